This design comes from an exercise in tuning for small area on the open sky130 flow, not from production work.
Where RTL was checked, it was by simulation tests only, not by an equivalence proof against the original.
The runs stand in the order in which they began. Some may have run side by side, so a run need not build on the results above it, and the first need not be the original design.
Some runs may be left out. An edit can pass the tests and still lose a function that they never use.
For runs 1, 11, 13 to 16, 19 to 21, 30, 34 and 38, only the layout was checked, not whether the RTL still works.

<file path="flow/run.sh">
#!/bin/bash
# synth_recipe.tcl (not shown) runs the flow's synth.tcl, then flattens the netlist and writes it again
# the make line also repeats each setting of config.mk as NAME=value (left out here)
make -C /OpenROAD-flow-scripts/flow DESIGN_CONFIG=/design/flow/config.mk WORK_HOME=/design/flow/orfs CLKGATE_MAP_FILE= SYNTH_SCRIPT=/design/flow/synth_recipe.tcl finish
</file>
<file path="flow/config.mk">
export PLATFORM = sky130hd
export DESIGN_NAME = top_level
export DESIGN_NICKNAME = top_level
export VERILOG_FILES = /design/flow/design.v
export SDC_FILE = /design/flow/constraint.sdc
export NUM_CORES = 8
export LEC_CHECK = 0
export CAP_MARGIN = 20
export CORE_MARGIN = 2
export CORE_UTILIZATION = 30
export PLACE_DENSITY = 0.45
export SLEW_MARGIN = 20
</file>
<file path="flow/constraint.sdc">
create_clock -name core_clock -period 20.0 [get_ports {clk}]
set_input_delay 4.0000 -clock core_clock [delete_from_list [all_inputs] [get_ports {clk}]]
set_output_delay 4.0000 -clock core_clock [all_outputs]
set_load 0.01 [all_outputs]
</file>
<file path="flow/design.v">
module CU (
    clk, rst, st1, episode, step, controller
);
    input clk, rst;
    input [3:0] st1;
    output [3:0] step, controller;
    output [11:0] episode;
    reg [3:0] step_temp, controller_temp;
    reg [11:0] episode_temp;
    always @(posedge clk ) begin
        if (rst) begin
            controller_temp <= 4'd0;
            step_temp <= 4'd0;
            episode_temp <= 12'd0;
        end else begin
            controller_temp <= controller_temp + 4'd1;
            if(controller_temp == 4'd9) begin
                controller_temp <= 4'd1;
                step_temp <= step_temp + 4'd1;
                if ((step_temp == 4'd15)||(st1 == 4'd9)) begin
                    step_temp <= 4'd1;
                    episode_temp <= episode_temp + 12'd1;
                end
            end
        end
    end
    assign step = step_temp;
    assign controller = controller_temp;
    assign episode = episode_temp;
endmodule
module state_to_matrix_module (
    st, in_layer_1, in_layer_2, in_layer_3,
    in_layer_4, in_layer_5, in_layer_6,
    in_layer_7, in_layer_8, in_layer_9
);
    input [3:0] st;
    output signed [15:0] in_layer_1, in_layer_2, in_layer_3,
                        in_layer_4, in_layer_5, in_layer_6,
                        in_layer_7, in_layer_8, in_layer_9;
    assign in_layer_1 = (st == 4'd1)? 16'b000001_0000000000 : 16'd0;
    assign in_layer_2 = (st == 4'd2)? 16'b000001_0000000000 : 16'd0;
    assign in_layer_3 = (st == 4'd3)? 16'b000001_0000000000 : 16'd0;
    assign in_layer_4 = (st == 4'd4)? 16'b000001_0000000000 : 16'd0;
    assign in_layer_5 = (st == 4'd5)? 16'b000001_0000000000 : 16'd0;
    assign in_layer_6 = (st == 4'd6)? 16'b000001_0000000000 : 16'd0;
    assign in_layer_7 = (st == 4'd7)? 16'b000001_0000000000 : 16'd0;
    assign in_layer_8 = (st == 4'd8)? 16'b000001_0000000000 : 16'd0;
    assign in_layer_9 = (st == 4'd9)? 16'b000001_0000000000 : 16'd0;
endmodule
module reward_module (clk, st, st1, step, reward);
    input clk;
    input [3:0] step, st, st1;
    output [15:0] reward;
    wire [15:0] reward_temp, penalty_temp;
    parameter [15:0] minusfive_representation = -16'b000101_0000000000;
    parameter [15:0] ten_representation = 16'b001010_0000000000;
    assign reward_temp = ((st1 == 4'd5) || (st1 == 4'd7) 
                        || (st1 == 4'd8))? minusfive_representation :
                        ((st1 == 4'd9)? ten_representation : 16'd0);
    assign penalty_temp = ((st1 == st) || 
                        (step == 4'd15))? minusfive_representation : 16'd0;
    assign reward = reward_temp + penalty_temp;
endmodule
module a_reg_module (
    clk, rst, step, controller, a1, a
);
    input clk, rst;
    input [3:0] step, controller;
    input signed [15:0] a1;
    output signed [15:0] a;
    reg signed [15:0] temp;
    always @(posedge clk ) begin
        if(rst) begin
            temp <= 16'd0;
        end
        else begin
            if(step != 4'd0) begin
                if(controller == 4'd1) begin
                    temp <= a1;
                end
                else temp <= temp;
            end
            else temp <= temp;
        end
    end
    assign a = temp;
endmodule
module activationFunction(clk, rst, ctrl, z, dout);
 input clk;
 input rst;
 input [3:0] ctrl;
 input signed [15:0] z;
 output signed [15:0] dout;
 reg [15:0] a1;
 always @(posedge clk) begin
  if (rst == 1'b1) begin
    a1 <= 16'd0;
  end
  else
  begin
    if (ctrl == 4'b0011)
      begin
        if (z[15] == 1'b1) 
          begin
            if ((-z) > 16'b000101_0000000000)
            begin
              a1 <= 16'd0;
            end
            else if (((-z) > 16'b000010_0110000000) && ((-z) < 16'b000101_0000000000)) 
              a1 <= (16'b000001_0000000000)-(((-z) >> 5) + 16'b000000_1101100000);
            else if (((-z) > 16'b000001_0000000000) && ((-z) < 16'b000010_0110000000))
              a1 <= (16'b000001_0000000000)-(((-z) >> 3) + 16'b000000_1010000000);
            else
              a1 <= (16'b000001_0000000000)-(((-z) >> 2) + 16'b000000_1000000000);
          end
        else if (z[15] == 1'b0)
          begin
            if (z > 16'b000101_0000000000)
              a1 <= 16'b000001_0000000000;
            else if ((z > 16'b000010_0110000000) && (z < 16'b000101_0000000000))
              a1 <= (z>>5) + 16'b000000_1101100000;
            else if ((z > 16'b000001_0000000000) && (z < 16'b000010_0110000000))
              a1 <= (z>>3) + 16'b000000_1010000000;
            else
              a1 <= (z>>2) + 16'b000000_1000000000;
          end
        else
          begin
            a1 <= a1;
          end
      end
    else
      begin
        a1 <= a1;
      end
  end
 end
assign dout = a1;
endmodule
module activationFunctionB(clk, rst, ctrl, z, dout);
 input clk;
 input rst;
 input [3:0] ctrl;
 input signed [15:0] z;
 output signed [15:0] dout;
 reg [15:0] a1;
 always @(posedge clk) begin
  if (rst == 1'b1) begin
    a1 <= 16'd0;
  end
  else
  begin
    if (ctrl == 4'b0101)
      begin
        if (z[15] == 1'b1) 
          begin
            if ((-z) > 16'b000101_0000000000)
            begin
              a1 <= 16'd0;
            end
            else if (((-z) > 16'b000010_0110000000) && ((-z) < 16'b000101_0000000000)) 
              a1 <= (16'b000001_0000000000)-(((-z) >> 5) + 16'b000000_1101100000);
            else if (((-z) > 16'b000001_0000000000) && ((-z) < 16'b000010_0110000000))
              a1 <= (16'b000001_0000000000)-(((-z) >> 3) + 16'b000000_1010000000);
            else
              a1 <= (16'b000001_0000000000)-(((-z) >> 2) + 16'b000000_1000000000);
          end
        else if (z[15] == 1'b0)
          begin
            if (z > 16'b000101_0000000000)
              a1 <= 16'b000001_0000000000;
            else if ((z > 16'b000010_0110000000) && (z < 16'b000101_0000000000))
              a1 <= (z>>5) + 16'b000000_1101100000;
            else if ((z > 16'b000001_0000000000) && (z < 16'b000010_0110000000))
              a1 <= (z>>3) + 16'b000000_1010000000;
            else
              a1 <= (z>>2) + 16'b000000_1000000000;
          end
        else
          begin
            a1 <= a1;
          end
      end
    else
      begin
        a1 <= a1;
      end
  end
 end
assign dout = a1;
endmodule
module weight2(
 input clk, rst,
 input [3:0] st, ctrl, step,
 input signed [15:0] deltaw2_11, deltaw2_12, deltaw2_13, deltaw2_14,
deltaw2_15,
 input signed [15:0] deltaw2_21, deltaw2_22, deltaw2_23, deltaw2_24,
deltaw2_25,
 input signed [15:0] deltaw2_31, deltaw2_32, deltaw2_33, deltaw2_34,
deltaw2_35,
 input signed [15:0] deltaw2_41, deltaw2_42, deltaw2_43, deltaw2_44,
deltaw2_45,
 input signed [15:0] deltaw2_51, deltaw2_52, deltaw2_53, deltaw2_54,
deltaw2_55,
 input signed [15:0] deltaw2_61, deltaw2_62, deltaw2_63, deltaw2_64,
deltaw2_65,
 input signed [15:0] deltaw2_71, deltaw2_72, deltaw2_73, deltaw2_74,
deltaw2_75,
 input signed [15:0] deltaw2_81, deltaw2_82, deltaw2_83, deltaw2_84,
deltaw2_85,
 input signed [15:0] deltaw2_91, deltaw2_92, deltaw2_93, deltaw2_94,
deltaw2_95,
 output signed [15:0] w2_1, w2_2, w2_3, w2_4, w2_5
 );
 reg signed[15:0] w21[0:8];  
 reg signed[15:0] w22[0:8];  
 reg signed[15:0] w23[0:8];  
 reg signed[15:0] w24[0:8];  
 reg signed[15:0] w25[0:8];  
 always @(posedge clk) begin
   if (rst) begin  
     w21[0] <= 16'b0000000110101011;
     w21[1] <= 16'b0000000101001101;
     w21[2] <= 16'b0000000100101010;
     w21[3] <= 16'b0000000110001001;
     w21[4] <= 16'b0000000100000110;
     w21[5] <= 16'b0000000100100100;
     w21[6] <= 16'b0000000110000011;
     w21[7] <= 16'b0000000110101000;
     w21[8] <= 16'b0000000100010010;
     w22[0] <= 16'b0000001000100111;
     w22[1] <= 16'b0000000101001101;
     w22[2] <= 16'b0000000100101010;
     w22[3] <= 16'b0000000110001001;
     w22[4] <= 16'b0000000100000110;
     w22[5] <= 16'b0000000100100100;
     w22[6] <= 16'b0000000110000011;
     w22[7] <= 16'b0000000110101000;
     w22[8] <= 16'b0000000100010010;
     w23[0] <= 16'b0000000010001111;
     w23[1] <= 16'b0000000101001101;
     w23[2] <= 16'b0000000100101010;
     w23[3] <= 16'b0000000110001001;
     w23[4] <= 16'b0000000100000110;
     w23[5] <= 16'b0000000100100100;
     w23[6] <= 16'b0000000110000011;
     w23[7] <= 16'b0000000110101000;
     w23[8] <= 16'b0000000100010010;
     w24[0] <= 16'b0000000000101000;
     w24[1] <= 16'b0000000101001101;
     w24[2] <= 16'b0000000100101010;
     w24[3] <= 16'b0000000110001001;
     w24[4] <= 16'b0000000100000110;
     w24[5] <= 16'b0000000100100100;
     w24[6] <= 16'b0000000110000011;
     w24[7] <= 16'b0000000110101000;
     w24[8] <= 16'b0000000100010010;
     w25[0] <= 16'b0000001010111111;
     w25[1] <= 16'b0000000101001101;
     w25[2] <= 16'b0000000100101010;
     w25[3] <= 16'b0000000110001001;
     w25[4] <= 16'b0000000100000110;
     w25[5] <= 16'b0000000100100100;
     w25[6] <= 16'b0000000110000011;
     w25[7] <= 16'b0000000110101000;
     w25[8] <= 16'b0000000100010010;
   end
   else
   if (step != 4'b0000) begin
     if (ctrl == 4'b0001) begin
		 w21[0] <= deltaw2_11 + w21[0];
		 w21[1] <= deltaw2_21 + w21[1];
		 w21[2] <= deltaw2_31 + w21[2];
		 w21[3] <= deltaw2_41 + w21[3];
		 w21[4] <= deltaw2_51 + w21[4];
		 w21[5] <= deltaw2_61 + w21[5];
		 w21[6] <= deltaw2_71 + w21[6];
		 w21[7] <= deltaw2_81 + w21[7];
		 w21[8] <= deltaw2_91 + w21[8];
		 w22[0] <= deltaw2_12 + w22[0];
		 w22[1] <= deltaw2_22 + w22[1];
		 w22[2] <= deltaw2_32 + w22[2];
		 w22[3] <= deltaw2_42 + w22[3];
		 w22[4] <= deltaw2_52 + w22[4];
		 w22[5] <= deltaw2_62 + w22[5];
		 w22[6] <= deltaw2_72 + w22[6];
		 w22[7] <= deltaw2_82 + w22[7];
		 w22[8] <= deltaw2_92 + w22[8];
		 w23[0] <= deltaw2_13 + w23[0];
		 w23[1] <= deltaw2_23 + w23[1];
		 w23[2] <= deltaw2_33 + w23[2];
		 w23[3] <= deltaw2_43 + w23[3];
		 w23[4] <= deltaw2_53 + w23[4];
		 w23[5] <= deltaw2_63 + w23[5];
		 w23[6] <= deltaw2_73 + w23[6];
		 w23[7] <= deltaw2_83 + w23[7];
		 w23[8] <= deltaw2_93 + w23[8];
		 w24[0] <= deltaw2_14 + w24[0];
		 w24[1] <= deltaw2_24 + w24[1];
		 w24[2] <= deltaw2_34 + w24[2];
		 w24[3] <= deltaw2_44 + w24[3];
		 w24[4] <= deltaw2_54 + w24[4];
		 w24[5] <= deltaw2_64 + w24[5];
		 w24[6] <= deltaw2_74 + w24[6];
		 w24[7] <= deltaw2_84 + w24[7];
		 w24[8] <= deltaw2_94 + w24[8];
		 w25[0] <= deltaw2_15 + w25[0];
		 w25[1] <= deltaw2_25 + w25[1];
		 w25[2] <= deltaw2_35 + w25[2];
		 w25[3] <= deltaw2_45 + w25[3];
		 w25[4] <= deltaw2_55 + w25[4];
		 w25[5] <= deltaw2_65 + w25[5];
		 w25[6] <= deltaw2_75 + w25[6];
		 w25[7] <= deltaw2_85 + w25[7];
		 w25[8] <= deltaw2_95 + w25[8];
	  end
	  else begin
			w21[0] <= w21[0];
			w21[1] <= w21[1];
			w21[2] <= w21[2];
			w21[3] <= w21[3];
			w21[4] <= w21[4];
			w21[5] <= w21[5];
			w21[6] <= w21[6];
			w21[7] <= w21[7];
			w21[8] <= w21[8];
			w22[0] <= w22[0];
			w22[1] <= w22[1];
			w22[2] <= w22[2];
			w22[3] <= w22[3];
			w22[4] <= w22[4];
			w22[5] <= w22[5];
			w22[6] <= w22[6];
			w22[7] <= w22[7];
			w22[8] <= w22[8];
			w23[0] <= w23[0];
			w23[1] <= w23[1];
			w23[2] <= w23[2];
			w23[3] <= w23[3];
			w23[4] <= w23[4];
			w23[5] <= w23[5];
			w23[6] <= w23[6];
			w23[7] <= w23[7];
			w23[8] <= w23[8];
			w24[0] <= w24[0];
			w24[1] <= w24[1];
			w24[2] <= w24[2];
			w24[3] <= w24[3];
			w24[4] <= w24[4];
			w24[5] <= w24[5];
			w24[6] <= w24[6];
			w24[7] <= w24[7];
			w24[8] <= w24[8];
			w25[0] <= w25[0];
			w25[1] <= w25[1];
			w25[2] <= w25[2];
			w25[3] <= w25[3];
			w25[4] <= w25[4];
			w25[5] <= w25[5];
			w25[6] <= w25[6];
			w25[7] <= w25[7];
			w25[8] <= w25[8];
     	   end
   end
   else begin
		    w21[0] <= w21[0];
			w21[1] <= w21[1];
			w21[2] <= w21[2];
			w21[3] <= w21[3];
			w21[4] <= w21[4];
			w21[5] <= w21[5];
			w21[6] <= w21[6];
			w21[7] <= w21[7];
			w21[8] <= w21[8];
			w22[0] <= w22[0];
			w22[1] <= w22[1];
			w22[2] <= w22[2];
			w22[3] <= w22[3];
			w22[4] <= w22[4];
			w22[5] <= w22[5];
			w22[6] <= w22[6];
			w22[7] <= w22[7];
			w22[8] <= w22[8];
			w23[0] <= w23[0];
			w23[1] <= w23[1];
			w23[2] <= w23[2];
			w23[3] <= w23[3];
			w23[4] <= w23[4];
			w23[5] <= w23[5];
			w23[6] <= w23[6];
			w23[7] <= w23[7];
			w23[8] <= w23[8];
			w24[0] <= w24[0];
			w24[1] <= w24[1];
			w24[2] <= w24[2];
			w24[3] <= w24[3];
			w24[4] <= w24[4];
			w24[5] <= w24[5];
			w24[6] <= w24[6];
			w24[7] <= w24[7];
			w24[8] <= w24[8];
			w25[0] <= w25[0];
			w25[1] <= w25[1];
			w25[2] <= w25[2];
			w25[3] <= w25[3];
			w25[4] <= w25[4];
			w25[5] <= w25[5];
			w25[6] <= w25[6];
			w25[7] <= w25[7];
			w25[8] <= w25[8];
   		end
 end
wire [3:0] row = st - 4'd1;
assign w2_1 = (row < 4'd9) ? w21[row] : 16'sd0;
assign w2_2 = (row < 4'd9) ? w22[row] : 16'sd0;
assign w2_3 = (row < 4'd9) ? w23[row] : 16'sd0;
assign w2_4 = (row < 4'd9) ? w24[row] : 16'sd0;
assign w2_5 = (row < 4'd9) ? w25[row] : 16'sd0;
endmodule
module bias2 (input clk, rst,
			  input [3:0] ctrl, step,
			  input signed [15:0] deltab2_1, deltab2_2, deltab2_3, deltab2_4, deltab2_5,
			  output signed [15:0] bias2_1, bias2_2, bias2_3, bias2_4, bias2_5);
 reg signed [15:0] bias2 [0:4];
 always @(posedge clk) begin
   if (rst) begin  
     bias2[0] <= 16'b1111111111111111;
     bias2[1] <= 16'b1111111111111111;
     bias2[2] <= 16'b1111111111111111;
     bias2[3] <= 16'b1111111111111111;
     bias2[4] <= 16'b1111111111111111;
   end
   else
   if (step != 4'b0000) begin
	  if (ctrl == 4'b0001) begin
		 bias2[0] <= bias2[0] + deltab2_1;
		 bias2[1] <= bias2[1] + deltab2_2;
		 bias2[2] <= bias2[2] + deltab2_3;
		 bias2[3] <= bias2[3] + deltab2_4;
		 bias2[4] <= bias2[4] + deltab2_5;
	  end
     else begin
		    bias2[0] <= bias2[0];
			bias2[1] <= bias2[1];
			bias2[2] <= bias2[2];
			bias2[3] <= bias2[3];
			bias2[4] <= bias2[4];
	      end
   end
	else begin
		    bias2[0] <= bias2[0];
			bias2[1] <= bias2[1];
			bias2[2] <= bias2[2];
			bias2[3] <= bias2[3];
			bias2[4] <= bias2[4];
         end
 end
 assign bias2_1 = bias2[0];
 assign bias2_2 = bias2[1];
 assign bias2_3 = bias2[2];
 assign bias2_4 = bias2[3];
 assign bias2_5 = bias2[4];
endmodule
module weight3(
 input clk, rst,
 input [3:0] ctrl, step,
 input signed [15:0] deltaw3_11, deltaw3_12, deltaw3_13, deltaw3_14,
 input signed [15:0] deltaw3_21, deltaw3_22, deltaw3_23, deltaw3_24,
 input signed [15:0] deltaw3_31, deltaw3_32, deltaw3_33, deltaw3_34,
 input signed [15:0] deltaw3_41, deltaw3_42, deltaw3_43, deltaw3_44,
 input signed [15:0] deltaw3_51, deltaw3_52, deltaw3_53, deltaw3_54,
 output signed [15:0] w3_11, w3_12, w3_13, w3_14,
                      w3_21, w3_22, w3_23, w3_24,
					  w3_31, w3_32, w3_33, w3_34,
					  w3_41, w3_42, w3_43, w3_44,
					  w3_51, w3_52, w3_53, w3_54
 );
 reg signed[15:0] w31[0:4];  
 reg signed[15:0] w32[0:4];  
 reg signed[15:0] w33[0:4];  
 reg signed[15:0] w34[0:4];  
 always @(posedge clk) begin
   if (rst) begin  
     w31[0] <= 16'b0000000111001010;
     w31[1] <= 16'b0000001110100010;
     w31[2] <= 16'b0000000100101100;
     w31[3] <= 16'b0000000100100110;
     w31[4] <= 16'b0000000010000101;
     w32[0] <= 16'b0000000000010100;
     w32[1] <= 16'b0000001010110111;
     w32[2] <= 16'b0000000011011101;
     w32[3] <= 16'b0000000100100110;
     w32[4] <= 16'b0000000010110101;
     w33[0] <= 16'b0000000000010110;
     w33[1] <= 16'b0000001110000100;
     w33[2] <= 16'b0000000101100100;
     w33[3] <= 16'b0000000001011010;
     w33[4] <= 16'b0000000100110110;
     w34[0] <= 16'b0000000010100011;
     w34[1] <= 16'b0000000001011001;
     w34[2] <= 16'b0000000001010111;
     w34[3] <= 16'b0000000101010101;
     w34[4] <= 16'b0000000100101011;
   end
   else
   if (step != 4'b0000) begin  
     if (ctrl == 4'b0011) begin  
		 w31[0] <= deltaw3_11 + w31[0];
		 w31[1] <= deltaw3_21 + w31[1];
		 w31[2] <= deltaw3_31 + w31[2];
		 w31[3] <= deltaw3_41 + w31[3];
		 w31[4] <= deltaw3_51 + w31[4];
		 w32[0] <= deltaw3_12 + w32[0];
		 w32[1] <= deltaw3_22 + w32[1];
		 w32[2] <= deltaw3_32 + w32[2];
		 w32[3] <= deltaw3_42 + w32[3];
		 w32[4] <= deltaw3_52 + w32[4];
		 w33[0] <= deltaw3_13 + w33[0];
		 w33[1] <= deltaw3_23 + w33[1];
		 w33[2] <= deltaw3_33 + w33[2];
		 w33[3] <= deltaw3_43 + w33[3];
		 w33[4] <= deltaw3_53 + w33[4];
		 w34[0] <= deltaw3_14 + w34[0];
		 w34[1] <= deltaw3_24 + w34[1];
		 w34[2] <= deltaw3_34 + w34[2];
		 w34[3] <= deltaw3_44 + w34[3];
		 w34[4] <= deltaw3_54 + w34[4];
	  end
	  else begin
			w31[0] <= w31[0];
			w31[1] <= w31[1];
			w31[2] <= w31[2];
			w31[3] <= w31[3];
			w31[4] <= w31[4];
			w32[0] <= w32[0];
			w32[1] <= w32[1];
			w32[2] <= w32[2];
			w32[3] <= w32[3];
			w32[4] <= w32[4];
			w33[0] <= w33[0];
			w33[1] <= w33[1];
			w33[2] <= w33[2];
			w33[3] <= w33[3];
			w33[4] <= w33[4];
			w34[0] <= w34[0];
			w34[1] <= w34[1];
			w34[2] <= w34[2];
			w34[3] <= w34[3];
			w34[4] <= w34[4];
	  end
   end
   else begin
	        w31[0] <= w31[0];
			w31[1] <= w31[1];
			w31[2] <= w31[2];
			w31[3] <= w31[3];
			w31[4] <= w31[4];
			w32[0] <= w32[0];
			w32[1] <= w32[1];
			w32[2] <= w32[2];
			w32[3] <= w32[3];
			w32[4] <= w32[4];
			w33[0] <= w33[0];
			w33[1] <= w33[1];
			w33[2] <= w33[2];
			w33[3] <= w33[3];
			w33[4] <= w33[4];
			w34[0] <= w34[0];
			w34[1] <= w34[1];
			w34[2] <= w34[2];
			w34[3] <= w34[3];
			w34[4] <= w34[4];
        end
 end
assign w3_11 = w31[0];
assign w3_21 = w31[1];
assign w3_31 = w31[2];
assign w3_41 = w31[3];
assign w3_51 = w31[4];
assign w3_12 = w32[0];
assign w3_22 = w32[1];
assign w3_32 = w32[2];
assign w3_42 = w32[3];
assign w3_52 = w32[4];
assign w3_13 = w33[0];
assign w3_23 = w33[1];
assign w3_33 = w33[2];
assign w3_43 = w33[3];
assign w3_53 = w33[4];
assign w3_14 = w34[0];
assign w3_24 = w34[1];
assign w3_34 = w34[2];
assign w3_44 = w34[3];
assign w3_54 = w34[4];
endmodule
module bias3 (input clk, rst,
			  input [3:0] ctrl, step,
			  input signed  [15:0] deltab3_1, deltab3_2, deltab3_3, deltab3_4,
			  output signed [15:0] bias3_1, bias3_2, bias3_3, bias3_4);
 reg signed [15:0] bias3 [0:3];
 always @(posedge clk) begin
   if (rst) begin  
     bias3[0] <= 16'b1111111111111111;
     bias3[1] <= 16'b1111111111111111;
     bias3[2] <= 16'b1111111111111111;
     bias3[3] <= 16'b1111111111111111;
   end
   else
   if (step != 4'b0000) begin
	  if (ctrl == 4'b0011) begin
		 bias3[0] <= bias3[0] + deltab3_1;
		 bias3[1] <= bias3[1] + deltab3_2;
		 bias3[2] <= bias3[2] + deltab3_3;
		 bias3[3] <= bias3[3] + deltab3_4;
	  end
     else begin
		    bias3[0] <= bias3[0];
			bias3[1] <= bias3[1];
			bias3[2] <= bias3[2];
			bias3[3] <= bias3[3];
	      end
   end
   else begin
	        bias3[0] <= bias3[0];
			bias3[1] <= bias3[1];
			bias3[2] <= bias3[2];
			bias3[3] <= bias3[3];
   	    end
 end
 assign bias3_1 = bias3[0];
 assign bias3_2 = bias3[1];
 assign bias3_3 = bias3[2];
 assign bias3_4 = bias3[3];
endmodule
module fwd_prop(
 input clk, rst,
 input signed [15:0] deltaw2_11, deltaw2_12, deltaw2_13, deltaw2_14,
deltaw2_15,
 input signed [15:0] deltaw2_21, deltaw2_22, deltaw2_23, deltaw2_24,
deltaw2_25,
 input signed [15:0] deltaw2_31, deltaw2_32, deltaw2_33, deltaw2_34,
deltaw2_35,
 input signed [15:0] deltaw2_41, deltaw2_42, deltaw2_43, deltaw2_44,
deltaw2_45,
 input signed [15:0] deltaw2_51, deltaw2_52, deltaw2_53, deltaw2_54,
deltaw2_55,
 input signed [15:0] deltaw2_61, deltaw2_62, deltaw2_63, deltaw2_64,
deltaw2_65,
 input signed [15:0] deltaw2_71, deltaw2_72, deltaw2_73, deltaw2_74,
deltaw2_75,
 input signed [15:0] deltaw2_81, deltaw2_82, deltaw2_83, deltaw2_84,
deltaw2_85,
 input signed [15:0] deltaw2_91, deltaw2_92, deltaw2_93, deltaw2_94,
deltaw2_95,
 input signed [15:0] deltab2_1, deltab2_2, deltab2_3, deltab2_4, deltab2_5,
 input signed [15:0] deltaw3_11, deltaw3_12, deltaw3_13, deltaw3_14,
 input signed [15:0] deltaw3_21, deltaw3_22, deltaw3_23, deltaw3_24,
 input signed [15:0] deltaw3_31, deltaw3_32, deltaw3_33, deltaw3_34,
 input signed [15:0] deltaw3_41, deltaw3_42, deltaw3_43, deltaw3_44,
 input signed [15:0] deltaw3_51, deltaw3_52, deltaw3_53, deltaw3_54,
 input signed [15:0] deltab3_1, deltab3_2, deltab3_3, deltab3_4,
 input [3:0] ctrl, step, st,
 output signed [15:0] a2_1out, a2_2out, a2_3out, a2_4out, a2_5out,
 output signed [15:0] w3_11out, w3_12out, w3_13out, w3_14out,
                      w3_21out, w3_22out, w3_23out, w3_24out,
                      w3_31out, w3_32out, w3_33out, w3_34out,
                      w3_41out, w3_42out, w3_43out, w3_44out,
                      w3_51out, w3_52out, w3_53out, w3_54out,
 output signed [15:0] a3_1out, a3_2out, a3_3out, a3_4out,
 output signed [15:0] a2st_1, a2st_2, a2st_3, a2st_4, a2st_5,
 output signed [15:0] a3st_1, a3st_2, a3st_3, a3st_4
 );
 wire signed [15:0] w2_1, w2_2, w2_3, w2_4, w2_5;
 wire signed [15:0] w3_11, w3_12, w3_13, w3_14, 
                    w3_21, w3_22, w3_23, w3_24,
                    w3_31, w3_32, w3_33, w3_34, 
                    w3_41, w3_42, w3_43, w3_44, 
                    w3_51, w3_52, w3_53, w3_54;
 wire signed [15:0] bias2_1, bias2_2, bias2_3, bias2_4, bias2_5;
 wire signed [15:0] sumA_1, sumA_2, sumA_3, sumA_4, sumA_5;
 wire signed [15:0] a2_1, a2_2, a2_3, a2_4, a2_5;
 wire signed [15:0] a3_1, a3_2, a3_3, a3_4;
 wire signed [15:0] bias3_1, bias3_2, bias3_3, bias3_4;
 wire signed [31:0] mult_1, mult_2, mult_3, mult_4;
 wire signed [15:0] sumB_1, sumB_2, sumB_3, sumB_4;
 reg signed [15:0] zout2_1, zout2_2, zout2_3, zout2_4, zout2_5;
 reg signed [15:0] zout3_1, zout3_2, zout3_3, zout3_4;
weight2 read_weight_2 (.clk(clk), .rst(rst), .st(st), .ctrl(ctrl), .step(step), .w2_1(w2_1), .w2_2(w2_2), .w2_3(w2_3), .w2_4(w2_4), .w2_5(w2_5),
 .deltaw2_11(deltaw2_11), .deltaw2_12(deltaw2_12), .deltaw2_13(deltaw2_13
), .deltaw2_14(deltaw2_14), .deltaw2_15(deltaw2_15),
 .deltaw2_21(deltaw2_21), .deltaw2_22(deltaw2_22), .deltaw2_23(deltaw2_23
), .deltaw2_24(deltaw2_24), .deltaw2_25(deltaw2_25),
 .deltaw2_31(deltaw2_31), .deltaw2_32(deltaw2_32), .deltaw2_33(deltaw2_33
), .deltaw2_34(deltaw2_34), .deltaw2_35(deltaw2_35),
 .deltaw2_41(deltaw2_41), .deltaw2_42(deltaw2_42), .deltaw2_43(deltaw2_43
), .deltaw2_44(deltaw2_44), .deltaw2_45(deltaw2_45),
 .deltaw2_51(deltaw2_51), .deltaw2_52(deltaw2_52), .deltaw2_53(deltaw2_53
), .deltaw2_54(deltaw2_54), .deltaw2_55(deltaw2_55),
 .deltaw2_61(deltaw2_61), .deltaw2_62(deltaw2_62), .deltaw2_63(deltaw2_63
), .deltaw2_64(deltaw2_64), .deltaw2_65(deltaw2_65),
 .deltaw2_71(deltaw2_71), .deltaw2_72(deltaw2_72), .deltaw2_73(deltaw2_73
), .deltaw2_74(deltaw2_74), .deltaw2_75(deltaw2_75),
 .deltaw2_81(deltaw2_81), .deltaw2_82(deltaw2_82), .deltaw2_83(deltaw2_83
), .deltaw2_84(deltaw2_84), .deltaw2_85(deltaw2_85),
 .deltaw2_91(deltaw2_91), .deltaw2_92(deltaw2_92), .deltaw2_93(deltaw2_93
), .deltaw2_94(deltaw2_94), .deltaw2_95(deltaw2_95));
bias2 BIAS2 (.clk(clk), .rst(rst), .ctrl(ctrl), .step(step), .bias2_1(bias2_1), .bias2_2(bias2_2), .bias2_3(bias2_3), .bias2_4(bias2_4), .bias2_5(bias2_5), .deltab2_1(deltab2_1), .deltab2_2(deltab2_2), .deltab2_3(deltab2_3), .deltab2_4(deltab2_4), .deltab2_5(deltab2_5));
assign sumA_1 = (w2_1 + bias2_1);
assign sumA_2 = (w2_2 + bias2_2);
assign sumA_3 = (w2_3 + bias2_3);
assign sumA_4 = (w2_4 + bias2_4);
assign sumA_5 = (w2_5 + bias2_5);
always @(posedge clk)
 begin
   if (rst == 1'b1)
    begin
      zout2_1 <= 16'b000000_0000000000;
      zout2_2 <= 16'b000000_0000000000;
      zout2_3 <= 16'b000000_0000000000;
      zout2_4 <= 16'b000000_0000000000;
      zout2_5 <= 16'b000000_0000000000;
    end
   else
    begin
     if (step != 4'b0000)
      begin
        if (ctrl == 4'b0010)
         begin
          zout2_1 <= sumA_1;
          zout2_2 <= sumA_2;
          zout2_3 <= sumA_3;
          zout2_4 <= sumA_4;
          zout2_5 <= sumA_5;
         end
        else
         begin
          zout2_1 <= zout2_1;
          zout2_2 <= zout2_2;
          zout2_3 <= zout2_3;
          zout2_4 <= zout2_4;
          zout2_5 <= zout2_5;
         end
      end
     else
      begin
          zout2_1 <= zout2_1;
          zout2_2 <= zout2_2;
          zout2_3 <= zout2_3;
          zout2_4 <= zout2_4;
          zout2_5 <= zout2_5;
      end
    end
 end
activationFunction acf1 (.clk(clk), .rst(rst), .ctrl(ctrl), .z(zout2_1), .dout(a2_1));
activationFunction acf2 (.clk(clk), .rst(rst), .ctrl(ctrl), .z(zout2_2), .dout(a2_2));
activationFunction acf3 (.clk(clk), .rst(rst), .ctrl(ctrl), .z(zout2_3), .dout(a2_3));
activationFunction acf4 (.clk(clk), .rst(rst), .ctrl(ctrl), .z(zout2_4), .dout(a2_4));
activationFunction acf5 (.clk(clk), .rst(rst), .ctrl(ctrl), .z(zout2_5), .dout(a2_5));
a_reg_module a2st_1_mod (.clk(clk), .rst(rst), .step(step), .controller(ctrl), .a1(a2_1), .a(a2st_1));
a_reg_module a2st_2_mod (.clk(clk), .rst(rst), .step(step), .controller(ctrl), .a1(a2_2), .a(a2st_2));
a_reg_module a2st_3_mod (.clk(clk), .rst(rst), .step(step), .controller(ctrl), .a1(a2_3), .a(a2st_3));
a_reg_module a2st_4_mod (.clk(clk), .rst(rst), .step(step), .controller(ctrl), .a1(a2_4), .a(a2st_4));
a_reg_module a2st_5_mod (.clk(clk), .rst(rst), .step(step), .controller(ctrl), .a1(a2_5), .a(a2st_5));
weight3 read_weight_3
(.step(step), .clk(clk), .rst(rst), .ctrl(ctrl), .w3_11(w3_11), .w3_12(w3_12), .w3_13(w3_13), .w3_14(w3_14),
 .w3_21(w3_21), .w3_22(w3_22), .w3_23(w3_23), .w3_24(w3_24), .w3_31(w3_31), .w3_32(w3_32), .w3_33(w3_33),
 .w3_34(w3_34), .w3_41(w3_41), .w3_42(w3_42), .w3_43(w3_43), .w3_44(w3_44), .w3_51(w3_51), .w3_52(w3_52),
 .w3_53(w3_53), .w3_54(w3_54),
 .deltaw3_11(deltaw3_11), .deltaw3_12(deltaw3_12), .deltaw3_13(deltaw3_13), .deltaw3_14(deltaw3_14),
 .deltaw3_21(deltaw3_21), .deltaw3_22(deltaw3_22), .deltaw3_23(deltaw3_23), .deltaw3_24(deltaw3_24),
 .deltaw3_31(deltaw3_31), .deltaw3_32(deltaw3_32), .deltaw3_33(deltaw3_33), .deltaw3_34(deltaw3_34),
 .deltaw3_41(deltaw3_41), .deltaw3_42(deltaw3_42), .deltaw3_43(deltaw3_43), .deltaw3_44(deltaw3_44),
 .deltaw3_51(deltaw3_51), .deltaw3_52(deltaw3_52), .deltaw3_53(deltaw3_53), .deltaw3_54(deltaw3_54));
bias3 BIAS3 (.clk(clk), .rst(rst), .ctrl(ctrl), .step(step), .bias3_1(bias3_1), .bias3_2(bias3_2), .bias3_3(bias3_3), .bias3_4(bias3_4), .deltab3_1(deltab3_1), .deltab3_2(deltab3_2), .deltab3_3(deltab3_3), .deltab3_4(deltab3_4));
assign mult_1 = (w3_11 * a2_1) + (w3_21 * a2_2) + (w3_31 * a2_3) + (w3_41 * a2_4) + (w3_51 * a2_5);
assign mult_2 = (w3_12 * a2_1) + (w3_22 * a2_2) + (w3_32 * a2_3) + (w3_42 * a2_4) + (w3_52 * a2_5);
assign mult_3 = (w3_13 * a2_1) + (w3_23 * a2_2) + (w3_33 * a2_3) + (w3_43 * a2_4) + (w3_53 * a2_5);
assign mult_4 = (w3_14 * a2_1) + (w3_24 * a2_2) + (w3_34 * a2_3) + (w3_44 * a2_4) + (w3_54 * a2_5);
assign sumB_1 = mult_1[25:10] + bias3_1;
assign sumB_2 = mult_2[25:10] + bias3_2;
assign sumB_3 = mult_3[25:10] + bias3_3;
assign sumB_4 = mult_4[25:10] + bias3_4;
always @(posedge clk)
 begin
   if (rst == 1'b1)
    begin
	      zout3_1 <= 16'b000000_0000000000;
          zout3_2 <= 16'b000000_0000000000;
          zout3_3 <= 16'b000000_0000000000;
          zout3_4 <= 16'b000000_0000000000;
    end
   else
    begin
     if (step != 4'b0000)
      begin
        if (ctrl == 4'b0100)
         begin
          zout3_1 <= sumB_1;
          zout3_2 <= sumB_2;
          zout3_3 <= sumB_3;
          zout3_4 <= sumB_4;
         end
        else
         begin
          zout3_1 <= zout3_1;
          zout3_2 <= zout3_2;
          zout3_3 <= zout3_3;
          zout3_4 <= zout3_4;
         end
      end
     else
      begin
          zout3_1 <= zout3_1;
          zout3_2 <= zout3_2;
          zout3_3 <= zout3_3;
          zout3_4 <= zout3_4;
      end
    end
 end
activationFunctionB acf_out_1 (.clk(clk), .rst(rst), .ctrl(ctrl), .z(zout3_1), .dout(a3_1));
activationFunctionB acf_out_2 (.clk(clk), .rst(rst), .ctrl(ctrl), .z(zout3_2), .dout(a3_2));
activationFunctionB acf_out_3 (.clk(clk), .rst(rst), .ctrl(ctrl), .z(zout3_3), .dout(a3_3));
activationFunctionB acf_out_4 (.clk(clk), .rst(rst), .ctrl(ctrl), .z(zout3_4), .dout(a3_4));
a_reg_module a3st_1_mod (.clk(clk), .rst(rst), .step(step), .controller(ctrl), .a1(a3_1), .a(a3st_1));
a_reg_module a3st_2_mod (.clk(clk), .rst(rst), .step(step), .controller(ctrl), .a1(a3_2), .a(a3st_2));
a_reg_module a3st_3_mod (.clk(clk), .rst(rst), .step(step), .controller(ctrl), .a1(a3_3), .a(a3st_3));
a_reg_module a3st_4_mod (.clk(clk), .rst(rst), .step(step), .controller(ctrl), .a1(a3_4), .a(a3st_4));
assign a2_1out = a2_1;
assign a2_2out = a2_2;
assign a2_3out = a2_3;
assign a2_4out = a2_4;
assign a2_5out = a2_5;
assign a3_1out = a3_1;
assign a3_2out = a3_2;
assign a3_3out = a3_3;
assign a3_4out = a3_4;
assign w3_11out = w3_11;
assign w3_12out = w3_12;
assign w3_13out = w3_13;
assign w3_14out = w3_14;
assign w3_21out = w3_21;
assign w3_22out = w3_22;
assign w3_23out = w3_23;
assign w3_24out = w3_24;
assign w3_31out = w3_31;
assign w3_32out = w3_32;
assign w3_33out = w3_33;
assign w3_34out = w3_34;
assign w3_41out = w3_41;
assign w3_42out = w3_42;
assign w3_43out = w3_43;
assign w3_44out = w3_44;
assign w3_51out = w3_51;
assign w3_52out = w3_52;
assign w3_53out = w3_53;
assign w3_54out = w3_54;
endmodule
module Action_determiner (
    clk, rst, seed, step, controller, episode,
    Qst_0, Qst_1, Qst_2, Qst_3, 
    Qst1_0, Qst1_1, Qst1_2, Qst1_3, act, st, st1, Qt, maxQt1
);
    input clk, rst;
    input [11:0] seed;
    input [3:0] step, controller;
    input [11:0] episode;
    input [15:0] Qst_0, Qst_1, Qst_2, Qst_3;
    input [15:0] Qst1_0, Qst1_1, Qst1_2, Qst1_3;
    output [1:0] act;
    output [3:0] st, st1;
    output [15:0] Qt, maxQt1;
    wire comparison_result;
    wire [1:0] qmax_act, random_act;
    qnext_max qnex_max_mod(
        Qst1_0, Qst1_1, Qst1_2, Qst1_3, maxQt1
    );
    qmax_action qmaxact_mod(
        Qst_0, Qst_1, Qst_2, Qst_3, Qt, qmax_act
    );
    random_action randomact_mod(
        clk, rst, seed, episode, random_act, comparison_result
    );
    assign act = comparison_result? qmax_act : random_act;
    grid_checker check(
        clk, rst, act, step, controller, st, st1
    );
endmodule
module qnext_max (
    Qst1_0, Qst1_1, Qst1_2, Qst1_3, maxQt1
);
    input signed [15:0] Qst1_0, Qst1_1, Qst1_2, Qst1_3;
    output signed [15:0] maxQt1;
    wire signed [15:0] wire1, wire2;
    assign wire1 = (Qst1_0 > Qst1_1)? Qst1_0 : Qst1_1;
    assign wire2 = (Qst1_2 > Qst1_3)? Qst1_2 : Qst1_3;
    assign maxQt1 = (wire1 > wire2)? wire1 : wire2;
endmodule
module qmax_action (
    Qst_0, Qst_1, Qst_2, Qst_3, Qt, qmax_act
);
    input signed [15:0] Qst_0, Qst_1, Qst_2, Qst_3;
    output [1:0] qmax_act;
    output signed [15:0] Qt;
    parameter right = 2'd0; 
    parameter up = 2'd1; 
    parameter left = 2'd2; 
    parameter down = 2'd3;
    wire signed [15:0] wire1, wire2, wire3;
    assign wire1 = (Qst_0 > Qst_1)? Qst_0 : Qst_1;
    assign wire2 = (Qst_2 > Qst_3)? Qst_2 : Qst_3;
    assign wire3 = (wire1 > wire2)? wire1 : wire2;
    assign Qt = wire3;
    assign qmax_act = (wire3 == Qst_0)? right :
                        (wire3 == Qst_1)? up :
                        (wire3 == Qst_2)? left : down;
endmodule
module LFSR(clk, rst, seed, random);
    input clk, rst;
    input [11:0] seed;
    output [11:0] random; 
    reg [11:0] reg_rand; 
    wire feedback; 
    parameter init = 12'b001010010110;  
    assign feedback = reg_rand[10] ^ reg_rand[7]; 
    always @ (posedge clk) begin 
        if (rst) reg_rand <= seed;
        else reg_rand <= {reg_rand[10:0], feedback}; 
    end
    assign random = reg_rand; 
endmodule
module random_action(
    clk, rst, seed, episode, random_act, comparison_result
);
    input clk, rst;
    input [11:0] seed;
    input [11:0] episode;
    output comparison_result;
    output [1:0] random_act;
    wire [11:0] random;
    LFSR random_generator(clk, rst, seed, random);
    assign comparison_result = (episode < random)? 1'b1 : 1'b0;
    assign random_act = random[1:0];
endmodule
module grid_checker (
    clk, rst, act, step, controller, st, st1
);
    input clk, rst;
    input [1:0] act;
    input [3:0] step, controller;
    output [3:0] st, st1;
    wire [1:0] i_new, j_new, i_next, j_next;
    wire [1:0] i_current_moved,j_current_moved;
    wire [1:0] i_current, j_current;
    wire [3:0] current_state, next_state;
    wire initial_pos = 1'b1;
    assign i_current_moved = ((step == 4'd15) || rst)? 3'd1 : ((act == 2'd1)? (i_current - 3'd1) : ((act == 2'd3)? (i_current + 3'd1) : i_current));
    assign j_current_moved = ((step == 4'd15) || rst)? 3'd1 : ((act == 2'd2)? (j_current - 3'd1) : ((act == 2'd0)? (j_current + 3'd1) : j_current));
    assign i_new = ((i_current_moved == 3'd0) || (i_current_moved == 3'd4))? i_current : i_current_moved;
    assign j_new = ((j_current_moved == 3'd0) || (j_current_moved == 3'd4))? j_current : j_current_moved;
    assign i_next = ((step == 4'd15) || rst)? initial_pos : i_new;
    assign j_next = ((step == 4'd15) || rst)? initial_pos : j_new;
    assign next_state = ((i_next - 1)*3) + j_next;
    regpos regpos_i (clk, rst, controller, i_next, i_current);
    regpos regpos_j (clk, rst, controller, j_next, j_current);
    regstate reg_state (clk, rst, controller, next_state, current_state);
    assign st1 = next_state;
    assign st = current_state;
endmodule
module regpos (
    clk, rst, controller, din, dout
);
    input clk, rst;
    input [3:0] controller, din;
    output reg [1:0] dout;
    always @(posedge clk ) begin
        if (rst) begin
            dout <= 2'd1;
        end else begin
            if(controller == 4'd1) begin
                dout <= din;    
            end
            else 
                dout <= dout;
        end
    end
endmodule
module regstate (
    clk, rst, controller, din, dout
);
    input clk, rst;
    input [3:0] controller, din;
    output reg [3:0] dout;
    always @(posedge clk ) begin
        if (rst) begin
            dout <= 4'd1;
        end else begin
            if(controller == 4'd1) begin
                dout <= din;    
            end
            else 
                dout <= dout;
        end
    end
endmodule
module dadz_module (
    clk, rst, step, controller, a, dadz
);
    input  clk, rst;
    input [3:0] step, controller;
    input signed [15:0] a;
    output signed [15:0] dadz;
    reg signed [31:0] temp;
    parameter [15:0] one_representation = 16'b000001_0000000000;
    always @(posedge clk ) begin
        if(rst) begin
            temp = 31'd0;
        end
        else begin
            if(step != 4'd0) begin
                if(controller == 4'd6) begin
                    temp <= (one_representation - a) * a;
                end
                else temp = temp;
            end
            else temp = temp;
        end
    end
    assign dadz = temp[25:10];
endmodule
module delta3_module (
    clk, rst, act, step, controller, reward, maxQt1, Qt, delta3
);
    input clk, rst;
    input [1:0] act;
    input [3:0] step, controller;
    input signed [15:0] reward, maxQt1, Qt;
    output signed [15:0] delta3;
    reg signed [31:0] temp;
    wire signed [31:0] mul1, update_temp;
    assign mul1 = (maxQt1 >>> 1) + (maxQt1 >>> 2) + (maxQt1 >>> 3);
    assign update_temp = mul1 + reward - Qt;
    always @(posedge clk ) begin
        if(rst) begin
            temp = 31'd0;
        end
        else begin
            if(step != 4'd0) begin
                if((controller == 4'd7) && (act == 2'd0))begin
                    temp <= update_temp;
                end
                else temp = temp;
            end
            else temp = temp;
        end
    end
    assign delta3 = temp[25:10];
endmodule
module delta3_module1 (
    clk, rst, act, step, controller, reward, maxQt1, Qt, delta3
);
    input clk, rst;
    input [1:0] act;
    input [3:0] step, controller;
    input signed [15:0] reward, maxQt1, Qt;
    output signed [15:0] delta3;
    reg signed [31:0] temp;
    wire signed [31:0] mul1, update_temp;
    assign mul1 = (maxQt1 >>> 1) + (maxQt1 >>> 2) + (maxQt1 >>> 3);
    assign update_temp = mul1 + reward - Qt;
    always @(posedge clk ) begin
        if(rst) begin
            temp = 31'd0;
        end
        else begin
            if(step != 4'd0) begin
                if((controller == 4'd7) && (act == 2'd1))begin
                    temp <= update_temp;
                end
                else temp = temp;
            end
            else temp = temp;
        end
    end
    assign delta3 = temp[25:10];
endmodule
module delta3_module2 (
    clk, rst, act, step, controller, reward, maxQt1, Qt, delta3
);
    input clk, rst;
    input [1:0] act;
    input [3:0] step, controller;
    input signed [15:0] reward, maxQt1, Qt;
    output signed [15:0] delta3;
    reg signed [31:0] temp;
    wire signed [31:0] mul1, update_temp;
    assign mul1 = (maxQt1 >>> 1) + (maxQt1 >>> 2) + (maxQt1 >>> 3);
    assign update_temp = mul1 + reward - Qt;
    always @(posedge clk ) begin
        if(rst) begin
            temp = 31'd0;
        end
        else begin
            if(step != 4'd0) begin
                if((controller == 4'd7) && (act == 2'd2))begin
                    temp <= update_temp;
                end
                else temp = temp;
            end
            else temp = temp;
        end
    end
    assign delta3 = temp[25:10];
endmodule
module delta3_module3 (
    clk, rst, act, step, controller, reward, maxQt1, Qt, delta3
);
    input clk, rst;
    input [1:0] act;
    input [3:0] step, controller;
    input signed [15:0] reward, maxQt1, Qt;
    output signed [15:0] delta3;
    reg signed [31:0] temp;
    wire signed [31:0] mul1, update_temp;
    assign mul1 = (maxQt1 >>> 1) + (maxQt1 >>> 2) + (maxQt1 >>> 3);
    assign update_temp = mul1 + reward - Qt;
    always @(posedge clk ) begin
        if(rst) begin
            temp = 31'd0;
        end
        else begin
            if(step != 4'd0) begin
                if((controller == 4'd7) && (act == 2'd3))begin
                    temp <= update_temp;
                end
                else temp = temp;
            end
            else temp = temp;
        end
    end
    assign delta3 = temp[25:10];
endmodule
module dcdw23_module (
    clk, rst, step, controller, a2, delta3, deltaw3
);
    input clk, rst;
    input [3:0] step, controller;
    input signed [15:0] a2, delta3;
    output signed [15:0] deltaw3;
    reg signed [31:0] temp;
    always @(posedge clk ) begin
        if (rst) begin
            temp <= 32'd0;
        end else begin
            if(step != 4'd0) begin
                if(controller == 9) begin
                    temp <= (a2*delta3);
                end
                else temp <= temp;
            end
            else temp <= temp;
        end
    end
    assign deltaw3 = (temp[25:10]) * 16'b000000_0000100000;
endmodule
module delta2_module (
    clk, rst, controller, step, w3i1, w3i2, w3i3, w3i4,
    delta31, delta32, delta33, delta34, dadz, delta2
);
    input clk, rst;
    input [3:0] step, controller;
    input signed [15:0] w3i1, w3i2, w3i3, w3i4;
    input signed [15:0] delta31, delta32, delta33, delta34, dadz;
    output signed [15:0] delta2;
    reg signed [47:0] temp;
    wire signed [47:0] mul1, mul2, mul3, mul4;
    assign mul1 = (w3i1 * delta31);
    assign mul2 = (w3i2 * delta32);
    assign mul3 = (w3i3 * delta33);
    assign mul4 = (w3i4 * delta34);
    always @(posedge clk ) begin
        if(rst) begin
            temp <= 48'd0;
        end
        else begin
            if(step != 4'd0) begin
                if(controller == 4'd8) begin
                    temp <= (mul1 + mul2 + mul3 + mul4)* dadz;
                end
                else temp <= temp;
            end
            else temp <= temp;
        end
    end
    assign delta2 = temp[37:22];
endmodule
module dcdw12_module (
    clk, rst, step, controller, in_layer, delta2, deltaw2
);
    input clk, rst;
    input [3:0] step, controller;
    input signed [15:0] in_layer, delta2;
    output signed [15:0] deltaw2;
    reg signed [31:0] temp;
    always @(posedge clk ) begin
        if (rst) begin
            temp <= 32'd0;
        end else begin
            if(step != 4'd0) begin
                if(controller == 9) begin
                    temp <= (in_layer*delta2);
                end
                else temp <= temp;
            end
            else temp <= temp;
        end
    end
    assign deltaw2 = (temp[25:10]) * 16'b000000_0000100000;
endmodule
module db_module (
    clk, rst, step, controller, delta, deltab
);
    input clk, rst;
    input [3:0] step, controller;
    input signed [15:0] delta;
    output signed [15:0] deltab;
    reg signed [31:0] temp;
	 always @(posedge clk ) begin
        if (rst) begin
            temp <= 32'd0;
        end else begin
            if(step != 4'd0) begin
                if(controller == 9) begin
                    temp <= (delta);
                end
                else temp <= temp;
            end
            else temp <= temp;
        end
    end
    assign deltab = (temp[25:10]) * 16'b000000_0000100000;
endmodule
module Backward (
    clk, rst, 
    step, controller, st, st1,
    act,
    a3_0, a3_1, a3_2, a3_3,
    a2_0, a2_1, a2_2, a2_3, a2_4,
    w3_0_0, w3_0_1, w3_0_2, w3_0_3, w3_0_4, 
    w3_1_0, w3_1_1, w3_1_2, w3_1_3, w3_1_4, 
    w3_2_0, w3_2_1, w3_2_2, w3_2_3, w3_2_4,
    w3_3_0, w3_3_1, w3_3_2, w3_3_3, w3_3_4,
    Qt, maxQt1,
    deltaw3_0_0, deltaw3_0_1, deltaw3_0_2, deltaw3_0_3, deltaw3_0_4,
    deltaw3_1_0, deltaw3_1_1, deltaw3_1_2, deltaw3_1_3, deltaw3_1_4,
    deltaw3_2_0, deltaw3_2_1, deltaw3_2_2, deltaw3_2_3, deltaw3_2_4,
    deltaw3_3_0, deltaw3_3_1, deltaw3_3_2, deltaw3_3_3, deltaw3_3_4,
    deltaw2_0_0, deltaw2_0_1, deltaw2_0_2, deltaw2_0_3, deltaw2_0_4, 
    deltaw2_0_5, deltaw2_0_6, deltaw2_0_7, deltaw2_0_8,
    deltaw2_1_0, deltaw2_1_1, deltaw2_1_2, deltaw2_1_3, deltaw2_1_4, 
    deltaw2_1_5, deltaw2_1_6, deltaw2_1_7, deltaw2_1_8,
    deltaw2_2_0, deltaw2_2_1, deltaw2_2_2, deltaw2_2_3, deltaw2_2_4, 
    deltaw2_2_5, deltaw2_2_6, deltaw2_2_7, deltaw2_2_8,
    deltaw2_3_0, deltaw2_3_1, deltaw2_3_2, deltaw2_3_3, deltaw2_3_4, 
    deltaw2_3_5, deltaw2_3_6, deltaw2_3_7, deltaw2_3_8,
    deltaw2_4_0, deltaw2_4_1, deltaw2_4_2, deltaw2_4_3, deltaw2_4_4, 
    deltaw2_4_5, deltaw2_4_6, deltaw2_4_7, deltaw2_4_8,
    deltab3_0, deltab3_1, deltab3_2, deltab3_3,
    deltab2_0, deltab2_1, deltab2_2, deltab2_3, deltab2_4
);
    input clk, rst;
    input [1:0] act;
    input [3:0] step, controller, st, st1;
    input signed [15:0] Qt, maxQt1;
    input signed [15:0] a3_0, a3_1, a3_2, a3_3;
    input signed [15:0] a2_0, a2_1, a2_2, a2_3, a2_4;
    input signed [15:0] w3_0_0, w3_1_0, w3_2_0, w3_3_0,
                        w3_0_1, w3_1_1, w3_2_1, w3_3_1,
                        w3_0_2, w3_1_2, w3_2_2, w3_3_2,
                        w3_0_3, w3_1_3, w3_2_3, w3_3_3,
                        w3_0_4, w3_1_4, w3_2_4, w3_3_4;
    output signed [15:0] deltaw3_0_0, deltaw3_0_1, deltaw3_0_2, deltaw3_0_3, deltaw3_0_4,
                        deltaw3_1_0, deltaw3_1_1, deltaw3_1_2, deltaw3_1_3, deltaw3_1_4,
                        deltaw3_2_0, deltaw3_2_1, deltaw3_2_2, deltaw3_2_3, deltaw3_2_4,
                        deltaw3_3_0, deltaw3_3_1, deltaw3_3_2, deltaw3_3_3, deltaw3_3_4;
    output signed [15:0] deltaw2_0_0, deltaw2_0_1, deltaw2_0_2, deltaw2_0_3, deltaw2_0_4, 
                        deltaw2_0_5, deltaw2_0_6, deltaw2_0_7, deltaw2_0_8,
                        deltaw2_1_0, deltaw2_1_1, deltaw2_1_2, deltaw2_1_3, deltaw2_1_4, 
                        deltaw2_1_5, deltaw2_1_6, deltaw2_1_7, deltaw2_1_8,
                        deltaw2_2_0, deltaw2_2_1, deltaw2_2_2, deltaw2_2_3, deltaw2_2_4, 
                        deltaw2_2_5, deltaw2_2_6, deltaw2_2_7, deltaw2_2_8,
                        deltaw2_3_0, deltaw2_3_1, deltaw2_3_2, deltaw2_3_3, deltaw2_3_4, 
                        deltaw2_3_5, deltaw2_3_6, deltaw2_3_7, deltaw2_3_8,
                        deltaw2_4_0, deltaw2_4_1, deltaw2_4_2, deltaw2_4_3, deltaw2_4_4, 
                        deltaw2_4_5, deltaw2_4_6, deltaw2_4_7, deltaw2_4_8;
    output signed [15:0] deltab3_0, deltab3_1, deltab3_2, deltab3_3;
    output signed [15:0] deltab2_0, deltab2_1, deltab2_2, deltab2_3, deltab2_4;
    wire signed [15:0] reward;
    wire signed [15:0] dadz2_0, dadz2_1, dadz2_2, dadz2_3, dadz2_4;
    wire signed [15:0] delta3_0, delta3_1, delta3_2, delta3_3;
    wire signed [15:0] delta2_0, delta2_1, delta2_2, delta2_3, delta2_4;
    wire signed [15:0] in_layer1, in_layer2, in_layer3,
                        in_layer4, in_layer5, in_layer6,
                        in_layer7, in_layer8, in_layer9;
    reward_module rewardmodule(clk, st, st1, step, reward);
    dadz_module dadz2_0_module(
        clk, rst, step, controller, a2_0, dadz2_0
    );
    dadz_module dadz2_1_module(
        clk, rst, step, controller, a2_1, dadz2_1
    );
    dadz_module dadz2_2_module(
        clk, rst, step, controller, a2_2, dadz2_2
    );
    dadz_module dadz2_3_module(
        clk, rst, step, controller, a2_3, dadz2_3
    );
    dadz_module dadz2_4_module(
        clk, rst, step, controller, a2_4, dadz2_4
    );
    delta3_module delta3_0_mod(
        clk, rst, act, step, controller, reward, maxQt1, Qt, delta3_0
    );
    delta3_module1 delta3_1_mod(
        clk, rst, act, step, controller, reward, maxQt1, Qt, delta3_1
    );
    delta3_module2 delta3_2_mod(
        clk, rst, act, step, controller, reward, maxQt1, Qt, delta3_2
    );
    delta3_module3 delta3_3_mod(
        clk, rst, act, step, controller, reward, maxQt1, Qt, delta3_3
    );
    dcdw23_module dcdw23_mod0_0(
        clk, rst, step, controller, a2_0, delta3_0, deltaw3_0_0
    );
    dcdw23_module dcdw23_mod0_1(
        clk, rst, step, controller, a2_1, delta3_0, deltaw3_0_1
    );
    dcdw23_module dcdw23_mod0_2(
        clk, rst, step, controller, a2_2, delta3_0, deltaw3_0_2
    );
    dcdw23_module dcdw23_mod0_3(
        clk, rst, step, controller, a2_3, delta3_0, deltaw3_0_3
    );
    dcdw23_module dcdw23_mod0_4(
        clk, rst, step, controller, a2_4, delta3_0, deltaw3_0_4
    );
    dcdw23_module dcdw23_mod1_0(
        clk, rst, step, controller, a2_0, delta3_1, deltaw3_1_0
    );
    dcdw23_module dcdw23_mod1_1(
        clk, rst, step, controller, a2_1, delta3_1, deltaw3_1_1
    );
    dcdw23_module dcdw23_mod1_2(
        clk, rst, step, controller, a2_2, delta3_1, deltaw3_1_2
    );
    dcdw23_module dcdw23_mod1_3(
        clk, rst, step, controller, a2_3, delta3_1, deltaw3_1_3
    );
    dcdw23_module dcdw23_mod1_4(
        clk, rst, step, controller, a2_4, delta3_1, deltaw3_1_4
    );
    dcdw23_module dcdw23_mod2_0(
        clk, rst, step, controller, a2_0, delta3_2, deltaw3_2_0
    );
    dcdw23_module dcdw23_mod2_1(
        clk, rst, step, controller, a2_1, delta3_2, deltaw3_2_1
    );
    dcdw23_module dcdw23_mod2_2(
        clk, rst, step, controller, a2_2, delta3_2, deltaw3_2_2
    );
    dcdw23_module dcdw23_mod2_3(
        clk, rst, step, controller, a2_3, delta3_2, deltaw3_2_3
    );
    dcdw23_module dcdw23_mod2_4(
        clk, rst, step, controller, a2_4, delta3_2, deltaw3_2_4
    );
    dcdw23_module dcdw23_mod3_0(
        clk, rst, step, controller, a2_0, delta3_3, deltaw3_3_0
    );
    dcdw23_module dcdw23_mod3_1(
        clk, rst, step, controller, a2_1, delta3_3, deltaw3_3_1
    );
    dcdw23_module dcdw23_mod3_2(
        clk, rst, step, controller, a2_2, delta3_3, deltaw3_3_2
    );
    dcdw23_module dcdw23_mod3_3(
        clk, rst, step, controller, a2_3, delta3_3, deltaw3_3_3
    );
    dcdw23_module dcdw23_mod3_4(
        clk, rst, step, controller, a2_4, delta3_3, deltaw3_3_4
    );
    delta2_module delta2_0_mod(
        clk, rst, controller, step, 
        w3_0_0, w3_1_0, w3_2_0, w3_3_0,
        delta3_0, delta3_1, delta3_2, delta3_3, 
        dadz2_0, delta2_0
    );
    delta2_module delta2_1_mod(
        clk, rst, controller, step, 
        w3_0_1, w3_1_1, w3_2_1, w3_3_1,
        delta3_0, delta3_1, delta3_2, delta3_3, 
        dadz2_1, delta2_1
    );
    delta2_module delta2_2_mod(
        clk, rst, controller, step, 
        w3_0_2, w3_1_2, w3_2_2, w3_3_2,
        delta3_0, delta3_1, delta3_2, delta3_3, 
        dadz2_2, delta2_2
    );
    delta2_module delta2_3_mod(
        clk, rst, controller, step, 
        w3_0_3, w3_1_3, w3_2_3, w3_3_3,
        delta3_0, delta3_1, delta3_2, delta3_3, 
        dadz2_3, delta2_3
    );
    delta2_module delta2_4_mod(
        clk, rst, controller, step, 
        w3_0_4, w3_1_4, w3_2_4, w3_3_4,
        delta3_0, delta3_1, delta3_2, delta3_3, 
        dadz2_4, delta2_4
    );
    state_to_matrix_module matrix_x(
        st, in_layer1, in_layer2, in_layer3,
        in_layer4, in_layer5, in_layer6,
        in_layer7, in_layer8, in_layer9
    );
    dcdw12_module dcdw12_mod0_0(
        clk, rst, step, controller, in_layer1, delta2_0, deltaw2_0_0
    );
    dcdw12_module dcdw12_mod0_1(
        clk, rst, step, controller, in_layer2, delta2_0, deltaw2_0_1
    );
    dcdw12_module dcdw12_mod0_2(
        clk, rst, step, controller, in_layer3, delta2_0, deltaw2_0_2
    );
    dcdw12_module dcdw12_mod0_3(
        clk, rst, step, controller, in_layer4, delta2_0, deltaw2_0_3
    );
    dcdw12_module dcdw12_mod0_4(
        clk, rst, step, controller, in_layer5, delta2_0, deltaw2_0_4
    );
    dcdw12_module dcdw12_mod0_5(
        clk, rst, step, controller, in_layer6, delta2_0, deltaw2_0_5
    );
    dcdw12_module dcdw12_mod0_6(
        clk, rst, step, controller, in_layer7, delta2_0, deltaw2_0_6
    );
    dcdw12_module dcdw12_mod0_7(
        clk, rst, step, controller, in_layer8, delta2_0, deltaw2_0_7
    );
    dcdw12_module dcdw12_mod0_8(
        clk, rst, step, controller, in_layer9, delta2_0, deltaw2_0_8
    );
    dcdw12_module dcdw12_mod1_0(
        clk, rst, step, controller, in_layer1, delta2_1, deltaw2_1_0
    );
    dcdw12_module dcdw12_mod1_1(
        clk, rst, step, controller, in_layer2, delta2_1, deltaw2_1_1
    );
    dcdw12_module dcdw12_mod1_2(
        clk, rst, step, controller, in_layer3, delta2_1, deltaw2_1_2
    );
    dcdw12_module dcdw12_mod1_3(
        clk, rst, step, controller, in_layer4, delta2_1, deltaw2_1_3
    );
    dcdw12_module dcdw12_mod1_4(
        clk, rst, step, controller, in_layer5, delta2_1, deltaw2_1_4
    );
    dcdw12_module dcdw12_mod1_5(
        clk, rst, step, controller, in_layer6, delta2_1, deltaw2_1_5
    );
    dcdw12_module dcdw12_mod1_6(
        clk, rst, step, controller, in_layer7, delta2_1, deltaw2_1_6
    );
    dcdw12_module dcdw12_mod1_7(
        clk, rst, step, controller, in_layer8, delta2_1, deltaw2_1_7
    );
    dcdw12_module dcdw12_mod1_8(
        clk, rst, step, controller, in_layer9, delta2_1, deltaw2_1_8
    );
    dcdw12_module dcdw12_mod2_0(
        clk, rst, step, controller, in_layer1, delta2_2, deltaw2_2_0
    );
    dcdw12_module dcdw12_mod2_1(
        clk, rst, step, controller, in_layer2, delta2_2, deltaw2_2_1
    );
    dcdw12_module dcdw12_mod2_2(
        clk, rst, step, controller, in_layer3, delta2_2, deltaw2_2_2
    );
    dcdw12_module dcdw12_mod2_3(
        clk, rst, step, controller, in_layer4, delta2_2, deltaw2_2_3
    );
    dcdw12_module dcdw12_mod2_4(
        clk, rst, step, controller, in_layer5, delta2_2, deltaw2_2_4
    );
    dcdw12_module dcdw12_mod2_5(
        clk, rst, step, controller, in_layer6, delta2_2, deltaw2_2_5
    );
    dcdw12_module dcdw12_mod2_6(
        clk, rst, step, controller, in_layer7, delta2_2, deltaw2_2_6
    );
    dcdw12_module dcdw12_mod2_7(
        clk, rst, step, controller, in_layer8, delta2_2, deltaw2_2_7
    );
    dcdw12_module dcdw12_mod2_8(
        clk, rst, step, controller, in_layer9, delta2_2, deltaw2_2_8
    );
    dcdw12_module dcdw12_mod3_0(
        clk, rst, step, controller, in_layer1, delta2_3, deltaw2_3_0
    );
    dcdw12_module dcdw12_mod3_1(
        clk, rst, step, controller, in_layer2, delta2_3, deltaw2_3_1
    );
    dcdw12_module dcdw12_mod3_2(
        clk, rst, step, controller, in_layer3, delta2_3, deltaw2_3_2
    );
    dcdw12_module dcdw12_mod3_3(
        clk, rst, step, controller, in_layer4, delta2_3, deltaw2_3_3
    );
    dcdw12_module dcdw12_mod3_4(
        clk, rst, step, controller, in_layer5, delta2_3, deltaw2_3_4
    );
    dcdw12_module dcdw12_mod3_5(
        clk, rst, step, controller, in_layer6, delta2_3, deltaw2_3_5
    );
    dcdw12_module dcdw12_mod3_6(
        clk, rst, step, controller, in_layer7, delta2_3, deltaw2_3_6
    );
    dcdw12_module dcdw12_mod3_7(
        clk, rst, step, controller, in_layer8, delta2_3, deltaw2_3_7
    );
    dcdw12_module dcdw12_mod3_8(
        clk, rst, step, controller, in_layer9, delta2_3, deltaw2_3_8
    );
	 dcdw12_module dcdw12_mod4_0(
        clk, rst, step, controller, in_layer1, delta2_4, deltaw2_4_0
    );
    dcdw12_module dcdw12_mod4_1(
        clk, rst, step, controller, in_layer2, delta2_4, deltaw2_4_1
    );
    dcdw12_module dcdw12_mod4_2(
        clk, rst, step, controller, in_layer3, delta2_4, deltaw2_4_2
    );
    dcdw12_module dcdw12_mod4_3(
        clk, rst, step, controller, in_layer4, delta2_4, deltaw2_4_3
    );
    dcdw12_module dcdw12_mod4_4(
        clk, rst, step, controller, in_layer5, delta2_4, deltaw2_4_4
    );
    dcdw12_module dcdw12_mod4_5(
        clk, rst, step, controller, in_layer6, delta2_4, deltaw2_4_5
    );
    dcdw12_module dcdw12_mod4_6(
        clk, rst, step, controller, in_layer7, delta2_4, deltaw2_4_6
    );
    dcdw12_module dcdw12_mod4_7(
        clk, rst, step, controller, in_layer8, delta2_4, deltaw2_4_7
    );
    dcdw12_module dcdw12_mod4_8(
        clk, rst, step, controller, in_layer9, delta2_4, deltaw2_4_8
    );
    db_module db2_0(
        clk, rst, step, controller, delta2_0, deltab2_0
    );
    db_module db2_1(
        clk, rst, step, controller, delta2_1, deltab2_1
    );
    db_module db2_2(
        clk, rst, step, controller, delta2_2, deltab2_2
    );
    db_module db2_3(
        clk, rst, step, controller, delta2_3, deltab2_3
    );
    db_module db2_4(
        clk, rst, step, controller, delta2_4, deltab2_4
    );
    db_module db3_0(
        clk, rst, step, controller, delta3_0, deltab3_0
    );
    db_module db3_1(
        clk, rst, step, controller, delta3_1, deltab3_1
    );
    db_module db3_2(
        clk, rst, step, controller, delta3_2, deltab3_2
    );
    db_module db3_3(
        clk, rst, step, controller, delta3_3, deltab3_3
    );
endmodule
module top_level (
    clk, rst, seed,
    action, state, next_state, step_o, phase, episode_o, q_cur, q_next
);
    input clk, rst;
    input [11:0] seed;           
    output [1:0] action;         
    output [3:0] state;          
    output [3:0] next_state;     
    output [3:0] step_o;         
    output [3:0] phase;          
    output [11:0] episode_o;     
    output [63:0] q_cur;         
    output [63:0] q_next;        
    wire [1:0] act;
    wire [3:0] step, controller, st, st1;
    wire [11:0] episode;
    wire signed [15:0] Qt, maxQt1;
    wire signed [15:0] deltaw2_0_0, deltaw2_1_0, deltaw2_2_0, deltaw2_3_0, deltaw2_4_0,
                        deltaw2_0_1, deltaw2_1_1, deltaw2_2_1, deltaw2_3_1, deltaw2_4_1,
                        deltaw2_0_2, deltaw2_1_2, deltaw2_2_2, deltaw2_3_2, deltaw2_4_2,
                        deltaw2_0_3, deltaw2_1_3, deltaw2_2_3, deltaw2_3_3, deltaw2_4_3,
                        deltaw2_0_4, deltaw2_1_4, deltaw2_2_4, deltaw2_3_4, deltaw2_4_4,
                        deltaw2_0_5, deltaw2_1_5, deltaw2_2_5, deltaw2_3_5, deltaw2_4_5,
                        deltaw2_0_6, deltaw2_1_6, deltaw2_2_6, deltaw2_3_6, deltaw2_4_6,
                        deltaw2_0_7, deltaw2_1_7, deltaw2_2_7, deltaw2_3_7, deltaw2_4_7,
                        deltaw2_0_8, deltaw2_1_8, deltaw2_2_8, deltaw2_3_8, deltaw2_4_8;
    wire signed [15:0] deltab2_0, deltab2_1, deltab2_2, deltab2_3, deltab2_4;
    wire signed [15:0] deltaw3_0_0, deltaw3_1_0, deltaw3_2_0, deltaw3_3_0,
                        deltaw3_0_1, deltaw3_1_1, deltaw3_2_1, deltaw3_3_1,
                        deltaw3_0_2, deltaw3_1_2, deltaw3_2_2, deltaw3_3_2,
                        deltaw3_0_3, deltaw3_1_3, deltaw3_2_3, deltaw3_3_3,
                        deltaw3_0_4, deltaw3_1_4, deltaw3_2_4, deltaw3_3_4;
    wire signed [15:0] deltab3_0, deltab3_1, deltab3_2, deltab3_3;
    wire signed [15:0] a2_1out, a2_2out, a2_3out, a2_4out, a2_5out;
    wire signed [15:0] w3_0_0, w3_1_0, w3_2_0, w3_3_0,
                        w3_0_1, w3_1_1, w3_2_1, w3_3_1,
                        w3_0_2, w3_1_2, w3_2_2, w3_3_2,
                        w3_0_3, w3_1_3, w3_2_3, w3_3_3,
                        w3_0_4, w3_1_4, w3_2_4, w3_3_4;
    wire signed [15:0] a3_1out, a3_2out, a3_3out, a3_4out;
    wire signed [15:0] a2st_1, a2st_2, a2st_3, a2st_4, a2st_5;
    wire signed [15:0] a3st_1, a3st_2, a3st_3, a3st_4;
    CU CU_mod(
        clk, rst, st1, episode, step, controller
    );
fwd_prop forward_porp(
    clk, rst,
    deltaw2_0_0, deltaw2_1_0, deltaw2_2_0, deltaw2_3_0, deltaw2_4_0,
    deltaw2_0_1, deltaw2_1_1, deltaw2_2_1, deltaw2_3_1, deltaw2_4_1,
    deltaw2_0_2, deltaw2_1_2, deltaw2_2_2, deltaw2_3_2, deltaw2_4_2,
    deltaw2_0_3, deltaw2_1_3, deltaw2_2_3, deltaw2_3_3, deltaw2_4_3,
    deltaw2_0_4, deltaw2_1_4, deltaw2_2_4, deltaw2_3_4, deltaw2_4_4,
    deltaw2_0_5, deltaw2_1_5, deltaw2_2_5, deltaw2_3_5, deltaw2_4_5,
    deltaw2_0_6, deltaw2_1_6, deltaw2_2_6, deltaw2_3_6, deltaw2_4_6,
    deltaw2_0_7, deltaw2_1_7, deltaw2_2_7, deltaw2_3_7, deltaw2_4_7,
    deltaw2_0_8, deltaw2_1_8, deltaw2_2_8, deltaw2_3_8, deltaw2_4_8,
    deltab2_0, deltab2_1, deltab2_2, deltab2_3, deltab2_4,
    deltaw3_0_0, deltaw3_1_0, deltaw3_2_0, deltaw3_3_0,
    deltaw3_0_1, deltaw3_1_1, deltaw3_2_1, deltaw3_3_1,
    deltaw3_0_2, deltaw3_1_2, deltaw3_2_2, deltaw3_3_2,
    deltaw3_0_3, deltaw3_1_3, deltaw3_2_3, deltaw3_3_3,
    deltaw3_0_4, deltaw3_1_4, deltaw3_2_4, deltaw3_3_4,
    deltab3_0, deltab3_1, deltab3_2, deltab3_3,
    controller, step, st,
    a2_1out, a2_2out, a2_3out, a2_4out, a2_5out,
    w3_0_0, w3_1_0, w3_2_0, w3_3_0,
    w3_0_1, w3_1_1, w3_2_1, w3_3_1,
    w3_0_2, w3_1_2, w3_2_2, w3_3_2,
    w3_0_3, w3_1_3, w3_2_3, w3_3_3,
    w3_0_4, w3_1_4, w3_2_4, w3_3_4,
    a3_1out, a3_2out, a3_3out, a3_4out,
    a2st_1, a2st_2, a2st_3, a2st_4, a2st_5,
    a3st_1, a3st_2, a3st_3, a3st_4
);
Action_determiner action_determiner_mod(
    clk, rst, seed, step, controller, episode,
    a3st_1, a3st_2, a3st_3, a3st_4,
    a3_1out, a3_2out, a3_3out, a3_4out, act, st, st1, Qt, maxQt1
);
Backward backprop(
    clk, rst, 
    step, controller, st, st1,
    act,
    a3st_1, a3st_2, a3st_3, a3st_4,
    a2st_1, a2st_2, a2st_3, a2st_4, a2st_5,
    w3_0_0, w3_0_1, w3_0_2, w3_0_3, w3_0_4, 
    w3_1_0, w3_1_1, w3_1_2, w3_1_3, w3_1_4, 
    w3_2_0, w3_2_1, w3_2_2, w3_2_3, w3_2_4,
    w3_3_0, w3_3_1, w3_3_2, w3_3_3, w3_3_4,
    Qt, maxQt1,
    deltaw3_0_0, deltaw3_0_1, deltaw3_0_2, deltaw3_0_3, deltaw3_0_4,
    deltaw3_1_0, deltaw3_1_1, deltaw3_1_2, deltaw3_1_3, deltaw3_1_4,
    deltaw3_2_0, deltaw3_2_1, deltaw3_2_2, deltaw3_2_3, deltaw3_2_4,
    deltaw3_3_0, deltaw3_3_1, deltaw3_3_2, deltaw3_3_3, deltaw3_3_4,
    deltaw2_0_0, deltaw2_0_1, deltaw2_0_2, deltaw2_0_3, deltaw2_0_4, 
    deltaw2_0_5, deltaw2_0_6, deltaw2_0_7, deltaw2_0_8,
    deltaw2_1_0, deltaw2_1_1, deltaw2_1_2, deltaw2_1_3, deltaw2_1_4, 
    deltaw2_1_5, deltaw2_1_6, deltaw2_1_7, deltaw2_1_8,
    deltaw2_2_0, deltaw2_2_1, deltaw2_2_2, deltaw2_2_3, deltaw2_2_4, 
    deltaw2_2_5, deltaw2_2_6, deltaw2_2_7, deltaw2_2_8,
    deltaw2_3_0, deltaw2_3_1, deltaw2_3_2, deltaw2_3_3, deltaw2_3_4, 
    deltaw2_3_5, deltaw2_3_6, deltaw2_3_7, deltaw2_3_8,
    deltaw2_4_0, deltaw2_4_1, deltaw2_4_2, deltaw2_4_3, deltaw2_4_4, 
    deltaw2_4_5, deltaw2_4_6, deltaw2_4_7, deltaw2_4_8,
    deltab3_0, deltab3_1, deltab3_2, deltab3_3,
    deltab2_0, deltab2_1, deltab2_2, deltab2_3, deltab2_4
);
    assign action = act;
    assign state = st;
    assign next_state = st1;
    assign step_o = step;
    assign phase = controller;
    assign episode_o = episode;
    assign q_cur = {a3st_4, a3st_3, a3st_2, a3st_1};
    assign q_next = {a3_4out, a3_3out, a3_2out, a3_1out};
endmodule
</file>
==> reports/metrics.yaml, run 1 <==
status:
  outcome: "no timing/DRC/antenna violations"
finish:
  drive_above_1_share: 0.04074
  layout_common_cells: "inv_1, fa_1, nand2_1"
  area_growth_pct: 7.761
  final_common_cell: "inv_1"
  fin_util: 0.3241
  nets: 74800
die:
  initial_utilization: 0.3008
  fp.dieW_um: 1342
  coreArea_um2: 1787000
  die_h_um: 1342
  ios: 172
  dieArea_um2: 1802000
  rows: 491
setup_path:
  worstPathArrival_ns: 17.70
  worstSetupPathType: "reg -> reg"
  startpoint_type: "flop"
  path_max_fanout: 39
  cp_common_cell: "fa_1"
  r2r-start: "backprop.delta3_1_mod.temp[10]"
  crit_required_ns: 21.06
  slowest_delay_ns: 0.66
  crit_family: "adder cells"
  rr_worst_depth: 51
  critPathBufInv: 11
  r2r_end: "backprop.delta2_4_mod.temp[37]"
  reg2reg_slack_ns: 3.36
  slowest_stage: "dfxtp_4"
  endpoint_kind: "flop"
sta:
  finalSetupViolations: 0
  max_freq_mhz: 60.09
  tightest_slew_ns: 1.291
  period_minus_slack_ns: 16.64
  relSlewSlack: 0.1330
  whs_ns: 0.4415
  fin_setup_tns_ns: 0
  skew_ns: 0.1724
  post-route-period-util: 0.8321
  rsz0062_at_grt: "no"
  finalHoldViolCount: 0
  slew_violations: 0
worst_hold_path:
  min_path_type: "reg -> reg"
  min_from: "backprop.delta2_0_mod.temp[33]"
  worstHoldEndpoint: "backprop.db2_0.temp[11]"
  hold_depth: 2
clock_tree:
  clkLatencyLatePin_ns: 1.19
  clkTransAtPathRegs_ns: 0.06
  root_buffer: "clkbuf_16"
  ctsResizeCount: 0
  ctsHtreeMaxLevel: 5
  ctsLongestPathBuffers: 5
  cts_tree: "yes"
  numCtsBuffers: 333
  clock-sinks: 2222
  cts_hold_buffers: 0
  post-cts-setup-buffers: 0
logic_synthesis:
  avgSynthCellArea_um2: 8.953
  synth_seq_cells: 2222
  ys_types: 111
  async_flop_share: 0
  netlist_area_um2: 537400
  syn_inst: 60020
  synth-edff-count: 0
  synth-seq-area-share: 0.08278
  synth_ff_type: "dfxtp_1"
  yosys_warnings: 34
global_routing:
  grt.total_usage: 0.2409
  grt_first_pass_wirelength_um: 3133000
  first_global_vias: 421100
  antenna_found_initial: 219
  gr-total-overflow: 0
  grt_max_degree: 172
routing:
  avgRoutedWirePerCell_um: 26.39
  drtAntennaViolNets: 0
  wl_met2_um: 954500
  wl_met1_um: 933600
  wl_met3_um: 179600
  drc_errors: 0
  drt_iter0_drc: 33220
  drt_wl_total_um: 2176000
  num_vias: 401800
  routed_via_density: 4.872
  drtPass1Iterations: 8
  highest_layer: "met5"
place:
  dp_hpwl_um: 1742000
  port-buffer-count: 171
  gp_congestion: 0.9427
job:
  max-cap-violations: 0
## flip-flops by register name (all words and copies together) (netlist names), 44 cells and up, named ones only
name,count
forward_porp.read_weight_2.w21,99
forward_porp.read_weight_2.w22,99
forward_porp.read_weight_2.w23,99
forward_porp.read_weight_2.w24,99
forward_porp.read_weight_2.w25,99
forward_porp.BIAS2.bias2,55
forward_porp.read_weight_3.w31,55
forward_porp.read_weight_3.w32,55
forward_porp.read_weight_3.w33,55
forward_porp.read_weight_3.w34,55
forward_porp.BIAS3.bias3,44
## metal layers
metal | track usage | up-vias
met5 | 0 | -
met1 | 0.3250 | 210800
met4 | 0.09682 | 86
li1 | - | 175800
met2 | 0.3738 | 12680
met3 | 0.05465 | 2380
## worst max-delay path by stage
| stage | start | endpoint | slack [ns] | cells after the start |
|---|---|---|---|---|
| after floorplan | backprop.delta3_0_mod.temp[18] | backprop.delta2_0_mod.temp[36] | 5.75 | 49 |
| after global placement | backprop.delta3_1_mod.temp[10] | backprop.delta2_4_mod.temp[37] | 3.45 | 50 |
| after global routing | backprop.delta3_1_mod.temp[10] | backprop.delta2_4_mod.temp[37] | 2.54 | 51 |
| after detailed placement | backprop.delta3_3_mod.temp[10] | backprop.delta2_1_mod.temp[37] | 3.54 | 48 |
| final | backprop.delta3_1_mod.temp[10] | backprop.delta2_4_mod.temp[37] | 3.36 | 51 |
| after CTS | backprop.delta3_3_mod.temp[12] | backprop.delta2_2_mod.temp[36] | 3.47 | 48 |
## synthesized netlist by cell type, types with 19 or more instances
cell type  number  area share
inv_1       12530       0.088
fa_1        11850        0.44
nand2_1      9009       0.063
ha_1         4537        0.11
and2_1       3551       0.041
clkbuf_1     3121       0.022
a21oi_1      2534       0.024
dfxtp_1      2222       0.083
xnor2_1      1747       0.028
nor2_1       1533       0.011
nand2b_1     1257       0.015
xor2_1        718       0.012
o21ai_0       710      0.0066
nand3_1       649      0.0060
nor2b_1       564      0.0066
a21o_1        545      0.0076
nor3_1        322      0.0030
o21bai_1      305      0.0043
a22oi_1       231      0.0032
a211oi_1      194      0.0027
or3_1         172      0.0020
buf_1         141     0.00098
mux2i_1       141      0.0026
a221oi_1      134      0.0022
o211ai_1      125      0.0017
o311ai_0      107      0.0017
and3_1        105      0.0012
o21a_1         93      0.0013
nand4_1        78     0.00091
a31oi_1        65     0.00076
a222oi_1       61      0.0011
a22o_1         50     0.00081
nor4_1         40     0.00047
o31ai_1        38     0.00053
or2_2          38     0.00044
a41o_1         33     0.00061
nand3b_1       27     0.00038
nor3b_1        26     0.00036
mux2_2         25     0.00052
a2111oi_0      20     0.00033
a211o_1        19     0.00031
## metrics by stage
stage                     cell area (µm²)  std cells  setup WS, ns
final                              579100      82460         3.357
after global routing               578800      82360         2.542
after CTS                          578700      82330         3.474
after detailed placement           567300      81720         3.538
after global placement             567200      81720         3.448
after floorplan                    537400      60020         5.751
## area by class of cell
type,count,area [µm²]
antenna,131,327.8
timing repair buffer,1322,10740
tap,23660,29610
fill,187900,1207000
inverter,12550,47120
multi-input combinational,41970,434900
sequential,2222,45040
clock buffer,458,9569
clock inverter,146,1809
## worst min-delay path, stage by stage (launching register included)
cell and delay [ns]:
dfxtp_1 0.36, nand2_1 0.07, a21oi_1 0.05
## logic make-up after synthesis
| group | after synthesis | synth area share |
|---|---|---|
| compound gates | 5463 | 0.06279 |
| xor+xnor | 2473 | 0.04050 |
| simple gates | 17470 | 0.1527 |
| mux | 173 | 0.003325 |
| flops | 2222 | 0.08278 |
| fa+ha+maj | 16390 | 0.5472 |
| buf+inv | 15830 | 0.1107 |
Power of run 1 is not shown: the default activity estimate is doubtful for this run.
==> run 2, diff against run 1 <==
==> flow/design.v (replaced) <==
module top_level (
    clk, rst, seed,
    action, state, next_state, step_o, phase, episode_o, q_cur, q_next
);
    input clk, rst;
    input [11:0] seed;
    output [1:0] action;
    output [3:0] state;
    output [3:0] next_state;
    output [3:0] step_o;
    output [3:0] phase;
    output [11:0] episode_o;
    output [63:0] q_cur;
    output [63:0] q_next;
    integer r, p, i;
    function [15:0] w2init;           
        input integer row, col;
        begin
            case (row)
            0: case (col)
                0: w2init = 16'b0000000110101011;
                1: w2init = 16'b0000001000100111;
                2: w2init = 16'b0000000010001111;
                3: w2init = 16'b0000000000101000;
                default: w2init = 16'b0000001010111111;
               endcase
            1: w2init = 16'b0000000101001101;
            2: w2init = 16'b0000000100101010;
            3: w2init = 16'b0000000110001001;
            4: w2init = 16'b0000000100000110;
            5: w2init = 16'b0000000100100100;
            6: w2init = 16'b0000000110000011;
            7: w2init = 16'b0000000110101000;
            default: w2init = 16'b0000000100010010;
            endcase
        end
    endfunction
    function [15:0] w3init;           
        input integer out, col;
        begin
            case (out*5+col)
            0:  w3init = 16'b0000000111001010;
            1:  w3init = 16'b0000001110100010;
            2:  w3init = 16'b0000000100101100;
            3:  w3init = 16'b0000000100100110;
            4:  w3init = 16'b0000000010000101;
            5:  w3init = 16'b0000000000010100;
            6:  w3init = 16'b0000001010110111;
            7:  w3init = 16'b0000000011011101;
            8:  w3init = 16'b0000000100100110;
            9:  w3init = 16'b0000000010110101;
            10: w3init = 16'b0000000000010110;
            11: w3init = 16'b0000001110000100;
            12: w3init = 16'b0000000101100100;
            13: w3init = 16'b0000000001011010;
            14: w3init = 16'b0000000100110110;
            15: w3init = 16'b0000000010100011;
            16: w3init = 16'b0000000001011001;
            17: w3init = 16'b0000000001010111;
            18: w3init = 16'b0000000101010101;
            default: w3init = 16'b0000000100101011;
            endcase
        end
    endfunction
    function [4:0] w3lo;
        input integer out;
        input [2:0] col;
        reg [15:0] t;
        begin
            t = w3init(out, col);
            w3lo = t[4:0];
        end
    endfunction
    function [4:0] w2lof;
        input [3:0] row;
        input [2:0] col;
        reg [15:0] t;
        begin
            t = w2init(row, col);
            w2lof = t[4:0];
        end
    endfunction
    function [11:0] actf;
        input [15:0] z;
        reg [15:0] nz, a1;
        begin
            nz = -z;
            if (z[15] == 1'b1) begin
                if (nz > 16'b000101_0000000000)
                    a1 = 16'd0;
                else if ((nz > 16'b000010_0110000000) && (nz < 16'b000101_0000000000))
                    a1 = (16'b000001_0000000000)-((nz >> 5) + 16'b000000_1101100000);
                else if ((nz > 16'b000001_0000000000) && (nz < 16'b000010_0110000000))
                    a1 = (16'b000001_0000000000)-((nz >> 3) + 16'b000000_1010000000);
                else
                    a1 = (16'b000001_0000000000)-((nz >> 2) + 16'b000000_1000000000);
            end else begin
                if (z > 16'b000101_0000000000)
                    a1 = 16'b000001_0000000000;
                else if ((z > 16'b000010_0110000000) && (z < 16'b000101_0000000000))
                    a1 = (z >> 5) + 16'b000000_1101100000;
                else if ((z > 16'b000001_0000000000) && (z < 16'b000010_0110000000))
                    a1 = (z >> 3) + 16'b000000_1010000000;
                else
                    a1 = (z >> 2) + 16'b000000_1000000000;
            end
            actf = a1[11:0];
        end
    endfunction
    function [3:0] gmove;
        input [1:0] ci, cj, a;
        input [3:0] stp;
        reg [1:0] im, jm, in_, jn;
        begin
            im = (a == 2'd1) ? (ci - 2'd1) : ((a == 2'd3) ? (ci + 2'd1) : ci);
            jm = (a == 2'd2) ? (cj - 2'd1) : ((a == 2'd0) ? (cj + 2'd1) : cj);
            in_ = (im == 2'd0) ? ci : im;
            jn = (jm == 2'd0) ? cj : jm;
            gmove = (stp == 4'd15) ? 4'b0101 : {in_, jn};
        end
    endfunction
    function [3:0] ij2st;
        input [3:0] ij;
        begin
            ij2st = ((ij[3:2] - 4'd1) * 4'd3) + ij[1:0];
        end
    endfunction
    function [11:0] lfsr_sh;
        input [11:0] x;
        begin
            lfsr_sh = {x[10:0], x[10] ^ x[7]};
        end
    endfunction
    reg [3:0] ctrl, step;
    reg [11:0] ep;
    wire [3:0] st1;
    always @(posedge clk) begin
        if (rst) begin
            ctrl <= 4'd0;
            step <= 4'd0;
            ep <= 12'd0;
        end else begin
            ctrl <= ctrl + 4'd1;
            if (ctrl == 4'd9) begin
                ctrl <= 4'd1;
                step <= step + 4'd1;
                if ((step == 4'd15) || (st1 == 4'd9)) begin
                    step <= 4'd1;
                    ep <= ep + 12'd1;
                end
            end
        end
    end
    reg [11:0] lf;
    always @(posedge clk) begin
        if (rst) lf <= seed;
        else lf <= lfsr_sh(lf);
    end
    reg [11:0] qc0, qc1, qc2, qc3, qn0, qn1, qn2, qn3;
    wire signed [11:0] sc0 = qc0, sc1 = qc1, sc2 = qc2, sc3 = qc3;
    wire signed [11:0] cm1 = (sc0 > sc1) ? sc0 : sc1;
    wire signed [11:0] cm2 = (sc2 > sc3) ? sc2 : sc3;
    wire signed [11:0] qt = (cm1 > cm2) ? cm1 : cm2;
    wire [1:0] qact = (qt == sc0) ? 2'd0 : (qt == sc1) ? 2'd1 : (qt == sc2) ? 2'd2 : 2'd3;
    wire signed [11:0] sn0 = qn0, sn1 = qn1, sn2 = qn2, sn3 = qn3;
    wire signed [11:0] nm1 = (sn0 > sn1) ? sn0 : sn1;
    wire signed [11:0] nm2 = (sn2 > sn3) ? sn2 : sn3;
    wire signed [11:0] qmx = (nm1 > nm2) ? nm1 : nm2;
    wire [1:0] act = (ep < lf) ? qact : lf[1:0];
    reg [1:0] gi, gj;
    wire [3:0] ijn = gmove(gi, gj, act, step);
    assign st1 = ij2st(ijn);
    wire [3:0] st = ij2st({gi, gj});
    always @(posedge clk) begin
        if (rst) begin
            gi <= 2'd1;
            gj <= 2'd1;
        end else if (ctrl == 4'd1) begin
            gi <= ijn[3:2];
            gj <= ijn[1:0];
        end
    end
    reg signed [4:0] dl0, dl1, dl2, dl3;
    wire [11:0] lf7 = lfsr_sh(lf);
    wire [1:0] act7 = (ep < lf7) ? qact : lf7[1:0];
    wire [3:0] st1_7 = ij2st(gmove(gi, gj, act7, step));
    wire signed [15:0] rw_a = ((st1_7 == 4'd5) || (st1_7 == 4'd7) || (st1_7 == 4'd8)) ? -16'sd5120 :
                              ((st1_7 == 4'd9) ? 16'sd10240 : 16'sd0);
    wire signed [15:0] rw_b = ((st1_7 == st) || (step == 4'd15)) ? -16'sd5120 : 16'sd0;
    wire signed [15:0] rwd = rw_a + rw_b;
    wire signed [15:0] tdu = (qmx >>> 1) + (qmx >>> 2) + (qmx >>> 3) + rwd - qt;
    wire signed [4:0] tdd = tdu[14:10];
    always @(posedge clk) begin
        if (rst) begin
            dl0 <= 5'sd0; dl1 <= 5'sd0; dl2 <= 5'sd0; dl3 <= 5'sd0;
        end else if ((ctrl == 4'd6) && (step != 4'd0)) begin
            case (act7)
                2'd0: dl0 <= tdd;
                2'd1: dl1 <= tdd;
                2'd2: dl2 <= tdd;
                default: dl3 <= tdd;
            endcase
        end
    end
    wire [11:0] lf9 = lfsr_sh(lfsr_sh(lf));
    wire [11:0] lf1 = lfsr_sh(lf9);
    wire [1:0] act9 = (ep < lf9) ? qact : lf9[1:0];
    wire wrap9 = (step == 4'd15) || (ij2st(gmove(gi, gj, act9, step)) == 4'd9);
    wire [11:0] ep1 = wrap9 ? ep + 12'd1 : ep;
    wire [3:0] step1 = wrap9 ? 4'd1 : step + 4'd1;
    wire [1:0] act1 = (ep1 < lf1) ? qact : lf1[1:0];
    wire [3:0] stnew = ij2st(gmove(gi, gj, act1, step1));
    reg [3:0] st_old, st_new;
    always @(posedge clk) begin
        if (rst) begin
            st_old <= 4'd1;
            st_new <= 4'd1;
        end else if (ctrl == 4'd7) begin
            st_old <= st;
            st_new <= stnew;
        end
    end
    reg run;
    always @(posedge clk) begin
        if (rst) run <= 1'b0;
        else if (ctrl == 4'd6) run <= 1'b1;
    end
    wire s1 = (ctrl == 4'd7) || (ctrl == 4'd8) || (ctrl == 4'd9) || (ctrl == 4'd1) || (ctrl == 4'd2);
    wire s2 = run && ((ctrl == 4'd8) || (ctrl == 4'd9) || (ctrl == 4'd1) || (ctrl == 4'd2) || (ctrl == 4'd3));
    wire s3 = run && ((ctrl == 4'd9) || (ctrl == 4'd1) || (ctrl == 4'd2) || (ctrl == 4'd3) || (ctrl == 4'd4));
    reg [2:0] ph;
    always @(posedge clk) begin
        if (rst) ph <= 3'd0;
        else ph <= (ph == 3'd4) ? 3'd0 : ph + 3'd1;
    end
    function [2:0] colat;
        input [2:0] phase_, pos;
        reg [3:0] s;
        begin
            s = phase_ + pos;
            colat = (s >= 4'd5) ? s - 4'd5 : s;
        end
    endfunction
    wire [2:0] col0 = colat(ph, 3'd0);    
    wire [2:0] col4 = colat(ph, 3'd4);    
    wire [2:0] col3 = colat(ph, 3'd3);    
    reg [9*55-1:0] w2r;         
    reg [54:0] b2r;             
    reg [4*55-1:0] w3r;         
    reg [54:0] apr;             
    reg [54:0] acr;             
    reg [10:0] b3h0, b3h1, b3h2, b3h3;
    wire signed [15:0] w3s0 = {w3r[0*55 +: 11], w3lo(0, col0)};
    wire signed [15:0] w3s1 = {w3r[1*55 +: 11], w3lo(1, col0)};
    wire signed [15:0] w3s2 = {w3r[2*55 +: 11], w3lo(2, col0)};
    wire signed [15:0] w3s3 = {w3r[3*55 +: 11], w3lo(3, col0)};
    wire signed [21:0] sdel = w3s0 * dl0 + w3s1 * dl1 + w3s2 * dl2 + w3s3 * dl3;
    wire [10:0] aprev = apr[10:0];
    wire [19:0] asq = aprev[9:0] * aprev[9:0];
    wire [9:0] dzp = aprev[9:0] - ((asq + 20'd1023) >> 10);
    wire [8:0] dadz = aprev[10] ? 9'd0 : dzp[8:0];         
    wire signed [9:0] dadz_s = {1'b0, dadz};
    wire signed [30:0] pd = sdel * dadz_s;
    wire [7:0] delta2 = pd[29:22];                         
    wire signed [11:0] aps = {1'b0, aprev};
    wire signed [16:0] ad0 = aps * dl0, ad1 = aps * dl1, ad2 = aps * dl2, ad3 = aps * dl3;
    wire [10:0] w3n0 = w3r[0*55 +: 11] + {{4{ad0[16]}}, ad0[16:10]};
    wire [10:0] w3n1 = w3r[1*55 +: 11] + {{4{ad1[16]}}, ad1[16:10]};
    wire [10:0] w3n2 = w3r[2*55 +: 11] + {{4{ad2[16]}}, ad2[16:10]};
    wire [10:0] w3n3 = w3r[3*55 +: 11] + {{4{ad3[16]}}, ad3[16:10]};
    reg [7:0] d2r;
    always @(posedge clk) begin
        if (rst) d2r <= 8'd0;
        else if (s1) d2r <= delta2;
    end
    wire [3:0] orow = st_old - 4'd1;
    wire [3:0] nrow = st_new - 4'd1;
    reg [10:0] w2o, w2nr;
    always @* begin
        w2o = 11'd0;
        w2nr = 11'd0;
        for (r = 0; r < 9; r = r + 1) begin
            w2o = w2o | ({11{orow == r}} & w2r[r*55+44 +: 11]);
            w2nr = w2nr | ({11{nrow == r}} & w2r[r*55+44 +: 11]);
        end
    end
    wire [10:0] w2u = w2o + {{3{d2r[7]}}, d2r};
    wire [10:0] w2n = (st_new == st_old) ? w2u : w2nr;
    wire [10:0] b2n = b2r[54:44] - {10'd0, d2r[7]};
    wire [4:0] w2lo = w2lof(nrow, col4);
    wire [15:0] z2 = {w2n, w2lo} + {b2n, 5'b11111};
    wire [11:0] anext_f = actf(z2);
    wire [10:0] anext = anext_f[10:0];
    wire signed [11:0] acur3 = {1'b0, acr[43:33]};
    wire signed [15:0] w3t0 = {w3r[0*55+33 +: 11], w3lo(0, col3)};
    wire signed [15:0] w3t1 = {w3r[1*55+33 +: 11], w3lo(1, col3)};
    wire signed [15:0] w3t2 = {w3r[2*55+33 +: 11], w3lo(2, col3)};
    wire signed [15:0] w3t3 = {w3r[3*55+33 +: 11], w3lo(3, col3)};
    wire signed [27:0] m0 = w3t0 * acur3, m1 = w3t1 * acur3, m2 = w3t2 * acur3, m3 = w3t3 * acur3;
    reg [25:0] acc0, acc1, acc2, acc3;
    wire clr = (ctrl == 4'd9);
    always @(posedge clk) begin
        if (rst) begin
            acc0 <= 26'd0; acc1 <= 26'd0; acc2 <= 26'd0; acc3 <= 26'd0;
        end else if (s3) begin
            acc0 <= (clr ? 26'd0 : acc0) + m0[25:0];
            acc1 <= (clr ? 26'd0 : acc1) + m1[25:0];
            acc2 <= (clr ? 26'd0 : acc2) + m2[25:0];
            acc3 <= (clr ? 26'd0 : acc3) + m3[25:0];
        end
    end
    always @(posedge clk) begin
        if (rst) begin
            for (r = 0; r < 9; r = r + 1)
                for (p = 0; p < 5; p = p + 1)
                    w2r[(r*5+p)*11 +: 11] <= w2init(r, p) >> 5;
            for (p = 0; p < 5; p = p + 1)
                b2r[p*11 +: 11] <= 11'h7FF;
            for (i = 0; i < 4; i = i + 1)
                for (p = 0; p < 5; p = p + 1)
                    w3r[(i*5+p)*11 +: 11] <= w3init(i, p) >> 5;
            apr <= 55'd0;
            acr <= {5{11'd512}};
        end else begin
            for (r = 0; r < 9; r = r + 1) begin
                w2r[r*55 +: 55] <= {w2r[r*55 +: 11], w2r[r*55+11 +: 44]};
                if (s2 && (orow == r)) w2r[r*55+33 +: 11] <= w2u;
            end
            b2r <= {b2r[10:0], b2r[54:11]};
            if (s2) b2r[43:33] <= b2n;
            for (i = 0; i < 4; i = i + 1) begin
                w3r[i*55 +: 55] <= {w3r[i*55 +: 11], w3r[i*55+11 +: 44]};
            end
            if (s1) begin
                w3r[0*55+44 +: 11] <= w3n0;
                w3r[1*55+44 +: 11] <= w3n1;
                w3r[2*55+44 +: 11] <= w3n2;
                w3r[3*55+44 +: 11] <= w3n3;
            end
            apr <= {s1 ? acr[10:0] : apr[10:0], apr[54:11]};
            acr <= {acr[10:0], acr[54:11]};
            if (s2) acr[43:33] <= anext;
        end
    end
    wire [15:0] z30 = acc0[25:10] + {b3h0, 5'b11111};
    wire [15:0] z31 = acc1[25:10] + {b3h1, 5'b11111};
    wire [15:0] z32 = acc2[25:10] + {b3h2, 5'b11111};
    wire [15:0] z33 = acc3[25:10] + {b3h3, 5'b11111};
    always @(posedge clk) begin
        if (rst) begin
            b3h0 <= 11'h7FF; b3h1 <= 11'h7FF; b3h2 <= 11'h7FF; b3h3 <= 11'h7FF;
            qn0 <= 12'd0; qn1 <= 12'd0; qn2 <= 12'd0; qn3 <= 12'd0;
            qc0 <= 12'd0; qc1 <= 12'd0; qc2 <= 12'd0; qc3 <= 12'd0;
        end else begin
            if (ctrl == 4'd7) begin
                b3h0 <= b3h0 - {10'd0, dl0[4]};
                b3h1 <= b3h1 - {10'd0, dl1[4]};
                b3h2 <= b3h2 - {10'd0, dl2[4]};
                b3h3 <= b3h3 - {10'd0, dl3[4]};
            end
            if (ctrl == 4'd5) begin
                qn0 <= actf(z30);
                qn1 <= actf(z31);
                qn2 <= actf(z32);
                qn3 <= actf(z33);
            end
            if ((ctrl == 4'd1) && (step != 4'd0)) begin
                qc0 <= qn0; qc1 <= qn1; qc2 <= qn2; qc3 <= qn3;
            end
        end
    end
    assign action = act;
    assign state = st;
    assign next_state = st1;
    assign step_o = step;
    assign phase = ctrl;
    assign episode_o = ep;
    assign q_cur = {{4{qc3[11]}}, qc3, {4{qc2[11]}}, qc2, {4{qc1[11]}}, qc1, {4{qc0[11]}}, qc0};
    assign q_next = {{4{qn3[11]}}, qn3, {4{qn2[11]}}, qn2, {4{qn1[11]}}, qn1, {4{qn0[11]}}, qn0};
endmodule
==> reports/metrics.yaml, run 2 <==
logic_synthesis:
  netlist_area_um2: 113000  # -79%
  synth_ff_type: "dfxtp_1"
  ys_types: 113  # +1.8%
  syn_inst: 12810  # -79%
  synth-edff-count: 0  # unchanged
  synth_area_leader_cell: "fa_1"
  async_flop_share: 0  # unchanged
  yosysMostFrequentCell: "inv_1"
  avgSynthCellArea_um2: 8.828  # -1.4%
  yosysTopAreaCellShare: 0.2433  # -0.1983
  synthTopCellsByCount: "inv_1, nand2_1, fa_1, dfxtp_1, ha_1"
  synth_seq_cells: 1200  # -46%
  synth_area_leaders: "fa_1, dfxtp_1, ha_1, inv_1, nand2_1"
  yosys_warnings: 1  # -97%
  synth-seq-area-share: 0.2125  # +0.1297
setup_path:
  reg2reg_slack_ns: 3.34  # -0.02 ns
  path_max_fanout: 14  # -64%
  worstSetupPathType: "reg -> reg"
  cp_common_cell: "fa_1"
  slowest_stage: "xor2_1"
  worstPathArrival_ns: 17.45  # -0.25 ns
  slowest_delay_ns: 0.59  # -0.07 ns
  crit_required_ns: 20.79  # -0.27 ns
  endpoint_kind: "flop"
  startpoint_type: "flop"
sta:
  tightest_slew_ns: 1.095  # -0.1959 ns
  skew_ns: 0.09324  # -0.07912 ns
  finalHoldViolCount: 0  # unchanged
  relSlewSlack: 0.2583  # +0.1253
  fin_setup_tns_ns: 0  # unchanged
  period_minus_slack_ns: 16.66  # +0.01721 ns
  finalSetupViolations: 0  # unchanged
  max_freq_mhz: 60.02  # -0.10%
  rsz0062_at_grt: "no"
  slew_violations: 0  # unchanged
  post-route-period-util: 0.8330  # +0.0008605
status:
  outcome: "no timing/DRC/antenna violations"
routing:
  drc_errors: 0  # unchanged
  drtAntennaViolNets: 0  # unchanged
  drt_iter0_drc: 4976  # -85%
  drt_wl_total_um: 341400  # -84%
  routed_via_density: 4.694  # -3.7%
  num_vias: 83670  # -79%
  avgRoutedWirePerCell_um: 19.15  # -27%
  drtPass1Iterations: 6  # -2
global_routing:
  grt.total_usage: 0.1794  # -0.06157
  first_global_vias: 85250  # -80%
  grt_max_degree: 205  # +19%
  antenna_found_initial: 18  # -92%
  grt_first_pass_wirelength_um: 533600  # -83%
  gr-total-overflow: 0  # unchanged
clock_tree:
  cts_tree: "yes"
  cts_hold_buffers: 0  # unchanged
  ctsHtreeMaxLevel: 4  # -1
  post-cts-setup-buffers: 0  # unchanged
  numCtsBuffers: 153  # -54%
  clock-sinks: 1200  # -46%
  clkTransAtPathRegs_ns: 0.07  # about the same
  root_buffer: "clkbuf_16"
  ctsResizeCount: 0  # unchanged
  clkLatencyLatePin_ns: 0.87  # -0.32 ns
  ctsLongestPathBuffers: 4  # -1
place:
  dp_hpwl_um: 261100  # -85%
  post_dp_cell_area_um2: 120200  # -79%
  port-buffer-count: 171  # unchanged
  gp_congestion: 0.8633  # -8.4%
worst_hold_path:
  min_path_type: "reg -> reg"
job:
  max-cap-violations: 0  # unchanged
die:
  fp.dieW_um: 617.9  # -54%
  dieArea_um2: 381800  # -79%
  rows: 225  # -54%
  coreArea_um2: 375300  # -79%
  ios: 172  # unchanged
  die_h_um: 617.9  # -54%
  initial_utilization: 0.3012  # +0.0004437
finish:
  regMostFlops: "w2r"
  nets: 15060  # -80%
  reg_top3: "w2r (495), w3r (220)"
  drive_above_1_share: 0.06223  # +0.02149
  layout_common_cells: "inv_1, nand2_1, fa_1"
  largest_reg_flops: 495
  area_growth_pct: 11.22
  final_common_cell: "inv_1"
  final_area_um2: 125700  # -78%
-- run 2: changes by cell type after synthesis, sizes merged, moves of 437 or more --
cell / change
clkbuf: -2553
nand3: -532
dfxtp: -1022
nand2b: -1125
xor2: -549
nor2: -799
xnor2: -1328
o21ai: -437
and2: -2889
inv: -10820
a21oi: -1907
ha: -3568
nand2: -7573
fa: -10480
-- run 2: path summary, 6_finish.rpt --
kind              startpoint  endpoint  cells after the start
setup / recovery       ph[1]    d2r[7]                     60
hold / removal      w2r[143]  w2r[132]                      1
setup reg to reg       ph[1]    d2r[7]                     60
hold reg to reg     w2r[143]  w2r[132]                      1
-- run 2: cell type report --
| type | count | area [µm²] |
|---|---|---|
| fill | 39230 | 249500 |
| sequential | 1200 | 24050 |
| tap | 4994 | 6248 |
| clock inverter | 75 | 1122 |
| multi-input combinational | 9251 | 80210 |
| antenna | 9 | 22.52 |
| clock buffer | 200 | 4308 |
| inverter | 1718 | 6449 |
| timing repair buffer | 380 | 3318 |
-- run 2: cell families (layout without fill, tap and decap cells) --
kind of cell	Yosys count	after routing	share of synthesized area
AND/OR/NAND/NOR	4374	4374	0.1941
multiplexers	127	127	0.01183
XOR/XNOR	593	593	0.04651
flip-flops	1200	1200	0.2125
adder cells (fa/ha/maj)	2343	2343	0.3506
AO/OA/AOI/OAI	1814	1814	0.1048
buffers and inverters	2355	2373	0.07970
other	0	9	0
-- run 2: per-stage QoR --
step	instances	util	hold WS [ns]	worst slack (ns)
final	17830	0.3350	0.3507	3.340
after global routing	17820	0.3350	0.3648	1.884
after CTS	17820	0.3349	0.3444	3.159
after detailed placement	17540	0.3204	0.3923	3.190
after global placement	17540	0.3203	0.3900	3.250
after floorplan	12810	-	0.3895	5.109
-- run 2: worst max-delay path: cells and delay by family, from the launching register on --
family                   cells  cell delay, ns
flip-flops                   1            0.56
AND/OR/NAND/NOR              4            0.88
AO/OA/AOI/OAI               28            5.71
adder cells (fa/ha/maj)     17            7.47
XOR/XNOR                     2            0.77
buffers and inverters        9            1.20
-- run 2: layer usage --
layer | share of wire | GRT usage
met5 | 0.000038 | 0
met4 | 0.020 | 0.03612
met3 | 0.036 | 0.01745
met2 | 0.44 | 0.2845
met1 | 0.50 | 0.2633
Power of run 2 is not shown: the default activity estimate is doubtful for this run.
## Run 3: large edit since run 2, in outline
flow/design.v: 380 -> 2954 lines; modules unchanged: 0
  mac_arith: new, 1308 lines, not shown
  fa_cell: new, 4 lines
  ha_cell: new, 4 lines
  bwd_arith: new, 1245 lines, not shown
  top_level: edited, 380 -> 393 lines, not shown
==> module fa_cell as of run 3 <==
module fa_cell (input a, input b, input c, output s, output co);
    assign s = a ^ b ^ c;
    assign co = (a & b) | (a & c) | (b & c);
endmodule
==> module ha_cell as of run 3 <==
module ha_cell (input a, input b, output s, output co);
    assign s = a ^ b;
    assign co = a & b;
endmodule
--- a/flow/config.mk
+++ b/flow/config.mk
@@ -12 +12,3 @@
 export SLEW_MARGIN = 20
+export SYNTH_HIERARCHICAL = 1
+export SYNTH_MINIMUM_KEEP_SIZE = 0
==> reports/metrics.yaml, run 3 <==
status:
  outcome: "no timing/DRC/antenna violations"
routing:
  drtPass1Iterations: 6  # unchanged
  avgRoutedWirePerCell_um: 21.28  # +11%
  drc_errors: 0  # unchanged
  drt_wl_total_um: 313800  # -8.1%
  routed_via_density: 5.033  # +7.2%
  drt_iter0_drc: 4811  # -3.3%
  drtAntennaViolNets: 0  # unchanged
  num_vias: 74240  # -11%
worst_hold_path:
  min_path_type: "reg -> reg"
  min_from: "w2r[178]"
global_routing:
  gr-total-overflow: 0  # unchanged
  grt.total_usage: 0.1962  # +0.01680
  grt_first_pass_wirelength_um: 483600  # -9.4%
  grt_max_degree: 192  # -6.3%
  antenna_found_initial: 5  # -13
  first_global_vias: 78020  # -8.5%
logic_synthesis:
  synth_area_leader_cell: "dfxtp_1"
  synth-seq-area-share: 0.2601  # +0.04758
  synthTopCellsByCount: "nand2_1, dfxtp_1, fa_1, nor2_1, a21oi_1"
  synth_ff_type: "dfxtp_1"
  netlist_area_um2: 94220  # -17%
  yosysMostFrequentCell: "nand2_1"
  async_flop_share: 0  # unchanged
  synth-edff-count: 0  # unchanged
  synth_seq_cells: 1224  # +2.0%
  yosys_warnings: 7  # +6
  avgSynthCellArea_um2: 8.831  # about the same
  syn_inst: 10670  # -17%
  synth_area_leaders: "dfxtp_1, fa_1, nand2_1, ha_1, a21oi_1"
  ys_types: 125  # +11%
  yosysTopAreaCellShare: 0.2601  # +0.01676
setup_path:
  reg2reg_slack_ns: 2.69  # -0.65 ns
  cp_common_cell: "ha_1"
  crit_required_ns: 20.62  # -0.17 ns
  r2r-start: "st_old[0]"
  worstSetupPathType: "reg -> reg"
  endpoint_kind: "flop"
  worstPathArrival_ns: 17.93  # +0.48 ns
  path_max_fanout: 20  # +6
  critPathBufInv: 3  # -6
  slowest_stage: "xnor2_1"
  crit_path_start: "st_old[0]"
  crit_family: "compound AO/OA/AOI/OAI gates"
  slowest_delay_ns: 0.81  # +0.22 ns
  startpoint_type: "flop"
die:
  die_h_um: 564.4  # -8.7%
  rows: 205  # -8.9%
  coreArea_um2: 312200  # -17%
  fp.dieW_um: 564.4  # -8.7%
  initial_utilization: 0.3018  # +0.0005764
  dieArea_um2: 318500  # -17%
  ios: 172  # unchanged
place:
  dp_hpwl_um: 228500  # -12%
  gp_congestion: 0.8733  # +1.2%
  port-buffer-count: 171  # unchanged
sta:
  period_minus_slack_ns: 17.31  # +0.6499 ns
  tightest_slew_ns: 1.288  # +0.1926 ns
  finalHoldViolCount: 0  # unchanged
  post-route-period-util: 0.8655  # +0.03250
  relSlewSlack: 0.1382  # -0.1201
  skew_ns: 0.06614  # -0.02710 ns
  slew_violations: 0  # unchanged
  max_freq_mhz: 57.77  # -3.8%
  finalSetupViolations: 0  # unchanged
  fin_setup_tns_ns: 0  # unchanged
  rsz0062_at_grt: "no"
finish:
  nets: 12310  # -18%
  drive_above_1_share: 0.05063  # -0.01160
  area_growth_pct: 11.08
  largest_reg_flops: 495  # unchanged
  final_common_cell: "nand2_1"
  regMostFlops: "w2r"
  reg_top3: "w2r (495), w3r (220)"
  fillers: 32260  # -18%
  layout_common_cells: "nand2_1, dfxtp_1, fa_1"
clock_tree:
  clkLatencyLatePin_ns: 0.83  # -0.04 ns
  ctsLongestPathBuffers: 4  # unchanged
  cts_tree: "yes"
  clkTransAtPathRegs_ns: 0.07  # about the same
  ctsResizeCount: 0  # unchanged
  numCtsBuffers: 145  # -5.2%
  clock-sinks: 1224  # +2.0%
  ctsHtreeMaxLevel: 4  # unchanged
  cts_hold_buffers: 0  # unchanged
  root_buffer: "clkbuf_16"
  post-cts-setup-buffers: 0  # unchanged
job:
  max-cap-violations: 0  # unchanged
[run 3: logic make-up (layout without fill, tap and decap cells)]
logic type	count (synthesis)	count (layout)	share of synthesized area
muxes	80	80	0.009097
other	0	5	0
xor gates and xnor gates	391	391	0.03692
AOI/OAI and AO/OA	1648	1648	0.1118
DFF	1224	1224	0.2601
adders and majority gates	1792	1792	0.3309
and+or+nand+nor	4407	4407	0.2046
buffers and inverters	1127	1064	0.04656
[run 3: worst paths after layout]
kind              endpoint  cells past startpoint
setup / recovery    dl2[3]                     68
hold / removal    w2r[167]                      1
setup reg to reg    dl2[3]                     68
hold reg to reg   w2r[167]                      1
[run 3: layout make-up]
| type | instances | area, µm² | share of cell area |
|---|---|---|---|
| multi-input cells | 8318 | 65550 | 0.6264 |
| flip-flops and latches | 1224 | 24530 | 0.2344 |
| well taps | 4140 | 5180 | 0.04949 |
| clock buffers | 202 | 4138 | 0.03954 |
| repair buffers | 315 | 2848 | 0.02721 |
| inverters | 498 | 1877 | 0.01793 |
| clock inverters | 49 | 520.5 | 0.004973 |
| diodes | 5 | 12.51 | 0.0001196 |
[run 3: metrics by stage]
| step | std cells | worst slack [ns] | cell area, µm² | util | hold WS (ns) |
|---|---|---|---|---|---|
| after floorplan | 10670 | 5.645 | 94220 | - | 0.3517 |
| after global placement | 14500 | 2.786 | 99900 | 0.3200 | 0.3523 |
| after detailed placement | 14500 | 2.931 | 99940 | 0.3201 | 0.3548 |
| after CTS | 14750 | 2.752 | 104600 | 0.3351 | 0.3424 |
| after global routing | 14750 | 1.228 | 104600 | 0.3352 | 0.3443 |
| final | 14750 | 2.690 | 104700 | 0.3353 | 0.3477 |
[run 3: worst register-to-register path: cells and delay by family (launching register included)]
family                   cells  cell delay [ns]
adder cells (fa/ha/maj)      8             2.81
AO/OA/AOI/OAI               32             6.85
buffers and inverters        3             0.41
flip-flops                   1             0.56
XOR/XNOR                     4             1.56
multiplexers                 4             1.23
AND/OR/NAND/NOR             17             3.71
[run 3: metal layers]
layer / part of all wire / track usage
met4: 0.022 / 0.04426
met2: 0.48 / 0.3321
met3: 0.045 / 0.02421
met5: 0.000029 / 0
met1: 0.45 / 0.2658
[run 3: per-module statistics from Yosys, one instance, submodules excluded]
module | cell area, µm² | cells inside | times used | flops+latches
mac_arith | 9569 | 1707 | 1 | 0
fa_cell | 20.02 | 1 | 1138 | 0
ha_cell | 12.51 | 1 | 16 | 0
bwd_arith | 8613 | 1515 | 1 | 0
top_level | 53050 | 6293 | 1 | 1224
Power of run 3 is not shown: the default activity estimate is doubtful for this run.
--- run 4: outline of the changes from run 3 ---
flow/design.v: 2954 -> 2909 lines; modules unchanged: 2
  mac_arith: edited, 1308 -> 1309 lines, not shown
  bwd_arith: edited, 1245 -> 1203 lines, not shown
  top_level: edited, 393 -> 389 lines, not shown
==> reports/metrics.yaml, run 4 <==
sta:
  skew_ns: 0.07655  # +0.01041 ns
  finalHoldViolCount: 0  # unchanged
  finalSetupViolations: 0  # unchanged
  slew_violations: 0  # unchanged
  tightest_slew_ns: 1.182  # -0.1063 ns
  period_minus_slack_ns: 18.24  # +0.9330 ns
  post-route-period-util: 0.9122  # +0.04665
  rsz0062_at_grt: "no"
  relSlewSlack: 0.2093  # +0.07110
  fin_setup_tns_ns: 0  # unchanged
  max_freq_mhz: 54.82  # -5.1%
die:
  fp.dieW_um: 555.4  # -1.6%
  coreArea_um2: 302800  # -3.0%
  ios: 172  # unchanged
  initial_utilization: 0.3012  # -0.0005978
  rows: 202  # -1.5%
  die_h_um: 555.4  # -1.6%
  dieArea_um2: 308400  # -3.2%
global_routing:
  antenna_found_initial: 12  # +7
  gr-total-overflow: 0  # unchanged
  first_global_vias: 72910  # -6.6%
  grt_first_pass_wirelength_um: 462800  # -4.3%
  grt.total_usage: 0.1939  # -0.002248
  grt_max_degree: 165  # -14%
routing:
  drtAntennaViolNets: 0  # unchanged
  avgRoutedWirePerCell_um: 21.59  # +1.5%
  drc_errors: 0  # unchanged
  routed_via_density: 5.008  # -0.49%
  drtPass1Iterations: 8  # +2
  drt_wl_total_um: 301000  # -4.1%
  num_vias: 69830  # -5.9%
  drt_iter0_drc: 4633  # -3.7%
finish:
  layout_common_cells: "nand2_1, dfxtp_1, fa_1"
  largest_reg_flops: 495  # unchanged
  reg_top3: "w2r (495), w3r (220)"
  nets: 11610  # -5.6%
  regMostFlops: "w2r"
  drive_above_1_share: 0.05464  # +0.004009
  final_common_cell: "nand2_1"
  area_growth_pct: 11.72
setup_path:
  crit_cells: 73  # +7.4%
  crit_required_ns: 20.64  # +0.02 ns
  crit_path_start: "st_old[3]"
  worstSetupPathType: "reg -> reg"
  rr_worst_depth: 73  # +7.4%
  reg2reg_slack_ns: 1.76  # -0.93 ns
  path_max_fanout: 21  # +5.0%
  cp_common_cell: "a21oi_1"
  slowest_stage: "xnor2_1"
  crit_family: "compound AO/OA/AOI/OAI gates"
  r2r-start: "st_old[3]"
  endpoint: "dl0[4]"
  r2r_end: "dl0[4]"
  critPathBufInv: 5  # +2
  worstPathArrival_ns: 18.88  # +0.95 ns
  endpoint_kind: "flop"
  slowest_delay_ns: 0.75  # -0.06 ns
  startpoint_type: "flop"
clock_tree:
  numCtsBuffers: 153  # +5.5%
  root_buffer: "clkbuf_16"
  cts_tree: "yes"
  cts_hold_buffers: 0  # unchanged
  clkTransAtPathRegs_ns: 0.06  # about the same
  clkLatencyLatePin_ns: 0.85  # +0.02 ns
  ctsResizeCount: 0  # unchanged
  clock-sinks: 1224  # unchanged
  ctsLongestPathBuffers: 4  # unchanged
  post-cts-setup-buffers: 0  # unchanged
  ctsHtreeMaxLevel: 4  # unchanged
place:
  port-buffer-count: 171  # unchanged
  gp_congestion: 0.8738  # about the same
  dp_hpwl_um: 221500  # -3.1%
logic_synthesis:
  synth_compound_area_frac: 0.1048  # -0.006999
  ys_types: 112  # -10%
  yosysTopAreaCellShare: 0.2687  # +0.008581
  synth_top_family_by_area: "adder cells"
  synth_area_leaders: "dfxtp_1, fa_1, nand2_1, ha_1, nor2_1"
  synth_seq_cells: 1224  # unchanged
  yosysMostFrequentCell: "nand2_1"
  synth_ff_type: "dfxtp_1"
  syn_inst: 9971  # -6.5%
  synth_area_leader_cell: "dfxtp_1"
  synth-seq-area-share: 0.2687  # +0.008581
  synthAdderAreaFrac: 0.3348  # +0.003921
  yosys.area_share.xor_xnor: 0.03408  # -0.002843
  synthTopCellsByCount: "nand2_1, dfxtp_1, fa_1, nor2_1, ha_1"
  yosys_warnings: 7  # unchanged
  synth-edff-count: 0  # unchanged
  synth.mux.area_fraction: 0.01916  # +0.01007
  netlist_area_um2: 91210  # -3.2%
  yosys.area_share.simple: 0.1933  # -0.01137
  async_flop_share: 0  # unchanged
  avgSynthCellArea_um2: 9.147  # +3.6%
worst_hold_path:
  min_path_type: "reg -> reg"
job:
  max-cap-violations: 0  # unchanged
status:
  outcome: "no timing/DRC/antenna violations"
-- run 4: worst min-delay path by stage --
stage                           to     start  cells past startpoint
after detailed placement  w3r[143]  w3r[154]                      1
final                     w2r[448]  w2r[459]                      1
after global routing      w2r[117]  w2r[128]                      1
after CTS                 w2r[393]  w2r[404]                      1
after floorplan             acr[0]   acr[11]                      1
after global placement     apr[16]   apr[27]                      1
-- run 4: layout make-up --
| class | instances | area, µm² |
|---|---|---|
| well taps | 3978 | 4977 |
| flip-flops and latches | 1224 | 24520 |
| clock inverters | 65 | 852.1 |
| diodes | 9 | 22.52 |
| inverters | 457 | 1725 |
| fillers | 31090 | 200900 |
| clock buffers | 199 | 4254 |
| multi-input cells | 7702 | 62750 |
| repair buffers | 309 | 2803 |
-- run 4: modules after synthesis (local to each module, per instance) --
module	copies in the design	cells inside	cell area [µm²]	flops+latches
top_level	1	5591	50020	1224
fa_cell	1118	1	20.02	0
mac_arith	1	1756	10060	0
ha_cell	16	1	12.51	0
bwd_arith	1	1490	8541	0
-- run 4: kinds of logic (layout without fill, tap and decap cells) --
logic type / count (synthesis) / count (layout)
AND/OR/NAND/NOR: 3972 / 3972
flip-flops: 1224 / 1224
multiplexers: 168 / 168
adder cells (fa/ha/maj): 1754 / 1754
other: 0 / 9
XOR/XNOR: 354 / 354
AO/OA/AOI/OAI: 1454 / 1454
buffers and inverters: 1045 / 1030
-- run 4: layer usage --
| layer | global-route usage | up-vias | routed length (µm) |
|---|---|---|---|
| li1 | - | 32390 | - |
| met1 | 0.2815 | 35340 | 145100 |
| met2 | 0.3083 | 1760 | 136700 |
| met3 | 0.02178 | 335 | 13540 |
| met4 | 0.04153 | 2 | 5664 |
| met5 | 0 | - | 8 |
-- run 4: worst reg2reg max path: cells and delay by family (launching register included) --
| kind | cells | cell delay (ns) |
|---|---|---|
| multiplexers | 6 | 2.23 |
| adder cells (fa/ha/maj) | 8 | 2.69 |
| AO/OA/AOI/OAI | 32 | 6.11 |
| AND/OR/NAND/NOR | 19 | 4.32 |
| buffers and inverters | 5 | 0.78 |
| XOR/XNOR | 3 | 1.38 |
| flip-flops | 1 | 0.55 |
-- run 4: per-stage QoR --
step / setup slack [ns] / util / cells / instance area [µm²] / hold slack (ns)
after floorplan: 4.916 / - / 9971 / 91210 / 0.3517
after global placement: 1.946 / 0.3195 / 13670 / 96740 / 0.3523
after detailed placement: 2.064 / 0.3195 / 13670 / 96740 / 0.3548
after CTS: 1.988 / 0.3364 / 13930 / 101800 / 0.2981
after global routing: 0.4874 / 0.3365 / 13940 / 101900 / 0.3140
final: 1.757 / 0.3365 / 13940 / 101900 / 0.2994
Power of run 4 is not shown: the default activity estimate is doubtful for this run.
==> run 5, diff against run 4 <==
--- a/flow/config.mk
+++ b/flow/config.mk
@@ -10,2 +10,3 @@
 export CORE_UTILIZATION = 30
+export CTS_BUF_LIST = sky130_fd_sc_hd__clkbuf_4
 export PLACE_DENSITY = 0.45
==> reports/metrics.yaml, run 5 <==
status:
  outcome: "no timing/DRC/antenna violations"
logic_synthesis:
  synth_seq_cells: 1224  # unchanged
  ys_types: 112  # unchanged
  synthAdderAreaFrac: 0.3348  # unchanged
  synth-edff-count: 0  # unchanged
  synth_area_leaders: "dfxtp_1, fa_1, nand2_1, ha_1, nor2_1"
  synth_top_family_by_area: "adder cells"
  synthTopCellsByCount: "nand2_1, dfxtp_1, fa_1, nor2_1, ha_1"
  avgSynthCellArea_um2: 9.147  # unchanged
  synth-seq-area-share: 0.2687  # unchanged
  async_flop_share: 0  # unchanged
  yosys.area_share.simple: 0.1933  # unchanged
  synth.mux.area_fraction: 0.01916  # unchanged
  netlist_area_um2: 91210  # unchanged
  yosys.area_share.xor_xnor: 0.03408  # unchanged
  yosysMostFrequentCell: "nand2_1"
  synth_area_leader_cell: "dfxtp_1"
  synth_compound_area_frac: 0.1048  # unchanged
  yosys_warnings: 7  # unchanged
  syn_inst: 9971  # unchanged
  yosysTopAreaCellShare: 0.2687  # unchanged
  synth_ff_type: "dfxtp_1"
die:
  coreArea_um2: 302800  # unchanged
  fp.dieW_um: 555.4  # unchanged
  ios: 172  # unchanged
  die_h_um: 555.4  # unchanged
  dieArea_um2: 308400  # unchanged
  initial_utilization: 0.3012  # unchanged
  rows: 202  # unchanged
routing:
  drc_errors: 0  # unchanged
  drtPass1Iterations: 6  # -2
  routed_via_density: 4.972  # -0.72%
  drt_wl_total_um: 302100  # +0.36%
  num_vias: 70920  # +1.6%
  drtAntennaViolNets: 0  # unchanged
  avgRoutedWirePerCell_um: 21.18  # -1.9%
  drt_iter0_drc: 4798  # +3.6%
sta:
  rsz0062_at_grt: "no"
  tightest_slew_ns: 1.192  # +0.01001 ns
  relSlewSlack: 0.2026  # -0.006701
  post-route-period-util: 0.9112  # -0.0009275
  skew_ns: 0.1320  # +0.05544 ns
  period_minus_slack_ns: 18.22  # -0.01855 ns
  slew_violations: 0  # unchanged
  fin_setup_tns_ns: 0  # unchanged
  whs_ns: 0.3025  # +0.003038 ns
  max_freq_mhz: 54.87  # +0.10%
  finalHoldViolCount: 0  # unchanged
  finalSetupViolations: 0  # unchanged
place:
  dp_hpwl_um: 221500  # unchanged
  gp_congestion: 0.8738  # unchanged
  post_dp_cell_area_um2: 96740  # unchanged
  port-buffer-count: 171  # unchanged
finish:
  final_common_cell: "nand2_1"
  layout_common_cells: "nand2_1, dfxtp_1, fa_1"
  largest_reg_flops: 495  # unchanged
  drive_above_1_share: 0.07828  # +0.02364
  area_growth_pct: 10.62
  reg_top3: "w2r (495), w3r (220)"
  nets: 11800  # +1.6%
  regMostFlops: "w2r"
  final_area_um2: 100900  # -0.99%
setup_path:
  startpoint_type: "flop"
  path_max_fanout: 21  # unchanged
  r2r-start: "st_old[3]"
  endpoint_kind: "flop"
  rr_worst_depth: 73  # unchanged
  worstSetupPathType: "reg -> reg"
  crit_required_ns: 21.19  # +0.55 ns
  slowest_stage: "xnor2_1"
  cp_common_cell: "a21oi_1"
  crit_path_start: "st_old[3]"
  slowest_delay_ns: 0.72  # -0.03 ns
  endpoint: "dl0[2]"
  r2r_end: "dl0[2]"
  reg2reg_slack_ns: 1.78  # +0.02 ns
  worstPathArrival_ns: 19.42  # +0.54 ns
clock_tree:
  ctsResizeCount: 0  # unchanged
  clkLatencyLatePin_ns: 1.35  # +0.50 ns
  clkTransAtPathRegs_ns: 0.06  # about the same
  root_buffer: "clkbuf_4"
  cts_hold_buffers: 0  # unchanged
  numCtsBuffers: 342  # +120%
  ctsLongestPathBuffers: 4  # unchanged
  clock-sinks: 1224  # unchanged
  ctsHtreeMaxLevel: 5  # +1
  post-cts-setup-buffers: 0  # unchanged
  cts_tree: "yes"
global_routing:
  grt_first_pass_wirelength_um: 465700  # +0.63%
  gr-total-overflow: 0  # unchanged
  grt_max_degree: 165  # unchanged
  grt.total_usage: 0.1948  # +0.0008684
  first_global_vias: 74490  # +2.2%
  antenna_found_initial: 16  # +4
worst_hold_path:
  min_path_type: "reg -> reg"
job:
  max-cap-violations: 0  # unchanged
[run 5: cell counts after synthesis]
No cell type changed its count.
[run 5: logic make-up after synthesis]
group	after synthesis
simple gates	3972
fa+ha+maj	1754
compound gates	1454
flops	1224
buf+inv	1045
xor+xnor	354
mux	168
[run 5: modules after synthesis, one instance, submodules excluded]
module     cells inside  flip-flops and latches  times used
ha_cell               1                       0          16
top_level          5591                    1224           1
bwd_arith          1490                       0           1
mac_arith          1756                       0           1
fa_cell               1                       0        1118
[run 5: per-layer routing]
metal	track usage	wire length [µm]	vias up
met1	0.2783	144400	35700
met2	0.3084	137200	1871
met3	0.02913	14970	383
li1	-	-	32960
met4	0.04401	5420	6
met5	0	41	-
[run 5: worst min path at each step]
stage / startpoint / to / slack, ns / depth (start not counted)
5_1_grt: w2r[470] / w2r[459] / 0.31 / 1
6_report: w3r[28] / w3r[17] / 0.30 / 1
3_5_place_dp: w3r[154] / w3r[143] / 0.35 / 1
3_3_place_gp: apr[27] / apr[16] / 0.35 / 1
4_1_cts: w2r[470] / w2r[459] / 0.28 / 1
2_1_floorplan: acr[11] / acr[0] / 0.35 / 1
[run 5: metrics by stage]
step | instances | utilization | worst slack, ns
2_1_floorplan | 9971 | - | 4.916
3_3_place_gp | 13670 | 0.3195 | 1.946
3_5_place_dp | 13670 | 0.3195 | 2.064
4_1_cts | 14250 | 0.3330 | 1.959
5_1_grt | 14250 | 0.3331 | 0.4276
6_report | 14270 | 0.3332 | 1.776
[run 5: final cells by class]
cell class / count / area (µm²)
Sequential cell: 1224 / 24520
Inverter: 457 / 1725
Fill cell: 31400 / 201900
Clock inverter: 118 / 623.1
Clock buffer: 461 / 3461
Antenna cell: 16 / 40.04
Multi-Input combinational cell: 7702 / 62750
Timing Repair Buffer: 309 / 2803
Tap cell: 3978 / 4977
[run 5: critical path, delay by kind of cell (launching register included)]
family	cells	cell delay [ns]
AOI/OAI and AO/OA	33	6.57
and+or+nand+nor	18	4.27
adders and majority gates	8	2.68
muxes	5	1.83
xor gates and xnor gates	3	1.36
buffers and inverters	6	0.84
DFF	1	0.55
Power of run 5 is not shown: the default activity estimate is doubtful for this run.
==> run 6, diff against run 5 <==
--- a/flow/config.mk
+++ b/flow/config.mk
@@ -11,2 +11,3 @@
 export CTS_BUF_LIST = sky130_fd_sc_hd__clkbuf_4
+export CTS_CLUSTER_SIZE = 30
 export PLACE_DENSITY = 0.45
==> reports/metrics.yaml, run 6 <==
global_routing:
  grt_first_pass_wirelength_um: 465700  # unchanged
  antenna_found_initial: 16  # unchanged
  grt.total_usage: 0.1948  # unchanged
  first_global_vias: 74490  # unchanged
  gr-total-overflow: 0  # unchanged
  grt_max_degree: 165  # unchanged
clock_tree:
  clkLatencyLatePin_ns: 1.35  # about the same
  ctsLongestPathBuffers: 4  # unchanged
  ctsHtreeMaxLevel: 5  # unchanged
  numCtsBuffers: 342  # unchanged
  root_buffer: "clkbuf_4"
  cts_hold_buffers: 0  # unchanged
  cts_tree: "yes"
  clkTransAtPathRegs_ns: 0.06  # about the same
  clock-sinks: 1224  # unchanged
  post-cts-setup-buffers: 0  # unchanged
  ctsResizeCount: 0  # unchanged
sta:
  post-route-period-util: 0.9112  # unchanged
  relSlewSlack: 0.2026  # unchanged
  skew_ns: 0.1320  # unchanged
  finalSetupViolations: 0  # unchanged
  max_freq_mhz: 54.87  # unchanged
  fin_ws_ns: 1.776  # unchanged
  whs_ns: 0.3025  # unchanged
  fin_setup_tns_ns: 0  # unchanged
  finalHoldViolCount: 0  # unchanged
  period_minus_slack_ns: 18.22  # unchanged
  tightest_slew_ns: 1.192  # unchanged
  rsz0062_at_grt: "no"
  slew_violations: 0  # unchanged
logic_synthesis:
  yosysMostFrequentCell: "nand2_1"
  async_flop_share: 0  # unchanged
  synth_area_leader_cell: "dfxtp_1"
  ys_types: 112  # unchanged
  synth-seq-area-share: 0.2687  # unchanged
  yosys_warnings: 7  # unchanged
  avgSynthCellArea_um2: 9.147  # unchanged
  yosysTopAreaCellShare: 0.2687  # unchanged
  syn_inst: 9971  # unchanged
  synth_seq_cells: 1224  # unchanged
  synth_ff_type: "dfxtp_1"
  netlist_area_um2: 91210  # unchanged
  synth-edff-count: 0  # unchanged
  synthTopCellsByCount: "nand2_1, dfxtp_1, fa_1, nor2_1, ha_1"
  synth_area_leaders: "dfxtp_1, fa_1, nand2_1, ha_1, nor2_1"
finish:
  final_common_cell: "nand2_1"
  layout_common_cells: "nand2_1, dfxtp_1, fa_1"
  largest_reg_flops: 495  # unchanged
  nets: 11800  # unchanged
  drive_above_1_share: 0.07828  # unchanged
  area_growth_pct: 10.62  # unchanged
  reg_top3: "w2r (495), w3r (220)"
  regMostFlops: "w2r"
routing:
  drtPass1Iterations: 6  # unchanged
  num_vias: 70920  # unchanged
  drtAntennaViolNets: 0  # unchanged
  drc_errors: 0  # unchanged
  routed_via_density: 4.972  # unchanged
  drt_iter0_drc: 4798  # unchanged
  drt_wl_total_um: 302100  # unchanged
  avgRoutedWirePerCell_um: 21.18  # unchanged
setup_path:
  slowest_delay_ns: 0.72  # about the same
  endpoint_kind: "flop"
  rr_worst_depth: 73  # unchanged
  worstPathArrival_ns: 19.42  # about the same
  cp_common_cell: "a21oi_1"
  worstSetupPathType: "reg -> reg"
  r2r_end: "dl0[2]"
  reg2reg_slack_ns: 1.78  # about the same
  crit_family: "compound AO/OA/AOI/OAI gates"
  startpoint_type: "flop"
  path_max_fanout: 21  # unchanged
  crit_cells: 73  # unchanged
  crit_required_ns: 21.19  # about the same
  r2r-start: "st_old[3]"
  critPathBufInv: 6  # unchanged
  slowest_stage: "xnor2_1"
worst_hold_path:
  min_path_type: "reg -> reg"
  min_from: "w3r[28]"
  hold_depth: 1  # unchanged
  worstHoldEndpoint: "w3r[17]"
die:
  dieArea_um2: 308400  # unchanged
  coreArea_um2: 302800  # unchanged
  initial_utilization: 0.3012  # unchanged
  ios: 172  # unchanged
  fp.dieW_um: 555.4  # unchanged
  rows: 202  # unchanged
  die_h_um: 555.4  # unchanged
job:
  max-cap-violations: 0  # unchanged
place:
  dp_hpwl_um: 221500  # unchanged
  dp_worst_setup_slack_ns: 2.064  # unchanged
  gp_congestion: 0.8738  # unchanged
  port-buffer-count: 171  # unchanged
status:
  outcome: "no timing/DRC/antenna violations"
==> run 6: cell families (layout without fill, tap and decap cells) <==
family / count (synthesis) / after routing / synth area share
xor+xnor: 354 / 354 / 0.03408
fa+ha+maj: 1754 / 1754 / 0.3348
simple gates: 3972 / 3972 / 0.1933
compound gates: 1454 / 1454 / 0.1048
buf+inv: 1045 / 1345 / 0.04520
other cells: 0 / 16 / 0
flops: 1224 / 1224 / 0.2687
mux: 168 / 168 / 0.01916
==> run 6: per-module statistics from Yosys, one instance, submodules excluded <==
module     cells inside  area, µm²  times used  flops+latches
bwd_arith          1490       8541           1              0
fa_cell               1      20.02        1118              0
top_level          5591      50020           1           1224
ha_cell               1      12.51          16              0
mac_arith          1756      10060           1              0
==> run 6: how the worst max path moves through the flow <==
stage	startpoint	to	slack, ns
floorplan	st_old[2]	dl0[2]	4.92
global placement	st_old[3]	dl0[2]	1.95
detailed placement	st_old[3]	dl0[2]	2.06
CTS	st_old[3]	dl0[2]	1.96
global route	st_old[0]	dl1[2]	0.43
finish	st_old[3]	dl0[2]	1.78
==> run 6: routing by layer <==
metal / part of all wire / GRT usage / vias up
met2: 0.45 / 0.3084 / 1871
met1: 0.48 / 0.2783 / 35700
met5: 0.00014 / 0 / -
met4: 0.018 / 0.04401 / 6
li1: - / - / 32960
met3: 0.050 / 0.02913 / 383
==> run 6: worst reg2reg max path, delay by kind of cell, from the launching register on <==
family | cells | cell delay (ns)
AOI/OAI and AO/OA | 33 | 6.59
and+or+nand+nor | 18 | 4.27
adders and majority gates | 8 | 2.68
muxes | 5 | 1.84
xor gates and xnor gates | 3 | 1.36
buffers and inverters | 6 | 0.86
DFF | 1 | 0.55
==> run 6: area by class of cell <==
type | count | area [µm²]
fillers | 31400 | 201900
inverters | 457 | 1725
clock inverters | 118 | 623.1
flip-flops and latches | 1224 | 24520
clock buffers | 461 | 3461
repair buffers | 309 | 2803
well taps | 3978 | 4977
diodes | 16 | 40.04
multi-input cells | 7702 | 62750
==> run 6: through the flow <==
| step | util | cell area, µm² | std cells |
|---|---|---|---|
| finish | 0.3332 | 100900 | 14270 |
| global route | 0.3331 | 100900 | 14250 |
| CTS | 0.3330 | 100800 | 14250 |
| detailed placement | 0.3195 | 96740 | 13670 |
| global placement | 0.3195 | 96740 | 13670 |
| floorplan | - | 91210 | 9971 |
Power of run 6 is not shown: the default activity estimate is doubtful for this run.
==> run 7, diff against run 6 <==
--- a/flow/config.mk
+++ b/flow/config.mk
@@ -10,4 +10,3 @@
 export CORE_UTILIZATION = 30
-export CTS_BUF_LIST = sky130_fd_sc_hd__clkbuf_4
-export CTS_CLUSTER_SIZE = 30
+export CTS_BUF_LIST = sky130_fd_sc_hd__clkbuf_8
 export PLACE_DENSITY = 0.45
==> reports/metrics.yaml, run 7 <==
status:
  outcome: "no timing/DRC/antenna violations"
logic_synthesis:
  synth_compound_area_frac: 0.1048  # unchanged
  ys_types: 112  # unchanged
  synth_area_leader_cell: "dfxtp_1"
  yosys_warnings: 7  # unchanged
  avgSynthCellArea_um2: 9.147  # unchanged
  yosys.area_share.xor_xnor: 0.03408  # unchanged
  synthAdderAreaFrac: 0.3348  # unchanged
  syn_inst: 9971  # unchanged
  netlist_area_um2: 91210  # unchanged
  synth-edff-count: 0  # unchanged
  synth-seq-area-share: 0.2687  # unchanged
  async_flop_share: 0  # unchanged
  synth_area_leaders: "dfxtp_1, fa_1, nand2_1, ha_1, nor2_1"
  yosysTopAreaCellShare: 0.2687  # unchanged
  synth.mux.area_fraction: 0.01916  # unchanged
  synthTopCellsByCount: "nand2_1, dfxtp_1, fa_1, nor2_1, ha_1"
  synth_seq_cells: 1224  # unchanged
  synth_top_family_by_area: "adder cells"
  yosysMostFrequentCell: "nand2_1"
  synth_ff_type: "dfxtp_1"
  yosys.area_share.simple: 0.1933  # unchanged
routing:
  drtAntennaViolNets: 0  # unchanged
  drtPass1Iterations: 6  # unchanged
  num_vias: 70180  # -1.1%
  drt_iter0_drc: 4665  # -2.8%
  routed_via_density: 4.986  # +0.29%
  drt_wl_total_um: 301900  # about the same
  avgRoutedWirePerCell_um: 21.45  # +1.3%
  drc_errors: 0  # unchanged
finish:
  layout_common_cells: "nand2_1, dfxtp_1, fa_1"
  regMostFlops: "w2r"
  reg_top3: "w2r (495), w3r (220)"
  final_common_cell: "nand2_1"
  drive_above_1_share: 0.06431  # -0.01397
  largest_reg_flops: 495  # unchanged
  area_growth_pct: 11.47
  nets: 11680  # -1.0%
sta:
  slew_violations: 0  # unchanged
  fin_ws_ns: 1.775  # -0.0006000 ns
  finalSetupViolations: 0  # unchanged
  fin_setup_tns_ns: 0  # unchanged
  skew_ns: 0.1101  # -0.02189 ns
  max_freq_mhz: 54.87  # about the same
  post-route-period-util: 0.9113  # about the same
  rsz0062_at_grt: "no"
  relSlewSlack: 0.1643  # -0.03829
  finalHoldViolCount: 0  # unchanged
  tightest_slew_ns: 1.249  # +0.05722 ns
  period_minus_slack_ns: 18.23  # +0.0006000 ns
clock_tree:
  ctsHtreeMaxLevel: 4  # -1
  post-cts-setup-buffers: 0  # unchanged
  root_buffer: "clkbuf_8"
  ctsLongestPathBuffers: 4  # unchanged
  cts_tree: "yes"
  clock-sinks: 1224  # unchanged
  numCtsBuffers: 221  # -35%
  cts_hold_buffers: 0  # unchanged
  clkTransAtPathRegs_ns: 0.07  # about the same
  ctsResizeCount: 0  # unchanged
  clkLatencyLatePin_ns: 1.04  # -0.31 ns
global_routing:
  gr-total-overflow: 0  # unchanged
  antenna_found_initial: 11  # -5
  first_global_vias: 73600  # -1.2%
  grt.total_usage: 0.1944  # -0.0003916
  grt_first_pass_wirelength_um: 464400  # -0.27%
  grt_max_degree: 165  # unchanged
place:
  port-buffer-count: 171  # unchanged
  gp_congestion: 0.8738  # unchanged
  dp_worst_setup_slack_ns: 2.064  # unchanged
  dp_hpwl_um: 221500  # unchanged
setup_path:
  endpoint_kind: "flop"
  cp_common_cell: "a21oi_1"
  crit_required_ns: 20.87  # -0.32 ns
  path_max_fanout: 21  # unchanged
  worstPathArrival_ns: 19.09  # -0.33 ns
  startpoint_type: "flop"
  slowest_stage: "xnor2_1"
  worstSetupPathType: "reg -> reg"
  slowest_delay_ns: 0.72  # about the same
die:
  die_h_um: 555.4  # unchanged
  dieArea_um2: 308400  # unchanged
  coreArea_um2: 302800  # unchanged
  initial_utilization: 0.3012  # unchanged
  fp.dieW_um: 555.4  # unchanged
  ios: 172  # unchanged
  rows: 202  # unchanged
job:
  max-cap-violations: 0  # unchanged
worst_hold_path:
  min_path_type: "reg -> reg"
run 7: cell type report:
cell class	count	area, µm²
Clock inverter	129	1165
Tap cell	3978	4977
Sequential cell	1224	24520
Timing Repair Buffer	309	2803
Fill cell	31180	201100
Clock buffer	271	3730
Antenna cell	4	10.01
Multi-Input combinational cell	7702	62750
Inverter	457	1725
run 7: path summary, 6_finish.rpt:
kind | startpoint | endpoint | slack (ns) | cells after the start
hold reg to reg | w2r[395] | w2r[439] | 0.27 | 1
setup / recovery | st_old[3] | dl0[2] | 1.77 | 74
setup reg to reg | st_old[3] | dl0[2] | 1.77 | 74
hold / removal | w2r[395] | w2r[439] | 0.27 | 1
run 7: critical path, delay by kind of cell, from the launching register on:
family | cells | cell delay, ns
flip-flops | 1 | 0.55
adder cells (fa/ha/maj) | 8 | 2.67
AO/OA/AOI/OAI | 31 | 5.87
AND/OR/NAND/NOR | 20 | 4.99
buffers and inverters | 7 | 0.95
multiplexers | 4 | 1.54
XOR/XNOR | 4 | 1.47
run 7: through the flow:
stage | instances | area (µm²) | hold WS (ns) | utilization
finish | 14070 | 101700 | 0.2670 | 0.3358
global route | 14070 | 101700 | 0.2853 | 0.3358
CTS | 14070 | 101600 | 0.2656 | 0.3357
detailed placement | 13670 | 96740 | 0.3548 | 0.3195
global placement | 13670 | 96740 | 0.3523 | 0.3195
floorplan | 9971 | 91210 | 0.3517 | -
run 7: layer usage:
metal	routed length [µm]	vias to the layer above	GRT usage
met2	137200	1760	0.3092
met4	5552	4	0.04226
met3	13730	361	0.02403
met1	145400	35510	0.2804
met5	27	-	0
li1	-	32540	-
run 7: cells by family (layout without fill, tap and decap cells):
logic type	Yosys count	after routing
compound gates	1454	1454
xor+xnor	354	354
fa+ha+maj	1754	1754
buf+inv	1045	1166
flops	1224	1224
mux	168	168
other cells	0	4
simple gates	3972	3972
run 7: modules after synthesis, one instance, submodules excluded:
module | cells inside | flip-flops and latches
fa_cell | 1 | 0
mac_arith | 1756 | 0
top_level | 5591 | 1224
bwd_arith | 1490 | 0
ha_cell | 1 | 0
Power of run 7 is not shown: the default activity estimate is doubtful for this run.
## Run 8: large edit since run 7, in outline
flow/design.v: 2909 -> 3425 lines; modules unchanged: 2
  mac_arith: edited, 1309 -> 1617 lines, not shown
  bwd_arith: edited, 1203 -> 1371 lines, not shown
  top_level: edited, 389 -> 420 lines, not shown
  rs_cell: new, 9 lines
==> module rs_cell as of run 8 <==
module rs_cell #(parameter V = 1'b0) (input q, input rst, input rstn, output d);
    generate
        if (V) begin : g_one
            assign d = ~(q & rstn);
        end else begin : g_zero
            assign d = ~(q | rst);
        end
    endgenerate
endmodule
--- a/flow/config.mk
+++ b/flow/config.mk
@@ -10,3 +10,3 @@
 export CORE_UTILIZATION = 30
-export CTS_BUF_LIST = sky130_fd_sc_hd__clkbuf_8
+export CTS_BUF_LIST = sky130_fd_sc_hd__clkbuf_4
 export PLACE_DENSITY = 0.45
==> reports/metrics.yaml, run 8 <==
setup_path:
  crit_family: "compound AO/OA/AOI/OAI gates"
  slowest_stage: "nor3_1"
  rr_worst_depth: 66  # -11%
  slowest_delay_ns: 0.76  # +0.04 ns
  worstPathArrival_ns: 18.48  # -0.61 ns
  cp_common_cell: "a21o_1"
  startpoint_type: "flop"
  reg2reg_slack_ns: 2.51  # +0.73 ns
  critPathBufInv: 4  # -3
  worstSetupPathType: "reg -> reg"
  crit_required_ns: 20.99  # +0.12 ns
  r2r_end: "dl3[4]"
  path_max_fanout: 18  # -14%
  endpoint_kind: "flop"
  r2r-start: "st_old[3]"
finish:
  drive_above_1_share: 0.07859  # +0.01428
  nets: 11370  # -2.7%
  area_growth_pct: 11.44  # about the same
  largest_reg_flops: 495  # unchanged
  reg_top3: "w2r (495), w3r (220)"
  fillers: 30220  # -3.1%
  final_common_cell: "nand2_1"
  layout_common_cells: "nand2_1, fa_1, dfxtp_1"
  regMostFlops: "w2r"
  final_area_um2: 98560  # -3.1%
global_routing:
  grt.total_usage: 0.1902  # -0.004181
  grt_first_pass_wirelength_um: 442000  # -4.8%
  first_global_vias: 71520  # -2.8%
  antenna_found_initial: 11  # unchanged
  grt_max_degree: 154  # -6.7%
  gr-total-overflow: 0  # unchanged
sta:
  finalSetupViolations: 0  # unchanged
  fin_setup_tns_ns: 0  # unchanged
  period_minus_slack_ns: 17.49  # -0.7330 ns
  tightest_slew_ns: 1.317  # +0.06817 ns
  max_freq_mhz: 57.17  # +4.2%
  relSlewSlack: 0.1187  # -0.04562
  post-route-period-util: 0.8746  # -0.03665
  slew_violations: 0  # unchanged
  rsz0062_at_grt: "no"
  finalHoldViolCount: 0  # unchanged
  skew_ns: 0.1443  # +0.03418 ns
place:
  port-buffer-count: 171  # unchanged
  post_dp_cell_area_um2: 94400  # -2.4%
  dp_hpwl_um: 208500  # -5.9%
  gp_congestion: 0.8681  # -0.65%
die:
  coreArea_um2: 293600  # -3.0%
  die_h_um: 547.0  # -1.5%
  ios: 172  # unchanged
  rows: 199  # -1.5%
  dieArea_um2: 299200  # -3.0%
  fp.dieW_um: 547.0  # -1.5%
  initial_utilization: 0.3013  # about the same
clock_tree:
  clock-sinks: 1224  # unchanged
  ctsLongestPathBuffers: 4  # unchanged
  cts_hold_buffers: 0  # unchanged
  clkTransAtPathRegs_ns: 0.06  # about the same
  root_buffer: "clkbuf_4"
  numCtsBuffers: 340  # +54%
  cts_tree: "yes"
  ctsResizeCount: 0  # unchanged
  ctsHtreeMaxLevel: 5  # +1
  post-cts-setup-buffers: 0  # unchanged
  clkLatencyLatePin_ns: 1.21  # +0.17 ns
logic_synthesis:
  ys_types: 102  # -8.9%
  avgSynthCellArea_um2: 9.405  # +2.8%
  synth_area_leader_cell: "fa_1"
  yosysMostFrequentCell: "nand2_1"
  yosys_warnings: 7  # unchanged
  async_flop_share: 0  # unchanged
  synth_area_leaders: "fa_1, dfxtp_1, nand2_1, ha_1, nor2_1"
  syn_inst: 9403  # -5.7%
  synthTopCellsByCount: "nand2_1, fa_1, dfxtp_1, nor2_1, inv_1"
  synth_seq_cells: 1224  # unchanged
  synth-edff-count: 0  # unchanged
  yosysTopAreaCellShare: 0.2931  # +0.02448
  netlist_area_um2: 88440  # -3.0%
  synth-seq-area-share: 0.2771  # +0.008404
  synth_ff_type: "dfxtp_1"
routing:
  routed_via_density: 4.881  # -2.1%
  drt_wl_total_um: 284300  # -5.8%
  avgRoutedWirePerCell_um: 20.69  # -3.5%
  drtAntennaViolNets: 0  # unchanged
  num_vias: 67060  # -4.4%
  drc_errors: 0  # unchanged
  drtPass1Iterations: 7  # +1
  drt_iter0_drc: 4172  # -11%
worst_hold_path:
  hold_depth: 1  # unchanged
  min_from: "w2r[279]"
  min_path_type: "reg -> reg"
  worstHoldEndpoint: "w2r[323]"
status:
  outcome: "no timing/DRC/antenna violations"
job:
  max-cap-violations: 0  # unchanged
-- run 8: cell types whose count changed after synthesis, moves of 52 or more --
cell,delta
xnor2_1,-70
nand2_1,-52
a21o_1,-72
clkbuf_1,-183
fa_1,+149
a21oi_1,-88
inv_1,+116
ha_1,-140
buf_2,+73
xor2_1,-61
-- run 8: cell type report --
class / instances / area [µm²] / share of cell area
clock buffers: 461 / 3461 / 0.03512
clock inverters: 99 / 658.1 / 0.006678
well taps: 3919 / 4903 / 0.04975
diodes: 8 / 20.02 / 0.0002031
flip-flops and latches: 1224 / 24510 / 0.2487
multi-input cells: 7122 / 59890 / 0.6076
inverters: 575 / 2166 / 0.02198
repair buffers: 330 / 2948 / 0.02991
-- run 8: Yosys stat by module (local to each module, per instance), excerpt --
module	copies in the design	cells inside	cell area (µm²)
mac_arith	1	1200	5727
bwd_arith	1	1408	7607
ha_cell	16	1	12.51
fa_cell	1270	1	20.02
top_level	1	4805	46840
-- run 8: layer usage --
metal / vias up / routed length, µm / part of all wire / track usage
met4: 10 / 6242 / 0.022 / 0.04731
met5: - / 70 / 0.00025 / 0
met3: 385 / 13720 / 0.048 / 0.02934
met2: 1751 / 130700 / 0.46 / 0.3056
li1: 30810 / - / - / -
met1: 34110 / 133600 / 0.47 / 0.2666
-- run 8: worst max path at each step --
stage          startpoint     end  slack [ns]  cells past startpoint
2_1_floorplan   st_old[3]  dl3[4]        4.82                     74
3_3_place_gp    st_old[3]  dl3[4]        2.61                     66
3_5_place_dp    st_old[3]  dl3[4]        2.70                     66
4_1_cts         st_old[3]  dl3[4]        2.52                     66
5_1_grt         st_old[3]  dl3[4]         1.0                     62
6_report        st_old[3]  dl3[4]        2.51                     66
-- run 8: stage by stage --
| step | instances | util | hold WS (ns) | worst slack, ns |
|---|---|---|---|---|
| 2_1_floorplan | 9403 | - | 0.3517 | 4.825 |
| 3_3_place_gp | 13170 | 0.3215 | 0.3517 | 2.606 |
| 3_5_place_dp | 13170 | 0.3216 | 0.3548 | 2.704 |
| 4_1_cts | 13730 | 0.3356 | 0.2588 | 2.524 |
| 5_1_grt | 13730 | 0.3357 | 0.2828 | 0.9962 |
| 6_report | 13740 | 0.3357 | 0.2589 | 2.508 |
-- run 8: logic make-up (layout without fill, tap and decap cells) --
kind of cell	count (synthesis)	in the layout	share of synthesized area
simple gates	3816	3816	0.1904
mux	134	134	0.01600
fa+ha+maj	1762	1762	0.3591
flops	1224	1224	0.2771
xor+xnor	224	224	0.02248
other cells	0	8	0
buf+inv	1057	1465	0.04820
compound gates	1186	1186	0.08670
Power of run 8 is not shown: the default activity estimate is doubtful for this run.
==> run 9, diff against run 8 <==
--- a/flow/config.mk
+++ b/flow/config.mk
@@ -10,3 +10,5 @@
 export CORE_UTILIZATION = 30
-export CTS_BUF_LIST = sky130_fd_sc_hd__clkbuf_4
+export CTS_BUF_LIST = sky130_fd_sc_hd__clkbuf_8
+export CTS_CLUSTER_DIAMETER = 80
+export CTS_CLUSTER_SIZE = 15
 export PLACE_DENSITY = 0.45
==> reports/metrics.yaml, run 9 <==
status:
  outcome: "no timing/DRC/antenna violations"
place:
  dp_hpwl_um: 208500  # unchanged
  gp_congestion: 0.8681  # unchanged
  dp_cells: 13170  # unchanged
  dp_worst_setup_slack_ns: 2.704  # unchanged
  port-buffer-count: 171  # unchanged
sta:
  tightest_slew_ns: 1.307  # -0.01017 ns
  post-route-period-util: 0.8662  # -0.008424
  max_freq_mhz: 57.72  # +0.97%
  fin_ws_ns: 2.676  # +0.1685 ns
  finalSetupViolations: 0  # unchanged
  period_minus_slack_ns: 17.32  # -0.1685 ns
  finalHoldViolCount: 0  # unchanged
  rsz0062_at_grt: "no"
  fin_setup_tns_ns: 0  # unchanged
  slew_violations: 0  # unchanged
  relSlewSlack: 0.1255  # +0.006804
  skew_ns: 0.08030  # -0.06398 ns
routing:
  drt_wl_total_um: 280800  # -1.2%
  drt_iter0_drc: 4344  # +4.1%
  drc_errors: 0  # unchanged
  avgRoutedWirePerCell_um: 21.07  # +1.8%
  routed_via_density: 4.900  # +0.38%
  drtAntennaViolNets: 0  # unchanged
  drtPass1Iterations: 7  # unchanged
  num_vias: 65300  # -2.6%
setup_path:
  critPathBufInv: 4  # unchanged
  startpoint_type: "flop"
  slowest_delay_ns: 0.76  # about the same
  crit_family: "compound AO/OA/AOI/OAI gates"
  slowest_stage: "a21oi_2"
  path_max_fanout: 18  # unchanged
  worstPathArrival_ns: 18.05  # -0.43 ns
  crit_required_ns: 20.73  # -0.26 ns
  worstSetupPathType: "reg -> reg"
  cp_common_cell: "a21o_1"
  endpoint_kind: "flop"
clock_tree:
  numCtsBuffers: 107  # -69%
  clock-sinks: 1224  # unchanged
  ctsLongestPathBuffers: 3  # -1
  ctsResizeCount: 0  # unchanged
  cts_hold_buffers: 0  # unchanged
  clkLatencyLatePin_ns: 0.90  # -0.31 ns
  cts_tree: "yes"
  ctsHtreeMaxLevel: 3  # -2
  root_buffer: "clkbuf_8"
  post-cts-setup-buffers: 0  # unchanged
  clkTransAtPathRegs_ns: 0.09  # +0.03 ns
finish:
  drive_above_1_share: 0.04457  # -0.03401
  regMostFlops: "w2r"
  largest_reg_flops: 495  # unchanged
  fillers: 30170  # -0.17%
  nets: 11130  # -2.0%
  layout_common_cells: "nand2_1, fa_1, dfxtp_1"
  final_common_cell: "nand2_1"
  layout.cells.non_filler: 13330  # -3.0%
  reg_top3: "w2r (495), w3r (220)"
  area_growth_pct: 9.023
logic_synthesis:
  avgSynthCellArea_um2: 9.405  # unchanged
  synth_area_leader_cell: "fa_1"
  netlist_area_um2: 88440  # unchanged
  synth-seq-area-share: 0.2771  # unchanged
  syn_inst: 9403  # unchanged
  async_flop_share: 0  # unchanged
  yosys_warnings: 7  # unchanged
  yosysMostFrequentCell: "nand2_1"
  synth-edff-count: 0  # unchanged
  synth_area_leaders: "fa_1, dfxtp_1, nand2_1, ha_1, nor2_1"
  yosysTopAreaCellShare: 0.2931  # unchanged
  ys_types: 102  # unchanged
  synth_ff_type: "dfxtp_1"
  synthTopCellsByCount: "nand2_1, fa_1, dfxtp_1, nor2_1, inv_1"
  synth_seq_cells: 1224  # unchanged
die:
  ios: 172  # unchanged
  coreArea_um2: 293600  # unchanged
  dieArea_um2: 299200  # unchanged
  fp.dieW_um: 547.0  # unchanged
  die_h_um: 547.0  # unchanged
  rows: 199  # unchanged
  initial_utilization: 0.3013  # unchanged
global_routing:
  grt.total_usage: 0.1879  # -0.002299
  antenna_found_initial: 5  # -6
  first_global_vias: 69110  # -3.4%
  grt_max_degree: 154  # unchanged
  gr-total-overflow: 0  # unchanged
  grt_first_pass_wirelength_um: 435900  # -1.4%
worst_hold_path:
  min_path_type: "reg -> reg"
job:
  max-cap-violations: 0  # unchanged
## run 9: cell types whose count changed in the layout (fill, tap and decap cells not counted), sizes merged
cell and delta:
diode -2, clkinvlp -2, clkinv -68, inv +14
buf +1, bufinv -5, clkbuf -351
## run 9: stage by stage
step	hold WS, ns	area, µm²	utilization
floorplan	0.3517	88440	-
global placement	0.3517	94370	0.3215
detailed placement	0.3548	94400	0.3216
CTS	0.3339	96380	0.3283
global route	0.3485	96410	0.3284
finish	0.3403	96420	0.3285
## run 9: final timing paths
| kind | startpoint | end | slack (ns) | cells after the start |
|---|---|---|---|---|
| setup reg to reg | st_old[3] | dl3[4] | 2.68 | 66 |
| hold / removal | w2r[290] | w2r[279] | 0.34 | 1 |
| setup / recovery | st_old[3] | dl3[4] | 2.68 | 66 |
| hold reg to reg | w2r[290] | w2r[279] | 0.34 | 1 |
## run 9: Yosys stat by module (local to each module, per instance), a selection
module,flops+latches,cells,area (µm²),copies in the design
top_level,1224,4805,46840,1
mac_arith,0,1200,5727,1
bwd_arith,0,1408,7607,1
ha_cell,0,1,12.51,16
fa_cell,0,1,20.02,1270
## run 9: logic make-up (layout without fill, tap and decap cells)
| group | count (synthesis) | in the layout | synth area share |
|---|---|---|---|
| mux | 134 | 134 | 0.01600 |
| xor+xnor | 224 | 224 | 0.02248 |
| other cells | 0 | 6 | 0 |
| compound gates | 1186 | 1186 | 0.08670 |
| simple gates | 3816 | 3816 | 0.1904 |
| flops | 1224 | 1224 | 0.2771 |
| buf+inv | 1057 | 1054 | 0.04820 |
| fa+ha+maj | 1762 | 1762 | 0.3591 |
## run 9: layout make-up
cell class,instances,area [µm²],area share
Sequential cell,1224,24510,0.2542
Inverter,575,2166,0.02246
Clock buffer,110,1514,0.01570
Timing Repair Buffer,331,2959,0.03069
Clock inverter,38,467.9,0.004853
Multi-Input combinational cell,7122,59880,0.6211
Tap cell,3919,4903,0.05086
Antenna cell,6,15.01,0.0001557
## run 9: per-layer routing
metal / GRT usage / wire [µm] / up-vias
li1: - / - / 30060
met1: 0.2684 / 133000 / 33300
met2: 0.3038 / 129100 / 1636
met3: 0.02355 / 13150 / 295
met4: 0.03825 / 5479 / 2
met5: 0 / 14 / -
Power of run 9 is not shown: the default activity estimate is doubtful for this run.
==> run 10, diff against run 9 <==
--- a/flow/config.mk
+++ b/flow/config.mk
@@ -10,5 +10,5 @@
 export CORE_UTILIZATION = 30
-export CTS_BUF_LIST = sky130_fd_sc_hd__clkbuf_8
-export CTS_CLUSTER_DIAMETER = 80
-export CTS_CLUSTER_SIZE = 15
+export CTS_BUF_LIST = sky130_fd_sc_hd__clkbuf_16
+export CTS_CLUSTER_DIAMETER = 120
+export CTS_CLUSTER_SIZE = 24
 export PLACE_DENSITY = 0.45
==> reports/metrics.yaml, run 10 <==
place:
  port-buffer-count: 171  # unchanged
  dp_hpwl_um: 208500  # unchanged
  gp_congestion: 0.8681  # unchanged
finish:
  nets: 11090  # -0.37%
  reg_top3: "w2r (495), w3r (220)"
  area_growth_pct: 8.933  # about the same
  drive_above_1_share: 0.03833  # -0.006241
  fillers: 30130  # -0.15%
  largest_reg_flops: 495  # unchanged
  final_common_cell: "nand2_1"
  regMostFlops: "w2r"
  layout_common_cells: "nand2_1, fa_1, dfxtp_1"
die:
  fp.dieW_um: 547.0  # unchanged
  dieArea_um2: 299200  # unchanged
  rows: 199  # unchanged
  coreArea_um2: 293600  # unchanged
  initial_utilization: 0.3013  # unchanged
  die_h_um: 547.0  # unchanged
  ios: 172  # unchanged
setup_path:
  r2r_end: "dl3[4]"
  worstSetupPathType: "reg -> reg"
  crit_path_start: "st_old[3]"
  r2r-start: "st_old[3]"
  startpoint_type: "flop"
  slowest_delay_ns: 0.77  # about the same
  slowest_stage: "nor3_1"
  path_max_fanout: 18  # unchanged
  reg2reg_slack_ns: 2.53  # -0.15 ns
  endpoint: "dl3[4]"
  rr_worst_depth: 62  # -6.1%
  worstPathArrival_ns: 18.04  # about the same
  endpoint_kind: "flop"
  crit_required_ns: 20.57  # -0.16 ns
  cp_common_cell: "ha_1"
status:
  outcome: "no timing/DRC/antenna violations"
sta:
  finalHoldViolCount: 0  # unchanged
  fin_setup_tns_ns: 0  # unchanged
  period_minus_slack_ns: 17.47  # +0.1481 ns
  slew_violations: 0  # unchanged
  finalSetupViolations: 0  # unchanged
  post-route-period-util: 0.8736  # +0.007406
  rsz0062_at_grt: "no"
  max_freq_mhz: 57.24  # -0.85%
  tightest_slew_ns: 1.253  # -0.05365 ns
  skew_ns: 0.06266  # -0.01764 ns
  relSlewSlack: 0.1614  # +0.03590
clock_tree:
  numCtsBuffers: 66  # -38%
  post-cts-setup-buffers: 0  # unchanged
  ctsResizeCount: 0  # unchanged
  clkTransAtPathRegs_ns: 0.10  # about the same
  ctsHtreeMaxLevel: 3  # unchanged
  clock-sinks: 1224  # unchanged
  ctsLongestPathBuffers: 3  # unchanged
  cts_tree: "yes"
  cts_hold_buffers: 0  # unchanged
  root_buffer: "clkbuf_16"
  clkLatencyLatePin_ns: 0.73  # -0.17 ns
routing:
  routed_via_density: 4.905  # +0.11%
  drtPass1Iterations: 8  # +1
  drt_wl_total_um: 279800  # -0.33%
  drtAntennaViolNets: 0  # unchanged
  drt_iter0_drc: 4198  # -3.4%
  num_vias: 65050  # -0.37%
  avgRoutedWirePerCell_um: 21.10  # +0.15%
  drc_errors: 0  # unchanged
logic_synthesis:
  synth_seq_cells: 1224  # unchanged
  yosysTopAreaCellShare: 0.2931  # unchanged
  synth-seq-area-share: 0.2771  # unchanged
  synth_area_leaders: "fa_1, dfxtp_1, nand2_1, ha_1, nor2_1"
  syn_inst: 9403  # unchanged
  ys_types: 102  # unchanged
  avgSynthCellArea_um2: 9.405  # unchanged
  async_flop_share: 0  # unchanged
  synth_ff_type: "dfxtp_1"
  synth_area_leader_cell: "fa_1"
  yosys_warnings: 7  # unchanged
  synthTopCellsByCount: "nand2_1, fa_1, dfxtp_1, nor2_1, inv_1"
  netlist_area_um2: 88440  # unchanged
  synth-edff-count: 0  # unchanged
  yosysMostFrequentCell: "nand2_1"
global_routing:
  antenna_found_initial: 3  # -2
  gr-total-overflow: 0  # unchanged
  grt_first_pass_wirelength_um: 434800  # -0.26%
  grt.total_usage: 0.1875  # -0.0004191
  grt_max_degree: 154  # unchanged
  first_global_vias: 68630  # -0.69%
worst_hold_path:
  min_path_type: "reg -> reg"
job:
  max-cap-violations: 0  # unchanged
==> run 10: changes by cell type in the layout (fill, tap and decap cells not counted), sizes merged <==
| cell | delta |
|---|---|
| bufinv | -4 |
| clkbuf | -43 |
| clkinv | +1 |
| clkinvlp | -2 |
| diode | -3 |
| inv | -13 |
==> run 10: critical path, delay by kind of cell, from the launching register on <==
family,cells,cell delay (ns)
XOR/XNOR,3,1.18
multiplexers,1,0.45
flip-flops,1,0.60
adder cells (fa/ha/maj),8,2.86
buffers and inverters,4,0.47
AO/OA/AOI/OAI,27,7.26
AND/OR/NAND/NOR,19,4.47
==> run 10: worst min-delay path by stage <==
stage / from / end / slack (ns) / cells past startpoint
floorplan: acr[11] / acr[0] / 0.35 / 1
global placement: w2r[295] / w2r[284] / 0.35 / 1
detailed placement: w2r[135] / w2r[124] / 0.35 / 1
CTS: w2r[15] / w2r[4] / 0.32 / 1
global route: b2r[17] / b2r[6] / 0.33 / 1
finish: b2r[17] / b2r[6] / 0.33 / 1
==> run 10: layout make-up <==
| class | instances | area [µm²] | area share |
|---|---|---|---|
| multi-input combinational | 7122 | 59880 | 0.6216 |
| sequential | 1224 | 24510 | 0.2544 |
| tap | 3919 | 4903 | 0.05090 |
| timing repair buffer | 331 | 2959 | 0.03072 |
| inverter | 575 | 2166 | 0.02248 |
| clock buffer | 67 | 1677 | 0.01740 |
| clock inverter | 20 | 232.7 | 0.002416 |
| antenna | 3 | 7.507 | 0.00007792 |
==> run 10: logic make-up after synthesis <==
kind of cell / after synthesis / share of synthesized area
buffers and inverters: 1057 / 0.04820
DFF: 1224 / 0.2771
and+or+nand+nor: 3816 / 0.1904
adders and majority gates: 1762 / 0.3591
xor gates and xnor gates: 224 / 0.02248
AOI/OAI and AO/OA: 1186 / 0.08670
muxes: 134 / 0.01600
==> run 10: metrics by stage <==
stage | utilization | hold slack [ns] | cells | setup WS (ns) | instance area (µm²)
finish | 0.3282 | 0.3259 | 13260 | 2.528 | 96340
global route | 0.3282 | 0.3307 | 13260 | 1.016 | 96330
CTS | 0.3281 | 0.3247 | 13260 | 2.546 | 96310
detailed placement | 0.3216 | 0.3548 | 13170 | 2.704 | 94400
global placement | 0.3215 | 0.3517 | 13170 | 2.606 | 94370
floorplan | - | 0.3517 | 9403 | 4.825 | 88440
==> run 10: Yosys stat by module, one instance, submodules excluded, excerpt <==
module	flip-flops and latches	cells	copies in the design	cell area [µm²]
top_level	1224	4805	1	46840
bwd_arith	0	1408	1	7607
mac_arith	0	1200	1	5727
fa_cell	0	1	1270	20.02
ha_cell	0	1	16	12.51
==> run 10: metal layers <==
layer  track usage  share of wire
met2        0.3034           0.46
met3       0.02165          0.043
met5             0       0.000079
met4       0.03800          0.019
met1        0.2688           0.48
Power of run 10 is not shown: the default activity estimate is doubtful for this run.
--- run 11: outline of the changes from run 10 ---
flow/design.v: 3425 -> 3641 lines; modules unchanged: 4
  bwd_arith: edited, 1371 -> 1589 lines, shown in part
  top_level: edited, 420 -> 418 lines, not shown
==> module bwd_arith, changes in run 11, first 14 of 886 lines <==
@@ -4,4 +4,5 @@
     input [10:0] aprev,
+    input [10:0] w3h0, w3h1, w3h2, w3h3,
     output [7:0] delta2,
-    output [4:0] q0, q1, q2, q3
+    output [10:0] w3n0, w3n1, w3n2, w3n3
 );
@@ -11,3 +12,3 @@
     wire [29:0] pd;
-    wire [14:0] ad0, ad1, ad2, ad3;
+    wire [20:0] ad0, ad1, ad2, ad3;
     wire gs_1 = ~((w3s0[0] & dl0[4]) ^ ~(w3s0[1] & dl0[3]));
@@ -684,3 +685,60 @@
     wire [19:0] gq_o;
removed: flow/run.sh
==> flow/flow/run.sh (new file) <==
#!/bin/bash
set -euo pipefail
export BUFFER_PORTS_ARGS="-buffer_cell sky130_fd_sc_hd__buf_1"
export CTS_ARGS="-sink_clustering_enable -repair_clock_nets -dont_use_dummy_load -buf_list sky130_fd_sc_hd__clkbuf_8 -sink_clustering_size 15 -sink_clustering_max_diameter 80"
bash standard.sh > standard.log 2>&1
==> flow/standard.sh (new file) <==
#!/bin/bash
# synth_recipe.tcl (not shown) runs the flow's synth.tcl, then flattens the netlist and writes it again
# the make line also repeats each setting of config.mk as NAME=value (left out here)
make -C /OpenROAD-flow-scripts/flow DESIGN_CONFIG=/design/flow/config.mk WORK_HOME=/design/flow/orfs CLKGATE_MAP_FILE= SYNTH_SCRIPT=/design/flow/synth_recipe.tcl "${@:-finish}"
--- a/flow/config.mk
+++ b/flow/config.mk
@@ -10,5 +10,5 @@
 export CORE_UTILIZATION = 30
-export CTS_BUF_LIST = sky130_fd_sc_hd__clkbuf_16
-export CTS_CLUSTER_DIAMETER = 120
-export CTS_CLUSTER_SIZE = 24
+export CTS_BUF_LIST = sky130_fd_sc_hd__clkbuf_8
+export CTS_CLUSTER_DIAMETER = 80
+export CTS_CLUSTER_SIZE = 15
 export PLACE_DENSITY = 0.45
==> reports/metrics.yaml, run 11 <==
sta:
  tightest_slew_ns: 1.159  # -0.09469 ns
  rsz0062_at_grt: "no"
  fin_setup_tns_ns: 0  # unchanged
  period_minus_slack_ns: 17.04  # -0.4336 ns
  slew_violations: 0  # unchanged
  skew_ns: 0.1552  # +0.09258 ns
  post-route-period-util: 0.8519  # -0.02168
  finalSetupViolations: 0  # unchanged
  finalHoldViolCount: 0  # unchanged
  relSlewSlack: 0.2247  # +0.06336
  max_freq_mhz: 58.69  # +2.5%
setup_path:
  path_max_fanout: 22  # +4
  endpoint_kind: "flop"
  worstPathArrival_ns: 17.84  # -0.20 ns
  startpoint_type: "flop"
  worstSetupPathType: "reg -> reg"
  reg2reg_slack_ns: 2.96  # +0.43 ns
  cp_common_cell: "ha_1"
  slowest_stage: "xor2_1"
  crit_required_ns: 20.80  # +0.23 ns
  slowest_delay_ns: 0.76  # about the same
routing:
  routed_via_density: 4.885  # -0.41%
  drt_iter0_drc: 4522  # +7.7%
  drtPass1Iterations: 21  # +13
  drtAntennaViolNets: 0  # unchanged
  drt_wl_total_um: 285800  # +2.1%
  avgRoutedWirePerCell_um: 21.68  # +2.8%
  num_vias: 64390  # -1.0%
  drc_errors: 0  # unchanged
clock_tree:
  clkTransAtPathRegs_ns: 0.10  # about the same
  ctsLongestPathBuffers: 3  # unchanged
  root_buffer: "clkbuf_8"
  clock-sinks: 1224  # unchanged
  cts_hold_buffers: 0  # unchanged
  clkLatencyLatePin_ns: 0.95  # +0.22 ns
  cts_tree: "yes"
  post-cts-setup-buffers: 0  # unchanged
  numCtsBuffers: 111  # +68%
  ctsHtreeMaxLevel: 3  # unchanged
  ctsResizeCount: 0  # unchanged
finish:
  regMostFlops: "w2r"
  reg_top3: "w2r (495), w3r (220)"
  drive_above_1_share: 0.04237  # +0.004035
  layout.cells.non_filler: 13180  # -0.62%
  nets: 11020  # -0.64%
  largest_reg_flops: 495  # unchanged
  area_growth_pct: 6.923
  final_common_cell: "nand2_1"
  layout_common_cells: "nand2_1, fa_1, dfxtp_1"
  fillers: 30650  # +1.7%
logic_synthesis:
  ys_types: 112  # +9.8%
  yosys.area_share.xor_xnor: 0.02164  # -0.0008356
  async_flop_share: 0  # unchanged
  syn_inst: 9335  # -0.72%
  synth.mux.area_fraction: 0.02435  # +0.008344
  synth_top_family_by_area: "adder cells"
  synthAdderAreaFrac: 0.3627  # +0.003554
  synthTopCellsByCount: "nand2_1, fa_1, dfxtp_1, nor2_1, inv_1"
  yosys.area_share.simple: 0.1866  # -0.003808
  synth_area_leaders: "fa_1, dfxtp_1, nand2_1, ha_1, nor2_1"
  avgSynthCellArea_um2: 9.481  # +0.80%
  netlist_area_um2: 88500  # about the same
  yosysMostFrequentCell: "nand2_1"
  synth_compound_area_frac: 0.07692  # -0.009773
  synth-seq-area-share: 0.2769  # about the same
  synth_ff_type: "dfxtp_1"
  yosys_warnings: 7  # unchanged
  yosysTopAreaCellShare: 0.3047  # +0.01156
  synth-edff-count: 0  # unchanged
  synth_seq_cells: 1224  # unchanged
  synth_area_leader_cell: "fa_1"
global_routing:
  grt_max_degree: 165  # +7.1%
  first_global_vias: 67440  # -1.7%
  grt_first_pass_wirelength_um: 436400  # +0.37%
  grt.met3_usage: 0.02583  # +0.004188
  met2_usage: 0.2992  # -0.004214
  grt.total_usage: 0.1904  # +0.002882
  antenna_found_initial: 10  # +7
  gr-total-overflow: 0  # unchanged
  gr-usage-met1: 0.2765  # +0.007711
  top_usage_layer: "met2"
place:
  gp_congestion: 0.8729  # +0.55%
  port-buffer-count: 171  # unchanged
  dp_cells: 13060  # -0.83%
  dp_hpwl_um: 209700  # +0.57%
die:
  coreArea_um2: 293800  # about the same
  initial_utilization: 0.3012  # about the same
  fp.dieW_um: 547.1  # about the same
  dieArea_um2: 299400  # about the same
  ios: 172  # unchanged
  rows: 199  # unchanged
  die_h_um: 547.1  # about the same
status:
  outcome: "no timing/DRC/antenna violations"
worst_hold_path:
  min_path_type: "reg -> reg"
job:
  max-cap-violations: 0  # unchanged
[run 11: cell count changes after synthesis, sizes merged, moves of 26 or more]
| cell | change |
|---|---|
| ha | -57 |
| nand3 | -26 |
| o31ai | +35 |
| mux2i | +49 |
| o21ai | -47 |
| fa | +52 |
| inv | +52 |
| nand2 | +46 |
| a21oi | -35 |
| nand2b | -33 |
[run 11: logic make-up after synthesis]
| logic type | count (synthesis) |
|---|---|
| and+or+nand+nor | 3759 |
| adders and majority gates | 1758 |
| DFF | 1224 |
| buffers and inverters | 1121 |
| AOI/OAI and AO/OA | 1052 |
| xor gates and xnor gates | 217 |
| muxes | 204 |
[run 11: path summary, 6_finish.rpt]
path	cells past startpoint	end	startpoint
worst max-delay path	64	dl3[2]	st_old[3]
worst min-delay path	1	w3r[15]	w3r[26]
worst max register to register	64	dl3[2]	st_old[3]
worst min register to register	1	w3r[15]	w3r[26]
[run 11: per-layer routing]
layer  wire length (µm)  up-vias
li1                   -    29450
met1             135700    32970
met2             129100     1632
met3              14690      340
met4               6275        0
met5                  0        -
[run 11: metrics by stage]
step	cell area (µm²)	hold WS, ns	util	setup WS [ns]
6_report	94630	0.2618	0.3221	2.962
5_1_grt	94620	0.2891	0.3221	1.685
4_1_cts	94600	0.2779	0.3220	3.151
3_5_place_dp	93070	0.3548	0.3168	3.197
3_3_place_gp	93070	0.3526	0.3168	3.353
2_1_floorplan	88500	0.3517	-	5.435
[run 11: per-module statistics from Yosys (local to each module, per instance), excerpt]
module,times used,cell area [µm²],flops+latches,cells
top_level,1,45940,1224,4677
fa_cell,1326,20.02,0,1
ha_cell,17,12.51,0,1
mac_arith,1,5727,0,1200
bwd_arith,1,7436,0,1411
[run 11: layout make-up]
cell class                 instances  area (µm²)  share of cell area
clock buffer                     111        1528             0.01614
inverter                         624        2350             0.02483
sequential                      1224       24520              0.2592
tap                             3919        4903             0.05182
multi-input combinational       6990       59620              0.6300
antenna                            8       20.02           0.0002116
timing repair buffer             303        1687             0.01782
[run 11: critical path: cells and delay by family, from the launching register on]
kind / cells / cell delay [ns]
xor+xnor: 2 / 0.89
buf+inv: 4 / 0.48
mux: 2 / 0.43
simple gates: 19 / 4.15
compound gates: 27 / 6.81
fa+ha+maj: 10 / 3.52
flops: 1 / 0.62
Power of run 11 is not shown: the default activity estimate is doubtful for this run.
==> run 12, diff against run 11 <==
==> flow/design.v: back to that of run 8 <==
==> flow/run.sh (new file) <==
#!/bin/bash
# synth_recipe.tcl (not shown) runs the flow's synth.tcl, then flattens the netlist and writes it again
# the make line also repeats each setting of config.mk as NAME=value (left out here)
make -C /OpenROAD-flow-scripts/flow DESIGN_CONFIG=/design/flow/config.mk WORK_HOME=/design/flow/orfs CLKGATE_MAP_FILE= SYNTH_SCRIPT=/design/flow/synth_recipe.tcl finish
--- a/flow/config.mk
+++ b/flow/config.mk
@@ -10,5 +10,5 @@
 export CORE_UTILIZATION = 30
-export CTS_BUF_LIST = sky130_fd_sc_hd__clkbuf_8
-export CTS_CLUSTER_DIAMETER = 80
-export CTS_CLUSTER_SIZE = 15
+export CTS_BUF_LIST = sky130_fd_sc_hd__clkbuf_16
+export CTS_CLUSTER_DIAMETER = 130
+export CTS_CLUSTER_SIZE = 27
 export PLACE_DENSITY = 0.45
removed: flow/flow/run.sh
removed: flow/standard.sh
==> reports/metrics.yaml, run 12 <==
status:
  outcome: "no timing/DRC/antenna violations"
routing:
  drc_errors: 0  # unchanged
  avgRoutedWirePerCell_um: 21.11  # -2.7%
  routed_via_density: 4.908  # +0.46%
  drt_wl_total_um: 279600  # -2.2%
  drtAntennaViolNets: 0  # unchanged
  drtPass1Iterations: 7  # -67%
  drt_iter0_drc: 4237  # -6.3%
  num_vias: 65010  # +0.97%
job:
  max-cap-violations: 0  # unchanged
finish:
  regMostFlops: "w2r"
  area_growth_pct: 8.617
  final_area_um2: 96060  # +1.5%
  nets: 11080  # +0.55%
  multi_input_comb_area_um2: 59880  # +0.45%
  final_common_cell: "nand2_1"
  area.sequential_um2: 24510  # about the same
  drive_above_1_share: 0.03732  # -0.005054
  reg_top3: "w2r (495), w3r (220)"
  largest_reg_flops: 495  # unchanged
  layout_common_cells: "nand2_1, fa_1, dfxtp_1"
  fillers: 30150  # -1.6%
setup_path:
  slowest_delay_ns: 0.76  # about the same
  path_max_fanout: 18  # -18%
  cp_common_cell: "ha_1"
  crit_family: "compound AO/OA/AOI/OAI gates"
  crit_required_ns: 20.60  # -0.20 ns
  worstSetupPathType: "reg -> reg"
  endpoint_kind: "flop"
  worstPathArrival_ns: 18.04  # +0.20 ns
  critPathBufInv: 4  # unchanged
  crit_cells: 62  # -3.1%
  startpoint_type: "flop"
  slowest_stage: "nor3_1"
  rr_worst_depth: 62  # -3.1%
logic_synthesis:
  synthTopCellsByCount: "nand2_1, fa_1, dfxtp_1, nor2_1, inv_1"
  synth_area_leader_cell: "fa_1"
  syn_inst: 9403  # +0.73%
  synth_ff_type: "dfxtp_1"
  synth-edff-count: 0  # unchanged
  yosysTopAreaCellShare: 0.2931  # -0.01156
  async_flop_share: 0  # unchanged
  avgSynthCellArea_um2: 9.405  # -0.79%
  yosys_warnings: 7  # unchanged
  synth_seq_cells: 1224  # unchanged
  synth-seq-area-share: 0.2771  # about the same
  synth_area_leaders: "fa_1, dfxtp_1, nand2_1, ha_1, nor2_1"
  netlist_area_um2: 88440  # about the same
  yosysMostFrequentCell: "nand2_1"
  ys_types: 102  # -8.9%
clock_tree:
  cts_hold_buffers: 0  # unchanged
  numCtsBuffers: 56  # -50%
  clock-sinks: 1224  # unchanged
  clkLatencyLatePin_ns: 0.74  # -0.21 ns
  ctsLongestPathBuffers: 3  # unchanged
  post-cts-setup-buffers: 0  # unchanged
  clkTransAtPathRegs_ns: 0.10  # about the same
  ctsResizeCount: 0  # unchanged
  root_buffer: "clkbuf_16"
  cts_tree: "yes"
  ctsHtreeMaxLevel: 2  # -1
die:
  ios: 172  # unchanged
  initial_utilization: 0.3013  # about the same
  dieArea_um2: 299200  # about the same
  die_h_um: 547.0  # about the same
  rows: 199  # unchanged
  coreArea_um2: 293600  # about the same
  fp.dieW_um: 547.0  # about the same
sta:
  slew_violations: 0  # unchanged
  rsz0062_at_grt: "no"
  relSlewSlack: 0.1907  # -0.03401
  post-route-period-util: 0.8721  # +0.02024
  finalHoldViolCount: 0  # unchanged
  max_freq_mhz: 57.33  # -2.3%
  skew_ns: 0.05095  # -0.1043 ns
  period_minus_slack_ns: 17.44  # +0.4048 ns
  fin_setup_tns_ns: 0  # unchanged
  finalSetupViolations: 0  # unchanged
  tightest_slew_ns: 1.209  # +0.05083 ns
global_routing:
  gr-total-overflow: 0  # unchanged
  first_global_vias: 68660  # +1.8%
  grt_max_degree: 154  # -6.7%
  grt_first_pass_wirelength_um: 434500  # -0.42%
  grt.total_usage: 0.1870  # -0.003396
  antenna_found_initial: 4  # -6
place:
  post_dp_cell_area_um2: 94400  # +1.4%
  dp_hpwl_um: 208500  # -0.56%
  port-buffer-count: 171  # unchanged
  gp_congestion: 0.8681  # -0.55%
worst_hold_path:
  min_path_type: "reg -> reg"
  hold_depth: 1  # unchanged
## run 12: changes by cell type after synthesis, moves of 25 or more
| cell | before | now |
|---|---|---|
| nor3_1 | 76 | 101 |
| a21oi_1 | 313 | 352 |
| nand3_1 | 106 | 132 |
| ha_1 | 407 | 464 |
| nand2_1 | 2155 | 2109 |
| fa_1 | 1347 | 1295 |
| o31ai_1 | 67 | 34 |
| o21ai_0 | 229 | 274 |
| nand2b_1 | 57 | 91 |
| mux2i_1 | 159 | 110 |
| inv_1 | 620 | 569 |
## run 12: final cells by class
| type | count | area share |
|---|---|---|
| Clock buffer | 57 | 0.01485 |
| Multi-Input combinational cell | 7122 | 0.6234 |
| Sequential cell | 1224 | 0.2552 |
| Timing Repair Buffer | 331 | 0.03080 |
| Clock inverter | 17 | 0.002149 |
| Antenna cell | 1 | 0.00002605 |
| Tap cell | 3919 | 0.05105 |
| Inverter | 575 | 0.02255 |
## run 12: final timing paths
path | end | slack [ns] | from
min | w2r[4] | 0.36 | w2r[15]
max | dl3[4] | 2.56 | st_old[3]
min reg2reg | w2r[4] | 0.36 | w2r[15]
max reg2reg | dl3[4] | 2.56 | st_old[3]
## run 12: per-stage QoR
| step | hold slack [ns] | cells | utilization | worst slack [ns] |
|---|---|---|---|---|
| after detailed placement | 0.3548 | 13170 | 0.3216 | 2.704 |
| final | 0.3592 | 13250 | 0.3272 | 2.557 |
| after global placement | 0.3517 | 13170 | 0.3215 | 2.606 |
| after CTS | 0.3450 | 13240 | 0.3271 | 2.566 |
| after global routing | 0.3654 | 13250 | 0.3272 | 1.050 |
| after floorplan | 0.3517 | 9403 | - | 4.825 |
## run 12: cells by family (layout without fill, tap and decap cells)
family | Yosys count | after routing | share of synthesized area
xor+xnor | 224 | 224 | 0.02248
mux | 134 | 134 | 0.01600
buf+inv | 1057 | 980 | 0.04820
compound gates | 1186 | 1186 | 0.08670
flops | 1224 | 1224 | 0.2771
other cells | 0 | 1 | 0
simple gates | 3816 | 3816 | 0.1904
fa+ha+maj | 1762 | 1762 | 0.3591
## run 12: routing by layer
metal | up-vias | wire length, µm | part of all wire | track usage
met1 | 33290 | 134000 | 0.48 | 0.2696
met3 | 240 | 11370 | 0.041 | 0.01929
met2 | 1523 | 128800 | 0.46 | 0.3036
met4 | 4 | 5376 | 0.019 | 0.03542
li1 | 29950 | - | - | -
met5 | - | 33 | 0.00012 | 0
## run 12: modules after synthesis, one instance, submodules excluded, excerpt
| module | cell area [µm²] | copies in the design |
|---|---|---|
| bwd_arith | 7607 | 1 |
| fa_cell | 20.02 | 1270 |
| ha_cell | 12.51 | 16 |
| mac_arith | 5727 | 1 |
| top_level | 46840 | 1 |
Power of run 12 is not shown: the default activity estimate is doubtful for this run.
## Run 13: large edit since run 12, in outline
flow/design.v: 3425 -> 3646 lines; modules unchanged: 4
  bwd_arith: edited, 1371 -> 1589 lines, shown in part
  top_level: edited, 420 -> 423 lines, not shown
==> module bwd_arith, changes in run 13, first 14 of 886 lines <==
@@ -4,4 +4,5 @@
     input [10:0] aprev,
+    input [10:0] w3h0, w3h1, w3h2, w3h3,
     output [7:0] delta2,
-    output [4:0] q0, q1, q2, q3
+    output [10:0] w3n0, w3n1, w3n2, w3n3
 );
@@ -11,3 +12,3 @@
     wire [29:0] pd;
-    wire [14:0] ad0, ad1, ad2, ad3;
+    wire [20:0] ad0, ad1, ad2, ad3;
     wire gs_1 = ~((w3s0[0] & dl0[4]) ^ ~(w3s0[1] & dl0[3]));
@@ -684,3 +685,60 @@
     wire [19:0] gq_o;
removed: flow/run.sh
==> flow/flow/run.sh (new file) <==
#!/bin/bash
set -euo pipefail
export BUFFER_PORTS_ARGS="-buffer_cell sky130_fd_sc_hd__buf_1"
export CTS_ARGS="-sink_clustering_enable -repair_clock_nets -dont_use_dummy_load -buf_list sky130_fd_sc_hd__clkbuf_8 -sink_clustering_size 15 -sink_clustering_max_diameter 80"
bash standard.sh > standard.log 2>&1
==> flow/standard.sh (new file) <==
#!/bin/bash
# synth_recipe.tcl (not shown) runs the flow's synth.tcl, then flattens the netlist and writes it again
# the make line also repeats each setting of config.mk as NAME=value (left out here)
make -C /OpenROAD-flow-scripts/flow DESIGN_CONFIG=/design/flow/config.mk WORK_HOME=/design/flow/orfs CLKGATE_MAP_FILE= SYNTH_SCRIPT=/design/flow/synth_recipe.tcl "${@:-finish}"
--- a/flow/config.mk
+++ b/flow/config.mk
@@ -10,5 +10,5 @@
 export CORE_UTILIZATION = 30
-export CTS_BUF_LIST = sky130_fd_sc_hd__clkbuf_16
-export CTS_CLUSTER_DIAMETER = 130
-export CTS_CLUSTER_SIZE = 27
+export CTS_BUF_LIST = sky130_fd_sc_hd__clkbuf_8
+export CTS_CLUSTER_DIAMETER = 80
+export CTS_CLUSTER_SIZE = 15
 export PLACE_DENSITY = 0.45
==> reports/metrics.yaml, run 13 <==
clock_tree:
  cts_hold_buffers: 0  # unchanged
  clock-sinks: 1224  # unchanged
  numCtsBuffers: 111  # +98%
  root_buffer: "clkbuf_8"
  ctsResizeCount: 0  # unchanged
  ctsHtreeMaxLevel: 3  # +1
  post-cts-setup-buffers: 0  # unchanged
  clkLatencyLatePin_ns: 0.92  # +0.18 ns
  cts_tree: "yes"
  ctsLongestPathBuffers: 3  # unchanged
  clkTransAtPathRegs_ns: 0.10  # about the same
sta:
  whs_ns: 0.2816  # -0.07760 ns
  finalHoldViolCount: 0  # unchanged
  fin_setup_tns_ns: 0  # unchanged
  period_minus_slack_ns: 17.24  # -0.1987 ns
  max_freq_mhz: 57.99  # +1.2%
  slew_violations: 0  # unchanged
  skew_ns: 0.1507  # +0.09977 ns
  post-route-period-util: 0.8622  # -0.009936
  rsz0062_at_grt: "no"
  relSlewSlack: 0.1970  # +0.006231
  tightest_slew_ns: 1.195  # -0.01482 ns
  finalSetupViolations: 0  # unchanged
die:
  die_h_um: 546.1  # -0.16%
  coreArea_um2: 293100  # -0.17%
  ios: 172  # unchanged
  rows: 199  # unchanged
  fp.dieW_um: 546.1  # -0.16%
  initial_utilization: 0.3008  # -0.0004316
  dieArea_um2: 298200  # -0.31%
place:
  dp_cells: 13030  # -1.0%
  dp_hpwl_um: 214000  # +2.6%
  gp_congestion: 0.8765  # +0.97%
  port-buffer-count: 171  # unchanged
finish:
  layout_common_cells: "nand2_1, fa_1, dfxtp_1"
  fin_util: 0.3226  # -0.004623
  nets: 10990  # -0.80%
  fillers: 30470  # +1.1%
  regMostFlops: "w2r"
  layout.cells.non_filler: 13150  # -0.73%
  reg_top3: "w2r (495), w3r (220)"
  drive_above_1_share: 0.04987  # +0.01255
  area_growth_pct: 7.236
  area.sequential_um2: 24520  # about the same
  final_common_cell: "nand2_1"
  multi_input_comb_area_um2: 59320  # -0.94%
  largest_reg_flops: 495  # unchanged
logic_synthesis:
  yosys_warnings: 7  # unchanged
  ys_types: 120  # +18%
  synth_area_leader_cell: "fa_1"
  synthTopCellsByCount: "nand2_1, fa_1, dfxtp_1, nor2_1, inv_1"
  async_flop_share: 0  # unchanged
  synth_area_leaders: "fa_1, dfxtp_1, nand2_1, ha_1, nor2_1"
  yosysTopAreaCellShare: 0.3059  # +0.01273
  netlist_area_um2: 88160  # -0.31%
  syn_inst: 9267  # -1.4%
  avgSynthCellArea_um2: 9.514  # +1.2%
  synth_seq_cells: 1224  # unchanged
  synth_ff_type: "dfxtp_1"
  synth-seq-area-share: 0.2779  # +0.0008690
  yosysMostFrequentCell: "nand2_1"
  synth-edff-count: 0  # unchanged
job:
  max-cap-violations: 0  # unchanged
routing:
  avgRoutedWirePerCell_um: 22.26  # +5.4%
  num_vias: 65060  # +0.080%
  drt_wl_total_um: 292700  # +4.7%
  drc_errors: 0  # unchanged
  drtAntennaViolNets: 0  # unchanged
  drtPass1Iterations: 8  # +1
  drt_iter0_drc: 4741  # +12%
  routed_via_density: 4.948  # +0.82%
setup_path:
  crit_required_ns: 20.74  # +0.14 ns
  startpoint_type: "flop"
  slowest_stage: "nor3_1"
  endpoint_kind: "flop"
  worstSetupPathType: "reg -> reg"
  slowest_delay_ns: 0.90  # +0.14 ns
  cp_common_cell: "a21oi_1"
  worstPathArrival_ns: 17.99  # -0.05 ns
  path_max_fanout: 23  # +5
global_routing:
  first_global_vias: 68260  # -0.59%
  gr-total-overflow: 0  # unchanged
  antenna_found_initial: 6  # +2
  grt.total_usage: 0.1959  # +0.008915
  grt_max_degree: 110  # -29%
  grt_first_pass_wirelength_um: 446900  # +2.8%
worst_hold_path:
  min_path_type: "reg -> reg"
status:
  outcome: "no timing/DRC/antenna violations"
[run 13: cell count changes after synthesis, sizes merged, moves of 48 or more]
cell	change
a31oi	+48
ha	-57
nand2	-57
inv	+53
fa	+52
o21ai	-82
[run 13: logic make-up after synthesis]
group,after synthesis,share of synthesized area
flip-flops,1224,0.2779
AO/OA/AOI/OAI,1061,0.07946
buffers and inverters,1113,0.05092
multiplexers,153,0.01822
XOR/XNOR,215,0.02153
adder cells (fa/ha/maj),1757,0.3640
AND/OR/NAND/NOR,3744,0.1879
[run 13: layer usage]
layer  track usage  vias up  routed length (µm)
li1              -    29400                   -
met1        0.2894    33540              140700
met2        0.2996     1785              128600
met3       0.02697      345               16180
met4       0.04809        0                7199
met5             0        -                   0
[run 13: critical path, delay by kind of cell (launching register included)]
| family | cells | cell delay, ns |
|---|---|---|
| AO/OA/AOI/OAI | 29 | 5.70 |
| AND/OR/NAND/NOR | 16 | 4.61 |
| adder cells (fa/ha/maj) | 8 | 3.18 |
| multiplexers | 4 | 1.35 |
| XOR/XNOR | 2 | 1.12 |
| flip-flops | 1 | 0.63 |
| buffers and inverters | 4 | 0.50 |
[run 13: final cells by class]
class,count,share of cell area
inverters,622,0.02477
diodes,6,0.0001588
repair buffers,337,0.02018
clock buffers,111,0.01616
multi-input cells,6930,0.6275
flip-flops and latches,1224,0.2594
well taps,3919,0.05186
[run 13: final timing paths]
kind         endpoint  depth (start not counted)       from  slack (ns)
min          w3r[169]                          1   w3r[180]        0.28
max            dl0[3]                         63  st_old[2]        2.76
min reg2reg  w3r[169]                          1   w3r[180]        0.28
max reg2reg    dl0[3]                         63  st_old[2]        2.76
[run 13: modules after synthesis, one instance, submodules excluded, a selection]
module,times used,flops+latches,area [µm²]
top_level,1,1224,45600
bwd_arith,1,0,7436
mac_arith,1,0,5727
fa_cell,1326,0,20.02
ha_cell,17,0,12.51
[run 13: stage by stage]
stage | area, µm² | setup slack, ns
2_1_floorplan | 88160 | 5.747
3_3_place_gp | 92980 | 2.668
3_5_place_dp | 92990 | 2.527
5_1_grt | 94530 | 1.453
6_report | 94540 | 2.756
4_1_cts | 94520 | 2.501
Power of run 13 is not shown: the default activity estimate is doubtful for this run.
==> run 14, diff against run 13 <==
--- a/flow/config.mk
+++ b/flow/config.mk
@@ -7,3 +7,3 @@
 export LEC_CHECK = 0
-export CAP_MARGIN = 20
+export CAP_MARGIN = 5
 export CORE_MARGIN = 2
@@ -14,3 +14,3 @@
 export PLACE_DENSITY = 0.45
-export SLEW_MARGIN = 20
+export SLEW_MARGIN = 5
 export SYNTH_HIERARCHICAL = 1
==> reports/metrics.yaml, run 14 <==
clock_tree:
  numCtsBuffers: 110  # -0.90%
  cts_hold_buffers: 0  # unchanged
  clkTransAtPathRegs_ns: 0.10  # about the same
  post-cts-setup-buffers: 0  # unchanged
  ctsLongestPathBuffers: 3  # unchanged
  ctsResizeCount: 0  # unchanged
  ctsHtreeMaxLevel: 3  # unchanged
  clkLatencyLatePin_ns: 0.88  # -0.04 ns
  root_buffer: "clkbuf_8"
  cts_tree: "yes"
  clock-sinks: 1224  # unchanged
setup_path:
  startpoint_type: "flop"
  crit_required_ns: 20.74  # about the same
  path_max_fanout: 23  # unchanged
  worstSetupPathType: "reg -> reg"
  slowest_delay_ns: 0.82  # -0.08 ns
  endpoint_kind: "flop"
  cp_common_cell: "a21oi_1"
  slowest_stage: "a21oi_2"
  worstPathArrival_ns: 18.41  # +0.42 ns
sta:
  post-route-period-util: 0.8833  # +0.02105
  period_minus_slack_ns: 17.67  # +0.4209 ns
  whs_ns: 0.3352  # +0.05364 ns
  slew_violations: 0  # unchanged
  relSlewSlack: 0.1800  # -0.01696
  tightest_slew_ns: 1.220  # +0.02522 ns
  rsz0062_at_grt: "no"
  max_freq_mhz: 56.61  # -2.4%
  finalHoldViolCount: 0  # unchanged
  finalSetupViolations: 0  # unchanged
  skew_ns: 0.1115  # -0.03926 ns
  fin_setup_tns_ns: 0  # unchanged
finish:
  multi_input_comb_area_um2: 59310  # about the same
  area_growth_pct: 7.197  # about the same
  layout_common_cells: "nand2_1, fa_1, dfxtp_1"
  largest_reg_flops: 495  # unchanged
  fillers: 30400  # -0.24%
  nets: 10990  # -0.018%
  area.sequential_um2: 24520  # unchanged
  regMostFlops: "w2r"
  reg_top3: "w2r (495), w3r (220)"
  drive_above_1_share: 0.04966  # -0.0002061
  final_common_cell: "nand2_1"
logic_synthesis:
  yosysMostFrequentCell: "nand2_1"
  synthTopCellsByCount: "nand2_1, fa_1, dfxtp_1, nor2_1, inv_1"
  synth_ff_type: "dfxtp_1"
  synth_area_leaders: "fa_1, dfxtp_1, nand2_1, ha_1, nor2_1"
  yosys_warnings: 7  # unchanged
  synth-seq-area-share: 0.2779  # unchanged
  yosysTopAreaCellShare: 0.3059  # unchanged
  synth-edff-count: 0  # unchanged
  ys_types: 120  # unchanged
  synth_area_leader_cell: "fa_1"
  async_flop_share: 0  # unchanged
  netlist_area_um2: 88160  # unchanged
  syn_inst: 9267  # unchanged
  synth_seq_cells: 1224  # unchanged
  avgSynthCellArea_um2: 9.514  # unchanged
global_routing:
  gr-total-overflow: 0  # unchanged
  grt.total_usage: 0.1957  # -0.0002464
  grt.met3_usage: 0.03011  # +0.003146
  top_usage_layer: "met2"
  gr-usage-met1: 0.2859  # -0.003520
  first_global_vias: 68250  # -0.015%
  grt_first_pass_wirelength_um: 445800  # -0.24%
  antenna_found_initial: 7  # +1
  grt_max_degree: 110  # unchanged
  met2_usage: 0.3007  # +0.001091
routing:
  drc_errors: 0  # unchanged
  num_vias: 65130  # +0.097%
  drtAntennaViolNets: 0  # unchanged
  avgRoutedWirePerCell_um: 22.27  # about the same
  drt_wl_total_um: 292800  # about the same
  routed_via_density: 4.954  # +0.11%
  drt_iter0_drc: 4783  # +0.89%
  drtPass1Iterations: 7  # -1
place:
  dp_hpwl_um: 213600  # -0.19%
  port-buffer-count: 171  # unchanged
  gp_congestion: 0.8765  # unchanged
status:
  outcome: "no timing/DRC/antenna violations"
worst_hold_path:
  min_path_type: "reg -> reg"
die:
  ios: 172  # unchanged
  rows: 199  # unchanged
  fp.dieW_um: 546.1  # unchanged
  dieArea_um2: 298200  # unchanged
  coreArea_um2: 293100  # unchanged
  initial_utilization: 0.3008  # unchanged
  die_h_um: 546.1  # unchanged
job:
  max-cap-violations: 0  # unchanged
==> run 14: path summary, 6_finish.rpt <==
path / start / endpoint / slack (ns) / depth (start not counted)
worst min register to register: w2r[406] / w2r[395] / 0.34 / 1
worst max-delay path: st_old[0] / dl3[3] / 2.33 / 61
worst min-delay path: w2r[406] / w2r[395] / 0.34 / 1
worst max register to register: st_old[0] / dl3[3] / 2.33 / 61
==> run 14: critical path, delay by kind of cell (launching register included) <==
kind                       cells  cell delay, ns
buffers and inverters          4            0.57
muxes                          3            1.20
DFF                            1            0.68
xor gates and xnor gates       2            1.13
and+or+nand+nor               22            5.47
AOI/OAI and AO/OA             23            5.76
adders and majority gates      7            2.74
==> run 14: through the flow <==
step | utilization | setup slack (ns) | cells | instance area (µm²)
6_report | 0.3225 | 2.335 | 13150 | 94510
5_1_grt | 0.3224 | 1.056 | 13140 | 94500
4_1_cts | 0.3224 | 2.243 | 13140 | 94490
3_5_place_dp | 0.3173 | 2.325 | 13030 | 92980
3_3_place_gp | 0.3173 | 2.668 | 13030 | 92980
2_1_floorplan | - | 5.747 | 9267 | 88160
==> run 14: cell type report <==
type                    instances  share of cell area
inverters                     622             0.02478
multi-input cells            6930              0.6276
diodes                          6           0.0001589
repair buffers                336             0.02007
clock buffers                 110             0.01602
well taps                    3919             0.05188
flip-flops and latches       1224              0.2595
==> run 14: per-module statistics from Yosys, one instance, submodules excluded, a selection <==
| module | area, µm² | copies in the design |
|---|---|---|
| top_level | 45600 | 1 |
| bwd_arith | 7436 | 1 |
| mac_arith | 5727 | 1 |
| fa_cell | 20.02 | 1326 |
| ha_cell | 12.51 | 17 |
==> run 14: cell families after synthesis <==
group                      Yosys count  synth area share
and+or+nand+nor                   3744            0.1879
adders and majority gates         1757            0.3640
DFF                               1224            0.2779
buffers and inverters             1113           0.05092
AOI/OAI and AO/OA                 1061           0.07946
xor gates and xnor gates           215           0.02153
muxes                              153           0.01822
==> run 14: metal layers <==
layer	share of wire	wire length [µm]	vias up
li1	-	-	29390
met5	0.000041	12	-
met2	0.44	128700	1866
met1	0.48	140000	33510
met4	0.025	7461	2
met3	0.057	16620	362
Power of run 14 is not shown: the default activity estimate is doubtful for this run.
==> run 15, diff against run 14 <==
--- a/flow/config.mk
+++ b/flow/config.mk
@@ -7,5 +7,5 @@
 export LEC_CHECK = 0
-export CAP_MARGIN = 5
+export CAP_MARGIN = 20
 export CORE_MARGIN = 2
-export CORE_UTILIZATION = 30
+export CORE_UTILIZATION = 50
 export CTS_BUF_LIST = sky130_fd_sc_hd__clkbuf_8
@@ -13,4 +13,4 @@
 export CTS_CLUSTER_SIZE = 15
-export PLACE_DENSITY = 0.45
-export SLEW_MARGIN = 5
+export PLACE_DENSITY = 0.6
+export SLEW_MARGIN = 20
 export SYNTH_HIERARCHICAL = 1
==> reports/metrics.yaml, run 15 <==
status:
  outcome: "no timing/DRC/antenna violations"
place:
  port-buffer-count: 171  # unchanged
  gp_congestion: 0.9445  # +7.8%
  post_dp_cell_area_um2: 90910  # -2.2%
  dp_cells: 11450  # -12%
  dp_hpwl_um: 191200  # -11%
clock_tree:
  ctsLongestPathBuffers: 3  # unchanged
  clock-sinks: 1224  # unchanged
  ctsResizeCount: 0  # unchanged
  cts_tree: "yes"
  root_buffer: "clkbuf_8"
  clkTransAtPathRegs_ns: 0.10  # about the same
  ctsHtreeMaxLevel: 3  # unchanged
  numCtsBuffers: 106  # -3.6%
  clkLatencyLatePin_ns: 0.92  # +0.04 ns
  post-cts-setup-buffers: 0  # unchanged
  cts_hold_buffers: 0  # unchanged
routing:
  drt_iter0_drc: 5081  # +6.2%
  drtAntennaViolNets: 0  # unchanged
  drtPass1Iterations: 9  # +2
  drt_wl_total_um: 262500  # -10%
  num_vias: 65350  # +0.34%
  avgRoutedWirePerCell_um: 22.71  # +2.0%
  drc_errors: 0  # unchanged
  routed_via_density: 5.654  # +14%
die:
  die_h_um: 423.9  # -22%
  fp.dieW_um: 423.9  # -22%
  ios: 172  # unchanged
  coreArea_um2: 175700  # -40%
  initial_utilization: 0.5017  # +0.2009
  dieArea_um2: 179700  # -40%
  rows: 154  # -23%
setup_path:
  reg2reg_slack_ns: 3.06  # +0.73 ns
  r2r_end: "dl0[3]"
  endpoint_kind: "flop"
  cp_common_cell: "o21a_1"
  startpoint_type: "flop"
  slowest_stage: "xnor2_1"
  worstSetupPathType: "reg -> reg"
  rr_worst_depth: 60  # -1.6%
  crit_required_ns: 20.75  # about the same
  path_max_fanout: 23  # unchanged
  worstPathArrival_ns: 17.69  # -0.72 ns
  slowest_delay_ns: 0.86  # +0.04 ns
  r2r-start: "st_old[3]"
sta:
  fin_setup_tns_ns: 0  # unchanged
  max_freq_mhz: 59.03  # +4.3%
  post-route-period-util: 0.8470  # -0.03628
  slew_violations: 0  # unchanged
  finalSetupViolations: 0  # unchanged
  period_minus_slack_ns: 16.94  # -0.7257 ns
  rsz0062_at_grt: "no"
  tightest_slew_ns: 1.311  # +0.09081 ns
  finalHoldViolCount: 0  # unchanged
  skew_ns: 0.1843  # +0.07288 ns
  relSlewSlack: 0.1230  # -0.05700
logic_synthesis:
  synth_seq_cells: 1224  # unchanged
  synth-seq-area-share: 0.2779  # unchanged
  yosys_warnings: 7  # unchanged
  ys_types: 120  # unchanged
  synth_ff_type: "dfxtp_1"
  synthTopCellsByCount: "nand2_1, fa_1, dfxtp_1, nor2_1, inv_1"
  syn_inst: 9267  # unchanged
  synth-edff-count: 0  # unchanged
  yosysTopAreaCellShare: 0.3059  # unchanged
  avgSynthCellArea_um2: 9.514  # unchanged
  synth_area_leader_cell: "fa_1"
  netlist_area_um2: 88160  # unchanged
  yosysMostFrequentCell: "nand2_1"
  synth_area_leaders: "fa_1, dfxtp_1, nand2_1, ha_1, nor2_1"
  async_flop_share: 0  # unchanged
finish:
  final_common_cell: "nand2_1"
  largest_reg_flops: 495  # unchanged
  layout.cells.non_filler: 11560  # -12%
  fin_util: 0.5258  # +0.2033
  layout_common_cells: "nand2_1, fa_1, dfxtp_1"
  drive_above_1_share: 0.04733  # -0.002329
  reg_top3: "w2r (495), w3r (220)"
  area_growth_pct: 4.803
  fillers: 16340  # -46%
  regMostFlops: "w2r"
  final_area_um2: 92400  # -2.2%
  nets: 10980  # -0.10%
global_routing:
  grt_max_degree: 120  # +9.1%
  grt_first_pass_wirelength_um: 410900  # -7.8%
  gr-total-overflow: 0  # unchanged
  grt.total_usage: 0.2962  # +0.1005
  antenna_found_initial: 6  # -1
  first_global_vias: 67860  # -0.57%
worst_hold_path:
  worstHoldEndpoint: "w2r[462]"
  min_from: "w2r[473]"
  hold_depth: 1  # unchanged
  min_path_type: "reg -> reg"
job:
  max-cap-violations: 0  # unchanged
run 15: area by class of cell:
type	instances	area [µm²]	area share
Timing Repair Buffer	329	1832	0.01982
Inverter	622	2342	0.02535
Clock buffer	106	1459	0.01579
Tap cell	2340	2928	0.03169
Multi-Input combinational cell	6930	59310	0.6419
Antenna cell	7	17.52	0.0001896
Sequential cell	1224	24510	0.2653
run 15: logic make-up after synthesis:
group | count (synthesis) | share of synthesized area
AO/OA/AOI/OAI | 1061 | 0.07946
XOR/XNOR | 215 | 0.02153
flip-flops | 1224 | 0.2779
buffers and inverters | 1113 | 0.05092
AND/OR/NAND/NOR | 3744 | 0.1879
multiplexers | 153 | 0.01822
adder cells (fa/ha/maj) | 1757 | 0.3640
run 15: through the flow:
stage / hold slack, ns / setup WS [ns]
CTS: 0.3210 / 2.901
finish: 0.3262 / 3.061
global route: 0.3295 / 1.933
global placement: 0.3523 / 3.129
floorplan: 0.3517 / 5.747
detailed placement: 0.3552 / 3.120
run 15: Yosys stat by module, one instance, submodules excluded, a selection:
module | times used | area (µm²) | flip-flops and latches | cells
bwd_arith | 1 | 7436 | 0 | 1411
top_level | 1 | 45600 | 1224 | 4609
fa_cell | 1326 | 20.02 | 0 | 1
mac_arith | 1 | 5727 | 0 | 1200
ha_cell | 17 | 12.51 | 0 | 1
run 15: worst max-delay path by stage:
| stage | from | to | slack, ns | depth (start not counted) |
|---|---|---|---|---|
| global route | st_old[3] | dl0[3] | 1.93 | 61 |
| floorplan | st_old[0] | dl0[3] | 5.75 | 77 |
| CTS | st_old[3] | dl0[3] | 2.90 | 59 |
| finish | st_old[3] | dl0[3] | 3.06 | 60 |
| global placement | st_old[3] | dl0[3] | 3.13 | 69 |
| detailed placement | st_old[3] | dl0[3] | 3.12 | 68 |
run 15: per-layer routing:
layer	up-vias	part of all wire	global-route usage
li1	29380	-	-
met2	2298	0.47	0.4756
met4	2	0.033	0.09324
met1	33220	0.43	0.4108
met5	-	0.000046	0
met3	454	0.068	0.04796
run 15: critical path: cells and delay by family, from the launching register on:
kind	cells	cell delay [ns]
AOI/OAI and AO/OA	28	6.27
muxes	3	1.00
xor gates and xnor gates	3	1.31
and+or+nand+nor	13	3.80
adders and majority gates	9	3.29
buffers and inverters	4	0.41
DFF	1	0.65
Power of run 15 is not shown: the default activity estimate is doubtful for this run.
==> run 16, diff against run 15 <==
==> flow/flow/run.sh (replaced) <==
#!/bin/bash
set -euo pipefail
export BUFFER_PORTS_ARGS="-buffer_cell sky130_fd_sc_hd__buf_1"
export CTS_ARGS="-sink_clustering_enable -repair_clock_nets -dont_use_dummy_load -buf_list sky130_fd_sc_hd__clkbuf_16 -sink_clustering_size 24 -sink_clustering_max_diameter 120"
bash standard.sh > standard.log 2>&1
--- a/flow/config.mk
+++ b/flow/config.mk
@@ -9,7 +9,7 @@
 export CORE_MARGIN = 2
-export CORE_UTILIZATION = 50
-export CTS_BUF_LIST = sky130_fd_sc_hd__clkbuf_8
-export CTS_CLUSTER_DIAMETER = 80
-export CTS_CLUSTER_SIZE = 15
-export PLACE_DENSITY = 0.6
+export CORE_UTILIZATION = 30
+export CTS_BUF_LIST = sky130_fd_sc_hd__clkbuf_16
+export CTS_CLUSTER_DIAMETER = 120
+export CTS_CLUSTER_SIZE = 24
+export PLACE_DENSITY = 0.45
 export SLEW_MARGIN = 20
==> reports/metrics.yaml, run 16 <==
status:
  outcome: "no timing/DRC/antenna violations"
setup_path:
  worstPathArrival_ns: 17.87  # +0.18 ns
  startpoint_type: "flop"
  cp_common_cell: "a21oi_1"
  worstSetupPathType: "reg -> reg"
  slowest_delay_ns: 0.86  # about the same
  endpoint_kind: "flop"
  path_max_fanout: 23  # unchanged
  slowest_stage: "nor3_1"
  crit_required_ns: 20.57  # -0.18 ns
logic_synthesis:
  async_flop_share: 0  # unchanged
  synthTopCellsByCount: "nand2_1, fa_1, dfxtp_1, nor2_1, inv_1"
  synth.mux.area_fraction: 0.01822  # unchanged
  netlist_area_um2: 88160  # unchanged
  yosysMostFrequentCell: "nand2_1"
  yosys.area_share.xor_xnor: 0.02153  # unchanged
  synth-seq-area-share: 0.2779  # unchanged
  yosys.area_share.simple: 0.1879  # unchanged
  synthAdderAreaFrac: 0.3640  # unchanged
  syn_inst: 9267  # unchanged
  yosysTopAreaCellShare: 0.3059  # unchanged
  synth_seq_cells: 1224  # unchanged
  synth_compound_area_frac: 0.07946  # unchanged
  synth_area_leader_cell: "fa_1"
  synth_area_leaders: "fa_1, dfxtp_1, nand2_1, ha_1, nor2_1"
  avgSynthCellArea_um2: 9.514  # unchanged
  synth_ff_type: "dfxtp_1"
  synth-edff-count: 0  # unchanged
  ys_types: 120  # unchanged
  synth_top_family_by_area: "adder cells"
  yosys_warnings: 7  # unchanged
routing:
  num_vias: 65050  # -0.45%
  drc_errors: 0  # unchanged
  drt_wl_total_um: 291900  # +11%
  drtAntennaViolNets: 0  # unchanged
  drtPass1Iterations: 6  # -3
  drt_iter0_drc: 4636  # -8.8%
  routed_via_density: 4.966  # -12%
  avgRoutedWirePerCell_um: 22.29  # -1.9%
sta:
  finalHoldViolCount: 0  # unchanged
  fin_setup_tns_ns: 0  # unchanged
  max_freq_mhz: 57.78  # -2.1%
  period_minus_slack_ns: 17.31  # +0.3661 ns
  tightest_slew_ns: 1.246  # -0.06461 ns
  relSlewSlack: 0.1624  # +0.03939
  skew_ns: 0.07947  # -0.1049 ns
  finalSetupViolations: 0  # unchanged
  rsz0062_at_grt: "no"
  post-route-period-util: 0.8653  # +0.01831
  slew_violations: 0  # unchanged
clock_tree:
  clkLatencyLatePin_ns: 0.72  # -0.20 ns
  ctsLongestPathBuffers: 3  # unchanged
  cts_hold_buffers: 0  # unchanged
  clkTransAtPathRegs_ns: 0.11  # about the same
  ctsHtreeMaxLevel: 3  # unchanged
  ctsResizeCount: 0  # unchanged
  clock-sinks: 1224  # unchanged
  root_buffer: "clkbuf_16"
  post-cts-setup-buffers: 0  # unchanged
  numCtsBuffers: 66  # -38%
  cts_tree: "yes"
die:
  coreArea_um2: 293100  # +67%
  rows: 199  # +29%
  fp.dieW_um: 546.1  # +29%
  ios: 172  # unchanged
  initial_utilization: 0.3008  # -0.2009
  die_h_um: 546.1  # +29%
  dieArea_um2: 298200  # +66%
global_routing:
  grt_first_pass_wirelength_um: 445300  # +8.4%
  antenna_found_initial: 4  # -2
  grt.total_usage: 0.1953  # -0.1009
  first_global_vias: 67950  # +0.14%
  grt_max_degree: 110  # -8.3%
  gr-total-overflow: 0  # unchanged
finish:
  drive_above_1_share: 0.04532  # -0.002014
  reg_top3: "w2r (495), w3r (220)"
  fillers: 30460  # +86%
  largest_reg_flops: 495  # unchanged
  final_area_um2: 94660  # +2.4%
  layout.cells.non_filler: 13100  # +13%
  area_growth_pct: 7.367
  num_antenna_cells: 0  # -7
  nets: 10950  # -0.29%
  final_common_cell: "nand2_1"
  regMostFlops: "w2r"
  layout_common_cells: "nand2_1, fa_1, dfxtp_1"
place:
  dp_hpwl_um: 214000  # +12%
  port-buffer-count: 171  # unchanged
  dp_cells: 13030  # +14%
  post_dp_cell_area_um2: 92990  # +2.3%
  gp_congestion: 0.8765  # -7.2%
worst_hold_path:
  min_path_type: "reg -> reg"
job:
  max-cap-violations: 0  # unchanged
-- run 16: cells by family (layout without fill, tap and decap cells) --
kind of cell | after synthesis | count (layout)
buf+inv | 1113 | 1025
fa+ha+maj | 1757 | 1757
xor+xnor | 215 | 215
flops | 1224 | 1224
mux | 153 | 153
simple gates | 3744 | 3744
compound gates | 1061 | 1061
-- run 16: stage by stage --
| step | setup slack [ns] | hold WS, ns | utilization |
|---|---|---|---|
| after CTS | 2.464 | 0.3472 | 0.3229 |
| after floorplan | 5.747 | 0.3517 | - |
| after detailed placement | 2.527 | 0.3548 | 0.3173 |
| after global placement | 2.668 | 0.3519 | 0.3173 |
| after global routing | 1.454 | 0.3443 | 0.3230 |
| final | 2.694 | 0.3423 | 0.3230 |
-- run 16: area by class of cell --
cell class / instances / area [µm²] / area share
clock buffer: 66 / 1652 / 0.01745
inverter: 622 / 2342 / 0.02474
multi-input combinational: 6930 / 59330 / 0.6268
sequential: 1224 / 24520 / 0.2591
tap: 3919 / 4903 / 0.05180
timing repair buffer: 337 / 1908 / 0.02016
-- run 16: critical path: cells and delay by family (launching register included) --
kind                       cells  cell delay, ns
AOI/OAI and AO/OA             27            6.05
adders and majority gates      7            2.99
and+or+nand+nor               16            4.46
muxes                          4            1.39
xor gates and xnor gates       2            1.14
DFF                            1            0.62
buffers and inverters          4            0.49
-- run 16: final timing paths --
path | depth (start not counted) | slack (ns) | startpoint | end
setup / recovery | 60 | 2.69 | st_old[2] | dl0[3]
hold reg to reg | 1 | 0.34 | w3r[160] | w3r[149]
hold / removal | 1 | 0.34 | w3r[160] | w3r[149]
setup reg to reg | 60 | 2.69 | st_old[2] | dl0[3]
-- run 16: layer usage --
metal	up-vias	GRT usage	part of all wire
li1	29300	-	-
met1	33590	0.2891	0.48
met2	1839	0.3002	0.44
met3	323	0.02600	0.053
met4	0	0.04439	0.023
met5	-	0	0
-- run 16: Yosys stat by module, one instance, submodules excluded, a selection --
module     copies in the design  cell area (µm²)  cells inside
ha_cell                      17            12.51             1
bwd_arith                     1             7436          1411
top_level                     1            45600          4609
fa_cell                    1326            20.02             1
mac_arith                     1             5727          1200
Power of run 16 is not shown: the default activity estimate is doubtful for this run.
## Run 17: large edit since run 16, in outline
flow/design.v: 3646 -> 3648 lines; modules unchanged: 4
  bwd_arith: edited, 1589 -> 1589 lines, not shown
  top_level: edited, 423 -> 425 lines, not shown
removed: flow/flow/run.sh
removed: flow/standard.sh
==> flow/run.sh (new file) <==
#!/bin/bash
# synth_recipe.tcl (not shown) runs the flow's synth.tcl, then flattens the netlist and writes it again
# the make line also repeats each setting of config.mk as NAME=value (left out here)
make -C /OpenROAD-flow-scripts/flow DESIGN_CONFIG=/design/flow/config.mk WORK_HOME=/design/flow/orfs CLKGATE_MAP_FILE= SYNTH_SCRIPT=/design/flow/synth_recipe.tcl finish
--- a/flow/config.mk
+++ b/flow/config.mk
@@ -9,7 +9,7 @@
 export CORE_MARGIN = 2
-export CORE_UTILIZATION = 30
-export CTS_BUF_LIST = sky130_fd_sc_hd__clkbuf_16
-export CTS_CLUSTER_DIAMETER = 120
-export CTS_CLUSTER_SIZE = 24
-export PLACE_DENSITY = 0.45
+export CORE_UTILIZATION = 50
+export CTS_BUF_LIST = sky130_fd_sc_hd__clkbuf_8
+export CTS_CLUSTER_DIAMETER = 80
+export CTS_CLUSTER_SIZE = 15
+export PLACE_DENSITY = 0.6
 export SLEW_MARGIN = 20
==> reports/metrics.yaml, run 17 <==
status:
  outcome: "no timing/DRC/antenna violations"
sta:
  fin_setup_tns_ns: 0  # unchanged
  period_minus_slack_ns: 18.63  # +1.325 ns
  rsz0062_at_grt: "no"
  relSlewSlack: 0.2282  # +0.06579
  tightest_slew_ns: 1.146  # -0.1004 ns
  finalHoldViolCount: 0  # unchanged
  slew_violations: 0  # unchanged
  finalSetupViolations: 0  # unchanged
  max_freq_mhz: 53.68  # -7.1%
  post-route-period-util: 0.9315  # +0.06623
  skew_ns: 0.09344  # +0.01397 ns
  whs_ns: 0.3007  # -0.04165 ns
worst_hold_path:
  worstHoldEndpoint: "w3r[176]"
  min_path_type: "reg -> reg"
  min_from: "w3r[187]"
  hold_depth: 1  # unchanged
setup_path:
  critPathBufInv: 6  # +2
  r2r-start: "st_old[0]"
  startpoint_type: "flop"
  slowest_stage: "a2111oi_1"
  slowest_delay_ns: 0.88  # +0.02 ns
  r2r_end: "dl1[4]"
  path_max_fanout: 17  # -26%
  endpoint_kind: "flop"
  worstSetupPathType: "reg -> reg"
  crit_required_ns: 20.77  # +0.20 ns
  rr_worst_depth: 67  # +12%
  worstPathArrival_ns: 19.40  # +1.53 ns
  reg2reg_slack_ns: 1.37  # -1.32 ns
  crit_family: "compound AO/OA/AOI/OAI gates"
logic_synthesis:
  synth_area_leaders: "fa_1, dfxtp_1, nand2_1, ha_1, nor2_1"
  synthTopCellsByCount: "nand2_1, fa_1, dfxtp_1, nor2_1, inv_1"
  synth_ff_type: "dfxtp_1"
  yosysMostFrequentCell: "nand2_1"
  async_flop_share: 0  # unchanged
  yosysTopAreaCellShare: 0.3096  # +0.003741
  syn_inst: 9093  # -1.9%
  synth_seq_cells: 1224  # unchanged
  netlist_area_um2: 87230  # -1.1%
  synth_area_leader_cell: "fa_1"
  synth-seq-area-share: 0.2809  # +0.002982
  avgSynthCellArea_um2: 9.593  # +0.83%
  synth-edff-count: 0  # unchanged
  yosys_warnings: 7  # unchanged
  ys_types: 116  # -3.3%
die:
  rows: 153  # -23%
  dieArea_um2: 177800  # -40%
  coreArea_um2: 173600  # -41%
  initial_utilization: 0.5024  # +0.2015
  die_h_um: 421.7  # -23%
  fp.dieW_um: 421.7  # -23%
  ios: 172  # unchanged
routing:
  drtAntennaViolNets: 0  # unchanged
  drt_iter0_drc: 4845  # +4.5%
  drtPass1Iterations: 7  # +1
  num_vias: 63340  # -2.6%
  routed_via_density: 5.576  # +12%
  drc_errors: 0  # unchanged
  avgRoutedWirePerCell_um: 22.21  # -0.35%
  drt_wl_total_um: 252200  # -14%
finish:
  nets: 10780  # -1.6%
  layout.cells.non_filler: 11360  # -13%
  regMostFlops: "w2r"
  final_area_um2: 92650  # -2.1%
  area_growth_pct: 6.218
  largest_reg_flops: 495  # unchanged
  reg_top3: "w2r (495), w3r (220)"
  drive_above_1_share: 0.05061  # +0.005288
  final_common_cell: "nand2_1"
  layout_common_cells: "nand2_1, fa_1, dfxtp_1"
clock_tree:
  clock-sinks: 1224  # unchanged
  ctsLongestPathBuffers: 3  # unchanged
  cts_hold_buffers: 0  # unchanged
  clkTransAtPathRegs_ns: 0.12  # about the same
  clkLatencyLatePin_ns: 0.92  # +0.20 ns
  root_buffer: "clkbuf_8"
  post-cts-setup-buffers: 0  # unchanged
  ctsHtreeMaxLevel: 3  # unchanged
  cts_tree: "yes"
  ctsResizeCount: 0  # unchanged
  numCtsBuffers: 100  # +52%
place:
  dp_hpwl_um: 184200  # -14%
  post_dp_cell_area_um2: 90830  # -2.3%
  gp_congestion: 0.9371  # +6.9%
  port-buffer-count: 171  # unchanged
  dp_cells: 11220  # -14%
global_routing:
  met2_usage: 0.4580  # +0.1578
  grt_max_degree: 146  # +33%
  top_usage_layer: "met2"
  first_global_vias: 66450  # -2.2%
  grt.total_usage: 0.2873  # +0.09203
  antenna_found_initial: 4  # unchanged
  gr-usage-met1: 0.4044  # +0.1153
  gr-total-overflow: 0  # unchanged
  grt_first_pass_wirelength_um: 397100  # -11%
  grt.met3_usage: 0.04843  # +0.02243
job:
  max-cap-violations: 0  # unchanged
==> run 17: cell types whose count changed after synthesis, sizes merged, moves of 35 or more <==
cell / change
xnor2: -38
o21ai: +74
a31oi: -37
nor2: -39
a21o: +35
inv: -35
==> run 17: area by class of cell <==
type,instances,area [µm²]
antenna,3,7.507
clock buffer,102,1404
inverter,589,2218
sequential,1224,24510
timing repair buffer,338,2995
clock inverter,28,371.6
fill,15870,80980
multi-input combinational,6749,58230
tap,2325,2909
==> run 17: worst register-to-register path: cells and delay by family, from the launching register on <==
| kind | cells | cell delay [ns] |
|---|---|---|
| compound gates | 26 | 7.28 |
| simple gates | 16 | 3.80 |
| fa+ha+maj | 9 | 3.17 |
| xor+xnor | 7 | 1.61 |
| mux | 3 | 1.14 |
| buf+inv | 6 | 0.87 |
| flops | 1 | 0.65 |
==> run 17: worst max path at each step <==
stage               from      to  cells past startpoint
2_1_floorplan  st_old[3]  dl2[4]                     70
3_3_place_gp   st_old[0]  dl2[4]                     67
3_5_place_dp   st_old[0]  dl2[4]                     67
4_1_cts        st_old[0]  dl2[4]                     67
5_1_grt        st_old[0]  dl1[4]                     72
6_report       st_old[0]  dl1[4]                     67
==> run 17: cells by family (layout without fill, tap and decap cells) <==
logic type / Yosys count / count (layout) / share of synthesized area
buf+inv: 1120 / 1057 / 0.05329
mux: 158 / 158 / 0.01870
compound gates: 1087 / 1087 / 0.08153
flops: 1224 / 1224 / 0.2809
simple gates: 3581 / 3581 / 0.1797
fa+ha+maj: 1763 / 1763 / 0.3690
xor+xnor: 160 / 160 / 0.01684
other cells: 0 / 3 / 0
==> run 17: through the flow <==
step,utilization,worst slack [ns]
after detailed placement,0.5231,1.449
after floorplan,-,4.116
after global routing,0.5336,0.03562
after global placement,0.5231,1.684
after CTS,0.5333,1.409
final,0.5336,1.370
==> run 17: modules after synthesis, one instance, submodules excluded, excerpt <==
module | cells | copies in the design | cell area, µm² | flops+latches
ha_cell | 1 | 17 | 12.51 | 0
fa_cell | 1 | 1326 | 20.02 | 0
bwd_arith | 1411 | 1 | 7697 | 0
top_level | 4435 | 1 | 44400 | 1224
mac_arith | 1200 | 1 | 5727 | 0
==> run 17: metal layers <==
metal | wire length, µm | share of wire
met2 | 116900 | 0.46
met4 | 7019 | 0.028
met1 | 111800 | 0.44
met5 | 13 | 0.000052
met3 | 16500 | 0.065
Power of run 17 is not shown: the default activity estimate is doubtful for this run.
==> run 18, diff against run 17 <==
==> flow/flow/run.sh (new file) <==
#!/bin/bash
set -euo pipefail
export BUFFER_PORTS_ARGS="-buffer_cell sky130_fd_sc_hd__buf_1"
export CTS_ARGS="-sink_clustering_enable -repair_clock_nets -dont_use_dummy_load -buf_list sky130_fd_sc_hd__clkbuf_8 -sink_clustering_size 15 -sink_clustering_max_diameter 80"
bash standard.sh > standard.log 2>&1
==> flow/standard.sh (new file) <==
#!/bin/bash
# synth_recipe.tcl (not shown) runs the flow's synth.tcl, then flattens the netlist and writes it again
# the make line also repeats each setting of config.mk as NAME=value (left out here)
make -C /OpenROAD-flow-scripts/flow DESIGN_CONFIG=/design/flow/config.mk WORK_HOME=/design/flow/orfs CLKGATE_MAP_FILE= SYNTH_SCRIPT=/design/flow/synth_recipe.tcl "${@:-finish}"
--- a/flow/config.mk
+++ b/flow/config.mk
@@ -7,3 +7,3 @@
 export LEC_CHECK = 0
-export CAP_MARGIN = 20
+export CAP_MARGIN = 5
 export CORE_MARGIN = 2
@@ -14,3 +14,3 @@
 export PLACE_DENSITY = 0.6
-export SLEW_MARGIN = 20
+export SLEW_MARGIN = 5
 export SYNTH_HIERARCHICAL = 1
removed: flow/run.sh
==> reports/metrics.yaml, run 18 <==
finish:
  area_growth_pct: 4.465
  regMostFlops: "w2r"
  reg_top3: "w2r (495), w3r (220)"
  multi_input_comb_area_um2: 58210  # about the same
  nets: 10780  # -0.028%
  layout_common_cells: "nand2_1, fa_1, dfxtp_1"
  final_common_cell: "nand2_1"
  largest_reg_flops: 495  # unchanged
  fillers: 16000  # +0.84%
  area.sequential_um2: 24510  # about the same
  drive_above_1_share: 0.04590  # -0.004705
setup_path:
  startpoint_type: "flop"
  rr_worst_depth: 66  # -1.5%
  path_max_fanout: 17  # unchanged
  slowest_delay_ns: 1.03  # +0.15 ns
  slowest_stage: "a2111oi_0"
  crit_required_ns: 20.63  # -0.14 ns
  endpoint_kind: "flop"
  worstPathArrival_ns: 19.09  # -0.31 ns
  worstSetupPathType: "reg -> reg"
  cp_common_cell: "ha_1"
logic_synthesis:
  synth_area_leaders: "fa_1, dfxtp_1, nand2_1, ha_1, nor2_1"
  async_flop_share: 0  # unchanged
  synth_area_leader_cell: "fa_1"
  yosysMostFrequentCell: "nand2_1"
  synth_seq_cells: 1224  # unchanged
  ys_types: 116  # unchanged
  synth_ff_type: "dfxtp_1"
  yosysTopAreaCellShare: 0.3096  # unchanged
  synth-edff-count: 0  # unchanged
  synthTopCellsByCount: "nand2_1, fa_1, dfxtp_1, nor2_1, inv_1"
  synth-seq-area-share: 0.2809  # unchanged
  syn_inst: 9093  # unchanged
  netlist_area_um2: 87230  # unchanged
  yosys_warnings: 7  # unchanged
  avgSynthCellArea_um2: 9.593  # unchanged
routing:
  drt_wl_total_um: 249900  # -0.94%
  drtPass1Iterations: 8  # +1
  drt_iter0_drc: 5001  # +3.2%
  num_vias: 63220  # -0.19%
  drc_errors: 0  # unchanged
  avgRoutedWirePerCell_um: 22.06  # -0.66%
  drtAntennaViolNets: 0  # unchanged
  routed_via_density: 5.582  # about the same
die:
  ios: 172  # unchanged
  coreArea_um2: 173600  # unchanged
  initial_utilization: 0.5024  # unchanged
  fp.dieW_um: 421.7  # unchanged
  rows: 153  # unchanged
  dieArea_um2: 177800  # unchanged
  die_h_um: 421.7  # unchanged
sta:
  tightest_slew_ns: 1.337  # +0.1916 ns
  finalSetupViolations: 0  # unchanged
  post-route-period-util: 0.9230  # -0.008483
  fin_setup_tns_ns: 0  # unchanged
  rsz0062_at_grt: "no"
  relSlewSlack: 0.1085  # -0.1197
  finalHoldViolCount: 0  # unchanged
  max_freq_mhz: 54.17  # +0.92%
  skew_ns: 0.1581  # +0.06469 ns
  period_minus_slack_ns: 18.46  # -0.1697 ns
  slew_violations: 0  # unchanged
place:
  gp_congestion: 0.9342  # -0.31%
  dp_hpwl_um: 182200  # -1.1%
  port-buffer-count: 171  # unchanged
global_routing:
  grt_max_degree: 217  # +49%
  antenna_found_initial: 8  # +4
  grt.total_usage: 0.2845  # -0.002821
  first_global_vias: 66230  # -0.32%
  gr-total-overflow: 0  # unchanged
  grt_first_pass_wirelength_um: 393800  # -0.85%
clock_tree:
  cts_tree: "yes"
  clkLatencyLatePin_ns: 0.94  # +0.02 ns
  clock-sinks: 1224  # unchanged
  post-cts-setup-buffers: 0  # unchanged
  ctsHtreeMaxLevel: 3  # unchanged
  clkTransAtPathRegs_ns: 0.09  # -0.03 ns
  ctsLongestPathBuffers: 3  # unchanged
  root_buffer: "clkbuf_8"
  cts_hold_buffers: 0  # unchanged
  numCtsBuffers: 101  # +1.0%
job:
  max-cap-violations: 0  # unchanged
worst_hold_path:
  hold_depth: 1  # unchanged
  min_path_type: "reg -> reg"
status:
  outcome: "no timing/DRC/antenna violations"
[run 18: layout make-up]
type / instances / share of cell area
well taps: 2325 / 0.03192
repair buffers: 334 / 0.02065
multi-input cells: 6749 / 0.6388
clock buffers: 101 / 0.01526
diodes: 4 / 0.0001098
flip-flops and latches: 1224 / 0.2689
inverters: 589 / 0.02435
[run 18: path summary, 6_finish.rpt]
| kind | startpoint | to | slack, ns |
|---|---|---|---|
| max | st_old[0] | dl2[4] | 1.54 |
| min | w2r[349] | w2r[338] | 0.27 |
| max reg2reg | st_old[0] | dl2[4] | 1.54 |
| min reg2reg | w2r[349] | w2r[338] | 0.27 |
[run 18: cells by family (layout without fill, tap and decap cells)]
family	count (synthesis)	in the layout	share of synthesized area
xor gates and xnor gates	160	160	0.01684
buffers and inverters	1120	1024	0.05329
other	0	4	0
AOI/OAI and AO/OA	1087	1087	0.08153
muxes	158	158	0.01870
and+or+nand+nor	3581	3581	0.1797
DFF	1224	1224	0.2809
adders and majority gates	1763	1763	0.3690
[run 18: per-module statistics from Yosys, one instance, submodules excluded, a selection]
| module | cell area, µm² | cells inside |
|---|---|---|
| fa_cell | 20.02 | 1 |
| ha_cell | 12.51 | 1 |
| mac_arith | 5727 | 1200 |
| top_level | 44400 | 4435 |
| bwd_arith | 7697 | 1411 |
[run 18: repair_timing]
action                                  in CTS  in global routing
endpoints found under the setup margin       0                  1
resized for setup                            0                  1
hold endpoints to repair                     0                  0
[run 18: layer usage]
| layer | GRT usage | part of all wire | vias to the layer above |
|---|---|---|---|
| li1 | - | - | 28520 |
| met5 | 0 | 0.000048 | - |
| met1 | 0.3982 | 0.44 | 32170 |
| met4 | 0.08017 | 0.029 | 2 |
| met2 | 0.4588 | 0.47 | 2162 |
| met3 | 0.04432 | 0.064 | 367 |
[run 18: worst max-delay path, delay by kind of cell, from the launching register on]
family,cells,cell delay [ns]
xor gates and xnor gates,6,1.34
adders and majority gates,10,3.29
and+or+nand+nor,18,4.43
AOI/OAI and AO/OA,26,7.01
muxes,2,0.79
DFF,1,0.63
buffers and inverters,4,0.72
[run 18: through the flow]
stage                 util  cell area (µm²)  setup WS, ns  hold WS (ns)  std cells
floorplan                -            87230         4.116        0.3517       9093
global placement    0.5167            89720         1.812        0.3527      11220
detailed placement  0.5167            89720         1.684        0.3548      11220
CTS                 0.5247            91110         1.534        0.2695      11320
global route        0.5248            91120       0.09589        0.2810      11330
finish              0.5248            91120         1.540        0.2740      11330
Power of run 18 is not shown: the default activity estimate is doubtful for this run.
==> run 19, diff against run 18 <==
--- a/flow/design.v
+++ b/flow/design.v
@@ -3365,9 +3365,4 @@
     reg [11:0] qc0, qc1, qc2, qc3, qn0, qn1, qn2, qn3;
-    wire signed [11:0] sc0 = qc0, sc1 = qc1, sc2 = qc2, sc3 = qc3;
-    wire ge01 = (sc0 >= sc1), ge23 = (sc2 >= sc3);
-    wire signed [11:0] cm1 = ge01 ? sc0 : sc1;
-    wire signed [11:0] cm2 = ge23 ? sc2 : sc3;
-    wire gew = (cm1 >= cm2);
-    wire signed [11:0] qt = gew ? cm1 : cm2;
-    wire [1:0] qact = gew ? {1'b0, ~ge01} : {1'b1, ~ge23};
+    reg signed [11:0] mxr, qt;
+    reg [1:0] ixr, qact;
     wire [1:0] act = (ep < lf) ? qact : lf[1:0];
@@ -3389,5 +3384,8 @@
     wire signed [11:0] sn0 = pq0, sn1 = pq1, sn2 = aA, sn3 = aB;
-    wire signed [11:0] nm1 = (sn0 > sn1) ? sn0 : sn1;
-    wire signed [11:0] nm2 = (sn2 > sn3) ? sn2 : sn3;
-    wire signed [11:0] qmx = (nm1 > nm2) ? nm1 : nm2;
+    wire nge01 = (sn0 >= sn1), nge23 = (sn2 >= sn3);
+    wire signed [11:0] nm1 = nge01 ? sn0 : sn1;
+    wire signed [11:0] nm2 = nge23 ? sn2 : sn3;
+    wire ngew = (nm1 >= nm2);
+    wire signed [11:0] qmx = ngew ? nm1 : nm2;
+    wire [1:0] qmi = ngew ? {1'b0, ~nge01} : {1'b1, ~nge23};
     reg signed [4:0] dl0, dl1, dl2, dl3;
@@ -3614,2 +3612,3 @@
             qc0 <= 12'd0; qc1 <= 12'd0; qc2 <= 12'd0; qc3 <= 12'd0;
+            mxr <= 12'sd0; ixr <= 2'd0; qt <= 12'sd0; qact <= 2'd0;
         end else begin
@@ -3624,2 +3623,4 @@
                 qn3 <= aB;
+                mxr <= qmx;
+                ixr <= qmi;
             end
@@ -3627,2 +3628,4 @@
                 qc0 <= qn0; qc1 <= qn1; qc2 <= qn2; qc3 <= qn3;
+                qt <= mxr;
+                qact <= ixr;
             end
==> reports/metrics.yaml, run 19 <==
global_routing:
  grt.total_usage: 0.2779  # -0.006591
  grt_first_pass_wirelength_um: 386300  # -1.9%
  grt_max_degree: 163  # -25%
  first_global_vias: 65450  # -1.2%
  gr-total-overflow: 0  # unchanged
  antenna_found_initial: 5  # -3
worst_hold_path:
  min_path_type: "reg -> reg"
  min_from: "w3r[104]"
  hold_depth: 1  # unchanged
setup_path:
  crit_family: "compound AO/OA/AOI/OAI gates"
  slowest_stage: "or4b_2"
  r2r-start: "st_old[3]"
  crit_path_start: "st_old[3]"
  path_max_fanout: 14  # -3
  startpoint_type: "flop"
  critPathBufInv: 5  # +1
  crit_cells: 85  # +29%
  worstPathArrival_ns: 19.14  # +0.05 ns
  endpoint_kind: "flop"
  cp_common_cell: "a21o_1"
  slowest_delay_ns: 0.65  # -0.38 ns
  worstSetupPathType: "reg -> reg"
  crit_required_ns: 20.68  # +0.05 ns
  rr_worst_depth: 85  # +29%
sta:
  slew_violations: 0  # unchanged
  finalHoldViolCount: 0  # unchanged
  fin_setup_tns_ns: 0  # unchanged
  relSlewSlack: 0.1179  # +0.009343
  fin_ws_ns: 1.532  # -0.007530 ns
  tightest_slew_ns: 1.318  # -0.01889 ns
  rsz0062_at_grt: "no"
  skew_ns: 0.1220  # -0.03618 ns
  max_freq_mhz: 54.15  # about the same
  post-route-period-util: 0.9234  # about the same
  finalSetupViolations: 0  # unchanged
  period_minus_slack_ns: 18.47  # +0.007530 ns
place:
  port-buffer-count: 171  # unchanged
  dp_cells: 11140  # -0.72%
  gp_congestion: 0.9247  # -1.0%
  dp_hpwl_um: 175900  # -3.4%
  dp_worst_setup_slack_ns: 0.8055  # -0.8784 ns
finish:
  fin_util: 0.5250  # about the same
  area_growth_pct: 4.532  # about the same
  nets: 10660  # -1.0%
  fillers: 15990  # -0.075%
  final_common_cell: "nand2_1"
  area.sequential_um2: 25070  # +2.3%
  drive_above_1_share: 0.04988  # +0.003978
  regMostFlops: "w2r"
  reg_top3: "w2r (495), w3r (220)"
  layout.cells.non_filler: 11250  # -0.67%
  multi_input_comb_area_um2: 57680  # -0.90%
  largest_reg_flops: 495  # unchanged
  layout_common_cells: "nand2_1, fa_1, dfxtp_1"
logic_synthesis:
  yosysMostFrequentCell: "nand2_1"
  synth_seq_cells: 1252  # +2.3%
  syn_inst: 9019  # -0.81%
  avgSynthCellArea_um2: 9.658  # +0.68%
  async_flop_share: 0  # unchanged
  synth_area_leaders: "fa_1, dfxtp_1, nand2_1, ha_1, nor2_1"
  synthTopCellsByCount: "nand2_1, fa_1, dfxtp_1, nor2_1, inv_1"
  netlist_area_um2: 87110  # -0.14%
  synth_ff_type: "dfxtp_1"
  yosysTopAreaCellShare: 0.3100  # +0.0004269
  synth-seq-area-share: 0.2877  # +0.006822
  synth-edff-count: 0  # unchanged
  synth_area_leader_cell: "fa_1"
  ys_types: 124  # +6.9%
  yosys_warnings: 7  # unchanged
die:
  rows: 153  # unchanged
  initial_utilization: 0.5022  # about the same
  die_h_um: 421.4  # about the same
  dieArea_um2: 177600  # -0.13%
  coreArea_um2: 173400  # -0.11%
  fp.dieW_um: 421.4  # about the same
  ios: 172  # unchanged
routing:
  wl_met2_um: 112900  # -2.8%
  drtAntennaViolNets: 0  # unchanged
  drt_iter0_drc: 4476  # -10%
  drtPass1Iterations: 7  # -1
  highest_layer: "met5"
  avgRoutedWirePerCell_um: 21.63  # -2.0%
  wl_met1_um: 109500  # -1.0%
  routed_via_density: 5.553  # -0.51%
  drt_wl_total_um: 243300  # -2.6%
  wl_met3_um: 14270  # -10%
  num_vias: 62470  # -1.2%
  drc_errors: 0  # unchanged
job:
  max-cap-violations: 0  # unchanged
clock_tree:
  clkLatencyLatePin_ns: 0.89  # -0.05 ns
  clkTransAtPathRegs_ns: 0.10  # about the same
  clock-sinks: 1252  # +2.3%
  root_buffer: "clkbuf_8"
  ctsHtreeMaxLevel: 3  # unchanged
  cts_tree: "yes"
  cts_hold_buffers: 0  # unchanged
  ctsLongestPathBuffers: 3  # unchanged
  numCtsBuffers: 104  # +3.0%
status:
  outcome: "no timing/DRC/antenna violations"
[run 19: final timing paths]
kind              slack, ns  endpoint
setup / recovery       1.53    dl1[4]
hold reg to reg        0.31   w3r[93]
hold / removal         0.31   w3r[93]
setup reg to reg       1.53    dl1[4]
[run 19: area by class of cell]
| cell class | instances | area share |
|---|---|---|
| antenna | 4 | 0.0001099 |
| clock buffer | 104 | 0.01572 |
| inverter | 560 | 0.02321 |
| multi-input combinational | 6677 | 0.6335 |
| sequential | 1252 | 0.2754 |
| tap | 2325 | 0.03195 |
| timing repair buffer | 328 | 0.02017 |
[run 19: stage by stage]
stage                     hold WS, ns  cell area (µm²)
after global placement         0.3521            89540
after CTS                      0.3008            90970
after floorplan                0.3517            87110
final                          0.3108            91050
after global routing           0.3157            91050
after detailed placement       0.3548            89540
[run 19: timing repair]
action,4_1_cts,5_1_grt
resized for setup,0,13
setup endpoints to repair,0,4
setup buffers,0,2
[run 19: Yosys stat by module (local to each module, per instance), a selection]
| module | times used | flops+latches |
|---|---|---|
| ha_cell | 17 | 0 |
| fa_cell | 1326 | 0 |
| bwd_arith | 1 | 0 |
| top_level | 1 | 1252 |
| mac_arith | 1 | 0 |
[run 19: kinds of logic after synthesis]
logic type | synth area share
AOI/OAI and AO/OA | 0.07847
xor gates and xnor gates | 0.01817
adders and majority gates | 0.3643
buffers and inverters | 0.05224
DFF | 0.2877
muxes | 0.01862
and+or+nand+nor | 0.1805
[run 19: routing by layer]
| metal | vias up | global-route usage |
|---|---|---|
| met5 | - | 0 |
| met4 | 2 | 0.07599 |
| met3 | 396 | 0.04026 |
| met2 | 2136 | 0.4468 |
| met1 | 31690 | 0.3932 |
| li1 | 28250 | - |
[run 19: worst reg2reg max path: cells and delay by family, from the launching register on]
kind / cells / cell delay (ns)
AND/OR/NAND/NOR: 18 / 4.24
XOR/XNOR: 6 / 1.65
multiplexers: 2 / 0.44
adder cells (fa/ha/maj): 10 / 2.47
flip-flops: 1 / 0.52
buffers and inverters: 5 / 0.81
AO/OA/AOI/OAI: 44 / 8.13
Power of run 19 is not shown: the default activity estimate is doubtful for this run.
==> run 20, diff against run 19 <==
==> flow/flow/run.sh (replaced) <==
#!/bin/bash
set -euo pipefail
export BUFFER_PORTS_ARGS="-buffer_cell sky130_fd_sc_hd__buf_1"
export CTS_ARGS="-sink_clustering_enable -repair_clock_nets -dont_use_dummy_load -buf_list sky130_fd_sc_hd__clkbuf_8 -sink_clustering_size 20 -sink_clustering_max_diameter 60"
bash standard.sh > standard.log 2>&1
==> reports/metrics.yaml, run 20 <==
finish:
  fillers: 16020  # +0.19%
  reg_top3: "w2r (495), w3r (220)"
  layout.cells.non_filler: 11250  # -0.018%
  area_growth_pct: 4.480  # about the same
  largest_reg_flops: 495  # unchanged
  nets: 10660  # -0.0094%
  regMostFlops: "w2r"
  drive_above_1_share: 0.04922  # -0.0006671
  final_area_um2: 91010  # about the same
  final_common_cell: "nand2_1"
  layout_common_cells: "nand2_1, fa_1, dfxtp_1"
sta:
  skew_ns: 0.1582  # +0.03624 ns
  finalHoldViolCount: 0  # unchanged
  fin_ws_ns: 1.429  # -0.1029 ns
  finalSetupViolations: 0  # unchanged
  relSlewSlack: 0.1540  # +0.03612
  rsz0062_at_grt: "no"
  period_minus_slack_ns: 18.57  # +0.1029 ns
  max_freq_mhz: 53.85  # -0.55%
  slew_violations: 0  # unchanged
  tightest_slew_ns: 1.256  # -0.06259 ns
  post-route-period-util: 0.9285  # +0.005144
  fin_setup_tns_ns: 0  # unchanged
clock_tree:
  cts_tree: "yes"
  clkTransAtPathRegs_ns: 0.11  # about the same
  ctsLongestPathBuffers: 3  # unchanged
  clock-sinks: 1252  # unchanged
  ctsHtreeMaxLevel: 3  # unchanged
  clkLatencyLatePin_ns: 0.92  # +0.03 ns
  numCtsBuffers: 103  # -0.96%
  root_buffer: "clkbuf_8"
routing:
  num_vias: 62420  # -0.080%
  drc_errors: 0  # unchanged
  routed_via_density: 5.550  # about the same
  drt_wl_total_um: 243300  # about the same
  drtPass1Iterations: 8  # +1
  drt_iter0_drc: 4553  # +1.7%
  drtAntennaViolNets: 0  # unchanged
  avgRoutedWirePerCell_um: 21.63  # about the same
setup_path:
  critPathBufInv: 2  # -3
  slowest_delay_ns: 0.71  # +0.06 ns
  path_max_fanout: 12  # -2
  cp_common_cell: "a21o_1"
  worstSetupPathType: "reg -> reg"
  worstPathArrival_ns: 19.35  # +0.21 ns
  startpoint_type: "flop"
  slowest_stage: "xnor2_1"
  endpoint_kind: "flop"
  crit_family: "compound AO/OA/AOI/OAI gates"
  crit_required_ns: 20.78  # +0.10 ns
logic_synthesis:
  synth_area_leaders: "fa_1, dfxtp_1, nand2_1, ha_1, nor2_1"
  yosys_warnings: 7  # unchanged
  ys_types: 124  # unchanged
  yosysTopAreaCellShare: 0.3100  # unchanged
  yosysMostFrequentCell: "nand2_1"
  syn_inst: 9019  # unchanged
  synth-edff-count: 0  # unchanged
  netlist_area_um2: 87110  # unchanged
  synthTopCellsByCount: "nand2_1, fa_1, dfxtp_1, nor2_1, inv_1"
  async_flop_share: 0  # unchanged
  synth_seq_cells: 1252  # unchanged
  synth-seq-area-share: 0.2877  # unchanged
  synth_area_leader_cell: "fa_1"
  avgSynthCellArea_um2: 9.658  # unchanged
  synth_ff_type: "dfxtp_1"
place:
  gp_congestion: 0.9247  # unchanged
  dp_worst_setup_slack_ns: 0.8055  # unchanged
  port-buffer-count: 171  # unchanged
  dp_cells: 11140  # unchanged
  dp_hpwl_um: 175900  # unchanged
  post_dp_cell_area_um2: 89540  # unchanged
die:
  dieArea_um2: 177600  # unchanged
  die_h_um: 421.4  # unchanged
  rows: 153  # unchanged
  ios: 172  # unchanged
  initial_utilization: 0.5022  # unchanged
  fp.dieW_um: 421.4  # unchanged
  coreArea_um2: 173400  # unchanged
global_routing:
  antenna_found_initial: 5  # unchanged
  grt_first_pass_wirelength_um: 386300  # unchanged
  grt_max_degree: 163  # unchanged
  grt.total_usage: 0.2777  # about the same
  first_global_vias: 65370  # -0.12%
  gr-total-overflow: 0  # unchanged
status:
  outcome: "no timing/DRC/antenna violations"
job:
  max-cap-violations: 0  # unchanged
worst_hold_path:
  min_path_type: "reg -> reg"
run 20: cell counts after synthesis:
Identical to the previous run, type by type.
run 20: metrics by stage:
step	util	hold WS, ns
after global placement	0.5163	0.3521
final	0.5247	0.2779
after CTS	0.5244	0.2735
after global routing	0.5247	0.2645
after detailed placement	0.5163	0.3548
after floorplan	-	0.3517
run 20: cell type report:
| class | count | area (µm²) | share of cell area |
|---|---|---|---|
| multi-input cells | 6677 | 57650 | 0.6335 |
| flip-flops and latches | 1252 | 25070 | 0.2755 |
| well taps | 2325 | 2909 | 0.03196 |
| inverters | 560 | 2113 | 0.02322 |
| repair buffers | 328 | 1837 | 0.02018 |
| clock buffers | 103 | 1418 | 0.01558 |
| diodes | 3 | 7.507 | 0.00008249 |
run 20: modules after synthesis, one instance, submodules excluded, excerpt:
| module | cells inside | copies in the design | flip-flops and latches |
|---|---|---|---|
| bwd_arith | 1411 | 1 | 0 |
| fa_cell | 1 | 1326 | 0 |
| ha_cell | 1 | 17 | 0 |
| mac_arith | 1200 | 1 | 0 |
| top_level | 4361 | 1 | 1252 |
run 20: cell families (layout without fill, tap and decap cells):
family,count (synthesis),count (layout),synth area share
other cells,0,3,0
simple gates,3587,3587,0.1805
xor+xnor,169,169,0.01817
compound gates,1039,1039,0.07847
fa+ha+maj,1727,1727,0.3643
buf+inv,1090,991,0.05224
mux,155,155,0.01862
flops,1252,1252,0.2877
run 20: what timing repair did:
| item | 4_1_cts | 5_1_grt |
|---|---|---|
| hold buffers | 0 | 0 |
| setup endpoints to repair | 0 | 4 |
| gates resized for setup | 0 | 8 |
| buffers inserted | 0 | 2 |
run 20: worst reg2reg max path: cells and delay by family (launching register included):
kind | cells | cell delay [ns]
flops | 1 | 0.59
fa+ha+maj | 10 | 3.49
buf+inv | 2 | 0.15
simple gates | 16 | 4.04
mux | 2 | 0.64
xor+xnor | 4 | 1.59
compound gates | 40 | 7.99
run 20: path summary, 6_finish.rpt:
kind	startpoint	depth (start not counted)	end	slack, ns
worst min-delay path	w2r[317]	1	w2r[306]	0.28
worst max register to register	st_old[2]	74	dl0[4]	1.43
worst max-delay path	st_old[2]	74	dl0[4]	1.43
worst min register to register	w2r[317]	1	w2r[306]	0.28
run 20: routing by layer:
metal	vias up	GRT usage	routed length (µm)
met2	2155	0.4433	112200
met1	31630	0.3925	109000
met4	2	0.08321	7271
met5	-	0	13
li1	28250	-	-
met3	392	0.04066	14750
Power of run 20 is not shown: the default activity estimate is doubtful for this run.
==> run 21, diff against run 20 <==
==> flow/flow/run.sh (replaced) <==
#!/bin/bash
set -euo pipefail
export BUFFER_PORTS_ARGS="-buffer_cell sky130_fd_sc_hd__buf_1"
export CTS_ARGS="-sink_clustering_enable -repair_clock_nets -dont_use_dummy_load -buf_list sky130_fd_sc_hd__clkbuf_16 -sink_clustering_size 30 -sink_clustering_max_diameter 80"
bash standard.sh > standard.log 2>&1
==> reports/metrics.yaml, run 21 <==
clock_tree:
  root_buffer: "clkbuf_16"
  clkTransAtPathRegs_ns: 0.11  # about the same
  ctsLongestPathBuffers: 3  # unchanged
  clock-sinks: 1252  # unchanged
  ctsHtreeMaxLevel: 3  # unchanged
  numCtsBuffers: 76  # -26%
  cts_tree: "yes"
  clkLatencyLatePin_ns: 0.73  # -0.19 ns
logic_synthesis:
  synth_area_leaders: "fa_1, dfxtp_1, nand2_1, ha_1, nor2_1"
  syn_inst: 9019  # unchanged
  synth-seq-area-share: 0.2877  # unchanged
  synth_seq_cells: 1252  # unchanged
  yosysTopAreaCellShare: 0.3100  # unchanged
  async_flop_share: 0  # unchanged
  synthTopCellsByCount: "nand2_1, fa_1, dfxtp_1, nor2_1, inv_1"
  synth-edff-count: 0  # unchanged
  synth_area_leader_cell: "fa_1"
  synth_ff_type: "dfxtp_1"
  avgSynthCellArea_um2: 9.658  # unchanged
  ys_types: 124  # unchanged
  yosys_warnings: 7  # unchanged
  yosysMostFrequentCell: "nand2_1"
  netlist_area_um2: 87110  # unchanged
sta:
  post-route-period-util: 0.9307  # +0.002112
  rsz0062_at_grt: "no"
  tightest_slew_ns: 1.241  # -0.01439 ns
  relSlewSlack: 0.1694  # +0.01538
  max_freq_mhz: 53.73  # -0.23%
  fin_setup_tns_ns: 0  # unchanged
  skew_ns: 0.09576  # -0.06243 ns
  slew_violations: 0  # unchanged
  finalSetupViolations: 0  # unchanged
  period_minus_slack_ns: 18.61  # +0.04223 ns
  finalHoldViolCount: 0  # unchanged
setup_path:
  cp_common_cell: "a21o_1"
  startpoint_type: "flop"
  slowest_stage: "xnor2_1"
  crit_path_start: "st_old[2]"
  crit_required_ns: 20.57  # -0.21 ns
  worstPathArrival_ns: 19.18  # -0.17 ns
  worstSetupPathType: "reg -> reg"
  path_max_fanout: 12  # unchanged
  r2r-start: "st_old[2]"
  endpoint_kind: "flop"
  slowest_delay_ns: 0.72  # about the same
die:
  dieArea_um2: 177600  # unchanged
  coreArea_um2: 173400  # unchanged
  rows: 153  # unchanged
  fp.dieW_um: 421.4  # unchanged
  die_h_um: 421.4  # unchanged
  ios: 172  # unchanged
  initial_utilization: 0.5022  # unchanged
global_routing:
  gr-total-overflow: 0  # unchanged
  grt_first_pass_wirelength_um: 385900  # -0.11%
  first_global_vias: 65290  # -0.13%
  grt.total_usage: 0.2775  # about the same
  antenna_found_initial: 3  # -2
  grt_max_degree: 163  # unchanged
finish:
  largest_reg_flops: 495  # unchanged
  area_growth_pct: 5.027
  drive_above_1_share: 0.04633  # -0.002887
  layout_common_cells: "nand2_1, fa_1, dfxtp_1"
  regMostFlops: "w2r"
  reg_top3: "w2r (495), w3r (220)"
  num_antenna_cells: 0  # -3
  nets: 10640  # -0.25%
  final_common_cell: "nand2_1"
  fillers: 15910  # -0.69%
routing:
  drc_errors: 0  # unchanged
  routed_via_density: 5.569  # +0.35%
  num_vias: 62470  # +0.082%
  drt_iter0_drc: 4719  # +3.6%
  drtAntennaViolNets: 0  # unchanged
  drt_wl_total_um: 243100  # about the same
  avgRoutedWirePerCell_um: 21.67  # +0.19%
  drtPass1Iterations: 9  # +1
job:
  max-cap-violations: 0  # unchanged
worst_hold_path:
  min_path_type: "reg -> reg"
  min_from: "b2r[12]"
place:
  port-buffer-count: 171  # unchanged
  gp_congestion: 0.9247  # unchanged
  dp_hpwl_um: 175900  # unchanged
status:
  outcome: "no timing/DRC/antenna violations"
## run 21: layer usage
| metal | vias to the layer above | track usage | wire length (µm) | part of all wire |
|---|---|---|---|---|
| li1 | 28240 | - | - | - |
| met1 | 31740 | 0.3931 | 108700 | 0.45 |
| met2 | 2138 | 0.4448 | 112700 | 0.46 |
| met3 | 355 | 0.03871 | 14760 | 0.061 |
| met4 | 0 | 0.08029 | 6904 | 0.028 |
| met5 | - | 0.0005376 | 0 | 0 |
## run 21: repair_timing
item                       CTS  global route
hold buffers                 0             0
setup buffers                0             2
gates resized for setup      0             8
setup endpoints to repair    0             4
## run 21: Yosys stat by module (local to each module, per instance), excerpt
module | cell area (µm²) | flops+latches
bwd_arith | 7697 | 0
top_level | 44280 | 1252
ha_cell | 12.51 | 0
mac_arith | 5727 | 0
fa_cell | 20.02 | 0
## run 21: worst paths after layout
| path | slack [ns] | depth (start not counted) | endpoint |
|---|---|---|---|
| setup / recovery | 1.39 | 74 | dl0[4] |
| hold / removal | 0.29 | 1 | b2r[1] |
| setup reg to reg | 1.39 | 74 | dl0[4] |
| hold reg to reg | 0.29 | 1 | b2r[1] |
## run 21: kinds of logic (layout without fill, tap and decap cells)
kind of cell,after synthesis,after routing,synth area share
and+or+nand+nor,3587,3587,0.1805
adders and majority gates,1727,1727,0.3643
DFF,1252,1252,0.2877
buffers and inverters,1090,964,0.05224
AOI/OAI and AO/OA,1039,1039,0.07847
xor gates and xnor gates,169,169,0.01817
muxes,155,155,0.01862
## run 21: layout make-up
| class | instances | area (µm²) | share of cell area |
|---|---|---|---|
| repair buffers | 328 | 1837 | 0.02008 |
| flip-flops and latches | 1252 | 25070 | 0.2741 |
| inverters | 560 | 2113 | 0.02310 |
| multi-input cells | 6677 | 57650 | 0.6302 |
| well taps | 2325 | 2909 | 0.03180 |
| clock buffers | 76 | 1902 | 0.02079 |
## run 21: critical path, delay by kind of cell (launching register included)
kind / cells / cell delay, ns
buffers and inverters: 2 / 0.15
AOI/OAI and AO/OA: 40 / 7.95
muxes: 2 / 0.66
adders and majority gates: 10 / 3.50
DFF: 1 / 0.58
xor gates and xnor gates: 4 / 1.59
and+or+nand+nor: 16 / 4.02
## run 21: per-stage QoR
| stage | setup WS [ns] | cells | util | hold slack, ns | area, µm² |
|---|---|---|---|---|---|
| after floorplan | 3.056 | 9019 | - | 0.3517 | 87110 |
| after global placement | 0.9742 | 11140 | 0.5163 | 0.3521 | 89540 |
| after detailed placement | 0.8055 | 11140 | 0.5163 | 0.3548 | 89540 |
| after CTS | 0.7639 | 11220 | 0.5272 | 0.2921 | 91440 |
| after global routing | 0.02072 | 11220 | 0.5275 | 0.3078 | 91490 |
| final | 1.387 | 11220 | 0.5275 | 0.2855 | 91490 |
Power of run 21 is not shown: the default activity estimate is doubtful for this run.
==> run 22: too many edits to list; what changed since run 21 <==
flow/design.v: 3651 -> 3616 lines; modules unchanged: 3
  bwd_arith: edited, 1589 -> 1589 lines, not shown
  top_level: edited, 428 -> 402 lines, not shown
  removed: rs_cell
==> flow/flow/run.sh (replaced) <==
#!/bin/bash
set -euo pipefail
export BUFFER_PORTS_ARGS="-buffer_cell sky130_fd_sc_hd__buf_1"
export CTS_ARGS="-sink_clustering_enable -repair_clock_nets -dont_use_dummy_load -buf_list sky130_fd_sc_hd__clkbuf_8 -sink_clustering_size 15 -sink_clustering_max_diameter 80"
bash standard.sh > standard.log 2>&1
==> reports/metrics.yaml, run 22 <==
clock_tree:
  root_buffer: "clkbuf_8"
  ctsLongestPathBuffers: 3  # unchanged
  numCtsBuffers: 107  # +41%
  clock-sinks: 1252  # unchanged
  cts_tree: "yes"
  cts_hold_buffers: 0  # unchanged
  clkLatencyLatePin_ns: 0.89  # +0.16 ns
  clkTransAtPathRegs_ns: 0.11  # about the same
  ctsHtreeMaxLevel: 3  # unchanged
logic_synthesis:
  yosysTopAreaCellShare: 0.3212  # +0.01115
  yosysMostFrequentCell: "nand2_1"
  synth_ff_type: "dfxtp_1"
  synth-seq-area-share: 0.3021  # +0.01440
  avgSynthCellArea_um2: 10.28  # +6.5%
  synth_area_leaders: "fa_1, dfxtp_1, nand2_1, ha_1, and2_1"
  synth_area_leader_cell: "fa_1"
  ys_types: 119  # -4.0%
  async_flop_share: 0  # unchanged
  netlist_area_um2: 84080  # -3.5%
  synthTopCellsByCount: "nand2_1, fa_1, dfxtp_1, inv_1, ha_1"
  synth-edff-count: 34  # +34
  synth_seq_cells: 1252  # unchanged
  yosys_warnings: 7  # unchanged
  syn_inst: 8177  # -9.3%
setup_path:
  slowest_stage: "edfxtp_1"
  crit_required_ns: 20.79  # +0.22 ns
  endpoint_kind: "flop"
  crit_family: "compound AO/OA/AOI/OAI gates"
  startpoint_type: "flop"
  path_max_fanout: 21  # +9
  slowest_delay_ns: 0.59  # -0.13 ns
  critPathBufInv: 8  # +6
  worstPathArrival_ns: 19.32  # +0.14 ns
  worstSetupPathType: "reg -> reg"
global_routing:
  grt_first_pass_wirelength_um: 371500  # -3.7%
  grt.met3_usage: 0.04217  # +0.003466
  antenna_found_initial: 8  # +5
  first_global_vias: 62090  # -4.9%
  gr-total-overflow: 0  # unchanged
  met2_usage: 0.4480  # +0.003139
  grt.total_usage: 0.2800  # +0.002504
  grt_max_degree: 77  # -53%
  gr-usage-met1: 0.3914  # -0.001692
  top_usage_layer: "met2"
place:
  post_dp_cell_area_um2: 86920  # -2.9%
  port-buffer-count: 171  # unchanged
  gp_congestion: 0.9168  # -0.85%
  dp_hpwl_um: 176800  # +0.49%
  dp_worst_setup_slack_ns: 0.8076  # +0.002084 ns
routing:
  drt_iter0_drc: 4673  # -0.97%
  drtAntennaViolNets: 0  # unchanged
  drt_wl_total_um: 238100  # -2.1%
  routed_via_density: 5.633  # +1.1%
  avgRoutedWirePerCell_um: 22.92  # +5.8%
  drtPass1Iterations: 6  # -3
  num_vias: 58510  # -6.3%
  drc_errors: 0  # unchanged
sta:
  period_minus_slack_ns: 18.53  # -0.08262 ns
  post-route-period-util: 0.9265  # -0.004131
  relSlewSlack: 0.1447  # -0.02470
  slew_violations: 0  # unchanged
  fin_ws_ns: 1.470  # +0.08262 ns
  finalHoldViolCount: 0  # unchanged
  whs_ns: 0.2650  # -0.02050 ns
  fin_setup_tns_ns: 0  # unchanged
  rsz0062_at_grt: "no"
  finalSetupViolations: 0  # unchanged
  skew_ns: 0.1253  # +0.02955 ns
  tightest_slew_ns: 1.272  # +0.03076 ns
  max_freq_mhz: 53.97  # +0.45%
die:
  ios: 172  # unchanged
  rows: 150  # -2.0%
  initial_utilization: 0.5034  # +0.001149
  fp.dieW_um: 414.1  # -1.7%
  die_h_um: 414.1  # -1.7%
  dieArea_um2: 171500  # -3.4%
  coreArea_um2: 167000  # -3.7%
finish:
  final_area_um2: 88520  # -3.2%
  largest_reg_flops: 495  # unchanged
  layout_common_cells: "nand2_1, fa_1, dfxtp_1"
  drive_above_1_share: 0.05562  # +0.009288
  final_common_cell: "nand2_1"
  regMostFlops: "w2r"
  area_growth_pct: 5.275
  reg_top3: "w2r (495), w3r (220)"
  nets: 9919  # -6.7%
status:
  outcome: "no timing/DRC/antenna violations"
job:
  max-cap-violations: 0  # unchanged
worst_hold_path:
  min_path_type: "reg -> reg"
## run 22: layer usage
metal,share of wire,wire (µm)
met5,0,0
met4,0.034,8073
met3,0.063,14990
met2,0.46,110200
met1,0.44,104800
## run 22: metrics by stage
step	utilization	instances
3_5_place_dp	0.5204	10270
2_1_floorplan	-	8177
4_1_cts	0.5292	10370
3_3_place_gp	0.5204	10270
5_1_grt	0.5299	10390
6_report	0.5299	10390
## run 22: cell families (layout without fill, tap and decap cells)
| logic type | count (synthesis) | in the layout | synth area share |
|---|---|---|---|
| AOI/OAI and AO/OA | 1016 | 1016 | 0.08034 |
| xor gates and xnor gates | 181 | 181 | 0.01903 |
| adders and majority gates | 1723 | 1723 | 0.3768 |
| buffers and inverters | 1029 | 1033 | 0.04949 |
| DFF | 1252 | 1252 | 0.3021 |
| muxes | 177 | 177 | 0.02211 |
| other | 0 | 2 | 0 |
| and+or+nand+nor | 2799 | 2799 | 0.1501 |
## run 22: worst paths after layout
check             startpoint  endpoint  slack [ns]  cells after the start
setup / recovery   st_old[3]    dl1[4]        1.47                     80
hold / removal      w2r[261]  w2r[250]        0.26                      0
setup reg to reg   st_old[3]    dl1[4]        1.47                     80
hold reg to reg     w2r[261]  w2r[250]        0.26                      0
## run 22: cell type report
| class | instances | area (µm²) |
|---|---|---|
| antenna | 2 | 5.005 |
| clock buffer | 107 | 1473 |
| fill | 15110 | 78520 |
| inverter | 563 | 2113 |
| multi-input combinational | 5896 | 54680 |
| sequential | 1252 | 25410 |
| tap | 2204 | 2758 |
| timing repair buffer | 363 | 2087 |
## run 22: what timing repair did
action | CTS | global route
endpoints found under the setup margin | 0 | 12
buffers inserted | 0 | 12
gates resized for setup | 0 | 7
## run 22: per-module statistics from Yosys, one instance, submodules excluded
module	cells inside	cell area (µm²)
top_level	4223	44160
bwd_arith	1411	7436
mac_arith	1200	5727
fa_cell	1	20.02
ha_cell	1	12.51
## run 22: worst register-to-register path: cells and delay by family, from the launching register on
kind                       cells  cell delay (ns)
muxes                          2             0.90
DFF                            1             0.59
adders and majority gates     11             3.61
buffers and inverters          8             1.22
AOI/OAI and AO/OA             44             8.86
xor gates and xnor gates       4             0.81
and+or+nand+nor               11             2.46
Power of run 22 is not shown: the default activity estimate is doubtful for this run.
--- run 23: outline of the changes from run 22 ---
flow/design.v: 3616 -> 3616 lines; modules unchanged: 3
  mac_arith: edited, 1617 -> 1617 lines, not shown
  bwd_arith: edited, 1589 -> 1589 lines, not shown
--- a/flow/config.mk
+++ b/flow/config.mk
@@ -7,3 +7,3 @@
 export LEC_CHECK = 0
-export CAP_MARGIN = 5
+export CAP_MARGIN = 12
 export CORE_MARGIN = 2
@@ -14,3 +14,3 @@
 export PLACE_DENSITY = 0.6
-export SLEW_MARGIN = 5
+export SLEW_MARGIN = 12
 export SYNTH_HIERARCHICAL = 1
==> reports/metrics.yaml, run 23 <==
clock_tree:
  ctsHtreeMaxLevel: 3  # unchanged
  clock-sinks: 1252  # unchanged
  clkLatencyLatePin_ns: 0.88  # about the same
  clkTransAtPathRegs_ns: 0.09  # -0.02 ns
  root_buffer: "clkbuf_8"
  numCtsBuffers: 101  # -5.6%
  cts_tree: "yes"
  ctsLongestPathBuffers: 3  # unchanged
global_routing:
  antenna_found_initial: 16  # +8
  first_global_vias: 60420  # -2.7%
  grt_first_pass_wirelength_um: 362200  # -2.5%
  gr-total-overflow: 0  # unchanged
  grt.total_usage: 0.2795  # -0.0005054
  grt_max_degree: 100  # +30%
logic_synthesis:
  yosysTopAreaCellShare: 0.3247  # +0.003518
  syn_inst: 8133  # -0.54%
  avgSynthCellArea_um2: 10.26  # -0.25%
  synth_area_leader_cell: "fa_1"
  ys_types: 115  # -3.4%
  synth-edff-count: 34  # unchanged
  yosysMostFrequentCell: "nand2_1"
  synth_ff_type: "dfxtp_1"
  netlist_area_um2: 83420  # -0.79%
  synthTopCellsByCount: "nand2_1, fa_1, dfxtp_1, inv_1, ha_1"
  synth-seq-area-share: 0.3045  # +0.002406
  yosys_warnings: 7  # unchanged
  synth_area_leaders: "fa_1, dfxtp_1, nand2_1, ha_1, and2_1"
  synth_seq_cells: 1252  # unchanged
  async_flop_share: 0  # unchanged
setup_path:
  cp_common_cell: "a21oi_1"
  worstPathArrival_ns: 19.30  # -0.02 ns
  reg2reg_slack_ns: 1.49  # +0.02 ns
  startpoint_type: "flop"
  endpoint_kind: "flop"
  r2r_end: "dl2[4]"
  slowest_stage: "or4b_2"
  r2r-start: "st_old[3]"
  path_max_fanout: 19  # -9.5%
  crit_family: "compound AO/OA/AOI/OAI gates"
  rr_worst_depth: 87  # +8.8%
  critPathBufInv: 8  # unchanged
  crit_path_start: "st_old[3]"
  worstSetupPathType: "reg -> reg"
  crit_required_ns: 20.79  # about the same
  slowest_delay_ns: 0.64  # +0.05 ns
die:
  initial_utilization: 0.5045  # +0.001075
  ios: 172  # unchanged
  rows: 149  # -0.67%
  coreArea_um2: 165400  # -1.0%
  dieArea_um2: 170100  # -0.78%
  fp.dieW_um: 412.5  # -0.39%
  die_h_um: 412.5  # -0.39%
finish:
  largest_reg_flops: 495  # unchanged
  layout_common_cells: "nand2_1, fa_1, dfxtp_1"
  area_growth_pct: 5.125
  reg_top3: "w2r (495), w3r (220)"
  final_common_cell: "nand2_1"
  drive_above_1_share: 0.05133  # -0.004287
  regMostFlops: "w2r"
  nets: 9860  # -0.59%
routing:
  routed_via_density: 5.637  # about the same
  wl_met3_um: 16470  # +9.9%
  drt_wl_total_um: 235000  # -1.3%
  wl_met1_um: 100500  # -4.1%
  drtAntennaViolNets: 0  # unchanged
  drtPass1Iterations: 7  # +1
  wl_met2_um: 109200  # -0.91%
  highest_layer: "met5"
  drt_iter0_drc: 4924  # +5.4%
  drc_errors: 0  # unchanged
  num_vias: 58140  # -0.63%
  avgRoutedWirePerCell_um: 22.79  # -0.59%
job:
  max-cap-violations: 0  # unchanged
sta:
  max_freq_mhz: 54.02  # about the same
  finalSetupViolations: 0  # unchanged
  rsz0062_at_grt: "no"
  fin_setup_tns_ns: 0  # unchanged
  slew_violations: 0  # unchanged
  tightest_slew_ns: 1.169  # -0.1033 ns
  finalHoldViolCount: 0  # unchanged
  skew_ns: 0.09210  # -0.03321 ns
  period_minus_slack_ns: 18.51  # -0.01772 ns
  post-route-period-util: 0.9256  # about the same
  relSlewSlack: 0.2179  # +0.07326
worst_hold_path:
  min_from: "w2r[63]"
  worstHoldEndpoint: "w2r[107]"
  min_path_type: "reg -> reg"
  hold_depth: 0  # unchanged
place:
  gp_congestion: 0.9314  # +1.6%
  dp_hpwl_um: 173700  # -1.8%
  port-buffer-count: 171  # unchanged
status:
  outcome: "no timing/DRC/antenna violations"
run 23: final cells by class:
class	instances	area, µm²
Fill cell	14780	77670
Multi-Input combinational cell	5864	54040
Sequential cell	1252	25410
Tap cell	2189	2739
Inverter	553	2076
Timing Repair Buffer	354	2032
Clock buffer	101	1390
Antenna cell	2	5.005
run 23: how the worst max path moves through the flow:
stage,endpoint,slack (ns),cells past startpoint
floorplan,dl3[4],2.96,90
global placement,dl3[4],0.35,86
detailed placement,dl3[4],0.31,84
CTS,dl3[4],0.20,86
global route,dl2[4],0.10,87
finish,dl2[4],1.49,87
run 23: per-module statistics from Yosys, one instance, submodules excluded:
| module | flops+latches | area, µm² | copies in the design | cells |
|---|---|---|---|---|
| mac_arith | 0 | 5728 | 1 | 1200 |
| top_level | 1252 | 43660 | 1 | 4205 |
| ha_cell | 0 | 12.51 | 13 | 1 |
| fa_cell | 0 | 20.02 | 1330 | 1 |
| bwd_arith | 0 | 7244 | 1 | 1385 |
run 23: repair_timing:
item,4_1_cts,5_1_grt
setup endpoints to repair,0,16
resized for setup,0,4
buffers inserted,0,8
hold buffers,0,0
run 23: kinds of logic after synthesis:
group	share of synthesized area
AND/OR/NAND/NOR	0.1504
adder cells (fa/ha/maj)	0.3799
flip-flops	0.3045
buffers and inverters	0.04941
AO/OA/AOI/OAI	0.07994
XOR/XNOR	0.01804
multiplexers	0.01780
run 23: through the flow:
stage	setup WS (ns)	hold slack, ns	instances	area, µm²	utilization
floorplan	2.960	0.3096	8133	83420	-
finish	1.487	0.2495	10320	87690	0.5303
detailed placement	0.3071	0.3121	10200	86210	0.5213
global route	0.1034	0.2477	10310	87690	0.5303
global placement	0.3540	0.3096	10200	86210	0.5213
CTS	0.2023	0.2396	10300	87600	0.5297
run 23: routing by layer:
metal	global-route usage	vias up
met5	0	-
met1	0.3830	29680
met3	0.04707	451
met2	0.4472	2140
met4	0.1019	6
li1	-	25860
Power of run 23 is not shown: the default activity estimate is doubtful for this run.
==> run 24, diff against run 23 <==
--- a/flow/config.mk
+++ b/flow/config.mk
@@ -7,3 +7,3 @@
 export LEC_CHECK = 0
-export CAP_MARGIN = 12
+export CAP_MARGIN = 20
 export CORE_MARGIN = 2
@@ -14,3 +14,3 @@
 export PLACE_DENSITY = 0.6
-export SLEW_MARGIN = 12
+export SLEW_MARGIN = 20
 export SYNTH_HIERARCHICAL = 1
==> reports/metrics.yaml, run 24 <==
status:
  outcome: "no timing/DRC/antenna violations"
global_routing:
  gr-total-overflow: 0  # unchanged
  grt_max_degree: 100  # unchanged
  grt_first_pass_wirelength_um: 362500  # about the same
  first_global_vias: 60450  # +0.061%
  grt.total_usage: 0.2795  # about the same
  antenna_found_initial: 19  # +3
routing:
  drc_errors: 0  # unchanged
  drtPass1Iterations: 7  # unchanged
  num_vias: 58040  # -0.18%
  routed_via_density: 5.627  # -0.18%
  avgRoutedWirePerCell_um: 22.78  # about the same
  drt_iter0_drc: 4709  # -4.4%
  drtAntennaViolNets: 0  # unchanged
  drt_wl_total_um: 235000  # about the same
logic_synthesis:
  avgSynthCellArea_um2: 10.26  # unchanged
  yosys_warnings: 7  # unchanged
  yosysTopAreaCellShare: 0.3247  # unchanged
  synth_area_leaders: "fa_1, dfxtp_1, nand2_1, ha_1, and2_1"
  async_flop_share: 0  # unchanged
  synthTopCellsByCount: "nand2_1, fa_1, dfxtp_1, inv_1, ha_1"
  yosysMostFrequentCell: "nand2_1"
  synth-edff-count: 34  # unchanged
  synth_area_leader_cell: "fa_1"
  ys_types: 115  # unchanged
  synth-seq-area-share: 0.3045  # unchanged
  netlist_area_um2: 83420  # unchanged
  synth_seq_cells: 1252  # unchanged
  synth_ff_type: "dfxtp_1"
  syn_inst: 8133  # unchanged
finish:
  area_growth_pct: 5.187  # about the same
  final_common_cell: "nand2_1"
  final_area_um2: 87750  # about the same
  nets: 9859  # -0.010%
  reg_top3: "w2r (495), w3r (220)"
  layout_common_cells: "nand2_1, fa_1, dfxtp_1"
  regMostFlops: "w2r"
  drive_above_1_share: 0.05158  # +0.0002525
  largest_reg_flops: 495  # unchanged
clock_tree:
  ctsLongestPathBuffers: 3  # unchanged
  clkLatencyLatePin_ns: 0.87  # about the same
  cts_hold_buffers: 0  # unchanged
  clkTransAtPathRegs_ns: 0.10  # about the same
  root_buffer: "clkbuf_8"
  cts_tree: "yes"
  ctsHtreeMaxLevel: 3  # unchanged
  clock-sinks: 1252  # unchanged
  numCtsBuffers: 102  # +0.99%
setup_path:
  path_max_fanout: 19  # unchanged
  cp_common_cell: "a21oi_1"
  crit_family: "compound AO/OA/AOI/OAI gates"
  startpoint_type: "flop"
  critPathBufInv: 8  # unchanged
  slowest_stage: "or4b_2"
  slowest_delay_ns: 0.65  # about the same
  crit_required_ns: 20.76  # -0.03 ns
  endpoint_kind: "flop"
  worstPathArrival_ns: 19.16  # -0.14 ns
  worstSetupPathType: "reg -> reg"
sta:
  max_freq_mhz: 54.33  # +0.59%
  finalHoldViolCount: 0  # unchanged
  skew_ns: 0.1194  # +0.02728 ns
  rsz0062_at_grt: "no"
  fin_setup_tns_ns: 0  # unchanged
  tightest_slew_ns: 1.231  # +0.06192 ns
  relSlewSlack: 0.1765  # -0.04143
  whs_ns: 0.2517  # +0.002234 ns
  post-route-period-util: 0.9202  # -0.005400
  slew_violations: 0  # unchanged
  finalSetupViolations: 0  # unchanged
  period_minus_slack_ns: 18.40  # -0.1080 ns
place:
  gp_congestion: 0.9314  # unchanged
  port-buffer-count: 171  # unchanged
  dp_hpwl_um: 174000  # +0.17%
  post_dp_cell_area_um2: 86230  # about the same
worst_hold_path:
  min_path_type: "reg -> reg"
die:
  fp.dieW_um: 412.5  # unchanged
  initial_utilization: 0.5045  # unchanged
  ios: 172  # unchanged
  rows: 149  # unchanged
  dieArea_um2: 170100  # unchanged
  die_h_um: 412.5  # unchanged
  coreArea_um2: 165400  # unchanged
job:
  max-cap-violations: 0  # unchanged
[run 24: per-layer routing]
| layer | track usage | wire, µm | share of wire |
|---|---|---|---|
| met1 | 0.3812 | 99630 | 0.42 |
| met2 | 0.4484 | 109200 | 0.46 |
| met3 | 0.04913 | 17220 | 0.073 |
| met4 | 0.1004 | 8815 | 0.038 |
| met5 | 0 | 55 | 0.00023 |
[run 24: area by class of cell]
type                    instances  area, µm²
repair buffers                352       2053
diodes                          3      7.507
multi-input cells            5864      54060
fillers                     14770      77620
flip-flops and latches       1252      25410
well taps                    2189       2739
clock buffers                 102       1404
inverters                     553       2076
[run 24: what timing repair did]
item | CTS | global route
endpoints found under the setup margin | 0 | 16
gates resized for setup | 0 | 6
buffers inserted | 0 | 5
[run 24: cells by family (layout without fill, tap and decap cells)]
kind of cell / after synthesis / in the layout / share of synthesized area
multiplexers: 145 / 145 / 0.01780
XOR/XNOR: 171 / 171 / 0.01804
AND/OR/NAND/NOR: 2817 / 2817 / 0.1504
adder cells (fa/ha/maj): 1721 / 1721 / 0.3799
other: 0 / 3 / 0
buffers and inverters: 1017 / 1007 / 0.04941
AO/OA/AOI/OAI: 1010 / 1010 / 0.07994
flip-flops: 1252 / 1252 / 0.3045
[run 24: modules after synthesis (local to each module, per instance)]
module | flip-flops and latches | area, µm² | copies in the design | cells
top_level | 1252 | 43660 | 1 | 4205
fa_cell | 0 | 20.02 | 1330 | 1
mac_arith | 0 | 5728 | 1 | 1200
ha_cell | 0 | 12.51 | 13 | 1
bwd_arith | 0 | 7244 | 1 | 1385
[run 24: per-stage QoR]
stage,cells,util,worst slack [ns]
finish,10320,0.5306,1.595
global route,10310,0.5306,0.1465
CTS,10310,0.5299,0.2776
detailed placement,10200,0.5214,0.3959
global placement,10200,0.5213,0.3540
floorplan,8133,-,2.960
[run 24: path summary, 6_finish.rpt]
check / start / endpoint / depth (start not counted) / slack (ns)
worst min register to register: acr[21] / acr[10] / 0 / 0.25
worst min-delay path: acr[21] / acr[10] / 0 / 0.25
worst max register to register: st_old[3] / dl3[4] / 87 / 1.60
worst max-delay path: st_old[3] / dl3[4] / 87 / 1.60
Power of run 24 is not shown: the default activity estimate is doubtful for this run.
==> run 25, diff against run 24 <==
--- a/flow/config.mk
+++ b/flow/config.mk
@@ -9,3 +9,3 @@
 export CORE_MARGIN = 2
-export CORE_UTILIZATION = 50
+export CORE_UTILIZATION = 65
 export CTS_BUF_LIST = sky130_fd_sc_hd__clkbuf_8
@@ -13,3 +13,3 @@
 export CTS_CLUSTER_SIZE = 15
-export PLACE_DENSITY = 0.6
+export PLACE_DENSITY = 0.75
 export SLEW_MARGIN = 20
==> reports/metrics.yaml, run 25 <==
logic_synthesis:
  avgSynthCellArea_um2: 10.26  # unchanged
  ys_types: 115  # unchanged
  yosys_warnings: 7  # unchanged
  synth_area_leader_cell: "fa_1"
  synth_ff_type: "dfxtp_1"
  async_flop_share: 0  # unchanged
  synth_area_leaders: "fa_1, dfxtp_1, nand2_1, ha_1, and2_1"
  yosysMostFrequentCell: "nand2_1"
  yosysTopAreaCellShare: 0.3247  # unchanged
  synthTopCellsByCount: "nand2_1, fa_1, dfxtp_1, inv_1, ha_1"
  synth-seq-area-share: 0.3045  # unchanged
  synth_seq_cells: 1252  # unchanged
  syn_inst: 8133  # unchanged
  synth-edff-count: 34  # unchanged
  netlist_area_um2: 83420  # unchanged
sta:
  slew_violations: 0  # unchanged
  tightest_slew_ns: 1.202  # -0.02884 ns
  fin_setup_tns_ns: 0  # unchanged
  finalSetupViolations: 0  # unchanged
  relSlewSlack: 0.1988  # +0.02226
  skew_ns: 0.1613  # +0.04188 ns
  whs_ns: 0.2778  # +0.02608 ns
  max_freq_mhz: 54.19  # -0.26%
  rsz0062_at_grt: "no"
  period_minus_slack_ns: 18.45  # +0.04788 ns
  fin_ws_ns: 1.547  # -0.04788 ns
  finalHoldViolCount: 0  # unchanged
  post-route-period-util: 0.9226  # +0.002394
finish:
  reg_top3: "w2r (495), w3r (220)"
  area.sequential_um2: 25400  # about the same
  regMostFlops: "w2r"
  multi_input_comb_area_um2: 54060  # about the same
  fillers: 9775  # -34%
  final_common_cell: "nand2_1"
  area_growth_pct: 4.126
  final_area_um2: 86860  # -1.0%
  nets: 9836  # -0.23%
  drive_above_1_share: 0.04889  # -0.002693
  layout_common_cells: "nand2_1, fa_1, dfxtp_1"
  largest_reg_flops: 495  # unchanged
worst_hold_path:
  min_path_type: "reg -> reg"
  hold_depth: 0  # unchanged
  worstHoldEndpoint: "w2r[285]"
  min_from: "w2r[296]"
clock_tree:
  clock-sinks: 1252  # unchanged
  numCtsBuffers: 99  # -2.9%
  ctsLongestPathBuffers: 3  # unchanged
  clkTransAtPathRegs_ns: 0.10  # about the same
  clkLatencyLatePin_ns: 0.88  # about the same
  cts_tree: "yes"
  root_buffer: "clkbuf_8"
  cts_hold_buffers: 0  # unchanged
  ctsHtreeMaxLevel: 3  # unchanged
global_routing:
  gr-usage-met1: 0.4701  # +0.08891
  grt_first_pass_wirelength_um: 349700  # -3.5%
  grt_max_degree: 82  # -18%
  gr-total-overflow: 0  # unchanged
  first_global_vias: 61540  # +1.8%
  grt.met3_usage: 0.06657  # +0.01744
  grt.total_usage: 0.3464  # +0.06696
  top_usage_layer: "met2"
  met2_usage: 0.5488  # +0.1004
  antenna_found_initial: 11  # -8
setup_path:
  slowest_delay_ns: 0.64  # about the same
  endpoint_kind: "flop"
  reg2reg_slack_ns: 1.55  # -0.05 ns
  startpoint_type: "flop"
  r2r-start: "st_old[1]"
  crit_required_ns: 20.74  # -0.02 ns
  r2r_end: "dl2[4]"
  slowest_stage: "or4b_2"
  path_max_fanout: 21  # +2
  worstPathArrival_ns: 19.19  # +0.03 ns
  cp_common_cell: "a21oi_1"
  worstSetupPathType: "reg -> reg"
  rr_worst_depth: 87  # unchanged
die:
  fp.dieW_um: 362.2  # -12%
  ios: 172  # unchanged
  dieArea_um2: 131200  # -23%
  die_h_um: 362.2  # -12%
  coreArea_um2: 127500  # -23%
  rows: 131  # -12%
  initial_utilization: 0.6542  # +0.1497
place:
  gp_congestion: 0.9409  # +1.0%
  post_dp_cell_area_um2: 85430  # -0.92%
  dp_worst_setup_slack_ns: 0.7820  # +0.3861 ns
  port-buffer-count: 171  # unchanged
  dp_hpwl_um: 164700  # -5.3%
routing:
  routed_via_density: 6.008  # +6.8%
  drtPass1Iterations: 9  # +2
  drt_iter0_drc: 5709  # +21%
  drt_wl_total_um: 223500  # -4.9%
  num_vias: 58660  # +1.1%
  avgRoutedWirePerCell_um: 22.89  # +0.48%
  drtAntennaViolNets: 0  # unchanged
  drc_errors: 0  # unchanged
job:
  max-cap-violations: 0  # unchanged
status:
  outcome: "no timing/DRC/antenna violations"
## run 25: modules after synthesis, one instance, submodules excluded
module | area, µm² | flops+latches | copies in the design | cells
ha_cell | 12.51 | 0 | 13 | 1
top_level | 43660 | 1252 | 1 | 4205
fa_cell | 20.02 | 0 | 1330 | 1
mac_arith | 5728 | 0 | 1 | 1200
bwd_arith | 7244 | 0 | 1 | 1385
## run 25: logic make-up (layout without fill, tap and decap cells)
logic type      after synthesis  after routing  share of synthesized area
simple gates               2817           2817                     0.1504
fa+ha+maj                  1721           1721                     0.3799
flops                      1252           1252                     0.3045
buf+inv                    1017            984                    0.04941
compound gates             1010           1010                    0.07994
xor+xnor                    171            171                    0.01804
mux                         145            145                    0.01780
other cells                   0              2                          0
## run 25: area by class of cell
cell class              instances  share of cell area
multi-input cells            5864              0.6224
diodes                          2          0.00005762
well taps                    1662             0.02394
repair buffers                332             0.02153
inverters                     553             0.02390
clock buffers                  99             0.01569
flip-flops and latches       1252              0.2925
## run 25: what timing repair did
action,4_1_cts,5_1_grt
resized for setup,0,4
setup endpoints to repair,0,12
setup buffers,0,3
## run 25: how the worst max path moves through the flow
stage	start	endpoint	slack [ns]	cells past startpoint
3_3_place_gp	st_old[3]	dl3[4]	0.94	86
5_1_grt	st_old[3]	dl2[4]	0.06	86
4_1_cts	st_old[1]	dl2[4]	0.75	85
2_1_floorplan	st_old[2]	dl3[4]	2.96	90
3_5_place_dp	st_old[3]	dl2[4]	0.78	85
6_report	st_old[1]	dl2[4]	1.55	87
## run 25: routing by layer
| layer | vias up | wire length (µm) |
|---|---|---|
| met4 | 4 | 9876 |
| met3 | 606 | 19720 |
| li1 | 25790 | - |
| met1 | 29530 | 90100 |
| met2 | 2738 | 103800 |
| met5 | - | 27 |
## run 25: through the flow
stage | std cells | util
2_1_floorplan | 8133 | -
3_3_place_gp | 9658 | 0.6699
3_5_place_dp | 9658 | 0.6700
4_1_cts | 9757 | 0.6806
5_1_grt | 9763 | 0.6811
6_report | 9764 | 0.6812
## run 25: critical path, delay by kind of cell, from the launching register on
family          cells  cell delay [ns]
fa+ha+maj          11             3.64
simple gates       23             4.86
buf+inv             7             1.00
flops               1             0.54
compound gates     39             6.73
mux                 1             0.14
xor+xnor            6             1.43
Power of run 25 is not shown: the default activity estimate is doubtful for this run.
==> run 26, diff against run 25 <==
==> flow/flow/run.sh (replaced) <==
#!/bin/bash
set -euo pipefail
export BUFFER_PORTS_ARGS="-buffer_cell sky130_fd_sc_hd__buf_1"
export CTS_ARGS="-sink_clustering_enable -repair_clock_nets -dont_use_dummy_load -buf_list sky130_fd_sc_hd__clkbuf_8 -sink_clustering_size 18 -sink_clustering_max_diameter 60"
bash standard.sh > standard.log 2>&1
--- a/flow/config.mk
+++ b/flow/config.mk
@@ -11,4 +11,4 @@
 export CTS_BUF_LIST = sky130_fd_sc_hd__clkbuf_8
-export CTS_CLUSTER_DIAMETER = 80
-export CTS_CLUSTER_SIZE = 15
+export CTS_CLUSTER_DIAMETER = 60
+export CTS_CLUSTER_SIZE = 18
 export PLACE_DENSITY = 0.75
==> reports/metrics.yaml, run 26 <==
status:
  outcome: "no timing/DRC/antenna violations"
sta:
  slew_violations: 0  # unchanged
  skew_ns: 0.1660  # +0.004720 ns
  period_minus_slack_ns: 18.46  # +0.004950 ns
  max_freq_mhz: 54.18  # about the same
  relSlewSlack: 0.2162  # +0.01740
  post-route-period-util: 0.9229  # about the same
  fin_ws_ns: 1.542  # -0.004950 ns
  tightest_slew_ns: 1.167  # -0.03508 ns
  whs_ns: 0.1653  # -0.1125 ns
  finalSetupViolations: 0  # unchanged
  finalHoldViolCount: 0  # unchanged
global_routing:
  antenna_found_initial: 11  # unchanged
  grt.total_usage: 0.3461  # -0.0003750
  first_global_vias: 61500  # -0.080%
  gr-total-overflow: 0  # unchanged
  grt_first_pass_wirelength_um: 349600  # about the same
  grt_max_degree: 82  # unchanged
logic_synthesis:
  synth_area_leaders: "fa_1, dfxtp_1, nand2_1, ha_1, and2_1"
  yosysMostFrequentCell: "nand2_1"
  ys_types: 115  # unchanged
  synthTopCellsByCount: "nand2_1, fa_1, dfxtp_1, inv_1, ha_1"
  synth_area_leader_cell: "fa_1"
  async_flop_share: 0  # unchanged
  netlist_area_um2: 83420  # unchanged
  yosys_warnings: 7  # unchanged
  synth-edff-count: 34  # unchanged
  synth_seq_cells: 1252  # unchanged
  avgSynthCellArea_um2: 10.26  # unchanged
  syn_inst: 8133  # unchanged
  synth-seq-area-share: 0.3045  # unchanged
  yosysTopAreaCellShare: 0.3247  # unchanged
  synth_ff_type: "dfxtp_1"
setup_path:
  startpoint_type: "flop"
  path_max_fanout: 21  # unchanged
  slowest_delay_ns: 0.64  # about the same
  worstPathArrival_ns: 19.27  # +0.08 ns
  crit_required_ns: 20.81  # +0.07 ns
  endpoint_kind: "flop"
  slowest_stage: "or4b_2"
  crit_family: "compound AO/OA/AOI/OAI gates"
  worstSetupPathType: "reg -> reg"
  critPathBufInv: 8  # +1
  cp_common_cell: "a21oi_1"
clock_tree:
  ctsHtreeMaxLevel: 3  # unchanged
  ctsLongestPathBuffers: 3  # unchanged
  root_buffer: "clkbuf_8"
  cts_tree: "yes"
  clkTransAtPathRegs_ns: 0.11  # about the same
  numCtsBuffers: 104  # +5.1%
  clkLatencyLatePin_ns: 0.88  # about the same
  clock-sinks: 1252  # unchanged
finish:
  fillers: 9789  # +0.14%
  area_growth_pct: 4.204  # about the same
  reg_top3: "w2r (495), w3r (220)"
  layout_common_cells: "nand2_1, fa_1, dfxtp_1"
  final_area_um2: 86930  # about the same
  drive_above_1_share: 0.04923  # +0.0003400
  largest_reg_flops: 495  # unchanged
  layout.cells.non_filler: 9769  # +0.051%
  nets: 9841  # +0.051%
  regMostFlops: "w2r"
  final_common_cell: "nand2_1"
routing:
  drt_wl_total_um: 223600  # about the same
  num_vias: 58830  # +0.28%
  drc_errors: 0  # unchanged
  drtPass1Iterations: 7  # -2
  drt_iter0_drc: 5630  # -1.4%
  drtAntennaViolNets: 0  # unchanged
  routed_via_density: 6.022  # +0.23%
  avgRoutedWirePerCell_um: 22.89  # about the same
die:
  dieArea_um2: 131200  # unchanged
  ios: 172  # unchanged
  coreArea_um2: 127500  # unchanged
  die_h_um: 362.2  # unchanged
  rows: 131  # unchanged
  initial_utilization: 0.6542  # unchanged
  fp.dieW_um: 362.2  # unchanged
place:
  dp_hpwl_um: 164700  # unchanged
  post_dp_cell_area_um2: 85430  # unchanged
  dp_worst_setup_slack_ns: 0.7820  # unchanged
  dp_cells: 9658  # unchanged
  port-buffer-count: 171  # unchanged
  gp_congestion: 0.9409  # unchanged
worst_hold_path:
  min_path_type: "reg -> reg"
job:
  max-cap-violations: 0  # unchanged
==> run 26: logic make-up after synthesis <==
kind of cell	count (synthesis)	share of synthesized area
fa+ha+maj	1721	0.3799
simple gates	2817	0.1504
flops	1252	0.3045
mux	145	0.01780
xor+xnor	171	0.01804
compound gates	1010	0.07994
buf+inv	1017	0.04941
==> run 26: path summary, 6_finish.rpt <==
kind / startpoint / endpoint / slack [ns] / cells past startpoint
min: w3r[20] / w3r[9] / 0.17 / 0
max: st_old[3] / dl2[4] / 1.54 / 86
min reg2reg: w3r[20] / w3r[9] / 0.17 / 0
max reg2reg: st_old[3] / dl2[4] / 1.54 / 86
==> run 26: layout make-up <==
class | instances | area [µm²] | share of cell area
Multi-Input combinational cell | 5864 | 54060 | 0.6219
Sequential cell | 1252 | 25400 | 0.2923
Tap cell | 1662 | 2079 | 0.02392
Inverter | 553 | 2076 | 0.02388
Timing Repair Buffer | 332 | 1871 | 0.02152
Clock buffer | 104 | 1431 | 0.01647
Antenna cell | 2 | 5.005 | 0.00005758
==> run 26: timing repair <==
| item | in CTS | in global routing |
|---|---|---|
| buffers inserted | 0 | 3 |
| hold buffers | 0 | 0 |
| endpoints found under the hold margin | 0 | 0 |
| gates resized for setup | 0 | 2 |
| setup endpoints to repair | 0 | 12 |
==> run 26: modules after synthesis, one instance, submodules excluded <==
module	copies in the design	cell area (µm²)
top_level	1	43660
bwd_arith	1	7244
mac_arith	1	5728
fa_cell	1330	20.02
ha_cell	13	12.51
==> run 26: through the flow <==
step | setup TNS [ns] | utilization
final | 0 | 0.6817
after detailed placement | 0 | 0.6700
after CTS | 0 | 0.6812
after floorplan | 0 | -
after global routing | -0.01210 | 0.6816
after global placement | 0 | 0.6699
==> run 26: worst register-to-register path: cells and delay by family (launching register included) <==
family / cells / cell delay (ns)
compound gates: 39 / 6.90
xor+xnor: 5 / 1.19
flops: 1 / 0.55
buf+inv: 8 / 1.16
fa+ha+maj: 10 / 3.38
mux: 2 / 0.50
simple gates: 22 / 4.79
==> run 26: routing by layer <==
metal	GRT usage	vias to the layer above	share of wire
met5	0	-	0.00017
met1	0.4698	29570	0.40
met3	0.06632	598	0.089
met4	0.1478	6	0.044
li1	-	25800	-
met2	0.5481	2853	0.46
Power of run 26 is not shown: the default activity estimate is doubtful for this run.
==> run 27, diff against run 26 <==
==> flow/flow/run.sh (replaced) <==
#!/bin/bash
set -euo pipefail
export BUFFER_PORTS_ARGS="-buffer_cell sky130_fd_sc_hd__buf_1"
export CTS_ARGS="-sink_clustering_enable -repair_clock_nets -dont_use_dummy_load -buf_list sky130_fd_sc_hd__clkbuf_8 -sink_clustering_size 15 -sink_clustering_max_diameter 80"
bash standard.sh > standard.log 2>&1
--- a/flow/config.mk
+++ b/flow/config.mk
@@ -9,7 +9,7 @@
 export CORE_MARGIN = 2
-export CORE_UTILIZATION = 65
+export CORE_UTILIZATION = 75
 export CTS_BUF_LIST = sky130_fd_sc_hd__clkbuf_8
-export CTS_CLUSTER_DIAMETER = 60
-export CTS_CLUSTER_SIZE = 18
-export PLACE_DENSITY = 0.75
+export CTS_CLUSTER_DIAMETER = 80
+export CTS_CLUSTER_SIZE = 15
+export PLACE_DENSITY = 0.85
 export SLEW_MARGIN = 20
==> reports/metrics.yaml, run 27 <==
status:
  outcome: "no timing/DRC/antenna violations"
routing:
  routed_via_density: 6.345  # +5.4%
  drt_wl_total_um: 229400  # +2.6%
  drc_errors: 0  # unchanged
  drt_iter0_drc: 6778  # +20%
  drtPass1Iterations: 7  # unchanged
  num_vias: 60660  # +3.1%
  drtAntennaViolNets: 0  # unchanged
  avgRoutedWirePerCell_um: 24.00  # +4.8%
worst_hold_path:
  hold_depth: 0  # unchanged
  min_from: "acr[15]"
  worstHoldEndpoint: "acr[4]"
  min_path_type: "reg -> reg"
setup_path:
  startpoint_type: "flop"
  worstPathArrival_ns: 19.49  # +0.22 ns
  crit_required_ns: 20.70  # -0.11 ns
  endpoint_kind: "flop"
  r2r_end: "dl2[4]"
  crit_family: "compound AO/OA/AOI/OAI gates"
  rr_worst_depth: 85  # -1.2%
  path_max_fanout: 19  # -9.5%
  slowest_stage: "a222oi_1"
  critPathBufInv: 9  # +1
  slowest_delay_ns: 0.67  # +0.03 ns
  cp_common_cell: "a21oi_1"
  worstSetupPathType: "reg -> reg"
  r2r-start: "st_old[3]"
  reg2reg_slack_ns: 1.20  # -0.34 ns
logic_synthesis:
  synth-seq-area-share: 0.3045  # unchanged
  netlist_area_um2: 83420  # unchanged
  avgSynthCellArea_um2: 10.26  # unchanged
  synth_area_leaders: "fa_1, dfxtp_1, nand2_1, ha_1, and2_1"
  synth-edff-count: 34  # unchanged
  synth_ff_type: "dfxtp_1"
  synthTopCellsByCount: "nand2_1, fa_1, dfxtp_1, inv_1, ha_1"
  async_flop_share: 0  # unchanged
  yosysMostFrequentCell: "nand2_1"
  syn_inst: 8133  # unchanged
  synth_area_leader_cell: "fa_1"
  ys_types: 115  # unchanged
  synth_seq_cells: 1252  # unchanged
  yosysTopAreaCellShare: 0.3247  # unchanged
  yosys_warnings: 7  # unchanged
sta:
  skew_ns: 0.07449  # -0.09148 ns
  max_freq_mhz: 53.20  # -1.8%
  period_minus_slack_ns: 18.80  # +0.3378 ns
  finalSetupViolations: 0  # unchanged
  whs_ns: 0.2880  # +0.1227 ns
  fin_setup_tns_ns: 0  # unchanged
  relSlewSlack: 0.2147  # -0.001420
  slew_violations: 0  # unchanged
  post-route-period-util: 0.9398  # +0.01689
  finalHoldViolCount: 0  # unchanged
  tightest_slew_ns: 1.174  # +0.006771 ns
  rsz0062_at_grt: "no"
die:
  ios: 172  # unchanged
  die_h_um: 337.5  # -6.8%
  dieArea_um2: 113900  # -13%
  coreArea_um2: 110500  # -13%
  initial_utilization: 0.7548  # +0.1006
  rows: 122  # -6.9%
  fp.dieW_um: 337.5  # -6.8%
clock_tree:
  numCtsBuffers: 96  # -7.7%
  clkLatencyLatePin_ns: 0.82  # -0.06 ns
  ctsLongestPathBuffers: 3  # unchanged
  cts_tree: "yes"
  root_buffer: "clkbuf_8"
  clkTransAtPathRegs_ns: 0.11  # about the same
  ctsHtreeMaxLevel: 3  # unchanged
  clock-sinks: 1252  # unchanged
global_routing:
  grt_first_pass_wirelength_um: 355400  # +1.6%
  grt_max_degree: 95  # +16%
  first_global_vias: 63410  # +3.1%
  grt.total_usage: 0.4115  # +0.06539
  antenna_found_initial: 8  # -3
  gr-total-overflow: 0  # unchanged
place:
  dp_hpwl_um: 168600  # +2.3%
  gp_congestion: 0.9711  # +3.2%
  port-buffer-count: 171  # unchanged
finish:
  area_growth_pct: 3.583
  layout_common_cells: "nand2_1, fa_1, dfxtp_1"
  reg_top3: "w2r (495), w3r (220)"
  nets: 9803  # -0.39%
  largest_reg_flops: 495  # unchanged
  final_common_cell: "nand2_1"
  regMostFlops: "w2r"
  drive_above_1_share: 0.04549  # -0.003735
job:
  max-cap-violations: 0  # unchanged
run 27: cell types whose count changed in the layout (fill, tap and decap cells not counted), moves of 3 or more:
cell      before  now
buf_4        158  129
clkbuf_8     104   96
o21ai_0      196  193
o21ai_1       25   28
run 27: modules after synthesis, one instance, submodules excluded:
module	cells	copies in the design	cell area (µm²)
top_level	4205	1	43660
bwd_arith	1385	1	7244
mac_arith	1200	1	5728
fa_cell	1	1330	20.02
ha_cell	1	13	12.51
run 27: worst max-delay path by stage:
stage	startpoint	to	slack [ns]	cells after the start
floorplan	st_old[2]	dl3[4]	2.96	90
global route	st_old[3]	dl2[4]	0.04	86
detailed placement	st_old[1]	dl3[4]	0.82	85
finish	st_old[3]	dl2[4]	1.20	85
global placement	st_old[1]	dl3[4]	1.20	85
CTS	st_old[1]	dl2[4]	0.66	85
run 27: routing by layer:
| layer | GRT usage | vias up | wire length, µm |
|---|---|---|---|
| met3 | 0.1190 | 946 | 27820 |
| met1 | 0.5439 | 30170 | 84840 |
| li1 | - | 25740 | - |
| met4 | 0.2065 | 6 | 13430 |
| met2 | 0.6260 | 3798 | 103300 |
| met5 | 0 | - | 34 |
run 27: cell families (layout without fill, tap and decap cells):
kind of cell               after synthesis  after routing  synth area share
and+or+nand+nor                       2817           2817            0.1504
adders and majority gates             1721           1721            0.3799
DFF                                   1252           1252            0.3045
buffers and inverters                 1017            951           0.04941
AOI/OAI and AO/OA                     1010           1010           0.07994
xor gates and xnor gates               171            171           0.01804
muxes                                  145            145           0.01780
other                                    0              4                 0
run 27: what timing repair did:
item                       in CTS  in global routing
resized for setup               0                  8
buffers inserted                0                  4
hold buffers                    0                  0
setup endpoints to repair       0                 12
run 27: cell type report:
| type | count | area (µm²) |
|---|---|---|
| Timing Repair Buffer | 302 | 1662 |
| Sequential cell | 1252 | 25410 |
| Clock buffer | 96 | 1321 |
| Fill cell | 7103 | 24110 |
| Tap cell | 1488 | 1862 |
| Inverter | 553 | 2079 |
| Antenna cell | 4 | 10.01 |
| Multi-Input combinational cell | 5864 | 54070 |
run 27: metrics by stage:
stage	instance area, µm²	util	instances	setup slack, ns
after floorplan	83420	-	8133	2.960
after global placement	84980	0.7689	9454	1.199
after detailed placement	84980	0.7689	9454	0.8238
after CTS	86300	0.7809	9550	0.6616
after global routing	86400	0.7818	9557	0.03847
final	86410	0.7819	9559	1.205
Power of run 27 is not shown: the default activity estimate is doubtful for this run.
==> run 28, diff against run 27 <==
--- a/flow/flow/run.sh
+++ b/flow/flow/run.sh
@@ -3,2 +3,3 @@
 export BUFFER_PORTS_ARGS="-buffer_cell sky130_fd_sc_hd__buf_1"
+export RECOVER_POWER=100
 export CTS_ARGS="-sink_clustering_enable -repair_clock_nets -dont_use_dummy_load -buf_list sky130_fd_sc_hd__clkbuf_8 -sink_clustering_size 15 -sink_clustering_max_diameter 80"
--- a/flow/config.mk
+++ b/flow/config.mk
@@ -9,3 +9,3 @@
 export CORE_MARGIN = 2
-export CORE_UTILIZATION = 75
+export CORE_UTILIZATION = 65
 export CTS_BUF_LIST = sky130_fd_sc_hd__clkbuf_8
@@ -13,3 +13,3 @@
 export CTS_CLUSTER_SIZE = 15
-export PLACE_DENSITY = 0.85
+export PLACE_DENSITY = 0.75
 export SLEW_MARGIN = 20
==> reports/metrics.yaml, run 28 <==
status:
  outcome: "complete, but fails checks"
  so_faults: "capacitance limit, slew limit"
setup_path:
  slowest_delay_ns: 0.64  # -0.03 ns
  rr_worst_depth: 84  # -1.2%
  startpoint_type: "flop"
  reg2reg_slack_ns: 1.51  # +0.31 ns
  path_max_fanout: 21  # +2
  crit_required_ns: 20.74  # +0.04 ns
  r2r-start: "st_old[1]"
  endpoint_kind: "flop"
  worstSetupPathType: "reg -> reg"
  slowest_stage: "or4b_2"
  r2r_end: "dl2[4]"
  cp_common_cell: "a21oi_1"
  worstPathArrival_ns: 19.23  # -0.26 ns
global_routing:
  grt.total_usage: 0.3464  # -0.06502
  first_global_vias: 61540  # -2.9%
  antenna_found_initial: 11  # +3
  grt_first_pass_wirelength_um: 349700  # -1.6%
  gr-total-overflow: 0  # unchanged
  grt_max_degree: 82  # -14%
die:
  ios: 172  # unchanged
  dieArea_um2: 131200  # +15%
  fp.dieW_um: 362.2  # +7.3%
  die_h_um: 362.2  # +7.3%
  rows: 131  # +7.4%
  initial_utilization: 0.6542  # -0.1006
  coreArea_um2: 127500  # +15%
finish:
  largest_reg_flops: 495  # unchanged
  fillers: 9852  # +39%
  area.sequential_um2: 25400  # about the same
  multi_input_comb_area_um2: 53990  # -0.15%
  reg_top3: "w2r (495), w3r (220)"
  final_common_cell: "nand2_1"
  nets: 9836  # +0.34%
  regMostFlops: "w2r"
  drive_above_1_share: 0.03901  # -0.006482
  area_growth_pct: 3.772
  layout_common_cells: "nand2_1, fa_1, dfxtp_1"
sta:
  post-route-period-util: 0.9243  # -0.01550
  period_minus_slack_ns: 18.49  # -0.3101 ns
  max_freq_mhz: 54.10  # +1.7%
  skew_ns: 0.1621  # +0.08759 ns
  fin_setup_tns_ns: 0  # unchanged
  relSlewSlack: -1.143  # -1.358
  slew_violations: 409  # +409
  finalSetupViolations: 0  # unchanged
  rsz0062_at_grt: "no"
  whs_ns: 0.2666  # -0.02142 ns
  tightest_slew_ns: 3.215  # +2.041 ns
  finalHoldViolCount: 0  # unchanged
clock_tree:
  clock-sinks: 1252  # unchanged
  ctsLongestPathBuffers: 3  # unchanged
  ctsHtreeMaxLevel: 3  # unchanged
  clkLatencyLatePin_ns: 0.88  # +0.06 ns
  cts_tree: "yes"
  numCtsBuffers: 99  # +3.1%
  root_buffer: "clkbuf_8"
  clkTransAtPathRegs_ns: 0.10  # about the same
  cts_hold_buffers: 0  # unchanged
logic_synthesis:
  async_flop_share: 0  # unchanged
  synth-seq-area-share: 0.3045  # unchanged
  synthTopCellsByCount: "nand2_1, fa_1, dfxtp_1, inv_1, ha_1"
  syn_inst: 8133  # unchanged
  synth_area_leader_cell: "fa_1"
  synth-edff-count: 34  # unchanged
  yosysTopAreaCellShare: 0.3247  # unchanged
  netlist_area_um2: 83420  # unchanged
  yosys_warnings: 7  # unchanged
  ys_types: 115  # unchanged
  avgSynthCellArea_um2: 10.26  # unchanged
  synth_seq_cells: 1252  # unchanged
  yosysMostFrequentCell: "nand2_1"
  synth_ff_type: "dfxtp_1"
  synth_area_leaders: "fa_1, dfxtp_1, nand2_1, ha_1, and2_1"
routing:
  drt_iter0_drc: 5597  # -17%
  avgRoutedWirePerCell_um: 22.87  # -4.7%
  drtPass1Iterations: 9  # +2
  routed_via_density: 6.020  # -5.1%
  drtAntennaViolNets: 0  # unchanged
  drt_wl_total_um: 223200  # -2.7%
  drc_errors: 0  # unchanged
  num_vias: 58770  # -3.1%
worst_hold_path:
  min_path_type: "reg -> reg"
  hold_depth: 0  # unchanged
  min_from: "w2r[170]"
  worstHoldEndpoint: "w2r[214]"
place:
  port-buffer-count: 171  # unchanged
  gp_congestion: 0.9409  # -3.1%
  dp_hpwl_um: 164700  # -2.3%
job:
  max-cap-violations: 12  # +12
## run 28: cell counts after synthesis
No cell type changed its count.
## run 28: cell type report
cell class | count | area share
clock buffers | 99 | 0.01574
repair buffers | 332 | 0.01909
well taps | 1662 | 0.02402
flip-flops and latches | 1252 | 0.2935
multi-input cells | 5864 | 0.6237
inverters | 553 | 0.02398
diodes | 1 | 0.00002891
## run 28: Yosys stat by module, one instance, submodules excluded
module / flip-flops and latches / cells / times used
top_level: 1252 / 4205 / 1
mac_arith: 0 / 1200 / 1
ha_cell: 0 / 1 / 13
bwd_arith: 0 / 1385 / 1
fa_cell: 0 / 1 / 1330
## run 28: per-layer routing
layer,vias up,global-route usage,wire length [µm]
met5,-,0,37
met4,6,0.1478,9837
met3,585,0.06657,20250
met2,2836,0.5488,103600
met1,29550,0.4701,89500
li1,25800,-,-
## run 28: metrics by stage
stage,std cells,cell area [µm²],setup WS (ns),util
floorplan,8133,83420,2.960,-
global placement,9658,85430,0.9424,0.6699
detailed placement,9658,85430,0.7820,0.6700
CTS,9757,86790,0.7483,0.6806
global route,9763,86570,0.06668,0.6788
finish,9763,86570,1.515,0.6788
## run 28: cell families (layout without fill, tap and decap cells)
kind of cell	Yosys count	after routing	synth area share
other cells	0	1	0
xor+xnor	171	171	0.01804
compound gates	1010	1010	0.07994
simple gates	2817	2817	0.1504
flops	1252	1252	0.3045
buf+inv	1017	984	0.04941
mux	145	145	0.01780
fa+ha+maj	1721	1721	0.3799
## run 28: worst max path at each step
stage | to | cells after the start | slack (ns) | from
finish | dl2[4] | 84 | 1.51 | st_old[1]
CTS | dl2[4] | 85 | 0.75 | st_old[1]
global placement | dl3[4] | 86 | 0.94 | st_old[3]
detailed placement | dl2[4] | 85 | 0.78 | st_old[3]
global route | dl2[4] | 87 | 0.07 | st_old[3]
floorplan | dl3[4] | 90 | 2.96 | st_old[2]
## run 28: critical path, delay by kind of cell (launching register included)
family	cells	cell delay, ns
mux	2	0.49
xor+xnor	5	0.86
compound gates	41	8.38
fa+ha+maj	10	3.38
flops	1	0.54
simple gates	19	3.76
buf+inv	7	0.95
## run 28: repair_timing
item	4_1_cts	5_1_grt
endpoints found under the setup margin	0	12
resized for setup	0	4
setup buffers	0	3
Power of run 28 is not shown: the default activity estimate is doubtful for this run.
==> run 29, diff against run 28 <==
==> flow/flow/run.sh (replaced) <==
#!/bin/bash
set -euo pipefail
export BUFFER_PORTS_ARGS="-buffer_cell sky130_fd_sc_hd__buf_1"
export CTS_ARGS="-sink_clustering_enable -repair_clock_nets -dont_use_dummy_load -buf_list sky130_fd_sc_hd__clkbuf_8 -sink_clustering_size 15 -sink_clustering_max_diameter 80"
bash standard.sh > standard.log 2>&1
--- a/flow/config.mk
+++ b/flow/config.mk
@@ -9,3 +9,3 @@
 export CORE_MARGIN = 2
-export CORE_UTILIZATION = 65
+export CORE_UTILIZATION = 70
 export CTS_BUF_LIST = sky130_fd_sc_hd__clkbuf_8
@@ -13,3 +13,3 @@
 export CTS_CLUSTER_SIZE = 15
-export PLACE_DENSITY = 0.75
+export PLACE_DENSITY = 0.8
 export SLEW_MARGIN = 20
==> reports/metrics.yaml, run 29 <==
status:
  outcome: "no timing/DRC/antenna violations"
logic_synthesis:
  synth_ff_type: "dfxtp_1"
  synth_area_leaders: "fa_1, dfxtp_1, nand2_1, ha_1, and2_1"
  async_flop_share: 0  # unchanged
  synth-seq-area-share: 0.3045  # unchanged
  syn_inst: 8133  # unchanged
  avgSynthCellArea_um2: 10.26  # unchanged
  yosys_warnings: 7  # unchanged
  netlist_area_um2: 83420  # unchanged
  ys_types: 115  # unchanged
  synthTopCellsByCount: "nand2_1, fa_1, dfxtp_1, inv_1, ha_1"
  synth_area_leader_cell: "fa_1"
  synth_seq_cells: 1252  # unchanged
  yosysTopAreaCellShare: 0.3247  # unchanged
  yosysMostFrequentCell: "nand2_1"
  synth-edff-count: 34  # unchanged
place:
  port-buffer-count: 171  # unchanged
  dp_cells: 9518  # -1.4%
  dp_hpwl_um: 168800  # +2.5%
  post_dp_cell_area_um2: 85140  # -0.34%
  gp_congestion: 0.9535  # +1.3%
sta:
  fin_setup_tns_ns: 0  # unchanged
  finalSetupViolations: 0  # unchanged
  max_freq_mhz: 53.66  # -0.80%
  post-route-period-util: 0.9317  # +0.007472
  skew_ns: 0.07885  # -0.08324 ns
  period_minus_slack_ns: 18.63  # +0.1494 ns
  rsz0062_at_grt: "no"
  finalHoldViolCount: 0  # unchanged
  slew_violations: 0  # -100%
  tightest_slew_ns: 1.153  # -2.062 ns
  relSlewSlack: 0.2268  # +1.370
die:
  dieArea_um2: 121900  # -7.1%
  die_h_um: 349.2  # -3.6%
  coreArea_um2: 118100  # -7.4%
  rows: 126  # -3.8%
  initial_utilization: 0.7065  # +0.05229
  ios: 172  # unchanged
  fp.dieW_um: 349.2  # -3.6%
clock_tree:
  cts_hold_buffers: 0  # unchanged
  ctsHtreeMaxLevel: 3  # unchanged
  numCtsBuffers: 97  # -2.0%
  ctsLongestPathBuffers: 3  # unchanged
  root_buffer: "clkbuf_8"
  clkLatencyLatePin_ns: 0.82  # -0.06 ns
  clkTransAtPathRegs_ns: 0.10  # about the same
  cts_tree: "yes"
  clock-sinks: 1252  # unchanged
setup_path:
  worstPathArrival_ns: 19.35  # +0.12 ns
  endpoint_kind: "flop"
  path_max_fanout: 19  # -9.5%
  crit_cells: 86  # +2.4%
  rr_worst_depth: 86  # +2.4%
  worstSetupPathType: "reg -> reg"
  critPathBufInv: 7  # unchanged
  crit_required_ns: 20.71  # -0.03 ns
  slowest_delay_ns: 0.64  # about the same
  slowest_stage: "or4b_2"
  startpoint_type: "flop"
  crit_family: "compound AO/OA/AOI/OAI gates"
  cp_common_cell: "a21oi_1"
job:
  max-cap-violations: 0  # -12
finish:
  layout_common_cells: "nand2_1, fa_1, dfxtp_1"
  largest_reg_flops: 495  # unchanged
  layout.cells.non_filler: 9623  # -1.4%
  area_growth_pct: 3.783  # about the same
  final_common_cell: "nand2_1"
  reg_top3: "w2r (495), w3r (220)"
  final_area_um2: 86570  # about the same
  regMostFlops: "w2r"
  nets: 9820  # -0.16%
  drive_above_1_share: 0.04701  # +0.007994
worst_hold_path:
  min_path_type: "reg -> reg"
  hold_depth: 0  # unchanged
global_routing:
  grt.total_usage: 0.3787  # +0.03225
  grt_first_pass_wirelength_um: 353300  # +1.0%
  gr-total-overflow: 0  # unchanged
  first_global_vias: 62300  # +1.2%
  grt_max_degree: 96  # +17%
  antenna_found_initial: 8  # -3
routing:
  drt_wl_total_um: 227100  # +1.7%
  routed_via_density: 6.207  # +3.1%
  drtAntennaViolNets: 0  # unchanged
  drc_errors: 0  # unchanged
  avgRoutedWirePerCell_um: 23.60  # +3.2%
  drtPass1Iterations: 10  # +1
  num_vias: 59730  # +1.6%
  drt_iter0_drc: 6606  # +18%
==> run 29: cell counts after synthesis <==
Identical to the previous run, type by type.
==> run 29: cell type report <==
cell class	instances	area (µm²)
Clock buffer	97	1335
Tap cell	1536	1922
Antenna cell	3	7.507
Fill cell	8376	31510
Multi-Input combinational cell	5864	54080
Sequential cell	1252	25400
Inverter	553	2079
Timing Repair Buffer	318	1749
==> run 29: layer usage <==
metal  routed length [µm]  part of all wire  global-route usage
met1                89050              0.39              0.5139
met2               102000              0.45              0.5789
met3                24460              0.11             0.09187
met4                11550             0.051              0.1771
met5                   35           0.00015                   0
==> run 29: worst paths after layout <==
path | slack, ns | end | startpoint
worst max register to register | 1.37 | dl2[4] | st_old[3]
worst max-delay path | 1.37 | dl2[4] | st_old[3]
worst min register to register | 0.27 | w2r[173] | w2r[184]
worst min-delay path | 0.27 | w2r[173] | w2r[184]
==> run 29: cells by family after synthesis <==
kind of cell / count (synthesis) / synth area share
flops: 1252 / 0.3045
mux: 145 / 0.01780
xor+xnor: 171 / 0.01804
simple gates: 2817 / 0.1504
fa+ha+maj: 1721 / 0.3799
buf+inv: 1017 / 0.04941
compound gates: 1010 / 0.07994
==> run 29: per-module statistics from Yosys, one instance, submodules excluded <==
module	times used	cell area [µm²]
bwd_arith	1	7244
ha_cell	13	12.51
mac_arith	1	5728
top_level	1	43660
fa_cell	1330	20.02
==> run 29: timing repair <==
| action | 4_1_cts | 5_1_grt |
|---|---|---|
| hold endpoints to repair | 0 | 0 |
| endpoints found under the setup margin | 0 | 16 |
| setup buffers | 0 | 5 |
| resized for setup | 0 | 7 |
==> run 29: through the flow <==
stage | setup WS (ns) | util | hold slack [ns]
finish | 1.365 | 0.7332 | 0.2702
global route | 0.02485 | 0.7332 | 0.2779
CTS | 0.4296 | 0.7324 | 0.2636
detailed placement | 0.6260 | 0.7211 | 0.3121
global placement | 0.8644 | 0.7210 | 0.3096
floorplan | 2.960 | - | 0.3096
Power of run 29 is not shown: the default activity estimate is doubtful for this run.
--- run 30: outline of the changes from run 29 ---
flow/design.v: 3616 -> 3616 lines; modules unchanged: 3
  mac_arith: edited, 1617 -> 1617 lines, not shown
  top_level: edited, 402 -> 402 lines, not shown
==> reports/metrics.yaml, run 30 <==
status:
  outcome: "no timing/DRC/antenna violations"
sta:
  max_freq_mhz: 53.26  # -0.75%
  tightest_slew_ns: 1.224  # +0.07127 ns
  post-route-period-util: 0.9387  # +0.007005
  finalHoldViolCount: 0  # unchanged
  rsz0062_at_grt: "no"
  finalSetupViolations: 0  # unchanged
  relSlewSlack: 0.1839  # -0.04289
  skew_ns: 0.1229  # +0.04401 ns
  slew_violations: 0  # unchanged
  period_minus_slack_ns: 18.77  # +0.1401 ns
  fin_setup_tns_ns: 0  # unchanged
logic_synthesis:
  yosys_warnings: 7  # unchanged
  synth_seq_cells: 1252  # unchanged
  synth_ff_type: "dfxtp_1"
  yosys.area_share.simple: 0.1499  # -0.0005313
  synth-seq-area-share: 0.3004  # -0.004132
  synth_top_family_by_area: "adder cells"
  ys_types: 117  # +1.7%
  synth_area_leader_cell: "fa_1"
  synth.mux.area_fraction: 0.02144  # +0.003635
  synthTopCellsByCount: "nand2_1, fa_1, dfxtp_1, inv_1, ha_1"
  syn_inst: 8237  # +1.3%
  netlist_area_um2: 84570  # +1.4%
  synthAdderAreaFrac: 0.3752  # -0.004710
  async_flop_share: 0  # unchanged
  avgSynthCellArea_um2: 10.27  # about the same
  yosys.area_share.xor_xnor: 0.01789  # -0.0001560
  synth-edff-count: 34  # unchanged
  synth_compound_area_frac: 0.07944  # -0.0005076
  yosysTopAreaCellShare: 0.3203  # -0.004405
  synth_area_leaders: "fa_1, dfxtp_1, nand2_1, ha_1, and2_1"
  yosysMostFrequentCell: "nand2_1"
setup_path:
  endpoint_kind: "flop"
  cp_common_cell: "a21o_1"
  worstSetupPathType: "reg -> reg"
  rr_worst_depth: 84  # -2.3%
  slowest_delay_ns: 0.63  # about the same
  slowest_stage: "edfxtp_1"
  crit_required_ns: 20.68  # -0.03 ns
  worstPathArrival_ns: 19.45  # +0.10 ns
  path_max_fanout: 15  # -4
  startpoint_type: "flop"
place:
  dp_hpwl_um: 169400  # +0.38%
  post_dp_cell_area_um2: 85680  # +0.63%
  port-buffer-count: 171  # unchanged
  gp_congestion: 0.9494  # -0.43%
finish:
  regMostFlops: "w2r"
  largest_reg_flops: 495  # unchanged
  reg_top3: "w2r (495), w3r (220)"
  nets: 9836  # +0.16%
  final_common_cell: "nand2_1"
  area_growth_pct: 2.998
  final_area_um2: 87100  # +0.61%
  drive_above_1_share: 0.05237  # +0.005359
  layout_common_cells: "nand2_1, fa_1, dfxtp_1"
  fin_util: 0.7270  # -0.006201
  fillers: 8740  # +4.3%
global_routing:
  grt_max_degree: 89  # -7.3%
  first_global_vias: 62540  # +0.39%
  grt.total_usage: 0.3770  # -0.001704
  grt_first_pass_wirelength_um: 356000  # +0.75%
  gr-total-overflow: 0  # unchanged
  antenna_found_initial: 7  # -1
clock_tree:
  clkTransAtPathRegs_ns: 0.10  # about the same
  clkLatencyLatePin_ns: 0.86  # +0.04 ns
  numCtsBuffers: 98  # +1.0%
  clock-sinks: 1252  # unchanged
  ctsHtreeMaxLevel: 3  # unchanged
  root_buffer: "clkbuf_8"
  cts_tree: "yes"
  ctsLongestPathBuffers: 3  # unchanged
die:
  ios: 172  # unchanged
  die_h_um: 351.6  # +0.68%
  rows: 127  # +0.79%
  fp.dieW_um: 351.6  # +0.68%
  coreArea_um2: 119800  # +1.5%
  dieArea_um2: 123600  # +1.4%
  initial_utilization: 0.7058  # about the same
job:
  max-cap-violations: 0  # unchanged
routing:
  num_vias: 59810  # +0.14%
  avgRoutedWirePerCell_um: 23.49  # -0.47%
  routed_via_density: 6.158  # -0.79%
  drtPass1Iterations: 7  # -3
  drt_wl_total_um: 228100  # +0.46%
  drc_errors: 0  # unchanged
  drtAntennaViolNets: 0  # unchanged
  drt_iter0_drc: 6027  # -8.8%
worst_hold_path:
  hold_depth: 0  # unchanged
  min_path_type: "reg -> reg"
run 30: cell types whose count changed after synthesis, moves of 19 or more:
cell / before / now
nor2_1: 293 / 318
mux2_2: 17 / 48
xnor2_1: 115 / 96
nand2_1: 1712 / 1688
buf_4: 34 / 143
inv_1: 541 / 501
run 30: final timing paths:
kind,end,slack (ns),from
setup / recovery,dl2[4],1.23,st_old[1]
hold / removal,w2r[124],0.25,w2r[135]
setup reg to reg,dl2[4],1.23,st_old[1]
hold reg to reg,w2r[124],0.25,w2r[135]
run 30: Yosys stat by module, one instance, submodules excluded:
module     copies in the design  cells  flops+latches  area (µm²)
top_level                     1   4257           1252       44230
bwd_arith                     1   1385              0        7244
mac_arith                     1   1252              0        6301
fa_cell                    1330      1              0       20.02
ha_cell                      13      1              0       12.51
run 30: layout make-up:
cell class                 instances  area, µm²  share of cell area
multi-input combinational       5914      54590              0.6267
sequential                      1252      25410              0.2917
tap                             1612       2017             0.02316
inverter                         510       1914             0.02198
timing repair buffer             323       1815             0.02084
clock buffer                      98       1349             0.01549
antenna                            4      10.01           0.0001149
run 30: kinds of logic (layout without fill, tap and decap cells):
family / count (synthesis) / after routing
flip-flops: 1252 / 1252
AND/OR/NAND/NOR: 2831 / 2831
buffers and inverters: 1071 / 931
AO/OA/AOI/OAI: 1017 / 1017
adder cells (fa/ha/maj): 1724 / 1724
XOR/XNOR: 171 / 171
other: 0 / 4
multiplexers: 171 / 171
run 30: what timing repair did:
item | CTS | global route
setup endpoints to repair | 0 | 1
hold endpoints to repair | 0 | 0
gates resized for setup | 0 | 3
hold buffers | 0 | 0
setup buffers | 0 | 0
run 30: through the flow:
step / cells / setup WS, ns / hold slack (ns)
global route: 9710 / 0.02976 / 0.2568
global placement: 9608 / 1.470 / 0.3096
finish: 9713 / 1.225 / 0.2521
floorplan: 8237 / 3.122 / 0.3096
detailed placement: 9609 / 1.282 / 0.3121
CTS: 9707 / 1.230 / 0.2376
run 30: per-layer routing:
layer  vias up  part of all wire  track usage
li1      25900                 -            -
met1     29940              0.39       0.5067
met2      3291              0.46       0.5905
met3       684             0.096      0.08070
met4         6             0.051       0.1756
met5         -           0.00015            0
run 30: critical path: cells and delay by family (launching register included):
kind / cells / cell delay [ns]
compound gates: 46 / 9.69
fa+ha+maj: 9 / 3.12
simple gates: 17 / 2.74
xor+xnor: 4 / 1.08
mux: 3 / 0.78
flops: 1 / 0.63
buf+inv: 5 / 0.45
Power of run 30 is not shown: the default activity estimate is doubtful for this run.
==> run 31, diff against run 30 <==
==> flow/design.v: back to that of run 23 <==
--- a/flow/config.mk
+++ b/flow/config.mk
@@ -13,2 +13,4 @@
 export CTS_CLUSTER_SIZE = 15
+export GPL_ROUTABILITY_DRIVEN = 0
+export GPL_TIMING_DRIVEN = 0
 export PLACE_DENSITY = 0.8
==> reports/metrics.yaml, run 31 <==
setup_path:
  cp_common_cell: "a21oi_1"
  startpoint_type: "flop"
  worstSetupPathType: "reg -> reg"
  r2r-start: "st_old[3]"
  slowest_stage: "or4b_2"
  path_max_fanout: 10  # -5
  crit_path_start: "st_old[3]"
  endpoint_kind: "flop"
  crit_required_ns: 20.70  # +0.02 ns
  slowest_delay_ns: 0.64  # about the same
  rr_worst_depth: 92  # +9.5%
  worstPathArrival_ns: 19.75  # +0.30 ns
die:
  ios: 172  # unchanged
  die_h_um: 349.2  # -0.67%
  coreArea_um2: 118100  # -1.4%
  rows: 126  # -0.79%
  dieArea_um2: 121900  # -1.3%
  fp.dieW_um: 349.2  # -0.67%
  initial_utilization: 0.7065  # about the same
finish:
  drive_above_1_share: 0.04790  # -0.004463
  largest_reg_flops: 495  # unchanged
  area_growth_pct: 5.155
  nets: 10150  # +3.2%
  regMostFlops: "w2r"
  layout_common_cells: "nand2_1, fa_1, dfxtp_1"
  final_common_cell: "nand2_1"
  fin_util: 0.7429  # +0.01590
  reg_top3: "w2r (495), w3r (220)"
global_routing:
  top_usage_layer: "met2"
  grt.met3_usage: 0.1371  # +0.05636
  grt_max_degree: 18  # -80%
  antenna_found_initial: 15  # +8
  first_global_vias: 64020  # +2.4%
  gr-usage-met1: 0.5111  # +0.004410
  gr-total-overflow: 0  # unchanged
  grt.total_usage: 0.4119  # +0.03492
  met2_usage: 0.6041  # +0.01364
  grt_first_pass_wirelength_um: 376400  # +5.7%
clock_tree:
  ctsHtreeMaxLevel: 3  # unchanged
  clkLatencyLatePin_ns: 0.84  # -0.02 ns
  ctsLongestPathBuffers: 3  # unchanged
  cts_tree: "yes"
  clkTransAtPathRegs_ns: 0.10  # about the same
  cts_hold_buffers: 0  # unchanged
  root_buffer: "clkbuf_8"
  clock-sinks: 1252  # unchanged
  numCtsBuffers: 96  # -2.0%
logic_synthesis:
  syn_inst: 8133  # -1.3%
  yosysTopAreaCellShare: 0.3247  # +0.004405
  yosys_warnings: 7  # unchanged
  synth_seq_cells: 1252  # unchanged
  synthTopCellsByCount: "nand2_1, fa_1, dfxtp_1, inv_1, ha_1"
  netlist_area_um2: 83420  # -1.4%
  ys_types: 115  # -1.7%
  async_flop_share: 0  # unchanged
  synth-edff-count: 34  # unchanged
  avgSynthCellArea_um2: 10.26  # about the same
  yosysMostFrequentCell: "nand2_1"
  synth_area_leaders: "fa_1, dfxtp_1, nand2_1, ha_1, and2_1"
  synth_ff_type: "dfxtp_1"
  synth-seq-area-share: 0.3045  # +0.004132
  synth_area_leader_cell: "fa_1"
job:
  max-cap-violations: 0  # unchanged
sta:
  period_minus_slack_ns: 19.05  # +0.2748 ns
  finalHoldViolCount: 0  # unchanged
  skew_ns: 0.1692  # +0.04629 ns
  fin_ws_ns: 0.9504  # -0.2748 ns
  finalSetupViolations: 0  # unchanged
  tightest_slew_ns: 1.263  # +0.03885 ns
  max_freq_mhz: 52.49  # -1.4%
  slew_violations: 0  # unchanged
  relSlewSlack: 0.1580  # -0.02590
  post-route-period-util: 0.9525  # +0.01374
routing:
  num_vias: 62460  # +4.4%
  drt_wl_total_um: 247800  # +8.6%
  wl_met1_um: 86790  # -3.3%
  drc_errors: 0  # unchanged
  drt_iter0_drc: 7321  # +21%
  drtAntennaViolNets: 0  # unchanged
  drtPass1Iterations: 10  # +3
  wl_met2_um: 106800  # +2.0%
  routed_via_density: 6.272  # +1.9%
  highest_layer: "met5"
  avgRoutedWirePerCell_um: 24.88  # +5.9%
  wl_met3_um: 31710  # +45%
place:
  dp_worst_setup_slack_ns: -1.035  # -2.317 ns
  port-buffer-count: 171  # unchanged
  dp_hpwl_um: 192600  # +14%
worst_hold_path:
  min_from: "w3r[29]"
  hold_depth: 0  # unchanged
  min_path_type: "reg -> reg"
status:
  outcome: "no timing/DRC/antenna violations"
==> run 31: cell count changes in the layout (fill, tap and decap cells not counted), sizes merged, moves of 18 or more <==
| cell | before | now |
|---|---|---|
| nor2 | 319 | 295 |
| mux2 | 48 | 17 |
| buf | 322 | 355 |
| inv | 503 | 548 |
| xnor2 | 97 | 116 |
| or2 | 36 | 18 |
| xor2 | 74 | 55 |
| a21o | 78 | 60 |
| nand2 | 1688 | 1712 |
| clkbuf | 99 | 389 |
==> run 31: worst max-delay path, delay by kind of cell, from the launching register on <==
family	cells	cell delay (ns)
AOI/OAI and AO/OA	38	6.48
and+or+nand+nor	25	5.02
adders and majority gates	11	3.37
buffers and inverters	11	2.01
xor gates and xnor gates	6	1.13
DFF	1	0.57
muxes	1	0.33
==> run 31: cell type report <==
cell class	instances	area, µm²
multi-input cells	5864	54130
fillers	8147	30360
flip-flops and latches	1252	25400
inverters	553	2076
plain buffers	461	2063
well taps	1536	1922
clock buffers	96	1321
repair buffers	187	773.2
diodes	10	25.02
==> run 31: cells by family (layout without fill, tap and decap cells) <==
kind of cell / Yosys count / after routing / share of synthesized area
buf+inv: 1017 / 1297 / 0.04941
mux: 145 / 145 / 0.01780
xor+xnor: 171 / 171 / 0.01804
flops: 1252 / 1252 / 0.3045
simple gates: 2817 / 2817 / 0.1504
fa+ha+maj: 1721 / 1721 / 0.3799
compound gates: 1010 / 1010 / 0.07994
other cells: 0 / 10 / 0
==> run 31: repair_timing <==
item | CTS | global route
endpoints found under the hold margin | 0 | 0
resized for setup | 20 | 41
pin swaps | 1 | 1
endpoints found under the setup margin | 18 | 20
buffers inserted | 2 | 9
==> run 31: worst paths after layout <==
check | endpoint | slack, ns
setup / recovery | dl2[4] | 0.95
hold / removal | w3r[18] | 0.29
setup reg to reg | dl2[4] | 0.95
hold reg to reg | w3r[18] | 0.29
==> run 31: metrics by stage <==
step	cells	area [µm²]	setup TNS (ns)	hold slack (ns)
CTS	9941	87460	0	0.2881
finish	9959	87720	0	0.2852
detailed placement	9843	86060	-10.31	0.3121
global placement	9840	85980	-4.825	0.3096
floorplan	8133	83420	0	0.3096
global route	9952	87700	-0.4206	0.2786
==> run 31: modules after synthesis (local to each module, per instance) <==
module / copies in the design / cells inside
mac_arith: 1 / 1200
ha_cell: 13 / 1
bwd_arith: 1 / 1385
top_level: 1 / 4205
fa_cell: 1330 / 1
Power of run 31 is not shown: the default activity estimate is doubtful for this run.
==> run 32, diff against run 31 <==
--- a/flow/config.mk
+++ b/flow/config.mk
@@ -13,3 +13,2 @@
 export CTS_CLUSTER_SIZE = 15
-export GPL_ROUTABILITY_DRIVEN = 0
 export GPL_TIMING_DRIVEN = 0
==> reports/metrics.yaml, run 32 <==
job:
  max-cap-violations: 0  # unchanged
logic_synthesis:
  synth_ff_type: "dfxtp_1"
  yosysMostFrequentCell: "nand2_1"
  async_flop_share: 0  # unchanged
  avgSynthCellArea_um2: 10.26  # unchanged
  netlist_area_um2: 83420  # unchanged
  ys_types: 115  # unchanged
  synth_area_leaders: "fa_1, dfxtp_1, nand2_1, ha_1, and2_1"
  synth-seq-area-share: 0.3045  # unchanged
  yosysTopAreaCellShare: 0.3247  # unchanged
  synth_area_leader_cell: "fa_1"
  synth-edff-count: 34  # unchanged
  synthTopCellsByCount: "nand2_1, fa_1, dfxtp_1, inv_1, ha_1"
  synth_seq_cells: 1252  # unchanged
  yosys_warnings: 7  # unchanged
  syn_inst: 8133  # unchanged
routing:
  wl_met1_um: 93370  # +7.6%
  drc_errors: 0  # unchanged
  wl_met2_um: 114500  # +7.3%
  routed_via_density: 6.293  # +0.34%
  drt_iter0_drc: 7269  # -0.71%
  avgRoutedWirePerCell_um: 26.19  # +5.2%
  drtAntennaViolNets: 0  # unchanged
  wl_met3_um: 30410  # -4.1%
  num_vias: 62660  # +0.31%
  drt_wl_total_um: 260700  # +5.2%
  drtPass1Iterations: 8  # -2
  highest_layer: "met5"
setup_path:
  crit_path_start: "st_old[2]"
  worstPathArrival_ns: 19.89  # +0.14 ns
  r2r_end: "dl0[4]"
  endpoint_kind: "flop"
  cp_common_cell: "a21oi_1"
  slowest_stage: "or4b_2"
  reg2reg_slack_ns: 0.78  # -0.17 ns
  worstSetupPathType: "reg -> reg"
  startpoint_type: "flop"
  r2r-start: "st_old[2]"
  crit_required_ns: 20.67  # -0.03 ns
  slowest_delay_ns: 0.64  # about the same
  path_max_fanout: 10  # unchanged
  rr_worst_depth: 90  # -2.2%
clock_tree:
  clock-sinks: 1252  # unchanged
  clkLatencyLatePin_ns: 0.85  # about the same
  cts_tree: "yes"
  cts_hold_buffers: 0  # unchanged
  ctsHtreeMaxLevel: 3  # unchanged
  root_buffer: "clkbuf_8"
  clkTransAtPathRegs_ns: 0.11  # about the same
  numCtsBuffers: 97  # +1.0%
  ctsLongestPathBuffers: 3  # unchanged
sta:
  relSlewSlack: 0.1150  # -0.04303
  post-route-period-util: 0.9609  # +0.008404
  finalHoldViolCount: 0  # unchanged
  skew_ns: 0.1583  # -0.01083 ns
  max_freq_mhz: 52.04  # -0.87%
  whs_ns: 0.2331  # -0.05211 ns
  finalSetupViolations: 0  # unchanged
  period_minus_slack_ns: 19.22  # +0.1681 ns
  slew_violations: 0  # unchanged
  fin_setup_tns_ns: 0  # unchanged
  tightest_slew_ns: 1.317  # +0.05441 ns
place:
  gp_congestion: 1.052
  port-buffer-count: 171  # unchanged
  dp_hpwl_um: 203600  # +5.7%
  post_dp_cell_area_um2: 86070  # about the same
worst_hold_path:
  min_path_type: "reg -> reg"
  min_from: "w3r[28]"
  worstHoldEndpoint: "w3r[17]"
  hold_depth: 0  # unchanged
finish:
  final_area_um2: 87800  # about the same
  regMostFlops: "w2r"
  drive_above_1_share: 0.04838  # +0.0004812
  reg_top3: "w2r (495), w3r (220)"
  nets: 10150  # -0.0099%
  final_common_cell: "nand2_1"
  layout_common_cells: "nand2_1, fa_1, dfxtp_1"
  largest_reg_flops: 495  # unchanged
  area_growth_pct: 5.251  # about the same
  fillers: 8344  # +2.4%
global_routing:
  antenna_found_initial: 12  # -3
  gr-total-overflow: 0  # unchanged
  first_global_vias: 64900  # +1.4%
  grt_max_degree: 19  # +1
  grt.total_usage: 0.4320  # +0.02014
  grt_first_pass_wirelength_um: 390200  # +3.7%
die:
  initial_utilization: 0.7065  # unchanged
  fp.dieW_um: 349.2  # unchanged
  dieArea_um2: 121900  # unchanged
  ios: 172  # unchanged
  die_h_um: 349.2  # unchanged
  coreArea_um2: 118100  # unchanged
  rows: 126  # unchanged
status:
  outcome: "no timing/DRC/antenna violations"
-- run 32: cell counts after synthesis --
Identical to the previous run, type by type.
-- run 32: logic make-up (layout without fill, tap and decap cells) --
kind of cell,Yosys count,in the layout,share of synthesized area
flip-flops,1252,1252,0.3045
other,0,8,0
buffers and inverters,1017,1296,0.04941
AO/OA/AOI/OAI,1010,1010,0.07994
AND/OR/NAND/NOR,2817,2817,0.1504
multiplexers,145,145,0.01780
XOR/XNOR,171,171,0.01804
adder cells (fa/ha/maj),1721,1721,0.3799
-- run 32: area by class of cell --
cell class | instances | area (µm²) | area share
timing repair buffer | 185 | 758.2 | 0.008636
buffer | 461 | 2067 | 0.02354
multi-input combinational | 5864 | 54200 | 0.6174
antenna | 8 | 20.02 | 0.0002280
clock buffer | 97 | 1335 | 0.01521
tap | 1536 | 1922 | 0.02189
sequential | 1252 | 25400 | 0.2893
inverter | 553 | 2090 | 0.02380
-- run 32: worst max-delay path, delay by kind of cell (launching register included) --
kind	cells	cell delay (ns)
fa+ha+maj	9	3.09
xor+xnor	6	1.15
mux	1	0.25
buf+inv	10	2.22
simple gates	23	4.78
flops	1	0.59
compound gates	41	6.96
-- run 32: per-layer routing --
layer  global-route usage  vias to the layer above
li1                     -                    26460
met1               0.5490                    31330
met2               0.6439                     3935
met3               0.1146                      937
met4               0.3103                        4
met5                    0                        -
-- run 32: worst max-delay path by stage --
stage,endpoint,slack (ns),cells past startpoint
floorplan,dl3[4],2.96,90
global placement,dl2[4],-1.10,87
detailed placement,dl2[4],-1.52,88
CTS,dl0[4],0.05,92
global route,dl0[4],-0.03,91
finish,dl0[4],0.78,90
-- run 32: Yosys stat by module (local to each module, per instance) --
module     area, µm²  flip-flops and latches  copies in the design  cells inside
ha_cell        12.51                       0                    13             1
bwd_arith       7244                       0                     1          1385
top_level      43660                    1252                     1          4205
fa_cell        20.02                       0                  1330             1
mac_arith       5728                       0                     1          1200
-- run 32: per-stage QoR --
stage	setup WS, ns	util	cells
2_1_floorplan	2.960	-	8133
6_report	0.7823	0.7436	9956
3_3_place_gp	-1.098	0.7282	9840
5_1_grt	-0.03300	0.7435	9952
4_1_cts	0.05054	0.7413	9942
3_5_place_dp	-1.520	0.7289	9843
-- run 32: timing repair --
item                                    4_1_cts  5_1_grt
gates resized for setup                      31       47
setup buffers                                 3        8
endpoints found under the setup margin       20       20
pin swaps                                     1        5
Power of run 32 is not shown: the default activity estimate is doubtful for this run.
==> run 33, diff against run 32 <==
--- a/flow/design.v
+++ b/flow/design.v
@@ -3365,4 +3365,4 @@
     reg [11:0] qc0, qc1, qc2, qc3, qn0, qn1, qn2, qn3;
-    reg signed [11:0] mxr, qt;
     reg [1:0] ixr, qact;
+    wire signed [11:0] qt = (qact == 2'd0) ? qc0 : (qact == 2'd1) ? qc1 : (qact == 2'd2) ? qc2 : qc3;
     wire [1:0] act = (ep < lf) ? qact : lf[1:0];
@@ -3597,3 +3597,2 @@
                 qn3 <= q0 ? 12'd512 : aB;
-                mxr <= q0 ? 12'sd512 : qmx;
                 ixr <= q0 ? 2'd0 : qmi;
@@ -3602,3 +3601,2 @@
                 qc0 <= qn0; qc1 <= qn1; qc2 <= qn2; qc3 <= qn3;
-                qt <= mxr;
                 qact <= ixr;
--- a/flow/config.mk
+++ b/flow/config.mk
@@ -13,3 +13,2 @@
 export CTS_CLUSTER_SIZE = 15
-export GPL_TIMING_DRIVEN = 0
 export PLACE_DENSITY = 0.8
==> reports/metrics.yaml, run 33 <==
status:
  outcome: "no timing/DRC/antenna violations"
setup_path:
  rr_worst_depth: 85  # -5.6%
  crit_required_ns: 20.73  # +0.06 ns
  worstSetupPathType: "reg -> reg"
  cp_common_cell: "a21o_1"
  slowest_stage: "and3_1"
  critPathBufInv: 8  # -2
  startpoint_type: "flop"
  endpoint_kind: "flop"
  r2r-start: "st_old[0]"
  slowest_delay_ns: 0.69  # +0.05 ns
  reg2reg_slack_ns: 1.48  # +0.70 ns
  r2r_end: "dl2[4]"
  crit_family: "compound AO/OA/AOI/OAI gates"
  path_max_fanout: 14  # +4
  worstPathArrival_ns: 19.24  # -0.65 ns
global_routing:
  gr-total-overflow: 0  # unchanged
  grt.total_usage: 0.3872  # -0.04486
  antenna_found_initial: 6  # -6
  grt_first_pass_wirelength_um: 361100  # -7.5%
  grt_max_degree: 89  # +70
  first_global_vias: 63460  # -2.2%
place:
  gp_congestion: 0.9563  # -9.1%
  dp_hpwl_um: 170300  # -16%
  port-buffer-count: 171  # unchanged
routing:
  wl_met1_um: 90100  # -3.5%
  drc_errors: 0  # unchanged
  routed_via_density: 6.232  # -0.97%
  wl_met2_um: 107000  # -6.6%
  drt_wl_total_um: 230600  # -12%
  drtPass1Iterations: 10  # +2
  drt_iter0_drc: 6411  # -12%
  wl_met3_um: 21180  # -30%
  num_vias: 59810  # -4.5%
  avgRoutedWirePerCell_um: 24.03  # -8.2%
  drtAntennaViolNets: 0  # unchanged
  highest_layer: "met5"
sta:
  max_freq_mhz: 54.01  # +3.8%
  slew_violations: 0  # unchanged
  period_minus_slack_ns: 18.52  # -0.7025 ns
  relSlewSlack: 0.2000  # +0.08501
  post-route-period-util: 0.9258  # -0.03513
  finalHoldViolCount: 0  # unchanged
  tightest_slew_ns: 1.185  # -0.1324 ns
  rsz0062_at_grt: "no"
  finalSetupViolations: 0  # unchanged
  fin_setup_tns_ns: 0  # unchanged
  skew_ns: 0.1076  # -0.05070 ns
die:
  die_h_um: 348.7  # -0.13%
  coreArea_um2: 117900  # -0.13%
  fp.dieW_um: 348.7  # -0.13%
  dieArea_um2: 121600  # -0.27%
  initial_utilization: 0.7055  # -0.0009866
  rows: 126  # unchanged
  ios: 172  # unchanged
worst_hold_path:
  hold_depth: 0  # unchanged
  min_from: "w2r[372]"
  min_path_type: "reg -> reg"
  worstHoldEndpoint: "w2r[361]"
logic_synthesis:
  synth-seq-area-share: 0.2967  # -0.007829
  synth_seq_cells: 1228  # -1.9%
  avgSynthCellArea_um2: 10.28  # +0.20%
  yosysMostFrequentCell: "nand2_1"
  async_flop_share: 0  # unchanged
  synth_area_leader_cell: "fa_1"
  yosysTopAreaCellShare: 0.3256  # +0.0008888
  synthTopCellsByCount: "nand2_1, fa_1, dfxtp_1, inv_1, ha_1"
  synth_area_leaders: "fa_1, dfxtp_1, nand2_1, ha_1, and2_1"
  netlist_area_um2: 83190  # -0.27%
  yosys_warnings: 7  # unchanged
  syn_inst: 8095  # -0.47%
  ys_types: 128  # +11%
  synth_ff_type: "dfxtp_1"
  synth-edff-count: 10  # -71%
finish:
  drive_above_1_share: 0.05288  # +0.004497
  final_common_cell: "nand2_1"
  regMostFlops: "w2r"
  reg_top3: "w2r (495), w3r (220)"
  nets: 9797  # -3.5%
  largest_reg_flops: 495  # unchanged
  area_growth_pct: 3.834
  layout_common_cells: "nand2_1, fa_1, dfxtp_1"
clock_tree:
  cts_tree: "yes"
  post-cts-setup-buffers: 0  # -3
  ctsLongestPathBuffers: 3  # unchanged
  ctsHtreeMaxLevel: 3  # unchanged
  clock-sinks: 1228  # -1.9%
  clkTransAtPathRegs_ns: 0.10  # about the same
  root_buffer: "clkbuf_8"
  clkLatencyLatePin_ns: 0.83  # -0.02 ns
  numCtsBuffers: 98  # +1.0%
  cts_hold_buffers: 0  # unchanged
  ctsResizeCount: 0  # -100%
job:
  max-cap-violations: 0  # unchanged
## run 33: cell type report
cell class                      instances  area [µm²]
Tap cell                             1536        1922
Timing Repair Buffer                  324        1819
Inverter                              569        2136
Multi-Input combinational cell       5837       54450
Antenna cell                            5       12.51
Fill cell                            8316       31540
Sequential cell                      1228       24690
Clock buffer                           98        1349
## run 33: modules after synthesis, one instance, submodules excluded
module / cells inside / flip-flops and latches / times used / area, µm²
bwd_arith: 1385 / 0 / 1 / 7244
fa_cell: 1 / 0 / 1330 / 20.02
ha_cell: 1 / 0 / 13 / 12.51
mac_arith: 1200 / 0 / 1 / 5728
top_level: 4167 / 1228 / 1 / 43430
## run 33: worst max path at each step
stage | start | end | slack [ns] | depth (start not counted)
floorplan | st_old[3] | dl1[4] | 4.88 | 86
global placement | st_old[0] | dl3[4] | 2.13 | 85
detailed placement | st_old[0] | dl3[4] | 1.88 | 84
CTS | st_old[0] | dl2[4] | 1.78 | 84
global route | st_old[0] | dl2[4] | 0.07 | 85
finish | st_old[0] | dl2[4] | 1.48 | 85
## run 33: layer usage
metal  track usage  vias up
met4        0.1814        2
met3       0.07664      750
met1        0.5176    30130
met5             0        -
met2        0.6140     3255
li1              -    25670
## run 33: through the flow
step / cell area [µm²] / worst slack, ns / cells / utilization / hold slack, ns
floorplan: 83190 / 4.883 / 8095 / - / 0.3096
global placement: 84970 / 2.128 / 9493 / 0.7205 / 0.3095
detailed placement: 84970 / 1.881 / 9493 / 0.7205 / 0.3121
CTS: 86320 / 1.777 / 9591 / 0.7320 / 0.2494
global route: 86370 / 0.07424 / 9593 / 0.7324 / 0.2473
finish: 86380 / 1.485 / 9597 / 0.7325 / 0.2545
## run 33: cell families after synthesis
kind of cell	after synthesis	share of synthesized area
AND/OR/NAND/NOR	2774	0.1491
adder cells (fa/ha/maj)	1725	0.3815
flip-flops	1228	0.2967
buffers and inverters	1030	0.05069
AO/OA/AOI/OAI	983	0.07896
XOR/XNOR	178	0.01901
multiplexers	177	0.02403
Power of run 33 is not shown: the default activity estimate is doubtful for this run.
==> run 34, diff against run 33 <==
--- a/flow/design.v
+++ b/flow/design.v
@@ -3381,3 +3381,3 @@
     end
-    reg [11:0] pq0, pq1;
+    wire [11:0] pq0, pq1;
     wire [11:0] aA, aB;
@@ -3427,10 +3427,5 @@
     end
-    reg run;
-    always @(posedge clk) begin
-        if (rst) run <= 1'b0;
-        else if (ctrl == 4'd6) run <= 1'b1;
-    end
     wire s1 = (ctrl == 4'd6) || (ctrl == 4'd7) || (ctrl == 4'd8) || (ctrl == 4'd9) || (ctrl == 4'd1);
-    wire s2 = run && ((ctrl == 4'd7) || (ctrl == 4'd8) || (ctrl == 4'd9) || (ctrl == 4'd1) || (ctrl == 4'd2));
-    wire s3 = run && ((ctrl == 4'd8) || (ctrl == 4'd9) || (ctrl == 4'd1) || (ctrl == 4'd2) || (ctrl == 4'd3));
+    wire s2 = (ctrl == 4'd7) || (ctrl == 4'd8) || (ctrl == 4'd9) || (ctrl == 4'd1) || (ctrl == 4'd2);
+    wire s3 = (ctrl == 4'd8) || (ctrl == 4'd9) || (ctrl == 4'd1) || (ctrl == 4'd2) || (ctrl == 4'd3);
     reg [2:0] ph;
@@ -3514,3 +3509,9 @@
         acc3 <= macc3;
+        if (ctrl == 4'd4) begin     
+            acc0[11:0] <= aA;
+            acc1[11:0] <= aB;
+        end
     end
+    assign pq0 = acc0[11:0];
+    assign pq1 = acc1[11:0];
     wire [10:0] w3n [0:3];
@@ -3571,4 +3572,5 @@
     wire qsel = (ctrl == 4'd5);
-    wire [15:0] zA = qsel ? acc2[25:10] : acc0[25:10];
-    wire [15:0] zB = qsel ? acc3[25:10] : acc1[25:10];
+    wire q0 = (step == 4'd0);
+    wire [15:0] zA = {16{~q0}} & (qsel ? acc2[25:10] : acc0[25:10]);
+    wire [15:0] zB = {16{~q0}} & (qsel ? acc3[25:10] : acc1[25:10]);
     assign aA = actf(s2 ? z2 : zA);
@@ -3576,7 +3578,2 @@
     wire b3upd = (ctrl == 4'd6);
-    wire q0 = (step == 4'd0);
-    always @(posedge clk) begin     
-        pq0 <= aA;
-        pq1 <= aB;
-    end
     always @(posedge clk) begin
@@ -3592,8 +3589,8 @@
             b3h3 <= b3h3 - {10'd0, dl3[4] & b3upd};
-            if (ctrl == 4'd5) begin    
-                qn0 <= q0 ? 12'd512 : pq0;
-                qn1 <= q0 ? 12'd512 : pq1;
-                qn2 <= q0 ? 12'd512 : aA;
-                qn3 <= q0 ? 12'd512 : aB;
-                ixr <= q0 ? 2'd0 : qmi;
+            if (ctrl == 4'd5) begin
+                qn0 <= pq0;
+                qn1 <= pq1;
+                qn2 <= aA;
+                qn3 <= aB;
+                ixr <= qmi;
             end
==> reports/metrics.yaml, run 34 <==
global_routing:
  met2_usage: 0.6363  # +0.02229
  top_usage_layer: "met2"
  gr-usage-met1: 0.5055  # -0.01209
  first_global_vias: 63290  # -0.26%
  gr-total-overflow: 0  # unchanged
  grt_first_pass_wirelength_um: 363400  # +0.64%
  antenna_found_initial: 10  # +4
  grt_max_degree: 95  # +6.7%
  grt.met3_usage: 0.08437  # +0.007726
  grt.total_usage: 0.3944  # +0.007222
logic_synthesis:
  synth-edff-count: 10  # unchanged
  yosys.area_share.xor_xnor: 0.01817  # -0.0008429
  yosysMostFrequentCell: "nand2_1"
  synth.mux.area_fraction: 0.02031  # -0.003720
  synthTopCellsByCount: "nand2_1, fa_1, dfxtp_1, inv_1, a21oi_1"
  yosys.area_share.simple: 0.1548  # +0.005772
  synth_seq_cells: 1203  # -2.0%
  async_flop_share: 0  # unchanged
  netlist_area_um2: 82780  # -0.49%
  synth-seq-area-share: 0.2921  # -0.004575
  syn_inst: 8215  # +1.5%
  synthAdderAreaFrac: 0.3831  # +0.001589
  synth_compound_area_frac: 0.08053  # +0.001570
  yosys_warnings: 7  # unchanged
  synth_area_leader_cell: "fa_1"
  avgSynthCellArea_um2: 10.08  # -1.9%
  yosysTopAreaCellShare: 0.3272  # +0.001614
  ys_types: 104  # -19%
  synth_area_leaders: "fa_1, dfxtp_1, nand2_1, ha_1, and2_1"
  synth_ff_type: "dfxtp_1"
  synth_top_family_by_area: "adder cells"
sta:
  slew_violations: 0  # unchanged
  fin_setup_tns_ns: 0  # unchanged
  finalHoldViolCount: 0  # unchanged
  period_minus_slack_ns: 17.62  # -0.8982 ns
  whs_ns: 0.2315  # -0.02300 ns
  skew_ns: 0.1197  # +0.01210 ns
  rsz0062_at_grt: "no"
  finalSetupViolations: 0  # unchanged
  max_freq_mhz: 56.76  # +5.1%
  tightest_slew_ns: 1.189  # +0.004494 ns
  relSlewSlack: 0.2070  # +0.007030
  post-route-period-util: 0.8808  # -0.04491
finish:
  area_growth_pct: 3.723
  drive_above_1_share: 0.04466  # -0.008217
  fillers: 8470  # +1.9%
  area.sequential_um2: 24180  # -2.0%
  final_common_cell: "nand2_1"
  nets: 9889  # +0.94%
  largest_reg_flops: 495  # unchanged
  multi_input_comb_area_um2: 54520  # +0.13%
  layout_common_cells: "nand2_1, fa_1, dfxtp_1"
  regMostFlops: "w2r"
  reg_top3: "w2r (495), w3r (220)"
setup_path:
  worstSetupPathType: "reg -> reg"
  worstPathArrival_ns: 18.22  # -1.02 ns
  path_max_fanout: 14  # unchanged
  slowest_stage: "a311oi_1"
  endpoint_kind: "flop"
  startpoint_type: "flop"
  crit_required_ns: 20.60  # -0.13 ns
  slowest_delay_ns: 0.87  # +0.18 ns
status:
  outcome: "no timing/DRC/antenna violations"
clock_tree:
  clkTransAtPathRegs_ns: 0.09  # about the same
  ctsResizeCount: 0  # unchanged
  ctsHtreeMaxLevel: 3  # unchanged
  ctsLongestPathBuffers: 3  # unchanged
  root_buffer: "clkbuf_8"
  cts_hold_buffers: 0  # unchanged
  numCtsBuffers: 97  # -1.0%
  post-cts-setup-buffers: 0  # unchanged
  clock-sinks: 1203  # -2.0%
  cts_tree: "yes"
  clkLatencyLatePin_ns: 0.83  # about the same
routing:
  avgRoutedWirePerCell_um: 24.28  # +1.0%
  num_vias: 60440  # +1.0%
  drtAntennaViolNets: 0  # unchanged
  drc_errors: 0  # unchanged
  routed_via_density: 6.238  # about the same
  drt_iter0_drc: 6412  # +0.016%
  drt_wl_total_um: 235200  # +2.0%
  drtPass1Iterations: 7  # -3
die:
  fp.dieW_um: 347.9  # -0.25%
  initial_utilization: 0.7039  # -0.001598
  coreArea_um2: 117600  # -0.27%
  die_h_um: 347.9  # -0.25%
  dieArea_um2: 121000  # -0.49%
  rows: 126  # unchanged
  ios: 172  # unchanged
place:
  dp_hpwl_um: 175100  # +2.8%
  port-buffer-count: 171  # unchanged
  gp_congestion: 0.9995  # +4.5%
worst_hold_path:
  min_path_type: "reg -> reg"
job:
  max-cap-violations: 0  # unchanged
run 34: changes by cell type in the layout (fill, tap and decap cells not counted), moves of 13 or more:
cell	change
a21oi_1	+107
nand2_1	+39
nand2b_1	+34
dfxtp_1	-21
mux2_2	-14
and3_1	+13
mux2i_1	-13
run 34: critical path, delay by kind of cell, from the launching register on:
kind	cells	cell delay (ns)
AO/OA/AOI/OAI	37	8.01
XOR/XNOR	5	1.33
adder cells (fa/ha/maj)	11	3.41
buffers and inverters	5	0.69
flip-flops	1	0.57
multiplexers	1	0.20
AND/OR/NAND/NOR	15	3.17
run 34: cells by family after synthesis:
kind of cell | count (synthesis)
buffers and inverters | 1047
multiplexers | 148
AND/OR/NAND/NOR | 2870
flip-flops | 1203
AO/OA/AOI/OAI | 1055
XOR/XNOR | 169
adder cells (fa/ha/maj) | 1723
run 34: worst paths after layout:
check | startpoint | endpoint | slack [ns] | cells after the start
max reg2reg | st_old[0] | dl0[4] | 2.38 | 74
min reg2reg | w2r[341] | w2r[330] | 0.23 | 0
min | w2r[341] | w2r[330] | 0.23 | 0
max | st_old[0] | dl0[4] | 2.38 | 74
run 34: stage by stage:
stage	cells	area, µm²	utilization	worst slack [ns]
6_report	9689	85860	0.7301	2.383
5_1_grt	9687	85860	0.7300	1.078
4_1_cts	9685	85820	0.7298	2.523
3_5_place_dp	9588	84490	0.7184	2.668
3_3_place_gp	9588	84490	0.7184	2.784
2_1_floorplan	8215	82780	-	3.925
run 34: final cells by class:
cell class / instances / share of cell area
sequential: 1203 / 0.2817
inverter: 566 / 0.02474
multi-input combinational: 5965 / 0.6350
timing repair buffer: 319 / 0.02058
clock buffer: 97 / 0.01555
antenna: 3 / 0.00008743
tap: 1536 / 0.02238
run 34: routing by layer:
metal | share of wire | up-vias
li1 | - | 25990
met1 | 0.37 | 30260
met2 | 0.47 | 3412
met3 | 0.095 | 764
met4 | 0.059 | 8
met5 | 0.00026 | -
run 34: per-module statistics from Yosys, one instance, submodules excluded:
module     times used  flops+latches  cells
top_level           1           1203   4287
mac_arith           1              0   1200
ha_cell            13              0      1
bwd_arith           1              0   1385
fa_cell          1330              0      1
Power of run 34 is not shown: the default activity estimate is doubtful for this run.
==> run 35, diff against run 34 <==
--- a/flow/design.v
+++ b/flow/design.v
@@ -3427,5 +3427,10 @@
     end
+    reg run;
+    always @(posedge clk) begin
+        if (rst) run <= 1'b0;
+        else if (ctrl == 4'd6) run <= 1'b1;
+    end
     wire s1 = (ctrl == 4'd6) || (ctrl == 4'd7) || (ctrl == 4'd8) || (ctrl == 4'd9) || (ctrl == 4'd1);
-    wire s2 = (ctrl == 4'd7) || (ctrl == 4'd8) || (ctrl == 4'd9) || (ctrl == 4'd1) || (ctrl == 4'd2);
-    wire s3 = (ctrl == 4'd8) || (ctrl == 4'd9) || (ctrl == 4'd1) || (ctrl == 4'd2) || (ctrl == 4'd3);
+    wire s2 = run && ((ctrl == 4'd7) || (ctrl == 4'd8) || (ctrl == 4'd9) || (ctrl == 4'd1) || (ctrl == 4'd2));
+    wire s3 = run && ((ctrl == 4'd8) || (ctrl == 4'd9) || (ctrl == 4'd1) || (ctrl == 4'd2) || (ctrl == 4'd3));
     reg [2:0] ph;
@@ -3572,5 +3577,4 @@
     wire qsel = (ctrl == 4'd5);
-    wire q0 = (step == 4'd0);
-    wire [15:0] zA = {16{~q0}} & (qsel ? acc2[25:10] : acc0[25:10]);
-    wire [15:0] zB = {16{~q0}} & (qsel ? acc3[25:10] : acc1[25:10]);
+    wire [15:0] zA = qsel ? acc2[25:10] : acc0[25:10];
+    wire [15:0] zB = qsel ? acc3[25:10] : acc1[25:10];
     assign aA = actf(s2 ? z2 : zA);
@@ -3578,2 +3582,3 @@
     wire b3upd = (ctrl == 4'd6);
+    wire q0 = (step == 4'd0);
     always @(posedge clk) begin
@@ -3589,8 +3594,8 @@
             b3h3 <= b3h3 - {10'd0, dl3[4] & b3upd};
-            if (ctrl == 4'd5) begin
-                qn0 <= pq0;
-                qn1 <= pq1;
-                qn2 <= aA;
-                qn3 <= aB;
-                ixr <= qmi;
+            if (ctrl == 4'd5) begin    
+                qn0 <= q0 ? 12'd512 : pq0;
+                qn1 <= q0 ? 12'd512 : pq1;
+                qn2 <= q0 ? 12'd512 : aA;
+                qn3 <= q0 ? 12'd512 : aB;
+                ixr <= q0 ? 2'd0 : qmi;
             end
==> reports/metrics.yaml, run 35 <==
sta:
  fin_setup_tns_ns: 0  # unchanged
  relSlewSlack: 0.1635  # -0.04350
  post-route-period-util: 0.9313  # +0.05047
  skew_ns: 0.1613  # +0.04154 ns
  finalSetupViolations: 0  # unchanged
  finalHoldViolCount: 0  # unchanged
  period_minus_slack_ns: 18.63  # +1.009 ns
  tightest_slew_ns: 1.250  # +0.06063 ns
  slew_violations: 0  # unchanged
  rsz0062_at_grt: "no"
  whs_ns: 0.2679  # +0.03642 ns
  max_freq_mhz: 53.69  # -5.4%
logic_synthesis:
  synth.mux.area_fraction: 0.02099  # +0.0006794
  netlist_area_um2: 82660  # -0.14%
  async_flop_share: 0  # unchanged
  yosys.area_share.simple: 0.1512  # -0.003627
  synth-seq-area-share: 0.2928  # +0.0006534
  yosysTopAreaCellShare: 0.3277  # +0.0004606
  avgSynthCellArea_um2: 10.16  # +0.84%
  synth_area_leaders: "fa_1, dfxtp_1, nand2_1, ha_1, and2_1"
  ys_types: 105  # +0.96%
  synth_ff_type: "dfxtp_1"
  synthTopCellsByCount: "nand2_1, fa_1, dfxtp_1, inv_1, ha_1"
  synth-edff-count: 10  # unchanged
  synth_seq_cells: 1204  # +0.083%
  synth_top_family_by_area: "adder cells"
  syn_inst: 8135  # -0.97%
  synthAdderAreaFrac: 0.3837  # +0.0005393
  synth_compound_area_frac: 0.08175  # +0.001218
  yosys.area_share.xor_xnor: 0.01906  # +0.0008883
  yosysMostFrequentCell: "nand2_1"
  synth_area_leader_cell: "fa_1"
  yosys_warnings: 7  # unchanged
place:
  dp_hpwl_um: 174600  # -0.27%
  port-buffer-count: 171  # unchanged
  gp_congestion: 0.9790  # -2.1%
finish:
  final_common_cell: "nand2_1"
  nets: 9830  # -0.60%
  area_growth_pct: 3.828
  fin_util: 0.7298  # about the same
  fillers: 8482  # +0.14%
  layout_common_cells: "nand2_1, fa_1, dfxtp_1"
  largest_reg_flops: 495  # unchanged
  reg_top3: "w2r (495), w3r (220)"
  area.sequential_um2: 24210  # about the same
  multi_input_comb_area_um2: 54390  # -0.24%
  drive_above_1_share: 0.04857  # +0.003910
  regMostFlops: "w2r"
routing:
  drt_wl_total_um: 235300  # about the same
  num_vias: 60070  # -0.61%
  avgRoutedWirePerCell_um: 24.41  # +0.56%
  routed_via_density: 6.234  # about the same
  drc_errors: 0  # unchanged
  drtPass1Iterations: 9  # +2
  drtAntennaViolNets: 0  # unchanged
  drt_iter0_drc: 6276  # -2.1%
die:
  die_h_um: 347.6  # about the same
  fp.dieW_um: 347.6  # about the same
  coreArea_um2: 117600  # unchanged
  ios: 172  # unchanged
  dieArea_um2: 120900  # -0.14%
  initial_utilization: 0.7029  # -0.0009894
  rows: 126  # unchanged
global_routing:
  gr-usage-met1: 0.5167  # +0.01115
  gr-total-overflow: 0  # unchanged
  first_global_vias: 63100  # -0.29%
  top_usage_layer: "met2"
  grt.total_usage: 0.3948  # +0.0004377
  antenna_found_initial: 11  # +1
  grt_max_degree: 91  # -4.2%
  met2_usage: 0.6098  # -0.02652
  grt_first_pass_wirelength_um: 362900  # -0.15%
  grt.met3_usage: 0.1003  # +0.01598
clock_tree:
  clkTransAtPathRegs_ns: 0.11  # +0.02 ns
  post-cts-setup-buffers: 0  # unchanged
  cts_hold_buffers: 0  # unchanged
  ctsResizeCount: 0  # unchanged
  numCtsBuffers: 98  # +1.0%
  clock-sinks: 1204  # +0.083%
  cts_tree: "yes"
  root_buffer: "clkbuf_8"
  clkLatencyLatePin_ns: 0.87  # +0.04 ns
  ctsLongestPathBuffers: 3  # unchanged
  ctsHtreeMaxLevel: 3  # unchanged
setup_path:
  endpoint_kind: "flop"
  slowest_stage: "a2111oi_1"
  slowest_delay_ns: 0.68  # -0.19 ns
  crit_required_ns: 20.69  # +0.09 ns
  path_max_fanout: 18  # +4
  startpoint_type: "flop"
  worstSetupPathType: "reg -> reg"
  cp_common_cell: "a21o_1"
  worstPathArrival_ns: 19.32  # +1.10 ns
worst_hold_path:
  min_path_type: "reg -> reg"
job:
  max-cap-violations: 0  # unchanged
status:
  outcome: "no timing/DRC/antenna violations"
==> run 35: cells by family after synthesis <==
logic type	after synthesis
compound gates	1029
fa+ha+maj	1723
buf+inv	1028
mux	153
xor+xnor	179
flops	1204
simple gates	2819
==> run 35: modules after synthesis (local to each module, per instance) <==
module | cells | flip-flops and latches
mac_arith | 1200 | 0
top_level | 4207 | 1204
fa_cell | 1 | 0
ha_cell | 1 | 0
bwd_arith | 1385 | 0
==> run 35: area by class of cell <==
type / instances / share of cell area
diodes: 9 / 0.0002624
clock buffers: 98 / 0.01571
flip-flops and latches: 1204 / 0.2820
inverters: 557 / 0.02436
multi-input cells: 5903 / 0.6337
well taps: 1536 / 0.02239
repair buffers: 329 / 0.02149
==> run 35: final timing paths <==
check                  from       end  slack, ns  cells past startpoint
hold / removal     w3r[196]  w3r[185]       0.27                      0
setup reg to reg  st_old[0]    dl2[4]       1.37                     82
hold reg to reg    w3r[196]  w3r[185]       0.27                      0
setup / recovery  st_old[0]    dl2[4]       1.37                     82
==> run 35: per-layer routing <==
| metal | wire, µm | vias up |
|---|---|---|
| met2 | 106000 | 3508 |
| met5 | 0 | - |
| li1 | - | 25790 |
| met4 | 14430 | 0 |
| met1 | 90290 | 29940 |
| met3 | 24480 | 830 |
==> run 35: metrics by stage <==
step	cell area [µm²]	cells	setup slack (ns)
3_5_place_dp	84420	9527	1.599
5_1_grt	85820	9633	0.05022
2_1_floorplan	82660	8135	3.775
4_1_cts	85770	9625	1.451
6_report	85830	9636	1.374
3_3_place_gp	84420	9527	1.725
==> run 35: worst max-delay path, delay by kind of cell (launching register included) <==
kind | cells | cell delay (ns)
multiplexers | 1 | 0.26
XOR/XNOR | 6 | 1.44
flip-flops | 1 | 0.60
buffers and inverters | 5 | 0.54
adder cells (fa/ha/maj) | 10 | 3.26
AO/OA/AOI/OAI | 45 | 9.32
AND/OR/NAND/NOR | 15 | 3.00
Power of run 35 is not shown: the default activity estimate is doubtful for this run.
==> run 36, diff against run 35 <==
--- a/flow/design.v
+++ b/flow/design.v
@@ -3278,2 +3278,22 @@
     endfunction
+    function [15:0] w3sel;
+        input integer out;
+        input [4:0] c1h;
+        integer c;
+        begin
+            w3sel = 16'd0;
+            for (c = 0; c < 5; c = c + 1)
+                w3sel = w3sel | ({16{c1h[c]}} & w3init(out, c));
+        end
+    endfunction
+    function [15:0] w2sel;
+        input integer row;
+        input [4:0] c1h;
+        integer c;
+        begin
+            w2sel = 16'd0;
+            for (c = 0; c < 5; c = c + 1)
+                w2sel = w2sel | ({16{c1h[c]}} & w2init(row, c));
+        end
+    endfunction
     function [4:0] w3lo;
@@ -3435,18 +3455,10 @@
     wire s3 = run && ((ctrl == 4'd8) || (ctrl == 4'd9) || (ctrl == 4'd1) || (ctrl == 4'd2) || (ctrl == 4'd3));
-    reg [2:0] ph;
+    reg [4:0] ph;
     always @(posedge clk) begin
-        if (rst) ph <= 3'd0;
-        else ph <= (ph == 3'd4) ? 3'd0 : ph + 3'd1;
+        if (rst) ph <= 5'b00001;
+        else ph <= {ph[3:0], ph[4]};
     end
-    function [2:0] colat;
-        input [2:0] phase_, pos;
-        reg [3:0] s;
-        begin
-            s = phase_ + pos;
-            colat = (s >= 4'd5) ? s - 4'd5 : s;
-        end
-    endfunction
-    wire [2:0] col0 = colat(ph, 3'd0);    
-    wire [2:0] col4 = colat(ph, 3'd4);    
-    wire [2:0] col3 = colat(ph, 3'd3);    
+    wire [4:0] col0 = ph;                           
+    wire [4:0] col4 = {ph[0], ph[4:1]};             
+    wire [4:0] col3 = {ph[1:0], ph[4:2]};           
     reg [9*55-1:0] w2r;         
@@ -3463,6 +3475,8 @@
     wire [10:0] w3h3 = w3r[3*55 +: 11];
-    wire signed [15:0] w3s0 = {w3h0, w3lo(0, col0)};
-    wire signed [15:0] w3s1 = {w3h1, w3lo(1, col0)};
-    wire signed [15:0] w3s2 = {w3h2, w3lo(2, col0)};
-    wire signed [15:0] w3s3 = {w3h3, w3lo(3, col0)};
+    wire [15:0] w3c0_0 = w3sel(0, col0), w3c1_0 = w3sel(1, col0), w3c2_0 = w3sel(2, col0), w3c3_0 = w3sel(3, col0);
+    wire [15:0] w3c0_3 = w3sel(0, col3), w3c1_3 = w3sel(1, col3), w3c2_3 = w3sel(2, col3), w3c3_3 = w3sel(3, col3);
+    wire signed [15:0] w3s0 = {w3h0, w3c0_0[4:0]};
+    wire signed [15:0] w3s1 = {w3h1, w3c1_0[4:0]};
+    wire signed [15:0] w3s2 = {w3h2, w3c2_0[4:0]};
+    wire signed [15:0] w3s3 = {w3h3, w3c3_0[4:0]};
     wire [10:0] aprev = apr[10:0];
@@ -3493,9 +3507,14 @@
     wire [10:0] b2n = b2r[54:44] - {10'd0, d2r[7]};
-    wire [4:0] w2lo = w2lof(nrow, col4);
+    reg [4:0] w2lo;
+    always @* begin
+        w2lo = 5'd0;
+        for (r = 0; r < 9; r = r + 1)
+            if (nrow == r) w2lo = w2sel(r, col4);
+    end
     wire [15:0] z2 = {w2n, w2lo} + {b2n, 5'b11111};
     wire [10:0] anext = aA[10:0];
-    wire signed [15:0] w3t0 = {w3r[0*55+33 +: 11], w3lo(0, col3)};
-    wire signed [15:0] w3t1 = {w3r[1*55+33 +: 11], w3lo(1, col3)};
-    wire signed [15:0] w3t2 = {w3r[2*55+33 +: 11], w3lo(2, col3)};
-    wire signed [15:0] w3t3 = {w3r[3*55+33 +: 11], w3lo(3, col3)};
+    wire signed [15:0] w3t0 = {w3r[0*55+33 +: 11], w3c0_3[4:0]};
+    wire signed [15:0] w3t1 = {w3r[1*55+33 +: 11], w3c1_3[4:0]};
+    wire signed [15:0] w3t2 = {w3r[2*55+33 +: 11], w3c2_3[4:0]};
+    wire signed [15:0] w3t3 = {w3r[3*55+33 +: 11], w3c3_3[4:0]};
     reg [25:0] acc0, acc1, acc2, acc3;
@@ -3532,3 +3551,3 @@
         for (gr = 0; gr < 9; gr = gr + 1) begin : g_w2
-            wire [15:0] c16 = w2init(gr, col4);
+            wire [15:0] c16 = w2sel(gr, col4);
             assign w2d[gr*55+33 +: 11] = (rload || (s2 && (orow == gr))) ? (rload ? c16[15:5] : w2u) : w2r[gr*55+44 +: 11];
@@ -3548,3 +3567,3 @@
         for (gr = 0; gr < 4; gr = gr + 1) begin : g_w3
-            wire [15:0] c16 = w3init(gr, col0);
+            wire [15:0] c16 = w3sel(gr, col0);
             assign w3d[gr*55+44 +: 11] = (rload || s1) ? (rload ? c16[15:5] : w3n[gr]) : w3r[gr*55 +: 11];
==> reports/metrics.yaml, run 36 <==
finish:
  final_common_cell: "nand2_1"
  layout_common_cells: "nand2_1, fa_1, dfxtp_1"
  final_area_um2: 85110  # -0.83%
  largest_reg_flops: 495  # unchanged
  drive_above_1_share: 0.05373  # +0.005158
  nets: 9652  # -1.8%
  fin_util: 0.7334  # +0.003637
  area_growth_pct: 3.987
  reg_top3: "w2r (495), w3r (220)"
  regMostFlops: "w2r"
sta:
  skew_ns: 0.1028  # -0.05843 ns
  whs_ns: 0.2901  # +0.02218 ns
  fin_setup_tns_ns: 0  # unchanged
  post-route-period-util: 0.9273  # -0.004016
  period_minus_slack_ns: 18.55  # -0.08032 ns
  max_freq_mhz: 53.92  # +0.43%
  tightest_slew_ns: 1.193  # -0.05659 ns
  slew_violations: 0  # unchanged
  finalSetupViolations: 0  # unchanged
  relSlewSlack: 0.2016  # +0.03811
  rsz0062_at_grt: "no"
  finalHoldViolCount: 0  # unchanged
place:
  gp_congestion: 0.9732  # -0.59%
  post_dp_cell_area_um2: 83720  # -0.82%
  port-buffer-count: 171  # unchanged
  dp_hpwl_um: 176100  # +0.83%
clock_tree:
  ctsResizeCount: 0  # unchanged
  cts_tree: "yes"
  ctsLongestPathBuffers: 3  # unchanged
  root_buffer: "clkbuf_8"
  cts_hold_buffers: 0  # unchanged
  post-cts-setup-buffers: 0  # unchanged
  numCtsBuffers: 97  # -1.0%
  clock-sinks: 1206  # +0.17%
  ctsHtreeMaxLevel: 3  # unchanged
  clkTransAtPathRegs_ns: 0.10  # about the same
  clkLatencyLatePin_ns: 0.82  # -0.05 ns
logic_synthesis:
  yosys_warnings: 7  # unchanged
  ys_types: 126  # +20%
  synth_ff_type: "dfxtp_1"
  avgSynthCellArea_um2: 10.27  # +1.1%
  synth-edff-count: 10  # unchanged
  synth_seq_cells: 1206  # +0.17%
  synthTopCellsByCount: "nand2_1, fa_1, dfxtp_1, inv_1, and2_1"
  yosysMostFrequentCell: "nand2_1"
  syn_inst: 7966  # -2.1%
  async_flop_share: 0  # unchanged
  netlist_area_um2: 81850  # -0.99%
  synth-seq-area-share: 0.2962  # +0.003403
  synth_area_leader_cell: "fa_1"
  yosysTopAreaCellShare: 0.3309  # +0.003261
  synth_area_leaders: "fa_1, dfxtp_1, nand2_1, ha_1, and2_1"
setup_path:
  slowest_stage: "o311ai_0"
  path_max_fanout: 22  # +4
  worstSetupPathType: "reg -> reg"
  reg2reg_slack_ns: 1.45  # +0.08 ns
  crit_required_ns: 20.63  # -0.06 ns
  startpoint_type: "flop"
  critPathBufInv: 5  # unchanged
  endpoint_kind: "flop"
  crit_family: "compound AO/OA/AOI/OAI gates"
  worstPathArrival_ns: 19.18  # -0.14 ns
  slowest_delay_ns: 0.80  # +0.12 ns
  cp_common_cell: "a21o_1"
global_routing:
  gr-total-overflow: 0  # unchanged
  grt_first_pass_wirelength_um: 368900  # +1.6%
  first_global_vias: 62610  # -0.77%
  grt.total_usage: 0.4041  # +0.009230
  antenna_found_initial: 12  # +1
  grt_max_degree: 94  # +3.3%
routing:
  avgRoutedWirePerCell_um: 25.08  # +2.7%
  drt_wl_total_um: 237700  # +1.0%
  drt_iter0_drc: 6031  # -3.9%
  drtPass1Iterations: 9  # unchanged
  num_vias: 59320  # -1.2%
  drtAntennaViolNets: 0  # unchanged
  routed_via_density: 6.259  # +0.40%
  drc_errors: 0  # unchanged
die:
  rows: 125  # -0.79%
  dieArea_um2: 119700  # -0.98%
  coreArea_um2: 116000  # -1.3%
  initial_utilization: 0.7053  # +0.002424
  die_h_um: 345.9  # -0.49%
  ios: 172  # unchanged
  fp.dieW_um: 345.9  # -0.49%
worst_hold_path:
  min_path_type: "reg -> reg"
job:
  max-cap-violations: 0  # unchanged
status:
  outcome: "no timing/DRC/antenna violations"
==> run 36: routing by layer <==
layer  vias to the layer above  part of all wire  track usage
li1                      25210                 -            -
met1                     29570              0.38       0.5252
met2                      3653              0.46       0.6348
met3                       880              0.11      0.09916
met4                         6             0.061       0.2077
met5                         -           0.00020     0.002001
==> run 36: worst paths after layout <==
kind	start	end	depth (start not counted)
max reg2reg	st_old[1]	dl2[4]	77
min	w2r[206]	w2r[195]	0
max	st_old[1]	dl2[4]	77
min reg2reg	w2r[206]	w2r[195]	0
==> run 36: final cells by class <==
class,count,area (µm²)
Fill cell,8345,30940
Clock buffer,97,1335
Antenna cell,7,17.52
Multi-Input combinational cell,5763,53690
Timing Repair Buffer,331,1859
Tap cell,1524,1907
Sequential cell,1206,24240
Inverter,550,2064
==> run 36: worst register-to-register path, delay by kind of cell (launching register included) <==
family	cells	cell delay (ns)
xor+xnor	3	0.77
simple gates	18	4.48
buf+inv	5	0.39
mux	1	0.32
fa+ha+maj	10	3.65
compound gates	40	8.08
flops	1	0.71
==> run 36: cells by family (layout without fill, tap and decap cells) <==
logic type	count (synthesis)	after routing	synth area share
AOI/OAI and AO/OA	897	897	0.07200
xor gates and xnor gates	167	167	0.01822
adders and majority gates	1689	1689	0.3823
buffers and inverters	1010	978	0.04999
DFF	1206	1206	0.2962
muxes	214	214	0.02895
other	1	21	0.00004582
and+or+nand+nor	2782	2782	0.1523
==> run 36: per-module statistics from Yosys (local to each module, per instance) <==
| module | area [µm²] | flip-flops and latches | cells | copies in the design |
|---|---|---|---|---|
| top_level | 42090 | 1206 | 4038 | 1 |
| fa_cell | 20.02 | 0 | 1 | 1330 |
| mac_arith | 5728 | 0 | 1200 | 1 |
| ha_cell | 12.51 | 0 | 1 | 13 |
| bwd_arith | 7244 | 0 | 1385 | 1 |
==> run 36: per-stage QoR <==
step | worst slack (ns) | instances
detailed placement | 1.582 | 9373
floorplan | 3.844 | 7979
global placement | 1.741 | 9373
finish | 1.454 | 9478
CTS | 1.435 | 9470
global route | 0.1638 | 9474
Power of run 36 is not shown: the default activity estimate is doubtful for this run.
==> run 37, diff against run 36 <==
--- a/flow/design.v
+++ b/flow/design.v
@@ -1625,2 +1625,5 @@
 endmodule
+module maj_cell (input a, input b, input c, output y);
+    assign y = (a & b) | (a & c) | (b & c);
+endmodule
 module bwd_arith (
@@ -3387,3 +3390,6 @@
     wire signed [11:0] qt = (qact == 2'd0) ? qc0 : (qact == 2'd1) ? qc1 : (qact == 2'd2) ? qc2 : qc3;
-    wire [1:0] act = (ep < lf) ? qact : lf[1:0];
+    wire [11:0] epn = ~ep;
+    wire c_act;
+    lt12 u_lt_act (.an(epn), .b(lf), .lt(c_act));
+    wire [1:0] act = c_act ? qact : lf[1:0];
     reg [1:0] gi, gj;
@@ -3412,3 +3418,5 @@
     wire [11:0] lf7 = lfsr_sh(lfsr_sh(lf));
-    wire [1:0] act7 = (ep < lf7) ? qact : lf7[1:0];
+    wire c_act7;
+    lt12 u_lt_act7 (.an(epn), .b(lf7), .lt(c_act7));
+    wire [1:0] act7 = c_act7 ? qact : lf7[1:0];
     wire [3:0] st1_7 = ij2st(gmove(gi, gj, act7, step));
@@ -3434,3 +3442,5 @@
     wire [11:0] lf1 = lfsr_sh(lf9);
-    wire [1:0] act9 = (ep < lf9) ? qact : lf9[1:0];
+    wire c_act9;
+    lt12 u_lt_act9 (.an(epn), .b(lf9), .lt(c_act9));
+    wire [1:0] act9 = c_act9 ? qact : lf9[1:0];
     wire wrap9 = (step == 4'd15) || (ij2st(gmove(gi, gj, act9, step)) == 4'd9);
@@ -3438,3 +3448,5 @@
     wire [3:0] step1 = wrap9 ? 4'd1 : step + 4'd1;
-    wire [1:0] act1 = (ep1 < lf1) ? qact : lf1[1:0];
+    wire c_act1;
+    lt12 u_lt_act1 (.an(~ep1), .b(lf1), .lt(c_act1));
+    wire [1:0] act1 = c_act1 ? qact : lf1[1:0];
     wire [3:0] stnew = ij2st(gmove(gi, gj, act1, step1));
@@ -3635 +3647,11 @@
 endmodule
+module lt12 (input [11:0] an, input [11:0] b, output lt);
+    wire [12:0] bw;
+    assign bw[1] = an[0] & b[0];
+    genvar i;
+    generate for (i = 1; i < 12; i = i + 1) begin : g_bw
+        maj_cell u (.a(an[i]), .b(b[i]), .c(bw[i]), .y(bw[i+1]));
+    end endgenerate
+    assign bw[0] = 1'b0;
+    assign lt = bw[12];
+endmodule
==> reports/metrics.yaml, run 37 <==
clock_tree:
  post-cts-setup-buffers: 0  # unchanged
  ctsHtreeMaxLevel: 3  # unchanged
  numCtsBuffers: 96  # -1.0%
  cts_hold_buffers: 0  # unchanged
  ctsResizeCount: 0  # unchanged
  cts_tree: "yes"
  clock-sinks: 1206  # unchanged
  root_buffer: "clkbuf_8"
  clkLatencyLatePin_ns: 0.78  # -0.04 ns
  clkTransAtPathRegs_ns: 0.09  # about the same
  ctsLongestPathBuffers: 3  # unchanged
sta:
  slew_violations: 0  # unchanged
  tightest_slew_ns: 1.179  # -0.01491 ns
  period_minus_slack_ns: 18.85  # +0.3079 ns
  finalSetupViolations: 0  # unchanged
  skew_ns: 0.1122  # +0.009390 ns
  finalHoldViolCount: 0  # unchanged
  relSlewSlack: 0.2116  # +0.009974
  rsz0062_at_grt: "no"
  post-route-period-util: 0.9427  # +0.01539
  fin_setup_tns_ns: 0  # unchanged
  max_freq_mhz: 53.04  # -1.6%
logic_synthesis:
  yosysMostFrequentCell: "nand2_1"
  synthTopCellsByCount: "nand2_1, fa_1, dfxtp_1, inv_1, and2_1"
  synth_area_leaders: "fa_1, dfxtp_1, nand2_1, ha_1, and2_1"
  synth_seq_cells: 1206  # unchanged
  netlist_area_um2: 80700  # -1.4%
  synth_ff_type: "dfxtp_1"
  synth_area_leader_cell: "fa_1"
  synth-edff-count: 10  # unchanged
  yosysTopAreaCellShare: 0.3356  # +0.004720
  syn_inst: 7779  # -2.3%
  yosys_warnings: 7  # unchanged
  avgSynthCellArea_um2: 10.37  # +0.96%
  synth-seq-area-share: 0.3004  # +0.004225
  async_flop_share: 0  # unchanged
  ys_types: 111  # -12%
global_routing:
  grt.total_usage: 0.3751  # -0.02894
  grt_first_pass_wirelength_um: 338500  # -8.2%
  first_global_vias: 59870  # -4.4%
  grt_max_degree: 100  # +6.4%
  antenna_found_initial: 5  # -7
  gr-total-overflow: 0  # unchanged
routing:
  drtPass1Iterations: 10  # +1
  drt_wl_total_um: 218000  # -8.3%
  drtAntennaViolNets: 0  # unchanged
  num_vias: 57070  # -3.8%
  avgRoutedWirePerCell_um: 23.55  # -6.1%
  drc_errors: 0  # unchanged
  drt_iter0_drc: 5787  # -4.0%
  routed_via_density: 6.167  # -1.5%
finish:
  area_growth_pct: 3.833
  drive_above_1_share: 0.05787  # +0.004143
  final_area_um2: 83790  # -1.6%
  regMostFlops: "w2r"
  nets: 9401  # -2.6%
  reg_top3: "w2r (495), w3r (220)"
  final_common_cell: "nand2_1"
  layout_common_cells: "nand2_1, fa_1, dfxtp_1"
  largest_reg_flops: 495  # unchanged
die:
  initial_utilization: 0.7057  # about the same
  fp.dieW_um: 343.5  # -0.70%
  dieArea_um2: 118000  # -1.4%
  ios: 172  # unchanged
  coreArea_um2: 114300  # -1.5%
  rows: 124  # -0.80%
  die_h_um: 343.5  # -0.70%
setup_path:
  endpoint_kind: "flop"
  rr_worst_depth: 84  # +9.1%
  path_max_fanout: 22  # unchanged
  worstSetupPathType: "reg -> reg"
  startpoint_type: "flop"
  slowest_stage: "and4b_1"
  reg2reg_slack_ns: 1.15  # -0.31 ns
  worstPathArrival_ns: 19.51  # +0.33 ns
  cp_common_cell: "a21o_1"
  slowest_delay_ns: 0.81  # about the same
  crit_required_ns: 20.66  # +0.03 ns
  r2r-start: "st_old[3]"
  r2r_end: "dl2[4]"
status:
  outcome: "no timing/DRC/antenna violations"
job:
  max-cap-violations: 0  # unchanged
place:
  gp_congestion: 0.9462  # -2.8%
  dp_hpwl_um: 159900  # -9.2%
  port-buffer-count: 171  # unchanged
  post_dp_cell_area_um2: 82430  # -1.5%
worst_hold_path:
  hold_depth: 0  # unchanged
  min_from: "w2r[131]"
  worstHoldEndpoint: "w2r[120]"
  min_path_type: "reg -> reg"
-- run 37: cell count changes after synthesis, sizes merged, moves of 19 or more --
cell / change
a222oi: +23
o21a: -19
nand2: -91
xnor2: +20
ha: -45
nor2: +20
nand2b: +31
maj3: +44
a22oi: -39
o21ai: -29
xor2: -23
-- run 37: final cells by class --
class                      count  area (µm²)
timing repair buffer         309        1702
tap                         1512        1892
antenna                        2       5.005
fill                        8040       30550
sequential                  1206       24250
clock buffer                  96        1321
multi-input combinational   5587       52590
inverter                     543        2038
-- run 37: routing by layer --
metal	vias up	part of all wire	GRT usage
li1	24490	-	-
met1	28770	0.39	0.4994
met2	3105	0.46	0.5931
met3	702	0.095	0.08311
met4	6	0.051	0.1722
met5	-	0.00033	0
-- run 37: worst max-delay path by stage --
stage,startpoint,endpoint,cells past startpoint
final,st_old[3],dl2[4],84
after detailed placement,st_old[2],dl3[4],85
after floorplan,st_old[3],dl3[4],83
after CTS,st_old[2],dl2[4],84
after global routing,st_old[0],dl2[4],84
after global placement,st_old[2],dl3[4],84
-- run 37: modules after synthesis (local to each module, per instance) --
module	times used	cells inside	flops+latches	cell area [µm²]
mac_arith	1	1200	0	5728
top_level	1	3803	1206	40420
lt12	4	1	0	6.256
bwd_arith	1	1385	0	7244
ha_cell	13	1	0	12.51
maj_cell	44	1	0	11.26
fa_cell	1330	1	0	20.02
-- run 37: per-stage QoR --
stage | utilization | hold WS (ns) | setup slack, ns | cells
3_3_place_gp | 0.7209 | 0.3096 | 1.506 | 9156
6_report | 0.7328 | 0.2365 | 1.146 | 9255
3_5_place_dp | 0.7209 | 0.3121 | 1.228 | 9156
2_1_floorplan | - | 0.3096 | 3.318 | 7792
5_1_grt | 0.7328 | 0.2403 | 0.02531 | 9254
4_1_cts | 0.7324 | 0.2298 | 1.162 | 9252
-- run 37: critical path, delay by kind of cell (launching register included) --
family	cells	cell delay (ns)
multiplexers	1	0.46
adder cells (fa/ha/maj)	11	3.21
flip-flops	1	0.56
AO/OA/AOI/OAI	50	10.21
XOR/XNOR	5	0.93
buffers and inverters	3	0.44
AND/OR/NAND/NOR	14	2.92
-- run 37: logic make-up (layout without fill, tap and decap cells) --
kind of cell	Yosys count	in the layout	synth area share
buffers and inverters	999	948	0.05000
XOR/XNOR	163	163	0.01778
other	1	16	0.00004647
multiplexers	196	196	0.02727
adder cells (fa/ha/maj)	1688	1688	0.3869
AO/OA/AOI/OAI	836	836	0.06793
AND/OR/NAND/NOR	2690	2690	0.1497
flip-flops	1206	1206	0.3004
Power of run 37 is not shown: the default activity estimate is doubtful for this run.
==> run 38, diff against run 37 <==
--- a/flow/design.v
+++ b/flow/design.v
@@ -3410,6 +3410,10 @@
     wire signed [11:0] sn0 = pq0, sn1 = pq1, sn2 = aA, sn3 = aB;
-    wire nge01 = (sn0 >= sn1), nge23 = (sn2 >= sn3);
+    wire nlt01, nlt23, nltw;
+    lt12 u_lt01 (.an({sn0[11], ~sn0[10:0]}), .b({~sn1[11], sn1[10:0]}), .lt(nlt01));
+    lt12 u_lt23 (.an({sn2[11], ~sn2[10:0]}), .b({~sn3[11], sn3[10:0]}), .lt(nlt23));
+    wire nge01 = ~nlt01, nge23 = ~nlt23;
     wire signed [11:0] nm1 = nge01 ? sn0 : sn1;
     wire signed [11:0] nm2 = nge23 ? sn2 : sn3;
-    wire ngew = (nm1 >= nm2);
+    lt12 u_ltw (.an({nm1[11], ~nm1[10:0]}), .b({~nm2[11], nm2[10:0]}), .lt(nltw));
+    wire ngew = ~nltw;
     wire signed [11:0] qmx = ngew ? nm1 : nm2;
==> reports/metrics.yaml, run 38 <==
status:
  outcome: "no timing/DRC/antenna violations"
worst_hold_path:
  min_from: "apr[53]"
  min_path_type: "reg -> reg"
clock_tree:
  numCtsBuffers: 97  # +1.0%
  clkLatencyLatePin_ns: 0.81  # +0.03 ns
  cts_tree: "yes"
  cts_hold_buffers: 0  # unchanged
  root_buffer: "clkbuf_8"
  ctsHtreeMaxLevel: 3  # unchanged
  ctsLongestPathBuffers: 3  # unchanged
  clkTransAtPathRegs_ns: 0.10  # about the same
  clock-sinks: 1206  # unchanged
  ctsResizeCount: 2  # +2
  post-cts-setup-buffers: 1  # +1
die:
  coreArea_um2: 114500  # +0.14%
  fp.dieW_um: 343.9  # about the same
  die_h_um: 343.9  # about the same
  rows: 124  # unchanged
  dieArea_um2: 118200  # +0.20%
  initial_utilization: 0.7062  # about the same
  ios: 172  # unchanged
sta:
  period_minus_slack_ns: 19.21  # +0.3603 ns
  post-route-period-util: 0.9607  # +0.01802
  skew_ns: 0.09432  # -0.01789 ns
  slew_violations: 0  # unchanged
  max_freq_mhz: 52.04  # -1.9%
  tightest_slew_ns: 1.166  # -0.01265 ns
  finalSetupViolations: 0  # unchanged
  relSlewSlack: 0.2201  # +0.008464
  finalHoldViolCount: 0  # unchanged
routing:
  wl_met3_um: 22200  # +6.8%
  drc_errors: 0  # unchanged
  drt_wl_total_um: 222500  # +2.1%
  wl_met1_um: 85590  # +0.95%
  num_vias: 58160  # +1.9%
  routed_via_density: 6.225  # +0.95%
  highest_layer: "met5"
  drtAntennaViolNets: 0  # unchanged
  avgRoutedWirePerCell_um: 23.81  # +1.1%
  drtPass1Iterations: 6  # -4
  wl_met2_um: 103600  # +2.5%
  drt_iter0_drc: 5518  # -4.6%
logic_synthesis:
  synth_seq_cells: 1206  # unchanged
  yosysTopAreaCellShare: 0.3355  # about the same
  synth_area_leaders: "fa_1, dfxtp_1, nand2_1, ha_1, and2_1"
  synth-seq-area-share: 0.2998  # -0.0005950
  ys_types: 112  # +0.90%
  synthTopCellsByCount: "nand2_1, fa_1, dfxtp_1, inv_1, and2_1"
  avgSynthCellArea_um2: 10.32  # -0.49%
  yosys_warnings: 7  # unchanged
  yosysMostFrequentCell: "nand2_1"
  synth_ff_type: "dfxtp_1"
  synth-edff-count: 10  # unchanged
  async_flop_share: 0  # unchanged
  syn_inst: 7833  # +0.69%
  netlist_area_um2: 80860  # +0.20%
  synth_area_leader_cell: "fa_1"
finish:
  largest_reg_flops: 495  # unchanged
  nets: 9449  # +0.51%
  reg_top3: "w2r (495), w3r (220)"
  multi_input_comb_area_um2: 53000  # +0.79%
  final_common_cell: "nand2_1"
  layout_common_cells: "nand2_1, fa_1, dfxtp_1"
  layout.cells.non_filler: 9343  # +0.95%
  area.sequential_um2: 24240  # about the same
  drive_above_1_share: 0.07077  # +0.01290
  fillers: 8090  # +0.62%
  regMostFlops: "w2r"
  area_growth_pct: 4.509
global_routing:
  grt_first_pass_wirelength_um: 345000  # +1.9%
  grt_max_degree: 110  # +10%
  gr-total-overflow: 0  # unchanged
  antenna_found_initial: 16  # +11
  grt.total_usage: 0.3825  # +0.007339
  first_global_vias: 60740  # +1.5%
setup_path:
  cp_common_cell: "maj3_2"
  path_max_fanout: 15  # -32%
  crit_required_ns: 20.71  # +0.05 ns
  r2r-start: "st_old[3]"
  slowest_stage: "or4_4"
  slowest_delay_ns: 0.56  # -0.25 ns
  startpoint_type: "flop"
  worstPathArrival_ns: 19.93  # +0.42 ns
  crit_path_start: "st_old[3]"
  worstSetupPathType: "reg -> reg"
  endpoint_kind: "flop"
place:
  port-buffer-count: 171  # unchanged
  dp_hpwl_um: 161900  # +1.3%
  dp_cells: 9218  # +0.68%
  gp_congestion: 0.9760  # +3.1%
job:
  max-cap-violations: 0  # unchanged
## run 38: cell count changes in the layout (fill, tap and decap cells not counted), sizes merged, moves of 13 or more
| cell | change |
|---|---|
| ha | -41 |
| o21ai | +25 |
| a21o | -31 |
| a211oi | +16 |
| a222oi | -24 |
| mux2i | -14 |
| nand3 | +18 |
| mux2 | -13 |
| maj3 | +33 |
| buf | +44 |
| o21a | +13 |
## run 38: through the flow
step                TNS [ns]  hold slack [ns]    util  area (µm²)  setup WS (ns)
finish                     0           0.2684  0.7380       84500         0.7857
global route         -0.2647           0.2623  0.7380       84500       -0.08719
CTS                        0           0.2698  0.7341       84060         0.1032
detailed placement   -0.5400           0.3121  0.7223       82700        -0.1737
global placement           0           0.3096  0.7223       82700        0.02657
floorplan                  0           0.3096       -       80910         0.1907
## run 38: modules after synthesis (local to each module, per instance)
module	flip-flops and latches	cells inside	cell area, µm²	copies in the design
bwd_arith	0	1389	7375	1
fa_cell	0	1	20.02	1330
ha_cell	0	1	12.51	13
lt12	0	1	6.256	7
mac_arith	0	1200	5728	1
maj_cell	0	1	11.26	77
top_level	1206	3817	40060	1
## run 38: final timing paths
| check | endpoint | slack, ns | depth (start not counted) |
|---|---|---|---|
| setup reg to reg | dl1[4] | 0.79 | 80 |
| hold reg to reg | apr[42] | 0.27 | 0 |
| hold / removal | apr[42] | 0.27 | 0 |
| setup / recovery | dl1[4] | 0.79 | 80 |
## run 38: critical path, delay by kind of cell, from the launching register on
family,cells,cell delay [ns]
adder cells (fa/ha/maj),31,10.16
AO/OA/AOI/OAI,22,4.06
AND/OR/NAND/NOR,18,3.23
buffers and inverters,6,0.63
flip-flops,1,0.50
XOR/XNOR,3,0.49
## run 38: area by class of cell
| class | instances | share of cell area |
|---|---|---|
| clock buffers | 97 | 0.01580 |
| diodes | 3 | 0.00008884 |
| flip-flops and latches | 1206 | 0.2869 |
| well taps | 1512 | 0.02239 |
| repair buffers | 353 | 0.02413 |
| multi-input cells | 5643 | 0.6272 |
| inverters | 529 | 0.02350 |
## run 38: metal layers
layer | vias up | global-route usage
li1 | 24820 | -
met1 | 29240 | 0.5072
met2 | 3301 | 0.6035
met3 | 775 | 0.08798
met4 | 20 | 0.1780
met5 | - | 0
## run 38: logic make-up (layout without fill, tap and decap cells)
kind of cell               count (synthesis)  count (layout)  synth area share
other                                      1              17        0.00004638
muxes                                    168             168           0.02330
DFF                                     1206            1206            0.2998
xor gates and xnor gates                 154             155           0.01732
adders and majority gates               1682            1682            0.3849
AOI/OAI and AO/OA                        878             878           0.07093
and+or+nand+nor                         2746            2746            0.1537
buffers and inverters                    998             979           0.04998
Power of run 38 is not shown: the default activity estimate is doubtful for this run.
==> run 39, diff against run 38 <==
--- a/flow/design.v
+++ b/flow/design.v
@@ -3410,10 +3410,6 @@
     wire signed [11:0] sn0 = pq0, sn1 = pq1, sn2 = aA, sn3 = aB;
-    wire nlt01, nlt23, nltw;
-    lt12 u_lt01 (.an({sn0[11], ~sn0[10:0]}), .b({~sn1[11], sn1[10:0]}), .lt(nlt01));
-    lt12 u_lt23 (.an({sn2[11], ~sn2[10:0]}), .b({~sn3[11], sn3[10:0]}), .lt(nlt23));
-    wire nge01 = ~nlt01, nge23 = ~nlt23;
+    wire nge01 = (sn0 >= sn1), nge23 = (sn2 >= sn3);
     wire signed [11:0] nm1 = nge01 ? sn0 : sn1;
     wire signed [11:0] nm2 = nge23 ? sn2 : sn3;
-    lt12 u_ltw (.an({nm1[11], ~nm1[10:0]}), .b({~nm2[11], nm2[10:0]}), .lt(nltw));
-    wire ngew = ~nltw;
+    wire ngew = (nm1 >= nm2);
     wire signed [11:0] qmx = ngew ? nm1 : nm2;
==> flow/flow/run.sh (replaced) <==
#!/bin/bash
set -euo pipefail
export BUFFER_PORTS_ARGS="-buffer_cell sky130_fd_sc_hd__buf_1"
export CTS_ARGS="-sink_clustering_enable -repair_clock_nets -dont_use_dummy_load -buf_list sky130_fd_sc_hd__clkbuf_16 -sink_clustering_size 24 -sink_clustering_max_diameter 100"
bash standard.sh > standard.log 2>&1
--- a/flow/config.mk
+++ b/flow/config.mk
@@ -10,5 +10,5 @@
 export CORE_UTILIZATION = 70
-export CTS_BUF_LIST = sky130_fd_sc_hd__clkbuf_8
-export CTS_CLUSTER_DIAMETER = 80
-export CTS_CLUSTER_SIZE = 15
+export CTS_BUF_LIST = sky130_fd_sc_hd__clkbuf_16
+export CTS_CLUSTER_DIAMETER = 100
+export CTS_CLUSTER_SIZE = 24
 export PLACE_DENSITY = 0.8
==> reports/metrics.yaml, run 39 <==
finish:
  area_growth_pct: 4.051
  layout_common_cells: "nand2_1, fa_1, dfxtp_1"
  largest_reg_flops: 495  # unchanged
  reg_top3: "w2r (495), w3r (220)"
  final_common_cell: "nand2_1"
  fillers: 7980  # -1.4%
  drive_above_1_share: 0.05360  # -0.01717
  regMostFlops: "w2r"
  final_area_um2: 83970  # -0.64%
  nets: 9365  # -0.89%
sta:
  rsz0062_at_grt: "no"
  finalHoldViolCount: 0  # unchanged
  post-route-period-util: 0.9371  # -0.02363
  tightest_slew_ns: 1.159  # -0.007099 ns
  skew_ns: 0.1315  # +0.03721 ns
  finalSetupViolations: 0  # unchanged
  whs_ns: 0.2891  # +0.02079 ns
  slew_violations: 0  # unchanged
  max_freq_mhz: 53.36  # +2.5%
  relSlewSlack: 0.2248  # +0.004749
  period_minus_slack_ns: 18.74  # -0.4725 ns
  fin_setup_tns_ns: 0  # unchanged
routing:
  drt_iter0_drc: 5864  # +6.3%
  drc_errors: 0  # unchanged
  avgRoutedWirePerCell_um: 23.74  # -0.29%
  routed_via_density: 6.204  # -0.33%
  num_vias: 57190  # -1.7%
  drtPass1Iterations: 7  # +1
  drtAntennaViolNets: 0  # unchanged
  drt_wl_total_um: 218800  # -1.6%
place:
  post_dp_cell_area_um2: 82430  # -0.33%
  port-buffer-count: 171  # unchanged
  dp_hpwl_um: 159900  # -1.2%
  gp_congestion: 0.9462  # -3.1%
clock_tree:
  post-cts-setup-buffers: 0  # -1
  clock-sinks: 1206  # unchanged
  ctsLongestPathBuffers: 3  # unchanged
  clkTransAtPathRegs_ns: 0.09  # about the same
  root_buffer: "clkbuf_16"
  numCtsBuffers: 60  # -38%
  cts_tree: "yes"
  ctsHtreeMaxLevel: 2  # -1
  clkLatencyLatePin_ns: 0.74  # -0.07 ns
setup_path:
  slowest_delay_ns: 0.56  # about the same
  endpoint_kind: "flop"
  slowest_stage: "edfxtp_1"
  worstSetupPathType: "reg -> reg"
  cp_common_cell: "a21o_1"
  startpoint_type: "flop"
  crit_required_ns: 20.56  # -0.15 ns
  path_max_fanout: 22  # +7
  critPathBufInv: 3  # -3
  crit_family: "compound AO/OA/AOI/OAI gates"
  rr_worst_depth: 83  # +3.8%
  crit_cells: 83  # +3.8%
  worstPathArrival_ns: 19.31  # -0.62 ns
die:
  fp.dieW_um: 343.5  # about the same
  rows: 124  # unchanged
  initial_utilization: 0.7057  # about the same
  die_h_um: 343.5  # about the same
  ios: 172  # unchanged
  dieArea_um2: 118000  # -0.20%
  coreArea_um2: 114300  # -0.14%
job:
  max-cap-violations: 0  # unchanged
logic_synthesis:
  synth_area_leader_cell: "fa_1"
  async_flop_share: 0  # unchanged
  syn_inst: 7779  # -0.69%
  synth_seq_cells: 1206  # unchanged
  synth_ff_type: "dfxtp_1"
  yosys_warnings: 7  # unchanged
  yosysMostFrequentCell: "nand2_1"
  synthTopCellsByCount: "nand2_1, fa_1, dfxtp_1, inv_1, and2_1"
  ys_types: 111  # -0.89%
  synth-edff-count: 10  # unchanged
  yosysTopAreaCellShare: 0.3356  # about the same
  avgSynthCellArea_um2: 10.37  # +0.49%
  synth_area_leaders: "fa_1, dfxtp_1, nand2_1, ha_1, and2_1"
  synth-seq-area-share: 0.3004  # +0.0005950
  netlist_area_um2: 80700  # -0.20%
global_routing:
  top_usage_layer: "met2"
  first_global_vias: 59920  # -1.4%
  grt.total_usage: 0.3767  # -0.005755
  gr-total-overflow: 0  # unchanged
  gr-usage-met1: 0.5038  # -0.003394
  antenna_found_initial: 4  # -12
  grt.met3_usage: 0.07482  # -0.01315
  met2_usage: 0.5993  # -0.004192
  grt_first_pass_wirelength_um: 340000  # -1.5%
  grt_max_degree: 100  # -9.1%
worst_hold_path:
  min_path_type: "reg -> reg"
  hold_depth: 0  # unchanged
status:
  outcome: "no timing/DRC/antenna violations"
==> run 39: worst paths after layout <==
check             startpoint  slack, ns  endpoint
setup / recovery   st_old[0]       1.26    dl0[4]
hold / removal      w2r[312]       0.29  w2r[301]
setup reg to reg   st_old[0]       1.26    dl0[4]
hold reg to reg     w2r[312]       0.29  w2r[301]
==> run 39: timing repair <==
action | 4_1_cts | 5_1_grt
endpoints found under the setup margin | 0 | 4
endpoints found under the hold margin | 0 | 0
hold buffers | 0 | 0
gates resized for setup | 0 | 3
==> run 39: per-stage QoR <==
step	util	setup WS [ns]	instances
6_report	0.7343	1.258	9218
3_3_place_gp	0.7209	1.506	9156
5_1_grt	0.7343	0.08670	9217
4_1_cts	0.7340	0.9999	9216
2_1_floorplan	-	3.318	7792
3_5_place_dp	0.7209	1.228	9156
==> run 39: modules after synthesis, one instance, submodules excluded <==
module,times used,flip-flops and latches,cell area [µm²],cells inside
bwd_arith,1,0,7244,1385
fa_cell,1330,0,20.02,1
ha_cell,13,0,12.51,1
lt12,4,0,6.256,1
mac_arith,1,0,5728,1200
maj_cell,44,0,11.26,1
top_level,1,1206,40420,3803
==> run 39: cell families after synthesis <==
family / count (synthesis) / share of synthesized area
AO/OA/AOI/OAI: 836 / 0.06793
adder cells (fa/ha/maj): 1688 / 0.3869
AND/OR/NAND/NOR: 2690 / 0.1497
buffers and inverters: 999 / 0.05000
XOR/XNOR: 163 / 0.01778
other: 1 / 0.00004647
flip-flops: 1206 / 0.3004
multiplexers: 196 / 0.02727
==> run 39: layer usage <==
layer  wire length (µm)  share of wire  vias up
li1                   -              -    24420
met2             102100           0.47     3249
met4              11430          0.052        4
met1              84180           0.38    28810
met3              21060          0.096      716
met5                 32        0.00015        -
==> run 39: final cells by class <==
type,instances,area (µm²),share of cell area
Multi-Input combinational cell,5587,52590,0.6263
Tap cell,1512,1892,0.02253
Antenna cell,1,2.502,0.00002980
Inverter,543,2038,0.02427
Sequential cell,1206,24250,0.2888
Clock buffer,60,1501,0.01788
Timing Repair Buffer,309,1694,0.02018
Power of run 39 is not shown: the default activity estimate is doubtful for this run.
==> run 40, diff against run 39 <==
==> flow/flow/run.sh (replaced) <==
#!/bin/bash
set -euo pipefail
export BUFFER_PORTS_ARGS="-buffer_cell sky130_fd_sc_hd__buf_1"
export CTS_ARGS="-sink_clustering_enable -repair_clock_nets -dont_use_dummy_load -buf_list sky130_fd_sc_hd__clkbuf_8 -sink_clustering_size 18 -sink_clustering_max_diameter 70"
bash standard.sh > standard.log 2>&1
--- a/flow/config.mk
+++ b/flow/config.mk
@@ -10,5 +10,5 @@
 export CORE_UTILIZATION = 70
-export CTS_BUF_LIST = sky130_fd_sc_hd__clkbuf_16
-export CTS_CLUSTER_DIAMETER = 100
-export CTS_CLUSTER_SIZE = 24
+export CTS_BUF_LIST = sky130_fd_sc_hd__clkbuf_8
+export CTS_CLUSTER_DIAMETER = 70
+export CTS_CLUSTER_SIZE = 18
 export PLACE_DENSITY = 0.8
==> reports/metrics.yaml, run 40 <==
logic_synthesis:
  synth_seq_cells: 1206  # unchanged
  syn_inst: 7779  # unchanged
  netlist_area_um2: 80700  # unchanged
  synth_area_leaders: "fa_1, dfxtp_1, nand2_1, ha_1, and2_1"
  synth.mux.area_fraction: 0.02727  # unchanged
  yosys_warnings: 7  # unchanged
  synth_compound_area_frac: 0.06793  # unchanged
  yosysMostFrequentCell: "nand2_1"
  async_flop_share: 0  # unchanged
  yosysTopAreaCellShare: 0.3356  # unchanged
  synth_top_family_by_area: "adder cells"
  synthAdderAreaFrac: 0.3869  # unchanged
  synth-edff-count: 10  # unchanged
  yosys.area_share.xor_xnor: 0.01778  # unchanged
  yosys.area_share.simple: 0.1497  # unchanged
  ys_types: 111  # unchanged
  synth-seq-area-share: 0.3004  # unchanged
  synthTopCellsByCount: "nand2_1, fa_1, dfxtp_1, inv_1, and2_1"
  synth_area_leader_cell: "fa_1"
  avgSynthCellArea_um2: 10.37  # unchanged
  synth_ff_type: "dfxtp_1"
setup_path:
  slowest_delay_ns: 0.80  # +0.24 ns
  r2r-start: "st_old[3]"
  path_max_fanout: 22  # unchanged
  startpoint_type: "flop"
  r2r_end: "dl2[4]"
  worstPathArrival_ns: 19.37  # +0.06 ns
  crit_family: "compound AO/OA/AOI/OAI gates"
  critPathBufInv: 3  # unchanged
  slowest_stage: "and4b_1"
  worstSetupPathType: "reg -> reg"
  reg2reg_slack_ns: 1.24  # -0.02 ns
  crit_required_ns: 20.61  # +0.05 ns
  rr_worst_depth: 83  # unchanged
  endpoint_kind: "flop"
  cp_common_cell: "a21o_1"
worst_hold_path:
  hold_depth: 0  # unchanged
  min_from: "acr[28]"
  min_path_type: "reg -> reg"
  worstHoldEndpoint: "acr[17]"
die:
  initial_utilization: 0.7057  # unchanged
  fp.dieW_um: 343.5  # unchanged
  die_h_um: 343.5  # unchanged
  rows: 124  # unchanged
  ios: 172  # unchanged
  dieArea_um2: 118000  # unchanged
  coreArea_um2: 114300  # unchanged
finish:
  layout.cells.non_filler: 9248  # +0.33%
  nets: 9394  # +0.31%
  drive_above_1_share: 0.05715  # +0.003549
  reg_top3: "w2r (495), w3r (220)"
  layout_common_cells: "nand2_1, fa_1, dfxtp_1"
  largest_reg_flops: 495  # unchanged
  area_growth_pct: 3.723
  fillers: 8078  # +1.2%
  final_area_um2: 83700  # -0.32%
  area.sequential_um2: 24250  # unchanged
  multi_input_comb_area_um2: 52590  # about the same
  regMostFlops: "w2r"
  final_common_cell: "nand2_1"
clock_tree:
  clock-sinks: 1206  # unchanged
  ctsHtreeMaxLevel: 3  # +1
  ctsLongestPathBuffers: 3  # unchanged
  clkTransAtPathRegs_ns: 0.11  # +0.02 ns
  clkLatencyLatePin_ns: 0.82  # +0.08 ns
  numCtsBuffers: 89  # +48%
  root_buffer: "clkbuf_8"
  post-cts-setup-buffers: 0  # unchanged
  cts_tree: "yes"
routing:
  drc_errors: 0  # unchanged
  drtAntennaViolNets: 0  # unchanged
  drtPass1Iterations: 9  # +2
  avgRoutedWirePerCell_um: 23.50  # -1.0%
  routed_via_density: 6.156  # -0.78%
  num_vias: 56930  # -0.45%
  drt_wl_total_um: 217300  # -0.69%
  drt_iter0_drc: 5880  # +0.27%
global_routing:
  antenna_found_initial: 3  # -1
  grt_max_degree: 100  # unchanged
  grt_first_pass_wirelength_um: 337900  # -0.60%
  grt.total_usage: 0.3750  # -0.001669
  gr-total-overflow: 0  # unchanged
  first_global_vias: 59770  # -0.24%
sta:
  max_freq_mhz: 53.30  # -0.10%
  slew_violations: 0  # unchanged
  skew_ns: 0.1320  # +0.0004810 ns
  tightest_slew_ns: 1.184  # +0.02545 ns
  finalHoldViolCount: 0  # unchanged
  finalSetupViolations: 0  # unchanged
  fin_setup_tns_ns: 0  # unchanged
  relSlewSlack: 0.2078  # -0.01703
  fin_ws_ns: 1.239  # -0.01912 ns
  period_minus_slack_ns: 18.76  # +0.01912 ns
  post-route-period-util: 0.9380  # +0.0009560
  rsz0062_at_grt: "no"
place:
  dp_worst_setup_slack_ns: 1.228  # unchanged
  gp_congestion: 0.9462  # unchanged
  port-buffer-count: 171  # unchanged
  post_dp_cell_area_um2: 82430  # unchanged
  dp_hpwl_um: 159900  # unchanged
  dp_cells: 9156  # unchanged
status:
  outcome: "no timing/DRC/antenna violations"
job:
  max-cap-violations: 0  # unchanged
## run 40: cell counts after synthesis
Identical to the previous run, type by type.
## run 40: per-layer routing
metal  share of wire  global-route usage  vias to the layer above
li1                -                   -                    24450
met3           0.095             0.07499                      721
met4           0.053              0.1759                        2
met5        0.000060                   0                        -
met2            0.47              0.5952                     3159
met1            0.39              0.5012                    28600
## run 40: cell families (layout without fill, tap and decap cells)
group,count (synthesis),count (layout)
multiplexers,196,196
AND/OR/NAND/NOR,2690,2690
flip-flops,1206,1206
AO/OA/AOI/OAI,836,836
other,1,16
buffers and inverters,999,941
adder cells (fa/ha/maj),1688,1688
XOR/XNOR,163,163
## run 40: worst max path at each step
stage	cells past startpoint	from	slack [ns]	to
after floorplan	83	st_old[3]	3.32	dl3[4]
after global placement	84	st_old[2]	1.51	dl3[4]
after detailed placement	85	st_old[2]	1.23	dl3[4]
after CTS	84	st_old[2]	1.04	dl2[4]
after global routing	84	st_old[0]	0.14	dl2[4]
final	83	st_old[3]	1.24	dl2[4]
## run 40: worst reg2reg max path: cells and delay by family, from the launching register on
family / cells / cell delay, ns
simple gates: 15 / 3.22
flops: 1 / 0.56
mux: 1 / 0.46
compound gates: 49 / 10.04
buf+inv: 3 / 0.40
xor+xnor: 5 / 0.94
fa+ha+maj: 10 / 2.96
## run 40: per-module statistics from Yosys, one instance, submodules excluded, excerpt
module     times used  flops+latches  cell area [µm²]  cells inside
bwd_arith           1              0             7244          1385
fa_cell          1330              0            20.02             1
lt12                4              0            6.256             1
mac_arith           1              0             5728          1200
maj_cell           44              0            11.26             1
top_level           1           1206            40420          3803
## run 40: through the flow
step / hold slack [ns] / utilization
final: 0.2628 / 0.7320
after CTS: 0.2657 / 0.7316
after floorplan: 0.3096 / -
after detailed placement: 0.3121 / 0.7209
after global routing: 0.2636 / 0.7320
after global placement: 0.3096 / 0.7209
## run 40: cell type report
cell class	count	area share
sequential	1206	0.2897
timing repair buffer	309	0.02033
tap	1512	0.02260
antenna	2	0.00005979
clock buffer	89	0.01463
inverter	543	0.02435
multi-input combinational	5587	0.6283
## run 40: timing repair
action                     CTS  global route
resized for setup            0             3
hold buffers                 0             0
setup endpoints to repair    0             4
Power of run 40 is not shown: the default activity estimate is doubtful for this run.
==> run 41: too many edits to list; what changed since run 40 <==
flow/design.v: 3657 -> 3760 lines; modules unchanged: 5
  mac_arith: edited, 1617 -> 1665 lines, not shown
  xnor_cell: new, 3 lines
  or_cell: new, 3 lines
  bwd_arith: edited, 1589 -> 1638 lines, not shown
==> module xnor_cell as of run 41 <==
module xnor_cell (input a, input b, output y);
    assign y = ~(a ^ b);
endmodule
==> module or_cell as of run 41 <==
module or_cell (input a, input b, output y);
    assign y = a | b;
endmodule
==> flow/flow/run.sh (replaced) <==
#!/bin/bash
set -euo pipefail
export BUFFER_PORTS_ARGS="-buffer_cell sky130_fd_sc_hd__buf_1"
export CTS_ARGS="-sink_clustering_enable -repair_clock_nets -dont_use_dummy_load -buf_list sky130_fd_sc_hd__clkbuf_8 -sink_clustering_size 15 -sink_clustering_max_diameter 80"
bash standard.sh > standard.log 2>&1
--- a/flow/config.mk
+++ b/flow/config.mk
@@ -11,4 +11,4 @@
 export CTS_BUF_LIST = sky130_fd_sc_hd__clkbuf_8
-export CTS_CLUSTER_DIAMETER = 70
-export CTS_CLUSTER_SIZE = 18
+export CTS_CLUSTER_DIAMETER = 80
+export CTS_CLUSTER_SIZE = 15
 export PLACE_DENSITY = 0.8
==> reports/metrics.yaml, run 41 <==
setup_path:
  crit_required_ns: 20.59  # -0.02 ns
  reg2reg_slack_ns: 1.68  # +0.44 ns
  path_max_fanout: 18  # -18%
  slowest_delay_ns: 0.61  # -0.19 ns
  r2r-start: "st_old[3]"
  crit_family: "compound AO/OA/AOI/OAI gates"
  critPathBufInv: 5  # +2
  worstSetupPathType: "reg -> reg"
  rr_worst_depth: 78  # -6.0%
  worstPathArrival_ns: 18.91  # -0.46 ns
  startpoint_type: "flop"
  cp_common_cell: "a21o_1"
  slowest_stage: "edfxtp_1"
  crit_cells: 78  # -6.0%
  crit_path_start: "st_old[3]"
  endpoint_kind: "flop"
finish:
  fin_util: 0.7319  # about the same
  largest_reg_flops: 495  # unchanged
  nets: 9340  # -0.57%
  area_growth_pct: 3.770  # about the same
  regMostFlops: "w2r"
  drive_above_1_share: 0.06201  # +0.004859
  final_common_cell: "nand2_1"
  layout_common_cells: "nand2_1, fa_1, dfxtp_1"
  reg_top3: "w2r (495), w3r (220)"
global_routing:
  first_global_vias: 61260  # +2.5%
  gr-total-overflow: 0  # unchanged
  antenna_found_initial: 8  # +5
  grt.total_usage: 0.4064  # +0.03132
  grt.met3_usage: 0.09835  # +0.02336
  top_usage_layer: "met2"
  met2_usage: 0.6371  # +0.04186
  grt_first_pass_wirelength_um: 361100  # +6.9%
  gr-usage-met1: 0.5251  # +0.02392
  grt_max_degree: 89  # -11%
die:
  fp.dieW_um: 343.2  # about the same
  rows: 124  # unchanged
  die_h_um: 343.2  # about the same
  dieArea_um2: 117800  # -0.19%
  ios: 172  # unchanged
  coreArea_um2: 114200  # -0.14%
  initial_utilization: 0.7053  # about the same
sta:
  relSlewSlack: 0.1720  # -0.03577
  post-route-period-util: 0.9162  # -0.02189
  skew_ns: 0.1375  # +0.005500 ns
  slew_violations: 0  # unchanged
  tightest_slew_ns: 1.242  # +0.05767 ns
  finalHoldViolCount: 0  # unchanged
  fin_setup_tns_ns: 0  # unchanged
  rsz0062_at_grt: "no"
  max_freq_mhz: 54.58  # +2.4%
  finalSetupViolations: 0  # unchanged
  period_minus_slack_ns: 18.32  # -0.4377 ns
logic_synthesis:
  synth_area_leaders: "fa_1, dfxtp_1, nand2_1, ha_1, xnor2_1"
  synthTopCellsByCount: "nand2_1, fa_1, dfxtp_1, inv_1, clkbuf_1"
  netlist_area_um2: 80540  # -0.19%
  yosysTopAreaCellShare: 0.3363  # +0.0006518
  async_flop_share: 0  # unchanged
  yosysMostFrequentCell: "nand2_1"
  synth-edff-count: 10  # unchanged
  synth-seq-area-share: 0.3010  # +0.0005834
  synth_seq_cells: 1206  # unchanged
  synth_ff_type: "dfxtp_1"
  avgSynthCellArea_um2: 10.29  # -0.83%
  synth_area_leader_cell: "fa_1"
  ys_types: 113  # +1.8%
  syn_inst: 7829  # +0.64%
  yosys_warnings: 7  # unchanged
clock_tree:
  numCtsBuffers: 96  # +7.9%
  root_buffer: "clkbuf_8"
  cts_tree: "yes"
  cts_hold_buffers: 0  # unchanged
  ctsLongestPathBuffers: 3  # unchanged
  clkLatencyLatePin_ns: 0.85  # +0.03 ns
  post-cts-setup-buffers: 0  # unchanged
  ctsResizeCount: 0  # unchanged
  clkTransAtPathRegs_ns: 0.10  # about the same
  clock-sinks: 1206  # unchanged
  ctsHtreeMaxLevel: 3  # unchanged
status:
  outcome: "no timing/DRC/antenna violations"
routing:
  drt_iter0_drc: 5633  # -4.2%
  drt_wl_total_um: 234700  # +8.0%
  num_vias: 58490  # +2.7%
  drc_errors: 0  # unchanged
  drtPass1Iterations: 7  # -2
  routed_via_density: 6.296  # +2.3%
  avgRoutedWirePerCell_um: 25.27  # +7.5%
  drtAntennaViolNets: 0  # unchanged
place:
  dp_hpwl_um: 172500  # +7.9%
  gp_congestion: 1.051  # +11%
  port-buffer-count: 171  # unchanged
worst_hold_path:
  hold_depth: 0  # unchanged
  min_path_type: "reg -> reg"
  min_from: "w2r[0]"
job:
  max-cap-violations: 0  # unchanged
## run 41: changes by cell type in the layout (fill, tap and decap cells not counted), moves of 30 or more
cell,previous run,this run
nand2_1,1623,1840
nand3_1,62,92
or2_1,2,99
inv_1,537,345
ha_1,291,198
xnor2_1,112,204
and2_1,342,184
## run 41: layout make-up
cell class,count,area (µm²)
fillers,8095,30610
flip-flops and latches,1206,24240
inverters,349,1310
clock buffers,96,1321
diodes,4,10.01
well taps,1512,1892
multi-input cells,5812,53100
repair buffers,310,1699
## run 41: per-layer routing
layer | wire length [µm] | vias to the layer above
li1 | - | 24830
met1 | 87600 | 29230
met2 | 107600 | 3505
met3 | 24140 | 921
met4 | 15380 | 4
met5 | 35 | -
## run 41: stage by stage
| stage | cells | hold WS [ns] | cell area (µm²) | worst slack [ns] |
|---|---|---|---|---|
| floorplan | 7842 | 0.3096 | 80590 | 3.628 |
| global placement | 9187 | 0.3095 | 82210 | 2.196 |
| detailed placement | 9187 | 0.3121 | 82210 | 2.100 |
| CTS | 9283 | 0.2418 | 83540 | 1.968 |
| global route | 9287 | 0.2513 | 83570 | 0.2386 |
| finish | 9289 | 0.2585 | 83580 | 1.677 |
## run 41: cells by family (layout without fill, tap and decap cells)
| group | Yosys count | after routing | share of synthesized area |
|---|---|---|---|
| simple gates | 2860 | 2860 | 0.1555 |
| fa+ha+maj | 1595 | 1595 | 0.3732 |
| flops | 1206 | 1206 | 0.3010 |
| compound gates | 903 | 903 | 0.07385 |
| buf+inv | 824 | 755 | 0.04199 |
| xor+xnor | 259 | 259 | 0.02872 |
| mux | 181 | 181 | 0.02565 |
| other cells | 1 | 18 | 0.00004656 |
## run 41: per-module statistics from Yosys, one instance, submodules excluded, a selection
module | times used | area (µm²) | cells inside | flops+latches
fa_cell | 1330 | 20.02 | 1 | 0
maj_cell | 44 | 11.26 | 1 | 0
bwd_arith | 1 | 6360 | 1287 | 0
top_level | 1 | 40840 | 3897 | 1206
xnor_cell | 93 | 8.758 | 1 | 0
ha_cell | 13 | 12.51 | 1 | 0
## run 41: worst paths after layout
check / endpoint
hold / removal: w2r[44]
setup / recovery: dl1[4]
hold reg to reg: w2r[44]
setup reg to reg: dl1[4]
Power of run 41 is not shown: the default activity estimate is doubtful for this run.
--- run 42: outline of the changes from run 41 ---
flow/design.v: 3760 -> 3760 lines; modules unchanged: 7
  bwd_arith: edited, 1638 -> 1638 lines, not shown
  top_level: edited, 430 -> 430 lines
==> module top_level, changes in run 42 <==
@@ -278,3 +278,3 @@
     wire [7:0] delta2;
-    wire [10:0] w3n0, w3n1, w3n2, w3n3;    
+    wire [10:0] w3nn0, w3nn1, w3nn2, w3nn3;    
     bwd_arith u_bwd (
@@ -284,3 +284,3 @@
         .w3h0(w3h0), .w3h1(w3h1), .w3h2(w3h2), .w3h3(w3h3),
-        .w3n0(w3n0), .w3n1(w3n1), .w3n2(w3n2), .w3n3(w3n3)
+        .w3nn0(w3nn0), .w3nn1(w3nn1), .w3nn2(w3nn2), .w3nn3(w3nn3)
     );
@@ -336,6 +336,6 @@
     wire [10:0] w3n [0:3];
-    assign w3n[0] = w3n0;
-    assign w3n[1] = w3n1;
-    assign w3n[2] = w3n2;
-    assign w3n[3] = w3n3;
+    assign w3n[0] = ~w3nn0;
+    assign w3n[1] = ~w3nn1;
+    assign w3n[2] = ~w3nn2;
+    assign w3n[3] = ~w3nn3;
     wire [9*55-1:0] w2d;
==> reports/metrics.yaml, run 42 <==
routing:
  num_vias: 57170  # -2.3%
  drtPass1Iterations: 9  # +2
  drtAntennaViolNets: 0  # unchanged
  drt_wl_total_um: 222600  # -5.2%
  drt_iter0_drc: 5964  # +5.9%
  routed_via_density: 6.270  # -0.41%
  drc_errors: 0  # unchanged
  avgRoutedWirePerCell_um: 24.41  # -3.4%
sta:
  slew_violations: 0  # unchanged
  finalSetupViolations: 0  # unchanged
  relSlewSlack: 0.2409  # +0.06889
  fin_ws_ns: 2.726  # +1.049 ns
  tightest_slew_ns: 1.130  # -0.1115 ns
  rsz0062_at_grt: "no"
  period_minus_slack_ns: 17.27  # -1.049 ns
  fin_setup_tns_ns: 0  # unchanged
  skew_ns: 0.1320  # -0.005555 ns
  finalHoldViolCount: 0  # unchanged
  post-route-period-util: 0.8637  # -0.05247
  max_freq_mhz: 57.89  # +6.1%
finish:
  regMostFlops: "w2r"
  area_growth_pct: 3.454
  drive_above_1_share: 0.05986  # -0.002149
  final_common_cell: "nand2_1"
  layout_common_cells: "nand2_1, fa_1, dfxtp_1"
  nets: 9167  # -1.9%
  reg_top3: "w2r (495), w3r (220)"
  largest_reg_flops: 495  # unchanged
logic_synthesis:
  yosysMostFrequentCell: "nand2_1"
  yosysTopAreaCellShare: 0.3375  # +0.001169
  ys_types: 111  # -1.8%
  synth_ff_type: "dfxtp_1"
  avgSynthCellArea_um2: 10.44  # +1.5%
  synth_seq_cells: 1206  # unchanged
  synth-seq-area-share: 0.3020  # +0.001046
  synthTopCellsByCount: "nand2_1, fa_1, dfxtp_1, inv_1, clkbuf_1"
  syn_inst: 7688  # -1.8%
  synth-edff-count: 10  # unchanged
  netlist_area_um2: 80260  # -0.35%
  yosys_warnings: 7  # unchanged
  synth_area_leader_cell: "fa_1"
  synth_area_leaders: "fa_1, dfxtp_1, nand2_1, ha_1, xnor2_1"
  async_flop_share: 0  # unchanged
clock_tree:
  root_buffer: "clkbuf_8"
  ctsLongestPathBuffers: 3  # unchanged
  cts_hold_buffers: 0  # unchanged
  numCtsBuffers: 95  # -1.0%
  ctsResizeCount: 0  # unchanged
  cts_tree: "yes"
  post-cts-setup-buffers: 0  # unchanged
  clkTransAtPathRegs_ns: 0.10  # about the same
  clock-sinks: 1206  # unchanged
  clkLatencyLatePin_ns: 0.82  # -0.03 ns
  ctsHtreeMaxLevel: 3  # unchanged
setup_path:
  cp_common_cell: "a21oi_1"
  reg2reg_slack_ns: 2.73  # +1.05 ns
  slowest_delay_ns: 0.66  # +0.05 ns
  slowest_stage: "xor2_1"
  startpoint_type: "flop"
  path_max_fanout: 25  # +7
  endpoint_kind: "flop"
  crit_required_ns: 20.64  # +0.05 ns
  r2r-start: "st_old[2]"
  rr_worst_depth: 79  # +1.3%
  worstSetupPathType: "reg -> reg"
  r2r_end: "dl2[4]"
  worstPathArrival_ns: 17.92  # -0.99 ns
status:
  outcome: "no timing/DRC/antenna violations"
global_routing:
  grt_first_pass_wirelength_um: 344400  # -4.6%
  antenna_found_initial: 13  # +5
  gr-total-overflow: 0  # unchanged
  grt.total_usage: 0.3841  # -0.02231
  grt_max_degree: 84  # -5.6%
  first_global_vias: 59800  # -2.4%
die:
  dieArea_um2: 117400  # -0.34%
  initial_utilization: 0.7039  # -0.001487
  ios: 172  # unchanged
  fp.dieW_um: 342.6  # -0.17%
  rows: 124  # unchanged
  coreArea_um2: 114000  # -0.14%
  die_h_um: 342.6  # -0.17%
worst_hold_path:
  min_path_type: "reg -> reg"
  hold_depth: 0  # unchanged
  worstHoldEndpoint: "w2r[190]"
  min_from: "w2r[201]"
place:
  dp_hpwl_um: 163000  # -5.5%
  dp_worst_setup_slack_ns: 3.076  # +0.9764 ns
  port-buffer-count: 171  # unchanged
  gp_congestion: 0.9390  # -11%
job:
  max-cap-violations: 0  # unchanged
[run 42: through the flow]
| step | instance area [µm²] | util | std cells | hold slack (ns) |
|---|---|---|---|---|
| CTS | 82960 | 0.7275 | 9110 | 0.2401 |
| finish | 83040 | 0.7282 | 9117 | 0.2488 |
| global placement | 81650 | 0.7160 | 9015 | 0.3096 |
| global route | 83030 | 0.7281 | 9114 | 0.2525 |
| detailed placement | 81650 | 0.7160 | 9015 | 0.3121 |
| floorplan | 80310 | - | 7701 | 0.3096 |
[run 42: layout make-up]
cell class | instances | area (µm²)
antenna | 4 | 10.01
clock buffer | 95 | 1308
fill | 8202 | 31000
inverter | 325 | 1220
multi-input combinational | 5655 | 52570
sequential | 1206 | 24240
tap | 1512 | 1892
timing repair buffer | 320 | 1789
[run 42: per-module statistics from Yosys, one instance, submodules excluded]
module	flops+latches	times used	cells
maj_cell	0	44	1
ha_cell	0	13	1
or_cell	0	97	1
top_level	1206	1	3796
lt12	0	4	1
xnor_cell	0	93	1
mac_arith	0	1	1064
fa_cell	0	1330	1
bwd_arith	0	1	1247
[run 42: worst max path at each step]
stage / slack (ns) / startpoint / endpoint / cells after the start
6_report: 2.73 / st_old[2] / dl2[4] / 79
5_1_grt: 1.44 / st_old[2] / dl1[4] / 82
4_1_cts: 2.95 / st_old[2] / dl1[4] / 79
3_5_place_dp: 3.08 / st_old[2] / dl1[4] / 79
3_3_place_gp: 3.40 / st_old[2] / dl1[4] / 80
2_1_floorplan: 4.46 / st_old[0] / dl2[4] / 86
[run 42: kinds of logic (layout without fill, tap and decap cells)]
group	Yosys count	after routing	share of synthesized area
AOI/OAI and AO/OA	875	875	0.07344
muxes	178	178	0.02521
adders and majority gates	1594	1594	0.3743
DFF	1206	1206	0.3020
and+or+nand+nor	2732	2732	0.1508
xor gates and xnor gates	262	262	0.02896
other	1	18	0.00004672
buffers and inverters	840	740	0.04519
[run 42: worst max-delay path: cells and delay by family (launching register included)]
kind	cells	cell delay [ns]
AO/OA/AOI/OAI	39	6.99
AND/OR/NAND/NOR	18	3.50
adder cells (fa/ha/maj)	10	3.19
XOR/XNOR	5	1.32
buffers and inverters	6	0.98
flip-flops	1	0.58
multiplexers	1	0.52
[run 42: layer usage]
layer,track usage,up-vias,share of wire
met5,0,-,0.00036
met4,0.1833,8,0.056
met3,0.08915,800,0.10
met2,0.5964,3426,0.46
met1,0.5155,28640,0.38
li1,-,24300,-
Power of run 42 is not shown: the default activity estimate is doubtful for this run.
==> run 43, diff against run 42 <==
--- a/flow/design.v
+++ b/flow/design.v
@@ -3714,3 +3714,3 @@
     assign aA = actf(s2 ? z2 : zA);
-    assign aB = actf(zB);
+    actf_ripple u_actB (.z(zB), .a(aB));    
     wire b3upd = (ctrl == 4'd6);
@@ -3760 +3760,24 @@
 endmodule
+module actf_ripple (input [15:0] z, output [11:0] a);
+    wire neg = z[15];
+    wire satp = ~neg & (z > 16'd5120);
+    wire satn = neg & (z < 16'hEC00);
+    wire segc = neg ? ((z > 16'hEC00) & (z < 16'hF680)) : ((z > 16'd2432) & (z < 16'd5120));
+    wire segb = neg ? ((z > 16'hF680) & (z < 16'hFC00)) : ((z > 16'd1024) & (z < 16'd2432));
+    wire [11:0] sh = segc ? {{4{z[15]}}, z[12:5]} : (segb ? {{2{z[15]}}, z[12:3]} : z[13:2]);
+    wire [11:0] k = segc ? (neg ? 12'd160 : 12'd864) : (segb ? (neg ? 12'd384 : 12'd640) : 12'd512);
+    wire lz = segc ? (z[4:0] == 5'd0) : (segb ? (z[2:0] == 3'd0) : (z[1:0] == 2'd0));
+    wire cin = neg & ~lz;
+    wire [12:0] c;
+    wire [11:0] s;
+    assign c[0] = cin;
+    genvar i;
+    generate for (i = 0; i < 12; i = i + 1) begin : g
+        if (i < 5) begin : h
+            ha_cell u (.a(sh[i]), .b(c[i]), .s(s[i]), .co(c[i+1]));
+        end else begin : f
+            fa_cell u (.a(sh[i]), .b(k[i]), .c(c[i]), .s(s[i]), .co(c[i+1]));
+        end
+    end endgenerate
+    assign a = satp ? 12'd1024 : (satn ? 12'd0 : s);
+endmodule
==> reports/metrics.yaml, run 43 <==
setup_path:
  worstSetupPathType: "reg -> reg"
  startpoint_type: "flop"
  worstPathArrival_ns: 19.02  # +1.10 ns
  crit_required_ns: 20.67  # +0.03 ns
  r2r-start: "st_old[2]"
  reg2reg_slack_ns: 1.65  # -1.07 ns
  cp_common_cell: "a21o_1"
  endpoint_kind: "flop"
  slowest_stage: "nor2_1"
  slowest_delay_ns: 0.73  # +0.07 ns
  r2r_end: "dl2[4]"
  path_max_fanout: 24  # -4.0%
  rr_worst_depth: 80  # +1.3%
global_routing:
  grt.met3_usage: 0.09399  # +0.004835
  grt.total_usage: 0.3865  # +0.002413
  antenna_found_initial: 6  # -7
  grt_first_pass_wirelength_um: 344000  # -0.13%
  grt_max_degree: 96  # +14%
  top_usage_layer: "met2"
  first_global_vias: 60170  # +0.62%
  met2_usage: 0.6098  # +0.01345
  gr-total-overflow: 0  # unchanged
  gr-usage-met1: 0.5012  # -0.01435
routing:
  drt_iter0_drc: 5626  # -5.7%
  drc_errors: 0  # unchanged
  avgRoutedWirePerCell_um: 24.42  # about the same
  num_vias: 56850  # -0.55%
  routed_via_density: 6.219  # -0.82%
  drt_wl_total_um: 223200  # +0.29%
  drtPass1Iterations: 9  # unchanged
  drtAntennaViolNets: 0  # unchanged
sta:
  tightest_slew_ns: 1.129  # -0.001690 ns
  fin_setup_tns_ns: 0  # unchanged
  period_minus_slack_ns: 18.35  # +1.074 ns
  max_freq_mhz: 54.50  # -5.9%
  post-route-period-util: 0.9174  # +0.05372
  slew_violations: 0  # unchanged
  finalSetupViolations: 0  # unchanged
  relSlewSlack: 0.2410  # about the same
  finalHoldViolCount: 0  # unchanged
  skew_ns: 0.1653  # +0.03332 ns
  rsz0062_at_grt: "no"
die:
  die_h_um: 342.2  # -0.13%
  initial_utilization: 0.7030  # -0.0008320
  ios: 172  # unchanged
  dieArea_um2: 117100  # -0.25%
  coreArea_um2: 113900  # -0.14%
  rows: 124  # unchanged
  fp.dieW_um: 342.2  # -0.13%
clock_tree:
  cts_hold_buffers: 0  # unchanged
  numCtsBuffers: 99  # +4.2%
  ctsLongestPathBuffers: 3  # unchanged
  clkLatencyLatePin_ns: 0.85  # +0.03 ns
  ctsHtreeMaxLevel: 3  # unchanged
  cts_tree: "yes"
  clkTransAtPathRegs_ns: 0.10  # about the same
  root_buffer: "clkbuf_8"
  post-cts-setup-buffers: 0  # unchanged
  clock-sinks: 1206  # unchanged
  ctsResizeCount: 0  # unchanged
logic_synthesis:
  yosys_warnings: 7  # unchanged
  synth_ff_type: "dfxtp_1"
  synth-seq-area-share: 0.3028  # +0.0007694
  async_flop_share: 0  # unchanged
  synth_seq_cells: 1206  # unchanged
  netlist_area_um2: 80060  # -0.25%
  synth_area_leader_cell: "fa_1"
  syn_inst: 7695  # +0.091%
  ys_types: 111  # unchanged
  synth_area_leaders: "fa_1, dfxtp_1, nand2_1, ha_1, xnor2_1"
  synthTopCellsByCount: "nand2_1, fa_1, dfxtp_1, clkbuf_1, inv_1"
  synth-edff-count: 10  # unchanged
  yosysTopAreaCellShare: 0.3401  # +0.002610
  avgSynthCellArea_um2: 10.40  # -0.34%
  yosysMostFrequentCell: "nand2_1"
job:
  max-cap-violations: 0  # unchanged
finish:
  final_common_cell: "nand2_1"
  largest_reg_flops: 495  # unchanged
  area_growth_pct: 3.657
  drive_above_1_share: 0.06361  # +0.003754
  fillers: 8085  # -1.4%
  nets: 9196  # +0.32%
  layout_common_cells: "nand2_1, fa_1, dfxtp_1"
  regMostFlops: "w2r"
  reg_top3: "w2r (495), w3r (220)"
worst_hold_path:
  min_from: "w3r[215]"
  hold_depth: 0  # unchanged
  min_path_type: "reg -> reg"
  worstHoldEndpoint: "w3r[204]"
status:
  outcome: "no timing/DRC/antenna violations"
place:
  dp_hpwl_um: 163400  # +0.29%
  gp_congestion: 0.9752  # +3.9%
  port-buffer-count: 171  # unchanged
-- run 43: changes by cell type after synthesis, sizes merged, moves of 11 or more --
cell	previous run	this run
and2	199	210
o31ai	65	20
nor2	261	312
mux2i	114	97
a222oi	31	15
and3	23	11
mux2	50	61
a21oi	230	245
xor2	63	51
a22o	22	8
a211oi	21	59
a221oi	5	17
a22oi	60	88
-- run 43: worst max-delay path by stage --
stage | slack, ns | startpoint | depth (start not counted) | end
finish | 1.65 | st_old[2] | 80 | dl2[4]
floorplan | 4.40 | st_old[2] | 83 | dl3[4]
global route | 0.21 | st_old[2] | 80 | dl3[4]
CTS | 1.85 | st_old[2] | 80 | dl2[4]
detailed placement | 2.05 | st_old[2] | 80 | dl2[4]
global placement | 2.10 | st_old[2] | 79 | dl3[4]
-- run 43: kinds of logic after synthesis --
| family | Yosys count | synth area share |
|---|---|---|
| AND/OR/NAND/NOR | 2781 | 0.1538 |
| multiplexers | 170 | 0.02413 |
| adder cells (fa/ha/maj) | 1600 | 0.3769 |
| buffers and inverters | 841 | 0.04534 |
| other | 2 | 0.00009381 |
| XOR/XNOR | 251 | 0.02755 |
| flip-flops | 1206 | 0.3028 |
| AO/OA/AOI/OAI | 844 | 0.06936 |
-- run 43: final cells by class --
type / count / area, µm² / area share
multi-input combinational: 5662 / 52370 / 0.6311
sequential: 1206 / 24240 / 0.2921
tap: 1512 / 1892 / 0.02280
timing repair buffer: 329 / 1872 / 0.02256
clock buffer: 99 / 1363 / 0.01642
inverter: 328 / 1231 / 0.01484
antenna: 5 / 12.51 / 0.0001508
-- run 43: worst max-delay path, delay by kind of cell (launching register included) --
family | cells | cell delay (ns)
AOI/OAI and AO/OA | 31 | 6.88
and+or+nand+nor | 25 | 4.30
adders and majority gates | 12 | 4.03
buffers and inverters | 6 | 0.95
xor gates and xnor gates | 5 | 0.83
DFF | 1 | 0.66
muxes | 1 | 0.48
-- run 43: stage by stage --
| stage | setup WS (ns) | std cells | instance area, µm² | hold WS, ns | utilization |
|---|---|---|---|---|---|
| after global routing | 0.2135 | 9138 | 82980 | 0.2251 | 0.7287 |
| after global placement | 2.097 | 9035 | 81540 | 0.3096 | 0.7161 |
| after CTS | 1.845 | 9134 | 82910 | 0.2118 | 0.7280 |
| after detailed placement | 2.048 | 9035 | 81540 | 0.3121 | 0.7161 |
| after floorplan | 4.397 | 7709 | 80110 | 0.3096 | - |
| final | 1.652 | 9141 | 82990 | 0.2368 | 0.7287 |
-- run 43: per-layer routing --
| metal | routed length (µm) | share of wire |
|---|---|---|
| met2 | 103400 | 0.46 |
| met3 | 22600 | 0.10 |
| met1 | 84470 | 0.38 |
| met4 | 12770 | 0.057 |
| met5 | 17 | 0.000076 |
Power of run 43 is not shown: the default activity estimate is doubtful for this run.

==> static timing again, ports no longer ideal <==
How much do the figures lean on ideal ports? The routed layouts below were timed once more, with nothing changed but the port constraints.
Step 1 assumes that a clkbuf_16 drives the clock port and a buf_2 every other input.
Step 2 also shifts input and output timing later by t, the mid clock arrival at the registers, as if the neighbouring blocks saw the same clock.
Slacks: ideal ports / drivers / drivers and shift; pairs: ideal ports / drivers.
run | t, ns | setup slack, ns | hold WS [ns] | cell pins on the clock port's net
run 1 | 1.292 | 3.357 / 3.357 / 3.357 | 0.441 / 0.441 / 0.441 | 1
run 2 | 0.915 | 3.340 / 3.340 / 3.340 | 0.351 / 0.351 / 0.351 | 1
run 3 | 0.878 | 2.690 / 2.690 / 2.690 | 0.348 / 0.348 / 0.348 | 1
run 4 | 0.903 | 1.757 / 1.757 / 1.757 | 0.299 / 0.299 / 0.299 | 1
run 5 | 1.369 | 1.776 / 1.776 / 1.776 | 0.302 / 0.302 / 0.302 | 1
run 6 | 1.369 | 1.776 / 1.776 / 1.776 | 0.302 / 0.302 / 0.302 | 1
run 7 | 1.075 | 1.775 / 1.775 / 1.775 | 0.267 / 0.267 / 0.267 | 1
run 8 | 1.220 | 2.508 / 2.508 / 2.508 | 0.259 / 0.259 / 0.259 | 1
run 9 | 0.949 | 2.676 / 2.676 / 2.676 | 0.340 / 0.340 / 0.340 | 1
run 10 | 0.792 | 2.528 / 2.528 / 2.528 | 0.326 / 0.326 / 0.326 | 1
run 11 | 0.963 | 2.962 / 2.962 / 2.962 | 0.262 / 0.262 / 0.262 | 1
run 12 | 0.805 | 2.557 / 2.557 / 2.557 | 0.359 / 0.359 / 0.359 | 1
run 13 | 0.930 | 2.756 / 2.756 / 2.756 | 0.282 / 0.282 / 0.282 | 1
run 14 | 0.923 | 2.335 / 2.335 / 2.335 | 0.335 / 0.335 / 0.335 | 1
run 15 | 0.922 | 3.061 / 3.061 / 3.061 | 0.326 / 0.326 / 0.326 | 1
run 16 | 0.774 | 2.694 / 2.694 / 2.694 | 0.342 / 0.342 / 0.342 | 1
run 17 | 0.952 | 1.370 / 1.370 / 1.370 | 0.301 / 0.301 / 0.301 | 1
run 18 | 0.927 | 1.540 / 1.540 / 1.540 | 0.274 / 0.274 / 0.274 | 1
run 19 | 0.909 | 1.532 / 1.532 / 1.532 | 0.311 / 0.311 / 0.311 | 1
run 20 | 0.915 | 1.429 / 1.429 / 1.429 | 0.278 / 0.278 / 0.278 | 1
run 21 | 0.774 | 1.387 / 1.387 / 1.387 | 0.285 / 0.285 / 0.285 | 1
run 22 | 0.915 | 1.470 / 1.470 / 1.470 | 0.265 / 0.265 / 0.265 | 1
run 23 | 0.909 | 1.487 / 1.487 / 1.487 | 0.249 / 0.249 / 0.249 | 1
run 24 | 0.885 | 1.595 / 1.595 / 1.595 | 0.252 / 0.252 / 0.252 | 1
run 25 | 0.873 | 1.547 / 1.547 / 1.547 | 0.278 / 0.278 / 0.278 | 1
run 26 | 0.869 | 1.542 / 1.542 / 1.542 | 0.165 / 0.165 / 0.165 | 1
run 27 | 0.860 | 1.205 / 1.205 / 1.205 | 0.288 / 0.288 / 0.288 | 1
run 28 | 0.874 | 1.515 / 1.515 / 1.515 | 0.267 / 0.267 / 0.267 | 1
run 29 | 0.847 | 1.365 / 1.365 / 1.365 | 0.270 / 0.270 / 0.270 | 1
run 30 | 0.875 | 1.225 / 1.225 / 1.225 | 0.252 / 0.252 / 0.252 | 1
run 31 | 0.834 | 0.950 / 0.950 / 0.950 | 0.285 / 0.285 / 0.285 | 1
run 32 | 0.834 | 0.782 / 0.782 / 0.782 | 0.233 / 0.233 / 0.233 | 1
run 33 | 0.868 | 1.485 / 1.485 / 1.485 | 0.254 / 0.254 / 0.254 | 1
run 34 | 0.844 | 2.383 / 2.383 / 2.383 | 0.231 / 0.231 / 0.231 | 1
run 35 | 0.873 | 1.374 / 1.374 / 1.374 | 0.268 / 0.268 / 0.268 | 1
run 36 | 0.851 | 1.454 / 1.454 / 1.454 | 0.290 / 0.290 / 0.290 | 1
run 37 | 0.805 | 1.146 / 1.146 / 1.146 | 0.237 / 0.237 / 0.237 | 1
run 38 | 0.850 | 0.786 / 0.786 / 0.786 | 0.268 / 0.268 / 0.268 | 1
run 39 | 0.754 | 1.258 / 1.258 / 1.258 | 0.289 / 0.289 / 0.289 | 1
run 40 | 0.826 | 1.239 / 1.239 / 1.239 | 0.263 / 0.263 / 0.263 | 1
run 41 | 0.850 | 1.677 / 1.677 / 1.677 | 0.259 / 0.259 / 0.259 | 1
run 42 | 0.826 | 2.726 / 2.726 / 2.726 | 0.249 / 0.249 / 0.249 | 1
run 43 | 0.843 | 1.652 / 1.652 / 1.652 | 0.237 / 0.237 / 0.237 | 1
